This design comes from an exercise in tuning for small area on the open sky130 flow, not from production work.
Where RTL was checked, it was by simulation tests only, not by an equivalence proof against the original.
The runs stand in the order in which they began. Some may have run side by side, so a run need not build on the results above it, and the first need not be the original design.
Some runs may be left out. An edit can pass the tests and still lose a function that they never use.
For runs 1 to 7, 11, 13 and 15 to 19, only the layout was checked, not whether the RTL still works.
The flow treats the clock pin as an ideal source, which a real chip does not have.

==> flow/design.v <==
`timescale 1ns / 1ps
module iob_reg_ca #(
   parameter DATA_W  = 1,
   parameter RST_VAL = {DATA_W{1'b0}}
) (
   input                   clk_i,
   input                   cke_i,
   input                   arst_i,
   input      [DATA_W-1:0] data_i,
   output reg [DATA_W-1:0] data_o
);
   always @(posedge clk_i, negedge arst_i) begin
      if (!arst_i) begin
         data_o <= RST_VAL;
      end else if (cke_i) begin
         data_o <= data_i;
      end
   end
endmodule
`timescale 1ns / 1ps
module iob_reg_cae #(
   parameter DATA_W  = 1,
   parameter RST_VAL = {DATA_W{1'b0}}
) (
   input                   clk_i,
   input                   cke_i,
   input                   arst_i,
   input                   en_i,
   input      [DATA_W-1:0] data_i,
   output reg [DATA_W-1:0] data_o
);
   always @(posedge clk_i, negedge arst_i) begin
      if (!arst_i) begin
         data_o <= RST_VAL;
      end else if (cke_i & en_i) begin
         data_o <= data_i;
      end
   end
endmodule
`timescale 1ns / 1ps
module iob_reverse #(
   parameter DATA_W = 21
) (
   input  [DATA_W-1:0] data_i,
   output [DATA_W-1:0] data_o
);
   genvar pos;
   generate
      for (pos = 0; pos < DATA_W; pos = pos + 1) begin : reverse
         assign data_o[pos] = data_i[(DATA_W-1)-pos];
      end
   endgenerate
endmodule
`timescale 1ns / 1ps
module iob_prio_enc #(
   parameter W    = 21,
   parameter MODE = "LOW"
) (
   input      [          W-1:0] unencoded_i,
   output reg [$clog2(W+1)-1:0] encoded_o
);
   wire [W+1-1:0] unencoded_int;
   assign unencoded_int = {(~(|unencoded_i)), unencoded_i};
   integer pos;
   generate
      if (MODE == "LOW") begin : gen_low_prio
         always @* begin
            encoded_o = 1'b0;   
            for (pos = W; pos != -1; pos = pos - 1) begin
               if (unencoded_int[pos]) begin
                  encoded_o = pos[$clog2(W)-1:0];
               end
            end
         end
      end else begin : gen_highest_prio   
         always @* begin
            encoded_o = 1'b0;   
            for (pos = {W{1'd0}}; pos < (W + 1); pos = pos + 1) begin
               if (unencoded_int[pos]) begin
                  encoded_o = pos[$clog2(W)-1:0];
               end
            end
         end
      end
   endgenerate
endmodule
`timescale 1ns / 1ps
module iob_ctls #(
   parameter W      = 21,
   parameter MODE   = 0,    
   parameter SYMBOL = 0     
) (
   input  [          W-1:0] data_i,
   output [$clog2(W+1)-1:0] count_o
);
   wire [W-1:0] data_int1;
   generate
      if (SYMBOL == 0) begin : g_zeros
         assign data_int1 = data_i;
      end else begin : g_ones
         assign data_int1 = ~data_i;
      end
   endgenerate
   wire [W-1:0] data_int2;
   generate
      if (MODE == 1) begin : g_reverse
         iob_reverse #(W) reverse0 (
            .data_i(data_int1),
            .data_o(data_int2)
         );
      end else begin : g_noreverse
         assign data_int2 = data_int1;
      end
   endgenerate
   iob_prio_enc #(
      .W   (W),
      .MODE("LOW")
   ) prio_encoder0 (
      .unencoded_i(data_int2),
      .encoded_o  (count_o)
   );
endmodule
`timescale 1ns / 1ps
module iob_axil2iob #(
   parameter AXIL_ADDR_W = 21,            
   parameter AXIL_DATA_W = 21,            
   parameter ADDR_W      = AXIL_ADDR_W,   
   parameter DATA_W      = AXIL_DATA_W    
) (
   input                      clk_i,
   input                      cke_i,
   input                      arst_i,
   input  [  AXIL_ADDR_W-1:0] axil_araddr_i,
   input                      axil_arvalid_i,
   output                     axil_arready_o,
   output [  AXIL_DATA_W-1:0] axil_rdata_o,
   output [            2-1:0] axil_rresp_o,
   output                     axil_rvalid_o,
   input                      axil_rready_i,
   input  [  AXIL_ADDR_W-1:0] axil_awaddr_i,
   input                      axil_awvalid_i,
   output                     axil_awready_o,
   input  [  AXIL_DATA_W-1:0] axil_wdata_i,
   input  [AXIL_DATA_W/8-1:0] axil_wstrb_i,
   input                      axil_wvalid_i,
   output                     axil_wready_o,
   output [            2-1:0] axil_bresp_o,
   output                     axil_bvalid_o,
   input                      axil_bready_i,
   output                     iob_valid_o,
   output [       ADDR_W-1:0] iob_addr_o,
   output [       DATA_W-1:0] iob_wdata_o,
   output [     DATA_W/8-1:0] iob_wstrb_o,
   input                      iob_rvalid_i,
   input  [       DATA_W-1:0] iob_rdata_i,
   input                      iob_ready_i,
   output                     iob_rready_o
);
   localparam WSTRB_W = DATA_W / 8;
   wire [ADDR_W-1:0] iob_addr;
   wire              iob_addr_en;
   assign axil_wready_o = iob_ready_i;
   assign axil_bresp_o  = 2'b0;
   wire axil_bvalid_nxt;
   assign axil_bvalid_nxt = (iob_valid_o & (|iob_wstrb_o)) ? iob_ready_i : (axil_bvalid_o & ~axil_bready_i);
   assign axil_arready_o = iob_ready_i;
   assign axil_rresp_o = 2'b0;
   assign axil_rvalid_o = iob_rvalid_i;
   assign axil_rdata_o = iob_rdata_i;
   assign iob_valid_o = axil_wvalid_i | axil_arvalid_i;
   assign iob_addr_o = axil_arvalid_i ? axil_araddr_i : axil_awvalid_i ? axil_awaddr_i : iob_addr;
   assign iob_wdata_o = axil_wdata_i;
   assign iob_wstrb_o = axil_wvalid_i ? axil_wstrb_i : {WSTRB_W{1'b0}};
   assign iob_rready_o = axil_rready_i;
   assign iob_addr_en = axil_arvalid_i | axil_awvalid_i;
   iob_reg_ca #(
      .DATA_W (1),
      .RST_VAL(0)
   ) iob_reg_bvalid (
      .clk_i (clk_i),
      .cke_i (cke_i),
      .arst_i(arst_i),
      .data_i(axil_bvalid_nxt),
      .data_o(axil_bvalid_o)
   );
   iob_reg_cae #(
      .DATA_W (ADDR_W),
      .RST_VAL(0)
   ) iob_reg_addr (
      .clk_i (clk_i),
      .cke_i (cke_i),
      .arst_i(arst_i),
      .en_i  (iob_addr_en),
      .data_i(iob_addr_o),
      .data_o(iob_addr)
   );
   wire awready_en;
   wire axil_awready_nxt;
   assign awready_en       = axil_awready_o ? axil_awvalid_i : (axil_bvalid_o & axil_bready_i);
   assign axil_awready_nxt = ~axil_awready_o;   
   iob_reg_cae #(
      .DATA_W (1),
      .RST_VAL(1)
   ) iob_reg_awready (
      .clk_i (clk_i),
      .cke_i (cke_i),
      .arst_i(arst_i),
      .en_i  (awready_en),
      .data_i(axil_awready_nxt),
      .data_o(axil_awready_o)
   );
endmodule
`timescale 1ns / 1ps
module iob_axil_macc_csrs #(
   parameter ADDR_W = 4,   
   parameter DATA_W = 32
) (
   input                 clk_i,
   input                 cke_i,
   input                 arst_i,
   input  [       2-1:0] axil_araddr_i,
   input                 axil_arvalid_i,
   output                axil_arready_o,
   output [  DATA_W-1:0] axil_rdata_o,
   output [       2-1:0] axil_rresp_o,
   output                axil_rvalid_o,
   input                 axil_rready_i,
   input  [       2-1:0] axil_awaddr_i,
   input                 axil_awvalid_i,
   output                axil_awready_o,
   input  [  DATA_W-1:0] axil_wdata_i,
   input  [DATA_W/8-1:0] axil_wstrb_i,
   input                 axil_wvalid_i,
   output                axil_wready_o,
   output [       2-1:0] axil_bresp_o,
   output                axil_bvalid_o,
   input                 axil_bready_i,
   output                en_o,
   input                 done_i,
   output                load_o,
   output [       8-1:0] a_o,
   output [       8-1:0] b_o,
   input  [      16-1:0] c_i
);
   wire                internal_iob_valid;
   wire [  ADDR_W-1:0] internal_iob_addr;
   wire [  DATA_W-1:0] internal_iob_wdata;
   wire [DATA_W/8-1:0] internal_iob_wstrb;
   wire                internal_iob_rvalid;
   wire [  DATA_W-1:0] internal_iob_rdata;
   wire                internal_iob_ready;
   wire                internal_iob_rready;
   wire                state;
   reg                 state_nxt;
   wire                write_en;
   wire [  ADDR_W-1:0] internal_iob_addr_stable;
   wire [  ADDR_W-1:0] internal_iob_addr_reg;
   wire                internal_iob_addr_reg_en;
   wire                en_wdata;
   wire                en_wen;
   wire                load_wdata;
   wire                load_wen;
   wire [       8-1:0] a_wdata;
   wire                a_wen;
   wire [       8-1:0] b_wdata;
   wire                b_wen;
   wire                iob_rvalid_out;
   reg                 iob_rvalid_nxt;
   wire [      32-1:0] iob_rdata_out;
   reg  [      32-1:0] iob_rdata_nxt;
   wire                iob_ready_out;
   reg                 iob_ready_nxt;
   reg                 iob_addr_i_0_8;
   reg                 iob_addr_i_4_16;
   reg                 iob_addr_i_8_0;
   function [31:0] iob_max;
      input [31:0] a;
      input [31:0] b;
      begin
         if (a > b) iob_max = a;
         else iob_max = b;
      end
   endfunction
   function [31:0] iob_min;
      input [31:0] a;
      input [31:0] b;
      begin
         if (a < b) iob_min = a;
         else iob_min = b;
      end
   endfunction
   function [31:0] iob_cshift_left;
      input [31:0] DATA;
      input integer DATA_W;
      input integer SHIFT;
      begin
         iob_cshift_left = (DATA << SHIFT) | (DATA >> (DATA_W - SHIFT));
      end
   endfunction
   function [31:0] iob_cshift_right;
      input [31:0] DATA;
      input integer DATA_W;
      input integer SHIFT;
      begin
         iob_cshift_right = (DATA >> SHIFT) | (DATA << (DATA_W - SHIFT));
      end
   endfunction
   localparam WSTRB_W = DATA_W / 8;
   localparam WAIT_REQ = 1'd0;
   localparam WAIT_RVALID = 1'd1;
   assign internal_iob_addr_reg_en = (state == WAIT_REQ);
   assign internal_iob_addr_stable = (state == WAIT_RVALID) ? internal_iob_addr_reg : internal_iob_addr;
   assign write_en = |internal_iob_wstrb;
   wire [($clog2(WSTRB_W)+1)-1:0] byte_offset;
   iob_ctls #(
      .W     (WSTRB_W),
      .MODE  (0),
      .SYMBOL(0)
   ) bo_inst (
      .data_i (internal_iob_wstrb),
      .count_o(byte_offset)
   );
   wire [ADDR_W-1:0] waddr;
   assign waddr    = ((internal_iob_addr_stable>>$clog2((DATA_W/8)))<<$clog2((DATA_W/8))) + byte_offset;
   assign en_wdata = internal_iob_wdata[0+:1];
   wire en_addressed_w;
   assign en_addressed_w = (waddr >= 0) && (waddr < 1);
   assign en_wen         = internal_iob_valid & (write_en & en_addressed_w);
   iob_reg_cae #(
      .DATA_W (1),
      .RST_VAL(1'd0)
   ) en_datareg (
      .clk_i (clk_i),
      .cke_i (cke_i),
      .arst_i(arst_i),
      .en_i  (en_wen),
      .data_i(en_wdata),
      .data_o(en_o)
   );
   assign load_wdata = internal_iob_wdata[16+:1];
   wire load_addressed_w;
   assign load_addressed_w = (waddr >= 2) && (waddr < 3);
   assign load_wen         = internal_iob_valid & (write_en & load_addressed_w);
   iob_reg_cae #(
      .DATA_W (1),
      .RST_VAL(1'd0)
   ) load_datareg (
      .clk_i (clk_i),
      .cke_i (cke_i),
      .arst_i(arst_i),
      .en_i  (load_wen),
      .data_i(load_wdata),
      .data_o(load_o)
   );
   assign a_wdata = internal_iob_wdata[24+:8];
   wire a_addressed_w;
   assign a_addressed_w = (waddr >= 3) && (waddr < 4);
   assign a_wen         = internal_iob_valid & (write_en & a_addressed_w);
   iob_reg_cae #(
      .DATA_W (8),
      .RST_VAL(8'd0)
   ) a_datareg (
      .clk_i (clk_i),
      .cke_i (cke_i),
      .arst_i(arst_i),
      .en_i  (a_wen),
      .data_i(a_wdata),
      .data_o(a_o)
   );
   assign b_wdata = internal_iob_wdata[0+:8];
   wire b_addressed_w;
   assign b_addressed_w = (waddr >= 4) && (waddr < 5);
   assign b_wen         = internal_iob_valid & (write_en & b_addressed_w);
   iob_reg_cae #(
      .DATA_W (8),
      .RST_VAL(8'd0)
   ) b_datareg (
      .clk_i (clk_i),
      .cke_i (cke_i),
      .arst_i(arst_i),
      .en_i  (b_wen),
      .data_i(b_wdata),
      .data_o(b_o)
   );
   assign internal_iob_rvalid = iob_rvalid_out;
   assign internal_iob_rdata  = iob_rdata_out;
   assign internal_iob_ready  = iob_ready_out;
   wire [7:0] byte_aligned_done_i;
   assign byte_aligned_done_i = done_i;
   wire [15:0] byte_aligned_c_i;
   assign byte_aligned_c_i = c_i;
   always @* begin
      iob_rdata_nxt  = 32'd0;
      iob_addr_i_0_8 = (((internal_iob_addr_stable>>$clog2((DATA_W/8)))<<$clog2((DATA_W/8))) == 0);
      if (iob_addr_i_0_8) begin
         iob_rdata_nxt[8+:8] = byte_aligned_done_i | 8'd0;
      end
      iob_addr_i_4_16 = ((
      ((internal_iob_addr_stable>>$clog2((DATA_W/8)))<<$clog2((DATA_W/8)))
      >= 4) && (
      ((internal_iob_addr_stable>>$clog2((DATA_W/8)))<<$clog2((DATA_W/8)))
      < 8));
      if (iob_addr_i_4_16) begin
         iob_rdata_nxt[16+:16] = byte_aligned_c_i | 16'd0;
      end
      iob_addr_i_8_0 = (((internal_iob_addr_stable>>$clog2((DATA_W/8)))<<$clog2((DATA_W/8))) == 8);
      if (iob_addr_i_8_0) begin
         iob_rdata_nxt[0+:16] = 16'h0081 | 16'd0;
      end
      iob_ready_nxt  = 1'b0;
      iob_rvalid_nxt = 1'b0;
      state_nxt      = state;
      case (state)
         WAIT_REQ: begin
            if (internal_iob_valid & (!internal_iob_ready)) begin   
               iob_ready_nxt = 1'b1;
               if (iob_ready_nxt && (!write_en)) begin
                  state_nxt = WAIT_RVALID;
               end
            end
         end
         default: begin   
            if (internal_iob_rready & internal_iob_rvalid) begin   
               iob_rvalid_nxt = 1'b0;
               state_nxt      = WAIT_REQ;
            end else begin
               iob_rvalid_nxt = 1'b1;
            end
         end
      endcase
   end   
   iob_reg_cae #(
      .DATA_W (ADDR_W),
      .RST_VAL({ADDR_W{1'b0}})
   ) internal_addr_reg (
      .clk_i (clk_i),
      .cke_i (cke_i),
      .arst_i(arst_i),
      .en_i  (internal_iob_addr_reg_en),
      .data_i(internal_iob_addr),
      .data_o(internal_iob_addr_reg)
   );
   iob_reg_ca #(
      .DATA_W (1),
      .RST_VAL(1'b0)
   ) state_reg (
      .clk_i (clk_i),
      .cke_i (cke_i),
      .arst_i(arst_i),
      .data_i(state_nxt),
      .data_o(state)
   );
   iob_axil2iob #(
      .AXIL_ADDR_W(ADDR_W),
      .AXIL_DATA_W(DATA_W)
   ) iob_axil2iob_coverter (
      .clk_i         (clk_i),
      .cke_i         (cke_i),
      .arst_i        (arst_i),
      .axil_araddr_i ({axil_araddr_i, 2'b0}),
      .axil_arvalid_i(axil_arvalid_i),
      .axil_arready_o(axil_arready_o),
      .axil_rdata_o  (axil_rdata_o),
      .axil_rresp_o  (axil_rresp_o),
      .axil_rvalid_o (axil_rvalid_o),
      .axil_rready_i (axil_rready_i),
      .axil_awaddr_i ({axil_awaddr_i, 2'b0}),
      .axil_awvalid_i(axil_awvalid_i),
      .axil_awready_o(axil_awready_o),
      .axil_wdata_i  (axil_wdata_i),
      .axil_wstrb_i  (axil_wstrb_i),
      .axil_wvalid_i (axil_wvalid_i),
      .axil_wready_o (axil_wready_o),
      .axil_bresp_o  (axil_bresp_o),
      .axil_bvalid_o (axil_bvalid_o),
      .axil_bready_i (axil_bready_i),
      .iob_valid_o   (internal_iob_valid),
      .iob_addr_o    (internal_iob_addr),
      .iob_wdata_o   (internal_iob_wdata),
      .iob_wstrb_o   (internal_iob_wstrb),
      .iob_rvalid_i  (internal_iob_rvalid),
      .iob_rdata_i   (internal_iob_rdata),
      .iob_ready_i   (internal_iob_ready),
      .iob_rready_o  (internal_iob_rready)
   );
   iob_reg_ca #(
      .DATA_W (1),
      .RST_VAL(1'b0)
   ) rvalid_reg (
      .clk_i (clk_i),
      .cke_i (cke_i),
      .arst_i(arst_i),
      .data_i(iob_rvalid_nxt),
      .data_o(iob_rvalid_out)
   );
   iob_reg_ca #(
      .DATA_W (32),
      .RST_VAL(32'b0)
   ) rdata_reg (
      .clk_i (clk_i),
      .cke_i (cke_i),
      .arst_i(arst_i),
      .data_i(iob_rdata_nxt),
      .data_o(iob_rdata_out)
   );
   iob_reg_ca #(
      .DATA_W (1),
      .RST_VAL(1'b0)
   ) ready_reg (
      .clk_i (clk_i),
      .cke_i (cke_i),
      .arst_i(arst_i),
      .data_i(iob_ready_nxt),
      .data_o(iob_ready_out)
   );
endmodule
`timescale 1ns / 1ps
module iob_axil_macc #(
   parameter DATA_W = 32
) (
   input                 clk_i,
   input                 cke_i,
   input                 arst_i,
   input  [       2-1:0] iob_csrs_axil_araddr_i,
   input                 iob_csrs_axil_arvalid_i,
   output                iob_csrs_axil_arready_o,
   output [  DATA_W-1:0] iob_csrs_axil_rdata_o,
   output [       2-1:0] iob_csrs_axil_rresp_o,
   output                iob_csrs_axil_rvalid_o,
   input                 iob_csrs_axil_rready_i,
   input  [       2-1:0] iob_csrs_axil_awaddr_i,
   input                 iob_csrs_axil_awvalid_i,
   output                iob_csrs_axil_awready_o,
   input  [  DATA_W-1:0] iob_csrs_axil_wdata_i,
   input  [DATA_W/8-1:0] iob_csrs_axil_wstrb_i,
   input                 iob_csrs_axil_wvalid_i,
   output                iob_csrs_axil_wready_o,
   output [       2-1:0] iob_csrs_axil_bresp_o,
   output                iob_csrs_axil_bvalid_o,
   input                 iob_csrs_axil_bready_i
);
   wire          arvalid = iob_csrs_axil_arvalid_i;
   wire          awvalid = iob_csrs_axil_awvalid_i;
   wire          wvalid = iob_csrs_axil_wvalid_i;
   wire [   3:0] wstrb = iob_csrs_axil_wstrb_i;
   wire [  31:0] wdata = iob_csrs_axil_wdata_i;
   reg           st;
   reg           rdy;
   reg           bvalid;
   reg           awready;
   reg  [   1:0] addr_q;   
   reg  [   1:0] ia;   
   wire          rvalid = st & ~rdy;
   wire          valid = wvalid | arvalid;
   wire          we = wvalid & (|wstrb);
   wire [   1:0] addr = arvalid ? iob_csrs_axil_araddr_i :
                        awvalid ? iob_csrs_axil_awaddr_i : addr_q;
   wire [   1:0] as = st ? ia : addr;
   wire          w0 = wvalid & (as == 2'd0);
   wire          en_wen = w0 & wstrb[0];
   wire          load_wen = w0 & (wstrb[2:0] == 3'b100);
   wire          a_wen = w0 & (wstrb == 4'b1000);
   wire          b_wen = wvalid & (as == 2'd1) & wstrb[0];
   always @(posedge clk_i, negedge arst_i) begin
      if (!arst_i) begin
         st      <= 1'b0;
         rdy     <= 1'b0;
         bvalid  <= 1'b0;
         awready <= 1'b1;
         addr_q  <= 2'd0;
      end else if (cke_i) begin
         rdy     <= ~st & ~rdy & valid;
         st      <= st ? (rdy | ~iob_csrs_axil_rready_i) : (~rdy & valid & ~we);
         bvalid  <= we ? rdy : (bvalid & ~iob_csrs_axil_bready_i);
         if (awready ? awvalid : (bvalid & iob_csrs_axil_bready_i)) awready <= ~awready;
         addr_q  <= addr;
      end
   end
   always @(posedge clk_i) begin
      if (cke_i & ~st) ia <= addr;
   end
   reg          en;
   reg          load;
   reg  [  7:0] a;
   reg  [  7:0] b;
   always @(posedge clk_i, negedge arst_i) begin
      if (!arst_i) begin
         en   <= 1'b0;
         load <= 1'b0;
         a    <= 8'd0;
         b    <= 8'd0;
      end else if (cke_i) begin
         if (en_wen) en <= wdata[0];
         if (load_wen) load <= wdata[16];
         if (a_wen) a <= wdata[31:24];
         if (b_wen) b <= wdata[7:0];
      end
   end
   reg          en_int;
   reg  [  2:0] dn;
   reg          done_int;
   reg  [ 15:0] acc;
   reg  [  7:0] a_s;
   reg  [  7:0] b_s;
   wire         enp = en & ~en_int;
   always @(posedge clk_i, negedge arst_i) begin
      if (!arst_i) begin
         en_int   <= 1'b0;
         dn       <= 3'd0;
         done_int <= 1'b0;
         acc      <= 16'd0;
      end else if (cke_i) begin
         en_int   <= en;
         dn       <= {dn[1:0], enp};
         done_int <= ~enp & (dn[2] | done_int);
         if (dn[2]) acc <= (load ? 16'd0 : acc) + a_s * b_s;
      end
   end
   always @(posedge clk_i) begin
      if (cke_i & dn[0]) begin
         a_s <= a;
         b_s <= b;
      end
   end
   reg  [ 15:0] cq;
   reg          dq;
   always @(posedge clk_i) begin
      if (cke_i) begin
         cq <= acc;
         dq <= done_int;
      end
   end
   wire ia0 = (ia == 2'd0);
   wire ia1 = (ia == 2'd1);
   wire ia2 = (ia == 2'd2);
   assign iob_csrs_axil_rdata_o   = {cq & {16{ia1}}, 7'd0, dq & ia0, ia2, 6'd0, ia2};
   assign iob_csrs_axil_rresp_o   = 2'b0;
   assign iob_csrs_axil_rvalid_o  = rvalid;
   assign iob_csrs_axil_arready_o = rdy;
   assign iob_csrs_axil_wready_o  = rdy;
   assign iob_csrs_axil_awready_o = awready;
   assign iob_csrs_axil_bresp_o   = 2'b0;
   assign iob_csrs_axil_bvalid_o  = bvalid;
endmodule
==> flow/run.sh <==
#!/bin/bash
# synth_recipe.tcl (not shown) runs the flow's synth.tcl, then flattens the netlist and writes it again
# the make line also repeats each setting of config.mk as NAME=value (left out here)
make -C /OpenROAD-flow-scripts/flow DESIGN_CONFIG=/design/flow/config.mk WORK_HOME=/design/flow/orfs CLKGATE_MAP_FILE= SYNTH_SCRIPT=/design/flow/synth_recipe.tcl finish
==> flow/config.mk <==
export PLATFORM = sky130hd
export DESIGN_NAME = iob_axil_macc
export DESIGN_NICKNAME = iob_axil_macc
export VERILOG_FILES = /design/flow/design.v
export SDC_FILE = /design/flow/constraint.sdc
export NUM_CORES = 4
export LEC_CHECK = 0
export ABC_AREA = 1
export CAP_MARGIN = 20
export CORE_MARGIN = 2
export CORE_UTILIZATION = 40
export SLEW_MARGIN = 20
==> flow/constraint.sdc <==
create_clock -name core_clock -period 5.0 [get_ports {clk_i}]
set_input_delay 1.0000 -clock core_clock [delete_from_list [all_inputs] [get_ports {clk_i}]]
set_output_delay 1.0000 -clock core_clock [all_outputs]
set_load 0.01 [all_outputs]
==> qor.csv, run 1 <==
metric;value;unit
share of layout cells above drive strength 1;3.44;%
CTS Buffer Depth;2;
initial DRC count;222;
Routed Antenna Nets;0;
Max Clock Freq;240;MHz
Post-CTS Setup Repair Bufs;0;
Final Hold Vio Count;0;
Clock Skew;0.00930;ns
Syn Inst Count;766;
number of port buffers;56;
RSZ-0062 raised after global routing;false;
Layout Utilization;47.1;%
Num CTS Buffers;9;
Synth area leader;dfrtp_1;
ys async rst share;56.3;%
gr ovfl total;0;
Die Span X;128;um
Finished Layout Cells;1003;
Slew HR;58.4;%
diodes inserted;0;
RD Place Congestion;0.905;
Clock Latency Late Sink;0.35;ns
Placeable Area;0.0151;sq mm
CP peak stage delay;0.55;ns
Multi-input gate area;0.00304;sq mm
Die Span Y;128;um
CP Capture Type;flop;
CTS tree;built;
initial core utilization;40.7;%
num rows;45;
top_reg_cell synth;dfrtp_1;
critical path fanouts, max;7;
Nets;943;
post_cts resized;0;
most common cell after layout, fill and taps aside;nand2_1;
worst setup path class;reg -> reg;
Fin Setup TNS;0;ns
WL/cell;12.4;um
global-route wire length before repair;20700;um
Cell variety after synth;29;
number of flops mapped to enable cells by yosys;35;
CTS sink count;80;
worst hold margin;0.442;ns
final setup vio count;0;
register area;0.00218;sq mm
Area growth syn-to-layout;15.8;%
register area share after synthesis;35.5;%
initial antenna violation count;0;
total vias in the final route;4528;
crit path DAT;4.38;ns
DRT Wirelength;12500;um
Layout fillers;1511;
DRC viols;0;
Max H-tree Level;3;
Least-Margin Pin Slew;0.625;ns
Detailed Place HPWL;10000;um
Final min period;4.17;ns
top post-synthesis cells by area;dfrtp_1 18%, edfxtp_1 17%, fa_1 16%;
Avg Inst Size Synth;8.01;sq um
most frequent cells in the layout;233 x nand2_1, 196 x inv_1, 55 x clkdlybuf4s50_1, 50 x fa_1, 44 x dfrtp_1;
count of state elements after synthesis;80;
top cell type's share of synthesized area;17.9;%
synth warn;1;
IO Count;89;
DR pass1 iterations;4;
Worst EP required;5.21;ns
vias in the first global route;4291;
CTS root buf;clkbuf_16;
status;finished clean;
via density per instance;4.51;
placed cells;987;
die area;0.0164;sq mm
period utilisation layout;83.4;%
Max Cap Viol;0;
cell mode on critical path;nand2_1;
GRT Util Overall;16.3;%
Mapped Area;0.00614;sq mm
Hold Buf Count CTS;0;
largest net degree at the start of global routing;46;
slowest CP cell;fa_1;
CP cell instances;inv_1 -> nand2_1 -> fa_1 -> inv_1 -> fa_1 -> inv_1 -> fa_1 -> fa_1 -> inv_1 -> ha_1 -> nand2_1 -> nand2_1 -> inv_1 -> nand2_1 -> nand2_1 -> nand2_1 -> nand2_1 -> nand3_1 -> o21ai_0;
Clk pin slew, worst setup/hold paths;0.07;ns
Hold/Removal Path Class;reg -> reg;
CP Launch Type;flop;
fin. max-slew vios;0;
## registers in the layout (all words and copies together) (netlist names), 2 cells and up
signal,flops
a,8
a_s,8
acc,16
addr_q,2
b,8
b_s,8
cq,16
dn,3
ia,2
## final timing paths
kind / start / end / slack (ns) / depth (start not counted)
min in group asynchronous: arst_i / b[5]$_DFFE_PN0P_ / 0.74 / 2
setup / recovery: load$_DFFE_PN0P_ / acc[9]$_DFFE_PN0P_ / 0.83 / 19
max in group asynchronous: arst_i / dn[0]$_DFFE_PN0P_ / 3.82 / 2
setup reg to reg: load$_DFFE_PN0P_ / acc[9]$_DFFE_PN0P_ / 0.83 / 19
hold reg to reg: done_int$_DFFE_PN0P_ / dq$_DFFE_PP_ / 0.44 / 0
hold / removal: done_int$_DFFE_PN0P_ / dq$_DFFE_PP_ / 0.44 / 0
## metrics by stage
| stage | area [sq um] | setup WS, ns |
|---|---|---|
| after floorplan | 6200 | 0.975 |
| after global placement | 6780 | 0.850 |
| after detailed placement | 6780 | 0.853 |
| after CTS | 7110 | 0.833 |
| after global routing | 7110 | 0.525 |
| final | 7110 | 0.829 |
## layer usage
layer | up-vias | track usage, % | routed length, um
met2 | 101 | 27.4 | 6040
met5 | - | 0 | 0
met3 | 20 | 2.92 | 459
li1 | 2304 | - | -
met1 | 2103 | 20.9 | 5700
met4 | 0 | 6.66 | 280
## cells in the mapped netlist (3+ instances only)
library cell,instances
dfrtp_1,44
clkbuf_1,19
nand3_1,37
a31oi_1,3
xor2_1,3
edfxtp_1,35
buf_4,20
xnor2_1,3
fa_1,50
nand2_1,233
a21oi_1,8
inv_1,196
ha_1,35
buf_2,4
nand4_1,3
o21ai_0,22
nand3b_1,3
nor2_1,35
## cell type report
| cell class | count | area share, % |
|---|---|---|
| multi-input cells | 461 | 42.7 |
| flip-flops and latches | 80 | 30.6 |
| inverters | 198 | 10.5 |
| repair buffers | 60 | 8.24 |
| well taps | 188 | 3.31 |
| clock buffers | 9 | 3.17 |
| clock inverters | 7 | 1.50 |
## critical path: cells and delay by family (launching register included)
kind / cells / cell delay, ns
adder cells (fa/ha/maj): 5 / 2.38
flip-flops: 1 / 0.37
AND/OR/NAND/NOR: 8 / 0.77
AO/OA/AOI/OAI: 1 / 0.09
buffers and inverters: 5 / 0.41
## kinds of logic after synthesis
family | synth area share [%]
compound gates | 3.02
xor+xnor | 0.856
fa+ha+maj | 23.4
buf+inv | 16.0
flops | 35.5
other cells | 0.0611
simple gates | 21.1
Power of run 1 is not shown: the default activity estimate is doubtful for this run.
==> run 2: changes to the inputs <==
--- a/flow/config.mk
+++ b/flow/config.mk
@@ -7,3 +7,2 @@
 export LEC_CHECK = 0
-export ABC_AREA = 1
 export CAP_MARGIN = 20
==> run 2 against run 1 <==
Critical path depth shrank 6. Synthesized cell count is 28% lower. Critical endpoint is now acc[13]$_DFFE_PN0P_. Highest routed layer unchanged. Die area shrank 5.1%. Register-to-register slack worse by 0.29 ns. Via count down 16%. Sequential cell count did not move. Sequential share of layout area grew 1.6 points. First-iteration DRC count fell by 28%. Routed wire length fell by 13%. Still clean. Maximum frequency is 6.4% lower. Clock skew down 0.0021 ns.
==> qor.csv, run 2 <==
metric;value;unit;change
Nets;735;;-22%
CTS root buf;clkbuf_16;;
Max Cap Viol;0;;unchanged
initial antenna violation count;0;;unchanged
critical path fanouts, max;8;;+1
Die Span Y;125;um;-2.6%
synth warn;1;;unchanged
Max H-tree Level;3;;unchanged
Final min period;4.46;ns;+0.286 ns
diodes inserted;0;;unchanged
status;finished clean;;
number of flops mapped to enable cells by yosys;35;;unchanged
initial core utilization;40.5;%;-0.22 points
Synth area leader;dfrtp_1;;
Max Clock Freq;224;MHz;-6.4%
via density per instance;4.80;;+6.2%
DRT Wirelength;10800;um;-13%
most frequent cells in the layout;90 x inv_1, 68 x nand2_1, 55 x clkdlybuf4s50_1, 54 x and2_1, 50 x fa_1;;
period utilisation layout;89.2;%;+5.7 points
top post-synthesis cells by count;90 x inv_1, 68 x nand2_1, 54 x and2_1;;
ys async rst share;56.3;%;unchanged
Hold/Removal Path Class;reg -> reg;;
worst setup path class;reg -> reg;;
Clock Latency Late Sink;0.34;ns;about the same
CP Capture Type;flop;;
post_cts resized;0;;unchanged
CTS sink count;80;;unchanged
top cell type's share of synthesized area;18.9;%;+1.0 points
fin. max-slew vios;0;;unchanged
gr ovfl total;0;;unchanged
placed cells;775;;-21%
die area;0.0155;sq mm;-5.1%
register area share after synthesis;37.5;%;+2.0 points
Placement Setup Slack;0.549;ns;-0.305 ns
Worst EP required;5.24;ns;+0.03 ns
Num CTS Buffers;9;;unchanged
crit path DAT;4.70;ns;+0.32 ns
Final Hold Vio Count;0;;unchanged
most frequent cell after synthesis;inv_1;;
Post-CTS Setup Repair Bufs;0;;unchanged
Area growth syn-to-layout;16.3;%;
number of port buffers;56;;unchanged
largest registers;acc: 16 flops, cq: 16 flops;;
Avg Inst Size Synth;10.6;sq um;+32%
count of state elements after synthesis;80;;unchanged
Fin Setup TNS;0;ns;unchanged
Hold Buf Count CTS;0;;unchanged
Placeable Area;0.0144;sq mm;-4.8%
WL/cell;13.7;um;+10%
global-route wire length before repair;18200;um;-12%
Least-Margin Pin Slew;0.827;ns;+0.203 ns
RD Place Congestion;0.814;;-10%
IO Count;89;;unchanged
top post-synthesis cells by area;dfrtp_1 19%, edfxtp_1 18%, fa_1 17%;;
Slew HR;44.7;%;-14 points
initial DRC count;160;;-28%
Routed Antenna Nets;0;;unchanged
DR pass1 iterations;4;;unchanged
Mapped Area;0.00581;sq mm;-5.3%
vias in the first global route;3902;;-9.1%
top_reg_cell synth;dfrtp_1;;
Die Span X;125;um;-2.6%
RSZ-0062 raised after global routing;false;;
Finished Layout Cells;791;;-21%
Syn Inst Count;548;;-28%
Cell variety after synth;50;;+72%
CTS tree;built;;
Clk pin slew, worst setup/hold paths;0.06;ns;about the same
CP Launch Type;flop;;
num rows;44;;-2.2%
PnR worst setup slack;0.542;ns;-0.286 ns
CTS Buffer Depth;2;;unchanged
Detailed Place HPWL;8720;um;-13%
most common cell after layout, fill and taps aside;inv_1;;
largest net degree at the start of global routing;46;;unchanged
GRT Util Overall;14.7;%;-1.6 points
Clock Skew;0.00724;ns;-0.00206 ns
share of layout cells above drive strength 1;7.25;%;+3.8 points
final setup vio count;0;;unchanged
DRC viols;0;;unchanged
total vias in the final route;3794;;-16%
==> run 2: cell families (layout without fill, tap and decap cells) <==
kind of cell	count (synthesis)	count (layout)	synth area share (%)
AOI/OAI and AO/OA	58	58	6.67
adders and majority gates	85	85	24.8
buffers and inverters	121	164	9.36
xor gates and xnor gates	7	7	1.29
DFF	80	80	37.5
muxes	24	24	5.12
and+or+nand+nor	172	172	15.3
other	1	17	0.0645
==> run 2: metrics by stage <==
step           utilization (%)  area [sq um]  hold WS, ns
2_1_floorplan                -          5870        0.421
3_3_place_gp              45.0          6470        0.432
3_5_place_dp              45.0          6470        0.435
4_1_cts                   47.0          6760        0.448
5_1_grt                   47.0          6760        0.457
6_report                  47.0          6760        0.446
==> run 2: area by class of cell <==
| type | count | area (sq um) |
|---|---|---|
| Fill cell | 1348 | 7610 |
| Multi-Input combinational cell | 363 | 3150 |
| Sequential cell | 80 | 2180 |
| Timing Repair Buffer | 58 | 573 |
| Inverter | 90 | 338 |
| Tap cell | 184 | 230 |
| Clock buffer | 10 | 229 |
| Clock inverter | 6 | 61.3 |
==> run 2: metal layers <==
metal | vias to the layer above | wire length, um | GRT usage, %
met3 | 15 | 379 | 3.61
met2 | 59 | 5620 | 25.3
met1 | 1900 | 4630 | 17.9
met5 | - | 0 | 0
met4 | 0 | 205 | 5.62
li1 | 1820 | - | -
==> run 2: critical path: stages, from the launching register on <==
cell      delay (ns)
edfxtp_1        0.53
and2_1          0.24
fa_1            0.50
inv_1           0.05
fa_1            0.54
fa_1            0.42
fa_1            0.51
inv_1           0.05
ha_1            0.35
a21oi_1         0.20
nor2b_1         0.28
a21oi_1         0.15
o31a_1          0.30
o31ai_1         0.22
==> run 2: path summary, 6_finish.rpt <==
path / start / endpoint / slack (ns) / depth (start not counted)
min: a[2]$_DFFE_PN0P_ / a_s[2]$_DFFE_PP_ / 0.45 / 0
max in group asynchronous: arst_i / acc[9]$_DFFE_PN0P_ / 3.93 / 1
min reg2reg: a[2]$_DFFE_PN0P_ / a_s[2]$_DFFE_PP_ / 0.45 / 0
max reg2reg: a_s[4]$_DFFE_PP_ / acc[13]$_DFFE_PN0P_ / 0.54 / 13
max: a_s[4]$_DFFE_PP_ / acc[13]$_DFFE_PN0P_ / 0.54 / 13
min in group asynchronous: arst_i / b[4]$_DFFE_PN0P_ / 0.66 / 1
Power of run 2 is not shown: the default activity estimate is doubtful for this run.
==> run 3: changes to the inputs <==
--- a/flow/config.mk
+++ b/flow/config.mk
@@ -10,2 +10,4 @@
 export CORE_UTILIZATION = 40
+export CTS_BUF_LIST = sky130_fd_sc_hd__clkbuf_8
+export CTS_CLUSTER_SIZE = 30
 export SLEW_MARGIN = 20
==> run 3 against run 2 <==
Still clean. Final cell count unchanged. Design area is 1.5% lower. Via count decreased by 0.47%. Sequential cell count is the same. Worst setup slack gained 0.0028 ns. Maximum frequency about the same. Critical path type unchanged. Largest cell class unchanged. Highest routed layer unchanged.
==> qor.csv, run 3 <==
metric;value;unit;change
CP cell instances;and2_1 -> fa_1 -> inv_1 -> fa_1 -> fa_1 -> fa_1 -> inv_1 -> ha_1 -> a21oi_1 -> nor2b_1 -> a21oi_1 -> o31a_1 -> o31ai_1;;
slowest CP cell;fa_1;;
global-route wire length before repair;18100;um;-0.50%
Hold Buf Count CTS;0;;unchanged
total vias in the final route;3776;;-0.47%
Die Span Y;125;um;unchanged
Synth Area in XOR/XNOR;1.29;%;unchanged
Die Span X;125;um;unchanged
largest registers;acc: 16 flops, cq: 16 flops;;
RD Place Congestion;0.814;;unchanged
PnR worst setup slack;0.545;ns;+0.00275 ns
Hold/Removal Path Class;reg -> reg;;
DRC viols;0;;unchanged
most frequent cells in the layout;91 x inv_1, 68 x nand2_1, 55 x clkdlybuf4s50_1, 54 x and2_1, 50 x fa_1;;
GRT Util Overall;14.6;%;-0.096 points
Max H-tree Level;3;;unchanged
CTS tree;built;;
status;finished clean;;
post-synthesis simple-gate area fraction;15.3;%;unchanged
Final min period;4.46;ns;-0.00275 ns
CTS root buf;clkbuf_8;;
fin. max-slew vios;0;;unchanged
crit path DAT;4.72;ns;+0.02 ns
die area;0.0155;sq mm;unchanged
Mapped Area;0.00581;sq mm;unchanged
number of flops mapped to enable cells by yosys;35;;unchanged
Avg Inst Size Synth;10.6;sq um;unchanged
top post-synthesis cells by area;dfrtp_1 19%, edfxtp_1 18%, fa_1 17%;;
top cell type's share of synthesized area;18.9;%;unchanged
Clock Skew;0.0113;ns;+0.00403 ns
Least-Margin Pin Slew;0.832;ns;+0.00500 ns
DRT Wirelength;10800;um;-0.66%
register area share after synthesis;37.5;%;unchanged
Post-Synth Adder-Cell Area;24.8;%;unchanged
Detailed Place HPWL;8720;um;unchanged
cell mode on critical path;fa_1;;
Final Hold Vio Count;0;;unchanged
count of state elements after synthesis;80;;unchanged
IO Count;89;;unchanged
delay-heaviest family, CP;adder cells;;
CTS Buffer Depth;2;;unchanged
Cell variety after synth;50;;unchanged
CP peak stage delay;0.54;ns;about the same
share of layout cells above drive strength 1;7.25;%;unchanged
Clock Latency Late Sink;0.37;ns;+0.03 ns
Synth area leader;dfrtp_1;;
WL/cell;13.6;um;-0.66%
Max Cap Viol;0;;unchanged
final setup vio count;0;;unchanged
Max Clock Freq;224;MHz;about the same
via density per instance;4.77;;-0.47%
number of port buffers;56;;unchanged
largest net degree at the start of global routing;46;;unchanged
diodes inserted;0;;unchanged
Layout Utilization;46.3;%;-0.71 points
initial DRC count;170;;+6.3%
RSZ-0062 raised after global routing;false;;
critical path fanouts, max;8;;unchanged
period utilisation layout;89.1;%;about the same
top_reg_cell synth;dfrtp_1;;
proportion of synthesized area in mux cells;5.12;%;unchanged
Nets;735;;unchanged
post_cts resized;0;;unchanged
synth warn;1;;unchanged
gr ovfl total;0;;unchanged
worst setup path class;reg -> reg;;
Area growth syn-to-layout;14.6;%;
DR pass1 iterations;4;;unchanged
initial antenna violation count;0;;unchanged
Placeable Area;0.0144;sq mm;unchanged
top post-synthesis cells by count;90 x inv_1, 68 x nand2_1, 54 x and2_1;;
num rows;44;;unchanged
most frequent cell after synthesis;inv_1;;
CP Capture Type;flop;;
Num CTS Buffers;9;;unchanged
most common cell after layout, fill and taps aside;inv_1;;
Worst EP required;5.27;ns;+0.03 ns
CTS sink count;80;;unchanged
Placement Setup Slack;0.549;ns;unchanged
crit path buf inv count;2;;unchanged
Slew HR;44.4;%;-0.33 points
Post-CTS Setup Repair Bufs;0;;unchanged
CP Launch Type;flop;;
Compound-Gate Fraction of Synth Area;6.67;%;unchanged
Fin Setup TNS;0;ns;unchanged
Routed Antenna Nets;0;;unchanged
Syn Inst Count;548;;unchanged
Clk pin slew, worst setup/hold paths;0.08;ns;+0.02 ns
ys async rst share;56.3;%;unchanged
initial core utilization;40.5;%;unchanged
vias in the first global route;3879;;-0.59%
largest family of logic cells by synthesized area;adder cells;;
## run 3: cell counts after synthesis
Identical to the previous run, type by type.
## run 3: layout make-up
cell class                 instances  area, sq um
clock inverter                     7         65.1
multi-input combinational        363         3150
fill                            1365         7710
timing repair buffer              58          573
tap                              184          230
inverter                          90          338
sequential                        80         2180
clock buffer                       9          124
## run 3: cells by family (layout without fill, tap and decap cells)
| group | count (synthesis) | after routing |
|---|---|---|
| xor gates and xnor gates | 7 | 7 |
| muxes | 24 | 24 |
| and+or+nand+nor | 172 | 172 |
| DFF | 80 | 80 |
| adders and majority gates | 85 | 85 |
| buffers and inverters | 121 | 164 |
| AOI/OAI and AO/OA | 58 | 58 |
| other | 1 | 17 |
## run 3: worst register-to-register path, delay by kind of cell (launching register included)
family / cells / cell delay, ns
flops: 1 / 0.52
fa+ha+maj: 5 / 2.35
buf+inv: 2 / 0.10
simple gates: 2 / 0.51
compound gates: 4 / 0.87
## run 3: routing by layer
layer	track usage [%]	share of wire [%]	vias to the layer above
met5	0	0	-
met4	5.22	1.7	0
met3	3.31	4.2	12
met2	25.4	52	76
met1	17.9	42	1866
li1	-	-	1822
## run 3: stage by stage
step           hold slack (ns)  cell area [sq um]  cells
2_1_floorplan            0.421               5870    564
3_3_place_gp             0.432               6470    775
3_5_place_dp             0.435               6470    775
4_1_cts                  0.452               6660    791
5_1_grt                  0.461               6660    791
6_report                 0.449               6660    791
## run 3: path summary, 6_finish.rpt
path                                  start             endpoint  slack (ns)  cells after the start
max                        b_s[2]$_DFFE_PP_  acc[13]$_DFFE_PN0P_        0.54                     13
min                        a[3]$_DFFE_PN0P_     a_s[3]$_DFFE_PP_        0.45                      0
max reg2reg                b_s[2]$_DFFE_PP_  acc[13]$_DFFE_PN0P_        0.54                     13
min reg2reg                a[3]$_DFFE_PN0P_     a_s[3]$_DFFE_PP_        0.45                      0
max in group asynchronous            arst_i   acc[9]$_DFFE_PN0P_        3.94                      1
min in group asynchronous            arst_i     b[4]$_DFFE_PN0P_        0.65                      1
Power of run 3 is not shown: the default activity estimate is doubtful for this run.
==> run 4: changes to the inputs <==
==> flow/flow/run.sh (new file) <==
#!/bin/bash
bash standard.sh \
  "BUFFER_PORTS_ARGS=-buffer_cell sky130_fd_sc_hd__buf_1" \
  "CTS_ARGS=-sink_clustering_enable -repair_clock_nets -dont_use_dummy_load -buf_list sky130_fd_sc_hd__clkbuf_8 -sink_clustering_size 30" \
  finish > standard.log 2>&1
==> flow/standard.sh (new file) <==
#!/bin/bash
# synth_recipe.tcl (not shown) runs the flow's synth.tcl, then flattens the netlist and writes it again
# the make line also repeats each setting of config.mk as NAME=value (left out here)
make -C /OpenROAD-flow-scripts/flow DESIGN_CONFIG=/design/flow/config.mk WORK_HOME=/design/flow/orfs CLKGATE_MAP_FILE= SYNTH_SCRIPT=/design/flow/synth_recipe.tcl "${@:-finish}"
--- a/flow/config.mk
+++ b/flow/config.mk
@@ -10,4 +10,2 @@
 export CORE_UTILIZATION = 40
-export CTS_BUF_LIST = sky130_fd_sc_hd__clkbuf_8
-export CTS_CLUSTER_SIZE = 30
 export SLEW_MARGIN = 20
removed: flow/run.sh
==> run 4 against run 3 <==
Design area down 6.0%. Still clean. Synthesized area unchanged. Non-clock buffer count is 2 higher. First-iteration DRC count down 19%. Critical path depth did not move. Critical path type unchanged. Critical endpoint unchanged. Largest cell class unchanged. Via count shrank 1.3%. Worst setup slack lost 0.038 ns. Synthesized cell count unchanged.
==> qor.csv, run 4 <==
metric;value;unit;change
synth warn;1;;unchanged
Detailed Place HPWL;8610;um;-1.2%
count of state elements after synthesis;80;;unchanged
Die Span Y;125;um;unchanged
CTS tree;built;;
die area;0.0155;sq mm;unchanged
status;finished clean;;
global-route wire length before repair;18200;um;+0.57%
crit path DAT;4.76;ns;+0.04 ns
cell mode on critical path;fa_1;;
top post-synthesis cells by count;90 x inv_1, 68 x nand2_1, 54 x and2_1;;
top cell type's share of synthesized area;18.9;%;unchanged
largest net degree at the start of global routing;46;;unchanged
Routed Antenna Nets;0;;unchanged
DRC viols;0;;unchanged
period utilisation layout;89.9;%;+0.75 points
Nets;737;;+0.27%
Die Span X;125;um;unchanged
delay-heaviest family, CP;adder cells;;
Max Clock Freq;223;MHz;-0.84%
num rows;44;;unchanged
worst setup path class;reg -> reg;;
Clock Latency Late Sink;0.37;ns;about the same
top post-synthesis cells by area;dfrtp_1 19%, edfxtp_1 18%, fa_1 17%;;
Worst EP required;5.27;ns;about the same
Max H-tree Level;3;;unchanged
Slew HR;47.6;%;+3.2 points
initial core utilization;40.5;%;unchanged
crit path buf inv count;2;;unchanged
register area;0.00218;sq mm;unchanged
largest registers;acc: 16 flops, cq: 16 flops;;
Final Hold Vio Count;0;;unchanged
most frequent cells in the layout;90 x inv_1, 68 x nand2_1, 55 x buf_1, 54 x and2_1, 50 x fa_1;;
slowest CP cell;fa_1;;
RSZ-0062 raised after global routing;false;;
Avg Inst Size Synth;10.6;sq um;unchanged
Num CTS Buffers;9;;unchanged
ys async rst share;56.3;%;unchanged
critical path fanouts, max;8;;unchanged
initial DRC count;137;;-19%
Clk pin slew, worst setup/hold paths;0.07;ns;about the same
diodes inserted;0;;unchanged
most frequent cell after synthesis;inv_1;;
most common cell after layout, fill and taps aside;inv_1;;
RD Place Congestion;0.835;;+2.7%
Final min period;4.49;ns;+0.0377 ns
CP cell instances;and2_1 -> fa_1 -> inv_1 -> fa_1 -> fa_1 -> fa_1 -> inv_1 -> ha_1 -> a21oi_1 -> nor2b_1 -> a21oi_1 -> o31a_1 -> o31ai_1;;
total vias in the final route;3727;;-1.3%
Post-CTS Setup Repair Bufs;0;;unchanged
gr ovfl total;0;;unchanged
vias in the first global route;3860;;-0.49%
Least-Margin Pin Slew;0.785;ns;-0.0473 ns
number of flops mapped to enable cells by yosys;35;;unchanged
Area growth syn-to-layout;7.73;%;
CTS sink count;80;;unchanged
initial antenna violation count;0;;unchanged
share of layout cells above drive strength 1;6.64;%;-0.60 points
CP peak stage delay;0.56;ns;+0.02 ns
Placeable Area;0.0144;sq mm;unchanged
Hold/Removal Path Class;reg -> reg;;
top_reg_cell synth;dfrtp_1;;
fin. max-slew vios;0;;unchanged
WL/cell;13.4;um;-1.1%
final setup vio count;0;;unchanged
register area share after synthesis;37.5;%;unchanged
via density per instance;4.74;;-0.67%
Cell variety after synth;50;;unchanged
Max Cap Viol;0;;unchanged
Syn Inst Count;548;;unchanged
GRT Util Overall;14.7;%;+0.055 points
DR pass1 iterations;4;;unchanged
DRT Wirelength;10600;um;-1.8%
Fin Setup TNS;0;ns;unchanged
Mapped Area;0.00581;sq mm;unchanged
CP Capture Type;flop;;
IO Count;89;;unchanged
Layout fillers;1403;;+2.8%
Multi-input gate area;0.00315;sq mm;unchanged
Hold Buf Count CTS;0;;unchanged
Synth area leader;dfrtp_1;;
post_cts resized;0;;unchanged
Clock Skew;0.0164;ns;+0.00512 ns
CTS Buffer Depth;2;;unchanged
number of port buffers;56;;unchanged
CP Launch Type;flop;;
CTS root buf;clkbuf_8;;
[run 4: cell counts after synthesis]
No cell type changed its count.
[run 4: path summary, 6_finish.rpt]
kind	from	to	slack, ns	cells past startpoint
worst min-delay path	a[3]$_DFFE_PN0P_	a_s[3]$_DFFE_PP_	0.45	0
worst min register to register	a[3]$_DFFE_PN0P_	a_s[3]$_DFFE_PP_	0.45	0
min in group asynchronous	arst_i	a[5]$_DFFE_PN0P_	0.70	2
max in group asynchronous	arst_i	acc[4]$_DFFE_PN0P_	3.88	2
worst max register to register	a_s[5]$_DFFE_PP_	acc[13]$_DFFE_PN0P_	0.51	13
worst max-delay path	a_s[5]$_DFFE_PP_	acc[13]$_DFFE_PN0P_	0.51	13
[run 4: kinds of logic after synthesis]
group	after synthesis	share of synthesized area (%)
xor+xnor	7	1.29
compound gates	58	6.67
flops	80	37.5
simple gates	172	15.3
fa+ha+maj	85	24.8
other cells	1	0.0645
mux	24	5.12
buf+inv	121	9.36
[run 4: cell type report]
class / count / area share (%)
multi-input combinational: 363 / 50.3
timing repair buffer: 60 / 3.86
inverter: 90 / 5.39
sequential: 80 / 34.8
clock buffer: 9 / 1.98
tap: 184 / 3.68
[run 4: metrics by stage]
step	utilization, %	instance area [sq um]	setup slack [ns]	hold slack [ns]	cells
floorplan	-	5870	0.724	0.421	564
global placement	42.7	6140	0.580	0.432	777
detailed placement	42.7	6140	0.580	0.434	777
CTS	43.6	6260	0.517	0.450	786
global route	43.6	6260	0.197	0.459	786
finish	43.6	6260	0.507	0.450	786
[run 4: worst reg2reg max path, stage by stage (launching register included)]
cell and delay, ns:
edfxtp_1 0.53, and2_1 0.22, fa_1 0.53, inv_1 0.05, fa_1 0.56, fa_1 0.43
fa_1 0.51, inv_1 0.05, ha_1 0.35, a21oi_1 0.20, nor2b_1 0.29, a21oi_1 0.15
o31a_1 0.30, o31ai_1 0.23
[run 4: routing by layer]
layer	global-route usage (%)	wire (um)	vias up
met5	0	0	-
met4	6.15	199	0
met3	2.88	312	14
met2	24.8	5490	60
met1	18.4	4570	1833
li1	-	-	1820
Power of run 4 is not shown: the default activity estimate is doubtful for this run.
==> run 5: changes to the inputs <==
==> flow/flow/run.sh (replaced) <==
#!/bin/bash
bash standard.sh \
  "BUFFER_PORTS_ARGS=-buffer_cell sky130_fd_sc_hd__buf_1" \
  "CTS_ARGS=-sink_clustering_enable -repair_clock_nets -dont_use_dummy_load -buf_list sky130_fd_sc_hd__clkbuf_4" \
  finish > standard.log 2>&1
==> run 5 against run 4 <==
Via count barely moved. Sequential cell count did not move. Critical path depth did not move. Register-to-register slack barely moved. Maximum frequency fell by 0.23%. Die area did not move. Clock skew rose by 0.012 ns. Synthesized cell count did not move. First-iteration DRC count rose by 2.9%.
==> qor.csv, run 5 <==
metric;value;unit;change
status;finished clean;;
Least-Margin Pin Slew;0.786;ns;+0.000521 ns
largest family of logic cells by synthesized area;adder cells;;
top_reg_cell synth;dfrtp_1;;
CTS tree;built;;
Hold Startpoint;a[3]$_DFFE_PN0P_;;
Clock Latency Late Sink;0.44;ns;+0.07 ns
Synth Area in XOR/XNOR;1.29;%;unchanged
CP peak stage delay;0.56;ns;about the same
Worst EP required;5.34;ns;+0.07 ns
ys async rst share;56.3;%;unchanged
Hold Buf Count CTS;0;;unchanged
most frequent cells in the layout;90 x inv_1, 68 x nand2_1, 55 x buf_1, 54 x and2_1, 50 x fa_1;;
IO Count;89;;unchanged
via density per instance;4.74;;about the same
number of flops mapped to enable cells by yosys;35;;unchanged
worst setup path class;reg -> reg;;
critical path fanouts, max;8;;unchanged
Finished Layout Cells;786;;unchanged
r2r endpoint;acc[13]$_DFFE_PN0P_;;
Clk pin slew, worst setup/hold paths;0.12;ns;+0.05 ns
Nets;737;;unchanged
Slew HR;47.5;%;about the same
GRT Util Overall;14.6;%;-0.12 points
initial DRC count;141;;+2.9%
most frequent cell after synthesis;inv_1;;
Layout fillers;1413;;+0.71%
RSZ-0062 raised after global routing;false;;
CTS Buffer Depth;2;;unchanged
count of state elements after synthesis;80;;unchanged
register area share after synthesis;37.5;%;unchanged
largest registers;acc: 16 flops, cq: 16 flops;;
DR pass1 iterations;4;;unchanged
Max H-tree Level;3;;unchanged
Max Clock Freq;222;MHz;-0.23%
Fin Setup TNS;0;ns;unchanged
most common cell after layout, fill and taps aside;inv_1;;
Syn Inst Count;548;;unchanged
Die Span Y;125;um;unchanged
top cell type's share of synthesized area;18.9;%;unchanged
Max Cap Viol;0;;unchanged
Detailed Place HPWL;8610;um;unchanged
CTS sink count;80;;unchanged
hold path endpoint;a_s[3]$_DFFE_PP_;;
largest net degree at the start of global routing;46;;unchanged
top post-synthesis cells by area;dfrtp_1 19%, edfxtp_1 18%, fa_1 17%;;
Final min period;4.50;ns;+0.0101 ns
final instance area;0.00621;sq mm;-0.90%
Hold/Removal Path Class;reg -> reg;;
RD Place Congestion;0.835;;unchanged
post_cts resized;0;;unchanged
initial core utilization;40.5;%;unchanged
R2R setup slack;0.50;ns;about the same
Cell variety after synth;50;;unchanged
synth warn;1;;unchanged
Avg Inst Size Synth;10.6;sq um;unchanged
Compound-Gate Fraction of Synth Area;6.67;%;unchanged
fin. max-slew vios;0;;unchanged
WL/cell;13.4;um;-0.25%
diodes inserted;0;;unchanged
Hold Path Depth;0;;unchanged
final setup vio count;0;;unchanged
initial antenna violation count;0;;unchanged
DRC viols;0;;unchanged
Num CTS Buffers;9;;unchanged
gr ovfl total;0;;unchanged
Synth area leader;dfrtp_1;;
worst hold margin;0.461;ns;+0.0110 ns
CP Capture Type;flop;;
period utilisation layout;90.1;%;+0.20 points
number of port buffers;56;;unchanged
global-route wire length before repair;18100;um;-0.34%
Clock Skew;0.0282;ns;+0.0118 ns
vias in the first global route;3852;;-0.21%
die area;0.0155;sq mm;unchanged
delay-heaviest family, CP;adder cells;;
CP Launch Type;flop;;
reg-to-reg startpoint;b_s[2]$_DFFE_PP_;;
placed cells;777;;unchanged
num rows;44;;unchanged
DRT Wirelength;10500;um;-0.25%
instance area at placement;0.00614;sq mm;unchanged
top post-synthesis cells by count;90 x inv_1, 68 x nand2_1, 54 x and2_1;;
total vias in the final route;3724;;-0.080%
share of layout cells above drive strength 1;6.64;%;unchanged
Area growth syn-to-layout;6.76;%;
crit path DAT;4.84;ns;+0.08 ns
Routed Antenna Nets;0;;unchanged
Worst Reg-to-Reg Cells;13;;unchanged
slowest CP cell;fa_1;;
post-synthesis simple-gate area fraction;15.3;%;unchanged
Mapped Area;0.00581;sq mm;unchanged
Post-Synth Adder-Cell Area;24.8;%;unchanged
Die Span X;125;um;unchanged
Final Hold Vio Count;0;;unchanged
CP cell instances;and2_1 -> fa_1 -> inv_1 -> fa_1 -> fa_1 -> fa_1 -> inv_1 -> ha_1 -> a21oi_1 -> nor2b_1 -> a21oi_1 -> o31a_1 -> o31ai_1;;
cell mode on critical path;fa_1;;
Placeable Area;0.0144;sq mm;unchanged
proportion of synthesized area in mux cells;5.12;%;unchanged
Post-CTS Setup Repair Bufs;0;;unchanged
CTS root buf;clkbuf_4;;
crit path buf inv count;2;;unchanged
-- run 5: cell count changes in the layout (fill, tap and decap cells not counted) --
| cell | previous run | this run |
|---|---|---|
| clkbuf_4 | 0 | 9 |
| clkbuf_8 | 9 | 0 |
-- run 5: final cells by class --
type | instances | area [sq um] | area share, %
clock buffer | 9 | 67.6 | 1.09
sequential | 80 | 2180 | 35.1
timing repair buffer | 60 | 241 | 3.89
inverter | 90 | 338 | 5.44
multi-input combinational | 363 | 3150 | 50.8
tap | 184 | 230 | 3.71
-- run 5: kinds of logic after synthesis --
family / count (synthesis)
AO/OA/AOI/OAI: 58
flip-flops: 80
AND/OR/NAND/NOR: 172
adder cells (fa/ha/maj): 85
multiplexers: 24
buffers and inverters: 121
other: 1
XOR/XNOR: 7
-- run 5: per-stage QoR --
stage               util (%)  worst slack, ns
floorplan                  -            0.724
global placement        42.7            0.580
detailed placement      42.7            0.580
CTS                     43.2            0.503
global route            43.2            0.181
finish                  43.2            0.497
-- run 5: worst max-delay path by stage --
stage	cells past startpoint	start	slack [ns]	to
after floorplan	15	load$_DFFE_PN0P_	0.72	acc[13]$_DFFE_PN0P_
after global placement	13	b_s[2]$_DFFE_PP_	0.58	acc[13]$_DFFE_PN0P_
after detailed placement	13	a_s[5]$_DFFE_PP_	0.58	acc[13]$_DFFE_PN0P_
after CTS	13	a_s[5]$_DFFE_PP_	0.50	acc[13]$_DFFE_PN0P_
after global routing	13	a_s[5]$_DFFE_PP_	0.18	acc[13]$_DFFE_PN0P_
final	13	b_s[2]$_DFFE_PP_	0.50	acc[13]$_DFFE_PN0P_
-- run 5: metal layers --
| layer | GRT usage (%) | share of wire (%) |
|---|---|---|
| met1 | 18.3 | 43 |
| met2 | 24.8 | 52 |
| met3 | 3.39 | 3.8 |
| met4 | 4.76 | 1.5 |
| met5 | 0 | 0 |
-- run 5: worst register-to-register path, cell delays in order, from the launching register on --
cell and delay (ns):
edfxtp_1 0.53, and2_1 0.23, fa_1 0.53, inv_1 0.05, fa_1 0.56, fa_1 0.43
fa_1 0.51, inv_1 0.05, ha_1 0.35, a21oi_1 0.20, nor2b_1 0.29, a21oi_1 0.15
o31a_1 0.30, o31ai_1 0.23
Power of run 5 is not shown: the default activity estimate is doubtful for this run.
==> run 6: changes to the inputs <==
--- a/flow/design.v
+++ b/flow/design.v
@@ -605,2 +605,9 @@
    wire         enp = en & ~en_int;
+   wire [ 15:0] acc_nxt;
+   macc_tree macc (
+      .a(a_s),
+      .b(b_s),
+      .m(acc & {16{~load}}),
+      .q(acc_nxt)
+   );
    always @(posedge clk_i, negedge arst_i) begin
@@ -615,3 +622,3 @@
          done_int <= ~enp & (dn[2] | done_int);
-         if (dn[2]) acc <= (load ? 16'd0 : acc) + a_s * b_s;
+         if (dn[2]) acc <= acc_nxt;
       end
@@ -644 +651,159 @@
 endmodule
+module macc_tree (
+   input  [ 7:0] a,
+   input  [ 7:0] b,
+   input  [15:0] m,
+   output [15:0] q
+);
+   wire n1, n2;
+   macc_ha h0 ((a[0] & b[5]), (a[1] & b[4]), n1, n2);
+   wire n3, n4;
+   macc_fa u0 ((a[0] & b[6]), (a[1] & b[5]), (a[2] & b[4]), n3, n4);
+   wire n5, n6;
+   macc_ha h1 ((a[3] & b[3]), (a[4] & b[2]), n5, n6);
+   wire n7, n8;
+   macc_fa u1 ((a[0] & b[7]), (a[1] & b[6]), (a[2] & b[5]), n7, n8);
+   wire n9, n10;
+   macc_fa u2 ((a[3] & b[4]), (a[4] & b[3]), (a[5] & b[2]), n9, n10);
+   wire n11, n12;
+   macc_ha h2 ((a[6] & b[1]), (a[7] & b[0]), n11, n12);
+   wire n13, n14;
+   macc_fa u3 ((a[1] & b[7]), (a[2] & b[6]), (a[3] & b[5]), n13, n14);
+   wire n15, n16;
+   macc_fa u4 ((a[4] & b[4]), (a[5] & b[3]), (a[6] & b[2]), n15, n16);
+   wire n17, n18;
+   macc_ha h3 ((a[7] & b[1]), m[8], n17, n18);
+   wire n19, n20;
+   macc_fa u5 ((a[2] & b[7]), (a[3] & b[6]), (a[4] & b[5]), n19, n20);
+   wire n21, n22;
+   macc_fa u6 ((a[5] & b[4]), (a[6] & b[3]), (a[7] & b[2]), n21, n22);
+   wire n23, n24;
+   macc_fa u7 ((a[3] & b[7]), (a[4] & b[6]), (a[5] & b[5]), n23, n24);
+   wire n25, n26;
+   macc_ha h4 ((a[0] & b[3]), (a[1] & b[2]), n25, n26);
+   wire n27, n28;
+   macc_fa u8 ((a[0] & b[4]), (a[1] & b[3]), (a[2] & b[2]), n27, n28);
+   wire n29, n30;
+   macc_ha h5 ((a[3] & b[1]), (a[4] & b[0]), n29, n30);
+   wire n31, n32;
+   macc_fa u9 ((a[2] & b[3]), (a[3] & b[2]), (a[4] & b[1]), n31, n32);
+   wire n33, n34;
+   macc_fa u10 ((a[5] & b[0]), m[5], n1, n33, n34);
+   wire n35, n36;
+   macc_fa u11 ((a[5] & b[1]), (a[6] & b[0]), m[6], n35, n36);
+   wire n37, n38;
+   macc_fa u12 (n2, n5, n3, n37, n38);
+   wire n39, n40;
+   macc_fa u13 (m[7], n6, n11, n39, n40);
+   wire n41, n42;
+   macc_fa u14 (n4, n7, n9, n41, n42);
+   wire n43, n44;
+   macc_fa u15 (n12, n17, n10, n43, n44);
+   wire n45, n46;
+   macc_fa u16 (n8, n13, n15, n45, n46);
+   wire n47, n48;
+   macc_fa u17 (m[9], n18, n14, n47, n48);
+   wire n49, n50;
+   macc_fa u18 (n16, n19, n21, n49, n50);
+   wire n51, n52;
+   macc_fa u19 ((a[6] & b[4]), (a[7] & b[3]), m[10], n51, n52);
+   wire n53, n54;
+   macc_fa u20 (n20, n22, n23, n53, n54);
+   wire n55, n56;
+   macc_fa u21 ((a[4] & b[7]), (a[5] & b[6]), (a[6] & b[5]), n55, n56);
+   wire n57, n58;
+   macc_fa u22 ((a[7] & b[4]), m[11], n24, n57, n58);
+   wire n59, n60;
+   macc_fa u23 ((a[5] & b[7]), (a[6] & b[6]), (a[7] & b[5]), n59, n60);
+   wire n61, n62;
+   macc_ha h6 ((a[0] & b[2]), (a[1] & b[1]), n61, n62);
+   wire n63, n64;
+   macc_fa u24 ((a[2] & b[1]), (a[3] & b[0]), m[3], n63, n64);
+   wire n65, n66;
+   macc_fa u25 (m[4], n26, n29, n65, n66);
+   wire n67, n68;
+   macc_fa u26 (n30, n28, n31, n67, n68);
+   wire n69, n70;
+   macc_fa u27 (n32, n35, n34, n69, n70);
+   wire n71, n72;
+   macc_fa u28 (n36, n39, n38, n71, n72);
+   wire n73, n74;
+   macc_fa u29 (n40, n42, n43, n73, n74);
+   wire n75, n76;
+   macc_fa u30 (n44, n46, n47, n75, n76);
+   wire n77, n78;
+   macc_fa u31 (n51, n48, n50, n77, n78);
+   wire n79, n80;
+   macc_fa u32 (n52, n55, n54, n79, n80);
+   wire n81, n82;
+   macc_fa u33 (m[12], n56, n59, n81, n82);
+   wire n83, n84;
+   macc_fa u34 ((a[6] & b[7]), (a[7] & b[6]), m[13], n83, n84);
+   wire n85, n86;
+   macc_ha h7 ((a[0] & b[1]), (a[1] & b[0]), n85, n86);
+   wire n87, n88;
+   macc_fa u35 ((a[2] & b[0]), m[2], n61, n87, n88);
+   wire n89, n90;
+   macc_fa u36 (n62, n25, n63, n89, n90);
+   wire n91, n92;
+   macc_fa u37 (n64, n27, n65, n91, n92);
+   wire n93, n94;
+   macc_fa u38 (n66, n33, n67, n93, n94);
+   wire n95, n96;
+   macc_fa u39 (n68, n37, n69, n95, n96);
+   wire n97, n98;
+   macc_fa u40 (n41, n70, n71, n97, n98);
+   wire n99, n100;
+   macc_fa u41 (n45, n72, n73, n99, n100);
+   wire n101, n102;
+   macc_fa u42 (n49, n74, n75, n101, n102);
+   wire n103, n104;
+   macc_fa u43 (n53, n76, n77, n103, n104);
+   wire n105, n106;
+   macc_fa u44 (n57, n78, n79, n105, n106);
+   wire n107, n108;
+   macc_fa u45 (n58, n81, n80, n107, n108);
+   wire n109, n110;
+   macc_fa u46 (n60, n83, n82, n109, n110);
+   wire n111, n112;
+   macc_fa u47 ((a[7] & b[7]), m[14], n84, n111, n112);
+   wire n113, n114;
+   macc_ha h8 ((a[0] & b[0]), m[0], n113, n114);
+   wire n115, n116;
+   macc_fa u48 (m[1], n85, n114, n115, n116);
+   wire n117, n118;
+   macc_fa u49 (n86, n87, n116, n117, n118);
+   wire n119, n120;
+   macc_fa u50 (n88, n89, n118, n119, n120);
+   wire n121, n122;
+   macc_fa u51 (n90, n91, n120, n121, n122);
+   wire n123, n124;
+   macc_fa u52 (n92, n93, n122, n123, n124);
+   wire n125, n126;
+   macc_fa u53 (n94, n95, n124, n125, n126);
+   wire n127, n128;
+   macc_fa u54 (n96, n97, n126, n127, n128);
+   wire [7:0] r0 = {m[15], n110, n108, n106, n104, n102, n100, n98};
+   wire [7:0] r1 = {n112, n111, n109, n107, n105, n103, n101, n99};
+   wire [7:0] rs = r0 + r1 + n128;
+   assign q = {rs[7], rs[6], rs[5], rs[4], rs[3], rs[2], rs[1], rs[0], n127, n125, n123, n121, n119, n117, n115, n113};
+endmodule
+module macc_fa (
+   input  x,
+   input  y,
+   input  z,
+   output s,
+   output c
+);
+   assign s = x ^ y ^ z;
+   assign c = (x & y) | (x & z) | (y & z);
+endmodule
+module macc_ha (
+   input  x,
+   input  y,
+   output s,
+   output c
+);
+   assign s = x ^ y;
+   assign c = x & y;
+endmodule
==> flow/flow/run.sh (replaced) <==
#!/bin/bash
bash standard.sh \
  "BUFFER_PORTS_ARGS=-buffer_cell sky130_fd_sc_hd__buf_1" \
  "CTS_ARGS=-sink_clustering_enable -repair_clock_nets -dont_use_dummy_load -buf_list sky130_fd_sc_hd__clkbuf_8 -sink_clustering_size 30" \
  finish > standard.log 2>&1
--- a/flow/config.mk
+++ b/flow/config.mk
@@ -11 +11,3 @@
 export SLEW_MARGIN = 20
+export SYNTH_HIERARCHICAL = 1
+export SYNTH_MINIMUM_KEEP_SIZE = 0
==> run 6 against run 5 <==
The layout now fails its checks (setup timing). Non-clock buffer count grew 16. Synthesized cell count shrank 11%. Die area shrank 1.5%. Synthesized area shrank 1.6%. Clock skew grew 0.0013 ns. Critical path type unchanged. Largest cell class unchanged.
==> qor.csv, run 6 <==
metric;value;unit;change
Detailed Place HPWL;8690;um;+0.93%
DRC viols;0;;unchanged
ys async rst share;56.3;%;unchanged
Placement Setup Slack;-0.207;ns;-0.788 ns
Worst EP required;5.25;ns;-0.09 ns
IO Count;89;;unchanged
register area share after synthesis;38.1;%;+0.60 points
layout violations;setup timing;;
Multi-input gate area;0.00330;sq mm;+4.6%
PnR worst setup slack;-0.00859;ns;-0.506 ns
Max Clock Freq;200;MHz;-10%
Fin Setup TNS;-0.00859;ns;-0.00859 ns
Num CTS Buffers;9;;unchanged
via density per instance;5.12;;+8.0%
top post-synthesis cells by area;fa_1 20%, dfrtp_1 19%, edfxtp_1 18%;;
worst setup path class;reg -> reg;;
r2r endpoint;acc[14]$_DFFE_PN0P_;;
Slew HR;38.2;%;-9.3 points
Area growth syn-to-layout;10.1;%;
Hold Path Depth;0;;unchanged
DRT Wirelength;11500;um;+9.0%
initial antenna violation count;0;;unchanged
Mapped Area;0.00572;sq mm;-1.6%
Least-Margin Pin Slew;0.925;ns;+0.139 ns
Syn Inst Count;489;;-11%
crit path buf inv count;2;;unchanged
CP peak stage delay;0.54;ns;-0.02 ns
synth warn;7;;+6
number of port buffers;56;;unchanged
Layout fillers;1261;;-11%
Clk pin slew, worst setup/hold paths;0.09;ns;-0.03 ns
largest registers;acc: 16 flops, cq: 16 flops;;
CTS root buf;clkbuf_8;;
Layout Utilization;45.2;%;+2.0 points
global-route wire length before repair;19100;um;+5.2%
Max H-tree Level;3;;unchanged
count of state elements after synthesis;80;;unchanged
final setup vio count;1;;+1
CTS Buffer Depth;2;;unchanged
slowest CP cell;fa_1;;
cell mode on critical path;fa_2;;
status;failed layout checks;;
CP cell instances;buf_4 -> and2_4 -> ha_4 -> fa_1 -> fa_1 -> fa_2 -> fa_2 -> fa_2 -> fa_2 -> fa_2 -> inv_2 -> fa_2 -> nor2b_4 -> o311ai_2 -> o311ai_2 -> mux2_4;;
RD Place Congestion;0.802;;-4.0%
Max Cap Viol;0;;unchanged
Synth area leader;fa_1;;
number of flops mapped to enable cells by yosys;35;;unchanged
Nets;666;;-9.6%
Hold/Removal Path Class;reg -> reg;;
CP Launch Type;flop;;
register area;0.00218;sq mm;unchanged
CTS sink count;80;;unchanged
Die Span X;124;um;-0.76%
crit path DAT;5.26;ns;+0.42 ns
GRT Util Overall;16.3;%;+1.8 points
WL/cell;15.9;um;+18%
critical path fanouts, max;5;;-3
die area;0.0153;sq mm;-1.5%
vias in the first global route;3715;;-3.6%
Clock Skew;0.0295;ns;+0.00128 ns
most common cell after layout, fill and taps aside;and2_1;;
Placeable Area;0.0139;sq mm;-3.0%
Final min period;5.01;ns;+0.506 ns
Hold Buf Count CTS;0;;unchanged
Hold Startpoint;a[5]$_DFFE_PN0P_;;
gr ovfl total;0;;unchanged
initial DRC count;165;;+17%
top post-synthesis cells by count;82 x and2_1, 57 x fa_1, 44 x dfrtp_1;;
Worst Reg-to-Reg Cells;16;;+3
total vias in the final route;3706;;-0.48%
Cell variety after synth;55;;+10%
initial core utilization;41.1;%;+0.61 points
Die Span Y;124;um;-0.76%
Routed Antenna Nets;0;;unchanged
R2R setup slack;-0.009;ns;-0.51 ns
top_reg_cell synth;dfrtp_1;;
share of layout cells above drive strength 1;14.7;%;+8.1 points
hold path endpoint;a_s[5]$_DFFE_PP_;;
most frequent cells in the layout;77 x and2_1, 54 x buf_1, 48 x fa_1, 44 x dfrtp_1, 35 x edfxtp_1;;
top cell type's share of synthesized area;19.9;%;+1.0 points
CTS tree;built;;
Clock Latency Late Sink;0.37;ns;-0.07 ns
num rows;43;;-2.3%
RSZ-0062 raised after global routing;true;;
reg-to-reg startpoint;b_s[0]$_DFFE_PP_;;
CP Capture Type;flop;;
Avg Inst Size Synth;11.7;sq um;+10%
fin. max-slew vios;0;;unchanged
largest net degree at the start of global routing;46;;unchanged
diodes inserted;0;;unchanged
most frequent cell after synthesis;and2_1;;
Final Hold Vio Count;0;;unchanged
DR pass1 iterations;4;;unchanged
delay-heaviest family, CP;adder cells;;
period utilisation layout;100;%;+10 points
-- run 6: changes by cell type after synthesis, sizes merged, moves of 12 or more --
cell	delta
ha	-20
nand4	+12
and2	+29
buf	+16
nand2	-51
inv	-62
-- run 6: metrics by stage --
step | instance area [sq um] | hold slack [ns] | cells
5_1_grt | 6300 | 0.460 | 724
3_3_place_gp | 6070 | 0.431 | 712
2_1_floorplan | 5810 | 0.423 | 505
3_5_place_dp | 6070 | 0.432 | 712
6_report | 6300 | 0.445 | 724
4_1_cts | 6240 | 0.447 | 724
-- run 6: final cells by class --
type / instances / area share [%]
Multi-Input combinational cell: 350 / 52.3
Sequential cell: 80 / 34.6
Timing Repair Buffer: 76 / 5.76
Tap cell: 180 / 3.58
Clock buffer: 9 / 1.97
Inverter: 29 / 1.77
-- run 6: modules after synthesis, one instance, submodules excluded --
module,times used,cells inside,cell area (sq um),flip-flops and latches
iob_axil_macc,1,311,3710,80
macc_tree,1,114,800,0
macc_fa,55,1,20.0,0
macc_ha,9,1,12.5,0
-- run 6: logic make-up (layout without fill, tap and decap cells) --
family	Yosys count	count (layout)	share of synthesized area, %
and+or+nand+nor	167	167	17.5
DFF	80	80	38.1
buffers and inverters	75	114	7.17
adders and majority gates	72	72	23.2
AOI/OAI and AO/OA	68	68	9.08
muxes	22	22	4.29
xor gates and xnor gates	4	4	0.612
other	1	17	0.0655
-- run 6: timing repair --
action                                  in CTS  in global routing
endpoints found under the setup margin       4                  4
resized for setup                            3                 13
setup buffers                                3                  1
pin swaps                                   13                 10
-- run 6: worst max-delay path by stage --
stage,from,end,cells past startpoint
final,b_s[0]$_DFFE_PP_,acc[14]$_DFFE_PN0P_,16
after global routing,b_s[0]$_DFFE_PP_,acc[14]$_DFFE_PN0P_,16
after CTS,a_s[0]$_DFFE_PP_,acc[14]$_DFFE_PN0P_,16
after detailed placement,b_s[0]$_DFFE_PP_,acc[14]$_DFFE_PN0P_,16
after global placement,b_s[0]$_DFFE_PP_,acc[14]$_DFFE_PN0P_,16
after floorplan,b_s[1]$_DFFE_PP_,acc[14]$_DFFE_PN0P_,16
-- run 6: routing by layer --
layer  share of wire [%]  track usage (%)
met3                 3.8             2.61
met2                  48             25.3
met5                   0                0
met4                 1.5             5.82
met1                  47             23.4
Power of run 6 is not shown: the default activity estimate is doubtful for this run.
==> run 7: changes to the inputs <==
--- a/flow/design.v
+++ b/flow/design.v
@@ -781,10 +781,6 @@
    macc_fa u52 (n92, n93, n122, n123, n124);
-   wire n125, n126;
-   macc_fa u53 (n94, n95, n124, n125, n126);
-   wire n127, n128;
-   macc_fa u54 (n96, n97, n126, n127, n128);
-   wire [7:0] r0 = {m[15], n110, n108, n106, n104, n102, n100, n98};
-   wire [7:0] r1 = {n112, n111, n109, n107, n105, n103, n101, n99};
-   wire [7:0] rs = r0 + r1 + n128;
-   assign q = {rs[7], rs[6], rs[5], rs[4], rs[3], rs[2], rs[1], rs[0], n127, n125, n123, n121, n119, n117, n115, n113};
+   wire [9:0] r0 = {m[15], n110, n108, n106, n104, n102, n100, n98, n96, n94};
+   wire [9:0] r1 = {n112, n111, n109, n107, n105, n103, n101, n99, n97, n95};
+   wire [9:0] rs = r0 + r1 + n124;
+   assign q = {rs[9], rs[8], rs[7], rs[6], rs[5], rs[4], rs[3], rs[2], rs[1], rs[0], n123, n121, n119, n117, n115, n113};
 endmodule
==> run 7 against run 6 <==
The run now finishes clean. Critical path type unchanged. Utilization fell by 0.91 points. Synthesized area rose by 0.68%. Design area fell by 1.6%. Via count rose by 1.2%. Critical path depth did not move. Routed wire length fell by 1.0%. Critical endpoint unchanged. Clock skew rose by 0.0031 ns.
==> qor.csv, run 7 <==
metric;value;unit;change
Detailed Place HPWL;8580;um;-1.3%
number of port buffers;56;;unchanged
Worst EP required;5.24;ns;about the same
status;finished clean;;
Final min period;4.76;ns;-0.252 ns
Placeable Area;0.0140;sq mm;+0.39%
ys async rst share;56.3;%;unchanged
register area share after synthesis;37.8;%;-0.26 points
Max Cap Viol;0;;unchanged
IO Count;89;;unchanged
Nets;671;;+0.75%
Syn Inst Count;502;;+2.7%
top_reg_cell synth;dfrtp_1;;
GRT Util Overall;16.3;%;-0.084 points
final instance area;0.00620;sq mm;-1.6%
PnR worst setup slack;0.243;ns;+0.252 ns
instance area at placement;0.00605;sq mm;-0.33%
top post-synthesis cells by area;dfrtp_1 19%, fa_1 19%, edfxtp_1 18%;;
DR pass1 iterations;4;;unchanged
CTS root buf;clkbuf_8;;
critical path fanouts, max;3;;-2
period utilisation layout;95.1;%;-5.0 points
Layout fillers;1341;;+6.3%
total vias in the final route;3752;;+1.2%
share of layout cells above drive strength 1;9.47;%;-5.2 points
vias in the first global route;3888;;+4.7%
Multi-input gate area;0.00325;sq mm;-1.6%
fin. max-slew vios;0;;unchanged
Synth area leader;dfrtp_1;;
WL/cell;15.6;um;-1.7%
initial core utilization;41.2;%;+0.12 points
RD Place Congestion;0.791;;-1.4%
worst setup path start;b_s[0]$_DFFE_PP_;;
most common cell after layout, fill and taps aside;and2_1;;
RSZ-0062 raised after global routing;false;;
gr ovfl total;0;;unchanged
Max Clock Freq;210;MHz;+5.3%
diodes inserted;0;;unchanged
Max H-tree Level;3;;unchanged
largest net degree at the start of global routing;46;;unchanged
Die Span X;124;um;+0.33%
CP cell instances;and2_1 -> ha_1 -> fa_1 -> fa_2 -> fa_2 -> fa_1 -> fa_1 -> inv_1 -> fa_2 -> fa_2 -> nor2b_1 -> o2111ai_1 -> nand3_1 -> o41ai_2 -> xnor2_1 -> mux2_2;;
Clk pin slew, worst setup/hold paths;0.09;ns;about the same
Routed Antenna Nets;0;;unchanged
Mapped Area;0.00576;sq mm;+0.68%
Die Span Y;124;um;+0.33%
crit path DAT;5.00;ns;-0.26 ns
num rows;43;;unchanged
r2r endpoint;acc[14]$_DFFE_PN0P_;;
CP Launch Type;flop;;
most frequent cell after synthesis;and2_1;;
number of flops mapped to enable cells by yosys;35;;unchanged
reg-to-reg startpoint;b_s[0]$_DFFE_PP_;;
Least-Margin Pin Slew;0.919;ns;-0.00607 ns
most frequent cells in the layout;82 x and2_1, 54 x buf_1, 51 x fa_1, 44 x dfrtp_1, 35 x edfxtp_1;;
count of state elements after synthesis;80;;unchanged
Num CTS Buffers;9;;unchanged
worst setup path class;reg -> reg;;
via density per instance;5.15;;+0.55%
CP peak stage delay;0.47;ns;-0.07 ns
CTS Buffer Depth;2;;unchanged
CTS sink count;80;;unchanged
global-route wire length before repair;19200;um;+0.55%
Critical path destination;acc[14]$_DFFE_PN0P_;;
slowest CP cell;fa_1;;
top cell type's share of synthesized area;19.1;%;-0.83 points
Hold/Removal Path Class;reg -> reg;;
CTS tree;built;;
initial DRC count;229;;+39%
register area;0.00218;sq mm;unchanged
Slew HR;38.6;%;+0.41 points
largest registers;acc: 16 flops, cq: 16 flops;;
Hold Buf Count CTS;0;;unchanged
synth warn;7;;unchanged
R2R setup slack;0.24;ns;+0.25 ns
DRC viols;0;;unchanged
Clock Skew;0.0326;ns;+0.00311 ns
Cell variety after synth;55;;unchanged
Area growth syn-to-layout;7.56;%;
final setup vio count;0;;-1
Avg Inst Size Synth;11.5;sq um;-1.9%
Clock Latency Late Sink;0.37;ns;about the same
die area;0.0154;sq mm;+0.66%
top post-synthesis cells by count;82 x and2_1, 55 x fa_1, 44 x dfrtp_1;;
Final Hold Vio Count;0;;unchanged
Worst Reg-to-Reg Cells;16;;unchanged
cell mode on critical path;fa_2;;
Placement Setup Slack;0.110;ns;+0.317 ns
initial antenna violation count;1;;+1
DRT Wirelength;11400;um;-1.0%
CP Capture Type;flop;;
Fin Setup TNS;0;ns;+0.00859 ns
-- run 7: how the worst min path moves through the flow --
stage / start / endpoint / slack, ns / cells after the start
final: en_int$_DFFE_PN0P_ / dn[0]$_DFFE_PN0P_ / 0.45 / 1
after global routing: a[4]$_DFFE_PN0P_ / a_s[4]$_DFFE_PP_ / 0.47 / 0
after CTS: b[4]$_DFFE_PN0P_ / b_s[4]$_DFFE_PP_ / 0.45 / 0
after detailed placement: a[3]$_DFFE_PN0P_ / a_s[3]$_DFFE_PP_ / 0.43 / 0
after global placement: en_int$_DFFE_PN0P_ / dn[0]$_DFFE_PN0P_ / 0.43 / 1
after floorplan: en_int$_DFFE_PN0P_ / dn[0]$_DFFE_PN0P_ / 0.42 / 1
-- run 7: metrics by stage --
| stage | hold slack [ns] | instances | util (%) |
|---|---|---|---|
| after global placement | 0.430 | 719 | 43.3 |
| after global routing | 0.471 | 729 | 44.3 |
| final | 0.450 | 729 | 44.3 |
| after CTS | 0.451 | 728 | 44.2 |
| after detailed placement | 0.429 | 719 | 43.3 |
| after floorplan | 0.423 | 518 | - |
-- run 7: repair_timing --
item | CTS | global route
resized for setup | 0 | 4
setup endpoints to repair | 0 | 3
setup buffers | 0 | 1
-- run 7: per-layer routing --
layer / vias to the layer above / routed length (um) / global-route usage [%]
met4: 0 / 164 / 4.56
met5: - / 0 / 0
met3: 11 / 603 / 4.26
met1: 1850 / 5300 / 21.9
li1: 1786 / - / -
met2: 105 / 5300 / 26.1
-- run 7: worst max-delay path: cells and delay by family, from the launching register on --
kind                     cells  cell delay [ns]
AO/OA/AOI/OAI                2             0.54
buffers and inverters        1             0.08
XOR/XNOR                     1             0.11
flip-flops                   1             0.44
AND/OR/NAND/NOR              3             0.39
multiplexers                 1             0.26
adder cells (fa/ha/maj)      8             2.80
-- run 7: per-module statistics from Yosys (local to each module, per instance) --
module | cell area (sq um) | cells | times used
macc_tree | 878 | 129 | 1
macc_ha | 12.5 | 1 | 9
iob_axil_macc | 3710 | 311 | 1
macc_fa | 20.0 | 1 | 53
-- run 7: cell type report --
class / count / share of cell area, %
Clock buffer: 9 / 2.00
Inverter: 32 / 1.98
Multi-Input combinational cell: 362 / 52.4
Sequential cell: 80 / 35.2
Tap cell: 180 / 3.63
Timing Repair Buffer: 66 / 4.85
-- run 7: cell families (layout without fill, tap and decap cells) --
| group | Yosys count | count (layout) | synth area share (%) |
|---|---|---|---|
| compound gates | 63 | 63 | 8.62 |
| xor+xnor | 8 | 8 | 1.22 |
| fa+ha+maj | 72 | 72 | 22.8 |
| buf+inv | 76 | 107 | 7.06 |
| flops | 80 | 80 | 37.8 |
| mux | 22 | 22 | 4.26 |
| other cells | 1 | 17 | 0.0651 |
| simple gates | 180 | 180 | 18.2 |
Power of run 7 is not shown: the default activity estimate is doubtful for this run.
==> run 8: changes to the inputs <==
--- a/flow/design.v
+++ b/flow/design.v
@@ -581,6 +581,42 @@
    end
-   reg          en;
-   reg          load;
-   reg  [  7:0] a;
-   reg  [  7:0] b;
+   reg           en;
+   reg           load;
+   reg  [   7:0] a;
+   reg  [   7:0] b;
+   wire          en_d;
+   wire          load_d;
+   wire [   7:0] a_d;
+   wire [   7:0] b_d;
+   macc_mux #(
+      .W(1)
+   ) en_mux (
+      .s (cke_i & en_wen),
+      .d0(en),
+      .d1(wdata[0]),
+      .y (en_d)
+   );
+   macc_mux #(
+      .W(1)
+   ) load_mux (
+      .s (cke_i & load_wen),
+      .d0(load),
+      .d1(wdata[16]),
+      .y (load_d)
+   );
+   macc_mux #(
+      .W(8)
+   ) a_mux (
+      .s (cke_i & a_wen),
+      .d0(a),
+      .d1(wdata[31:24]),
+      .y (a_d)
+   );
+   macc_mux #(
+      .W(8)
+   ) b_mux (
+      .s (cke_i & b_wen),
+      .d0(b),
+      .d1(wdata[7:0]),
+      .y (b_d)
+   );
    always @(posedge clk_i, negedge arst_i) begin
@@ -591,17 +627,18 @@
          b    <= 8'd0;
-      end else if (cke_i) begin
-         if (en_wen) en <= wdata[0];
-         if (load_wen) load <= wdata[16];
-         if (a_wen) a <= wdata[31:24];
-         if (b_wen) b <= wdata[7:0];
+      end else begin
+         en   <= en_d;
+         load <= load_d;
+         a    <= a_d;
+         b    <= b_d;
       end
    end
-   reg          en_int;
-   reg  [  2:0] dn;
-   reg          done_int;
-   reg  [ 15:0] acc;
-   reg  [  7:0] a_s;
-   reg  [  7:0] b_s;
-   wire         enp = en & ~en_int;
-   wire [ 15:0] acc_nxt;
+   reg           en_int;
+   reg  [   2:0] dn;
+   reg           done_int;
+   reg  [  15:0] acc;
+   reg  [   7:0] a_s;
+   reg  [   7:0] b_s;
+   wire [  15:0] acc_sum;
+   wire [  15:0] acc_d;
+   wire          enp = en & ~en_int;
    macc_tree macc (
@@ -610,3 +647,11 @@
       .m(acc & {16{~load}}),
-      .q(acc_nxt)
+      .q(acc_sum)
+   );
+   macc_mux #(
+      .W(16)
+   ) acc_mux (
+      .s (cke_i & dn[2]),
+      .d0(acc),
+      .d1(acc_sum),
+      .y (acc_d)
    );
@@ -618,7 +663,9 @@
          acc      <= 16'd0;
-      end else if (cke_i) begin
-         en_int   <= en;
-         dn       <= {dn[1:0], enp};
-         done_int <= ~enp & (dn[2] | done_int);
-         if (dn[2]) acc <= acc_nxt;
+      end else begin
+         if (cke_i) begin
+            en_int   <= en;
+            dn       <= {dn[1:0], enp};
+            done_int <= ~enp & (dn[2] | done_int);
+         end
+         acc <= acc_d;
       end
@@ -631,4 +678,4 @@
    end
-   reg  [ 15:0] cq;
-   reg          dq;
+   reg  [  15:0] cq;
+   reg           dq;
    always @(posedge clk_i) begin
@@ -651,2 +698,12 @@
 endmodule
+module macc_mux #(
+   parameter W = 1
+) (
+   input          s,
+   input  [W-1:0] d0,
+   input  [W-1:0] d1,
+   output [W-1:0] y
+);
+   assign y = s ? d1 : d0;
+endmodule
 module macc_tree (
--- a/flow/flow/run.sh
+++ b/flow/flow/run.sh
@@ -4,2 +4,3 @@
   "CTS_ARGS=-sink_clustering_enable -repair_clock_nets -dont_use_dummy_load -buf_list sky130_fd_sc_hd__clkbuf_8 -sink_clustering_size 30" \
+  RECOVER_POWER=100 MATCH_CELL_FOOTPRINT=0 \
   finish > standard.log 2>&1
==> run 8 against run 7 <==
Now fails the layout checks on capacitance limit, slew limit. Die area fell by 4.9%. Synthesized area fell by 5.1%. Sequential share of layout area rose by 2.4 points. Maximum frequency rose by 0.11%. Routed wire length fell by 19%. Largest cell class unchanged. Highest routed layer unchanged.
==> qor.csv, run 8 <==
metric;value;unit;change
status;failed layout checks;;
layout violations;capacitance limit, slew limit;;
Syn Inst Count;416;;-17%
CTS Buffer Depth;2;;unchanged
R2R setup slack;0.25;ns;about the same
Clk pin slew, worst setup/hold paths;0.08;ns;about the same
hold path endpoint;b_s[1]$_DFFE_PP_;;
Hold Startpoint;b[1]$_DFF_PN0_;;
slowest CP cell;fa_1;;
Least-Margin Pin Slew;2.32;ns;+1.40 ns
Compound-Gate Fraction of Synth Area;3.89;%;-4.7 points
Detailed Place HPWL;7390;um;-14%
vias in the first global route;3200;;-18%
critical path fanouts, max;4;;+1
via density per instance;4.71;;-8.5%
top post-synthesis cells by area;dfrtp_1 20%, fa_1 20%, edfxtp_1 19%;;
diodes inserted;0;;unchanged
largest family of logic cells by synthesized area;adder cells;;
delay-heaviest family, CP;adder cells;;
Max Cap Viol;1;;+1
most frequent cells in the layout;70 x and2_1, 54 x buf_1, 51 x fa_1, 44 x dfrtp_1, 35 x edfxtp_1;;
count of state elements after synthesis;80;;unchanged
RSZ-0062 raised after global routing;false;;
largest net degree at the start of global routing;46;;unchanged
number of flops mapped to enable cells by yosys;35;;unchanged
DRT Wirelength;9260;um;-19%
Mapped Area;0.00547;sq mm;-5.1%
gr ovfl total;0;;unchanged
Avg Inst Size Synth;13.1;sq um;+15%
Slew HR;-54.7;%;-93 points
Hold/Removal Path Class;reg -> reg;;
Final min period;4.75;ns;-0.00500 ns
global-route wire length before repair;16000;um;-17%
CTS tree;built;;
most common cell after layout, fill and taps aside;and2_1;;
Num CTS Buffers;9;;unchanged
top_reg_cell synth;dfrtp_1;;
register area share after synthesis;39.8;%;+2.0 points
Synth area leader;dfrtp_1;;
number of port buffers;56;;unchanged
crit path DAT;4.99;ns;about the same
CP Launch Type;flop;;
crit path buf inv count;1;;unchanged
DRC viols;0;;unchanged
Fin Setup TNS;0;ns;unchanged
initial core utilization;41.1;%;-0.065 points
num rows;42;;-2.3%
cell mode on critical path;fa_2;;
CP peak stage delay;0.48;ns;about the same
worst setup path class;reg -> reg;;
instance area at placement;0.00574;sq mm;-5.3%
most frequent cell after synthesis;and2_1;;
top post-synthesis cells by count;82 x and2_1, 55 x fa_1, 44 x dfrtp_1;;
total vias in the final route;3042;;-19%
final setup vio count;0;;unchanged
largest registers;acc: 16 flops, cq: 16 flops;;
r2r endpoint;acc[14]$_DFF_PN0_;;
Hold Path Depth;0;;-1
ys async rst share;56.3;%;unchanged
DR pass1 iterations;4;;unchanged
post-synthesis simple-gate area fraction;14.9;%;-3.2 points
Worst Reg-to-Reg Cells;16;;unchanged
share of layout cells above drive strength 1;11.7;%;+2.2 points
Max Clock Freq;210;MHz;+0.11%
Final Hold Vio Count;0;;unchanged
Routed Antenna Nets;0;;unchanged
reg-to-reg startpoint;a_s[1]$_DFFE_PP_;;
CTS root buf;clkbuf_8;;
initial antenna violation count;0;;-1
Synth Area in XOR/XNOR;1.28;%;+0.065 points
CP cell instances;and2_1 -> ha_1 -> fa_1 -> fa_2 -> fa_1 -> fa_2 -> fa_1 -> inv_1 -> fa_2 -> fa_2 -> nor2b_1 -> o2111ai_1 -> nand3_1 -> o41ai_2 -> xnor2_1 -> mux2_4;;
Die Span Y;121;um;-2.5%
IO Count;89;;unchanged
Worst EP required;5.24;ns;about the same
Die Span X;121;um;-2.5%
synth warn;7;;unchanged
proportion of synthesized area in mux cells;10.1;%;+5.9 points
initial DRC count;81;;-65%
CTS sink count;80;;unchanged
Nets;592;;-12%
top cell type's share of synthesized area;20.1;%;+1.0 points
period utilisation layout;95.0;%;-0.10 points
GRT Util Overall;14.0;%;-2.2 points
Placeable Area;0.0133;sq mm;-5.0%
RD Place Congestion;0.816;;+3.1%
fin. max-slew vios;46;;+46
CP Capture Type;flop;;
Clock Skew;0.0214;ns;-0.0112 ns
die area;0.0146;sq mm;-4.9%
Hold Buf Count CTS;0;;unchanged
Clock Latency Late Sink;0.36;ns;about the same
Post-Synth Adder-Cell Area;24.0;%;+1.2 points
final instance area;0.00580;sq mm;-6.3%
Max H-tree Level;3;;unchanged
Layout fillers;1263;;-5.8%
Cell variety after synth;45;;-18%
Area growth syn-to-layout;6.16;%;
WL/cell;14.3;um;-8.1%
## run 8: cell types whose count changed in the layout (fill, tap and decap cells not counted), moves of 9 or more
cell     delta
a31oi_1     -9
and2_0     +11
and2_1     -12
inv_1      -19
mux2_4     +11
nand4_1    -11
o32ai_1    -10
## run 8: Yosys stat by module, one instance, submodules excluded, excerpt
| module | area [sq um] | flip-flops and latches |
|---|---|---|
| iob_axil_macc | 2870 | 80 |
| macc_fa | 20.0 | 0 |
| macc_tree | 878 | 0 |
| macc_ha | 12.5 | 0 |
## run 8: final cells by class
class / instances / area [sq um] / share of cell area, %
Multi-Input combinational cell: 306 / 2970 / 51.2
Sequential cell: 80 / 2180 / 37.5
Timing Repair Buffer: 64 / 267 / 4.59
Tap cell: 176 / 220 / 3.79
Clock buffer: 9 / 124 / 2.13
Inverter: 11 / 41.3 / 0.712
## run 8: how the worst max path moves through the flow
| stage | from | end | cells after the start |
|---|---|---|---|
| 2_1_floorplan | b_s[1]$_DFFE_PP_ | acc[14]$_DFF_PN0_ | 16 |
| 3_5_place_dp | a_s[1]$_DFFE_PP_ | acc[14]$_DFF_PN0_ | 16 |
| 4_1_cts | a_s[1]$_DFFE_PP_ | acc[14]$_DFF_PN0_ | 16 |
| 6_report | a_s[1]$_DFFE_PP_ | acc[14]$_DFF_PN0_ | 16 |
| 3_3_place_gp | a_s[1]$_DFFE_PP_ | acc[14]$_DFF_PN0_ | 16 |
| 5_1_grt | a_s[0]$_DFFE_PP_ | acc[14]$_DFF_PN0_ | 16 |
## run 8: worst reg2reg max path, stage by stage, from the launching register on
cell and delay, ns:
edfxtp_1 0.42, and2_1 0.17, ha_1 0.33, fa_1 0.49
fa_2 0.41, fa_1 0.42, fa_2 0.40, fa_1 0.41
inv_1 0.08, fa_2 0.21, fa_2 0.21, nor2b_1 0.06
o2111ai_1 0.18, nand3_1 0.15, o41ai_2 0.33, xnor2_1 0.10
mux2_4 0.25
## run 8: metrics by stage
step	hold WS, ns	util, %	setup WS (ns)	instances
finish	0.447	43.6	0.248	646
global route	0.469	43.6	0.0204	646
CTS	0.452	44.1	0.165	645
detailed placement	0.432	43.1	0.205	636
global placement	0.437	43.1	0.271	636
floorplan	0.425	-	0.483	432
## run 8: routing by layer
layer | vias up | track usage (%) | wire length [um]
met4 | 0 | 5.23 | 180
met2 | 69 | 21.8 | 4240
met3 | 15 | 2.96 | 429
met5 | - | 0 | 0
met1 | 1503 | 19.4 | 4410
li1 | 1455 | - | -
## run 8: logic make-up after synthesis
| kind of cell | after synthesis |
|---|---|
| and+or+nand+nor | 140 |
| DFF | 80 |
| adders and majority gates | 72 |
| buffers and inverters | 46 |
| muxes | 40 |
| AOI/OAI and AO/OA | 29 |
| xor gates and xnor gates | 8 |
| other | 1 |
## run 8: repair_timing
| item | in CTS | in global routing |
|---|---|---|
| gates resized for setup | 0 | 4 |
| endpoints found under the setup margin | 0 | 1 |
| hold endpoints to repair | 0 | 0 |
| buffers inserted | 0 | 1 |
Power of run 8 is not shown: the default activity estimate is doubtful for this run.
==> run 9: changes to the inputs <==
==> flow/flow/run.sh (replaced) <==
#!/bin/bash
bash standard.sh \
  "BUFFER_PORTS_ARGS=-buffer_cell sky130_fd_sc_hd__buf_1" \
  "CTS_ARGS=-sink_clustering_enable -repair_clock_nets -dont_use_dummy_load -buf_list sky130_fd_sc_hd__clkbuf_8 -sink_clustering_size 30" \
  finish > standard.log 2>&1
==> run 9 against run 8 <==
Non-clock buffer count stayed put. Critical path depth stayed put. Highest routed layer unchanged. The run now finishes clean. Global-route usage stayed put.
==> qor.csv, run 9 <==
metric;value;unit;change
status;finished clean;;
die area;0.0146;sq mm;unchanged
CTS sink count;80;;unchanged
Fin Setup TNS;0;ns;unchanged
highest routed layer;met4;;
ys async rst share;56.3;%;unchanged
Avg Inst Size Synth;13.1;sq um;unchanged
gr ovfl total;0;;unchanged
Num CTS Buffers;9;;unchanged
DRC viols;0;;unchanged
DR WL met3;446;um;+4.0%
met2 WL;4240;um;about the same
period utilisation layout;95.0;%;about the same
DR pass1 iterations;4;;unchanged
Max H-tree Level;3;;unchanged
Layout fillers;1235;;-2.2%
largest registers;acc: 16 flops, cq: 16 flops;;
Die Span X;121;um;unchanged
number of flops mapped to enable cells by yosys;35;;unchanged
RD Place Congestion;0.816;;unchanged
most frequent cell after synthesis;and2_1;;
PnR worst setup slack;0.252;ns;+0.00381 ns
Clock Skew;0.0210;ns;-0.000323 ns
Routed Antenna Nets;0;;unchanged
CTS root buf;clkbuf_8;;
diodes inserted;0;;unchanged
DRT Wirelength;9230;um;-0.32%
RSZ-0062 raised after global routing;false;;
Final min period;4.75;ns;-0.00381 ns
Detailed Place HPWL;7390;um;unchanged
top post-synthesis cells by count;82 x and2_1, 55 x fa_1, 44 x dfrtp_1;;
Max Clock Freq;211;MHz;about the same
worst setup path class;reg -> reg;;
count of state elements after synthesis;80;;unchanged
Worst EP required;5.24;ns;about the same
initial antenna violation count;0;;unchanged
Nets;592;;unchanged
Placeable Area;0.0133;sq mm;unchanged
most frequent cells in the layout;82 x and2_1, 54 x buf_1, 51 x fa_1, 44 x dfrtp_1, 35 x edfxtp_1;;
Hold/Removal Path Class;reg -> reg;;
most common cell after layout, fill and taps aside;and2_1;;
Die Span Y;121;um;unchanged
metal1 wirelength;4360;um;-1.1%
number of port buffers;56;;unchanged
Least-Margin Pin Slew;0.977;ns;-1.34 ns
Placement Setup Slack;0.205;ns;unchanged
top cell type's share of synthesized area;20.1;%;unchanged
top post-synthesis cells by area;dfrtp_1 20%, fa_1 20%, edfxtp_1 19%;;
Clk pin slew, worst setup/hold paths;0.08;ns;about the same
share of layout cells above drive strength 1;14.0;%;+2.3 points
Final Hold Vio Count;0;;unchanged
top_reg_cell synth;dfrtp_1;;
num rows;42;;unchanged
CTS tree;built;;
total vias in the final route;3060;;+0.59%
Clock Latency Late Sink;0.37;ns;about the same
final setup vio count;0;;unchanged
fin. max-slew vios;0;;-100%
initial DRC count;80;;-1.2%
via density per instance;4.74;;+0.59%
global-route wire length before repair;16000;um;unchanged
IO Count;89;;unchanged
GRT Util Overall;14.0;%;unchanged
CTS Buffer Depth;2;;unchanged
Mapped Area;0.00547;sq mm;unchanged
critical path fanouts, max;4;;unchanged
crit path DAT;4.99;ns;about the same
Synth area leader;dfrtp_1;;
CP Launch Type;flop;;
Max Cap Viol;0;;-1
initial core utilization;41.1;%;unchanged
vias in the first global route;3200;;unchanged
WL/cell;14.3;um;-0.32%
Cell variety after synth;45;;unchanged
register area share after synthesis;39.8;%;unchanged
CP Capture Type;flop;;
Slew HR;34.6;%;+89 points
largest net degree at the start of global routing;46;;unchanged
Area growth syn-to-layout;7.62;%;
synth warn;7;;unchanged
Syn Inst Count;416;;unchanged
==> run 9: cell types whose count changed in the layout (fill, tap and decap cells not counted) <==
cell,delta
and2_0,-12
buf_4,+2
clkbuf_1,-3
dfstp_2,+1
o21ai_0,-1
a21oi_1,-1
mux2_1,-5
mux2_2,-12
mux2_4,+17
dfstp_1,-1
clkbuf_2,+1
a21oi_2,+1
o21ai_2,+1
and2_1,+12
==> run 9: per-module statistics from Yosys, one instance, submodules excluded, excerpt <==
module         times used  cells  area [sq um]  flops+latches
iob_axil_macc           1    187          2870             80
macc_ha                 9      1          12.5              0
macc_fa                53      1          20.0              0
macc_tree               1    129           878              0
==> run 9: metal layers <==
metal / GRT usage (%) / vias to the layer above
li1: - / 1455
met1: 19.4 / 1517
met2: 21.8 / 73
met3: 2.96 / 15
met4: 5.23 / 0
met5: 0 / -
==> run 9: timing repair <==
item | CTS | global route
setup buffers | 0 | 1
resized for setup | 0 | 4
endpoints found under the setup margin | 0 | 1
hold buffers | 0 | 0
==> run 9: area by class of cell <==
cell class                 count  area (sq um)  area share [%]
clock buffer                   9           124            2.11
inverter                      11          41.3           0.702
multi-input combinational    306          3040            51.7
sequential                    80          2180            37.0
tap                          176           220            3.74
timing repair buffer          64           275            4.68
==> run 9: worst max-delay path, cell delays in order, from the launching register on <==
cell and delay, ns:
edfxtp_1 0.42, and2_1 0.17, ha_1 0.33, fa_1 0.48
fa_2 0.41, fa_1 0.42, fa_2 0.40, fa_1 0.40
inv_1 0.08, fa_2 0.21, fa_2 0.21, nor2b_1 0.06
o2111ai_1 0.18, nand3_1 0.15, o41ai_2 0.33, xnor2_1 0.10
mux2_4 0.25
==> run 9: cells by family (layout without fill, tap and decap cells) <==
| logic type | Yosys count | count (layout) | synth area share [%] |
|---|---|---|---|
| fa+ha+maj | 72 | 72 | 24.0 |
| simple gates | 140 | 140 | 14.9 |
| xor+xnor | 8 | 8 | 1.28 |
| buf+inv | 46 | 84 | 5.81 |
| mux | 40 | 40 | 10.1 |
| compound gates | 29 | 29 | 3.89 |
| flops | 80 | 80 | 39.8 |
| other cells | 1 | 17 | 0.0686 |
==> run 9: final timing paths <==
| check | from | endpoint | slack [ns] | cells after the start |
|---|---|---|---|---|
| max | a_s[1]$_DFFE_PP_ | acc[14]$_DFF_PN0_ | 0.25 | 16 |
| min | b[1]$_DFF_PN0_ | b_s[1]$_DFFE_PP_ | 0.45 | 0 |
| max reg2reg | a_s[1]$_DFFE_PP_ | acc[14]$_DFF_PN0_ | 0.25 | 16 |
| min reg2reg | b[1]$_DFF_PN0_ | b_s[1]$_DFFE_PP_ | 0.45 | 0 |
| max in group asynchronous | arst_i | acc[10]$_DFF_PN0_ | 3.98 | 1 |
| min in group asynchronous | arst_i | addr_q[1]$_DFFE_PN0P_ | 0.62 | 1 |
==> run 9: through the flow <==
stage          hold slack, ns  instance area [sq um]  utilization [%]  instances
6_report                0.450                   5880             44.3        646
3_5_place_dp            0.432                   5740             43.1        636
4_1_cts                 0.452                   5860             44.1        645
5_1_grt                 0.474                   5880             44.3        646
3_3_place_gp            0.437                   5740             43.1        636
2_1_floorplan           0.425                   5530                -        432
Power of run 9 is not shown: the default activity estimate is doubtful for this run.
==> run 10: changes to the inputs <==
==> flow/run.sh (new file) <==
#!/bin/bash
# synth_recipe.tcl (not shown) runs the flow's synth.tcl, then flattens the netlist and writes it again
# the make line also repeats each setting of config.mk as NAME=value (left out here)
make -C /OpenROAD-flow-scripts/flow DESIGN_CONFIG=/design/flow/config.mk WORK_HOME=/design/flow/orfs CLKGATE_MAP_FILE= SYNTH_SCRIPT=/design/flow/synth_recipe.tcl finish
--- a/flow/config.mk
+++ b/flow/config.mk
@@ -10,2 +10,4 @@
 export CORE_UTILIZATION = 40
+export CTS_BUF_LIST = sky130_fd_sc_hd__clkbuf_8
+export CTS_CLUSTER_SIZE = 30
 export SLEW_MARGIN = 20
removed: flow/flow/run.sh
removed: flow/standard.sh
==> run 10 against run 9 <==
Global-route usage up 0.15 points. Utilization up 3.2 points. Die area unchanged. Clock-buffer cell count unchanged. Worst hold slack better by 0.0058 ns. Synthesized area unchanged. Non-clock buffer count up 2. Maximum frequency up 0.45%. Via count up 0.39%. Sequential cell count unchanged. Critical path depth unchanged. Sequential share of layout area down 2.5 points. Largest cell class unchanged.
==> qor.csv, run 10 <==
metric;value;unit;change
Max Cap Viol;0;;unchanged
Cell variety after synth;45;;unchanged
CTS Buffer Depth;2;;unchanged
CTS tree;built;;
RSZ-0062 raised after global routing;false;;
Detailed Place HPWL;7540;um;+2.0%
reg-to-reg startpoint;b_s[1]$_DFFE_PP_;;
Hold/Removal Path Class;reg -> reg;;
CP Launch Type;flop;;
largest net degree at the start of global routing;46;;unchanged
Max H-tree Level;3;;unchanged
top_reg_cell synth;dfrtp_1;;
Worst EP required;5.26;ns;+0.02 ns
top cell type's share of synthesized area;20.1;%;unchanged
initial antenna violation count;0;;unchanged
IO Count;89;;unchanged
Mapped Area;0.00547;sq mm;unchanged
most common cell after layout, fill and taps aside;and2_1;;
gr ovfl total;0;;unchanged
number of port buffers;56;;unchanged
Final Hold Vio Count;0;;unchanged
Die Span Y;121;um;unchanged
Num CTS Buffers;9;;unchanged
most frequent cells in the layout;82 x and2_1, 55 x clkdlybuf4s50_1, 50 x fa_1, 44 x dfrtp_1, 35 x edfxtp_1;;
Area growth syn-to-layout;15.4;%;
total vias in the final route;3072;;+0.39%
critical path fanouts, max;3;;-1
Routed Antenna Nets;0;;unchanged
Die Span X;121;um;unchanged
Max Clock Freq;212;MHz;+0.45%
DRC viols;0;;unchanged
count of state elements after synthesis;80;;unchanged
Clock Skew;0.0131;ns;-0.00790 ns
synth warn;7;;unchanged
Least-Margin Pin Slew;0.991;ns;+0.0139 ns
largest registers;acc: 16 flops, cq: 16 flops;;
hold path endpoint;dq$_DFFE_PP_;;
GRT Util Overall;14.2;%;+0.15 points
CP Capture Type;flop;;
CTS root buf;clkbuf_8;;
Avg Inst Size Synth;13.1;sq um;unchanged
number of flops mapped to enable cells by yosys;35;;unchanged
DR pass1 iterations;4;;unchanged
most frequent cell after synthesis;and2_1;;
fin. max-slew vios;0;;unchanged
die area;0.0146;sq mm;unchanged
share of layout cells above drive strength 1;15.2;%;+1.2 points
Nets;594;;+0.34%
Syn Inst Count;416;;unchanged
vias in the first global route;3271;;+2.2%
register area share after synthesis;39.8;%;unchanged
ys async rst share;56.3;%;unchanged
num rows;42;;unchanged
crit path DAT;4.98;ns;about the same
top post-synthesis cells by count;82 x and2_1, 55 x fa_1, 44 x dfrtp_1;;
Synth area leader;dfrtp_1;;
DRT Wirelength;9450;um;+2.4%
R2R setup slack;0.27;ns;+0.02 ns
global-route wire length before repair;16100;um;+0.64%
via density per instance;4.69;;-0.99%
Worst Reg-to-Reg Cells;16;;unchanged
period utilisation layout;94.5;%;-0.42 points
RD Place Congestion;0.819;;+0.36%
Fin Setup TNS;0;ns;unchanged
top post-synthesis cells by area;dfrtp_1 20%, fa_1 20%, edfxtp_1 19%;;
Hold Startpoint;done_int$_DFFE_PN0P_;;
status;finished clean;;
Clock Latency Late Sink;0.37;ns;about the same
Placeable Area;0.0133;sq mm;unchanged
Hold Path Depth;0;;unchanged
final setup vio count;0;;unchanged
Final min period;4.73;ns;-0.0211 ns
worst hold margin;0.456;ns;+0.00578 ns
CTS sink count;80;;unchanged
worst setup path class;reg -> reg;;
initial DRC count;108;;+35%
Hold Buf Count CTS;0;;unchanged
WL/cell;14.4;um;+0.99%
r2r endpoint;acc[14]$_DFF_PN0_;;
diodes inserted;0;;unchanged
Slew HR;33.7;%;-0.93 points
initial core utilization;41.1;%;unchanged
Clk pin slew, worst setup/hold paths;0.09;ns;about the same
-- run 10: cell counts after synthesis --
Identical to the previous run, type by type.
-- run 10: per-layer routing --
layer	vias to the layer above	wire length, um	GRT usage, %
met2	74	4490	22.7
li1	1473	-	-
met4	0	138	4.94
met3	11	337	2.96
met5	-	0	0
met1	1514	4490	19.2
-- run 10: worst max-delay path by stage --
stage                        endpoint  slack [ns]        startpoint
finish              acc[14]$_DFF_PN0_        0.27  b_s[1]$_DFFE_PP_
floorplan           acc[14]$_DFF_PN0_        0.48  b_s[1]$_DFFE_PP_
CTS                 acc[14]$_DFF_PN0_        0.19  a_s[1]$_DFFE_PP_
detailed placement  acc[14]$_DFF_PN0_        0.20  a_s[1]$_DFFE_PP_
global placement    acc[14]$_DFF_PN0_        0.27  a_s[1]$_DFFE_PP_
global route        acc[14]$_DFF_PN0_        0.05  b_s[1]$_DFFE_PP_
-- run 10: critical path, stage by stage, from the launching register on --
cell	delay (ns)
edfxtp_1	0.41
and2_1	0.18
ha_1	0.31
fa_1	0.48
fa_2	0.41
fa_2	0.37
fa_2	0.37
fa_1	0.40
inv_1	0.08
fa_2	0.21
fa_2	0.21
nor2b_1	0.06
o2111ai_1	0.17
nand3_1	0.14
o41ai_2	0.42
xnor2_1	0.13
mux2_4	0.26
-- run 10: per-module statistics from Yosys (local to each module, per instance), excerpt --
module	cells	times used	flops+latches
macc_ha	1	9	0
macc_tree	129	1	0
iob_axil_macc	187	1	80
macc_fa	1	53	0
-- run 10: cell families (layout without fill, tap and decap cells) --
family          count (synthesis)  in the layout  share of synthesized area, %
xor+xnor                        8              8                          1.28
mux                            40             40                          10.1
compound gates                 29             29                          3.89
buf+inv                        46             93                          5.81
other cells                     1             17                        0.0686
fa+ha+maj                      72             72                          24.0
simple gates                  140            140                          14.9
flops                          80             80                          39.8
-- run 10: stage by stage --
stage                     utilization [%]  cells  setup slack [ns]  instance area [sq um]
final                                47.5    655             0.273                   6310
after global routing                 47.5    655            0.0460                   6310
after CTS                            47.3    654             0.186                   6290
after detailed placement             45.8    638             0.205                   6090
after global placement               45.8    638             0.270                   6090
after floorplan                         -    432             0.483                   5530
-- run 10: repair_timing --
item	in CTS	in global routing
setup endpoints to repair	0	1
gates resized for setup	0	5
buffers inserted	0	1
-- run 10: cell type report --
type / instances / area [sq um]
clock inverter: 7 / 70.1
timing repair buffer: 66 / 633
sequential: 80 / 2180
inverter: 11 / 41.3
tap: 176 / 220
clock buffer: 9 / 124
fill: 1186 / 6990
multi-input combinational: 306 / 3040
Power of run 10 is not shown: the default activity estimate is doubtful for this run.
==> run 11: changes to the inputs <==
--- a/flow/design.v
+++ b/flow/design.v
@@ -637,13 +637,13 @@
    reg           done_int;
-   reg  [  15:0] acc;
+   reg  [  15:0] accn;   
    reg  [   7:0] a_s;
    reg  [   7:0] b_s;
-   wire [  15:0] acc_sum;
-   wire [  15:0] acc_d;
+   wire [  15:0] acc_sumn;
+   wire [  15:0] accn_d;
    wire          enp = en & ~en_int;
    macc_tree macc (
-      .a(a_s),
-      .b(b_s),
-      .m(acc & {16{~load}}),
-      .q(acc_sum)
+      .a (a_s),
+      .b (b_s),
+      .mn(accn | {16{load}}),
+      .qn(acc_sumn)
    );
@@ -653,5 +653,5 @@
       .s (cke_i & dn[2]),
-      .d0(acc),
-      .d1(acc_sum),
-      .y (acc_d)
+      .d0(accn),
+      .d1(acc_sumn),
+      .y (accn_d)
    );
@@ -662,3 +662,3 @@
          done_int <= 1'b0;
-         acc      <= 16'd0;
+         accn     <= 16'hffff;
       end else begin
@@ -669,3 +669,3 @@
          end
-         acc <= acc_d;
+         accn <= accn_d;
       end
@@ -678,3 +678,3 @@
    end
-   reg  [  15:0] cq;
+   reg  [  15:0] cqn;
    reg           dq;
@@ -682,3 +682,3 @@
       if (cke_i) begin
-         cq <= acc;
+         cqn <= accn;
          dq <= done_int;
@@ -689,3 +689,3 @@
    wire ia2 = (ia == 2'd2);
-   assign iob_csrs_axil_rdata_o   = {cq & {16{ia1}}, 7'd0, dq & ia0, ia2, 6'd0, ia2};
+   assign iob_csrs_axil_rdata_o   = {~cqn & {16{ia1}}, 7'd0, dq & ia0, ia2, 6'd0, ia2};
    assign iob_csrs_axil_rresp_o   = 2'b0;
@@ -711,41 +711,41 @@
    input  [ 7:0] b,
-   input  [15:0] m,
-   output [15:0] q
+   input  [15:0] mn,
+   output [15:0] qn
 );
    wire n1, n2;
-   macc_ha h0 ((a[0] & b[5]), (a[1] & b[4]), n1, n2);
+   macc_fa h0 (mn[5], ~(a[0] & b[5]), 1'b1, n1, n2);
    wire n3, n4;
-   macc_fa u0 ((a[0] & b[6]), (a[1] & b[5]), (a[2] & b[4]), n3, n4);
+   macc_fa u0 (mn[6], ~(a[0] & b[6]), ~(a[1] & b[5]), n3, n4);
    wire n5, n6;
-   macc_ha h1 ((a[3] & b[3]), (a[4] & b[2]), n5, n6);
+   macc_fa h1 (~(a[2] & b[4]), ~(a[3] & b[3]), 1'b1, n5, n6);
    wire n7, n8;
-   macc_fa u1 ((a[0] & b[7]), (a[1] & b[6]), (a[2] & b[5]), n7, n8);
+   macc_fa u1 (mn[7], ~(a[0] & b[7]), ~(a[1] & b[6]), n7, n8);
    wire n9, n10;
-   macc_fa u2 ((a[3] & b[4]), (a[4] & b[3]), (a[5] & b[2]), n9, n10);
+   macc_fa u2 (~(a[2] & b[5]), ~(a[3] & b[4]), ~(a[4] & b[3]), n9, n10);
    wire n11, n12;
-   macc_ha h2 ((a[6] & b[1]), (a[7] & b[0]), n11, n12);
+   macc_fa h2 (~(a[5] & b[2]), ~(a[6] & b[1]), 1'b1, n11, n12);
    wire n13, n14;
-   macc_fa u3 ((a[1] & b[7]), (a[2] & b[6]), (a[3] & b[5]), n13, n14);
+   macc_fa u3 (mn[8], ~(a[1] & b[7]), ~(a[2] & b[6]), n13, n14);
    wire n15, n16;
-   macc_fa u4 ((a[4] & b[4]), (a[5] & b[3]), (a[6] & b[2]), n15, n16);
+   macc_fa u4 (~(a[3] & b[5]), ~(a[4] & b[4]), ~(a[5] & b[3]), n15, n16);
    wire n17, n18;
-   macc_ha h3 ((a[7] & b[1]), m[8], n17, n18);
+   macc_fa h3 (~(a[6] & b[2]), ~(a[7] & b[1]), 1'b1, n17, n18);
    wire n19, n20;
-   macc_fa u5 ((a[2] & b[7]), (a[3] & b[6]), (a[4] & b[5]), n19, n20);
+   macc_fa u5 (mn[9], ~(a[2] & b[7]), ~(a[3] & b[6]), n19, n20);
    wire n21, n22;
-   macc_fa u6 ((a[5] & b[4]), (a[6] & b[3]), (a[7] & b[2]), n21, n22);
+   macc_fa u6 (~(a[4] & b[5]), ~(a[5] & b[4]), ~(a[6] & b[3]), n21, n22);
    wire n23, n24;
-   macc_fa u7 ((a[3] & b[7]), (a[4] & b[6]), (a[5] & b[5]), n23, n24);
+   macc_fa u7 (mn[10], ~(a[3] & b[7]), ~(a[4] & b[6]), n23, n24);
    wire n25, n26;
-   macc_ha h4 ((a[0] & b[3]), (a[1] & b[2]), n25, n26);
+   macc_fa h4 (mn[3], ~(a[0] & b[3]), 1'b1, n25, n26);
    wire n27, n28;
-   macc_fa u8 ((a[0] & b[4]), (a[1] & b[3]), (a[2] & b[2]), n27, n28);
+   macc_fa u8 (mn[4], ~(a[0] & b[4]), ~(a[1] & b[3]), n27, n28);
    wire n29, n30;
-   macc_ha h5 ((a[3] & b[1]), (a[4] & b[0]), n29, n30);
+   macc_fa h5 (~(a[2] & b[2]), ~(a[3] & b[1]), 1'b1, n29, n30);
    wire n31, n32;
-   macc_fa u9 ((a[2] & b[3]), (a[3] & b[2]), (a[4] & b[1]), n31, n32);
+   macc_fa u9 (~(a[1] & b[4]), ~(a[2] & b[3]), ~(a[3] & b[2]), n31, n32);
    wire n33, n34;
-   macc_fa u10 ((a[5] & b[0]), m[5], n1, n33, n34);
+   macc_fa u10 (~(a[4] & b[1]), ~(a[5] & b[0]), n1, n33, n34);
    wire n35, n36;
-   macc_fa u11 ((a[5] & b[1]), (a[6] & b[0]), m[6], n35, n36);
+   macc_fa u11 (~(a[4] & b[2]), ~(a[5] & b[1]), ~(a[6] & b[0]), n35, n36);
    wire n37, n38;
@@ -753,3 +753,3 @@
    wire n39, n40;
-   macc_fa u13 (m[7], n6, n11, n39, n40);
+   macc_fa u13 (~(a[7] & b[0]), n6, n11, n39, n40);
    wire n41, n42;
@@ -761,3 +761,3 @@
    wire n47, n48;
-   macc_fa u17 (m[9], n18, n14, n47, n48);
+   macc_fa u17 (~(a[7] & b[2]), n18, n14, n47, n48);
    wire n49, n50;
@@ -765,3 +765,3 @@
    wire n51, n52;
-   macc_fa u19 ((a[6] & b[4]), (a[7] & b[3]), m[10], n51, n52);
+   macc_fa u19 (~(a[5] & b[5]), ~(a[6] & b[4]), ~(a[7] & b[3]), n51, n52);
    wire n53, n54;
@@ -769,13 +769,13 @@
    wire n55, n56;
-   macc_fa u21 ((a[4] & b[7]), (a[5] & b[6]), (a[6] & b[5]), n55, n56);
+   macc_fa u21 (mn[11], ~(a[4] & b[7]), ~(a[5] & b[6]), n55, n56);
    wire n57, n58;
-   macc_fa u22 ((a[7] & b[4]), m[11], n24, n57, n58);
+   macc_fa u22 (~(a[6] & b[5]), ~(a[7] & b[4]), n24, n57, n58);
    wire n59, n60;
-   macc_fa u23 ((a[5] & b[7]), (a[6] & b[6]), (a[7] & b[5]), n59, n60);
+   macc_fa u23 (mn[12], ~(a[5] & b[7]), ~(a[6] & b[6]), n59, n60);
    wire n61, n62;
-   macc_ha h6 ((a[0] & b[2]), (a[1] & b[1]), n61, n62);
+   macc_fa h6 (mn[2], ~(a[0] & b[2]), 1'b1, n61, n62);
    wire n63, n64;
-   macc_fa u24 ((a[2] & b[1]), (a[3] & b[0]), m[3], n63, n64);
+   macc_fa u24 (~(a[1] & b[2]), ~(a[2] & b[1]), ~(a[3] & b[0]), n63, n64);
    wire n65, n66;
-   macc_fa u25 (m[4], n26, n29, n65, n66);
+   macc_fa u25 (~(a[4] & b[0]), n26, n29, n65, n66);
    wire n67, n68;
@@ -795,9 +795,9 @@
    wire n81, n82;
-   macc_fa u33 (m[12], n56, n59, n81, n82);
+   macc_fa u33 (~(a[7] & b[5]), n56, n59, n81, n82);
    wire n83, n84;
-   macc_fa u34 ((a[6] & b[7]), (a[7] & b[6]), m[13], n83, n84);
+   macc_fa u34 (mn[13], ~(a[6] & b[7]), ~(a[7] & b[6]), n83, n84);
    wire n85, n86;
-   macc_ha h7 ((a[0] & b[1]), (a[1] & b[0]), n85, n86);
+   macc_fa h7 (mn[1], ~(a[0] & b[1]), 1'b1, n85, n86);
    wire n87, n88;
-   macc_fa u35 ((a[2] & b[0]), m[2], n61, n87, n88);
+   macc_fa u35 (~(a[1] & b[1]), ~(a[2] & b[0]), n61, n87, n88);
    wire n89, n90;
@@ -825,7 +825,7 @@
    wire n111, n112;
-   macc_fa u47 ((a[7] & b[7]), m[14], n84, n111, n112);
+   macc_fa u47 (mn[14], ~(a[7] & b[7]), n84, n111, n112);
    wire n113, n114;
-   macc_ha h8 ((a[0] & b[0]), m[0], n113, n114);
+   macc_fa h8 (mn[0], ~(a[0] & b[0]), 1'b1, n113, n114);
    wire n115, n116;
-   macc_fa u48 (m[1], n85, n114, n115, n116);
+   macc_fa u48 (~(a[1] & b[0]), n85, n114, n115, n116);
    wire n117, n118;
@@ -838,6 +838,6 @@
    macc_fa u52 (n92, n93, n122, n123, n124);
-   wire [9:0] r0 = {m[15], n110, n108, n106, n104, n102, n100, n98, n96, n94};
+   wire [9:0] r0 = {mn[15], n110, n108, n106, n104, n102, n100, n98, n96, n94};
    wire [9:0] r1 = {n112, n111, n109, n107, n105, n103, n101, n99, n97, n95};
    wire [9:0] rs = r0 + r1 + n124;
-   assign q = {rs[9], rs[8], rs[7], rs[6], rs[5], rs[4], rs[3], rs[2], rs[1], rs[0], n123, n121, n119, n117, n115, n113};
+   assign qn = {rs[9], rs[8], rs[7], rs[6], rs[5], rs[4], rs[3], rs[2], rs[1], rs[0], n123, n121, n119, n117, n115, n113};
 endmodule
==> flow/flow/run.sh (new file) <==
#!/bin/bash
bash standard.sh \
  "BUFFER_PORTS_ARGS=-buffer_cell sky130_fd_sc_hd__buf_1" \
  "CTS_ARGS=-sink_clustering_enable -repair_clock_nets -dont_use_dummy_load -buf_list sky130_fd_sc_hd__clkbuf_8 -sink_clustering_size 30" \
  finish > standard.log 2>&1
==> flow/standard.sh (new file) <==
#!/bin/bash
# synth_recipe.tcl (not shown) runs the flow's synth.tcl, then flattens the netlist and writes it again
# the make line also repeats each setting of config.mk as NAME=value (left out here)
make -C /OpenROAD-flow-scripts/flow DESIGN_CONFIG=/design/flow/config.mk WORK_HOME=/design/flow/orfs CLKGATE_MAP_FILE= SYNTH_SCRIPT=/design/flow/synth_recipe.tcl "${@:-finish}"
--- a/flow/config.mk
+++ b/flow/config.mk
@@ -10,4 +10,2 @@
 export CORE_UTILIZATION = 40
-export CTS_BUF_LIST = sky130_fd_sc_hd__clkbuf_8
-export CTS_CLUSTER_SIZE = 30
 export SLEW_MARGIN = 20
removed: flow/run.sh
==> run 11 against run 10 <==
Synthesized area decreased by 0.82%. First-iteration DRC count increased by 55%. Critical path depth increased by 1. Still clean. Global-route usage increased by 0.52 points.
==> qor.csv, run 11 <==
metric;value;unit;change
Final Hold Vio Count;0;;unchanged
most frequent cells in the layout;75 x nand2_1, 55 x fa_1, 55 x buf_1, 35 x edfxtp_1;;
status;finished clean;;
initial DRC count;167;;+55%
Worst EP required;5.28;ns;+0.02 ns
IO Count;89;;unchanged
GRT Util Overall;14.7;%;+0.52 points
top_reg_cell synth;edfxtp_1;;
top post-synthesis cells by count;75 x nand2_1, 64 x fa_1, 35 x edfxtp_1;;
CP Capture Type;flop;;
Die Span X;120;um;-0.40%
Syn Inst Count;434;;+4.3%
period utilisation layout;95.4;%;+0.89 points
synth warn;7;;unchanged
DR pass1 iterations;4;;unchanged
RD Place Congestion;0.871;;+6.4%
global-route wire length before repair;16500;um;+2.6%
initial antenna violation count;0;;unchanged
number of flops mapped to enable cells by yosys;35;;unchanged
worst setup path class;reg -> reg;;
CP peak stage delay;0.41;ns;-0.07 ns
Routed Antenna Nets;0;;unchanged
Least-Margin Pin Slew;1.03;ns;+0.0428 ns
CP cell instances;buf_4 -> or2_2 -> fa_1 -> fa_2 -> fa_2 -> fa_2 -> fa_2 -> fa_2 -> inv_2 -> fa_2 -> fa_2 -> nor2b_1 -> o2111ai_1 -> nand3_1 -> o41ai_2 -> xnor2_1 -> mux2_4;;
num rows;42;;unchanged
CTS root buf;clkbuf_8;;
CTS sink count;80;;unchanged
Max H-tree Level;3;;unchanged
gr ovfl total;0;;unchanged
top cell type's share of synthesized area;23.6;%;+3.5 points
Clock Latency Late Sink;0.36;ns;about the same
via density per instance;4.74;;+1.1%
critical path fanouts, max;4;;+1
Num CTS Buffers;9;;unchanged
Layout fillers;1251;;+5.5%
Area growth syn-to-layout;8.29;%;
register area share after synthesis;40.5;%;+0.70 points
most common cell after layout, fill and taps aside;nand2_1;;
most frequent cell after synthesis;nand2_1;;
ys async rst share;56.3;%;unchanged
Layout Utilization;44.3;%;-3.1 points
die area;0.0145;sq mm;-0.79%
slowest CP cell;dfrtp_1;;
CTS Buffer Depth;2;;unchanged
WL/cell;14.7;um;+2.1%
Mapped Area;0.00542;sq mm;-0.82%
Hold Buf Count CTS;0;;unchanged
DRT Wirelength;9750;um;+3.2%
initial core utilization;40.9;%;-0.18 points
Max Cap Viol;0;;unchanged
Die Span Y;120;um;-0.40%
Hold Path Depth;0;;unchanged
share of layout cells above drive strength 1;22.6;%;+7.4 points
Avg Inst Size Synth;12.5;sq um;-4.9%
CTS tree;built;;
diodes inserted;0;;unchanged
CP Launch Type;flop;;
R2R setup slack;0.23;ns;-0.04 ns
final setup vio count;0;;unchanged
count of state elements after synthesis;80;;unchanged
Clk pin slew, worst setup/hold paths;0.08;ns;about the same
top post-synthesis cells by area;fa_1 24%, edfxtp_1 19%, dfrtp_1 13%;;
cell mode on critical path;fa_2;;
Max Clock Freq;210;MHz;-0.93%
largest registers;accn: 16 flops, cqn: 16 flops;;
largest net degree at the start of global routing;46;;unchanged
Synth area leader;fa_1;;
Nets;608;;+2.4%
Placeable Area;0.0132;sq mm;-0.40%
total vias in the final route;3139;;+2.2%
crit path DAT;5.05;ns;+0.07 ns
Detailed Place HPWL;7690;um;+2.1%
Cell variety after synth;46;;+2.2%
DRC viols;0;;unchanged
Final min period;4.77;ns;+0.0443 ns
Clock Skew;0.0246;ns;+0.0115 ns
Worst Reg-to-Reg Cells;17;;+1
Hold/Removal Path Class;reg -> reg;;
vias in the first global route;3314;;+1.3%
Slew HR;30.9;%;-2.9 points
fin. max-slew vios;0;;unchanged
number of port buffers;56;;unchanged
run 11: cell count changes after synthesis, sizes merged, moves of 9 or more:
cell | previous run | this run
clkbuf | 3 | 20
dfstp | 1 | 17
nor2 | 12 | 28
or2 | 0 | 16
fa | 55 | 64
ha | 17 | 8
nor2b | 22 | 5
and2 | 82 | 2
nand2 | 11 | 75
dfrtp | 44 | 28
run 11: layout make-up:
| type | instances | area, sq um | area share [%] |
|---|---|---|---|
| well taps | 176 | 220 | 3.75 |
| repair buffers | 71 | 327 | 5.56 |
| flip-flops and latches | 80 | 2200 | 37.4 |
| inverters | 11 | 41.3 | 0.703 |
| multi-input cells | 315 | 2960 | 50.4 |
| clock buffers | 9 | 124 | 2.11 |
run 11: through the flow:
step / instance area (sq um) / worst slack, ns / TNS (ns) / std cells / hold WS (ns)
floorplan: 5510 / 0.222 / 0 / 458 / 0.425
global placement: 5690 / 0.0189 / 0 / 649 / 0.436
detailed placement: 5690 / -0.0176 / -0.0176 / 649 / 0.447
CTS: 5830 / 0.00603 / 0 / 660 / 0.466
global route: 5870 / -0.00197 / -0.00197 / 662 / 0.479
finish: 5870 / 0.229 / 0 / 662 / 0.458
run 11: final timing paths:
| kind | from | to |
|---|---|---|
| setup / recovery | load$_DFF_PN0_ | accn[14]$_DFF_PN1_ |
| hold / removal | a[5]$_DFF_PN0_ | a_s[5]$_DFFE_PP_ |
| setup reg to reg | load$_DFF_PN0_ | accn[14]$_DFF_PN1_ |
| hold reg to reg | a[5]$_DFF_PN0_ | a_s[5]$_DFFE_PP_ |
| max in group asynchronous | arst_i | accn[8]$_DFF_PN1_ |
| min in group asynchronous | arst_i | addr_q[0]$_DFFE_PN0P_ |
run 11: timing repair:
action,in CTS,in global routing
pin swaps,4,15
endpoints found under the setup margin,1,1
setup buffers,2,2
resized for setup,4,7
run 11: worst max-delay path, delay by kind of cell, from the launching register on:
kind            cells  cell delay, ns
flops               1            0.41
compound gates      2            0.46
simple gates        3            0.50
mux                 1            0.26
xor+xnor            1            0.11
buf+inv             2            0.22
fa+ha+maj           8            2.72
run 11: per-layer routing:
metal | up-vias | global-route usage [%] | share of wire [%]
met5 | - | 0 | 0
met4 | 0 | 5.01 | 0.95
met3 | 7 | 3.35 | 5.8
met2 | 93 | 22.1 | 46
met1 | 1568 | 21.1 | 47
li1 | 1471 | - | -
run 11: cells by family after synthesis:
group | after synthesis | share of synthesized area, %
and+or+nand+nor | 140 | 11.4
DFF | 80 | 40.5
adders and majority gates | 72 | 25.5
buffers and inverters | 63 | 7.04
muxes | 40 | 10.2
AOI/OAI and AO/OA | 29 | 3.92
xor gates and xnor gates | 8 | 1.29
other | 2 | 0.139
run 11: per-module statistics from Yosys (local to each module, per instance), a selection:
module / area, sq um / flip-flops and latches / cells inside / times used
macc_fa: 20.0 / 0 / 1 / 62
iob_axil_macc: 2860 / 80 / 188 / 1
macc_tree: 782 / 0 / 146 / 1
Power of run 11 is left out: the tool's default activity adds up to more than one toggle a clock period on the data nets, which glitch-free logic cannot reach.
==> run 12: changes to the inputs <==
==> flow/design.v: back to that of run 8 <==
==> flow/flow/run.sh (replaced) <==
#!/bin/bash
# The standard layout (standard.sh), with three changes to how the
# layout is made:
#  - after floorplanning, every combinational cell from synthesis is swapped
#    to the smallest cell of its kind (flow/downsize.tcl); the later repair
#    steps size cells up again where timing, slew or load need it;
#  - the port buffers are buf_1 cells;
#  - the clock tree uses clkbuf_8 and no dummy loads.
# Each step's full output goes to its own log file in this folder.
set -euo pipefail
ODB="$PWD/orfs/results/sky130hd/iob_axil_macc/base/2_floorplan.odb"
ARGS=(
  "BUFFER_PORTS_ARGS=-buffer_cell sky130_fd_sc_hd__buf_1"
  "CTS_ARGS=-sink_clustering_enable -repair_clock_nets -dont_use_dummy_load -buf_list sky130_fd_sc_hd__clkbuf_8 -sink_clustering_size 30"
)
bash standard.sh "${ARGS[@]}" floorplan > standard_floorplan.log 2>&1
DS_ODB="$ODB" openroad -no_init -exit flow/downsize.tcl > downsize.log 2>&1
bash standard.sh "${ARGS[@]}" finish > standard_finish.log 2>&1
==> flow/flow/downsize.tcl (new file) <==
# Swap every combinational cell of the synthesized netlist to the smallest
# cell of the same kind (same base name and pins), before placement.  The
# flow's own repair steps then size up only what timing, slew or load need.
read_db $::env(DS_ODB)
set db [ord::get_db]
set block [ord::get_db_block]
set masters {}
foreach lib [$db getLibs] {
  foreach m [$lib getMasters] { dict set masters [$m getName] $m }
}
proc pins_of {m} {
  set p {}
  foreach t [$m getMTerms] { lappend p [$t getName] }
  return [lsort $p]
}
set swapped 0
set saved 0
foreach inst [$block getInsts] {
  set m [$inst getMaster]
  set name [$m getName]
  if {![regexp {^sky130_fd_sc_hd__([a-z0-9]+)_([0-9]+)$} $name -> base size]} { continue }
  if {[regexp {^(df|edf|sdf|dl|clk|conb|tap|fill|decap|lpflow|probe|diode|ebuf|einv)} $base]} { continue }
  set best $m
  set area [expr {[$m getWidth] * [$m getHeight]}]
  dict for {cn cm} $masters {
    if {![regexp "^sky130_fd_sc_hd__${base}_\[0-9\]+\$" $cn]} { continue }
    set a [expr {[$cm getWidth] * [$cm getHeight]}]
    if {$a < $area && [pins_of $cm] eq [pins_of $m]} { set best $cm; set area $a }
  }
  if {$best ne $m} {
    set saved [expr {$saved + [$m getWidth] * [$m getHeight] - $area}]
    $inst swapMaster $best
    incr swapped
  }
}
puts "downsize: swapped $swapped cells, saved [expr {$saved / 1.0e6}] um2"
write_db $::env(DS_ODB)
--- a/flow/config.mk
+++ b/flow/config.mk
@@ -9,3 +9,3 @@
 export CORE_MARGIN = 2
-export CORE_UTILIZATION = 40
+export CORE_UTILIZATION = 60
 export SLEW_MARGIN = 20
==> run 12 against run 11 <==
Register-to-register slack improved by 0.04 ns. Synthesized cell count decreased by 4.1%. Die area decreased by 32%. Clock skew increased by 0.00067 ns. Design area decreased by 3.1%. Non-clock buffer count decreased by 6. Worst hold slack got worse by 0.037 ns. Synthesized area increased by 0.83%.
==> qor.csv, run 12 <==
metric;value;unit;change
status;finished clean;;
WL/cell;15.4;um;+4.5%
hold path endpoint;a_s[3]$_DFFE_PP_;;
Clk pin slew, worst setup/hold paths;0.07;ns;about the same
Least-Margin Pin Slew;0.837;ns;-0.196 ns
delay-heaviest family, CP;adder cells;;
initial core utilization;62.4;%;+21 points
CTS tree;built;;
fin. max-slew vios;0;;unchanged
Num CTS Buffers;9;;unchanged
count of state elements after synthesis;80;;unchanged
Slew HR;44.2;%;+13 points
diodes inserted;0;;unchanged
Mapped Area;0.00547;sq mm;+0.83%
IO Count;89;;unchanged
CTS sink count;80;;unchanged
Fin Setup TNS;0;ns;unchanged
Die Span X;99.5;um;-17%
final setup vio count;0;;unchanged
CTS root buf;clkbuf_8;;
RSZ-0062 raised after global routing;false;;
most common cell after layout, fill and taps aside;and2_1;;
num rows;34;;-19%
Synth area leader;dfrtp_1;;
largest registers;acc: 16 flops, cq: 16 flops;;
Hold Startpoint;a[3]$_DFF_PN0_;;
critical path fanouts, max;7;;+3
RD Place Congestion;0.890;;+2.2%
Worst EP required;5.23;ns;-0.05 ns
largest net degree at the start of global routing;46;;unchanged
Max H-tree Level;3;;unchanged
Routed Antenna Nets;0;;unchanged
Hold Buf Count CTS;0;;unchanged
Max Clock Freq;211;MHz;+0.90%
number of port buffers;56;;unchanged
crit path DAT;4.95;ns;-0.10 ns
Max Cap Viol;0;;unchanged
top post-synthesis cells by area;dfrtp_1 20%, fa_1 20%, edfxtp_1 19%;;
initial DRC count;60;;-64%
Clock Latency Late Sink;0.35;ns;about the same
number of flops mapped to enable cells by yosys;35;;unchanged
crit path buf inv count;1;;-1
top post-synthesis cells by count;82 x and2_1, 55 x fa_1, 44 x dfrtp_1;;
CP cell instances;and2_1 -> ha_1 -> fa_1 -> fa_2 -> fa_2 -> fa_2 -> fa_1 -> inv_1 -> fa_2 -> fa_2 -> nor2b_1 -> o2111ai_1 -> nand3_1 -> o41ai_2 -> xnor2_1 -> mux2_1;;
cell mode on critical path;fa_2;;
CTS Buffer Depth;2;;unchanged
slowest CP cell;edfxtp_1;;
most frequent cells in the layout;82 x and2_1, 55 x buf_1, 50 x fa_1, 44 x dfrtp_1, 35 x edfxtp_1;;
placed cells;568;;-12%
synth warn;7;;unchanged
Area growth syn-to-layout;4.10;%;
vias in the first global route;3062;;-7.6%
worst setup path class;reg -> reg;;
ys async rst share;56.3;%;unchanged
Layout fillers;709;;-43%
Detailed Place HPWL;7210;um;-6.3%
Avg Inst Size Synth;13.1;sq um;+5.2%
CP peak stage delay;0.47;ns;+0.06 ns
register area;0.00218;sq mm;-0.91%
share of layout cells above drive strength 1;7.64;%;-15 points
Cell variety after synth;45;;-2.2%
r2r endpoint;acc[14]$_DFF_PN0_;;
DR pass1 iterations;4;;unchanged
reg-to-reg startpoint;a_s[1]$_DFFE_PP_;;
top cell type's share of synthesized area;20.1;%;-3.5 points
Hold Path Depth;0;;unchanged
DRC viols;0;;unchanged
most frequent cell after synthesis;and2_1;;
initial antenna violation count;0;;unchanged
die area;0.00989;sq mm;-32%
Final Hold Vio Count;0;;unchanged
Finished Layout Cells;579;;-13%
CP Launch Type;flop;;
Final min period;4.73;ns;-0.0424 ns
register area share after synthesis;39.8;%;-0.70 points
via density per instance;5.24;;+10%
Syn Inst Count;416;;-4.1%
gr ovfl total;0;;unchanged
DRT Wirelength;8920;um;-8.6%
Clock Skew;0.0253;ns;+0.000674 ns
total vias in the final route;3033;;-3.4%
Nets;593;;-2.5%
Hold/Removal Path Class;reg -> reg;;
Multi-input gate area;0.00293;sq mm;-0.93%
top_reg_cell synth;dfrtp_1;;
R2R setup slack;0.27;ns;+0.04 ns
global-route wire length before repair;14800;um;-10%
CP Capture Type;flop;;
period utilisation layout;94.6;%;-0.85 points
GRT Util Overall;19.3;%;+4.6 points
Die Span Y;99.5;um;-17%
Placeable Area;0.00876;sq mm;-34%
worst hold margin;0.421;ns;-0.0372 ns
Worst Reg-to-Reg Cells;16;;-1
[run 12: worst reg2reg max path: stages, from the launching register on]
cell       delay (ns)
edfxtp_1         0.47
and2_1           0.20
ha_1             0.34
fa_1             0.47
fa_2             0.38
fa_2             0.39
fa_2             0.37
fa_1             0.40
inv_1            0.08
fa_2             0.21
fa_2             0.22
nor2b_1          0.06
o2111ai_1        0.18
nand3_1          0.15
o41ai_2          0.33
xnor2_1          0.10
mux2_1           0.29
[run 12: logic make-up (layout without fill, tap and decap cells)]
kind of cell / Yosys count / count (layout) / synth area share [%]
AOI/OAI and AO/OA: 29 / 29 / 3.89
muxes: 40 / 40 / 10.1
adders and majority gates: 72 / 72 / 24.0
xor gates and xnor gates: 8 / 8 / 1.28
DFF: 80 / 80 / 39.8
buffers and inverters: 46 / 85 / 5.81
and+or+nand+nor: 140 / 140 / 14.9
other: 1 / 17 / 0.0686
[run 12: how the worst max path moves through the flow]
stage	to	start	cells after the start	slack, ns
floorplan	acc[14]$_DFF_PN0_	b_s[1]$_DFFE_PP_	16	0.48
global placement	acc[14]$_DFF_PN0_	a_s[1]$_DFFE_PP_	16	0.11
detailed placement	acc[14]$_DFF_PN0_	a_s[1]$_DFFE_PP_	16	0.07
CTS	acc[14]$_DFF_PN0_	a_s[1]$_DFFE_PP_	16	0.06
global route	acc[14]$_DFF_PN0_	a_s[1]$_DFFE_PP_	16	0.07
finish	acc[14]$_DFF_PN0_	a_s[1]$_DFFE_PP_	16	0.27
[run 12: stage by stage]
| stage | area, sq um | setup WS [ns] | utilization (%) |
|---|---|---|---|
| 2_1_floorplan | 5530 | 0.483 | - |
| 3_3_place_gp | 5530 | 0.115 | 63.1 |
| 3_5_place_dp | 5530 | 0.0663 | 63.1 |
| 4_1_cts | 5660 | 0.0573 | 64.5 |
| 5_1_grt | 5690 | 0.0731 | 64.9 |
| 6_report | 5690 | 0.271 | 64.9 |
[run 12: area by class of cell]
class	instances	share of cell area [%]
multi-input combinational	306	51.5
sequential	80	38.3
inverter	11	0.726
timing repair buffer	65	4.90
clock buffer	9	2.18
tap	108	2.37
[run 12: timing repair]
action,in CTS,in global routing
resized for setup,0,6
setup endpoints to repair,0,2
buffers inserted,0,2
[run 12: layer usage]
metal | vias to the layer above | global-route usage [%] | share of wire, %
met5 | - | 0 | 0
met4 | 0 | 5.58 | 1.1
met3 | 11 | 3.02 | 3.5
met2 | 74 | 29.6 | 46
met1 | 1493 | 29.0 | 50
li1 | 1455 | - | -
[run 12: Yosys stat by module, one instance, submodules excluded, excerpt]
| module | cells inside | flip-flops and latches | area, sq um |
|---|---|---|---|
| iob_axil_macc | 187 | 80 | 2870 |
| macc_ha | 1 | 0 | 12.5 |
| macc_tree | 129 | 0 | 878 |
| macc_fa | 1 | 0 | 20.0 |
Power of run 12 is not shown: the default activity estimate is doubtful for this run.
==> run 13: changes to the inputs <==
==> flow/design.v: back to that of run 11 <==
--- a/flow/config.mk
+++ b/flow/config.mk
@@ -9,3 +9,3 @@
 export CORE_MARGIN = 2
-export CORE_UTILIZATION = 60
+export CORE_UTILIZATION = 40
 export SLEW_MARGIN = 20
==> run 13 against run 12 <==
Design area increased by 1.6%. Via count increased by 5.0%. Sequential share of layout area decreased by 0.25 points. Critical path depth unchanged. Clock-buffer cell count unchanged. Largest cell class unchanged.
==> qor.csv, run 13 <==
metric;value;unit;change
Fin Setup TNS;0;ns;unchanged
Least-Margin Pin Slew;0.880;ns;+0.0430 ns
die area;0.0145;sq mm;+47%
initial antenna violation count;0;;unchanged
Hold/Removal Path Class;reg -> reg;;
cell mode on critical path;fa_2;;
largest family of logic cells by synthesized area;adder cells;;
most frequent cell after synthesis;nand2_1;;
Placement Setup Slack;-0.0827;ns;-0.149 ns
Nets;610;;+2.9%
Num CTS Buffers;9;;unchanged
reg-to-reg startpoint;load$_DFF_PN0_;;
total vias in the final route;3184;;+5.0%
PnR worst setup slack;0.190;ns;-0.0815 ns
Synth area leader;fa_1;;
GRT Util Overall;14.5;%;-4.8 points
Max H-tree Level;3;;unchanged
Placeable Area;0.0132;sq mm;+51%
top post-synthesis cells by count;75 x nand2_1, 64 x fa_1, 35 x edfxtp_1;;
DR pass1 iterations;4;;unchanged
Max Cap Viol;0;;unchanged
r2r endpoint;accn[14]$_DFF_PN1_;;
R2R setup slack;0.19;ns;-0.08 ns
period utilisation layout;96.2;%;+1.6 points
Hold Path Depth;0;;unchanged
Final Hold Vio Count;0;;unchanged
critical path fanouts, max;4;;-3
proportion of synthesized area in mux cells;10.2;%;+0.084 points
DRC viols;0;;unchanged
most frequent cells in the layout;75 x nand2_1, 55 x fa_1, 55 x buf_1, 35 x edfxtp_1;;
number of flops mapped to enable cells by yosys;35;;unchanged
top cell type's share of synthesized area;23.6;%;+3.5 points
share of layout cells above drive strength 1;17.2;%;+9.6 points
Finished Layout Cells;664;;+15%
largest registers;accn: 16 flops, cqn: 16 flops;;
crit path buf inv count;1;;unchanged
CP cell instances;or2_2 -> fa_1 -> fa_1 -> fa_2 -> fa_2 -> fa_2 -> fa_2 -> inv_2 -> fa_2 -> fa_2 -> nor2b_2 -> o2111ai_2 -> nand3_2 -> o41ai_2 -> xnor2_1 -> mux2_1;;
num rows;42;;+24%
RD Place Congestion;0.877;;-1.5%
diodes inserted;0;;unchanged
CP Capture Type;flop;;
top_reg_cell synth;edfxtp_1;;
most common cell after layout, fill and taps aside;nand2_1;;
Hold Buf Count CTS;0;;unchanged
initial DRC count;167;;+180%
count of state elements after synthesis;80;;unchanged
CP Launch Type;flop;;
slowest CP cell;fa_1;;
CP peak stage delay;0.53;ns;+0.06 ns
Clk pin slew, worst setup/hold paths;0.07;ns;about the same
IO Count;89;;unchanged
Compound-Gate Fraction of Synth Area;3.92;%;+0.032 points
final setup vio count;0;;unchanged
Syn Inst Count;434;;+4.3%
crit path DAT;5.09;ns;+0.14 ns
DRT Wirelength;9750;um;+9.3%
vias in the first global route;3347;;+9.3%
top post-synthesis cells by area;fa_1 24%, edfxtp_1 19%, dfrtp_1 13%;;
Synth Area in XOR/XNOR;1.29;%;+0.011 points
Cell variety after synth;46;;+2.2%
Final min period;4.81;ns;+0.0815 ns
CTS root buf;clkbuf_8;;
Routed Antenna Nets;0;;unchanged
fin. max-slew vios;0;;unchanged
Area growth syn-to-layout;6.62;%;
worst setup path class;reg -> reg;;
gr ovfl total;0;;unchanged
Avg Inst Size Synth;12.5;sq um;-4.9%
Max Clock Freq;208;MHz;-1.7%
Worst Reg-to-Reg Cells;16;;unchanged
placed cells;653;;+15%
status;finished clean;;
Clock Skew;0.0229;ns;-0.00240 ns
CTS tree;built;;
delay-heaviest family, CP;adder cells;;
hold path endpoint;b_s[6]$_DFFE_PP_;;
largest net degree at the start of global routing;46;;unchanged
Detailed Place HPWL;7760;um;+7.6%
register area share after synthesis;40.5;%;+0.70 points
ys async rst share;56.3;%;unchanged
Die Span Y;120;um;+21%
Mapped Area;0.00542;sq mm;-0.82%
initial core utilization;40.9;%;-21 points
Hold Startpoint;b[6]$_DFF_PN0_;;
worst setup path start;load$_DFF_PN0_;;
synth warn;7;;unchanged
WL/cell;14.7;um;-4.7%
post-synthesis simple-gate area fraction;11.4;%;-3.6 points
RSZ-0062 raised after global routing;true;;
Post-Synth Adder-Cell Area;25.5;%;+1.4 points
Slew HR;41.3;%;-2.9 points
Clock Latency Late Sink;0.36;ns;about the same
Worst EP required;5.28;ns;+0.05 ns
CTS sink count;80;;unchanged
global-route wire length before repair;16500;um;+11%
Die Span X;120;um;+21%
Layout fillers;1252;;+77%
number of port buffers;56;;unchanged
CTS Buffer Depth;2;;unchanged
via density per instance;4.80;;-8.5%
run 13: changes by cell type after synthesis, moves of 9 or more:
cell / delta
nor2b_1: -17
nand2_1: +64
or2_2: +16
clkbuf_1: +17
and2_1: -80
dfstp_2: +16
dfrtp_1: -16
nor2_1: +16
ha_1: -9
fa_1: +9
run 13: how the worst max path moves through the flow:
stage	to	slack, ns	cells past startpoint
final	accn[14]$_DFF_PN1_	0.19	16
after global routing	accn[14]$_DFF_PN1_	-0.06	16
after CTS	accn[14]$_DFF_PN1_	0.05	16
after detailed placement	accn[14]$_DFF_PN1_	-0.08	16
after global placement	accn[14]$_DFF_PN1_	-0.08	16
after floorplan	accn[14]$_DFF_PN1_	0.22	16
run 13: Yosys stat by module, one instance, submodules excluded, a selection:
module | cell area, sq um | flip-flops and latches | times used
macc_tree | 782 | 0 | 1
iob_axil_macc | 2860 | 80 | 1
macc_fa | 20.0 | 0 | 62
run 13: cell families (layout without fill, tap and decap cells):
kind of cell             Yosys count  count (layout)
other                              2              26
AO/OA/AOI/OAI                     29              29
flip-flops                        80              80
adder cells (fa/ha/maj)           72              72
multiplexers                      40              40
buffers and inverters             63              93
XOR/XNOR                           8               8
AND/OR/NAND/NOR                  140             140
run 13: timing repair:
item,in CTS,in global routing
resized for setup,4,10
pin swaps,4,9
gates cloned,0,0
setup endpoints to repair,1,2
setup buffers,1,1
run 13: per-layer routing:
| layer | GRT usage, % | part of all wire (%) |
|---|---|---|
| met5 | 0 | 0 |
| met4 | 6.47 | 2.7 |
| met3 | 2.88 | 5.0 |
| met2 | 22.2 | 46 |
| met1 | 20.0 | 46 |
run 13: final cells by class:
| class | count | area (sq um) | area share, % |
|---|---|---|---|
| Clock buffer | 9 | 124 | 2.14 |
| Inverter | 11 | 41.3 | 0.714 |
| Multi-Input combinational cell | 315 | 2860 | 49.4 |
| Sequential cell | 80 | 2200 | 38.0 |
| Tap cell | 176 | 220 | 3.81 |
| Timing Repair Buffer | 73 | 339 | 5.87 |
run 13: worst reg2reg max path: cells and delay by family (launching register included):
kind,cells,cell delay (ns)
compound gates,2,0.44
flops,1,0.41
simple gates,3,0.50
mux,1,0.29
buf+inv,1,0.07
xor+xnor,1,0.11
fa+ha+maj,8,2.90
run 13: through the flow:
stage / hold WS [ns] / area, sq um / util (%)
2_1_floorplan: 0.425 / 5510 / -
3_3_place_gp: 0.427 / 5600 / 42.3
3_5_place_dp: 0.427 / 5600 / 42.3
4_1_cts: 0.443 / 5740 / 43.4
5_1_grt: 0.465 / 5780 / 43.7
6_report: 0.441 / 5780 / 43.7
Power of run 13 is not shown: default switching activity piles up to over one toggle a cycle in this logic, so the estimate is an artifact.
==> run 14: changes to the inputs <==
==> flow/design.v: back to that of run 8 <==
==> run 14 against run 13 <==
Register-to-register slack improved by 0.05 ns. Critical path depth did not move. Synthesized cell count fell by 4.1%. First-iteration DRC count fell by 23%. Global-route usage fell by 0.85 points. Routed wire length fell by 7.5%. Non-clock buffer count fell by 9. Design area fell by 0.43%. Clock-buffer cell count did not move. Sequential share of layout area fell by 0.18 points. Critical path type unchanged. Largest cell class unchanged.
==> qor.csv, run 14 <==
metric;value;unit;change
Post-Synth Adder-Cell Area;24.0;%;-1.4 points
initial antenna violation count;0;;unchanged
number of flops mapped to enable cells by yosys;35;;unchanged
most common cell after layout, fill and taps aside;and2_1;;
final setup vio count;0;;unchanged
RD Place Congestion;0.841;;-4.0%
Nets;592;;-3.0%
die area;0.0146;sq mm;+0.80%
DRC viols;0;;unchanged
initial DRC count;128;;-23%
Fin Setup TNS;0;ns;unchanged
ys async rst share;56.3;%;unchanged
most frequent cells in the layout;82 x and2_1, 55 x fa_1, 55 x buf_1, 44 x dfrtp_1, 35 x edfxtp_1;;
Avg Inst Size Synth;13.1;sq um;+5.2%
r2r endpoint;acc[14]$_DFF_PN0_;;
status;finished clean;;
Die Span Y;121;um;+0.40%
Worst Reg-to-Reg Cells;16;;unchanged
Max Cap Viol;0;;unchanged
DRT Wirelength;9020;um;-7.5%
IO Count;89;;unchanged
most frequent cell after synthesis;and2_1;;
Synth Area in XOR/XNOR;1.28;%;-0.011 points
reg-to-reg startpoint;a_s[0]$_DFFE_PP_;;
placed cells;637;;-2.5%
proportion of synthesized area in mux cells;10.1;%;-0.084 points
Area growth syn-to-layout;5.29;%;
Compound-Gate Fraction of Synth Area;3.89;%;-0.032 points
worst setup path start;a_s[0]$_DFFE_PP_;;
WL/cell;14.0;um;-4.9%
largest net degree at the start of global routing;46;;unchanged
share of layout cells above drive strength 1;6.38;%;-11 points
crit path DAT;5.00;ns;-0.09 ns
critical path fanouts, max;4;;unchanged
vias in the first global route;3165;;-5.4%
num rows;42;;unchanged
R2R setup slack;0.24;ns;+0.05 ns
instance area at placement;0.00562;sq mm;+0.47%
Detailed Place HPWL;7230;um;-6.9%
via density per instance;4.63;;-3.4%
worst setup path class;reg -> reg;;
CP Launch Type;flop;;
Clock Skew;0.0203;ns;-0.00256 ns
largest family of logic cells by synthesized area;adder cells;;
Hold Startpoint;b[6]$_DFF_PN0_;;
count of state elements after synthesis;80;;unchanged
top_reg_cell synth;dfrtp_1;;
GRT Util Overall;13.6;%;-0.85 points
total vias in the final route;2991;;-6.1%
Final Hold Vio Count;0;;unchanged
top cell type's share of synthesized area;20.1;%;-3.5 points
Finished Layout Cells;646;;-2.7%
Clock Latency Late Sink;0.36;ns;about the same
CTS Buffer Depth;2;;unchanged
Worst EP required;5.24;ns;-0.04 ns
Clk pin slew, worst setup/hold paths;0.08;ns;about the same
Synth area leader;dfrtp_1;;
Final min period;4.76;ns;-0.0533 ns
CP Capture Type;flop;;
global-route wire length before repair;15600;um;-5.4%
Hold/Removal Path Class;reg -> reg;;
top post-synthesis cells by count;82 x and2_1, 55 x fa_1, 44 x dfrtp_1;;
register area share after synthesis;39.8;%;-0.70 points
CTS root buf;clkbuf_8;;
fin. max-slew vios;0;;unchanged
largest registers;acc: 16 flops, cq: 16 flops;;
number of port buffers;56;;unchanged
period utilisation layout;95.1;%;-1.1 points
hold path endpoint;b_s[6]$_DFFE_PP_;;
Die Span X;121;um;+0.40%
Layout Utilization;43.3;%;-0.36 points
DR pass1 iterations;4;;unchanged
RSZ-0062 raised after global routing;false;;
Cell variety after synth;45;;-2.2%
initial core utilization;41.1;%;+0.18 points
Hold Buf Count CTS;0;;unchanged
Hold Path Depth;0;;unchanged
post-synthesis simple-gate area fraction;14.9;%;+3.6 points
gr ovfl total;0;;unchanged
Routed Antenna Nets;0;;unchanged
Layout fillers;1248;;-0.32%
Least-Margin Pin Slew;0.856;ns;-0.0246 ns
Syn Inst Count;416;;-4.1%
Placeable Area;0.0133;sq mm;+0.40%
CTS tree;built;;
Max H-tree Level;3;;unchanged
Slew HR;42.8;%;+1.5 points
post_cts resized;0;;-4
final instance area;0.00576;sq mm;-0.43%
diodes inserted;0;;unchanged
Num CTS Buffers;9;;unchanged
Mapped Area;0.00547;sq mm;+0.83%
synth warn;7;;unchanged
Post-CTS Setup Repair Bufs;0;;-1
CTS sink count;80;;unchanged
Max Clock Freq;210;MHz;+1.1%
top post-synthesis cells by area;dfrtp_1 20%, fa_1 20%, edfxtp_1 19%;;
[run 14: changes by cell type in the layout (fill, tap and decap cells not counted), sizes merged]
cell / previous run / this run
ha: 8 / 17
nand2b: 4 / 3
buf: 72 / 63
and2: 2 / 82
dfstp: 17 / 1
nand2: 75 / 11
fa: 64 / 55
nor2b: 5 / 22
conb: 26 / 17
nor2: 28 / 12
dfrtp: 28 / 44
or2: 16 / 0
[run 14: cell type report]
cell class                 count  area (sq um)  area share (%)
tap                          176           220            3.83
timing repair buffer          64           272            4.72
clock buffer                   9           124            2.15
sequential                    80          2180            37.8
inverter                      11          41.3           0.717
multi-input combinational    306          2920            50.7
[run 14: routing by layer]
| metal | wire length (um) | global-route usage [%] |
|---|---|---|
| met4 | 197 | 6.54 |
| met1 | 4460 | 19.4 |
| met5 | 0 | 0 |
| met2 | 4020 | 20.3 |
| met3 | 347 | 2.30 |
[run 14: worst max-delay path, cell delays in order (launching register included)]
cell and delay (ns):
edfxtp_1 0.43, and2_1 0.17, ha_1 0.29, fa_1 0.49, fa_1 0.46, fa_1 0.43
fa_1 0.43, fa_1 0.40, inv_1 0.07, fa_1 0.20, fa_1 0.22, nor2b_1 0.07
o2111ai_1 0.19, nand3_1 0.14, o41ai_2 0.26, xnor2_1 0.10, mux2_1 0.29
[run 14: through the flow]
step / hold WS [ns] / setup WS (ns)
floorplan: 0.425 / 0.483
global placement: 0.427 / 0.182
detailed placement: 0.426 / 0.156
CTS: 0.442 / 0.106
global route: 0.450 / 0.0152
finish: 0.440 / 0.243
[run 14: worst max-delay path by stage]
stage	endpoint	slack, ns	cells past startpoint
final	acc[14]$_DFF_PN0_	0.24	16
after global routing	acc[14]$_DFF_PN0_	0.02	16
after CTS	acc[14]$_DFF_PN0_	0.11	16
after detailed placement	acc[14]$_DFF_PN0_	0.16	16
after global placement	acc[14]$_DFF_PN0_	0.18	16
after floorplan	acc[14]$_DFF_PN0_	0.48	16
[run 14: modules after synthesis (local to each module, per instance), excerpt]
| module | copies in the design | cell area [sq um] |
|---|---|---|
| iob_axil_macc | 1 | 2870 |
| macc_fa | 53 | 20.0 |
| macc_ha | 9 | 12.5 |
| macc_tree | 1 | 878 |
[run 14: cell families (layout without fill, tap and decap cells)]
| logic type | Yosys count | in the layout |
|---|---|---|
| and+or+nand+nor | 140 | 140 |
| xor gates and xnor gates | 8 | 8 |
| other | 1 | 17 |
| buffers and inverters | 46 | 84 |
| muxes | 40 | 40 |
| adders and majority gates | 72 | 72 |
| AOI/OAI and AO/OA | 29 | 29 |
| DFF | 80 | 80 |
Power of run 14 is not shown: the default activity estimate is doubtful for this run.
==> run 15: changes to the inputs <==
--- a/flow/design.v
+++ b/flow/design.v
@@ -637,3 +637,5 @@
    reg           done_int;
-   reg  [  15:0] acc;
+   reg  [  15:0] acc;   
+   reg           az;
+   reg           cz;
    reg  [   7:0] a_s;
@@ -641,3 +643,2 @@
    wire [  15:0] acc_sum;
-   wire [  15:0] acc_d;
    wire          enp = en & ~en_int;
@@ -646,13 +647,5 @@
       .b(b_s),
-      .m(acc & {16{~load}}),
+      .m(acc & {16{~(load | az)}}),
       .q(acc_sum)
    );
-   macc_mux #(
-      .W(16)
-   ) acc_mux (
-      .s (cke_i & dn[2]),
-      .d0(acc),
-      .d1(acc_sum),
-      .y (acc_d)
-   );
    always @(posedge clk_i, negedge arst_i) begin
@@ -662,3 +655,4 @@
          done_int <= 1'b0;
-         acc      <= 16'd0;
+         az       <= 1'b1;
+         cz       <= 1'b1;
       end else begin
@@ -668,4 +662,5 @@
             done_int <= ~enp & (dn[2] | done_int);
+            if (dn[2]) az <= 1'b0;
+            cz <= az;
          end
-         acc <= acc_d;
       end
@@ -673,2 +668,5 @@
    always @(posedge clk_i) begin
+      if (cke_i & dn[2]) acc <= acc_sum;
+   end
+   always @(posedge clk_i) begin
       if (cke_i & dn[0]) begin
@@ -689,3 +687,3 @@
    wire ia2 = (ia == 2'd2);
-   assign iob_csrs_axil_rdata_o   = {cq & {16{ia1}}, 7'd0, dq & ia0, ia2, 6'd0, ia2};
+   assign iob_csrs_axil_rdata_o   = {cq & {16{ia1 & ~cz}}, 7'd0, dq & ia0, ia2, 6'd0, ia2};
    assign iob_csrs_axil_rresp_o   = 2'b0;
==> run 15 against run 14 <==
Maximum frequency is 1.1% higher. Routed wire length is 0.81% lower. Critical path depth fell by 1. Sequential share of layout area increased by 2.6 points. Synthesized area is 1.7% lower. Design area is 0.80% lower. First-iteration DRC count increased by 12%. Still clean. Synthesized cell count shrank 3.1%.
==> qor.csv, run 15 <==
metric;value;unit;change
status;finished clean;;
period utilisation layout;94.1;%;-1.0 points
number of flops mapped to enable cells by yosys;51;;+46%
Max H-tree Level;3;;unchanged
slowest CP cell;fa_1;;
synth warn;7;;unchanged
diodes inserted;0;;unchanged
critical path fanouts, max;8;;+4
total vias in the final route;2965;;-0.87%
initial core utilization;40.7;%;-0.38 points
DRC viols;0;;unchanged
DR pass1 iterations;4;;unchanged
GRT Util Overall;13.2;%;-0.50 points
Fin Setup TNS;0;ns;unchanged
CP Capture Type;flop;;
Hold/Removal Path Class;reg -> reg;;
Avg Inst Size Synth;13.3;sq um;+1.5%
DRT Wirelength;8950;um;-0.81%
RD Place Congestion;0.868;;+3.2%
gr ovfl total;0;;unchanged
WL/cell;14.2;um;+1.4%
most frequent cells in the layout;98 x and2_1, 55 x fa_1, 54 x buf_1, 51 x edfxtp_1, 28 x dfrtp_1;;
top_reg_cell synth;edfxtp_1;;
worst setup path class;reg -> reg;;
Max Cap Viol;0;;unchanged
Least-Margin Pin Slew;0.843;ns;-0.0125 ns
Clock Latency Late Sink;0.35;ns;about the same
DR WL met3;411;um;+18%
RSZ-0062 raised after global routing;false;;
final setup vio count;0;;unchanged
CTS Buffer Depth;2;;unchanged
Layout fillers;1249;;+0.080%
Hold Buf Count CTS;0;;unchanged
Die Span Y;120;um;-0.83%
Mapped Area;0.00537;sq mm;-1.7%
top post-synthesis cells by area;edfxtp_1 29%, fa_1 20%, dfrtp_1 13%;;
instance area at placement;0.00558;sq mm;-0.82%
top cell type's share of synthesized area;28.5;%;+8.4 points
CTS sink count;82;;+2.5%
Hold Path Depth;0;;unchanged
via density per instance;4.69;;+1.3%
count of state elements after synthesis;82;;+2.5%
final instance area;0.00571;sq mm;-0.80%
Max Clock Freq;212;MHz;+1.1%
register area;0.00231;sq mm;+6.1%
CP cell instances;and2_1 -> ha_1 -> fa_1 -> fa_1 -> fa_1 -> fa_1 -> fa_1 -> inv_1 -> fa_1 -> fa_1 -> nor2b_1 -> o2111ai_1 -> nand3_1 -> o41ai_2 -> xnor2_1;;
share of layout cells above drive strength 1;5.48;%;-0.90 points
metal1 wirelength;4410;um;-0.96%
CTS tree;built;;
Area growth syn-to-layout;6.26;%;
r2r endpoint;acc[14]$_DFFE_PP_;;
Final Hold Vio Count;0;;unchanged
Detailed Place HPWL;7150;um;-1.0%
number of port buffers;56;;unchanged
Final min period;4.71;ns;-0.0504 ns
initial DRC count;143;;+12%
largest registers;acc: 16 flops, cq: 16 flops;;
num rows;42;;unchanged
Routed Antenna Nets;0;;unchanged
ys async rst share;37.8;%;-18 points
vias in the first global route;3023;;-4.5%
Nets;578;;-2.4%
most common cell after layout, fill and taps aside;and2_1;;
crit path DAT;4.80;ns;-0.20 ns
R2R setup slack;0.29;ns;+0.05 ns
CP peak stage delay;0.49;ns;about the same
Slew HR;43.8;%;+0.95 points
top post-synthesis cells by count;98 x and2_1, 55 x fa_1, 51 x edfxtp_1;;
most frequent cell after synthesis;and2_1;;
Hold Startpoint;acc[14]$_DFFE_PP_;;
Placement Setup Slack;0.263;ns;+0.106 ns
worst hold margin;0.439;ns;-0.000646 ns
hold path endpoint;cq[14]$_DFFE_PP_;;
Multi-input gate area;0.00276;sq mm;-5.4%
CP Launch Type;flop;;
reg-to-reg startpoint;b_s[1]$_DFFE_PP_;;
die area;0.0144;sq mm;-1.7%
highest routed layer;met4;;
CTS root buf;clkbuf_8;;
Synth area leader;edfxtp_1;;
Clock Skew;0.0197;ns;-0.000627 ns
Worst EP required;5.09;ns;-0.15 ns
Worst Reg-to-Reg Cells;15;;-1
met2 WL;4050;um;+0.65%
register area share after synthesis;43.0;%;+3.2 points
Cell variety after synth;44;;-2.2%
cell mode on critical path;fa_1;;
initial antenna violation count;0;;unchanged
Placeable Area;0.0132;sq mm;-0.79%
PnR worst setup slack;0.294;ns;+0.0504 ns
IO Count;89;;unchanged
global-route wire length before repair;14900;um;-4.4%
Die Span X;120;um;-0.83%
Syn Inst Count;403;;-3.1%
Num CTS Buffers;9;;unchanged
fin. max-slew vios;0;;unchanged
largest net degree at the start of global routing;36;;-22%
Clk pin slew, worst setup/hold paths;0.08;ns;about the same
[run 15: critical path: cells and delay by family, from the launching register on]
kind            cells  cell delay [ns]
compound gates      2             0.45
xor+xnor            1             0.09
fa+ha+maj           8             2.90
buf+inv             1             0.08
flops               1             0.48
simple gates        3             0.44
[run 15: per-layer routing]
| layer | GRT usage, % | vias up |
|---|---|---|
| li1 | - | 1416 |
| met1 | 18.9 | 1476 |
| met2 | 19.9 | 66 |
| met3 | 3.42 | 7 |
| met4 | 3.60 | 0 |
| met5 | 0 | - |
[run 15: per-stage QoR]
stage,utilization [%],std cells
2_1_floorplan,-,419
3_3_place_gp,42.3,623
3_5_place_dp,42.3,623
4_1_cts,43.2,632
5_1_grt,43.3,632
6_report,43.3,632
[run 15: final cells by class]
cell class	count	area share, %
Multi-Input combinational cell	293	48.4
Sequential cell	82	40.5
Tap cell	176	3.86
Inverter	11	0.723
Timing Repair Buffer	61	4.38
Clock buffer	9	2.17
[run 15: cell families after synthesis]
group / count (synthesis) / synth area share [%]
xor gates and xnor gates: 8 / 1.30
DFF: 82 / 43.0
other: 1 / 0.0698
AOI/OAI and AO/OA: 29 / 3.96
muxes: 25 / 6.45
adders and majority gates: 72 / 24.5
and+or+nand+nor: 142 / 15.4
buffers and inverters: 44 / 5.33
[run 15: repair_timing]
item                       4_1_cts  5_1_grt
buffers inserted                 0        0
setup endpoints to repair        0        1
resized for setup                0        1
[run 15: how the worst max path moves through the flow]
stage	cells after the start	slack, ns	from	to
detailed placement	15	0.26	b_s[1]$_DFFE_PP_	acc[14]$_DFFE_PP_
global route	15	0.06	a_s[1]$_DFFE_PP_	acc[14]$_DFFE_PP_
floorplan	15	0.60	b_s[1]$_DFFE_PP_	acc[14]$_DFFE_PP_
CTS	15	0.23	b_s[1]$_DFFE_PP_	acc[14]$_DFFE_PP_
global placement	15	0.26	b_s[1]$_DFFE_PP_	acc[14]$_DFFE_PP_
finish	15	0.29	b_s[1]$_DFFE_PP_	acc[14]$_DFFE_PP_
[run 15: Yosys stat by module (local to each module, per instance), excerpt]
module / copies in the design / flops+latches / cells inside / cell area, sq um
iob_axil_macc: 1 / 82 / 192 / 3030
macc_tree: 1 / 0 / 129 / 878
macc_fa: 53 / 0 / 1 / 20.0
macc_ha: 9 / 0 / 1 / 12.5
Power of run 15 is not shown: the default activity estimate is doubtful for this run.
==> run 16: changes to the inputs <==
--- a/flow/design.v
+++ b/flow/design.v
@@ -836,6 +836,8 @@
    macc_fa u52 (n92, n93, n122, n123, n124);
-   wire [9:0] r0 = {m[15], n110, n108, n106, n104, n102, n100, n98, n96, n94};
-   wire [9:0] r1 = {n112, n111, n109, n107, n105, n103, n101, n99, n97, n95};
-   wire [9:0] rs = r0 + r1 + n124;
-   assign q = {rs[9], rs[8], rs[7], rs[6], rs[5], rs[4], rs[3], rs[2], rs[1], rs[0], n123, n121, n119, n117, n115, n113};
+   wire n125, n126;
+   macc_fa u53 (n94, n95, n124, n125, n126);
+   wire [8:0] r0 = {m[15], n110, n108, n106, n104, n102, n100, n98, n96};
+   wire [8:0] r1 = {n112, n111, n109, n107, n105, n103, n101, n99, n97};
+   wire [8:0] rs = r0 + r1 + n126;
+   assign q = {rs[8], rs[7], rs[6], rs[5], rs[4], rs[3], rs[2], rs[1], rs[0], n125, n123, n121, n119, n117, n115, n113};
 endmodule
==> run 16 against run 15 <==
Still clean. Non-clock buffer count is 17 higher. Routed wire length down 2.1%. Worst setup slack worse by 0.11 ns. Critical path depth shrank 1. Register-to-register slack worse by 0.11 ns. Maximum frequency fell by 2.4%. Final cell count unchanged. Sequential share of layout area decreased by 0.57 points. First-iteration DRC count shrank 33%. Global-route usage rose by 0.19 points. Utilization increased by 0.79 points. Critical endpoint is now acc[13]$_DFFE_PP_.
==> qor.csv, run 16 <==
metric;value;unit;change
DR pass1 iterations;4;;unchanged
Die Span Y;119;um;-0.48%
delay-heaviest family, CP;adder cells;;
Hold/Removal Path Class;reg -> reg;;
Layout fillers;1262;;+1.0%
ys async rst share;37.8;%;unchanged
reg-to-reg startpoint;a_s[0]$_DFFE_PP_;;
cell mode on critical path;fa_2;;
initial core utilization;40.5;%;-0.24 points
CP peak stage delay;0.47;ns;-0.02 ns
gr ovfl total;0;;unchanged
top post-synthesis cells by area;edfxtp_1 29%, fa_1 21%, dfrtp_1 13%;;
number of flops mapped to enable cells by yosys;51;;unchanged
register area;0.00231;sq mm;unchanged
Max Cap Viol;0;;unchanged
Multi-input gate area;0.00274;sq mm;-0.72%
Mapped Area;0.00532;sq mm;-0.98%
Clock Skew;0.0243;ns;+0.00462 ns
synth warn;7;;unchanged
DRC viols;0;;unchanged
largest registers;acc: 16 flops, cq: 16 flops;;
top cell type's share of synthesized area;28.8;%;+0.28 points
CTS root buf;clkbuf_8;;
CTS tree;built;;
Least-Margin Pin Slew;0.826;ns;-0.0171 ns
Syn Inst Count;387;;-4.0%
Layout Utilization;44.1;%;+0.79 points
die area;0.0142;sq mm;-0.95%
CTS Buffer Depth;2;;unchanged
fin. max-slew vios;0;;unchanged
Die Span X;119;um;-0.48%
RD Place Congestion;0.809;;-6.8%
IO Count;89;;unchanged
Final Hold Vio Count;0;;unchanged
Synth area leader;edfxtp_1;;
Worst EP required;5.10;ns;about the same
Routed Antenna Nets;0;;unchanged
diodes inserted;0;;unchanged
Slew HR;44.9;%;+1.1 points
Detailed Place HPWL;7230;um;+1.1%
global-route wire length before repair;14900;um;about the same
Num CTS Buffers;9;;unchanged
status;finished clean;;
Placeable Area;0.0131;sq mm;-0.40%
most frequent cell after synthesis;and2_1;;
count of state elements after synthesis;82;;unchanged
PnR worst setup slack;0.180;ns;-0.114 ns
Clock Latency Late Sink;0.35;ns;about the same
Area growth syn-to-layout;8.84;%;
WP depth;14;;-1
share of layout cells above drive strength 1;11.4;%;+5.9 points
final instance area;0.00579;sq mm;+1.4%
crit path DAT;4.92;ns;+0.12 ns
Clk pin slew, worst setup/hold paths;0.08;ns;about the same
CP Capture Type;flop;;
GRT Util Overall;13.3;%;+0.19 points
R2R setup slack;0.18;ns;-0.11 ns
total vias in the final route;2906;;-2.0%
critical path fanouts, max;4;;-4
Cell variety after synth;45;;+2.3%
period utilisation layout;96.4;%;+2.3 points
CP cell instances;and2_4 -> ha_1 -> fa_1 -> fa_2 -> fa_2 -> fa_2 -> fa_2 -> fa_2 -> fa_2 -> fa_2 -> a21o_1 -> a21oi_2 -> o21ai_1 -> xor2_1;;
initial DRC count;96;;-33%
top_reg_cell synth;edfxtp_1;;
Critical path destination;acc[13]$_DFFE_PP_;;
number of port buffers;56;;unchanged
Placement Setup Slack;-0.460;ns;-0.723 ns
Worst Reg-to-Reg Cells;14;;-1
most common cell after layout, fill and taps aside;and2_1;;
Nets;578;;unchanged
num rows;42;;unchanged
worst setup path start;a_s[0]$_DFFE_PP_;;
top post-synthesis cells by count;98 x and2_1, 56 x fa_1, 51 x edfxtp_1;;
r2r endpoint;acc[13]$_DFFE_PP_;;
largest net degree at the start of global routing;35;;-2.8%
DRT Wirelength;8760;um;-2.1%
WL/cell;13.9;um;-2.1%
CP Launch Type;flop;;
vias in the first global route;3001;;-0.73%
most frequent cells in the layout;97 x and2_1, 54 x buf_1, 51 x edfxtp_1, 48 x fa_1, 28 x dfrtp_1;;
initial antenna violation count;0;;unchanged
CTS sink count;82;;unchanged
Max H-tree Level;3;;unchanged
crit path buf inv count;0;;-1
slowest CP cell;fa_1;;
Hold Buf Count CTS;0;;unchanged
Final min period;4.82;ns;+0.114 ns
via density per instance;4.60;;-2.0%
final setup vio count;0;;unchanged
register area share after synthesis;43.4;%;+0.42 points
Max Clock Freq;207;MHz;-2.4%
Avg Inst Size Synth;13.7;sq um;+3.1%
worst setup path class;reg -> reg;;
RSZ-0062 raised after global routing;false;;
instance area at placement;0.00562;sq mm;+0.67%
==> run 16: modules after synthesis (local to each module, per instance), excerpt <==
module / cells / flops+latches
macc_tree: 112 / 0
macc_ha: 1 / 0
iob_axil_macc: 192 / 82
macc_fa: 1 / 0
==> run 16: how the worst min path moves through the flow <==
stage | start | endpoint | slack, ns | depth (start not counted)
5_1_grt | acc[10]$_DFFE_PP_ | cq[10]$_DFFE_PP_ | 0.44 | 0
3_3_place_gp | acc[14]$_DFFE_PP_ | cq[14]$_DFFE_PP_ | 0.43 | 0
3_5_place_dp | acc[8]$_DFFE_PP_ | cq[8]$_DFFE_PP_ | 0.43 | 0
4_1_cts | acc[10]$_DFFE_PP_ | cq[10]$_DFFE_PP_ | 0.42 | 0
6_report | acc[10]$_DFFE_PP_ | cq[10]$_DFFE_PP_ | 0.43 | 0
2_1_floorplan | acc[0]$_DFFE_PP_ | cq[0]$_DFFE_PP_ | 0.42 | 0
==> run 16: area by class of cell <==
class | count | share of cell area (%)
Multi-Input combinational cell | 283 | 47.4
Inverter | 4 | 0.259
Clock buffer | 9 | 2.14
Timing Repair Buffer | 78 | 6.53
Sequential cell | 82 | 39.9
Tap cell | 176 | 3.80
==> run 16: cells by family (layout without fill, tap and decap cells) <==
kind of cell | Yosys count | after routing | share of synthesized area (%)
buffers and inverters | 38 | 91 | 5.03
AO/OA/AOI/OAI | 30 | 30 | 4.05
XOR/XNOR | 7 | 7 | 1.15
adder cells (fa/ha/maj) | 72 | 72 | 24.8
AND/OR/NAND/NOR | 131 | 131 | 14.7
flip-flops | 82 | 82 | 43.4
other | 1 | 17 | 0.0705
multiplexers | 26 | 26 | 6.70
==> run 16: through the flow <==
step / instances / setup TNS (ns) / hold slack (ns)
floorplan: 403 / 0 / 0.417
global placement: 620 / -1.27 / 0.427
detailed placement: 620 / -1.36 / 0.425
CTS: 631 / 0 / 0.422
global route: 632 / 0 / 0.442
finish: 632 / 0 / 0.426
==> run 16: repair_timing <==
action,4_1_cts,5_1_grt
cloned,0,0
setup endpoints to repair,6,3
gates resized for setup,10,2
setup buffers,2,1
pin swaps,7,12
==> run 16: per-layer routing <==
metal | GRT usage [%] | routed length, um | up-vias
met2 | 19.5 | 3920 | 59
met3 | 2.97 | 410 | 8
met4 | 4.85 | 103 | 0
li1 | - | - | 1399
met5 | 0 | 0 | -
met1 | 19.6 | 4320 | 1440
==> run 16: worst reg2reg max path: cells and delay by family (launching register included) <==
kind | cells | cell delay, ns
AO/OA/AOI/OAI | 3 | 0.45
XOR/XNOR | 1 | 0.15
adder cells (fa/ha/maj) | 9 | 3.31
flip-flops | 1 | 0.45
AND/OR/NAND/NOR | 1 | 0.19
Power of run 16 is not shown: the default activity estimate is doubtful for this run.
==> run 17: changes to the inputs <==
--- a/flow/design.v
+++ b/flow/design.v
@@ -836,8 +836,6 @@
    macc_fa u52 (n92, n93, n122, n123, n124);
-   wire n125, n126;
-   macc_fa u53 (n94, n95, n124, n125, n126);
-   wire [8:0] r0 = {m[15], n110, n108, n106, n104, n102, n100, n98, n96};
-   wire [8:0] r1 = {n112, n111, n109, n107, n105, n103, n101, n99, n97};
-   wire [8:0] rs = r0 + r1 + n126;
-   assign q = {rs[8], rs[7], rs[6], rs[5], rs[4], rs[3], rs[2], rs[1], rs[0], n125, n123, n121, n119, n117, n115, n113};
+   wire [9:0] r0 = {m[15], n110, n108, n106, n104, n102, n100, n98, n96, n94};
+   wire [9:0] r1 = {n112, n111, n109, n107, n105, n103, n101, n99, n97, n95};
+   wire [9:0] rs = r0 + r1 + n124;
+   assign q = {rs[9], rs[8], rs[7], rs[6], rs[5], rs[4], rs[3], rs[2], rs[1], rs[0], n123, n121, n119, n117, n115, n113};
 endmodule
--- a/flow/flow/run.sh
+++ b/flow/flow/run.sh
@@ -1,3 +1,3 @@
 #!/bin/bash
-# The standard layout (standard.sh), with three changes to how the
+# The standard layout (standard.sh), with four changes to how the
 # layout is made:
@@ -7,6 +7,9 @@
 #  - the port buffers are buf_1 cells;
-#  - the clock tree uses clkbuf_8 and no dummy loads.
+#  - the clock tree uses clkbuf_8 and no dummy loads;
+#  - after clock tree synthesis, clock buffers are swapped to smaller ones
+#    while every flip-flop clock pin keeps a slew under 110 ps
+#    (flow/clkdown.tcl).
 # Each step's full output goes to its own log file in this folder.
 set -euo pipefail
-ODB="$PWD/orfs/results/sky130hd/iob_axil_macc/base/2_floorplan.odb"
+RES="$PWD/orfs/results/sky130hd/iob_axil_macc/base"
 ARGS=(
@@ -16,3 +19,6 @@
 bash standard.sh "${ARGS[@]}" floorplan > standard_floorplan.log 2>&1
-DS_ODB="$ODB" openroad -no_init -exit flow/downsize.tcl > downsize.log 2>&1
+DS_ODB="$RES/2_floorplan.odb" openroad -no_init -exit flow/downsize.tcl > downsize.log 2>&1
+bash standard.sh "${ARGS[@]}" cts > standard_cts.log 2>&1
+PLATFORM_DIR="$FLOW_HOME/platforms/sky130hd" CD_ODB="$RES/4_cts.odb" CD_SDC="$RES/4_cts.sdc" \
+  CLK_SLEW_TARGET=0.110 openroad -no_init -exit flow/clkdown.tcl > clkdown.log 2>&1
 bash standard.sh "${ARGS[@]}" finish > standard_finish.log 2>&1
==> flow/flow/clkdown.tcl (new file) <==
set plat $::env(PLATFORM_DIR)
read_liberty $plat/lib/sky130_fd_sc_hd__tt_025C_1v80.lib
read_db $::env(CD_ODB)
read_sdc $::env(CD_SDC)
source $plat/setRC.tcl
set_propagated_clock [all_clocks]
set target $::env(CLK_SLEW_TARGET)
proc worst_clk_slew {} {
  estimate_parasitics -placement
  set w 0
  foreach pin [all_registers -clock_pins] {
    foreach e {rise fall} {
      set s [get_property $pin slew_max_$e]
      if {$s > $w} { set w $s }
    }
  }
  return $w
}
set block [ord::get_db_block]
set db [ord::get_db]
proc master {name} {
  foreach lib [$::db getLibs] {
    set m [$lib findMaster $name]
    if {$m ne "NULL"} { return $m }
  }
  return NULL
}
puts "clkdown: start worst clock-pin slew [worst_clk_slew]"
set order {sky130_fd_sc_hd__clkbuf_16 sky130_fd_sc_hd__clkbuf_8 sky130_fd_sc_hd__clkbuf_4 sky130_fd_sc_hd__clkbuf_2}
set saved 0
foreach inst [$block getInsts] {
  set m [[$inst getMaster] getName]
  set i [lsearch $order $m]
  if {$i < 0} { continue }
  # only the clock tree's buffers
  set onet [[$inst findITerm X] getNet]
  if {$onet eq "NULL" || [$onet getSigType] ne "CLOCK"} { continue }
  set cur [$inst getMaster]
  for {set j [expr {$i + 1}]} {$j < [llength $order]} {incr j} {
    set cand [master [lindex $order $j]]
    $inst swapMaster $cand
    set w [worst_clk_slew]
    if {$w > $target} {
      $inst swapMaster $cur
      break
    }
    set saved [expr {$saved + [$cur getWidth] - [$cand getWidth]}]
    set cur $cand
  }
}
puts "clkdown: saved [expr {$saved * 2.72 / 1000.0}] um2, worst clock-pin slew [worst_clk_slew]"
write_db $::env(CD_ODB)
==> run 17 against run 16 <==
Still clean. Clock-buffer cell count unchanged. First-iteration DRC count increased by 48%. Synthesized cell count increased by 4.1%. Critical path type unchanged.
==> qor.csv, run 17 <==
metric;value;unit;change
Max Cap Viol;0;;unchanged
initial antenna violation count;0;;unchanged
top cell type's share of synthesized area;28.5;%;-0.28 points
total vias in the final route;2935;;+1.0%
Least-Margin Pin Slew;0.850;ns;+0.0241 ns
largest net degree at the start of global routing;36;;+2.9%
Post-Synth Adder-Cell Area;24.5;%;-0.38 points
number of flops mapped to enable cells by yosys;51;;unchanged
vias in the first global route;3037;;+1.2%
WL/cell;14.1;um;+1.6%
diodes inserted;0;;unchanged
Slew HR;43.3;%;-1.6 points
cell mode on critical path;fa_1;;
CTS sink count;82;;unchanged
slowest CP cell;fa_1;;
Hold/Removal Path Class;reg -> reg;;
Layout fillers;1251;;-0.87%
CTS Buffer Depth;2;;unchanged
Synth area leader;edfxtp_1;;
Clk pin slew, worst setup/hold paths;0.10;ns;+0.02 ns
DRC viols;0;;unchanged
Avg Inst Size Synth;13.3;sq um;-3.0%
post-synthesis simple-gate area fraction;15.4;%;+0.69 points
Syn Inst Count;403;;+4.1%
Cell variety after synth;44;;-2.2%
Nets;578;;unchanged
CTS root buf;clkbuf_8;;
largest registers;acc: 16 flops, cq: 16 flops;;
top post-synthesis cells by count;98 x and2_1, 55 x fa_1, 51 x edfxtp_1;;
CP peak stage delay;0.49;ns;+0.02 ns
ys async rst share;37.8;%;unchanged
delay-heaviest family, CP;adder cells;;
GRT Util Overall;13.1;%;-0.20 points
DRT Wirelength;8910;um;+1.6%
Hold Buf Count CTS;0;;unchanged
Placeable Area;0.0132;sq mm;+0.40%
initial core utilization;40.7;%;+0.24 points
CP cell instances;and2_1 -> ha_1 -> fa_1 -> fa_1 -> fa_1 -> fa_1 -> fa_1 -> inv_1 -> fa_1 -> fa_1 -> nor2b_1 -> o2111ai_1 -> nand3_1 -> o41ai_1 -> xnor2_1;;
Compound-Gate Fraction of Synth Area;3.96;%;-0.086 points
post_cts resized;0;;-10
IO Count;89;;unchanged
Worst EP required;5.30;ns;+0.20 ns
period utilisation layout;93.7;%;-2.7 points
CP Capture Type;flop;;
share of layout cells above drive strength 1;5.26;%;-6.1 points
most common cell after layout, fill and taps aside;and2_1;;
Die Span X;120;um;+0.48%
Fin Setup TNS;0;ns;unchanged
RD Place Congestion;0.868;;+7.3%
Final Hold Vio Count;0;;unchanged
top post-synthesis cells by area;edfxtp_1 29%, fa_1 20%, dfrtp_1 13%;;
Area growth syn-to-layout;5.73;%;
Finished Layout Cells;632;;unchanged
Final min period;4.69;ns;-0.135 ns
initial DRC count;142;;+48%
fin. max-slew vios;0;;unchanged
num rows;42;;unchanged
Clock Latency Late Sink;0.54;ns;+0.19 ns
number of port buffers;56;;unchanged
CP Launch Type;flop;;
Num CTS Buffers;9;;unchanged
DR pass1 iterations;4;;unchanged
Max H-tree Level;3;;unchanged
worst setup path class;reg -> reg;;
Max Clock Freq;213;MHz;+2.9%
largest family of logic cells by synthesized area;adder cells;;
most frequent cells in the layout;98 x and2_1, 55 x fa_1, 54 x buf_1, 51 x edfxtp_1, 28 x dfrtp_1;;
Mapped Area;0.00537;sq mm;+0.99%
register area share after synthesis;43.0;%;-0.42 points
crit path buf inv count;1;;+1
Detailed Place HPWL;7150;um;-1.0%
critical path fanouts, max;8;;+4
proportion of synthesized area in mux cells;6.45;%;-0.25 points
Synth Area in XOR/XNOR;1.30;%;+0.15 points
final setup vio count;0;;unchanged
status;finished clean;;
global-route wire length before repair;14900;um;about the same
via density per instance;4.64;;+1.0%
die area;0.0144;sq mm;+0.96%
placed cells;623;;+0.48%
RSZ-0062 raised after global routing;false;;
count of state elements after synthesis;82;;unchanged
top_reg_cell synth;edfxtp_1;;
Clock Skew;0.0339;ns;+0.00963 ns
CTS tree;built;;
most frequent cell after synthesis;and2_1;;
Post-CTS Setup Repair Bufs;0;;-2
synth warn;7;;unchanged
Routed Antenna Nets;0;;unchanged
gr ovfl total;0;;unchanged
crit path DAT;4.99;ns;+0.07 ns
Die Span Y;120;um;+0.48%
-- run 17: layer usage --
metal / global-route usage [%] / vias to the layer above / share of wire, % / wire length, um
li1: - / 1421 / - / -
met1: 18.8 / 1445 / 50 / 4440
met2: 19.9 / 63 / 45 / 4020
met3: 3.14 / 6 / 4.0 / 354
met4: 4.04 / 0 / 1.1 / 95
met5: 0 / - / 0 / 0
-- run 17: area by class of cell --
class	count	area [sq um]	share of cell area [%]
flip-flops and latches	82	2310	40.7
clock buffers	9	103	1.81
multi-input cells	293	2760	48.5
well taps	176	220	3.88
repair buffers	61	250	4.41
inverters	11	41.3	0.727
-- run 17: kinds of logic after synthesis --
family	Yosys count
buffers and inverters	44
other	1
flip-flops	82
multiplexers	25
AO/OA/AOI/OAI	29
AND/OR/NAND/NOR	142
XOR/XNOR	8
adder cells (fa/ha/maj)	72
-- run 17: worst paths after layout --
check | slack (ns) | endpoint | cells after the start | startpoint
min in group asynchronous | 0.52 | a[6]$_DFF_PN0_ | 1 | arst_i
worst max register to register | 0.31 | acc[14]$_DFFE_PP_ | 15 | b_s[1]$_DFFE_PP_
max in group asynchronous | 3.98 | a[7]$_DFF_PN0_ | 1 | arst_i
worst max-delay path | 0.31 | acc[14]$_DFFE_PP_ | 15 | b_s[1]$_DFFE_PP_
worst min-delay path | 0.42 | a_s[5]$_DFFE_PP_ | 0 | a[5]$_DFF_PN0_
worst min register to register | 0.42 | a_s[5]$_DFFE_PP_ | 0 | a[5]$_DFF_PN0_
-- run 17: Yosys stat by module, one instance, submodules excluded, a selection --
module	flip-flops and latches	cell area, sq um	copies in the design	cells
iob_axil_macc	82	3030	1	192
macc_fa	0	20.0	53	1
macc_ha	0	12.5	9	1
macc_tree	0	878	1	129
-- run 17: worst reg2reg max path, delay by kind of cell (launching register included) --
kind                     cells  cell delay [ns]
AND/OR/NAND/NOR              3             0.40
buffers and inverters        1             0.08
AO/OA/AOI/OAI                2             0.51
flip-flops                   1             0.48
adder cells (fa/ha/maj)      8             2.90
XOR/XNOR                     1             0.10
-- run 17: stage by stage --
| stage | cell area [sq um] | hold WS, ns | utilization (%) | setup WS, ns |
|---|---|---|---|---|
| final | 5680 | 0.418 | 43.1 | 0.315 |
| after CTS | 5700 | 0.436 | 43.2 | 0.227 |
| after global placement | 5580 | 0.425 | 42.3 | 0.262 |
| after global routing | 5680 | 0.433 | 43.1 | 0.0195 |
| after floorplan | 5430 | 0.417 | - | 0.601 |
| after detailed placement | 5580 | 0.428 | 42.3 | 0.263 |
Power of run 17 is not shown: the default activity estimate is doubtful for this run.
==> run 18: changes to the inputs <==
--- a/flow/design.v
+++ b/flow/design.v
@@ -637,3 +637,3 @@
    reg           done_int;
-   reg  [  15:0] acc;   
+   reg  [  15:0] accn;   
    reg           az;
@@ -642,9 +642,9 @@
    reg  [   7:0] b_s;
-   wire [  15:0] acc_sum;
+   wire [  15:0] acc_sumn;
    wire          enp = en & ~en_int;
    macc_tree macc (
-      .a(a_s),
-      .b(b_s),
-      .m(acc & {16{~(load | az)}}),
-      .q(acc_sum)
+      .a (a_s),
+      .b (b_s),
+      .m (~(accn | {16{load | az}})),
+      .qn(acc_sumn)
    );
@@ -668,3 +668,3 @@
    always @(posedge clk_i) begin
-      if (cke_i & dn[2]) acc <= acc_sum;
+      if (cke_i & dn[2]) accn <= acc_sumn;
    end
@@ -676,3 +676,3 @@
    end
-   reg  [  15:0] cq;
+   reg  [  15:0] cqn;
    reg           dq;
@@ -680,3 +680,3 @@
       if (cke_i) begin
-         cq <= acc;
+         cqn <= accn;
          dq <= done_int;
@@ -687,3 +687,3 @@
    wire ia2 = (ia == 2'd2);
-   assign iob_csrs_axil_rdata_o   = {cq & {16{ia1 & ~cz}}, 7'd0, dq & ia0, ia2, 6'd0, ia2};
+   assign iob_csrs_axil_rdata_o   = {~(cqn | {16{~ia1 | cz}}), 7'd0, dq & ia0, ia2, 6'd0, ia2};
    assign iob_csrs_axil_rresp_o   = 2'b0;
@@ -710,3 +710,3 @@
    input  [15:0] m,
-   output [15:0] q
+   output [15:0] qn
 );
@@ -834,8 +834,6 @@
    macc_fa u51 (n90, n91, n120, n121, n122);
-   wire n123, n124;
-   macc_fa u52 (n92, n93, n122, n123, n124);
-   wire [9:0] r0 = {m[15], n110, n108, n106, n104, n102, n100, n98, n96, n94};
-   wire [9:0] r1 = {n112, n111, n109, n107, n105, n103, n101, n99, n97, n95};
-   wire [9:0] rs = r0 + r1 + n124;
-   assign q = {rs[9], rs[8], rs[7], rs[6], rs[5], rs[4], rs[3], rs[2], rs[1], rs[0], n123, n121, n119, n117, n115, n113};
+   wire [10:0] r0 = {m[15], n110, n108, n106, n104, n102, n100, n98, n96, n94, n92};
+   wire [10:0] r1 = {n112, n111, n109, n107, n105, n103, n101, n99, n97, n95, n93};
+   wire [10:0] rs = r0 + r1 + n122;
+   assign qn = {~rs[10], ~rs[9], ~rs[8], ~rs[7], ~rs[6], ~rs[5], ~rs[4], ~rs[3], ~rs[2], ~rs[1], ~rs[0], ~n121, ~n119, ~n117, ~n115, ~n113};
 endmodule
==> run 18 against run 17 <==
Design area is 0.13% lower. Utilization rose by 0.12 points. Worst setup slack worse by 0.091 ns. Non-clock buffer count is 6 higher. Clock-buffer cell count unchanged. Register-to-register slack worse by 0.09 ns. Global-route usage up 1.7 points. First-iteration DRC count decreased by 14%. Via count grew 3.4%. Maximum frequency is 1.9% lower. Critical path depth fell by 1. Critical path type unchanged. Clock skew down 0.0014 ns.
==> qor.csv, run 18 <==
metric;value;unit;change
status;finished clean;;
Clock Skew;0.0325;ns;-0.00144 ns
via density per instance;4.73;;+1.8%
post-synthesis simple-gate area fraction;14.3;%;-1.1 points
R2R setup slack;0.22;ns;-0.09 ns
total vias in the final route;3035;;+3.4%
placed cells;632;;+1.4%
number of flops mapped to enable cells by yosys;51;;unchanged
WL/cell;15.1;um;+7.2%
Clk pin slew, worst setup/hold paths;0.10;ns;about the same
Die Span Y;119;um;-0.48%
most frequent cell after synthesis;and2_1;;
post_cts resized;0;;unchanged
CTS root buf;clkbuf_8;;
die area;0.0142;sq mm;-0.95%
CTS sink count;82;;unchanged
final setup vio count;0;;unchanged
Hold Path Depth;0;;unchanged
Avg Inst Size Synth;13.2;sq um;-0.73%
ys async rst share;37.8;%;unchanged
DR pass1 iterations;6;;+2
Synth Area in XOR/XNOR;1.65;%;+0.34 points
CTS tree;built;;
Post-Synth Adder-Cell Area;24.6;%;+0.10 points
Worst Reg-to-Reg Cells;14;;-1
top_reg_cell synth;edfxtp_1;;
largest family of logic cells by synthesized area;adder cells;;
Slew HR;36.9;%;-6.4 points
worst setup path class;reg -> reg;;
Fin Setup TNS;0;ns;unchanged
Nets;587;;+1.6%
most common cell after layout, fill and taps aside;and2_1;;
Hold/Removal Path Class;reg -> reg;;
Worst EP required;5.33;ns;+0.03 ns
most frequent cells in the layout;67 x and2_1, 54 x fa_1, 54 x buf_1, 51 x edfxtp_1, 42 x nor2_1;;
num rows;42;;unchanged
Final min period;4.78;ns;+0.0907 ns
Mapped Area;0.00532;sq mm;-0.98%
top post-synthesis cells by area;edfxtp_1 29%, fa_1 20%, dfrtp_1 13%;;
Routed Antenna Nets;0;;unchanged
global-route wire length before repair;16000;um;+7.7%
Area growth syn-to-layout;6.63;%;
reg-to-reg startpoint;az$_DFFE_PN1P_;;
DRC viols;0;;unchanged
met3 usage;3.98;%;+0.84 points
Final Hold Vio Count;0;;unchanged
RD Place Congestion;0.793;;-8.6%
Compound-Gate Fraction of Synth Area;4.63;%;+0.67 points
share of layout cells above drive strength 1;6.88;%;+1.6 points
Cell variety after synth;52;;+18%
Least-Margin Pin Slew;0.946;ns;+0.0958 ns
CTS Buffer Depth;2;;unchanged
proportion of synthesized area in mux cells;6.51;%;+0.064 points
RSZ-0062 raised after global routing;false;;
top cell type's share of synthesized area;28.8;%;+0.28 points
DRT Wirelength;9700;um;+8.9%
Detailed Place HPWL;7640;um;+6.7%
gr ovfl total;0;;unchanged
synth warn;7;;unchanged
worst hold margin;0.424;ns;+0.00538 ns
register area share after synthesis;43.4;%;+0.42 points
crit path DAT;5.11;ns;+0.12 ns
CP Capture Type;flop;;
M2 GR Usage;22.1;%;+2.2 points
Max Cap Viol;0;;unchanged
largest registers;accn: 16 flops, cqn: 16 flops;;
Hold Startpoint;a[4]$_DFF_PN0_;;
count of state elements after synthesis;82;;unchanged
Synth area leader;edfxtp_1;;
IO Count;89;;unchanged
Hold Buf Count CTS;0;;unchanged
Num CTS Buffers;9;;unchanged
Syn Inst Count;402;;-0.25%
hold path endpoint;a_s[4]$_DFFE_PP_;;
top post-synthesis cells by count;67 x and2_1, 54 x fa_1, 51 x edfxtp_1;;
met1 global-route usage;20.2;%;+1.4 points
Clock Latency Late Sink;0.57;ns;+0.03 ns
Post-CTS Setup Repair Bufs;0;;unchanged
vias in the first global route;3122;;+2.8%
critical path fanouts, max;5;;-3
GRT busiest layer;met2;;
initial DRC count;122;;-14%
fin. max-slew vios;0;;unchanged
Die Span X;119;um;-0.48%
number of port buffers;56;;unchanged
GRT Util Overall;14.8;%;+1.7 points
largest net degree at the start of global routing;35;;-2.8%
period utilisation layout;95.5;%;+1.8 points
Max Clock Freq;209;MHz;-1.9%
initial core utilization;40.5;%;-0.24 points
Finished Layout Cells;642;;+1.6%
initial antenna violation count;1;;+1
Placeable Area;0.0131;sq mm;-0.40%
r2r endpoint;accn[13]$_DFFE_PP_;;
Max H-tree Level;3;;unchanged
CP Launch Type;flop;;
## run 18: changes by cell type after synthesis, moves of 2 or more
cell	previous run	this run
nor2_1	13	42
xor2_1	3	6
and3_1	0	3
buf_4	26	20
nand2b_1	3	1
and2_1	98	67
## run 18: cell type report
class / instances / area [sq um]
Fill cell: 1290 / 7460
Clock buffer: 9 / 96.3
Timing Repair Buffer: 67 / 295
Inverter: 11 / 41.3
Sequential cell: 82 / 2310
Multi-Input combinational cell: 296 / 2710
Tap cell: 176 / 220
Antenna cell: 1 / 2.50
## run 18: layer usage
metal / share of wire [%] / routed length [um]
met5: 0 / 0
met2: 45 / 4410
met3: 4.7 / 458
met4: 3.3 / 320
met1: 47 / 4520
## run 18: through the flow
| step | instance area [sq um] | util (%) | worst slack [ns] |
|---|---|---|---|
| global route | 5670 | 43.2 | 0.0163 |
| global placement | 5570 | 42.4 | 0.129 |
| finish | 5670 | 43.2 | 0.224 |
| CTS | 5700 | 43.4 | 0.0900 |
| floorplan | 5380 | - | 0.391 |
| detailed placement | 5570 | 42.4 | 0.107 |
## run 18: worst max path at each step
stage                     start                  to  cells after the start
3_3_place_gp   b_s[0]$_DFFE_PP_  accn[13]$_DFFE_PP_                     13
4_1_cts          az$_DFFE_PN1P_  accn[13]$_DFFE_PP_                     14
2_1_floorplan    az$_DFFE_PN1P_  accn[13]$_DFFE_PP_                     14
3_5_place_dp     az$_DFFE_PN1P_  accn[13]$_DFFE_PP_                     13
5_1_grt        b_s[0]$_DFFE_PP_  accn[15]$_DFFE_PP_                     13
6_report         az$_DFFE_PN1P_  accn[13]$_DFFE_PP_                     14
## run 18: modules after synthesis (local to each module, per instance), a selection
module,copies in the design,cells inside
iob_axil_macc,1,194
macc_fa,52,1
macc_ha,9,1
macc_tree,1,127
## run 18: cell families after synthesis
| group | Yosys count |
|---|---|
| flops | 82 |
| xor+xnor | 10 |
| buf+inv | 40 |
| fa+ha+maj | 72 |
| compound gates | 31 |
| other cells | 1 |
| mux | 25 |
| simple gates | 141 |
## run 18: critical path, stage by stage, from the launching register on
cell,delay [ns]
dfstp_2,0.54
or2_2,0.19
nor2_1,0.06
ha_1,0.21
fa_1,0.42
fa_1,0.44
fa_1,0.44
fa_1,0.43
fa_1,0.44
fa_1,0.46
a21o_1,0.18
a2111oi_1,0.36
buf_4,0.18
a21oi_1,0.07
xnor2_1,0.12
Power of run 18 is not shown: the default activity estimate is doubtful for this run.
==> run 19: changes to the inputs <==
--- a/flow/design.v
+++ b/flow/design.v
@@ -834,6 +834,8 @@
    macc_fa u51 (n90, n91, n120, n121, n122);
-   wire [10:0] r0 = {m[15], n110, n108, n106, n104, n102, n100, n98, n96, n94, n92};
-   wire [10:0] r1 = {n112, n111, n109, n107, n105, n103, n101, n99, n97, n95, n93};
-   wire [10:0] rs = r0 + r1 + n122;
-   assign qn = {~rs[10], ~rs[9], ~rs[8], ~rs[7], ~rs[6], ~rs[5], ~rs[4], ~rs[3], ~rs[2], ~rs[1], ~rs[0], ~n121, ~n119, ~n117, ~n115, ~n113};
+   wire n123, n124;
+   macc_fa u52 (n92, n93, n122, n123, n124);
+   wire [9:0] r0 = {m[15], n110, n108, n106, n104, n102, n100, n98, n96, n94};
+   wire [9:0] r1 = {n112, n111, n109, n107, n105, n103, n101, n99, n97, n95};
+   wire [9:0] rs = r0 + r1 + n124;
+   assign qn = {~rs[9], ~rs[8], ~rs[7], ~rs[6], ~rs[5], ~rs[4], ~rs[3], ~rs[2], ~rs[1], ~rs[0], ~n123, ~n121, ~n119, ~n117, ~n115, ~n113};
 endmodule
==> run 19 against run 18 <==
Global-route usage decreased by 0.21 points. Synthesized area decreased by 0.42%. Via count decreased by 0.46%. First-iteration DRC count increased by 14%. Worst setup slack got worse by 0.10 ns. Routed wire length decreased by 1.6%. Clock-buffer cell count unchanged.
==> qor.csv, run 19 <==
metric;value;unit;change
status;finished clean;;
Clk pin slew, worst setup/hold paths;0.09;ns;about the same
Cell variety after synth;50;;-3.8%
CP Launch Type;flop;;
total vias in the final route;3021;;-0.46%
CTS Buffer Depth;2;;unchanged
Clock Skew;0.0218;ns;-0.0107 ns
RSZ-0062 raised after global routing;false;;
crit path buf inv count;0;;-1
Final Hold Vio Count;0;;unchanged
IO Count;89;;unchanged
num rows;42;;unchanged
initial core utilization;40.5;%;about the same
Die Span Y;119;um;-0.21%
Area growth syn-to-layout;8.01;%;
DR pass1 iterations;4;;-2
number of flops mapped to enable cells by yosys;51;;unchanged
count of state elements after synthesis;82;;unchanged
Detailed Place HPWL;7340;um;-3.9%
Die Span X;119;um;-0.21%
Num CTS Buffers;9;;unchanged
die area;0.0142;sq mm;-0.41%
Mapped Area;0.00530;sq mm;-0.42%
register area share after synthesis;43.6;%;+0.18 points
crit path DAT;5.15;ns;+0.04 ns
Max H-tree Level;3;;unchanged
Final min period;4.88;ns;+0.101 ns
Routed Antenna Nets;0;;unchanged
RD Place Congestion;0.768;;-3.1%
CP cell instances;and2_1 -> ha_1 -> fa_2 -> fa_2 -> fa_2 -> fa_2 -> fa_2 -> fa_2 -> fa_2 -> a21o_1 -> a221o_1 -> o41ai_2 -> xor2_1;;
Syn Inst Count;398;;-1.0%
Nets;588;;+0.17%
top post-synthesis cells by count;67 x and2_1, 55 x fa_1, 51 x edfxtp_1;;
top_reg_cell synth;edfxtp_1;;
most common cell after layout, fill and taps aside;and2_1;;
largest net degree at the start of global routing;32;;-8.6%
via density per instance;4.70;;-0.62%
placed cells;630;;-0.32%
CTS sink count;82;;unchanged
Worst EP required;5.27;ns;-0.06 ns
final setup vio count;0;;unchanged
GRT Util Overall;14.6;%;-0.21 points
initial antenna violation count;1;;unchanged
synth warn;7;;unchanged
global-route wire length before repair;16000;um;-0.18%
worst setup path class;reg -> reg;;
largest registers;accn: 16 flops, cqn: 16 flops;;
CTS root buf;clkbuf_8;;
share of layout cells above drive strength 1;9.87;%;+3.0 points
Avg Inst Size Synth;13.3;sq um;+0.58%
DRC viols;0;;unchanged
Hold/Removal Path Class;reg -> reg;;
Placeable Area;0.0131;sq mm;-0.40%
top cell type's share of synthesized area;28.9;%;+0.12 points
ys async rst share;37.8;%;unchanged
Finished Layout Cells;643;;+0.16%
CTS tree;built;;
Least-Margin Pin Slew;0.947;ns;+0.000710 ns
Fin Setup TNS;0;ns;unchanged
Max Cap Viol;0;;unchanged
CP peak stage delay;0.46;ns;-0.08 ns
Layout Utilization;43.7;%;+0.55 points
Max Clock Freq;205;MHz;-2.1%
WL/cell;14.8;um;-1.8%
CP Capture Type;flop;;
most frequent cells in the layout;67 x and2_1, 54 x buf_1, 51 x edfxtp_1, 48 x fa_1, 40 x nor2_1;;
top post-synthesis cells by area;edfxtp_1 29%, fa_1 21%, dfrtp_1 13%;;
DRT Wirelength;9550;um;-1.6%
period utilisation layout;97.5;%;+2.0 points
Synth area leader;edfxtp_1;;
critical path fanouts, max;4;;-1
Clock Latency Late Sink;0.53;ns;-0.04 ns
cell mode on critical path;fa_2;;
fin. max-slew vios;0;;unchanged
gr ovfl total;0;;unchanged
number of port buffers;56;;unchanged
vias in the first global route;3196;;+2.4%
most frequent cell after synthesis;and2_1;;
slowest CP cell;edfxtp_1;;
delay-heaviest family, CP;adder cells;;
Slew HR;36.9;%;-0.047 points
Hold Buf Count CTS;0;;unchanged
initial DRC count;139;;+14%
run 19: area by class of cell:
class,count,area (sq um)
multi-input cells,292,2720
well taps,176,220
diodes,1,2.50
clock buffers,9,96.3
fillers,1254,7360
inverters,11,41.3
repair buffers,72,333
flip-flops and latches,82,2310
run 19: cell families (layout without fill, tap and decap cells):
group / count (synthesis) / in the layout / synth area share (%)
AND/OR/NAND/NOR: 142 / 142 / 14.5
flip-flops: 82 / 82 / 43.6
adder cells (fa/ha/maj): 72 / 72 / 24.8
buffers and inverters: 40 / 92 / 4.87
AO/OA/AOI/OAI: 28 / 28 / 4.32
multiplexers: 25 / 25 / 6.54
XOR/XNOR: 8 / 8 / 1.32
other: 1 / 18 / 0.0708
run 19: what timing repair did:
item | 4_1_cts | 5_1_grt
endpoints found under the setup margin | 2 | 1
setup buffers | 3 | 0
gates resized for setup | 10 | 0
pin swaps | 4 | 3
gates cloned | 0 | 0
run 19: per-stage QoR:
stage / cell area (sq um) / setup slack (ns) / hold slack [ns]
finish: 5720 / 0.123 / 0.443
global route: 5720 / 0.00477 / 0.451
CTS: 5750 / 0.0565 / 0.449
detailed placement: 5570 / -0.385 / 0.429
global placement: 5570 / -0.323 / 0.425
floorplan: 5360 / 0.00581 / 0.425
run 19: worst paths after layout:
check | startpoint | endpoint | slack [ns] | cells after the start
setup / recovery | b_s[0]$_DFFE_PP_ | accn[14]$_DFFE_PP_ | 0.12 | 13
hold / removal | done_int$_DFFE_PN0P_ | dq$_DFFE_PP_ | 0.44 | 0
setup reg to reg | b_s[0]$_DFFE_PP_ | accn[14]$_DFFE_PP_ | 0.12 | 13
hold reg to reg | done_int$_DFFE_PN0P_ | dq$_DFFE_PP_ | 0.44 | 0
max in group asynchronous | arst_i | dn[1]$_DFFE_PN0P_ | 3.97 | 1
min in group asynchronous | arst_i | a[0]$_DFF_PN0_ | 0.53 | 1
run 19: per-layer routing:
layer,vias up,global-route usage (%),wire (um)
met2,78,22.9,4490
met5,-,0,0
met3,7,3.11,417
li1,1444,-,-
met1,1492,20.0,4510
met4,0,5.80,131
run 19: worst register-to-register path: stages, from the launching register on:
cell and delay [ns]:
edfxtp_1 0.46, and2_1 0.20, ha_1 0.33, fa_2 0.43
fa_2 0.40, fa_2 0.39, fa_2 0.38, fa_2 0.37
fa_2 0.38, fa_2 0.40, a21o_1 0.18, a221o_1 0.33
o41ai_2 0.26, xor2_1 0.12
run 19: modules after synthesis (local to each module, per instance), excerpt:
module         copies in the design  area (sq um)  cells inside  flops+latches
iob_axil_macc                     1          2970           194             82
macc_fa                          53          20.0             1              0
macc_ha                           9          12.5             1              0
macc_tree                         1           863           122              0
Power of run 19 is not shown: the default activity estimate is doubtful for this run.
==> run 20: changes to the inputs <==
--- a/flow/design.v
+++ b/flow/design.v
@@ -637,3 +637,3 @@
    reg           done_int;
-   reg  [  15:0] accn;   
+   reg  [  15:0] acc;   
    reg           az;
@@ -642,9 +642,9 @@
    reg  [   7:0] b_s;
-   wire [  15:0] acc_sumn;
+   wire [  15:0] acc_sum;
    wire          enp = en & ~en_int;
    macc_tree macc (
-      .a (a_s),
-      .b (b_s),
-      .m (~(accn | {16{load | az}})),
-      .qn(acc_sumn)
+      .a(a_s),
+      .b(b_s),
+      .m(acc & {16{~(load | az)}}),
+      .q(acc_sum)
    );
@@ -668,3 +668,3 @@
    always @(posedge clk_i) begin
-      if (cke_i & dn[2]) accn <= acc_sumn;
+      if (cke_i & dn[2]) acc <= acc_sum;
    end
@@ -676,3 +676,3 @@
    end
-   reg  [  15:0] cqn;
+   reg  [  15:0] cq;
    reg           dq;
@@ -680,3 +680,3 @@
       if (cke_i) begin
-         cqn <= accn;
+         cq <= acc;
          dq <= done_int;
@@ -687,3 +687,3 @@
    wire ia2 = (ia == 2'd2);
-   assign iob_csrs_axil_rdata_o   = {~(cqn | {16{~ia1 | cz}}), 7'd0, dq & ia0, ia2, 6'd0, ia2};
+   assign iob_csrs_axil_rdata_o   = {cq & {16{ia1 & ~cz}}, 7'd0, dq & ia0, ia2, 6'd0, ia2};
    assign iob_csrs_axil_rresp_o   = 2'b0;
@@ -710,3 +710,3 @@
    input  [15:0] m,
-   output [15:0] qn
+   output [15:0] q
 );
@@ -834,8 +834,6 @@
    macc_fa u51 (n90, n91, n120, n121, n122);
-   wire n123, n124;
-   macc_fa u52 (n92, n93, n122, n123, n124);
-   wire [9:0] r0 = {m[15], n110, n108, n106, n104, n102, n100, n98, n96, n94};
-   wire [9:0] r1 = {n112, n111, n109, n107, n105, n103, n101, n99, n97, n95};
-   wire [9:0] rs = r0 + r1 + n124;
-   assign qn = {~rs[9], ~rs[8], ~rs[7], ~rs[6], ~rs[5], ~rs[4], ~rs[3], ~rs[2], ~rs[1], ~rs[0], ~n123, ~n121, ~n119, ~n117, ~n115, ~n113};
+   wire [10:0] r0 = {m[15], n110, n108, n106, n104, n102, n100, n98, n96, n94, n92};
+   wire [10:0] r1 = {n112, n111, n109, n107, n105, n103, n101, n99, n97, n95, n93};
+   wire [10:0] rs = r0 + r1 + n122;
+   assign q = {rs[10], rs[9], rs[8], rs[7], rs[6], rs[5], rs[4], rs[3], rs[2], rs[1], rs[0], n121, n119, n117, n115, n113};
 endmodule
==> run 20 against run 19 <==
Still clean. Global-route usage shrank 0.93 points. Synthesized area grew 1.3%. Design area down 1.2%. Routed wire length shrank 4.3%. Via count shrank 1.7%. Critical path depth rose by 1. First-iteration DRC count down 25%. Clock-buffer cell count did not move. Sequential share of layout area grew 0.47 points. Utilization is 0.85 points lower. Maximum frequency rose by 6.5%. Largest cell class unchanged.
==> qor.csv, run 20 <==
metric;value;unit;change
most frequent cell after synthesis;and2_1;;
CTS root buf;clkbuf_8;;
Hold Buf Count CTS;0;;unchanged
share of layout cells above drive strength 1;5.04;%;-4.8 points
Fin Setup TNS;0;ns;unchanged
Syn Inst Count;404;;+1.5%
RD Place Congestion;0.821;;+6.8%
final setup vio count;0;;unchanged
highest routed layer;met4;;
CTS sink count;82;;unchanged
DR pass1 iterations;5;;+1
CP Launch Type;flop;;
initial antenna violation count;0;;-1
Die Span X;120;um;+0.64%
total vias in the final route;2971;;-1.7%
met2 WL;4170;um;-7.2%
GRT Util Overall;13.7;%;-0.93 points
Least-Margin Pin Slew;0.845;ns;-0.101 ns
Max Clock Freq;218;MHz;+6.5%
Num CTS Buffers;9;;unchanged
Worst Reg-to-Reg Cells;14;;+1
WL/cell;14.5;um;-2.7%
DR WL met3;308;um;-26%
Layout fillers;1235;;-1.5%
Routed Antenna Nets;0;;unchanged
RSZ-0062 raised after global routing;false;;
top post-synthesis cells by count;98 x and2_1, 54 x fa_1, 51 x edfxtp_1;;
status;finished clean;;
crit path DAT;4.82;ns;-0.33 ns
largest net degree at the start of global routing;35;;+9.4%
top cell type's share of synthesized area;28.5;%;-0.38 points
number of flops mapped to enable cells by yosys;51;;unchanged
gr ovfl total;0;;unchanged
Hold Startpoint;b[1]$_DFF_PN0_;;
synth warn;7;;unchanged
DRT Wirelength;9130;um;-4.3%
Cell variety after synth;42;;-16%
Avg Inst Size Synth;13.3;sq um;-0.18%
Area growth syn-to-layout;5.36;%;
reg-to-reg startpoint;b_s[1]$_DFFE_PP_;;
vias in the first global route;3054;;-4.4%
metal1 wirelength;4560;um;+1.3%
hold path endpoint;b_s[1]$_DFFE_PP_;;
Placeable Area;0.0132;sq mm;+0.80%
R2R setup slack;0.42;ns;+0.30 ns
Die Span Y;120;um;+0.64%
IO Count;89;;unchanged
diodes inserted;0;;-1
DRC viols;0;;unchanged
Max Cap Viol;0;;unchanged
largest registers;acc: 16 flops, cq: 16 flops;;
Post-CTS Setup Repair Bufs;0;;-3
CTS tree;built;;
num rows;42;;unchanged
top_reg_cell synth;edfxtp_1;;
global-route wire length before repair;15300;um;-4.5%
Hold/Removal Path Class;reg -> reg;;
most common cell after layout, fill and taps aside;and2_1;;
Mapped Area;0.00537;sq mm;+1.3%
number of port buffers;56;;unchanged
Worst EP required;5.24;ns;-0.03 ns
fin. max-slew vios;0;;unchanged
period utilisation layout;91.6;%;-5.9 points
Slew HR;43.6;%;+6.8 points
Clk pin slew, worst setup/hold paths;0.10;ns;about the same
Final min period;4.58;ns;-0.296 ns
register area share after synthesis;43.1;%;-0.57 points
Hold Path Depth;0;;unchanged
initial core utilization;40.7;%;+0.21 points
critical path fanouts, max;8;;+4
top post-synthesis cells by area;edfxtp_1 29%, fa_1 20%, dfrtp_1 13%;;
Final Hold Vio Count;0;;unchanged
ys async rst share;37.8;%;unchanged
worst setup path class;reg -> reg;;
die area;0.0144;sq mm;+1.3%
CTS Buffer Depth;2;;unchanged
via density per instance;4.70;;about the same
Clock Skew;0.0278;ns;+0.00599 ns
Synth area leader;edfxtp_1;;
count of state elements after synthesis;82;;unchanged
initial DRC count;104;;-25%
r2r endpoint;acc[13]$_DFFE_PP_;;
most frequent cells in the layout;98 x and2_1, 54 x fa_1, 54 x buf_1, 51 x edfxtp_1, 28 x dfrtp_1;;
Clock Latency Late Sink;0.51;ns;-0.02 ns
post_cts resized;0;;-10
Max H-tree Level;3;;unchanged
Nets;578;;-1.7%
Detailed Place HPWL;7330;um;about the same
CP Capture Type;flop;;
run 20: changes by cell type after synthesis, sizes merged, moves of 3 or more:
cell,delta
nand3,+4
and3,-3
a21oi,+5
nand2,+4
buf,+4
xnor2,+5
and2,+31
nor2,-33
xor2,-3
run 20: worst max-delay path by stage:
stage | startpoint | end | slack (ns) | cells after the start
floorplan | b_s[1]$_DFFE_PP_ | acc[13]$_DFFE_PP_ | 0.73 | 14
global placement | b_s[2]$_DFFE_PP_ | acc[13]$_DFFE_PP_ | 0.46 | 14
detailed placement | b_s[2]$_DFFE_PP_ | acc[13]$_DFFE_PP_ | 0.43 | 14
CTS | b_s[2]$_DFFE_PP_ | acc[13]$_DFFE_PP_ | 0.41 | 14
global route | b_s[1]$_DFFE_PP_ | acc[13]$_DFFE_PP_ | 0.18 | 14
finish | b_s[1]$_DFFE_PP_ | acc[13]$_DFFE_PP_ | 0.42 | 14
run 20: kinds of logic after synthesis:
| kind of cell | after synthesis | share of synthesized area [%] |
|---|---|---|
| other | 1 | 0.0699 |
| adders and majority gates | 72 | 24.3 |
| xor gates and xnor gates | 10 | 1.63 |
| and+or+nand+nor | 141 | 15.4 |
| buffers and inverters | 42 | 5.13 |
| muxes | 25 | 6.46 |
| AOI/OAI and AO/OA | 31 | 3.96 |
| DFF | 82 | 43.1 |
run 20: metrics by stage:
stage / util (%) / hold WS (ns) / std cells / instance area, sq um / setup slack, ns
after floorplan: - / 0.417 / 420 / 5430 / 0.733
after global placement: 42.1 / 0.425 / 623 / 5560 / 0.460
after detailed placement: 42.1 / 0.427 / 623 / 5560 / 0.426
after CTS: 43.1 / 0.433 / 632 / 5680 / 0.414
after global routing: 42.9 / 0.419 / 632 / 5660 / 0.178
final: 42.9 / 0.419 / 632 / 5660 / 0.419
run 20: cell type report:
| cell class | count | area (sq um) | share of cell area, % |
|---|---|---|---|
| tap | 176 | 220 | 3.89 |
| sequential | 82 | 2310 | 40.9 |
| clock buffer | 9 | 96.3 | 1.70 |
| timing repair buffer | 59 | 235 | 4.16 |
| multi-input combinational | 296 | 2760 | 48.7 |
| inverter | 10 | 37.5 | 0.664 |
run 20: Yosys stat by module (local to each module, per instance), excerpt:
module | cells inside | copies in the design
macc_tree | 131 | 1
macc_ha | 1 | 9
macc_fa | 1 | 52
iob_axil_macc | 192 | 1
run 20: routing by layer:
metal  vias up  track usage [%]
li1       1425                -
met1      1471             19.7
met2        67             21.0
met3         8             2.80
met4         0             4.26
met5         -                0
run 20: worst max-delay path, stage by stage, from the launching register on:
cell      delay [ns]
edfxtp_1        0.49
and2_1          0.21
ha_1            0.31
fa_1            0.49
fa_1            0.46
fa_1            0.42
fa_1            0.42
fa_1            0.39
inv_1           0.08
fa_1            0.19
nand2b_1        0.14
a21oi_1         0.10
nor3_1          0.30
a21oi_1         0.14
xor2_1          0.16
Power of run 20 is not shown: the default activity estimate is doubtful for this run.
==> run 21: changes to the inputs <==
--- a/flow/flow/run.sh
+++ b/flow/flow/run.sh
@@ -16,2 +16,3 @@
   "BUFFER_PORTS_ARGS=-buffer_cell sky130_fd_sc_hd__buf_1"
+  "SKIP_REPAIR_TIE_FANOUT=1"
   "CTS_ARGS=-sink_clustering_enable -repair_clock_nets -dont_use_dummy_load -buf_list sky130_fd_sc_hd__clkbuf_8 -sink_clustering_size 30"
==> run 21 against run 20 <==
Still clean on timing, DRC and antenna. Register-to-register slack lost 0.02 ns. Maximum frequency shrank 0.49%. Worst setup slack worse by 0.023 ns. Routed wire length down 0.42%. Final cell count shrank 2.5%. Highest routed layer unchanged.
==> qor.csv, run 21 <==
metric;value;unit;change
Synth area leader;edfxtp_1;;
CTS sink count;82;;unchanged
fin. max-slew vios;0;;unchanged
Clock Skew;0.0265;ns;-0.00130 ns
RSZ-0062 raised after global routing;false;;
Syn Inst Count;404;;unchanged
PnR worst setup slack;0.396;ns;-0.0226 ns
most frequent cells in the layout;98 x and2_1, 54 x fa_1, 54 x buf_1, 51 x edfxtp_1, 28 x dfrtp_1;;
CP peak stage delay;0.50;ns;about the same
RD Place Congestion;0.834;;+1.7%
Least-Margin Pin Slew;0.850;ns;+0.00431 ns
CTS root buf;clkbuf_8;;
r2r endpoint;acc[13]$_DFFE_PP_;;
number of port buffers;56;;unchanged
diodes inserted;0;;unchanged
initial core utilization;40.7;%;unchanged
Hold Path Depth;0;;unchanged
number of flops mapped to enable cells by yosys;51;;unchanged
Area growth syn-to-layout;4.36;%;
GRT Util Overall;13.9;%;+0.17 points
global-route wire length before repair;15400;um;+0.68%
Placeable Area;0.0132;sq mm;unchanged
share of layout cells above drive strength 1;5.23;%;+0.18 points
Max Cap Viol;0;;unchanged
cell mode on critical path;fa_1;;
initial antenna violation count;0;;unchanged
Fin Setup TNS;0;ns;unchanged
Slew HR;43.4;%;-0.29 points
Worst Reg-to-Reg Cells;14;;unchanged
slowest CP cell;edfxtp_1;;
most common cell after layout, fill and taps aside;and2_1;;
Clock Latency Late Sink;0.54;ns;+0.03 ns
Placement Setup Slack;0.408;ns;-0.0180 ns
register area share after synthesis;43.1;%;unchanged
worst setup path class;reg -> reg;;
R2R setup slack;0.40;ns;-0.02 ns
IO Count;89;;unchanged
post_cts resized;0;;unchanged
Avg Inst Size Synth;13.3;sq um;unchanged
status;finished clean;;
most frequent cell after synthesis;and2_1;;
DRT Wirelength;9100;um;-0.42%
CTS Buffer Depth;2;;unchanged
gr ovfl total;0;;unchanged
DR pass1 iterations;4;;-1
critical path fanouts, max;8;;unchanged
top post-synthesis cells by area;edfxtp_1 29%, fa_1 20%, dfrtp_1 13%;;
count of state elements after synthesis;82;;unchanged
Worst EP required;5.26;ns;+0.02 ns
largest net degree at the start of global routing;35;;unchanged
total vias in the final route;2891;;-2.7%
Detailed Place HPWL;7340;um;about the same
hold path endpoint;a_s[6]$_DFFE_PP_;;
final setup vio count;0;;unchanged
vias in the first global route;2992;;-2.0%
Clk pin slew, worst setup/hold paths;0.09;ns;about the same
top_reg_cell synth;edfxtp_1;;
period utilisation layout;92.1;%;+0.45 points
Final min period;4.60;ns;+0.0226 ns
reg-to-reg startpoint;b_s[1]$_DFFE_PP_;;
WL/cell;14.8;um;+2.2%
CTS tree;built;;
CP Capture Type;flop;;
Die Span X;120;um;unchanged
Final Hold Vio Count;0;;unchanged
Hold/Removal Path Class;reg -> reg;;
top cell type's share of synthesized area;28.5;%;unchanged
num rows;42;;unchanged
Num CTS Buffers;9;;unchanged
ys async rst share;37.8;%;unchanged
Nets;562;;-2.8%
Max Clock Freq;217;MHz;-0.49%
Layout fillers;1263;;+2.3%
crit path DAT;4.87;ns;+0.05 ns
Mapped Area;0.00537;sq mm;unchanged
via density per instance;4.69;;-0.17%
top post-synthesis cells by count;98 x and2_1, 54 x fa_1, 51 x edfxtp_1;;
Post-CTS Setup Repair Bufs;0;;unchanged
die area;0.0144;sq mm;unchanged
CP cell instances;and2_1 -> ha_1 -> fa_1 -> fa_1 -> fa_1 -> fa_1 -> fa_1 -> inv_1 -> fa_1 -> nand2b_1 -> a21oi_1 -> nor3_1 -> a21oi_1 -> xor2_1;;
synth warn;7;;unchanged
Die Span Y;120;um;unchanged
Max H-tree Level;3;;unchanged
CP Launch Type;flop;;
Cell variety after synth;42;;unchanged
Hold Buf Count CTS;0;;unchanged
DRC viols;0;;unchanged
Hold Startpoint;a[6]$_DFF_PN0_;;
largest registers;acc: 16 flops, cq: 16 flops;;
Routed Antenna Nets;0;;unchanged
initial DRC count;163;;+57%
run 21: cell counts after synthesis:
Identical to the previous run, type by type.
run 21: final cells by class:
type	count	area [sq um]	share of cell area [%]
Multi-Input combinational cell	280	2700	48.1
Sequential cell	82	2310	41.3
Timing Repair Buffer	59	235	4.20
Tap cell	176	220	3.93
Clock buffer	9	103	1.83
Inverter	10	37.5	0.670
run 21: cells by family after synthesis:
logic type                 count (synthesis)  synth area share, %
AOI/OAI and AO/OA                         31                 3.96
and+or+nand+nor                          141                 15.4
adders and majority gates                 72                 24.3
DFF                                       82                 43.1
muxes                                     25                 6.46
xor gates and xnor gates                  10                 1.63
other                                      1               0.0699
buffers and inverters                     42                 5.13
run 21: worst max path at each step:
| stage | slack, ns | startpoint | cells after the start | to |
|---|---|---|---|---|
| 2_1_floorplan | 0.73 | b_s[1]$_DFFE_PP_ | 14 | acc[13]$_DFFE_PP_ |
| 4_1_cts | 0.38 | b_s[1]$_DFFE_PP_ | 14 | acc[13]$_DFFE_PP_ |
| 6_report | 0.40 | b_s[1]$_DFFE_PP_ | 14 | acc[13]$_DFFE_PP_ |
| 3_5_place_dp | 0.41 | b_s[1]$_DFFE_PP_ | 14 | acc[13]$_DFFE_PP_ |
| 3_3_place_gp | 0.46 | b_s[2]$_DFFE_PP_ | 14 | acc[13]$_DFFE_PP_ |
| 5_1_grt | 0.14 | b_s[1]$_DFFE_PP_ | 14 | acc[13]$_DFFE_PP_ |
run 21: worst max-delay path: cells and delay by family (launching register included):
kind / cells / cell delay, ns
buf+inv: 1 / 0.08
compound gates: 2 / 0.24
flops: 1 / 0.50
simple gates: 3 / 0.65
xor+xnor: 1 / 0.17
fa+ha+maj: 7 / 2.71
run 21: modules after synthesis (local to each module, per instance), a selection:
module,flip-flops and latches,cell area [sq um],cells inside,copies in the design
iob_axil_macc,82,3030,192,1
macc_ha,0,12.5,1,9
macc_tree,0,893,131,1
macc_fa,0,20.0,1,52
run 21: layer usage:
metal,track usage [%],vias up,share of wire [%]
met5,0,-,0
met4,4.63,0,1.4
met3,2.66,11,5.2
met2,20.4,59,45
met1,20.7,1412,49
li1,-,1409,-
run 21: through the flow:
| step | cell area (sq um) | cells | hold WS, ns | utilization (%) |
|---|---|---|---|---|
| CTS | 5620 | 616 | 0.438 | 42.6 |
| global placement | 5500 | 607 | 0.425 | 41.7 |
| global route | 5600 | 616 | 0.445 | 42.5 |
| detailed placement | 5500 | 607 | 0.425 | 41.7 |
| finish | 5600 | 616 | 0.424 | 42.5 |
| floorplan | 5370 | 404 | 0.417 | - |
Power of run 21 is not shown: the default activity estimate is doubtful for this run.
==> run 22: changes to the inputs <==
--- a/flow/design.v
+++ b/flow/design.v
@@ -637,3 +637,3 @@
    reg           done_int;
-   reg  [  15:0] acc;   
+   reg  [  15:0] accn;   
    reg           az;
@@ -642,9 +642,9 @@
    reg  [   7:0] b_s;
-   wire [  15:0] acc_sum;
+   wire [  15:0] acc_sumn;
    wire          enp = en & ~en_int;
    macc_tree macc (
-      .a(a_s),
-      .b(b_s),
-      .m(acc & {16{~(load | az)}}),
-      .q(acc_sum)
+      .a (a_s),
+      .b (b_s),
+      .mn(accn | {16{load | az}}),
+      .qn(acc_sumn)
    );
@@ -668,3 +668,3 @@
    always @(posedge clk_i) begin
-      if (cke_i & dn[2]) acc <= acc_sum;
+      if (cke_i & dn[2]) accn <= acc_sumn;
    end
@@ -676,3 +676,3 @@
    end
-   reg  [  15:0] cq;
+   reg  [  15:0] cqn;
    reg           dq;
@@ -680,3 +680,3 @@
       if (cke_i) begin
-         cq <= acc;
+         cqn <= accn;
          dq <= done_int;
@@ -687,3 +687,3 @@
    wire ia2 = (ia == 2'd2);
-   assign iob_csrs_axil_rdata_o   = {cq & {16{ia1 & ~cz}}, 7'd0, dq & ia0, ia2, 6'd0, ia2};
+   assign iob_csrs_axil_rdata_o   = {~(cqn | {16{~ia1 | cz}}), 7'd0, dq & ia0, ia2, 6'd0, ia2};
    assign iob_csrs_axil_rresp_o   = 2'b0;
@@ -709,41 +709,41 @@
    input  [ 7:0] b,
-   input  [15:0] m,
-   output [15:0] q
+   input  [15:0] mn,
+   output [15:0] qn
 );
    wire n1, n2;
-   macc_ha h0 ((a[0] & b[5]), (a[1] & b[4]), n1, n2);
+   macc_han h0 (mn[5], ~(a[0] & b[5]), n1, n2);
    wire n3, n4;
-   macc_fa u0 ((a[0] & b[6]), (a[1] & b[5]), (a[2] & b[4]), n3, n4);
+   macc_fa u0 (mn[6], ~(a[0] & b[6]), ~(a[1] & b[5]), n3, n4);
    wire n5, n6;
-   macc_ha h1 ((a[3] & b[3]), (a[4] & b[2]), n5, n6);
+   macc_han h1 (~(a[2] & b[4]), ~(a[3] & b[3]), n5, n6);
    wire n7, n8;
-   macc_fa u1 ((a[0] & b[7]), (a[1] & b[6]), (a[2] & b[5]), n7, n8);
+   macc_fa u1 (mn[7], ~(a[0] & b[7]), ~(a[1] & b[6]), n7, n8);
    wire n9, n10;
-   macc_fa u2 ((a[3] & b[4]), (a[4] & b[3]), (a[5] & b[2]), n9, n10);
+   macc_fa u2 (~(a[2] & b[5]), ~(a[3] & b[4]), ~(a[4] & b[3]), n9, n10);
    wire n11, n12;
-   macc_ha h2 ((a[6] & b[1]), (a[7] & b[0]), n11, n12);
+   macc_han h2 (~(a[5] & b[2]), ~(a[6] & b[1]), n11, n12);
    wire n13, n14;
-   macc_fa u3 ((a[1] & b[7]), (a[2] & b[6]), (a[3] & b[5]), n13, n14);
+   macc_fa u3 (mn[8], ~(a[1] & b[7]), ~(a[2] & b[6]), n13, n14);
    wire n15, n16;
-   macc_fa u4 ((a[4] & b[4]), (a[5] & b[3]), (a[6] & b[2]), n15, n16);
+   macc_fa u4 (~(a[3] & b[5]), ~(a[4] & b[4]), ~(a[5] & b[3]), n15, n16);
    wire n17, n18;
-   macc_ha h3 ((a[7] & b[1]), m[8], n17, n18);
+   macc_han h3 (~(a[6] & b[2]), ~(a[7] & b[1]), n17, n18);
    wire n19, n20;
-   macc_fa u5 ((a[2] & b[7]), (a[3] & b[6]), (a[4] & b[5]), n19, n20);
+   macc_fa u5 (mn[9], ~(a[2] & b[7]), ~(a[3] & b[6]), n19, n20);
    wire n21, n22;
-   macc_fa u6 ((a[5] & b[4]), (a[6] & b[3]), (a[7] & b[2]), n21, n22);
+   macc_fa u6 (~(a[4] & b[5]), ~(a[5] & b[4]), ~(a[6] & b[3]), n21, n22);
    wire n23, n24;
-   macc_fa u7 ((a[3] & b[7]), (a[4] & b[6]), (a[5] & b[5]), n23, n24);
+   macc_fa u7 (mn[10], ~(a[3] & b[7]), ~(a[4] & b[6]), n23, n24);
    wire n25, n26;
-   macc_ha h4 ((a[0] & b[3]), (a[1] & b[2]), n25, n26);
+   macc_han h4 (mn[3], ~(a[0] & b[3]), n25, n26);
    wire n27, n28;
-   macc_fa u8 ((a[0] & b[4]), (a[1] & b[3]), (a[2] & b[2]), n27, n28);
+   macc_fa u8 (mn[4], ~(a[0] & b[4]), ~(a[1] & b[3]), n27, n28);
    wire n29, n30;
-   macc_ha h5 ((a[3] & b[1]), (a[4] & b[0]), n29, n30);
+   macc_han h5 (~(a[2] & b[2]), ~(a[3] & b[1]), n29, n30);
    wire n31, n32;
-   macc_fa u9 ((a[2] & b[3]), (a[3] & b[2]), (a[4] & b[1]), n31, n32);
+   macc_fa u9 (~(a[1] & b[4]), ~(a[2] & b[3]), ~(a[3] & b[2]), n31, n32);
    wire n33, n34;
-   macc_fa u10 ((a[5] & b[0]), m[5], n1, n33, n34);
+   macc_fa u10 (~(a[4] & b[1]), ~(a[5] & b[0]), n1, n33, n34);
    wire n35, n36;
-   macc_fa u11 ((a[5] & b[1]), (a[6] & b[0]), m[6], n35, n36);
+   macc_fa u11 (~(a[4] & b[2]), ~(a[5] & b[1]), ~(a[6] & b[0]), n35, n36);
    wire n37, n38;
@@ -751,3 +751,3 @@
    wire n39, n40;
-   macc_fa u13 (m[7], n6, n11, n39, n40);
+   macc_fa u13 (~(a[7] & b[0]), n6, n11, n39, n40);
    wire n41, n42;
@@ -759,3 +759,3 @@
    wire n47, n48;
-   macc_fa u17 (m[9], n18, n14, n47, n48);
+   macc_fa u17 (~(a[7] & b[2]), n18, n14, n47, n48);
    wire n49, n50;
@@ -763,3 +763,3 @@
    wire n51, n52;
-   macc_fa u19 ((a[6] & b[4]), (a[7] & b[3]), m[10], n51, n52);
+   macc_fa u19 (~(a[5] & b[5]), ~(a[6] & b[4]), ~(a[7] & b[3]), n51, n52);
    wire n53, n54;
@@ -767,13 +767,13 @@
    wire n55, n56;
-   macc_fa u21 ((a[4] & b[7]), (a[5] & b[6]), (a[6] & b[5]), n55, n56);
+   macc_fa u21 (mn[11], ~(a[4] & b[7]), ~(a[5] & b[6]), n55, n56);
    wire n57, n58;
-   macc_fa u22 ((a[7] & b[4]), m[11], n24, n57, n58);
+   macc_fa u22 (~(a[6] & b[5]), ~(a[7] & b[4]), n24, n57, n58);
    wire n59, n60;
-   macc_fa u23 ((a[5] & b[7]), (a[6] & b[6]), (a[7] & b[5]), n59, n60);
+   macc_fa u23 (mn[12], ~(a[5] & b[7]), ~(a[6] & b[6]), n59, n60);
    wire n61, n62;
-   macc_ha h6 ((a[0] & b[2]), (a[1] & b[1]), n61, n62);
+   macc_han h6 (mn[2], ~(a[0] & b[2]), n61, n62);
    wire n63, n64;
-   macc_fa u24 ((a[2] & b[1]), (a[3] & b[0]), m[3], n63, n64);
+   macc_fa u24 (~(a[1] & b[2]), ~(a[2] & b[1]), ~(a[3] & b[0]), n63, n64);
    wire n65, n66;
-   macc_fa u25 (m[4], n26, n29, n65, n66);
+   macc_fa u25 (~(a[4] & b[0]), n26, n29, n65, n66);
    wire n67, n68;
@@ -793,9 +793,9 @@
    wire n81, n82;
-   macc_fa u33 (m[12], n56, n59, n81, n82);
+   macc_fa u33 (~(a[7] & b[5]), n56, n59, n81, n82);
    wire n83, n84;
-   macc_fa u34 ((a[6] & b[7]), (a[7] & b[6]), m[13], n83, n84);
+   macc_fa u34 (mn[13], ~(a[6] & b[7]), ~(a[7] & b[6]), n83, n84);
    wire n85, n86;
-   macc_ha h7 ((a[0] & b[1]), (a[1] & b[0]), n85, n86);
+   macc_han h7 (mn[1], ~(a[0] & b[1]), n85, n86);
    wire n87, n88;
-   macc_fa u35 ((a[2] & b[0]), m[2], n61, n87, n88);
+   macc_fa u35 (~(a[1] & b[1]), ~(a[2] & b[0]), n61, n87, n88);
    wire n89, n90;
@@ -823,7 +823,7 @@
    wire n111, n112;
-   macc_fa u47 ((a[7] & b[7]), m[14], n84, n111, n112);
+   macc_fa u47 (mn[14], ~(a[7] & b[7]), n84, n111, n112);
    wire n113, n114;
-   macc_ha h8 ((a[0] & b[0]), m[0], n113, n114);
+   macc_han h8 (mn[0], ~(a[0] & b[0]), n113, n114);
    wire n115, n116;
-   macc_fa u48 (m[1], n85, n114, n115, n116);
+   macc_fa u48 (~(a[1] & b[0]), n85, n114, n115, n116);
    wire n117, n118;
@@ -834,6 +834,6 @@
    macc_fa u51 (n90, n91, n120, n121, n122);
-   wire [10:0] r0 = {m[15], n110, n108, n106, n104, n102, n100, n98, n96, n94, n92};
+   wire [10:0] r0 = {mn[15], n110, n108, n106, n104, n102, n100, n98, n96, n94, n92};
    wire [10:0] r1 = {n112, n111, n109, n107, n105, n103, n101, n99, n97, n95, n93};
    wire [10:0] rs = r0 + r1 + n122;
-   assign q = {rs[10], rs[9], rs[8], rs[7], rs[6], rs[5], rs[4], rs[3], rs[2], rs[1], rs[0], n121, n119, n117, n115, n113};
+   assign qn = {rs[10], rs[9], rs[8], rs[7], rs[6], rs[5], rs[4], rs[3], rs[2], rs[1], rs[0], n121, n119, n117, n115, n113};
 endmodule
@@ -858 +858,10 @@
 endmodule
+module macc_han (
+   input  xn,
+   input  yn,
+   output sn,
+   output cn
+);
+   assign sn = ~(xn ^ yn);
+   assign cn = xn | yn;
+endmodule
==> run 22 against run 21 <==
Still clean on timing, DRC and antenna. Synthesized area about the same. Clock-buffer cell count unchanged. Routed wire length increased by 3.7%. Sequential cell count unchanged. Non-clock buffer count decreased by 2. Final cell count increased by 5.5%. First-iteration DRC count increased by 10%.
==> qor.csv, run 22 <==
metric;value;unit;change
worst hold margin;0.445;ns;+0.0212 ns
num rows;42;;unchanged
Synth area leader;edfxtp_1;;
Least-Margin Pin Slew;0.846;ns;-0.00403 ns
via density per instance;4.78;;+1.9%
Hold/Removal Path Class;reg -> reg;;
Avg Inst Size Synth;11.7;sq um;-12%
RD Place Congestion;0.890;;+6.6%
Worst EP required;5.29;ns;+0.03 ns
top post-synthesis cells by count;79 x nand2_1, 54 x fa_1, 51 x edfxtp_1;;
Nets;596;;+6.0%
status;finished clean;;
Hold Buf Count CTS;0;;unchanged
most frequent cell after synthesis;nand2_1;;
DR pass1 iterations;5;;+1
Syn Inst Count;457;;+13%
IO Count;89;;unchanged
Hold Startpoint;a[4]$_DFF_PN0_;;
worst setup path class;reg -> reg;;
total vias in the final route;3109;;+7.5%
RSZ-0062 raised after global routing;false;;
ys async rst share;37.8;%;unchanged
Placement Setup Slack;0.167;ns;-0.241 ns
Die Span Y;120;um;about the same
most frequent cells in the layout;79 x nand2_1, 54 x fa_1, 54 x buf_1, 51 x edfxtp_1, 46 x inv_1;;
Max Clock Freq;212;MHz;-2.6%
hold path endpoint;a_s[4]$_DFFE_PP_;;
reg-to-reg startpoint;az$_DFFE_PN1P_;;
CTS root buf;clkbuf_8;;
share of layout cells above drive strength 1;4.64;%;-0.59 points
final setup vio count;0;;unchanged
CTS tree;built;;
Max Cap Viol;0;;unchanged
critical path fanouts, max;18;;+10
WL/cell;14.5;um;-1.7%
PnR worst setup slack;0.273;ns;-0.123 ns
most common cell after layout, fill and taps aside;nand2_1;;
largest net degree at the start of global routing;35;;unchanged
GRT Util Overall;14.4;%;+0.54 points
diodes inserted;0;;unchanged
top cell type's share of synthesized area;28.6;%;about the same
Clock Skew;0.0324;ns;+0.00588 ns
die area;0.0143;sq mm;about the same
top_reg_cell synth;edfxtp_1;;
count of state elements after synthesis;82;;unchanged
Die Span X;120;um;about the same
top post-synthesis cells by area;edfxtp_1 29%, fa_1 20%, dfrtp_1 13%;;
register area share after synthesis;43.1;%;about the same
Cell variety after synth;43;;+2.4%
register area;0.00231;sq mm;about the same
Detailed Place HPWL;7460;um;+1.7%
Routed Antenna Nets;0;;unchanged
Placeable Area;0.0132;sq mm;unchanged
crit path DAT;5.01;ns;+0.14 ns
Hold Path Depth;0;;unchanged
largest registers;accn: 16 flops, cqn: 16 flops;;
R2R setup slack;0.27;ns;-0.12 ns
Area growth syn-to-layout;2.80;%;
Mapped Area;0.00536;sq mm;about the same
Final Hold Vio Count;0;;unchanged
initial DRC count;180;;+10%
vias in the first global route;3247;;+8.5%
fin. max-slew vios;0;;unchanged
Fin Setup TNS;0;ns;unchanged
DRC viols;0;;unchanged
number of port buffers;56;;unchanged
Multi-input gate area;0.00249;sq mm;-7.6%
period utilisation layout;94.5;%;+2.5 points
Num CTS Buffers;9;;unchanged
CP Launch Type;flop;;
gr ovfl total;0;;unchanged
Clock Latency Late Sink;0.53;ns;about the same
Final min period;4.73;ns;+0.123 ns
Max H-tree Level;3;;unchanged
global-route wire length before repair;15900;um;+3.7%
DRT Wirelength;9430;um;+3.7%
Layout fillers;1247;;-1.3%
number of flops mapped to enable cells by yosys;51;;unchanged
Post-CTS Setup Repair Bufs;0;;unchanged
initial antenna violation count;0;;unchanged
CP Capture Type;flop;;
synth warn;7;;unchanged
Clk pin slew, worst setup/hold paths;0.09;ns;about the same
initial core utilization;40.7;%;about the same
CTS sink count;82;;unchanged
Slew HR;43.6;%;+0.27 points
r2r endpoint;accn[13]$_DFFE_PP_;;
CTS Buffer Depth;2;;unchanged
Worst Reg-to-Reg Cells;16;;+2
## run 22: worst max-delay path by stage
stage	startpoint	end	slack [ns]
2_1_floorplan	load$_DFF_PN0_	accn[13]$_DFFE_PP_	0.59
3_3_place_gp	load$_DFF_PN0_	accn[13]$_DFFE_PP_	0.24
3_5_place_dp	load$_DFF_PN0_	accn[13]$_DFFE_PP_	0.17
4_1_cts	load$_DFF_PN0_	accn[13]$_DFFE_PP_	0.16
5_1_grt	az$_DFFE_PN1P_	accn[13]$_DFFE_PP_	0.002
6_report	az$_DFFE_PN1P_	accn[13]$_DFFE_PP_	0.27
## run 22: layout make-up
class	count	share of cell area, %
multi-input combinational	280	45.2
sequential	82	41.9
timing repair buffer	57	3.99
tap	176	3.99
inverter	46	3.13
clock buffer	9	1.75
## run 22: logic make-up (layout without fill, tap and decap cells)
family | count (synthesis) | count (layout) | share of synthesized area, %
xor+xnor | 10 | 10 | 1.63
buf+inv | 95 | 112 | 8.84
mux | 25 | 25 | 6.46
flops | 82 | 82 | 43.1
fa+ha+maj | 72 | 72 | 24.4
other cells | 1 | 1 | 0.0699
simple gates | 141 | 141 | 11.6
compound gates | 31 | 31 | 3.97
## run 22: worst max-delay path, stage by stage (launching register included)
cell      delay, ns
dfstp_2        0.70
or3_1          0.16
inv_1          0.04
ha_1           0.28
inv_1          0.08
fa_1           0.44
fa_1           0.46
fa_1           0.43
fa_1           0.42
fa_1           0.39
inv_1          0.08
fa_1           0.19
nand2b_1       0.14
a21oi_1        0.09
nor3_1         0.29
a21oi_1        0.13
xor2_1         0.15
## run 22: through the flow
stage          utilization [%]  instances  instance area, sq um
6_report                  41.8        650                  5510
5_1_grt                   41.8        650                  5510
4_1_cts                   42.0        650                  5540
3_5_place_dp              41.1        641                  5420
3_3_place_gp              41.1        641                  5420
2_1_floorplan                -        457                  5360
## run 22: timing repair
item                       4_1_cts  5_1_grt
setup endpoints to repair        0        1
hold endpoints to repair         0        0
resized for setup                0        1
## run 22: modules after synthesis, one instance, submodules excluded, a selection
module	cells	flip-flops and latches	copies in the design	cell area, sq um
iob_axil_macc	193	82	1	2990
macc_tree	147	0	1	793
macc_fa	1	0	52	20.0
macc_han	5	0	9	27.5
## run 22: routing by layer
layer	track usage [%]	share of wire [%]	vias to the layer above
met3	3.14	5.9	5
met2	22.3	47	87
met5	0	0	-
met4	5.44	0.81	0
met1	20.1	46	1527
li1	-	-	1490
Power of run 22 is not shown: the default activity estimate is doubtful for this run.
==> run 23: changes to the inputs <==
--- a/flow/flow/run.sh
+++ b/flow/flow/run.sh
@@ -16,3 +16,2 @@
   "BUFFER_PORTS_ARGS=-buffer_cell sky130_fd_sc_hd__buf_1"
-  "SKIP_REPAIR_TIE_FANOUT=1"
   "CTS_ARGS=-sink_clustering_enable -repair_clock_nets -dont_use_dummy_load -buf_list sky130_fd_sc_hd__clkbuf_8 -sink_clustering_size 30"
==> run 23 against run 22 <==
Critical path depth is the same. Register-to-register slack better by 0.04 ns. Design area is 1.1% higher. Sequential share of layout area shrank 0.40 points. Worst hold slack got worse by 0.020 ns. Global-route usage about the same. Routed wire length fell by 0.19%. Clock skew increased by 0.0048 ns. Final cell count rose by 2.5%. Die area unchanged. Sequential cell count stayed put. Non-clock buffer count did not move. Critical endpoint unchanged.
==> qor.csv, run 23 <==
metric;value;unit;change
fin. max-slew vios;0;;unchanged
largest net degree at the start of global routing;35;;unchanged
Clk pin slew, worst setup/hold paths;0.10;ns;about the same
Least-Margin Pin Slew;0.839;ns;-0.00639 ns
top post-synthesis cells by area;edfxtp_1 29%, fa_1 20%, dfrtp_1 13%;;
Final Hold Vio Count;0;;unchanged
Max Clock Freq;214;MHz;+0.95%
slowest CP cell;dfstp_4;;
Syn Inst Count;457;;unchanged
GRT Util Overall;14.4;%;about the same
RD Place Congestion;0.899;;+1.1%
hold path endpoint;cqn[8]$_DFFE_PP_;;
final setup vio count;0;;unchanged
cell mode on critical path;fa_1;;
Die Span Y;120;um;unchanged
critical path fanouts, max;18;;unchanged
share of layout cells above drive strength 1;4.69;%;+0.053 points
Hold Startpoint;accn[8]$_DFFE_PP_;;
register area share after synthesis;43.1;%;unchanged
RSZ-0062 raised after global routing;false;;
r2r endpoint;accn[13]$_DFFE_PP_;;
initial antenna violation count;0;;unchanged
number of port buffers;56;;unchanged
DR pass1 iterations;4;;-1
die area;0.0143;sq mm;unchanged
Hold Path Depth;0;;unchanged
global-route wire length before repair;16100;um;+1.0%
diodes inserted;0;;unchanged
Clock Latency Late Sink;0.53;ns;about the same
Slew HR;44.0;%;+0.43 points
Synth area leader;edfxtp_1;;
Max Cap Viol;0;;unchanged
Max H-tree Level;3;;unchanged
DRT Wirelength;9410;um;-0.19%
crit path DAT;4.96;ns;-0.05 ns
Die Span X;120;um;unchanged
Post-CTS Setup Repair Bufs;0;;unchanged
period utilisation layout;93.7;%;-0.89 points
most frequent cells in the layout;79 x nand2_1, 54 x fa_1, 54 x buf_1, 51 x edfxtp_1, 46 x inv_1;;
Avg Inst Size Synth;11.7;sq um;unchanged
top_reg_cell synth;edfxtp_1;;
CP Launch Type;flop;;
Clock Skew;0.0373;ns;+0.00485 ns
total vias in the final route;3143;;+1.1%
post_cts resized;0;;unchanged
CTS Buffer Depth;2;;unchanged
top post-synthesis cells by count;79 x nand2_1, 54 x fa_1, 51 x edfxtp_1;;
Placement Setup Slack;0.169;ns;+0.00220 ns
status;finished clean;;
initial DRC count;169;;-6.1%
Hold Buf Count CTS;0;;unchanged
most frequent cell after synthesis;nand2_1;;
Routed Antenna Nets;0;;unchanged
DRC viols;0;;unchanged
Final min period;4.68;ns;-0.0446 ns
PnR worst setup slack;0.317;ns;+0.0446 ns
gr ovfl total;0;;unchanged
count of state elements after synthesis;82;;unchanged
Cell variety after synth;43;;unchanged
CP Capture Type;flop;;
number of flops mapped to enable cells by yosys;51;;unchanged
Fin Setup TNS;0;ns;unchanged
largest registers;accn: 16 flops, cqn: 16 flops;;
Mapped Area;0.00536;sq mm;unchanged
top cell type's share of synthesized area;28.6;%;unchanged
synth warn;7;;unchanged
CTS sink count;82;;unchanged
num rows;42;;unchanged
CTS tree;built;;
most common cell after layout, fill and taps aside;nand2_1;;
ys async rst share;37.8;%;unchanged
IO Count;89;;unchanged
Detailed Place HPWL;7480;um;+0.29%
Nets;612;;+2.7%
vias in the first global route;3291;;+1.4%
worst setup path class;reg -> reg;;
initial core utilization;40.7;%;unchanged
Num CTS Buffers;9;;unchanged
CP peak stage delay;0.54;ns;-0.16 ns
Worst EP required;5.28;ns;about the same
WL/cell;14.1;um;-2.6%
CP cell instances;or3_1 -> inv_1 -> ha_1 -> inv_1 -> fa_1 -> fa_1 -> fa_1 -> fa_1 -> fa_1 -> inv_1 -> fa_1 -> nand2b_1 -> a21oi_1 -> nor3_2 -> a21oi_1 -> xor2_1;;
Hold/Removal Path Class;reg -> reg;;
via density per instance;4.72;;-1.3%
CTS root buf;clkbuf_8;;
Worst Reg-to-Reg Cells;16;;unchanged
reg-to-reg startpoint;az$_DFFE_PN1P_;;
R2R setup slack;0.32;ns;+0.04 ns
Placeable Area;0.0132;sq mm;unchanged
Area growth syn-to-layout;3.97;%;
==> run 23: logic make-up after synthesis <==
logic type	count (synthesis)	synth area share (%)
other	1	0.0699
and+or+nand+nor	141	11.6
adders and majority gates	72	24.4
AOI/OAI and AO/OA	31	3.97
buffers and inverters	95	8.84
DFF	82	43.1
muxes	25	6.46
xor gates and xnor gates	10	1.63
==> run 23: worst max-delay path by stage <==
stage / slack [ns] / startpoint / end / cells after the start
4_1_cts: 0.15 / load$_DFF_PN0_ / accn[13]$_DFFE_PP_ / 16
6_report: 0.32 / az$_DFFE_PN1P_ / accn[13]$_DFFE_PP_ / 16
2_1_floorplan: 0.59 / load$_DFF_PN0_ / accn[13]$_DFFE_PP_ / 16
3_5_place_dp: 0.17 / load$_DFF_PN0_ / accn[13]$_DFFE_PP_ / 16
5_1_grt: 0.03 / az$_DFFE_PN1P_ / accn[13]$_DFFE_PP_ / 16
3_3_place_gp: 0.25 / load$_DFF_PN0_ / accn[13]$_DFFE_PP_ / 16
==> run 23: worst max-delay path: cells and delay by family (launching register included) <==
| family | cells | cell delay [ns] |
|---|---|---|
| flip-flops | 1 | 0.54 |
| buffers and inverters | 3 | 0.22 |
| AND/OR/NAND/NOR | 3 | 0.73 |
| AO/OA/AOI/OAI | 2 | 0.21 |
| XOR/XNOR | 1 | 0.15 |
| adder cells (fa/ha/maj) | 7 | 2.57 |
==> run 23: per-module statistics from Yosys (local to each module, per instance), excerpt <==
| module | cell area (sq um) | cells | flip-flops and latches |
|---|---|---|---|
| macc_fa | 20.0 | 1 | 0 |
| iob_axil_macc | 2990 | 193 | 82 |
| macc_tree | 793 | 147 | 0 |
| macc_han | 27.5 | 5 | 0 |
==> run 23: routing by layer <==
metal	GRT usage (%)	vias up	share of wire, %	wire length (um)
li1	-	1500	-	-
met1	20.3	1542	48	4510
met2	22.1	86	45	4240
met3	3.66	15	5.4	507
met4	4.63	0	1.7	156
met5	0	-	0	0
==> run 23: cell type report <==
cell class                 count  area (sq um)
timing repair buffer          57           220
fill                        1229          7610
clock buffer                   9          90.1
multi-input combinational    296          2560
tap                          176           220
sequential                    82          2320
inverter                      46           173
==> run 23: through the flow <==
| step | area (sq um) | hold slack (ns) | utilization [%] | instances |
|---|---|---|---|---|
| 6_report | 5580 | 0.425 | 42.3 | 666 |
| 5_1_grt | 5580 | 0.453 | 42.3 | 666 |
| 4_1_cts | 5600 | 0.440 | 42.4 | 666 |
| 3_5_place_dp | 5480 | 0.428 | 41.5 | 657 |
| 3_3_place_gp | 5480 | 0.429 | 41.5 | 657 |
| 2_1_floorplan | 5420 | 0.417 | - | 473 |
Power of run 23 is not shown: the default activity estimate is doubtful for this run.
==> run 24: changes to the inputs <==
--- a/flow/flow/run.sh
+++ b/flow/flow/run.sh
@@ -1,3 +1,3 @@
 #!/bin/bash
-# The standard layout (standard.sh), with four changes to how the
+# The standard layout (standard.sh), with five changes to how the
 # layout is made:
@@ -6,2 +6,4 @@
 #    steps size cells up again where timing, slew or load need it;
+#  - the constant outputs share synthesis's one tie cell instead of getting
+#    a tie cell each (SKIP_REPAIR_TIE_FANOUT=1);
 #  - the port buffers are buf_1 cells;
@@ -16,2 +18,3 @@
   "BUFFER_PORTS_ARGS=-buffer_cell sky130_fd_sc_hd__buf_1"
+  "SKIP_REPAIR_TIE_FANOUT=1"
   "CTS_ARGS=-sink_clustering_enable -repair_clock_nets -dont_use_dummy_load -buf_list sky130_fd_sc_hd__clkbuf_8 -sink_clustering_size 30"
==> run 24 against run 23 <==
Register-to-register slack got worse by 0.04 ns. Final cell count fell by 2.4%. Worst hold slack improved by 0.020 ns. Critical path type unchanged. Synthesized area did not move. Die area did not move. Design area fell by 1.1%. Utilization fell by 0.47 points. Routed wire length rose by 0.19%. Sequential share of layout area rose by 0.40 points. Still clean. Clock skew fell by 0.0048 ns.
==> qor.csv, run 24 <==
metric;value;unit;change
status;finished clean;;
Clk pin slew, worst setup/hold paths;0.09;ns;about the same
most common cell after layout, fill and taps aside;nand2_1;;
initial DRC count;180;;+6.5%
largest registers;accn: 16 flops, cqn: 16 flops;;
DRT Wirelength;9430;um;+0.19%
share of layout cells above drive strength 1;4.64;%;-0.053 points
fin. max-slew vios;0;;unchanged
CTS root buf;clkbuf_8;;
Hold/Removal Path Class;reg -> reg;;
Die Span X;120;um;unchanged
Routed Antenna Nets;0;;unchanged
Clock Latency Late Sink;0.53;ns;about the same
global-route wire length before repair;15900;um;-1.0%
num rows;42;;unchanged
IO Count;89;;unchanged
Max Cap Viol;0;;unchanged
Num CTS Buffers;9;;unchanged
vias in the first global route;3247;;-1.3%
top post-synthesis cells by count;79 x nand2_1, 54 x fa_1, 51 x edfxtp_1;;
CTS sink count;82;;unchanged
Final min period;4.73;ns;+0.0446 ns
Least-Margin Pin Slew;0.846;ns;+0.00639 ns
Cell variety after synth;43;;unchanged
Syn Inst Count;457;;unchanged
DR pass1 iterations;5;;+1
Hold Buf Count CTS;0;;unchanged
crit path DAT;5.01;ns;+0.05 ns
Slew HR;43.6;%;-0.43 points
Final Hold Vio Count;0;;unchanged
final setup vio count;0;;unchanged
DRC viols;0;;unchanged
CP Launch Type;flop;;
CTS tree;built;;
number of flops mapped to enable cells by yosys;51;;unchanged
initial antenna violation count;0;;unchanged
Detailed Place HPWL;7460;um;-0.29%
CTS Buffer Depth;2;;unchanged
Die Span Y;120;um;unchanged
diodes inserted;0;;unchanged
die area;0.0143;sq mm;unchanged
worst setup path start;az$_DFFE_PN1P_;;
WL/cell;14.5;um;+2.7%
RSZ-0062 raised after global routing;false;;
synth warn;7;;unchanged
worst setup path class;reg -> reg;;
CP Capture Type;flop;;
Hold Startpoint;a[4]$_DFF_PN0_;;
number of port buffers;56;;unchanged
top_reg_cell synth;edfxtp_1;;
most frequent cell after synthesis;nand2_1;;
period utilisation layout;94.5;%;+0.89 points
critical path fanouts, max;18;;unchanged
most frequent cells in the layout;79 x nand2_1, 54 x fa_1, 54 x buf_1, 51 x edfxtp_1, 46 x inv_1;;
RD Place Congestion;0.890;;-1.0%
Area growth syn-to-layout;2.80;%;
initial core utilization;40.7;%;unchanged
Placeable Area;0.0132;sq mm;unchanged
Layout Utilization;41.8;%;-0.47 points
top cell type's share of synthesized area;28.6;%;unchanged
count of state elements after synthesis;82;;unchanged
Max H-tree Level;3;;unchanged
Nets;596;;-2.6%
ys async rst share;37.8;%;unchanged
Fin Setup TNS;0;ns;unchanged
total vias in the final route;3109;;-1.1%
Synth area leader;edfxtp_1;;
gr ovfl total;0;;unchanged
register area share after synthesis;43.1;%;unchanged
largest net degree at the start of global routing;35;;unchanged
top post-synthesis cells by area;edfxtp_1 29%, fa_1 20%, dfrtp_1 13%;;
Avg Inst Size Synth;11.7;sq um;unchanged
Mapped Area;0.00536;sq mm;unchanged
Clock Skew;0.0324;ns;-0.00485 ns
Worst EP required;5.29;ns;about the same
GRT Util Overall;14.4;%;about the same
Max Clock Freq;212;MHz;-0.94%
reg-to-reg startpoint;az$_DFFE_PN1P_;;
via density per instance;4.78;;+1.4%
==> run 24: kinds of logic (layout without fill, tap and decap cells) <==
kind of cell	count (synthesis)	count (layout)	synth area share [%]
other cells	1	1	0.0699
flops	82	82	43.1
xor+xnor	10	10	1.63
compound gates	31	31	3.97
simple gates	141	141	11.6
mux	25	25	6.46
buf+inv	95	112	8.84
fa+ha+maj	72	72	24.4
==> run 24: critical path, stage by stage (launching register included) <==
cell	delay (ns)
dfstp_2	0.70
or3_1	0.16
inv_1	0.04
ha_1	0.28
inv_1	0.08
fa_1	0.44
fa_1	0.46
fa_1	0.43
fa_1	0.42
fa_1	0.39
inv_1	0.08
fa_1	0.19
nand2b_1	0.14
a21oi_1	0.09
nor3_1	0.29
a21oi_1	0.13
xor2_1	0.15
==> run 24: area by class of cell <==
| type | count | area, sq um |
|---|---|---|
| fillers | 1247 | 7680 |
| multi-input cells | 280 | 2490 |
| flip-flops and latches | 82 | 2310 |
| repair buffers | 57 | 220 |
| well taps | 176 | 220 |
| inverters | 46 | 173 |
| clock buffers | 9 | 96.3 |
==> run 24: path summary, 6_finish.rpt <==
kind	endpoint	slack (ns)	cells past startpoint
setup reg to reg	accn[13]$_DFFE_PP_	0.27	16
hold / removal	a_s[4]$_DFFE_PP_	0.44	0
min in group asynchronous	load$_DFF_PN0_	0.54	1
hold reg to reg	a_s[4]$_DFFE_PP_	0.44	0
max in group asynchronous	load$_DFF_PN0_	3.92	1
setup / recovery	accn[13]$_DFFE_PP_	0.27	16
==> run 24: repair_timing <==
item                                    in CTS  in global routing
resized for setup                            0                  1
setup buffers                                0                  0
endpoints found under the setup margin       0                  1
==> run 24: layer usage <==
metal	up-vias	wire length, um	global-route usage [%]
met3	5	556	3.14
met5	-	0	0
met2	87	4420	22.3
li1	1490	-	-
met4	0	76	5.44
met1	1527	4380	20.1
==> run 24: metrics by stage <==
step / instances / hold WS, ns / instance area (sq um) / worst slack, ns
3_3_place_gp: 641 / 0.427 / 5420 / 0.241
2_1_floorplan: 457 / 0.417 / 5360 / 0.589
5_1_grt: 650 / 0.460 / 5510 / 0.00214
3_5_place_dp: 641 / 0.428 / 5420 / 0.167
6_report: 650 / 0.445 / 5510 / 0.273
4_1_cts: 650 / 0.446 / 5540 / 0.160
==> run 24: Yosys stat by module (local to each module, per instance), excerpt <==
module | copies in the design | cell area [sq um]
iob_axil_macc | 1 | 2990
macc_tree | 1 | 793
macc_fa | 52 | 20.0
macc_han | 9 | 27.5
Power of run 24 is not shown: the default activity estimate is doubtful for this run.
==> run 25: changes to the inputs <==
--- a/flow/design.v
+++ b/flow/design.v
@@ -713,3 +713,4 @@
    wire n1, n2;
-   macc_han h0 (mn[5], ~(a[0] & b[5]), n1, n2);
+   macc_xnor hs0 (mn[5], ~(a[0] & b[5]), n1);
+   macc_or hc0 (mn[5], ~(a[0] & b[5]), n2);
    wire n3, n4;
@@ -717,3 +718,4 @@
    wire n5, n6;
-   macc_han h1 (~(a[2] & b[4]), ~(a[3] & b[3]), n5, n6);
+   macc_xnor hs1 (~(a[2] & b[4]), ~(a[3] & b[3]), n5);
+   macc_or hc1 (~(a[2] & b[4]), ~(a[3] & b[3]), n6);
    wire n7, n8;
@@ -723,3 +725,4 @@
    wire n11, n12;
-   macc_han h2 (~(a[5] & b[2]), ~(a[6] & b[1]), n11, n12);
+   macc_xnor hs2 (~(a[5] & b[2]), ~(a[6] & b[1]), n11);
+   macc_or hc2 (~(a[5] & b[2]), ~(a[6] & b[1]), n12);
    wire n13, n14;
@@ -729,3 +732,4 @@
    wire n17, n18;
-   macc_han h3 (~(a[6] & b[2]), ~(a[7] & b[1]), n17, n18);
+   macc_xnor hs3 (~(a[6] & b[2]), ~(a[7] & b[1]), n17);
+   macc_or hc3 (~(a[6] & b[2]), ~(a[7] & b[1]), n18);
    wire n19, n20;
@@ -737,3 +741,4 @@
    wire n25, n26;
-   macc_han h4 (mn[3], ~(a[0] & b[3]), n25, n26);
+   macc_xnor hs4 (mn[3], ~(a[0] & b[3]), n25);
+   macc_or hc4 (mn[3], ~(a[0] & b[3]), n26);
    wire n27, n28;
@@ -741,3 +746,4 @@
    wire n29, n30;
-   macc_han h5 (~(a[2] & b[2]), ~(a[3] & b[1]), n29, n30);
+   macc_xnor hs5 (~(a[2] & b[2]), ~(a[3] & b[1]), n29);
+   macc_or hc5 (~(a[2] & b[2]), ~(a[3] & b[1]), n30);
    wire n31, n32;
@@ -773,3 +779,4 @@
    wire n61, n62;
-   macc_han h6 (mn[2], ~(a[0] & b[2]), n61, n62);
+   macc_xnor hs6 (mn[2], ~(a[0] & b[2]), n61);
+   macc_or hc6 (mn[2], ~(a[0] & b[2]), n62);
    wire n63, n64;
@@ -797,3 +804,4 @@
    wire n85, n86;
-   macc_han h7 (mn[1], ~(a[0] & b[1]), n85, n86);
+   macc_xnor hs7 (mn[1], ~(a[0] & b[1]), n85);
+   macc_or hc7 (mn[1], ~(a[0] & b[1]), n86);
    wire n87, n88;
@@ -825,3 +833,4 @@
    wire n113, n114;
-   macc_han h8 (mn[0], ~(a[0] & b[0]), n113, n114);
+   macc_xnor hs8 (mn[0], ~(a[0] & b[0]), n113);
+   macc_or hc8 (mn[0], ~(a[0] & b[0]), n114);
    wire n115, n116;
@@ -858,10 +867,15 @@
 endmodule
-module macc_han (
-   input  xn,
-   input  yn,
-   output sn,
-   output cn
+module macc_xnor (
+   input  x,
+   input  y,
+   output z
+);
+   assign z = ~(x ^ y);
+endmodule
+module macc_or (
+   input  x,
+   input  y,
+   output z
 );
-   assign sn = ~(xn ^ yn);
-   assign cn = xn | yn;
+   assign z = x | y;
 endmodule
==> run 25 against run 24 <==
First-iteration DRC count fell by 18%. Register-to-register slack improved by 0.04 ns. Critical path depth decreased by 2. Final cell count shrank 4.8%. Largest cell class unchanged. Synthesized cell count fell by 5.9%. Design area shrank 2.4%. Worst hold slack better by 0.0012 ns. Non-clock buffer count unchanged. Still clean. Clock skew is 0.0023 ns lower. Synthesized area shrank 2.1%. Worst setup slack better by 0.044 ns. Sequential cell count is the same.
==> qor.csv, run 25 <==
metric;value;unit;change
Max H-tree Level;3;;unchanged
CTS sink count;82;;unchanged
share of layout cells above drive strength 1;4.92;%;+0.28 points
largest registers;accn: 16 flops, cqn: 16 flops;;
IO Count;89;;unchanged
Avg Inst Size Synth;12.2;sq um;+4.0%
Clock Skew;0.0301;ns;-0.00234 ns
r2r endpoint;accn[13]$_DFFE_PP_;;
Clk pin slew, worst setup/hold paths;0.09;ns;about the same
Hold Path Depth;0;;unchanged
die area;0.0141;sq mm;-2.0%
number of flops mapped to enable cells by yosys;51;;unchanged
DRC viols;0;;unchanged
gr ovfl total;0;;unchanged
DRT Wirelength;9130;um;-3.2%
synth warn;7;;unchanged
DR pass1 iterations;4;;-1
Slew HR;46.3;%;+2.7 points
initial DRC count;148;;-18%
CTS Buffer Depth;2;;unchanged
Max Cap Viol;0;;unchanged
fin. max-slew vios;0;;unchanged
Die Span X;119;um;-1.0%
Detailed Place HPWL;7240;um;-3.0%
WL/cell;14.7;um;+1.7%
CTS root buf;clkbuf_8;;
Die Span Y;119;um;-1.0%
critical path fanouts, max;17;;-1
via density per instance;4.85;;+1.5%
period utilisation layout;93.7;%;-0.89 points
worst setup path class;reg -> reg;;
top_reg_cell synth;edfxtp_1;;
GRT Util Overall;14.0;%;-0.39 points
Fin Setup TNS;0;ns;unchanged
vias in the first global route;3121;;-3.9%
diodes inserted;0;;unchanged
Cell variety after synth;44;;+2.3%
most frequent cell after synthesis;nand2_1;;
crit path DAT;4.95;ns;-0.06 ns
Syn Inst Count;430;;-5.9%
number of port buffers;56;;unchanged
top cell type's share of synthesized area;29.2;%;+0.61 points
Hold Startpoint;accn[14]$_DFFE_PP_;;
Clock Latency Late Sink;0.53;ns;about the same
final setup vio count;0;;unchanged
RD Place Congestion;0.874;;-1.8%
global-route wire length before repair;15400;um;-3.1%
reg-to-reg startpoint;load$_DFF_PN0_;;
initial antenna violation count;0;;unchanged
Area growth syn-to-layout;2.53;%;
num rows;41;;-2.4%
Hold/Removal Path Class;reg -> reg;;
top post-synthesis cells by area;edfxtp_1 29%, fa_1 21%, dfrtp_1 13%;;
Synth area leader;edfxtp_1;;
Num CTS Buffers;9;;unchanged
CP Launch Type;flop;;
Final Hold Vio Count;0;;unchanged
Mapped Area;0.00525;sq mm;-2.1%
CP Capture Type;flop;;
hold path endpoint;cqn[14]$_DFFE_PP_;;
RSZ-0062 raised after global routing;false;;
Least-Margin Pin Slew;0.803;ns;-0.0429 ns
Max Clock Freq;214;MHz;+0.95%
Worst Reg-to-Reg Cells;14;;-2
Final min period;4.68;ns;-0.0444 ns
CTS tree;built;;
R2R setup slack;0.32;ns;+0.04 ns
count of state elements after synthesis;82;;unchanged
Worst EP required;5.27;ns;-0.02 ns
status;finished clean;;
most common cell after layout, fill and taps aside;nand2_1;;
total vias in the final route;3004;;-3.4%
register area share after synthesis;44.0;%;+0.92 points
Routed Antenna Nets;0;;unchanged
Placeable Area;0.0127;sq mm;-3.5%
initial core utilization;41.3;%;+0.61 points
Nets;560;;-6.0%
largest net degree at the start of global routing;35;;unchanged
most frequent cells in the layout;79 x nand2_1, 54 x fa_1, 54 x buf_1, 51 x edfxtp_1, 27 x dfrtp_1;;
top post-synthesis cells by count;79 x nand2_1, 54 x fa_1, 51 x edfxtp_1;;
ys async rst share;37.8;%;unchanged
-- run 25: changes by cell type in the layout (fill, tap and decap cells not counted), sizes merged --
cell   change
inv       -36
ha         -9
or2        +9
xnor2      +9
-- run 25: metrics by stage --
| step | cells | setup WS, ns | util, % | hold slack [ns] | cell area (sq um) |
|---|---|---|---|---|---|
| 2_1_floorplan | 430 | 0.676 | - | 0.417 | 5250 |
| 4_1_cts | 619 | 0.237 | 42.6 | 0.440 | 5420 |
| 6_report | 619 | 0.317 | 42.3 | 0.446 | 5380 |
| 3_5_place_dp | 610 | 0.253 | 41.6 | 0.428 | 5300 |
| 3_3_place_gp | 610 | 0.352 | 41.6 | 0.427 | 5300 |
| 5_1_grt | 619 | 0.0254 | 42.3 | 0.453 | 5380 |
-- run 25: what timing repair did --
action / 4_1_cts / 5_1_grt
setup buffers: 0 / 0
hold buffers: 0 / 0
hold endpoints to repair: 0 / 0
resized for setup: 0 / 1
endpoints found under the setup margin: 0 / 1
-- run 25: Yosys stat by module, one instance, submodules excluded, excerpt --
module         cell area [sq um]  copies in the design  flops+latches
iob_axil_macc               2990                     1             82
macc_fa                     20.0                    52              0
macc_or                     6.26                     9              0
macc_tree                    793                     1              0
macc_xnor                   8.76                     9              0
-- run 25: layer usage --
layer	vias to the layer above	share of wire (%)	GRT usage, %
li1	1444	-	-
met1	1460	48	19.2
met2	90	45	21.0
met3	10	6.2	4.78
met4	0	1.2	4.61
met5	-	0	0
-- run 25: final cells by class --
cell class | count | area (sq um)
fill | 1265 | 7340
multi-input combinational | 289 | 2510
clock buffer | 9 | 83.8
tap | 172 | 215
sequential | 82 | 2310
inverter | 10 | 37.5
timing repair buffer | 57 | 220
-- run 25: logic make-up after synthesis --
family	Yosys count	share of synthesized area, %
xor+xnor	19	3.17
mux	25	6.60
flops	82	44.0
compound gates	31	4.05
buf+inv	59	6.46
other cells	1	0.0714
fa+ha+maj	63	22.7
simple gates	150	12.9
-- run 25: how the worst max path moves through the flow --
stage,start,endpoint,depth (start not counted)
finish,load$_DFF_PN0_,accn[13]$_DFFE_PP_,14
global route,load$_DFF_PN0_,accn[13]$_DFFE_PP_,14
floorplan,load$_DFF_PN0_,accn[13]$_DFFE_PP_,14
CTS,load$_DFF_PN0_,accn[13]$_DFFE_PP_,14
detailed placement,load$_DFF_PN0_,accn[13]$_DFFE_PP_,14
global placement,load$_DFF_PN0_,accn[13]$_DFFE_PP_,14
-- run 25: critical path: stages, from the launching register on --
cell and delay (ns):
dfrtp_2 0.51, or3_1 0.43, xnor2_1 0.20, fa_1 0.47, fa_1 0.45, fa_1 0.43
fa_1 0.43, fa_1 0.40, inv_1 0.08, fa_1 0.19, nand2b_1 0.14, a21oi_1 0.09
nor3_1 0.31, a21oi_1 0.13, xor2_1 0.16
Power of run 25 is not shown: the default activity estimate is doubtful for this run.
==> run 26: changes to the inputs <==
--- a/flow/design.v
+++ b/flow/design.v
@@ -638,4 +638,5 @@
    reg  [  15:0] accn;   
-   reg           az;
-   reg           cz;
+   reg  [  15:0] cqn;   
+   reg           az;   
+   reg           cz;   
    reg  [   7:0] a_s;
@@ -643,2 +644,3 @@
    wire [  15:0] acc_sumn;
+   wire [   3:0] bsel = dn[1] ? b_s[3:0] : b_s[7:4];
    wire          enp = en & ~en_int;
@@ -646,4 +648,5 @@
       .a (a_s),
-      .b (b_s),
-      .mn(accn | {16{load | az}}),
+      .bs(bsel),
+      .xn(accn[15:4] | {12{~dn[2]}}),
+      .mn(cqn | {16{load | cz | dn[1]}}),
       .qn(acc_sumn)
@@ -663,3 +666,3 @@
             if (dn[2]) az <= 1'b0;
-            cz <= az;
+            if (~dn[2]) cz <= az;
          end
@@ -668,3 +671,3 @@
    always @(posedge clk_i) begin
-      if (cke_i & dn[2]) accn <= acc_sumn;
+      if (cke_i & (dn[1] | dn[2])) accn <= acc_sumn;
    end
@@ -676,9 +679,6 @@
    end
-   reg  [  15:0] cqn;
    reg           dq;
    always @(posedge clk_i) begin
-      if (cke_i) begin
-         cqn <= accn;
-         dq <= done_int;
-      end
+      if (cke_i) dq <= done_int;
+      if (cke_i & ~dn[2]) cqn <= accn;
    end
@@ -708,3 +708,4 @@
    input  [ 7:0] a,
-   input  [ 7:0] b,
+   input  [ 3:0] bs,
+   input  [11:0] xn,
    input  [15:0] mn,
@@ -713,136 +714,84 @@
    wire n1, n2;
-   macc_xnor hs0 (mn[5], ~(a[0] & b[5]), n1);
-   macc_or hc0 (mn[5], ~(a[0] & b[5]), n2);
+   macc_xnor hs0 (mn[6], xn[6], n1);
+   macc_or hc0 (mn[6], xn[6], n2);
    wire n3, n4;
-   macc_fa u0 (mn[6], ~(a[0] & b[6]), ~(a[1] & b[5]), n3, n4);
+   macc_fa u0 (mn[7], xn[7], ~(a[0] & bs[3]), n3, n4);
    wire n5, n6;
-   macc_xnor hs1 (~(a[2] & b[4]), ~(a[3] & b[3]), n5);
-   macc_or hc1 (~(a[2] & b[4]), ~(a[3] & b[3]), n6);
+   macc_xnor hs1 (~(a[1] & bs[2]), ~(a[2] & bs[1]), n5);
+   macc_or hc1 (~(a[1] & bs[2]), ~(a[2] & bs[1]), n6);
    wire n7, n8;
-   macc_fa u1 (mn[7], ~(a[0] & b[7]), ~(a[1] & b[6]), n7, n8);
+   macc_fa u1 (mn[8], xn[8], ~(a[1] & bs[3]), n7, n8);
    wire n9, n10;
-   macc_fa u2 (~(a[2] & b[5]), ~(a[3] & b[4]), ~(a[4] & b[3]), n9, n10);
+   macc_fa u2 (~(a[2] & bs[2]), ~(a[3] & bs[1]), ~(a[4] & bs[0]), n9, n10);
    wire n11, n12;
-   macc_xnor hs2 (~(a[5] & b[2]), ~(a[6] & b[1]), n11);
-   macc_or hc2 (~(a[5] & b[2]), ~(a[6] & b[1]), n12);
+   macc_fa u3 (mn[9], xn[9], ~(a[2] & bs[3]), n11, n12);
    wire n13, n14;
-   macc_fa u3 (mn[8], ~(a[1] & b[7]), ~(a[2] & b[6]), n13, n14);
+   macc_fa u4 (~(a[3] & bs[2]), ~(a[4] & bs[1]), ~(a[5] & bs[0]), n13, n14);
    wire n15, n16;
-   macc_fa u4 (~(a[3] & b[5]), ~(a[4] & b[4]), ~(a[5] & b[3]), n15, n16);
+   macc_fa u5 (mn[10], xn[10], ~(a[3] & bs[3]), n15, n16);
    wire n17, n18;
-   macc_xnor hs3 (~(a[6] & b[2]), ~(a[7] & b[1]), n17);
-   macc_or hc3 (~(a[6] & b[2]), ~(a[7] & b[1]), n18);
+   macc_fa u6 (~(a[4] & bs[2]), ~(a[5] & bs[1]), ~(a[6] & bs[0]), n17, n18);
    wire n19, n20;
-   macc_fa u5 (mn[9], ~(a[2] & b[7]), ~(a[3] & b[6]), n19, n20);
+   macc_fa u7 (mn[11], xn[11], ~(a[4] & bs[3]), n19, n20);
    wire n21, n22;
-   macc_fa u6 (~(a[4] & b[5]), ~(a[5] & b[4]), ~(a[6] & b[3]), n21, n22);
+   macc_fa u8 (~(a[5] & bs[2]), ~(a[6] & bs[1]), ~(a[7] & bs[0]), n21, n22);
    wire n23, n24;
-   macc_fa u7 (mn[10], ~(a[3] & b[7]), ~(a[4] & b[6]), n23, n24);
+   macc_fa u9 (mn[12], ~(a[5] & bs[3]), ~(a[6] & bs[2]), n23, n24);
    wire n25, n26;
-   macc_xnor hs4 (mn[3], ~(a[0] & b[3]), n25);
-   macc_or hc4 (mn[3], ~(a[0] & b[3]), n26);
+   macc_xnor hs2 (mn[5], xn[5], n25);
+   macc_or hc2 (mn[5], xn[5], n26);
    wire n27, n28;
-   macc_fa u8 (mn[4], ~(a[0] & b[4]), ~(a[1] & b[3]), n27, n28);
+   macc_fa u10 (~(a[0] & bs[2]), ~(a[1] & bs[1]), ~(a[2] & bs[0]), n27, n28);
    wire n29, n30;
-   macc_xnor hs5 (~(a[2] & b[2]), ~(a[3] & b[1]), n29);
-   macc_or hc5 (~(a[2] & b[2]), ~(a[3] & b[1]), n30);
+   macc_fa u11 (~(a[3] & bs[0]), n2, n5, n29, n30);
    wire n31, n32;
-   macc_fa u9 (~(a[1] & b[4]), ~(a[2] & b[3]), ~(a[3] & b[2]), n31, n32);
+   macc_fa u12 (n6, n4, n7, n31, n32);
    wire n33, n34;
-   macc_fa u10 (~(a[4] & b[1]), ~(a[5] & b[0]), n1, n33, n34);
+   macc_fa u13 (n10, n8, n11, n33, n34);
    wire n35, n36;
-   macc_fa u11 (~(a[4] & b[2]), ~(a[5] & b[1]), ~(a[6] & b[0]), n35, n36);
+   macc_fa u14 (n12, n14, n15, n35, n36);
    wire n37, n38;
-   macc_fa u12 (n2, n5, n3, n37, n38);
+   macc_fa u15 (n16, n18, n19, n37, n38);
    wire n39, n40;
-   macc_fa u13 (~(a[7] & b[0]), n6, n11, n39, n40);
+   macc_fa u16 (~(a[7] & bs[1]), n20, n22, n39, n40);
    wire n41, n42;
-   macc_fa u14 (n4, n7, n9, n41, n42);
+   macc_fa u17 (mn[13], ~(a[6] & bs[3]), ~(a[7] & bs[2]), n41, n42);
    wire n43, n44;
-   macc_fa u15 (n12, n17, n10, n43, n44);
+   macc_xnor hs3 (mn[4], xn[4], n43);
+   macc_or hc3 (mn[4], xn[4], n44);
    wire n45, n46;
-   macc_fa u16 (n8, n13, n15, n45, n46);
+   macc_fa u18 (~(a[0] & bs[1]), ~(a[1] & bs[0]), n25, n45, n46);
    wire n47, n48;
-   macc_fa u17 (~(a[7] & b[2]), n18, n14, n47, n48);
+   macc_fa u19 (n26, n1, n27, n47, n48);
    wire n49, n50;
-   macc_fa u18 (n16, n19, n21, n49, n50);
+   macc_fa u20 (n28, n3, n29, n49, n50);
    wire n51, n52;
-   macc_fa u19 (~(a[5] & b[5]), ~(a[6] & b[4]), ~(a[7] & b[3]), n51, n52);
+   macc_fa u21 (n9, n30, n31, n51, n52);
    wire n53, n54;
-   macc_fa u20 (n20, n22, n23, n53, n54);
+   macc_fa u22 (n13, n32, n33, n53, n54);
    wire n55, n56;
-   macc_fa u21 (mn[11], ~(a[4] & b[7]), ~(a[5] & b[6]), n55, n56);
+   macc_fa u23 (n17, n34, n35, n55, n56);
    wire n57, n58;
-   macc_fa u22 (~(a[6] & b[5]), ~(a[7] & b[4]), n24, n57, n58);
+   macc_fa u24 (n21, n36, n37, n57, n58);
    wire n59, n60;
-   macc_fa u23 (mn[12], ~(a[5] & b[7]), ~(a[6] & b[6]), n59, n60);
+   macc_fa u25 (n23, n38, n39, n59, n60);
    wire n61, n62;
-   macc_xnor hs6 (mn[2], ~(a[0] & b[2]), n61);
-   macc_or hc6 (mn[2], ~(a[0] & b[2]), n62);
+   macc_fa u26 (n24, n41, n40, n61, n62);
    wire n63, n64;
-   macc_fa u24 (~(a[1] & b[2]), ~(a[2] & b[1]), ~(a[3] & b[0]), n63, n64);
+   macc_fa u27 (mn[14], ~(a[7] & bs[3]), n42, n63, n64);
    wire n65, n66;
-   macc_fa u25 (~(a[4] & b[0]), n26, n29, n65, n66);
+   macc_xnor hs4 (mn[0], xn[0], n65);
+   macc_or hc4 (mn[0], xn[0], n66);
    wire n67, n68;
-   macc_fa u26 (n30, n28, n31, n67, n68);
+   macc_fa u28 (mn[1], xn[1], n66, n67, n68);
    wire n69, n70;
-   macc_fa u27 (n32, n35, n34, n69, n70);
+   macc_fa u29 (mn[2], xn[2], n68, n69, n70);
    wire n71, n72;
-   macc_fa u28 (n36, n39, n38, n71, n72);
+   macc_fa u30 (mn[3], xn[3], n70, n71, n72);
    wire n73, n74;
-   macc_fa u29 (n40, n42, n43, n73, n74);
-   wire n75, n76;
-   macc_fa u30 (n44, n46, n47, n75, n76);
-   wire n77, n78;
-   macc_fa u31 (n51, n48, n50, n77, n78);
-   wire n79, n80;
-   macc_fa u32 (n52, n55, n54, n79, n80);
-   wire n81, n82;
-   macc_fa u33 (~(a[7] & b[5]), n56, n59, n81, n82);
-   wire n83, n84;
-   macc_fa u34 (mn[13], ~(a[6] & b[7]), ~(a[7] & b[6]), n83, n84);
-   wire n85, n86;
-   macc_xnor hs7 (mn[1], ~(a[0] & b[1]), n85);
-   macc_or hc7 (mn[1], ~(a[0] & b[1]), n86);
-   wire n87, n88;
-   macc_fa u35 (~(a[1] & b[1]), ~(a[2] & b[0]), n61, n87, n88);
-   wire n89, n90;
-   macc_fa u36 (n62, n25, n63, n89, n90);
-   wire n91, n92;
-   macc_fa u37 (n64, n27, n65, n91, n92);
-   wire n93, n94;
-   macc_fa u38 (n66, n33, n67, n93, n94);
-   wire n95, n96;
-   macc_fa u39 (n68, n37, n69, n95, n96);
-   wire n97, n98;
-   macc_fa u40 (n41, n70, n71, n97, n98);
-   wire n99, n100;
-   macc_fa u41 (n45, n72, n73, n99, n100);
-   wire n101, n102;
-   macc_fa u42 (n49, n74, n75, n101, n102);
-   wire n103, n104;
-   macc_fa u43 (n53, n76, n77, n103, n104);
-   wire n105, n106;
-   macc_fa u44 (n57, n78, n79, n105, n106);
-   wire n107, n108;
-   macc_fa u45 (n58, n81, n80, n107, n108);
-   wire n109, n110;
-   macc_fa u46 (n60, n83, n82, n109, n110);
-   wire n111, n112;
-   macc_fa u47 (mn[14], ~(a[7] & b[7]), n84, n111, n112);
-   wire n113, n114;
-   macc_xnor hs8 (mn[0], ~(a[0] & b[0]), n113);
-   macc_or hc8 (mn[0], ~(a[0] & b[0]), n114);
-   wire n115, n116;
-   macc_fa u48 (~(a[1] & b[0]), n85, n114, n115, n116);
-   wire n117, n118;
-   macc_fa u49 (n86, n87, n116, n117, n118);
-   wire n119, n120;
-   macc_fa u50 (n88, n89, n118, n119, n120);
-   wire n121, n122;
-   macc_fa u51 (n90, n91, n120, n121, n122);
-   wire [10:0] r0 = {mn[15], n110, n108, n106, n104, n102, n100, n98, n96, n94, n92};
-   wire [10:0] r1 = {n112, n111, n109, n107, n105, n103, n101, n99, n97, n95, n93};
-   wire [10:0] rs = r0 + r1 + n122;
-   assign qn = {rs[10], rs[9], rs[8], rs[7], rs[6], rs[5], rs[4], rs[3], rs[2], rs[1], rs[0], n121, n119, n117, n115, n113};
+   macc_fa u31 (~(a[0] & bs[0]), n43, n72, n73, n74);
+   wire [10:0] r0 = {mn[15], n62, n60, n58, n56, n54, n52, n50, n48, n46, n44};
+   wire [10:0] r1 = {n64, n63, n61, n59, n57, n55, n53, n51, n49, n47, n45};
+   wire [10:0] rs = r0 + r1 + n74;
+   assign qn = {rs[10], rs[9], rs[8], rs[7], rs[6], rs[5], rs[4], rs[3], rs[2], rs[1], rs[0], n73, n71, n69, n67, n65};
 endmodule
==> run 26 against run 25 <==
Utilization grew 0.47 points. Routed wire length fell by 8.7%. Non-clock buffer count up 4. Maximum frequency fell by 0.49%. Sequential cell count stayed put. Still clean. Via count fell by 9.2%. Worst setup slack lost 0.023 ns. Worst hold slack worse by 0.018 ns. Clock-buffer cell count unchanged.
==> qor.csv, run 26 <==
metric;value;unit;change
status;finished clean;;
via density per instance;4.93;;+1.7%
Final Hold Vio Count;0;;unchanged
gr ovfl total;0;;unchanged
RSZ-0062 raised after global routing;false;;
Clock Latency Late Sink;0.49;ns;-0.04 ns
Avg Inst Size Synth;12.7;sq um;+3.9%
CP Launch Type;flop;;
total vias in the final route;2729;;-9.2%
Hold Buf Count CTS;0;;unchanged
IO Count;89;;unchanged
Max Cap Viol;0;;unchanged
Layout fillers;1084;;-14%
Worst Reg-to-Reg Cells;15;;+1
GRT Util Overall;13.8;%;-0.25 points
DRC viols;0;;unchanged
CTS tree;built;;
Syn Inst Count;378;;-12%
ys async rst share;37.8;%;unchanged
vias in the first global route;2756;;-12%
number of port buffers;56;;unchanged
die area;0.0129;sq mm;-8.4%
instance area at placement;0.00485;sq mm;-8.4%
Final min period;4.71;ns;+0.0230 ns
count of state elements after synthesis;82;;unchanged
Multi-input gate area;0.00208;sq mm;-17%
initial core utilization;41.5;%;+0.19 points
CTS Buffer Depth;2;;unchanged
DRT Wirelength;8340;um;-8.7%
Num CTS Buffers;9;;unchanged
share of layout cells above drive strength 1;7.09;%;+2.2 points
Worst EP required;5.21;ns;-0.06 ns
crit path DAT;4.92;ns;-0.03 ns
Detailed Place HPWL;6500;um;-10%
top_reg_cell synth;edfxtp_1;;
Max H-tree Level;3;;unchanged
Mapped Area;0.00479;sq mm;-8.7%
global-route wire length before repair;13900;um;-10%
final instance area;0.00495;sq mm;-8.1%
top post-synthesis cells by area;edfxtp_1 32%, dfrtp_1 15%, fa_1 14%;;
top post-synthesis cells by count;51 x edfxtp_1, 46 x nand2_1, 34 x fa_1;;
RD Place Congestion;0.865;;-0.98%
period utilisation layout;94.1;%;+0.46 points
Area growth syn-to-layout;3.18;%;
Placeable Area;0.0116;sq mm;-9.1%
Max Clock Freq;212;MHz;-0.49%
Slew HR;46.9;%;+0.56 points
fin. max-slew vios;0;;unchanged
most common cell after layout, fill and taps aside;buf_1;;
Post-CTS Setup Repair Bufs;0;;unchanged
Routed Antenna Nets;0;;unchanged
Die Span Y;113;um;-4.3%
CTS sink count;82;;unchanged
final setup vio count;0;;unchanged
initial antenna violation count;1;;+1
most frequent cells in the layout;55 x buf_1, 51 x edfxtp_1, 46 x nand2_1, 34 x fa_1, 28 x dfrtp_1;;
Hold/Removal Path Class;reg -> reg;;
number of flops mapped to enable cells by yosys;51;;unchanged
Clk pin slew, worst setup/hold paths;0.09;ns;about the same
num rows;39;;-4.9%
Hold Path Depth;0;;unchanged
initial DRC count;128;;-14%
Least-Margin Pin Slew;0.797;ns;-0.00549 ns
synth warn;7;;unchanged
register area share after synthesis;48.2;%;+4.2 points
Clock Skew;0.0312;ns;+0.00111 ns
critical path fanouts, max;3;;-14
Cell variety after synth;47;;+6.8%
Die Span X;113;um;-4.3%
post_cts resized;0;;unchanged
largest net degree at the start of global routing;32;;-8.6%
most frequent cell after synthesis;edfxtp_1;;
DR pass1 iterations;4;;unchanged
placed cells;543;;-11%
Nets;502;;-10%
register area;0.00231;sq mm;about the same
CTS root buf;clkbuf_8;;
worst setup path class;reg -> reg;;
largest registers;accn: 16 flops, cqn: 16 flops;;
top cell type's share of synthesized area;31.9;%;+2.8 points
worst hold margin;0.428;ns;-0.0180 ns
Finished Layout Cells;553;;-11%
Synth area leader;edfxtp_1;;
Fin Setup TNS;0;ns;unchanged
WL/cell;15.1;um;+2.2%
CP Capture Type;flop;;
==> run 26: cell types whose count changed in the layout (fill, tap and decap cells not counted), moves of 4 or more <==
cell,change
nand2_1,-33
nand2b_1,+22
fa_1,-20
or3_1,-16
or2b_1,+6
buf_4,+4
mux2_2,+4
or2_1,-4
xnor2_1,-4
==> run 26: worst max-delay path, stage by stage (launching register included) <==
cell      delay (ns)
dfstp_2         0.38
nor3_1          0.44
nand2b_1        0.16
or2_1           0.25
fa_1            0.42
fa_1            0.42
fa_1            0.42
fa_1            0.43
fa_1            0.40
inv_1           0.09
fa_1            0.20
nand2b_1        0.13
a21oi_1         0.11
nor3_1          0.30
a21oi_1         0.13
xor2_1          0.15
==> run 26: modules after synthesis, one instance, submodules excluded, a selection <==
| module | times used | cells | cell area, sq um |
|---|---|---|---|
| iob_axil_macc | 1 | 213 | 3160 |
| macc_fa | 32 | 1 | 20.0 |
| macc_xnor | 5 | 1 | 8.76 |
| macc_or | 5 | 1 | 6.26 |
| macc_tree | 1 | 103 | 628 |
==> run 26: stage by stage <==
step | setup WS (ns) | util [%]
5_1_grt | 0.0559 | 42.8
4_1_cts | 0.334 | 43.0
2_1_floorplan | 0.607 | -
6_report | 0.294 | 42.8
3_5_place_dp | 0.351 | 42.0
3_3_place_gp | 0.530 | 42.0
==> run 26: final cells by class <==
type / count / area share, %
clock buffers: 9 / 1.82
well taps: 143 / 3.62
multi-input cells: 247 / 42.0
diodes: 1 / 0.0506
flip-flops and latches: 82 / 46.7
repair buffers: 61 / 5.03
inverters: 10 / 0.759
==> run 26: path summary, 6_finish.rpt <==
check / startpoint / end / slack (ns)
setup / recovery: cz$_DFFE_PN1P_ / accn[13]$_DFFE_PP_ / 0.29
hold / removal: accn[0]$_DFFE_PP_ / cqn[0]$_DFFE_PP_ / 0.43
setup reg to reg: cz$_DFFE_PN1P_ / accn[13]$_DFFE_PP_ / 0.29
hold reg to reg: accn[0]$_DFFE_PP_ / cqn[0]$_DFFE_PP_ / 0.43
max in group asynchronous: arst_i / b[4]$_DFF_PN0_ / 3.91
min in group asynchronous: arst_i / dn[2]$_DFFE_PN0P_ / 0.57
==> run 26: layer usage <==
metal / track usage (%) / up-vias / share of wire (%)
met3: 2.82 / 10 / 3.5
li1: - / 1307 / -
met1: 20.6 / 1351 / 50
met5: 0 / - / 0
met4: 4.88 / 0 / 1.6
met2: 20.1 / 61 / 45
==> run 26: kinds of logic after synthesis <==
kind of cell	Yosys count	synth area share, %
AND/OR/NAND/NOR	125	12.9
flip-flops	82	48.2
buffers and inverters	49	6.55
adder cells (fa/ha/maj)	43	16.5
AO/OA/AOI/OAI	34	4.80
multiplexers	29	8.17
XOR/XNOR	15	2.74
other	1	0.0782
Power of run 26 is not shown: the default activity estimate is doubtful for this run.
==> run 27: changes to the inputs <==
--- a/flow/config.mk
+++ b/flow/config.mk
@@ -9,3 +9,3 @@
 export CORE_MARGIN = 2
-export CORE_UTILIZATION = 40
+export CORE_UTILIZATION = 60
 export SLEW_MARGIN = 20
==> run 27 against run 26 <==
Worst setup slack better by 0.16 ns. Non-clock buffer count unchanged. Design area down 0.96%. First-iteration DRC count down 33%. Critical endpoint unchanged. Critical path depth unchanged. Synthesized cell count unchanged. Die area down 32%. Clock-buffer cell count unchanged. Highest routed layer unchanged. Sequential share of layout area up 0.45 points.
==> qor.csv, run 27 <==
metric;value;unit;change
most frequent cells in the layout;55 x buf_1, 51 x edfxtp_1, 46 x nand2_1, 34 x fa_1, 28 x dfrtp_1;;
proportion of synthesized area in mux cells;8.17;%;unchanged
Final min period;4.55;ns;-0.160 ns
largest net degree at the start of global routing;32;;unchanged
Synth Area in XOR/XNOR;2.74;%;unchanged
Nets;502;;unchanged
status;finished clean;;
CTS root buf;clkbuf_8;;
top post-synthesis cells by area;edfxtp_1 32%, dfrtp_1 15%, fa_1 14%;;
CTS tree;built;;
most common cell after layout, fill and taps aside;buf_1;;
Post-Synth Adder-Cell Area;16.5;%;unchanged
via density per instance;5.38;;+8.9%
Slew HR;43.5;%;-3.4 points
worst setup path class;reg -> reg;;
initial DRC count;86;;-33%
global-route wire length before repair;14000;um;+1.1%
fin. max-slew vios;0;;unchanged
register area share after synthesis;48.2;%;unchanged
critical path fanouts, max;3;;unchanged
initial antenna violation count;0;;-1
Clock Skew;0.0296;ns;-0.00158 ns
ys async rst share;37.8;%;unchanged
number of port buffers;56;;unchanged
RSZ-0062 raised after global routing;false;;
count of state elements after synthesis;82;;unchanged
IO Count;89;;unchanged
largest registers;accn: 16 flops, cqn: 16 flops;;
Max Clock Freq;220;MHz;+3.5%
Max H-tree Level;3;;unchanged
num rows;32;;-18%
synth warn;7;;unchanged
Clock Latency Late Sink;0.52;ns;+0.03 ns
CTS sink count;82;;unchanged
slowest CP cell;fa_1;;
share of layout cells above drive strength 1;7.09;%;unchanged
Detailed Place HPWL;6380;um;-1.8%
Cell variety after synth;47;;unchanged
DRT Wirelength;8290;um;-0.58%
top cell type's share of synthesized area;31.9;%;unchanged
Hold/Removal Path Class;reg -> reg;;
Die Span Y;93.4;um;-18%
gr ovfl total;0;;unchanged
Avg Inst Size Synth;12.7;sq um;unchanged
post_cts resized;0;;unchanged
RD Place Congestion;0.813;;-6.1%
worst hold margin;0.416;ns;-0.0123 ns
Syn Inst Count;378;;unchanged
Compound-Gate Fraction of Synth Area;4.80;%;unchanged
CP Launch Type;flop;;
delay-heaviest family, CP;adder cells;;
CP Capture Type;flop;;
crit path DAT;4.79;ns;-0.13 ns
top post-synthesis cells by count;51 x edfxtp_1, 46 x nand2_1, 34 x fa_1;;
Final Hold Vio Count;0;;unchanged
period utilisation layout;90.9;%;-3.2 points
vias in the first global route;2839;;+3.0%
Area growth syn-to-layout;2.19;%;
most frequent cell after synthesis;edfxtp_1;;
CP cell instances;nor3_1 -> nand2b_1 -> or2_1 -> fa_1 -> fa_1 -> fa_1 -> fa_1 -> fa_1 -> inv_1 -> fa_1 -> nand2b_1 -> a21oi_1 -> nor3_1 -> a21oi_1 -> xor2_1;;
post-synthesis simple-gate area fraction;12.9;%;unchanged
largest family of logic cells by synthesized area;adder cells;;
top_reg_cell synth;edfxtp_1;;
DRC viols;0;;unchanged
Post-CTS Setup Repair Bufs;0;;unchanged
WL/cell;16.2;um;+7.6%
Hold Buf Count CTS;0;;unchanged
CTS Buffer Depth;2;;unchanged
Mapped Area;0.00479;sq mm;unchanged
initial core utilization;62.0;%;+21 points
die area;0.00872;sq mm;-32%
crit path buf inv count;1;;unchanged
Die Span X;93.4;um;-18%
DR pass1 iterations;4;;unchanged
CP peak stage delay;0.43;ns;about the same
diodes inserted;0;;-1
number of flops mapped to enable cells by yosys;51;;unchanged
final setup vio count;0;;unchanged
Fin Setup TNS;0;ns;unchanged
GRT Util Overall;21.4;%;+7.6 points
cell mode on critical path;fa_1;;
Least-Margin Pin Slew;0.848;ns;+0.0504 ns
total vias in the final route;2747;;+0.66%
Placeable Area;0.00773;sq mm;-33%
Worst EP required;5.24;ns;+0.03 ns
Num CTS Buffers;9;;unchanged
Synth area leader;edfxtp_1;;
Max Cap Viol;0;;unchanged
Clk pin slew, worst setup/hold paths;0.10;ns;about the same
Routed Antenna Nets;0;;unchanged
==> run 27: cell counts after synthesis <==
No cell type changed its count.
==> run 27: Yosys stat by module, one instance, submodules excluded, excerpt <==
module         cells inside  copies in the design
macc_xnor                 1                     5
macc_tree               103                     1
macc_fa                   1                    32
macc_or                   1                     5
iob_axil_macc           213                     1
==> run 27: path summary, 6_finish.rpt <==
kind | from | endpoint | slack (ns) | depth (start not counted)
max reg2reg | cz$_DFFE_PN1P_ | accn[13]$_DFFE_PP_ | 0.45 | 15
min in group asynchronous | arst_i | bvalid$_DFFE_PN0P_ | 0.54 | 1
min | a[1]$_DFF_PN0_ | a_s[1]$_DFFE_PP_ | 0.42 | 0
max | cz$_DFFE_PN1P_ | accn[13]$_DFFE_PP_ | 0.45 | 15
min reg2reg | a[1]$_DFF_PN0_ | a_s[1]$_DFFE_PP_ | 0.42 | 0
max in group asynchronous | arst_i | a[1]$_DFF_PN0_ | 3.95 | 1
==> run 27: through the flow <==
stage / cell area (sq um) / std cells / setup slack (ns) / util, %
2_1_floorplan: 4790 / 378 / 0.607 / -
3_3_place_gp: 4800 / 502 / 0.520 / 62.2
3_5_place_dp: 4800 / 502 / 0.451 / 62.2
4_1_cts: 4930 / 511 / 0.425 / 63.8
5_1_grt: 4900 / 511 / 0.140 / 63.4
6_report: 4900 / 511 / 0.454 / 63.4
==> run 27: logic make-up after synthesis <==
family | Yosys count
compound gates | 34
buf+inv | 49
flops | 82
xor+xnor | 15
simple gates | 125
other cells | 1
fa+ha+maj | 43
mux | 29
==> run 27: layer usage <==
metal  global-route usage (%)  routed length (um)
met1                     29.2                3720
met4                     6.62                 172
met2                     35.0                3960
met3                     4.51                 431
met5                        0                   0
==> run 27: worst register-to-register path, cell delays in order (launching register included) <==
cell      delay [ns]
dfstp_2         0.38
nor3_1          0.34
nand2b_1        0.14
or2_1           0.25
fa_1            0.42
fa_1            0.42
fa_1            0.43
fa_1            0.42
fa_1            0.40
inv_1           0.09
fa_1            0.20
nand2b_1        0.14
a21oi_1         0.09
nor3_1          0.27
a21oi_1         0.12
xor2_1          0.16
==> run 27: cell type report <==
class	count	area, sq um
clock buffers	9	96.3
fillers	652	2830
inverters	10	37.5
multi-input cells	247	2080
flip-flops and latches	82	2310
well taps	102	128
repair buffers	61	249
Power of run 27 is not shown: the default activity estimate is doubtful for this run.
==> run 28: changes to the inputs <==
--- a/flow/design.v
+++ b/flow/design.v
@@ -714,84 +714,78 @@
    wire n1, n2;
-   macc_xnor hs0 (mn[6], xn[6], n1);
-   macc_or hc0 (mn[6], xn[6], n2);
+   macc_fa u0 (mn[4], xn[4], ~(a[0] & bs[0]), n1, n2);
    wire n3, n4;
-   macc_fa u0 (mn[7], xn[7], ~(a[0] & bs[3]), n3, n4);
+   macc_fa u1 (mn[5], xn[5], ~(a[0] & bs[1]), n3, n4);
    wire n5, n6;
-   macc_xnor hs1 (~(a[1] & bs[2]), ~(a[2] & bs[1]), n5);
-   macc_or hc1 (~(a[1] & bs[2]), ~(a[2] & bs[1]), n6);
+   macc_fa u2 (~(a[1] & bs[0]), n2, n3, n5, n6);
    wire n7, n8;
-   macc_fa u1 (mn[8], xn[8], ~(a[1] & bs[3]), n7, n8);
+   macc_fa u3 (mn[6], xn[6], ~(a[0] & bs[2]), n7, n8);
    wire n9, n10;
-   macc_fa u2 (~(a[2] & bs[2]), ~(a[3] & bs[1]), ~(a[4] & bs[0]), n9, n10);
+   macc_fa u4 (~(a[1] & bs[1]), ~(a[2] & bs[0]), n4, n9, n10);
    wire n11, n12;
-   macc_fa u3 (mn[9], xn[9], ~(a[2] & bs[3]), n11, n12);
+   macc_fa u5 (n7, n6, n9, n11, n12);
    wire n13, n14;
-   macc_fa u4 (~(a[3] & bs[2]), ~(a[4] & bs[1]), ~(a[5] & bs[0]), n13, n14);
+   macc_fa u6 (mn[7], xn[7], ~(a[0] & bs[3]), n13, n14);
    wire n15, n16;
-   macc_fa u5 (mn[10], xn[10], ~(a[3] & bs[3]), n15, n16);
+   macc_fa u7 (~(a[1] & bs[2]), ~(a[2] & bs[1]), ~(a[3] & bs[0]), n15, n16);
    wire n17, n18;
-   macc_fa u6 (~(a[4] & bs[2]), ~(a[5] & bs[1]), ~(a[6] & bs[0]), n17, n18);
+   macc_fa u8 (n8, n13, n15, n17, n18);
    wire n19, n20;
-   macc_fa u7 (mn[11], xn[11], ~(a[4] & bs[3]), n19, n20);
+   macc_fa u9 (n10, n17, n12, n19, n20);
    wire n21, n22;
-   macc_fa u8 (~(a[5] & bs[2]), ~(a[6] & bs[1]), ~(a[7] & bs[0]), n21, n22);
+   macc_fa u10 (mn[8], xn[8], ~(a[1] & bs[3]), n21, n22);
    wire n23, n24;
-   macc_fa u9 (mn[12], ~(a[5] & bs[3]), ~(a[6] & bs[2]), n23, n24);
+   macc_fa u11 (~(a[2] & bs[2]), ~(a[3] & bs[1]), ~(a[4] & bs[0]), n23, n24);
    wire n25, n26;
-   macc_xnor hs2 (mn[5], xn[5], n25);
-   macc_or hc2 (mn[5], xn[5], n26);
+   macc_fa u12 (n14, n16, n21, n25, n26);
    wire n27, n28;
-   macc_fa u10 (~(a[0] & bs[2]), ~(a[1] & bs[1]), ~(a[2] & bs[0]), n27, n28);
+   macc_fa u13 (n23, n18, n25, n27, n28);
    wire n29, n30;
-   macc_fa u11 (~(a[3] & bs[0]), n2, n5, n29, n30);
+   macc_fa u14 (mn[9], xn[9], ~(a[2] & bs[3]), n29, n30);
    wire n31, n32;
-   macc_fa u12 (n6, n4, n7, n31, n32);
+   macc_fa u15 (~(a[3] & bs[2]), ~(a[4] & bs[1]), ~(a[5] & bs[0]), n31, n32);
    wire n33, n34;
-   macc_fa u13 (n10, n8, n11, n33, n34);
+   macc_fa u16 (n22, n24, n29, n33, n34);
    wire n35, n36;
-   macc_fa u14 (n12, n14, n15, n35, n36);
+   macc_fa u17 (n31, n26, n33, n35, n36);
    wire n37, n38;
-   macc_fa u15 (n16, n18, n19, n37, n38);
+   macc_fa u18 (mn[10], xn[10], ~(a[3] & bs[3]), n37, n38);
    wire n39, n40;
-   macc_fa u16 (~(a[7] & bs[1]), n20, n22, n39, n40);
+   macc_fa u19 (~(a[4] & bs[2]), ~(a[5] & bs[1]), ~(a[6] & bs[0]), n39, n40);
    wire n41, n42;
-   macc_fa u17 (mn[13], ~(a[6] & bs[3]), ~(a[7] & bs[2]), n41, n42);
+   macc_fa u20 (n30, n32, n37, n41, n42);
    wire n43, n44;
-   macc_xnor hs3 (mn[4], xn[4], n43);
-   macc_or hc3 (mn[4], xn[4], n44);
+   macc_fa u21 (n39, n34, n41, n43, n44);
    wire n45, n46;
-   macc_fa u18 (~(a[0] & bs[1]), ~(a[1] & bs[0]), n25, n45, n46);
+   macc_fa u22 (mn[11], xn[11], ~(a[4] & bs[3]), n45, n46);
    wire n47, n48;
-   macc_fa u19 (n26, n1, n27, n47, n48);
+   macc_fa u23 (~(a[5] & bs[2]), ~(a[6] & bs[1]), ~(a[7] & bs[0]), n47, n48);
    wire n49, n50;
-   macc_fa u20 (n28, n3, n29, n49, n50);
+   macc_fa u24 (n38, n40, n45, n49, n50);
    wire n51, n52;
-   macc_fa u21 (n9, n30, n31, n51, n52);
+   macc_fa u25 (n47, n42, n49, n51, n52);
    wire n53, n54;
-   macc_fa u22 (n13, n32, n33, n53, n54);
+   macc_fa u26 (mn[12], ~(a[5] & bs[3]), ~(a[6] & bs[2]), n53, n54);
    wire n55, n56;
-   macc_fa u23 (n17, n34, n35, n55, n56);
+   macc_fa u27 (~(a[7] & bs[1]), n46, n48, n55, n56);
    wire n57, n58;
-   macc_fa u24 (n21, n36, n37, n57, n58);
+   macc_fa u28 (n53, n50, n55, n57, n58);
    wire n59, n60;
-   macc_fa u25 (n23, n38, n39, n59, n60);
+   macc_fa u29 (mn[13], ~(a[6] & bs[3]), ~(a[7] & bs[2]), n59, n60);
    wire n61, n62;
-   macc_fa u26 (n24, n41, n40, n61, n62);
+   macc_fa u30 (n54, n59, n56, n61, n62);
    wire n63, n64;
-   macc_fa u27 (mn[14], ~(a[7] & bs[3]), n42, n63, n64);
+   macc_fa u31 (mn[14], ~(a[7] & bs[3]), n60, n63, n64);
    wire n65, n66;
-   macc_xnor hs4 (mn[0], xn[0], n65);
-   macc_or hc4 (mn[0], xn[0], n66);
+   macc_xnor hs0 (mn[0], xn[0], n65);
+   macc_or hc0 (mn[0], xn[0], n66);
    wire n67, n68;
-   macc_fa u28 (mn[1], xn[1], n66, n67, n68);
+   macc_fa u32 (mn[1], xn[1], n66, n67, n68);
    wire n69, n70;
-   macc_fa u29 (mn[2], xn[2], n68, n69, n70);
+   macc_fa u33 (mn[2], xn[2], n68, n69, n70);
    wire n71, n72;
-   macc_fa u30 (mn[3], xn[3], n70, n71, n72);
-   wire n73, n74;
-   macc_fa u31 (~(a[0] & bs[0]), n43, n72, n73, n74);
-   wire [10:0] r0 = {mn[15], n62, n60, n58, n56, n54, n52, n50, n48, n46, n44};
-   wire [10:0] r1 = {n64, n63, n61, n59, n57, n55, n53, n51, n49, n47, n45};
-   wire [10:0] rs = r0 + r1 + n74;
-   assign qn = {rs[10], rs[9], rs[8], rs[7], rs[6], rs[5], rs[4], rs[3], rs[2], rs[1], rs[0], n73, n71, n69, n67, n65};
+   macc_fa u34 (mn[3], xn[3], n70, n71, n72);
+   wire [11:0] r0 = {mn[15], n63, n58, n52, n44, n36, n28, n27, n19, n11, n5, n1};
+   wire [11:0] r1 = {n64, n62, n61, n57, n51, n43, n35, n20, 1'b1, 1'b1, 1'b1, 1'b1};
+   wire [11:0] rs = r0 + r1 + n72;
+   assign qn = {rs[11], rs[10], rs[9], rs[8], rs[7], rs[6], rs[5], rs[4], rs[3], rs[2], rs[1], rs[0], n71, n69, n67, n65};
 endmodule
--- a/flow/config.mk
+++ b/flow/config.mk
@@ -9,3 +9,3 @@
 export CORE_MARGIN = 2
-export CORE_UTILIZATION = 60
+export CORE_UTILIZATION = 40
 export SLEW_MARGIN = 20
==> run 28 against run 27 <==
Still clean. Utilization fell by 21 points. Clock skew increased by 0.011 ns. Critical path depth decreased by 4. Synthesized cell count is 3.4% lower. Global-route usage down 7.6 points. Sequential cell count unchanged. Design area is 0.28% lower. Largest cell class unchanged. Highest routed layer unchanged.
==> qor.csv, run 28 <==
metric;value;unit;change
Area growth syn-to-layout;3.01;%;
DR WL met3;404;um;-6.3%
CTS sink count;82;;unchanged
Least-Margin Pin Slew;0.867;ns;+0.0197 ns
CP peak stage delay;0.51;ns;+0.08 ns
total vias in the final route;2664;;-3.0%
Max Cap Viol;0;;unchanged
most common cell after layout, fill and taps aside;buf_1;;
Clk pin slew, worst setup/hold paths;0.10;ns;about the same
Clock Skew;0.0406;ns;+0.0110 ns
WL/cell;15.1;um;-7.2%
initial DRC count;126;;+47%
diodes inserted;0;;unchanged
number of port buffers;56;;unchanged
CP cell instances;mux2_2 -> nand2_1 -> fa_1 -> fa_1 -> fa_1 -> fa_1 -> nor3b_1 -> o211ai_1 -> a311o_1 -> a21oi_1 -> xnor2_1;;
vias in the first global route;2791;;-1.7%
top cell type's share of synthesized area;32.3;%;+0.35 points
CTS tree;built;;
Die Span X;113;um;+21%
Final Hold Vio Count;0;;unchanged
Num CTS Buffers;9;;unchanged
count of state elements after synthesis;82;;unchanged
Slew HR;41.9;%;-1.6 points
DRC viols;0;;unchanged
most frequent cells in the layout;55 x buf_1, 51 x edfxtp_1, 45 x nand2_1, 35 x fa_1, 28 x dfrtp_1;;
Layout Utilization;42.4;%;-21 points
Mapped Area;0.00474;sq mm;-1.1%
Cell variety after synth;50;;+6.4%
slowest CP cell;dfrtp_1;;
num rows;39;;+22%
highest routed layer;met4;;
initial antenna violation count;0;;unchanged
number of flops mapped to enable cells by yosys;51;;unchanged
worst setup path class;reg -> reg;;
metal1 wirelength;3680;um;-1.1%
CP Launch Type;flop;;
DR pass1 iterations;15;;+11
Max H-tree Level;3;;unchanged
post_cts resized;0;;unchanged
Placeable Area;0.0115;sq mm;+49%
period utilisation layout;90.9;%;about the same
cell mode on critical path;fa_1;;
Detailed Place HPWL;6400;um;+0.35%
Hold/Removal Path Class;reg -> reg;;
Syn Inst Count;365;;-3.4%
delay-heaviest family, CP;adder cells;;
RD Place Congestion;0.788;;-3.0%
top post-synthesis cells by area;edfxtp_1 32%, dfrtp_1 15%, fa_1 15%;;
Worst EP required;5.29;ns;+0.05 ns
Die Span Y;113;um;+21%
critical path fanouts, max;8;;+5
register area share after synthesis;48.7;%;+0.52 points
largest net degree at the start of global routing;32;;unchanged
Post-CTS Setup Repair Bufs;0;;unchanged
RSZ-0062 raised after global routing;false;;
ys async rst share;37.8;%;unchanged
die area;0.0127;sq mm;+46%
IO Count;89;;unchanged
CTS Buffer Depth;2;;unchanged
Avg Inst Size Synth;13.0;sq um;+2.5%
fin. max-slew vios;0;;unchanged
CTS root buf;clkbuf_8;;
Nets;489;;-2.6%
DRT Wirelength;8100;um;-2.3%
top post-synthesis cells by count;51 x edfxtp_1, 45 x nand2_1, 35 x fa_1;;
GRT Util Overall;13.8;%;-7.6 points
via density per instance;4.95;;-7.9%
final setup vio count;0;;unchanged
crit path buf inv count;0;;-1
CP Capture Type;flop;;
Max Clock Freq;220;MHz;about the same
Hold Buf Count CTS;0;;unchanged
most frequent cell after synthesis;edfxtp_1;;
met2 WL;3860;um;-2.5%
Routed Antenna Nets;0;;unchanged
Fin Setup TNS;0;ns;unchanged
Synth area leader;edfxtp_1;;
share of layout cells above drive strength 1;6.84;%;-0.26 points
worst hold margin;0.418;ns;+0.00278 ns
initial core utilization;41.2;%;-21 points
Final min period;4.55;ns;+0.00151 ns
synth warn;7;;unchanged
global-route wire length before repair;13700;um;-2.6%
largest registers;accn: 16 flops, cqn: 16 flops;;
Clock Latency Late Sink;0.53;ns;about the same
gr ovfl total;0;;unchanged
crit path DAT;4.83;ns;+0.04 ns
top_reg_cell synth;edfxtp_1;;
status;finished clean;;
## run 28: changes by cell type in the layout (fill, tap and decap cells not counted), sizes merged, moves of 2 or more
cell and change:
xnor2 -4, and2b +2, or2 -5, nor3 -2
o21ai +2, buf -2, inv -2, nand3 -3
## run 28: per-module statistics from Yosys, one instance, submodules excluded, excerpt
module | copies in the design | flops+latches
iob_axil_macc | 1 | 82
macc_tree | 1 | 0
macc_fa | 35 | 0
macc_xnor | 1 | 0
macc_or | 1 | 0
## run 28: final timing paths
check / from / end / slack (ns) / depth (start not counted)
setup / recovery: dn[1]$_DFFE_PN0P_ / accn[14]$_DFFE_PP_ / 0.45 / 11
hold reg to reg: done_int$_DFFE_PN0P_ / dq$_DFFE_PP_ / 0.42 / 0
setup reg to reg: dn[1]$_DFFE_PN0P_ / accn[14]$_DFFE_PP_ / 0.45 / 11
hold / removal: done_int$_DFFE_PN0P_ / dq$_DFFE_PP_ / 0.42 / 0
max in group asynchronous: arst_i / a[1]$_DFF_PN0_ / 3.95 / 1
min in group asynchronous: arst_i / rdy$_DFFE_PN0P_ / 0.52 / 1
## run 28: through the flow
step	instances	area (sq um)	worst slack (ns)
after floorplan	365	4740	0.797
after global placement	529	4790	0.463
after detailed placement	529	4790	0.373
after CTS	538	4910	0.353
after global routing	538	4890	0.128
final	538	4890	0.453
## run 28: kinds of logic (layout without fill, tap and decap cells)
kind of cell	after synthesis	count (layout)	share of synthesized area (%)
AOI/OAI and AO/OA	35	35	4.91
xor gates and xnor gates	10	10	1.85
adders and majority gates	44	44	17.1
buffers and inverters	46	76	6.30
DFF	82	82	48.7
muxes	29	29	8.26
other	1	1	0.0791
and+or+nand+nor	118	118	12.7
## run 28: area by class of cell
| class | instances | area, sq um |
|---|---|---|
| Clock buffer | 9 | 96.3 |
| Fill cell | 1083 | 6630 |
| Inverter | 8 | 30.0 |
| Multi-Input combinational cell | 237 | 2040 |
| Sequential cell | 82 | 2310 |
| Tap cell | 143 | 179 |
| Timing Repair Buffer | 59 | 234 |
## run 28: per-layer routing
layer	vias to the layer above	global-route usage (%)
li1	1272	-
met1	1307	18.9
met2	74	21.7
met3	11	3.27
met4	0	5.04
met5	-	0
Power of run 28 is not shown: the default activity estimate is doubtful for this run.
==> run 29: changes to the inputs <==
--- a/flow/config.mk
+++ b/flow/config.mk
@@ -9,3 +9,3 @@
 export CORE_MARGIN = 2
-export CORE_UTILIZATION = 40
+export CORE_UTILIZATION = 50
 export SLEW_MARGIN = 20
==> run 29 against run 28 <==
Non-clock buffer count is the same. Worst hold slack gained 0.010 ns. Final cell count shrank 2.6%. Die area fell by 19%. Maximum frequency rose by 2.3%. Worst setup slack better by 0.10 ns. Critical endpoint unchanged. Highest routed layer unchanged.
==> qor.csv, run 29 <==
metric;value;unit;change
status;finished clean;;
initial antenna violation count;0;;unchanged
CTS root buf;clkbuf_8;;
IO Count;89;;unchanged
Routed Antenna Nets;0;;unchanged
CTS sink count;82;;unchanged
period utilisation layout;88.9;%;-2.0 points
top post-synthesis cells by count;51 x edfxtp_1, 45 x nand2_1, 35 x fa_1;;
critical path fanouts, max;8;;unchanged
RSZ-0062 raised after global routing;false;;
most common cell after layout, fill and taps aside;buf_1;;
Fin Setup TNS;0;ns;unchanged
largest net degree at the start of global routing;32;;unchanged
Hold Startpoint;accn[3]$_DFFE_PP_;;
gr ovfl total;0;;unchanged
Avg Inst Size Synth;13.0;sq um;unchanged
Final min period;4.45;ns;-0.101 ns
DRT Wirelength;7730;um;-4.6%
Final Hold Vio Count;0;;unchanged
Clock Skew;0.0282;ns;-0.0124 ns
largest family of logic cells by synthesized area;adder cells;;
Placeable Area;0.00924;sq mm;-20%
Hold Path Depth;0;;unchanged
Max H-tree Level;3;;unchanged
Synth Area in XOR/XNOR;1.85;%;unchanged
top_reg_cell synth;edfxtp_1;;
number of port buffers;56;;unchanged
Syn Inst Count;365;;unchanged
Slew HR;47.6;%;+5.6 points
Layout fillers;835;;-23%
GRT Util Overall;16.7;%;+2.9 points
Worst Reg-to-Reg Cells;11;;unchanged
top cell type's share of synthesized area;32.3;%;unchanged
post_cts resized;0;;unchanged
total vias in the final route;2623;;-1.5%
worst setup path class;reg -> reg;;
register area share after synthesis;48.7;%;unchanged
placed cells;515;;-2.6%
via density per instance;5.01;;+1.1%
most frequent cell after synthesis;edfxtp_1;;
crit path DAT;4.70;ns;-0.13 ns
die area;0.0103;sq mm;-19%
Die Span X;101;um;-10%
initial DRC count;103;;-18%
synth warn;7;;unchanged
share of layout cells above drive strength 1;6.58;%;-0.25 points
count of state elements after synthesis;82;;unchanged
R2R setup slack;0.55;ns;+0.10 ns
Clock Latency Late Sink;0.49;ns;-0.04 ns
Post-Synth Adder-Cell Area;17.1;%;unchanged
Nets;489;;unchanged
Hold Buf Count CTS;0;;unchanged
Num CTS Buffers;9;;unchanged
post-synthesis simple-gate area fraction;12.7;%;unchanged
CTS Buffer Depth;2;;unchanged
hold path endpoint;cqn[3]$_DFFE_PP_;;
Post-CTS Setup Repair Bufs;0;;unchanged
CP Capture Type;flop;;
Max Clock Freq;225;MHz;+2.3%
top post-synthesis cells by area;edfxtp_1 32%, dfrtp_1 15%, fa_1 15%;;
RD Place Congestion;0.808;;+2.6%
Worst EP required;5.25;ns;-0.04 ns
num rows;35;;-10%
Finished Layout Cells;524;;-2.6%
DRC viols;0;;unchanged
final setup vio count;0;;unchanged
initial core utilization;51.3;%;+10 points
largest registers;accn: 16 flops, cqn: 16 flops;;
Layout Utilization;52.6;%;+10 points
fin. max-slew vios;0;;unchanged
Cell variety after synth;50;;unchanged
ys async rst share;37.8;%;unchanged
number of flops mapped to enable cells by yosys;51;;unchanged
Clk pin slew, worst setup/hold paths;0.10;ns;about the same
vias in the first global route;2654;;-4.9%
Least-Margin Pin Slew;0.784;ns;-0.0837 ns
global-route wire length before repair;13100;um;-4.1%
Area growth syn-to-layout;2.45;%;
WL/cell;14.8;um;-2.0%
r2r endpoint;accn[14]$_DFFE_PP_;;
Max Cap Viol;0;;unchanged
Compound-Gate Fraction of Synth Area;4.91;%;unchanged
Synth area leader;edfxtp_1;;
reg-to-reg startpoint;dn[1]$_DFFE_PN0P_;;
CP Launch Type;flop;;
Die Span Y;101;um;-10%
Detailed Place HPWL;6150;um;-3.9%
CTS tree;built;;
DR pass1 iterations;4;;-11
worst hold margin;0.429;ns;+0.0102 ns
diodes inserted;0;;unchanged
proportion of synthesized area in mux cells;8.26;%;unchanged
Hold/Removal Path Class;reg -> reg;;
Mapped Area;0.00474;sq mm;unchanged
most frequent cells in the layout;55 x buf_1, 51 x edfxtp_1, 45 x nand2_1, 35 x fa_1, 28 x dfrtp_1;;
[run 29: cell counts after synthesis]
Identical to the previous run, type by type.
[run 29: area by class of cell]
class	instances	area, sq um	share of cell area, %
tap	129	161	3.32
clock buffer	9	90.1	1.85
inverter	8	30.0	0.618
sequential	82	2310	47.6
multi-input combinational	237	2030	41.8
timing repair buffer	59	234	4.81
[run 29: per-layer routing]
| metal | track usage (%) | share of wire [%] |
|---|---|---|
| met1 | 24.8 | 49 |
| met2 | 24.8 | 45 |
| met3 | 4.00 | 5.4 |
| met4 | 5.09 | 0.93 |
| met5 | 0 | 0 |
[run 29: logic make-up (layout without fill, tap and decap cells)]
logic type / Yosys count / count (layout)
AO/OA/AOI/OAI: 35 / 35
XOR/XNOR: 10 / 10
adder cells (fa/ha/maj): 44 / 44
buffers and inverters: 46 / 76
flip-flops: 82 / 82
multiplexers: 29 / 29
other: 1 / 1
AND/OR/NAND/NOR: 118 / 118
[run 29: worst max-delay path, stage by stage (launching register included)]
cell and delay [ns]:
dfrtp_1 0.52, mux2_2 0.46, nand2_1 0.12, fa_1 0.44
fa_1 0.43, fa_1 0.46, fa_1 0.52, nor3b_1 0.43
o211ai_1 0.23, a311o_1 0.39, a21oi_1 0.17, xnor2_1 0.07
[run 29: worst max-delay path by stage]
stage	from	endpoint	slack [ns]	depth (start not counted)
detailed placement	dn[1]$_DFFE_PN0P_	accn[14]$_DFFE_PP_	0.52	11
global route	dn[1]$_DFFE_PN0P_	accn[14]$_DFFE_PP_	0.24	15
global placement	dn[1]$_DFFE_PN0P_	accn[14]$_DFFE_PP_	0.55	11
CTS	dn[1]$_DFFE_PN0P_	accn[14]$_DFFE_PP_	0.48	11
finish	dn[1]$_DFFE_PN0P_	accn[14]$_DFFE_PP_	0.55	11
floorplan	dn[1]$_DFFE_PN0P_	accn[14]$_DFFE_PP_	0.80	14
[run 29: through the flow]
step,setup WS [ns],area (sq um)
6_report,0.554,4860
5_1_grt,0.241,4860
4_1_cts,0.481,4890
3_5_place_dp,0.525,4770
3_3_place_gp,0.549,4770
2_1_floorplan,0.797,4740
[run 29: modules after synthesis (local to each module, per instance), a selection]
| module | cell area [sq um] | copies in the design | cells | flops+latches |
|---|---|---|---|---|
| iob_axil_macc | 3160 | 1 | 213 | 82 |
| macc_fa | 20.0 | 35 | 1 | 0 |
| macc_or | 6.26 | 1 | 1 | 0 |
| macc_tree | 577 | 1 | 95 | 0 |
| macc_xnor | 8.76 | 1 | 1 | 0 |
Power of run 29 is not shown: the default activity estimate is doubtful for this run.

==> port drivers added, routing unchanged <==
No port has a modelled driver above. Below, the same layouts with a new extraction and two added sets of constraints.
Step 1 sets driving cells, clkbuf_16 on the clock port and buf_2 on the other inputs (assumed; they add their load-dependent delay and slew).
Step 2 also shifts input and output timing later by t, the mid clock arrival at the registers, as if the neighbouring blocks saw the same clock.
Three values: ideal, step 1, step 2; two values: the first two.
run	t, ns	setup WS [ns]	latest minus earliest clock arrival (ns)	worst data-port slew with drivers (ns)
run 1	0.390	0.829 / 0.829 / 0.829	0.009 / 0.010	0.03
run 2	0.381	0.542 / 0.542 / 0.542	0.007 / 0.008	0.04
run 3	0.396	0.545 / 0.545 / 0.545	0.011 / 0.011	0.04
run 4	0.393	0.507 / 0.507 / 0.507	0.017 / 0.017	0.03
run 5	0.462	0.497 / 0.497 / 0.497	0.029 / 0.029	0.03
run 6	0.393	-0.009 / -0.009 / -0.009	0.030 / 0.030	0.03
run 7	0.390	0.243 / 0.243 / 0.243	0.033 / 0.033	0.04
run 8	0.383	0.248 / 0.248 / 0.248	0.026 / 0.026	0.03
run 9	0.383	0.252 / 0.252 / 0.252	0.026 / 0.026	0.03
run 10	0.396	0.273 / 0.273 / 0.273	0.013 / 0.013	0.07
run 11	0.378	0.229 / 0.229 / 0.229	0.025 / 0.025	0.04
run 12	0.361	0.271 / 0.271 / 0.271	0.025 / 0.025	0.04
run 13	0.383	0.190 / 0.190 / 0.190	0.023 / 0.023	0.05
run 14	0.380	0.243 / 0.243 / 0.243	0.021 / 0.021	0.03
run 15	0.373	0.294 / 0.294 / 0.294	0.020 / 0.020	0.04
run 16	0.377	0.180 / 0.180 / 0.180	0.025 / 0.025	0.04
run 17	0.553	0.315 / 0.315 / 0.315	0.034 / 0.034	0.03
run 18	0.591	0.224 / 0.224 / 0.224	0.032 / 0.033	0.04
run 19	0.557	0.123 / 0.123 / 0.123	0.023 / 0.023	0.03
run 20	0.524	0.419 / 0.419 / 0.419	0.028 / 0.028	0.04
run 21	0.553	0.396 / 0.396 / 0.396	0.027 / 0.027	0.04
run 22	0.548	0.273 / 0.273 / 0.273	0.035 / 0.035	0.03
run 23	0.536	0.317 / 0.317 / 0.317	0.038 / 0.038	0.03
run 24	0.548	0.273 / 0.273 / 0.273	0.035 / 0.035	0.03
run 25	0.547	0.317 / 0.317 / 0.317	0.031 / 0.031	0.04
run 26	0.500	0.294 / 0.294 / 0.294	0.031 / 0.031	0.04
run 27	0.522	0.454 / 0.454 / 0.454	0.030 / 0.029	0.03
run 28	0.542	0.453 / 0.453 / 0.453	0.041 / 0.041	0.04
run 29	0.508	0.554 / 0.554 / 0.554	0.029 / 0.028	0.04
